This design comes from an exercise in tuning for small area, a short achievable clock period and few clock cycles per item on the open sky130 flow, not from production work. The RTL was checked by simulation tests, not by an equivalence proof against the original design. Order is by start time. A run may have started before the one above it ended, and the first run may already hold edits. The series may have gaps, and a smaller design here may also do less where the tests do not look.

[flow/design.v]
`timescale 1ns/1ps
module gcd(opa, opb, start, resetn, clk, result, done);
input wire [31:0] opa;
input wire [31:0] opb;
input wire start, resetn;
input wire clk;
output wire [31:0] result;
output wire done;
reg     [31:0] r;
reg     [31:0] opa_reg;
reg     [31:0] opb_reg;
reg     start_reg;
reg     done_reg;
reg     run_reg;
wire    [31:0] mod_r;
wire    mod_ready;
assign result = opa_reg;
assign done = done_reg;
assign r_is_zero = (r == 0);
assign init = ({start,start_reg,run_reg} == 3'b100);
assign done_sig = run_reg & (r_is_zero | (opb_reg == 0)) & ~init;
assign r_run = run_reg;
mod mod1 (clk,resetn,r_run,opa_reg,opb_reg,mod_r,mod_ready);
always@(*) begin
    r = (mod_ready)?mod_r:32'b1;
end
always @(posedge clk or negedge resetn) begin
    if (~resetn)
        done_reg <= 0;
    else if(init)
        done_reg <= 0;
    else if (done_sig)
        done_reg <= 1;
end
always @(posedge clk or negedge resetn) begin
    if (~resetn)
        start_reg <= 0 ;
    else
        start_reg <= start;
end
always @(posedge clk or negedge resetn) begin
    if (~resetn)
        run_reg <= 0;
    else if (init)
        run_reg <= 1;
    else if (done_sig)
        run_reg <= 0;
end
always @(posedge clk or negedge resetn) begin
    if (~resetn) begin
        opa_reg <= 0;
        opb_reg <= 0;
    end
    else if (init)begin
        opa_reg <= opa;
        opb_reg <= opb;
    end
    else if (run_reg & mod_ready) begin
        opa_reg <= opb_reg;
        opb_reg <= r;
    end
end
endmodule
module mod(clk,resetn,run,A,B,result,ready);
input clk;
input resetn;
input run;
input [31:0] A,B;
output [31:0] result;
output ready;
reg [31:0] A_TEMP;
reg [33:0] B_TEMP;
reg [2:0] state,ns;
reg [33:0] temp;
wire flag1,flag2;
wire [33:0] bl,br,btemp,temptemp,templ,tempr;
wire [31:0] asub,atemp;
parameter s0=3'h0;
parameter s1=3'h1;
parameter s2=3'h2;
parameter s3=3'h3;
parameter s4=3'h4;
parameter s5=3'h5;
assign atemp = A_TEMP;
assign btemp = B_TEMP;
assign temptemp = temp;
assign flag1=(B_TEMP>{2'b0,A_TEMP});
assign flag2=(temp==1);
shl shl1( .a(btemp) , .al(bl) );
shr shr1( .a(btemp) , .ar(br) );
shl shl2( .a(temptemp) , .al(templ) );
shr shr2( .a(temptemp) , .ar(tempr) );
assign asub = A_TEMP - B_TEMP[31:0];
assign result=(state==s5)?A_TEMP:32'b0;
assign ready = (state == s5);
always@(posedge clk or negedge resetn) begin
  if(!resetn)
    state<=s0;
  else 
    state<=ns;
end
always @(posedge clk or negedge resetn) begin
    if (~resetn) begin
        temp<=34'b1;
        A_TEMP<=32'b0;
        B_TEMP<=34'b0;
    end
    else if(state==s1) begin
        temp<=1;
        A_TEMP<=A;
        B_TEMP<={2'b0,B};
    end
    else if(state==s2)
	 begin
	   B_TEMP<=bl;
	   temp<=templ;
    end
   else if(state==s3)
	  begin
       B_TEMP <= br;
		 temp <= tempr;
	  end
   else if(state==s4)
	  begin
	    temp <= tempr;
		 B_TEMP <= br;
	    if(!flag1) A_TEMP <= asub;
	  end
end
always@(*)
  case(state)
     s0 : if(run) 
            ns = s1;
        else 
            ns = s0;
     s1 : if(~run) ns = s0 ;
            else ns = s2;
     s2 : if(~run) 
            ns = s0 ;
          else
          if(flag1)
           ns=s3;
          else 
           ns=s2;
     s3 : if(~run) ns = s0; else ns=s4;
     s4 : if(~run) 
            ns = s0 ;
          else
            if(flag2)
               ns=s5;
            else
               ns=s4;  
     s5 : if (run) ns=s1; else ns = s0;
     default : ns=s0;
  endcase
endmodule
module shl(a,al);
input [33:0] a;
output [33:0] al;
assign al[33:1] = a[32:0];
assign al[0] = 0;
endmodule
module shr(a,ar);
input [33:0] a;
output [33:0] ar;
assign ar[32:0] = a[33:1];
assign ar[33] = 0;
endmodule
[flow/run.sh]
#!/bin/bash
# synth_recipe.tcl (not shown) runs the flow's synth.tcl, then flattens the netlist and writes it again
# the make line also repeats each setting of config.mk as NAME=value (left out here)
make -C /OpenROAD-flow-scripts/flow DESIGN_CONFIG=/design/flow/config.mk WORK_HOME=/design/flow/orfs CLKGATE_MAP_FILE= SYNTH_SCRIPT=/design/flow/synth_recipe.tcl finish
[flow/config.mk]
export PLATFORM = sky130hd
export DESIGN_NAME = gcd
export DESIGN_NICKNAME = gcd
export VERILOG_FILES = /design/flow/design.v
export SDC_FILE = /design/flow/constraint.sdc
export NUM_CORES = 4
export LEC_CHECK = 0
export CAP_MARGIN = 20
export CORE_MARGIN = 2
export CORE_UTILIZATION = 40
export SLEW_MARGIN = 20
[flow/constraint.sdc]
create_clock -name core_clock -period 4.0 [get_ports {clk}]
set_input_delay 0.8000 -clock core_clock [delete_from_list [all_inputs] [get_ports {clk}]]
set_output_delay 0.8000 -clock core_clock [all_outputs]
set_load 0.01 [all_outputs]
==> results of run 1 <==
[Yosys cell counts, types with 3 or more instances]
| cell | count |
|---|---|
| o21a_1 | 3 |
| o21ai_1 | 18 |
| nand3_1 | 10 |
| nor3_1 | 12 |
| and2_1 | 3 |
| clkbuf_1 | 84 |
| nor2_1 | 169 |
| buf_2 | 14 |
| xnor2_1 | 14 |
| o21ai_0 | 88 |
| o211ai_1 | 4 |
| o22ai_1 | 6 |
| xor2_1 | 12 |
| and3_1 | 6 |
| mux2i_1 | 36 |
| ha_1 | 63 |
| a21oi_2 | 4 |
| a22o_1 | 36 |
| dfrtp_1 | 169 |
| nor2b_1 | 36 |
| a32oi_1 | 33 |
| a21o_1 | 36 |
| a31oi_1 | 76 |
| nand2b_1 | 4 |
| o221ai_1 | 4 |
| or3_1 | 3 |
| nand4_1 | 13 |
| a21oi_1 | 133 |
| nor4_1 | 25 |
| nand2_1 | 226 |
| inv_1 | 74 |
| buf_1 | 10 |
| a221o_1 | 5 |
[final cells by class]
cell class,count,area [um^2],area share (%)
multi-input cells,1116,6709,49.62
flip-flops and latches,170,4262,31.52
repair buffers,119,1205,8.912
well taps,384,480.5,3.554
clock buffers,19,442.9,3.276
inverters,75,281.5,2.082
clock inverters,13,140.1,1.036
[worst max-delay path, cell delays in order (launching register included)]
cell and delay, ns:
dfrtp_1 0.41, inv_1 0.07, ha_1 0.40, a21o_1 0.21
a21o_1 0.17, a21oi_1 0.16, o21ai_1 0.12, a211oi_2 0.30
a21oi_2 0.13, nor2_4 0.50, buf_4 0.30, a2bb2oi_1 0.18
o21ai_0 0.13
[stage by stage]
step | hold WS (ns) | std cells | worst slack (ns)
after floorplan | 0.4984 | 1472 | 1.517
after global placement | 0.5112 | 1864 | 0.9602
after detailed placement | 0.5088 | 1864 | 0.9096
after CTS | 0.4765 | 1896 | 0.8018
after global routing | 0.5114 | 1896 | 0.5948
final | 0.4479 | 1896 | 0.7794
[worst max-delay path by stage]
stage	end	cells past startpoint	slack (ns)	start
6_report	mod1.A_TEMP[20]	12	0.78	mod1.B_TEMP[19]
5_1_grt	mod1.A_TEMP[20]	12	0.59	mod1.B_TEMP[19]
4_1_cts	mod1.A_TEMP[20]	12	0.80	mod1.B_TEMP[19]
3_5_place_dp	mod1.A_TEMP[20]	12	0.91	mod1.B_TEMP[7]
3_3_place_gp	mod1.A_TEMP[20]	12	0.96	mod1.B_TEMP[19]
2_1_floorplan	mod1.A_TEMP[31]	12	1.52	mod1.B_TEMP[14]
[logic make-up after synthesis]
group / count (synthesis) / synth area share [%]
and+or+nand+nor: 519 / 19.45
AOI/OAI and AO/OA: 471 / 25.78
buffers and inverters: 186 / 6.298
DFF: 170 / 36.49
adders and majority gates: 64 / 6.931
muxes: 36 / 3.090
xor gates and xnor gates: 26 / 1.953
[metal layers]
metal	up-vias	share of wire [%]
met5	-	0
met1	5191	48
met2	197	47
met3	35	3.0
met4	0	1.6
li1	5235	-
==> results.cfg, run 1 <==
[final_layout]
num-nets-final = 1630
layout_commonest_cell = nand2_1
drive_above_1_share_pct = 5.225
top_regs = mod1.B_TEMP: 34 flops, mod1.temp: 34 flops
layout_common_cells = nand2_1, nor2_1, dfrtp_1
post-route-cell-area_um2 = 13520
fin_util_pct = 47.11
nFillCells = 2880
area_growth_syn_to_layout_pct = 15.94
n_antenna_cell = 0

[placement]
io_buffers = 99
place_area_um2 = 12940
gp_congestion = 0.8539
dp_hpwl_mm = 22.65

[logic_synthesis]
synthTopCellsByArea = dfrtp_1, nand2_1, ha_1
ys_types = 67
yosys.area.top_type = dfrtp_1
netlist.area_leader.share_pct = 36.27
ys_seq_area_share_pct = 36.49
netlist_area_um2 = 11660
synth_area_per_cell_um2 = 7.922
yosys_warnings = 6
synth_edf_count = 0
syn-num-nets = 1603
synthCells = 1472
ys_seq_elements = 170
async_flop_share_pct = 100.0
synthFlopType = dfrtp_1

[clocking]
path_clk_slew_ns = 0.07
cts_buffers = 17
cts-resized-gates = 0
htreeDepth = 4
clockRootBuffer = clkbuf_16
hold_buffers = 0
postCtsSetupBuffers = 0
clock-sinks = 170
cts_max_path_buffers = 2
cts_tree = done
clk_latency_ns = 0.44

[sta]
setup_violations = 0
finalClockSkew_ns = 0.01731
max_freq_mhz = 310.5
final.min_clock_period_ns = 3.221
hold_violations = 0
slew_violations = 0
min_period_over_period_pct = 80.52
rsz0062_at_grt = false
slew_headroom_pct = 36.27
tns_ns = 0
worst_pin_slew_ns = 0.9559

[die]
io_pins = 100
die_x_um = 174.7
dieHeight_um = 174.7
dieArea_um2 = 30530
start_util_pct = 40.63
core-area_um2 = 28700
num_rows = 62

[drt]
wl_per_cell_um = 17.40
drtIter0Drc = 875
drtAntennaViolNets = 0
num_vias = 10660
routed_wl_mm = 32.99
drt_pass1_iterations = 5
vias_per_cell = 5.621
drcViolationCount = 0

[worst_setup_path]
cp-start-kind = register
arrival_ns = 3.51
endpoint_kind = register
worstPathMaxFanout = 22
rr_worst_depth = 12
r2r_slack_ns = 0.78
required_ns = 4.29
reg2reg_from = mod1.B_TEMP[19]
worstReg2RegEnd = mod1.A_TEMP[20]
critPathKind = reg -> reg

[global_route]
grt_pass1_vias = 10020
grt_max_degree = 98
gr-usage-all-layers_pct = 21.64
use_met3_pct = 2.720
gr-total-overflow = 0
grt_util_met1_pct = 30.00
top_usage_layer = met2
use_met2_pct = 35.84
grt_pass1_wl_mm = 53.83
antenna_found_initial = 0

[status]
status = complete, no violations

[job]
cap_violations = 0

[min_path]
hold_class = in -> async
Testbench counts, summed over its fixed seeds: cycles 1,113,683, items 8,000.
Power of run 1 is not shown: the default activity estimate is doubtful for this run.
==> run 2: changes to the inputs <==
==> flow/design.v (replaced) <==
`timescale 1ns/1ps
module gcd(opa, opb, start, resetn, clk, result, done);
input wire [31:0] opa;
input wire [31:0] opb;
input wire start, resetn;
input wire clk;
output wire [31:0] result;
output wire done;
reg  [31:0] A, B;
reg  [4:0]  k;
reg         flag;        
reg         rest;        
reg         run_reg;
reg         done_reg;
reg         start_reg;
assign result = B;
assign done   = done_reg;
wire init  = start & ~start_reg & ~run_reg;
wire swapcase = flag | ~B[0];               
wire [31:0] X = swapcase ? 32'd0 : A;
wire [31:0] Y = (swapcase | A[0]) ? B : 32'd0;
wire [31:0] xy_eq;      
wire        xy_gt;
wire        xy_same;
absdiff ad0 (.x(X), .y(Y), .d(xy_eq), .gt(xy_gt), .eq(xy_same));
wire [3:0] xl = X[4:1] ^ Y[4:1];
wire force1 = swapcase & (flag | ~A[0]);
wire [1:0] sh = force1 ? 2'd0 :
                xl[0] ? 2'd0 :
                xl[1] ? 2'd1 :
                xl[2] ? 2'd2 : 2'd3;
reg  [31:0] nA;
always @(*) begin
    case (sh)
        2'd0: nA = {1'b0, xy_eq[31:1]};
        2'd1: nA = {2'b0, xy_eq[31:2]};
        2'd2: nA = {3'b0, xy_eq[31:3]};
        default: nA = {4'b0, xy_eq[31:4]};
    endcase
end
wire swap   = swapcase | ~(xy_gt | xy_same);
wire finish = run_reg & ~rest & ~flag & xy_same;    
wire k1     = (k == 5'd1);
wire kz     = (k == 5'd0);
always @(posedge clk) begin
    if (init)
        A <= opa;
    else
        A <= nA;
end
always @(posedge clk) begin
    if (init)
        B <= opb;
    else if (run_reg & (rest | (finish & ~swapcase & ~kz)))
        B <= {B[30:0], 1'b0};
    else if (run_reg & swap)
        B <= A;
end
always @(posedge clk) begin
    if (init) begin
        k    <= 5'd0;
        flag <= 1'b0;
    end else if (rest | finish) begin
        k    <= k - 5'd1;
    end else begin
        if (flag) k <= k + 5'd1;
        flag <= ~flag & ~A[0] & ~B[0];
    end
end
always @(posedge clk or negedge resetn) begin
    if (~resetn) begin
        run_reg   <= 1'b0;
        done_reg  <= 1'b0;
        start_reg <= 1'b0;
        rest      <= 1'b0;
    end else begin
        start_reg <= start;
        if (init) begin
            run_reg  <= 1'b1;
            done_reg <= 1'b0;
            rest     <= 1'b0;
        end else if (run_reg) begin
            if ((finish & (swapcase | kz | k1)) | (rest & k1)) begin
                run_reg  <= 1'b0;
                done_reg <= 1'b1;
                rest     <= 1'b0;
            end else if (finish) begin
                rest     <= 1'b1;
            end
        end
    end
end
endmodule
module absdiff(x, y, d, gt, eq);
input  [31:0] x, y;
output [31:0] d;
output gt, eq;
wire [31:0] g0 = x & ~y;
wire [31:0] p0 = ~(x ^ y);
wire [31:0] G [0:5];
wire [31:0] P [0:5];
assign G[0] = g0;
assign P[0] = p0;
genvar l, i;
generate
    for (l = 0; l < 5; l = l + 1) begin : lv
        for (i = 0; i < 32; i = i + 1) begin : bt
            if (i & (1 << l)) begin : op
                assign G[l+1][i] = G[l][i] | (P[l][i] & G[l][((i >> l) << l) - 1]);
                assign P[l+1][i] = P[l][i] & P[l][((i >> l) << l) - 1];
            end else begin : pass
                assign G[l+1][i] = G[l][i];
                assign P[l+1][i] = P[l][i];
            end
        end
    end
endgenerate
wire cin = G[5][31];
wire [31:0] c = {G[5][30:0] | (P[5][30:0] & {31{cin}}), cin};
assign d  = p0 ^ c ^ {32{~cin}};
assign gt = cin;
assign eq = P[5][31];
endmodule
==> results.cfg, run 2 <==
[logic_synthesis]
synthTopCellsByArea = edfxtp_1, dfxtp_1, mux2i_1
syn-num-nets = 920
async_flop_share_pct = 5.405
ys_top_cells_by_count = nand2_1, a21oi_1, o21ai_0
synth_area_per_cell_um2 = 8.062
ys_seq_elements = 74
yosysMostFrequentCell = nand2_1
netlist_area_um2 = 6595
synthCells = 818
yosys_warnings = 2
synth_edf_count = 32
ys_seq_area_share_pct = 27.62
synthFlopType = dfxtp_1
yosys.area.top_type = edfxtp_1
netlist.area_leader.share_pct = 14.57
ys_types = 78

[final_layout]
num-nets-final = 1044
layout_commonest_cell = nand2_1
top_regs = A: 32 flops, B: 32 flops, k: 5 flops
fin_util_pct = 53.13
fin_cells = 1163
area_growth_syn_to_layout_pct = 28.89
drive_above_1_share_pct = 12.99
layout_common_cells = nand2_1, clkdlybuf4s50_1, a21oi_1
n_antenna_cell = 0

[min_path]
min_to = done_reg
hold_class = reg -> reg
min_delay_path_depth = 1
hp-start = done_reg

[status]
status = complete, no violations

[worst_setup_path]
crit_chain = nor2b_1 -> nand2b_1 -> buf_12 -> nand2_1 -> ha_2 -> and4_1 -> and3_1 -> buf_4 -> nand3_2 -> nor3b_4 -> a21o_1 -> nand3_2 -> buf_6 -> mux2i_1 -> o21ai_0
r2r_slack_ns = 0.21
reg2reg_from = B[0]
worstPathMaxFanout = 19
slowest_delay_ns = 0.39
path_delay_family = simple AND/OR/NAND/NOR gates
cp-start-kind = register
rr_worst_depth = 15
path_buf_inv = 3
crit_top_cell = nand3_2
endpoint_kind = register
slowest_stage = ha_2
critPathKind = reg -> reg
worstReg2RegEnd = B[1]
required_ns = 4.08
arrival_ns = 3.87

[sta]
worst_pin_slew_ns = 0.8702
rsz0062_at_grt = false
hold_violations = 0
min_period_over_period_pct = 94.78
slew_headroom_pct = 41.77
finalClockSkew_ns = 0.009441
setup_violations = 0
final.min_clock_period_ns = 3.791
max_freq_mhz = 263.8
tns_ns = 0
slew_violations = 0

[clocking]
hold_buffers = 0
cts_tree = done
htreeDepth = 3
clock-sinks = 74
cts_max_path_buffers = 2
clockRootBuffer = clkbuf_16
path_clk_slew_ns = 0.06
cts_buffers = 9
clk_latency_ns = 0.35

[global_route]
antenna_found_initial = 0
grt_max_degree = 47
grt_pass1_wl_mm = 37.83
gr-total-overflow = 0
gr-usage-all-layers_pct = 27.23
grt_pass1_vias = 6733

[die]
start_util_pct = 41.22
core-area_um2 = 16000
io_pins = 100
dieArea_um2 = 17530
num_rows = 46
dieHeight_um = 132.4
die_x_um = 132.4

[job]
cap_violations = 0

[drt]
num_vias = 6873
drcViolationCount = 0
drt_pass1_iterations = 5
drtIter0Drc = 548
routed_wl_mm = 23.99
drtAntennaViolNets = 0
wl_per_cell_um = 20.62
vias_per_cell = 5.910

[placement]
dp_cells = 1143
gp_congestion = 1.004
dp_hpwl_mm = 18.23
io_buffers = 99
## run 2: cell count changes after synthesis, moves of 38 or more
cell | before | now
clkbuf_1 | 84 | 28
inv_1 | 74 | 8
nor2_1 | 169 | 45
nand2_1 | 226 | 119
dfrtp_1 | 169 | 4
dfxtp_1 | 0 | 38
a31oi_1 | 76 | 13
a21oi_1 | 133 | 75
## run 2: kinds of logic after synthesis
logic type	after synthesis	share of synthesized area [%]
AO/OA/AOI/OAI	284	28.67
AND/OR/NAND/NOR	284	21.13
flip-flops	74	27.62
buffers and inverters	61	4.420
multiplexers	46	7.001
adder cells (fa/ha/maj)	35	6.640
XOR/XNOR	34	4.515
## run 2: per-layer routing
| layer | GRT usage [%] | part of all wire (%) |
|---|---|---|
| met5 | 0 | 0 |
| met4 | 8.841 | 2.7 |
| met3 | 3.768 | 5.3 |
| met2 | 43.35 | 45 |
| met1 | 38.08 | 47 |
## run 2: what timing repair did
action / CTS / global route
gates resized for setup: 0 / 13
setup buffers: 0 / 4
endpoints found under the setup margin: 0 / 52
## run 2: final cells by class
class | instances | area, um^2
repair buffers | 166 | 1526
multi-input cells | 683 | 4557
fillers | 1593 | 7500
inverters | 8 | 30.03
flip-flops and latches | 74 | 1822
clock buffers | 9 | 225.2
well taps | 216 | 270.3
clock inverters | 7 | 70.07
## run 2: per-stage QoR
step | hold slack, ns | cell area (um^2) | setup WS, ns
floorplan | 0.4853 | 6608 | 0.06765
global placement | 0.5087 | 8118 | 0.02480
detailed placement | 0.5054 | 8118 | 0.07654
CTS | 0.5252 | 8413 | 0.05669
global route | 0.5524 | 8501 | 0.002407
finish | 0.5194 | 8501 | 0.2089
## run 2: worst max path at each step
stage | from | endpoint | slack, ns | cells after the start
2_1_floorplan | B[0] | B[0] | 0.07 | 16
3_5_place_dp | B[0] | A[25] | 0.08 | 15
5_1_grt | B[0] | k[3] | 0.002 | 16
6_report | B[0] | B[1] | 0.21 | 15
3_3_place_gp | B[0] | A[25] | 0.02 | 15
4_1_cts | B[0] | A[25] | 0.06 | 15
Testbench counts for the RTL of run 2, summed over its fixed seeds: cycles 174,482, items 8,000.
Power of run 2 is left out: the tool's default activity adds up to more than one toggle a clock period on the data nets, which glitch-free logic cannot reach.
==> run 3: changes to the inputs <==
--- a/flow/config.mk
+++ b/flow/config.mk
@@ -8,4 +8,5 @@
 export CAP_MARGIN = 20
 export CORE_MARGIN = 2
 export CORE_UTILIZATION = 40
+export SETUP_SLACK_MARGIN = 1.2
 export SLEW_MARGIN = 20
==> results.cfg, run 3 <==
[status]
status = complete, no violations

[clocking]
clockRootBuffer = clkbuf_16
clock-sinks = 74
htreeDepth = 3
hold_buffers = 0
cts_buffers = 9
path_clk_slew_ns = 0.07
cts_max_path_buffers = 2
cts_tree = done
clk_latency_ns = 0.36

[worst_setup_path]
startpoint = B[0]
endpoint_kind = register
crit_top_cell = a21oi_4
cp-start-kind = register
worstPathMaxFanout = 8
reg2reg_from = B[0]
worstReg2RegEnd = B[15]
r2r_slack_ns = 0.46
rr_worst_depth = 16
critPathKind = reg -> reg
slowest_delay_ns = 0.45
arrival_ns = 3.62
endpoint = B[15]
slowest_stage = a221o_2
required_ns = 4.08
crit_chain = nor2b_4 -> nand2b_4 -> buf_6 -> nand2_4 -> ha_4 -> a21oi_4 -> o21ai_4 -> a221o_2 -> a21oi_4 -> buf_4 -> nand2_8 -> buf_8 -> o21ai_2 -> nand2_1 -> nand3_4 -> bufbuf_16

[sta]
worst_pin_slew_ns = 1.006
min_period_over_period_pct = 88.39
slew_headroom_pct = 32.67
setup_violations = 0
final.min_clock_period_ns = 3.536
tns_ns = 0
hold_violations = 0
slew_violations = 0
max_freq_mhz = 282.8
rsz0062_at_grt = true
finalClockSkew_ns = 0.01420
holdWs_ns = 0.5364

[final_layout]
drive_above_1_share_pct = 30.20
nFillCells = 1401
post-route-cell-area_um2 = 10090
layout_commonest_cell = nand2_1
layout_common_cells = nand2_1, clkdlybuf4s50_1, buf_4
top_regs = A: 32 flops, B: 32 flops, k: 5 flops
num-nets-final = 1097
area_growth_syn_to_layout_pct = 52.95
n_antenna_cell = 0

[drt]
routed_wl_mm = 27.57
drt_pass1_iterations = 5
drtAntennaViolNets = 0
drtIter0Drc = 537
drcViolationCount = 0
vias_per_cell = 5.984
wl_per_cell_um = 22.67
num_vias = 7277

[logic_synthesis]
ys_seq_elements = 74
syn-num-nets = 920
synth_area_per_cell_um2 = 8.062
yosysMostFrequentCell = nand2_1
ys_seq_area_share_pct = 27.62
synthFlopType = dfxtp_1
synth_edf_count = 32
ys_types = 78
async_flop_share_pct = 5.405
synthTopCellsByArea = edfxtp_1, dfxtp_1, mux2i_1
netlist.area_leader.share_pct = 14.57
yosys_warnings = 2
netlist_area_um2 = 6595
synthCells = 818
ys_top_cells_by_count = nand2_1, a21oi_1, o21ai_0
yosys.area.top_type = edfxtp_1

[die]
dieHeight_um = 132.4
start_util_pct = 41.22
num_rows = 46
io_pins = 100
die_x_um = 132.4
dieArea_um2 = 17530
core-area_um2 = 16000

[global_route]
grt_max_degree = 48
grt_pass1_vias = 7317
gr-usage-all-layers_pct = 30.88
gr-total-overflow = 0
antenna_found_initial = 0
grt_pass1_wl_mm = 42.07

[placement]
dp_hpwl_mm = 19.44
gp_congestion = 0.9807
io_buffers = 99
place_area_um2 = 8482

[job]
cap_violations = 0

[min_path]
hold_class = reg -> reg
run 3: area by class of cell:
| class | instances | area, um^2 | share of cell area [%] |
|---|---|---|---|
| clock inverters | 5 | 45.04 | 0.4465 |
| multi-input cells | 684 | 5498 | 54.50 |
| inverters | 8 | 30.03 | 0.2977 |
| well taps | 216 | 270.3 | 2.679 |
| repair buffers | 218 | 2167 | 21.48 |
| clock buffers | 11 | 254.0 | 2.518 |
| flip-flops and latches | 74 | 1823 | 18.07 |
run 3: kinds of logic (layout without fill, tap and decap cells):
family | after synthesis | after routing | share of synthesized area [%]
AOI/OAI and AO/OA | 284 | 284 | 28.67
and+or+nand+nor | 284 | 285 | 21.13
DFF | 74 | 74 | 27.62
buffers and inverters | 61 | 242 | 4.420
muxes | 46 | 46 | 7.001
adders and majority gates | 35 | 35 | 6.640
xor gates and xnor gates | 34 | 34 | 4.515
run 3: worst min-delay path by stage:
stage,depth (start not counted),from,end,slack [ns]
finish,1,done_reg,done_reg,0.54
global route,1,done_reg,done_reg,0.54
CTS,1,done_reg,done_reg,0.54
global placement,1,done_reg,done_reg,0.50
detailed placement,1,done_reg,done_reg,0.53
floorplan,2,k[4],k[4],0.49
run 3: worst max-delay path: cells and delay by family, from the launching register on:
| family | cells | cell delay [ns] |
|---|---|---|
| buf+inv | 4 | 0.80 |
| flops | 1 | 0.36 |
| simple gates | 6 | 0.86 |
| fa+ha+maj | 1 | 0.22 |
| compound gates | 5 | 1.03 |
run 3: per-layer routing:
metal	part of all wire [%]	GRT usage, %	vias up
met2	48	51.44	314
met1	43	40.55	3495
li1	-	-	3392
met4	3.6	11.59	0
met3	6.1	4.498	76
met5	0	0	-
run 3: repair_timing:
item                                    in CTS  in global routing
setup buffers                               42                 12
gates resized for setup                    114                 30
endpoints found under the setup margin     104                104
cloned                                       4                  3
pin swaps                                   46                 19
run 3: per-stage QoR:
step / setup WS, ns / cells / utilization [%]
after global placement: -0.07481 / 1139 / 53.01
after detailed placement: -0.006180 / 1139 / 53.01
after CTS: 0.5861 / 1201 / 61.01
final: 0.4644 / 1216 / 63.04
after floorplan: 0.5446 / 818 / -
after global routing: 0.3868 / 1216 / 63.04
Power of run 3 is left out for the same reason.
==> run 4: changes to the inputs <==
--- a/flow/design.v
+++ b/flow/design.v
@@ -10,21 +10,22 @@
 reg  [4:0]  k;
 reg         flag;        
 reg         rest;        
+reg         sc;          
+reg         ys;          
 reg         run_reg;
 reg         done_reg;
 reg         start_reg;
 assign result = B;
 assign done   = done_reg;
 wire init  = start & ~start_reg & ~run_reg;
-wire swapcase = flag | ~B[0];               
-wire [31:0] X = swapcase ? 32'd0 : A;
-wire [31:0] Y = (swapcase | A[0]) ? B : 32'd0;
-wire [31:0] xy_eq;      
-wire        xy_gt;
-wire        xy_same;
-absdiff ad0 (.x(X), .y(Y), .d(xy_eq), .gt(xy_gt), .eq(xy_same));
+wire [31:0] X = sc ? 32'd0 : A;
+wire [31:0] Y = ys ? B : 32'd0;
+wire [31:0] xy_d;       
+wire        xy_gt;      
+wire        xy_same;    
+absdiff ad0 (.x(X), .y(Y), .d(xy_d), .gt(xy_gt), .eq(xy_same));
 wire [3:0] xl = X[4:1] ^ Y[4:1];
-wire force1 = swapcase & (flag | ~A[0]);
+wire force1 = sc & (flag | ~A[0]);
 wire [1:0] sh = force1 ? 2'd0 :
                 xl[0] ? 2'd0 :
                 xl[1] ? 2'd1 :
@@ -32,16 +33,19 @@
 reg  [31:0] nA;
 always @(*) begin
     case (sh)
-        2'd0: nA = {1'b0, xy_eq[31:1]};
-        2'd1: nA = {2'b0, xy_eq[31:2]};
-        2'd2: nA = {3'b0, xy_eq[31:3]};
-        default: nA = {4'b0, xy_eq[31:4]};
+        2'd0: nA = {1'b0, xy_d[31:1]};
+        2'd1: nA = {2'b0, xy_d[31:2]};
+        2'd2: nA = {3'b0, xy_d[31:3]};
+        default: nA = {4'b0, xy_d[31:4]};
     endcase
 end
-wire swap   = swapcase | ~(xy_gt | xy_same);
+wire nA0 = force1 ? B[1] : (|xl);           
+wire swap   = sc | ~(xy_gt | xy_same);
 wire finish = run_reg & ~rest & ~flag & xy_same;    
 wire k1     = (k == 5'd1);
 wire kz     = (k == 5'd0);
+wire nflag = ~flag & ~A[0] & ~B[0];
+wire nsc   = nflag | (sc & ~A[0]);
 always @(posedge clk) begin
     if (init)
         A <= opa;
@@ -51,7 +55,7 @@
 always @(posedge clk) begin
     if (init)
         B <= opb;
-    else if (run_reg & (rest | (finish & ~swapcase & ~kz)))
+    else if (run_reg & (rest | (finish & ~sc & ~kz)))
         B <= {B[30:0], 1'b0};
     else if (run_reg & swap)
         B <= A;
@@ -60,11 +64,17 @@
     if (init) begin
         k    <= 5'd0;
         flag <= 1'b0;
-    end else if (rest | finish) begin
-        k    <= k - 5'd1;
+        sc   <= ~opb[0];
+        ys   <= ~opb[0] | opa[0];
     end else begin
-        if (flag) k <= k + 5'd1;
-        flag <= ~flag & ~A[0] & ~B[0];
+        if (rest | finish) begin
+            k    <= k - 5'd1;
+        end else begin
+            if (flag) k <= k + 5'd1;
+            flag <= nflag;
+        end
+        sc <= nsc;
+        ys <= nsc | nA0;
     end
 end
 always @(posedge clk or negedge resetn) begin
@@ -80,7 +90,7 @@
             done_reg <= 1'b0;
             rest     <= 1'b0;
         end else if (run_reg) begin
-            if ((finish & (swapcase | kz | k1)) | (rest & k1)) begin
+            if ((finish & (sc | kz | k1)) | (rest & k1)) begin
                 run_reg  <= 1'b0;
                 done_reg <= 1'b1;
                 rest     <= 1'b0;
--- a/flow/config.mk
+++ b/flow/config.mk
@@ -8,5 +8,4 @@
 export CAP_MARGIN = 20
 export CORE_MARGIN = 2
 export CORE_UTILIZATION = 40
-export SETUP_SLACK_MARGIN = 1.2
 export SLEW_MARGIN = 20
==> results.cfg, run 4 <==
[die]
dieArea_um2 = 17230
dieHeight_um = 131.3
num_rows = 46
core-area_um2 = 15890
io_pins = 100
start_util_pct = 40.79
die_x_um = 131.3

[worst_setup_path]
reg2reg_from = ys
worstPathMaxFanout = 32
critPathKind = reg -> reg
cp-start-kind = register
required_ns = 4.24
slowest_stage = or4_1
arrival_ns = 4.12
worstReg2RegEnd = A[18]
slowest_delay_ns = 0.50
endpoint_kind = register
crit_chain = buf_12 -> nand2_1 -> ha_1 -> a21o_1 -> a31o_1 -> a221o_1 -> or4_1 -> nor2b_1 -> nor2_8 -> mux2i_1 -> xnor2_1 -> o22ai_1 -> o41ai_1
crit_cells = 13
path_buf_inv = 1
path_delay_family = compound AO/OA/AOI/OAI gates
rr_worst_depth = 13
r2r_slack_ns = 0.12

[logic_synthesis]
ys_types = 73
syn-num-nets = 927
yosys.area.top_type = edfxtp_1
yosys_warnings = 2
yosysMostFrequentCell = nand2_1
netlist.area_leader.share_pct = 14.83
ys_top_cells_by_count = nand2_1, o21ai_0, a21oi_1
synth_edf_count = 32
synthFlopType = dfxtp_1
synthTopCellsByArea = edfxtp_1, dfxtp_1, nand2_1
ys_seq_area_share_pct = 28.73
ys_seq_elements = 76
synth_area_per_cell_um2 = 7.855
netlist_area_um2 = 6480
async_flop_share_pct = 5.263
synthCells = 825

[final_layout]
num-nets-final = 1058
fin_util_pct = 53.62
post-route-cell-area_um2 = 8518
layout_commonest_cell = nand2_1
layout_common_cells = nand2_1, clkdlybuf4s50_1, o21ai_0
area_growth_syn_to_layout_pct = 31.45
n_antenna_cell = 0
top_regs = A: 32 flops, B: 32 flops, k: 5 flops
drive_above_1_share_pct = 11.86

[clocking]
cts_buffers = 9
cts_max_path_buffers = 2
clk_latency_ns = 0.35
htreeDepth = 3
clock-sinks = 76
postCtsSetupBuffers = 0
cts_tree = done
clockRootBuffer = clkbuf_16
path_clk_slew_ns = 0.06

[min_path]
min_to = done_reg
hold_class = reg -> reg
hp-start = done_reg
min_delay_path_depth = 2

[job]
cap_violations = 0

[placement]
place_area_um2 = 8158
dp_hpwl_mm = 17.41
place_ws_ns = -0.2817
gp_congestion = 0.9843
io_buffers = 99

[sta]
finalClockSkew_ns = 0.006078
slew_headroom_pct = 45.43
holdWs_ns = 0.4888
slew_violations = 0
min_period_over_period_pct = 96.89
final.min_clock_period_ns = 3.876
setup_slack_ns = 0.1242
max_freq_mhz = 258.0
hold_violations = 0
worst_pin_slew_ns = 0.8155
setup_violations = 0

[drt]
drt_pass1_iterations = 6
routed_wl_mm = 23.86
drtAntennaViolNets = 0
vias_per_cell = 5.996
drcViolationCount = 0
drtIter0Drc = 679
wl_per_cell_um = 20.27
num_vias = 7057

[global_route]
use_met3_pct = 4.128
use_met2_pct = 42.81
grt_pass1_vias = 6965
antenna_found_initial = 0
gr-usage-all-layers_pct = 27.32
gr-total-overflow = 0
grt_pass1_wl_mm = 37.57
grt_util_met1_pct = 37.47
top_usage_layer = met2
grt_max_degree = 92

[status]
status = complete, no violations
==> run 4: per-stage QoR <==
stage	cells	setup TNS [ns]
final	1177	0
after global routing	1177	-0.04373
after CTS	1177	0
after detailed placement	1161	-13.24
after global placement	1161	-4.621
after floorplan	825	0
==> run 4: worst max path at each step <==
stage / from / to / slack (ns)
after floorplan: sc / B[0] / 0.02
after global placement: sc / A[26] / -0.22
after detailed placement: sc / B[26] / -0.28
after CTS: sc / A[18] / 0.06
after global routing: sc / A[27] / -0.04
final: ys / A[18] / 0.12
==> run 4: layer usage <==
layer	part of all wire (%)	vias to the layer above
li1	-	3333
met1	46	3357
met2	45	320
met3	6.3	47
met4	3.0	0
met5	0	-
==> run 4: cell type report <==
cell class              instances  area [um^2]
clock buffers                  12        246.5
multi-input cells             685         4405
fillers                      1515         7367
inverters                      10        37.54
well taps                     216        270.3
clock inverters                 4        72.57
flip-flops and latches         76         1866
repair buffers                174         1620
==> run 4: logic make-up after synthesis <==
family	synth area share (%)
buffers and inverters	4.055
flip-flops	28.73
AND/OR/NAND/NOR	21.32
XOR/XNOR	4.306
adder cells (fa/ha/maj)	6.758
multiplexers	6.970
AO/OA/AOI/OAI	27.86
==> run 4: what timing repair did <==
item / 4_1_cts / 5_1_grt
gates cloned: 0 / 0
resized for setup: 2 / 8
pin swaps: 0 / 0
hold endpoints to repair: 0 / 0
setup endpoints to repair: 94 / 93
hold buffers: 0 / 0
==> run 4: tightest hold or removal path: cells and delay by family, from the launching register on <==
family           cells  cell delay [ns]
DFF                  1             0.35
and+or+nand+nor      2             0.11
Testbench counts for the RTL of run 4, summed over its fixed seeds: cycles 174,482, items 8,000.
Power of run 4 is left out for the same reason.
==> run 5: changes to the inputs <==
==> flow/flow/run.sh (new file) <==
#!/bin/bash
set -e
export BUFFER_PORTS_ARGS="-buffer_cell sky130_fd_sc_hd__buf_1"
bash standard.sh > standard.log 2>&1
==> flow/standard.sh (new file) <==
#!/bin/bash
# synth_recipe.tcl (not shown) runs the flow's synth.tcl, then flattens the netlist and writes it again
# the make line also repeats each setting of config.mk as NAME=value (left out here)
make -C /OpenROAD-flow-scripts/flow DESIGN_CONFIG=/design/flow/config.mk WORK_HOME=/design/flow/orfs CLKGATE_MAP_FILE= SYNTH_SCRIPT=/design/flow/synth_recipe.tcl "${@:-finish}"
removed: flow/run.sh
==> results.cfg, run 5 <==
[drt]
routed_wl_mm = 21.66
drcViolationCount = 0
num_vias = 6810
vias_per_cell = 5.821
drtAntennaViolNets = 0
drt_pass1_iterations = 5
wl_per_cell_um = 18.51
drtIter0Drc = 557

[logic_synthesis]
async_flop_share_pct = 5.263
ys_seq_elements = 76
netlist.area_leader.share_pct = 14.83
synth_area_per_cell_um2 = 7.855
synth_edf_count = 32
yosysMostFrequentCell = nand2_1
netlist_area_um2 = 6480
ys_seq_area_share_pct = 28.73
yosys_warnings = 2
yosys.area.top_type = edfxtp_1
ys_types = 73
synthCells = 825
synthFlopType = dfxtp_1
synthTopCellsByArea = edfxtp_1, dfxtp_1, nand2_1
syn-num-nets = 927
ys_top_cells_by_count = nand2_1, o21ai_0, a21oi_1

[worst_setup_path]
worstReg2RegEnd = A[14]
rr_worst_depth = 14
arrival_ns = 4.11
worstPathMaxFanout = 32
endpoint_kind = register
r2r_slack_ns = 0.16
cp-start-kind = register
reg2reg_from = ys
required_ns = 4.27
critPathKind = reg -> reg

[clocking]
cts_tree = done
cts_buffers = 9
cts_max_path_buffers = 2
htreeDepth = 3
clk_latency_ns = 0.35
path_clk_slew_ns = 0.06
clock-sinks = 76
clockRootBuffer = clkbuf_16

[global_route]
gr-total-overflow = 0
grt_pass1_vias = 6617
grt_max_degree = 78
gr-usage-all-layers_pct = 25.01
grt_pass1_wl_mm = 34.84
antenna_found_initial = 0

[sta]
finalClockSkew_ns = 0.006095
final.min_clock_period_ns = 3.837
slew_headroom_pct = 52.29
max_freq_mhz = 260.6
worst_pin_slew_ns = 0.7157
slew_violations = 0
setup_violations = 0
min_period_over_period_pct = 95.93
hold_violations = 0

[die]
dieHeight_um = 131.3
num_rows = 46
start_util_pct = 40.79
die_x_um = 131.3
core-area_um2 = 15890
dieArea_um2 = 17230
io_pins = 100

[status]
status = complete, no violations

[final_layout]
top_regs = A: 32 flops, B: 32 flops, k: 5 flops
post-route-cell-area_um2 = 7893
layout_common_cells = nand2_1, buf_1, o21ai_0
area_growth_syn_to_layout_pct = 21.80
num-nets-final = 1051
n_antenna_cell = 0
layout_commonest_cell = nand2_1
drive_above_1_share_pct = 11.64

[placement]
dp_hpwl_mm = 16.04
io_buffers = 99
gp_congestion = 0.9549
place_area_um2 = 7428

[min_path]
hold_class = in -> async

[job]
cap_violations = 0
-- run 5: worst max-delay path by stage --
stage | endpoint | slack, ns | start
after global routing | A[18] | -0.05 | ys
final | A[14] | 0.16 | ys
after detailed placement | A[12] | 0.13 | ys
after floorplan | B[0] | 0.02 | sc
after global placement | A[22] | 0.18 | ys
after CTS | A[18] | 0.09 | ys
-- run 5: area by class of cell --
| cell class | instances | area, um^2 |
|---|---|---|
| inverters | 10 | 37.54 |
| multi-input cells | 685 | 4442 |
| clock buffers | 15 | 331.6 |
| well taps | 216 | 270.3 |
| clock inverters | 1 | 5.005 |
| flip-flops and latches | 76 | 1862 |
| repair buffers | 167 | 944.7 |
| fillers | 1642 | 7993 |
-- run 5: logic make-up after synthesis --
logic type | synth area share [%]
DFF | 28.73
AOI/OAI and AO/OA | 27.86
and+or+nand+nor | 21.32
xor gates and xnor gates | 4.306
buffers and inverters | 4.055
adders and majority gates | 6.758
muxes | 6.970
-- run 5: timing repair --
| action | in CTS | in global routing |
|---|---|---|
| setup endpoints to repair | 0 | 63 |
| hold buffers | 0 | 0 |
| setup buffers | 0 | 6 |
| gates resized for setup | 0 | 12 |
| endpoints found under the hold margin | 0 | 0 |
-- run 5: worst max-delay path, stage by stage (launching register included) --
cell and delay (ns):
dfxtp_1 0.35, buf_12 0.21, nand2_1 0.09, ha_1 0.29
a21o_1 0.20, a31o_1 0.24, a221o_1 0.37, or4_1 0.57
nand2b_4 0.14, buf_4 0.18, mux2i_1 0.24, xnor2_1 0.24
o32ai_1 0.17, mux2_2 0.28, o21ai_1 0.17
-- run 5: metal layers --
layer | share of wire (%) | global-route usage [%] | routed length, um | up-vias
met3 | 6.1 | 4.475 | 1324 | 49
met4 | 3.5 | 10.02 | 751 | 0
li1 | - | - | - | 3307
met2 | 43 | 38.65 | 9301 | 245
met5 | 0 | 0 | 0 | -
met1 | 47 | 34.59 | 10290 | 3209
-- run 5: per-stage QoR --
step                      hold WS [ns]  worst slack [ns]  std cells  utilization, %  TNS (ns)
after floorplan                 0.4781           0.02190        825               -         0
after global placement          0.4703            0.1822       1148           46.76         0
after detailed placement        0.4732            0.1295       1148           46.76         0
after CTS                       0.2718           0.09186       1164           48.88         0
after global routing            0.2822          -0.05059       1170           49.68  -0.05190
final                           0.2700            0.1627       1170           49.68         0
Power of run 5 is left out for the same reason.
==> run 6: changes to the inputs <==
--- a/flow/config.mk
+++ b/flow/config.mk
@@ -5,6 +5,7 @@
 export SDC_FILE = /design/flow/constraint.sdc
 export NUM_CORES = 4
 export LEC_CHECK = 0
+export ABC_AREA = 1
 export CAP_MARGIN = 20
 export CORE_MARGIN = 2
 export CORE_UTILIZATION = 40
==> results.cfg, run 6 <==
[clocking]
hold_buffers = 0
postCtsSetupBuffers = 0
cts_max_path_buffers = 2
clock-sinks = 76
cts_buffers = 9
clockRootBuffer = clkbuf_16
cts-resized-gates = 0
path_clk_slew_ns = 0.06
cts_tree = done
clk_latency_ns = 0.35
htreeDepth = 3

[placement]
dp_hpwl_mm = 15.70
dp_cells = 1529
io_buffers = 99
gp_congestion = 0.8846

[logic_synthesis]
ys_seq_area_share_pct = 25.95
synthCells = 1233
ys_top_cells_by_count = nand2_1, inv_1, o21ai_0
synth_area_per_cell_um2 = 5.819
yosysMostFrequentCell = nand2_1
yosys_warnings = 2
netlist.area_leader.share_pct = 26.11
synthFlopType = dfxtp_1
synth_edf_count = 32
ys_types = 42
netlist_area_um2 = 7174
syn-num-nets = 1335
synthTopCellsByArea = nand2_1, edfxtp_1, dfxtp_1
yosys.area.top_type = nand2_1
ys_seq_elements = 76
async_flop_share_pct = 5.263

[worst_setup_path]
crit_chain = buf_12 -> nand2_1 -> ha_1 -> nand2_2 -> nor2_2 -> nand2_1 -> nor2_2 -> inv_2 -> nor2_2 -> nand3_1 -> nand2_2 -> nand2_4 -> nand3_2 -> buf_12
arrival_ns = 3.67
worstReg2RegEnd = B[16]
endpoint_kind = register
path_buf_inv = 3
r2r_slack_ns = 0.37
slowest_delay_ns = 0.53
required_ns = 4.04
crit_top_cell = nor2_2
critPathKind = reg -> reg
rr_worst_depth = 14
worstPathMaxFanout = 28
slowest_stage = dfxtp_1
cp-start-kind = register
reg2reg_from = ys
path_delay_family = simple AND/OR/NAND/NOR gates

[sta]
slew_violations = 0
min_period_over_period_pct = 90.63
setup_violations = 0
final.min_clock_period_ns = 3.625
rsz0062_at_grt = false
worst_pin_slew_ns = 0.6509
finalClockSkew_ns = 0.006167
max_freq_mhz = 275.9
tns_ns = 0
hold_violations = 0
slew_headroom_pct = 56.56

[die]
die_x_um = 137.9
num_rows = 48
core-area_um2 = 17420
dieHeight_um = 137.9
io_pins = 100
start_util_pct = 41.19
dieArea_um2 = 19020

[drt]
drt_pass1_iterations = 5
wl_per_cell_um = 13.56
drtAntennaViolNets = 0
vias_per_cell = 5.054
drcViolationCount = 0
routed_wl_mm = 20.96
drtIter0Drc = 601
num_vias = 7808

[final_layout]
top_regs = A: 32 flops, B: 32 flops, k: 5 flops
area_growth_syn_to_layout_pct = 12.50
regArea_um2 = 1862
n_antenna_cell = 0
nFillCells = 1903
num-nets-final = 1417
multi_input_area_um2 = 4493
fin_cells = 1545
layout_commonest_cell = nand2_1
layout_common_cells = nand2_1, inv_1, buf_1
drive_above_1_share_pct = 5.833

[global_route]
grt_pass1_vias = 7090
grt_pass1_wl_mm = 33.92
gr-usage-all-layers_pct = 22.38
gr-total-overflow = 0
grt_max_degree = 58
antenna_found_initial = 0

[job]
cap_violations = 0

[status]
status = complete, no violations

[min_path]
hold_class = in -> async
[run 6: worst reg2reg max path: stages, from the launching register on]
cell	delay, ns
dfxtp_1	0.53
buf_12	0.21
nand2_1	0.08
ha_1	0.39
nand2_2	0.12
nor2_2	0.17
nand2_1	0.12
nor2_2	0.27
inv_2	0.13
nor2_2	0.22
nand3_1	0.11
nand2_2	0.16
nand2_4	0.21
nand3_2	0.31
buf_12	0.24
[run 6: metal layers]
layer	GRT usage (%)	routed length, um	vias up
li1	-	-	4075
met1	30.36	9930	3512
met2	37.02	9648	194
met3	3.180	1009	27
met4	6.463	367	0
met5	0	0	-
[run 6: layout make-up]
type / count / share of cell area, %
Multi-Input combinational cell: 951 / 55.67
Sequential cell: 76 / 23.07
Tap cell: 225 / 3.488
Clock inverter: 6 / 0.4960
Clock buffer: 10 / 2.837
Inverter: 158 / 7.363
Timing Repair Buffer: 119 / 7.084
[run 6: logic make-up after synthesis]
kind of cell / synth area share (%)
AOI/OAI and AO/OA: 14.61
xor gates and xnor gates: 0.7325
adders and majority gates: 6.104
buffers and inverters: 11.49
DFF: 25.95
and+or+nand+nor: 41.11
[run 6: how the worst max path moves through the flow]
stage	startpoint	cells past startpoint	slack (ns)	endpoint
CTS	ys	14	0.40	B[16]
global route	ys	15	0.1	B[11]
finish	ys	14	0.37	B[16]
global placement	ys	14	0.53	B[15]
detailed placement	ys	14	0.43	B[13]
floorplan	sc	15	0.43	B[0]
[run 6: metrics by stage]
stage	area [um^2]	setup slack (ns)	hold WS [ns]	util, %
after global routing	8071	0.09829	0.2838	46.34
final	8071	0.3749	0.2674	46.34
after floorplan	7174	0.4324	0.4564	-
after global placement	7802	0.5299	0.4758	44.80
after CTS	8071	0.4001	0.2601	46.34
after detailed placement	7802	0.4332	0.4770	44.80
Power of run 6 is not shown: the default activity estimate is doubtful for this run.
==> run 7: changes to the inputs <==
--- a/flow/config.mk
+++ b/flow/config.mk
@@ -5,8 +5,8 @@
 export SDC_FILE = /design/flow/constraint.sdc
 export NUM_CORES = 4
 export LEC_CHECK = 0
-export ABC_AREA = 1
 export CAP_MARGIN = 20
 export CORE_MARGIN = 2
 export CORE_UTILIZATION = 40
+export GPL_TIMING_DRIVEN = 0
 export SLEW_MARGIN = 20
==> results.cfg, run 7 <==
[status]
status = complete, no violations

[final_layout]
n_antenna_cell = 0
area_growth_syn_to_layout_pct = 22.11
layout_commonest_cell = nand2_1
layout_common_cells = nand2_1, buf_1, o21ai_0
num-nets-final = 1045
top_regs = A: 32 flops, B: 32 flops, k: 5 flops
drive_above_1_share_pct = 12.45

[logic_synthesis]
synth_edf_count = 32
synth_area_per_cell_um2 = 7.855
ys_top_cells_by_count = nand2_1, o21ai_0, a21oi_1
ys_seq_elements = 76
netlist.area_leader.share_pct = 14.83
syn-num-nets = 927
ys_types = 73
synthCells = 825
synthTopCellsByArea = edfxtp_1, dfxtp_1, nand2_1
yosys.area.top_type = edfxtp_1
synthFlopType = dfxtp_1
ys_seq_area_share_pct = 28.73
yosys_warnings = 2
netlist_area_um2 = 6480
yosysMostFrequentCell = nand2_1
async_flop_share_pct = 5.263

[sta]
holdWs_ns = 0.2642
slew_violations = 0
min_period_over_period_pct = 98.50
final.min_clock_period_ns = 3.940
slew_headroom_pct = 35.63
max_freq_mhz = 253.8
finalClockSkew_ns = 0.01236
rsz0062_at_grt = true
hold_violations = 0
setup_violations = 0
worst_pin_slew_ns = 0.9635

[global_route]
use_met3_pct = 4.784
antenna_found_initial = 0
grt_pass1_vias = 6502
grt_util_met1_pct = 38.32
grt_max_degree = 20
top_usage_layer = met2
gr-usage-all-layers_pct = 27.03
gr-total-overflow = 0
grt_pass1_wl_mm = 36.74
use_met2_pct = 42.25

[die]
die_x_um = 131.3
num_rows = 46
start_util_pct = 40.79
dieHeight_um = 131.3
io_pins = 100
core-area_um2 = 15890
dieArea_um2 = 17230

[clocking]
clockRootBuffer = clkbuf_16
path_clk_slew_ns = 0.06
cts_buffers = 9
hold_buffers = 0
clock-sinks = 76
htreeDepth = 3
clk_latency_ns = 0.36
cts_tree = done
cts_max_path_buffers = 2

[drt]
drcViolationCount = 0
routed_wl_mm = 24.21
drtIter0Drc = 858
wl_per_cell_um = 20.80
num_vias = 7034
drt_pass1_iterations = 5
drtAntennaViolNets = 0
vias_per_cell = 6.043

[placement]
dp_hpwl_mm = 17.61
gp_congestion = 0.9651
io_buffers = 99

[worst_setup_path]
critPathKind = reg -> reg
worstPathMaxFanout = 10
cp-start-kind = register
arrival_ns = 4.18
endpoint_kind = register
required_ns = 4.24

[min_path]
hold_class = in -> async

[job]
cap_violations = 0
[run 7: changes by cell type after synthesis, sizes merged, moves of 14 or more]
cell	delta
xnor2	+19
nor2	-39
a31oi	+14
nand2	-392
mux2i	+44
o21ai	-32
nand3	-63
nor2b	+36
inv	-148
[run 7: path summary, 6_finish.rpt]
path                                from   endpoint  slack, ns  cells after the start
worst max-delay path                  sc      A[13]       0.06                     14
worst min-delay path              resetn   done_reg       0.26                      1
worst max register to register        sc      A[13]       0.06                     14
worst min register to register  done_reg   done_reg       0.48                      2
max in group asynchronous         resetn  start_reg       3.55                      1
min in group core_clock         done_reg   done_reg       0.48                      2
[run 7: metal layers]
layer	vias up	share of wire (%)
li1	3295	-
met1	3338	45
met2	354	45
met3	47	8.2
met4	0	2.2
met5	-	0
[run 7: what timing repair did]
| action | 4_1_cts | 5_1_grt |
|---|---|---|
| resized for setup | 54 | 41 |
| setup endpoints to repair | 102 | 90 |
| setup buffers | 9 | 6 |
| pin swaps | 12 | 16 |
[run 7: worst max-delay path, stage by stage, from the launching register on]
cell       delay (ns)
dfxtp_4          0.38
clkbuf_16        0.18
nor2b_4          0.13
ha_4             0.23
a21o_1           0.20
a31o_4           0.28
a221o_1          0.37
or4_4            0.50
nor2b_1          0.16
buf_6            0.17
or3_1            0.40
and3_4           0.22
or2_1            0.24
a2bb2oi_1        0.14
a22o_1           0.23
[run 7: metrics by stage]
step                      setup TNS [ns]  utilization [%]  instances  setup slack (ns)  cell area [um^2]
after floorplan                        0                -        825           0.02190              6499
after global placement           -118.82            44.95       1140            -1.501              7141
after detailed placement         -120.96            45.12       1141            -1.540              7168
after CTS                              0            48.65       1163          0.001902              7727
after global routing            -0.05226            49.81       1164          -0.01981              7913
final                                  0            49.81       1164           0.06005              7913
[run 7: final cells by class]
type / count / area [um^2]
buffer: 46 / 275.3
clock buffer: 11 / 242.7
clock inverter: 5 / 36.28
fill: 1638 / 7973
inverter: 10 / 37.54
multi-input combinational: 685 / 4657
sequential: 76 / 1869
tap: 216 / 270.3
timing repair buffer: 115 / 524.3
[run 7: cells by family after synthesis]
logic type | after synthesis | synth area share (%)
DFF | 76 | 28.73
adders and majority gates | 35 | 6.758
AOI/OAI and AO/OA | 284 | 27.86
muxes | 45 | 6.970
and+or+nand+nor | 290 | 21.32
xor gates and xnor gates | 31 | 4.306
buffers and inverters | 64 | 4.055
Power of run 7 is left out: the tool's default activity adds up to more than one toggle a clock period on the data nets, which glitch-free logic cannot reach.
==> run 8: changes to the inputs <==
==> flow/config.mk (replaced) <==
export PLATFORM = sky130hd
export DESIGN_NAME = gcd
export DESIGN_NICKNAME = gcd
export VERILOG_FILES = /design/flow/design.v
export SDC_FILE = /design/flow/constraint.sdc
export NUM_CORES = 4
export LEC_CHECK = 0
export ABC_AREA = 1
export CAP_MARGIN = 20
export CORE_MARGIN = 2
export CORE_UTILIZATION = 60
export SLEW_MARGIN = 20
==> results.cfg, run 8 <==
[sta]
final.min_clock_period_ns = 3.635
slew_violations = 0
setup_slack_ns = 0.3645
rsz0062_at_grt = false
slew_headroom_pct = 38.66
finalClockSkew_ns = 0.004464
min_period_over_period_pct = 90.89
setup_violations = 0
hold_violations = 0
max_freq_mhz = 275.1
tns_ns = 0
worst_pin_slew_ns = 0.9175

[die]
die_x_um = 113.4
io_pins = 100
dieArea_um2 = 12850
num_rows = 39
dieHeight_um = 113.4
start_util_pct = 62.04
core-area_um2 = 11560

[global_route]
gr-total-overflow = 0
grt_pass1_wl_mm = 33.49
grt_pass1_vias = 7184
antenna_found_initial = 0
grt_max_degree = 104
gr-usage-all-layers_pct = 31.77

[logic_synthesis]
syn-num-nets = 1335
ys_seq_area_share_pct = 25.95
netlist_area_um2 = 7174
yosys.area.top_type = nand2_1
synth_edf_count = 32
ys_top_cells_by_count = nand2_1, inv_1, o21ai_0
async_flop_share_pct = 5.263
synthFlopType = dfxtp_1
synthCells = 1233
ys_seq_elements = 76
synthTopCellsByArea = nand2_1, edfxtp_1, dfxtp_1
yosysMostFrequentCell = nand2_1
netlist.area_leader.share_pct = 26.11
synth_area_per_cell_um2 = 5.819
yosys_warnings = 2
ys_types = 42

[worst_setup_path]
worstReg2RegEnd = B[15]
endpoint = B[15]
arrival_ns = 3.66
startpoint = sc
worstPathMaxFanout = 55
r2r_slack_ns = 0.36
required_ns = 4.03
critPathKind = reg -> reg
reg2reg_from = sc
rr_worst_depth = 15
cp-start-kind = register
endpoint_kind = register

[final_layout]
drive_above_1_share_pct = 5.615
top_regs = A: 32 flops, B: 32 flops, k: 5 flops
area_growth_syn_to_layout_pct = 11.23
num-nets-final = 1415
layout_commonest_cell = nand2_1
layout_common_cells = nand2_1, inv_1, buf_1
nFillCells = 1082

[drt]
drtIter0Drc = 618
num_vias = 7969
vias_per_cell = 5.451
drcViolationCount = 0
routed_wl_mm = 19.80
wl_per_cell_um = 13.54
drtAntennaViolNets = 0
drt_pass1_iterations = 5

[placement]
dp_hpwl_mm = 14.46
io_buffers = 99
gp_congestion = 0.9252
place_ws_ns = 0.4258

[clocking]
htreeDepth = 3
clock-sinks = 76
hold_buffers = 0
clk_latency_ns = 0.35
postCtsSetupBuffers = 0
path_clk_slew_ns = 0.06
cts_tree = done
clockRootBuffer = clkbuf_16
cts-resized-gates = 0
cts_buffers = 9
cts_max_path_buffers = 2

[min_path]
hold_class = in -> async

[status]
status = complete, no violations

[job]
cap_violations = 0
[run 8: cell types whose count changed after synthesis, sizes merged, moves of 32 or more]
cell | before | now
mux2i | 44 | 0
inv | 10 | 158
nor2b | 36 | 0
nand2 | 126 | 518
nand3 | 25 | 88
nor2 | 41 | 80
o21ai | 88 | 120
[run 8: how the worst min path moves through the flow]
stage                      to  cells past startpoint      from  slack, ns
global placement     done_reg                      2  done_reg       0.47
CTS                 start_reg                      1    resetn       0.27
floorplan                k[4]                      2      k[4]       0.46
global route             rest                      1    resetn       0.29
finish              start_reg                      1    resetn       0.27
detailed placement   done_reg                      2  done_reg       0.47
[run 8: cells by family after synthesis]
group | Yosys count | synth area share [%]
AO/OA/AOI/OAI | 198 | 14.61
XOR/XNOR | 6 | 0.7325
adder cells (fa/ha/maj) | 35 | 6.104
buffers and inverters | 206 | 11.49
flip-flops | 76 | 25.95
AND/OR/NAND/NOR | 712 | 41.11
[run 8: layer usage]
layer  GRT usage [%]  share of wire [%]  up-vias
met2           51.62                 46      317
li1                -                  -     4076
met3           3.910                7.0       50
met1           42.29                 44     3526
met4           14.55                2.9        0
met5               0                  0        -
[run 8: worst max-delay path, cell delays in order (launching register included)]
cell and delay (ns):
dfxtp_1 0.33, buf_4 0.26, nor2_1 0.09, ha_1 0.36, nand2_1 0.10, inv_1 0.07
nand2_1 0.07, nand2_1 0.07, a21oi_1 0.34, nand2_2 0.38, nand2_4 0.21, nand2_8 0.24
o21ai_0 0.24, nand2_1 0.07, nand3_1 0.09, buf_4 0.35
[run 8: cell type report]
type                            instances  area (um^2)  share of cell area (%)
Antenna cell                            1        2.502                 0.03136
Clock buffer                           14        295.3                   3.700
Clock inverter                          2        37.54                  0.4704
Inverter                              158        593.1                   7.432
Multi-Input combinational cell        951         4488                   56.24
Sequential cell                        76         1862                   23.33
Tap cell                              143        178.9                   2.242
Timing Repair Buffer                  117        523.0                   6.554
[run 8: per-stage QoR]
stage	instances	hold slack (ns)	cell area (um^2)	util, %
detailed placement	1445	0.4739	7645	66.10
finish	1462	0.2718	7980	69.00
floorplan	1233	0.4564	7174	-
global placement	1444	0.4662	7634	66.01
CTS	1461	0.2730	7978	68.98
global route	1461	0.2922	7978	68.98
Power of run 8 is not shown: the default activity estimate is doubtful for this run.
==> run 9: changes to the inputs <==
--- a/flow/config.mk
+++ b/flow/config.mk
@@ -8,5 +8,5 @@
 export ABC_AREA = 1
 export CAP_MARGIN = 20
 export CORE_MARGIN = 2
-export CORE_UTILIZATION = 60
+export CORE_UTILIZATION = 75
 export SLEW_MARGIN = 20
==> results.cfg, run 9 <==
[status]
status = complete, no violations

[final_layout]
area_growth_syn_to_layout_pct = 8.284
drive_above_1_share_pct = 5.403
num-nets-final = 1411
layout_commonest_cell = nand2_1
top_regs = A: 32 flops, B: 32 flops, k: 5 flops
layout_common_cells = nand2_1, inv_1, buf_1
n_antenna_cell = 0

[global_route]
grt_pass1_wl_mm = 31.55
gr-usage-all-layers_pct = 37.32
top_usage_layer = met2
grt_max_degree = 61
grt_pass1_vias = 7314
use_met2_pct = 61.74
antenna_found_initial = 0
gr-total-overflow = 0
grt_util_met1_pct = 47.82
use_met3_pct = 6.349

[worst_setup_path]
critPathKind = reg -> reg
rr_worst_depth = 17
crit_chain = buf_4 -> nor2_1 -> ha_1 -> nand2_1 -> nand2_1 -> nand2_1 -> nand2_1 -> a21oi_1 -> nand2_2 -> a21oi_4 -> o21ai_0 -> nand3_1 -> nand2_1 -> nand2_1 -> nand2_1 -> o21ai_1 -> nand2_1
endpoint = A[16]
endpoint_kind = register
crit_top_cell = nand2_1
arrival_ns = 3.87
worstReg2RegEnd = A[16]
startpoint = sc
cp-start-kind = register
required_ns = 4.25
worstPathMaxFanout = 24
path_delay_family = compound AO/OA/AOI/OAI gates
path_buf_inv = 1
crit_cells = 17
slowest_stage = a21oi_4
reg2reg_from = sc
r2r_slack_ns = 0.38
slowest_delay_ns = 0.66

[sta]
tns_ns = 0
setup_slack_ns = 0.3802
final.min_clock_period_ns = 3.620
hold_violations = 0
slew_headroom_pct = 21.63
setup_violations = 0
finalClockSkew_ns = 0.01304
slew_violations = 0
min_period_over_period_pct = 90.49
worst_pin_slew_ns = 1.174
max_freq_mhz = 276.3
rsz0062_at_grt = false

[clocking]
postCtsSetupBuffers = 0
clock-sinks = 76
cts_tree = done
cts-resized-gates = 0
clk_latency_ns = 0.36
htreeDepth = 3
cts_buffers = 9
clockRootBuffer = clkbuf_8
hold_buffers = 0
path_clk_slew_ns = 0.09
cts_max_path_buffers = 2

[job]
cap_violations = 0

[logic_synthesis]
syn-num-nets = 1335
ys_top_cells_by_count = nand2_1, inv_1, o21ai_0
yosysMostFrequentCell = nand2_1
synthFlopType = dfxtp_1
netlist.area_leader.share_pct = 26.11
synthCells = 1233
ys_seq_area_share_pct = 25.95
synthTopCellsByArea = nand2_1, edfxtp_1, dfxtp_1
yosys_warnings = 2
ys_types = 42
ys_seq_elements = 76
yosys.area.top_type = nand2_1
async_flop_share_pct = 5.263
synth_area_per_cell_um2 = 5.819
synth_edf_count = 32
netlist_area_um2 = 7174

[drt]
drcViolationCount = 0
drtAntennaViolNets = 0
vias_per_cell = 5.586
drt_pass1_iterations = 5
wl_per_cell_um = 13.15
drtIter0Drc = 603
num_vias = 8061
routed_wl_mm = 18.98

[die]
num_rows = 35
core-area_um2 = 9240
io_pins = 100
start_util_pct = 77.64
die_x_um = 101.8
dieArea_um2 = 10360
dieHeight_um = 101.8

[placement]
place_ws_ns = 0.5254
gp_congestion = 0.9587
dp_hpwl_mm = 13.69
io_buffers = 99

[min_path]
hold_class = in -> async
==> run 9: cell counts after synthesis <==
Identical to the previous run, type by type.
==> run 9: layout make-up <==
cell class	instances	area (um^2)
Tap cell	129	161.4
Fill cell	653	1471
Clock inverter	7	63.81
Clock buffer	9	123.9
Timing Repair Buffer	113	476.7
Multi-Input combinational cell	951	4488
Inverter	158	593.1
Sequential cell	76	1862
==> run 9: worst min-delay path by stage <==
stage	startpoint	endpoint	cells past startpoint
finish	resetn	start_reg	1
global route	resetn	start_reg	1
CTS	resetn	start_reg	1
detailed placement	flag	flag	2
global placement	done_reg	done_reg	2
floorplan	k[4]	k[4]	2
==> run 9: kinds of logic after synthesis <==
logic type | count (synthesis) | share of synthesized area (%)
compound gates | 198 | 14.61
xor+xnor | 6 | 0.7325
fa+ha+maj | 35 | 6.104
buf+inv | 206 | 11.49
flops | 76 | 25.95
simple gates | 712 | 41.11
==> run 9: per-stage QoR <==
step	util, %	instances	instance area (um^2)	hold slack, ns
2_1_floorplan	-	1233	7174	0.4564
3_3_place_gp	82.04	1427	7581	0.4641
3_5_place_dp	82.04	1427	7581	0.4811
4_1_cts	84.08	1443	7769	0.2453
5_1_grt	84.08	1443	7769	0.2598
6_report	84.08	1443	7769	0.2450
==> run 9: routing by layer <==
metal | vias up | wire length (um)
met5 | - | 0
met4 | 0 | 562
met3 | 63 | 1829
met2 | 425 | 8775
met1 | 3506 | 7813
li1 | 4067 | -
Power of run 9 is not shown: the default activity estimate is doubtful for this run.
==> run 10: changes to the inputs <==
--- a/flow/config.mk
+++ b/flow/config.mk
@@ -8,5 +8,6 @@
 export ABC_AREA = 1
 export CAP_MARGIN = 20
 export CORE_MARGIN = 2
-export CORE_UTILIZATION = 75
+export CORE_UTILIZATION = 40
+export CTS_BUF_LIST = sky130_fd_sc_hd__clkbuf_4 sky130_fd_sc_hd__clkbuf_8
 export SLEW_MARGIN = 20
==> results.cfg, run 10 <==
[status]
status = complete, no violations

[final_layout]
layout_commonest_cell = nand2_1
nFillCells = 1909
n_antenna_cell = 0
multi_input_area_um2 = 4493
layout_common_cells = nand2_1, inv_1, buf_1
num-nets-final = 1417
drive_above_1_share_pct = 5.909
top_regs = A: 32 flops, B: 32 flops, k: 5 flops
regArea_um2 = 1862
area_growth_syn_to_layout_pct = 11.14

[sta]
slew_violations = 0
slew_headroom_pct = 55.01
setup_violations = 0
min_period_over_period_pct = 90.12
finalClockSkew_ns = 0.01187
worst_pin_slew_ns = 0.6742
final.min_clock_period_ns = 3.605
tns_ns = 0
max_freq_mhz = 277.4
rsz0062_at_grt = false
hold_violations = 0

[logic_synthesis]
yosysMostFrequentCell = nand2_1
synthTopCellsByArea = nand2_1, edfxtp_1, dfxtp_1
syn-num-nets = 1335
netlist.area_leader.share_pct = 26.11
synth_edf_count = 32
ys_seq_elements = 76
yosys.area.top_type = nand2_1
synthFlopType = dfxtp_1
ys_top_cells_by_count = nand2_1, inv_1, o21ai_0
synthCells = 1233
yosys_warnings = 2
yosys.area_share.xor_xnor_pct = 0.7325
synth_top_family_by_area = simple AND/OR/NAND/NOR gates
synth_area_per_cell_um2 = 5.819
ys_types = 42
async_flop_share_pct = 5.263
synth_compound_area_share_pct = 14.61
netlist_area_um2 = 7174
synth-simple-area-share_pct = 41.11
synth_mux_area_share_pct = 0
ys_seq_area_share_pct = 25.95
synth_fa_ha_area_share_pct = 6.104

[clocking]
clockRootBuffer = clkbuf_8
cts-resized-gates = 0
htreeDepth = 3
clk_latency_ns = 0.39
cts_max_path_buffers = 2
cts_tree = done
hold_buffers = 0
postCtsSetupBuffers = 0
clock-sinks = 76
path_clk_slew_ns = 0.08
cts_buffers = 9

[global_route]
use_met2_pct = 36.99
gr-total-overflow = 0
gr-usage-all-layers_pct = 22.47
grt_pass1_vias = 7065
use_met3_pct = 3.472
antenna_found_initial = 0
top_usage_layer = met2
grt_max_degree = 58
grt_util_met1_pct = 30.24
grt_pass1_wl_mm = 33.89

[die]
die_x_um = 137.9
io_pins = 100
start_util_pct = 41.19
core-area_um2 = 17420
num_rows = 48
dieArea_um2 = 19020
dieHeight_um = 137.9

[worst_setup_path]
cp-start-kind = register
required_ns = 4.08
endpoint_kind = register
slowest_delay_ns = 0.53
worstPathMaxFanout = 28
crit_top_cell = nor2_2
critPathKind = reg -> reg
slowest_stage = dfxtp_1
arrival_ns = 3.68
crit_chain = buf_12 -> nand2_1 -> ha_1 -> nand2_2 -> nor2_2 -> nand2_1 -> nor2_2 -> inv_2 -> nor2_2 -> nand3_1 -> nand2_2 -> nand2_4 -> nand3_2 -> buf_12

[placement]
dp_hpwl_mm = 15.70
gp_congestion = 0.8846
io_buffers = 99

[drt]
wl_per_cell_um = 13.53
drtIter0Drc = 602
vias_per_cell = 5.073
drtAntennaViolNets = 0
drt_pass1_iterations = 8
routed_wl_mm = 20.91
drcViolationCount = 0
num_vias = 7838

[min_path]
hold_class = in -> async

[job]
cap_violations = 0
run 10: metal layers:
metal / share of wire [%] / wire length (um) / vias to the layer above
met5: 0 / 0 / -
met1: 47 / 9823 / 3519
li1: - / - / 4077
met4: 1.8 / 384 / 0
met2: 46 / 9588 / 214
met3: 5.3 / 1109 / 28
run 10: logic make-up (layout without fill, tap and decap cells):
family	Yosys count	after routing
buf+inv	206	293
fa+ha+maj	35	35
flops	76	76
compound gates	198	198
xor+xnor	6	6
simple gates	712	712
run 10: cell type report:
class / instances / share of cell area, %
clock buffer: 10 / 1.648
timing repair buffer: 119 / 7.171
multi-input combinational: 951 / 56.35
inverter: 158 / 7.453
tap: 225 / 3.531
clock inverter: 6 / 0.5021
sequential: 76 / 23.35
run 10: final timing paths:
| path | depth (start not counted) | slack, ns | end | from |
|---|---|---|---|---|
| max | 14 | 0.40 | B[18] | ys |
| min | 1 | 0.23 | start_reg | resetn |
| max reg2reg | 14 | 0.40 | B[18] | ys |
| min reg2reg | 2 | 0.50 | flag | flag |
| max in group asynchronous | 1 | 3.59 | run_reg | resetn |
| min in group core_clock | 2 | 0.50 | flag | flag |
run 10: per-stage QoR:
| step | utilization [%] | setup WS [ns] | hold slack [ns] | instance area [um^2] | cells |
|---|---|---|---|---|---|
| after detailed placement | 44.80 | 0.4332 | 0.4770 | 7802 | 1529 |
| after global placement | 44.80 | 0.5299 | 0.4758 | 7802 | 1529 |
| final | 45.78 | 0.3951 | 0.2292 | 7974 | 1545 |
| after global routing | 45.78 | 0.09031 | 0.2309 | 7974 | 1545 |
| after CTS | 45.78 | 0.3930 | 0.2142 | 7974 | 1545 |
| after floorplan | - | 0.4324 | 0.4564 | 7174 | 1233 |
run 10: worst max-delay path: cells and delay by family, from the launching register on:
| family | cells | cell delay [ns] |
|---|---|---|
| AND/OR/NAND/NOR | 10 | 1.75 |
| buffers and inverters | 3 | 0.58 |
| flip-flops | 1 | 0.53 |
| adder cells (fa/ha/maj) | 1 | 0.39 |
Power of run 10 is not shown: the default activity estimate is doubtful for this run.
==> run 11: changes to the inputs <==
--- a/flow/design.v
+++ b/flow/design.v
@@ -15,9 +15,11 @@
 reg         run_reg;
 reg         done_reg;
 reg         start_reg;
+reg         first;       
+wire done_now;
 assign result = B;
-assign done   = done_reg;
-wire init  = start & ~start_reg & ~run_reg;
+assign done   = done_reg | done_now;
+wire init  = start & ~start_reg & (~run_reg | done_now);
 wire [31:0] X = sc ? 32'd0 : A;
 wire [31:0] Y = ys ? B : 32'd0;
 wire [31:0] xy_d;       
@@ -44,6 +46,7 @@
 wire finish = run_reg & ~rest & ~flag & xy_same;    
 wire k1     = (k == 5'd1);
 wire kz     = (k == 5'd0);
+assign done_now = finish & ~sc & kz & ~first;
 wire nflag = ~flag & ~A[0] & ~B[0];
 wire nsc   = nflag | (sc & ~A[0]);
 always @(posedge clk) begin
@@ -83,8 +86,10 @@
         done_reg  <= 1'b0;
         start_reg <= 1'b0;
         rest      <= 1'b0;
+        first     <= 1'b0;
     end else begin
         start_reg <= start;
+        first     <= init;
         if (init) begin
             run_reg  <= 1'b1;
             done_reg <= 1'b0;
--- a/flow/config.mk
+++ b/flow/config.mk
@@ -9,5 +9,4 @@
 export CAP_MARGIN = 20
 export CORE_MARGIN = 2
 export CORE_UTILIZATION = 40
-export CTS_BUF_LIST = sky130_fd_sc_hd__clkbuf_4 sky130_fd_sc_hd__clkbuf_8
 export SLEW_MARGIN = 20
==> results.cfg, run 11 <==
[status]
status = complete, no violations

[sta]
tns_ns = 0
max_freq_mhz = 279.1
rsz0062_at_grt = false
min_period_over_period_pct = 89.58
setup_violations = 0
worst_pin_slew_ns = 0.8373
final.min_clock_period_ns = 3.583
slew_headroom_pct = 44.12
slew_violations = 0
finalClockSkew_ns = 0.01344
hold_violations = 0

[logic_synthesis]
ys_types = 46
synthCells = 1174
async_flop_share_pct = 6.494
netlist_area_um2 = 7151
ys_seq_area_share_pct = 26.39
synthTopCellsByArea = nand2_1, edfxtp_1, dfxtp_1
synth_area_per_cell_um2 = 6.091
yosysMostFrequentCell = nand2_1
synth_edf_count = 32
syn-num-nets = 1276
ys_seq_elements = 77
netlist.area_leader.share_pct = 23.04
yosys.area.top_type = nand2_1
ys_top_cells_by_count = nand2_1, inv_1, a21oi_1
yosys_warnings = 2
synthFlopType = dfxtp_1

[drt]
drtIter0Drc = 649
wl_per_cell_um = 15.67
vias_per_cell = 5.145
num_vias = 7645
drtAntennaViolNets = 0
drcViolationCount = 0
drt_pass1_iterations = 5
routed_wl_mm = 23.29

[worst_setup_path]
arrival_ns = 3.83
cp-start-kind = register
critPathKind = reg -> reg
endpoint_kind = register
worstPathMaxFanout = 32
required_ns = 4.25

[die]
io_pins = 100
dieArea_um2 = 18960
core-area_um2 = 17420
dieHeight_um = 137.7
num_rows = 48
die_x_um = 137.7
start_util_pct = 41.06

[placement]
dp_cells = 1470
dp_hpwl_mm = 17.49
gp_congestion = 0.9705
place_area_um2 = 7665
io_buffers = 99

[global_route]
antenna_found_initial = 0
gr-usage-all-layers_pct = 25.12
gr-total-overflow = 0
grt_pass1_vias = 6805
grt_pass1_wl_mm = 36.46
grt_max_degree = 53

[clocking]
cts-resized-gates = 0
cts_buffers = 9
path_clk_slew_ns = 0.07
postCtsSetupBuffers = 0
clock-sinks = 77
hold_buffers = 0
cts_tree = done
cts_max_path_buffers = 2
htreeDepth = 3
clk_latency_ns = 0.36
clockRootBuffer = clkbuf_16

[final_layout]
post-route-cell-area_um2 = 7959
area_growth_syn_to_layout_pct = 11.30
drive_above_1_share_pct = 6.423
n_antenna_cell = 0
layout_common_cells = nand2_1, inv_1, buf_1
layout_commonest_cell = nand2_1
num-nets-final = 1358
top_regs = A: 32 flops, B: 32 flops, k: 5 flops
fin_util_pct = 45.70
fin_cells = 1486

[job]
cap_violations = 0

[min_path]
hold_class = in -> async
run 11: worst paths after layout:
path / cells past startpoint / slack, ns / end / start
max in group asynchronous: 1 / 3.46 / start_reg / resetn
min reg2reg: 2 / 0.52 / flag / flag
min: 1 / 0.31 / first / resetn
max: 17 / 0.42 / A[7] / ys
min in group core_clock: 2 / 0.52 / flag / flag
max reg2reg: 17 / 0.42 / A[7] / ys
run 11: layer usage:
layer	vias up	routed length [um]	track usage, %	part of all wire, %
met5	-	0	0	0
met4	0	480	7.937	2.1
met3	35	1606	4.231	6.9
met2	253	9812	37.09	42
met1	3433	11390	37.06	49
li1	3924	-	-	-
run 11: layout make-up:
type / instances / area (um^2)
Clock buffer: 11 / 254.0
Clock inverter: 5 / 40.04
Fill cell: 1900 / 9458
Inverter: 145 / 545.5
Multi-Input combinational cell: 908 / 4434
Sequential cell: 77 / 1887
Tap cell: 225 / 281.5
Timing Repair Buffer: 115 / 516.7
run 11: critical path: stages (launching register included):
cell      delay (ns)
dfxtp_1         0.35
buf_12          0.21
nand2_1         0.09
ha_1            0.35
nand2_1         0.18
nor2_2          0.08
nand2_2         0.23
nor2_4          0.10
nand2_1         0.10
nor2_2          0.05
nand4_1         0.09
nand2_1         0.07
nand2_2         0.07
clkinv_2        0.31
nor2_2          0.73
o21ai_0         0.20
nor2_1          0.18
nor3_2          0.05
run 11: cells by family after synthesis:
family	count (synthesis)	synth area share (%)
adder cells (fa/ha/maj)	35	6.124
XOR/XNOR	11	1.557
buffers and inverters	189	11.60
AND/OR/NAND/NOR	672	40.11
AO/OA/AOI/OAI	190	14.23
flip-flops	77	26.39
run 11: stage by stage:
stage,setup slack [ns],hold slack [ns]
2_1_floorplan,0.3624,0.4747
3_3_place_gp,0.5987,0.5037
3_5_place_dp,0.5041,0.5027
4_1_cts,0.4171,0.3001
5_1_grt,0.1088,0.3142
6_report,0.4168,0.3059
Testbench counts for the RTL of run 11, summed over its fixed seeds: cycles 169,285, items 8,000.
Power of run 11 is not shown: default switching activity piles up to over one toggle a cycle in this logic, so the estimate is an artifact.
==> run 12: changes to the inputs <==
--- a/flow/config.mk
+++ b/flow/config.mk
@@ -9,4 +9,5 @@
 export CAP_MARGIN = 20
 export CORE_MARGIN = 2
 export CORE_UTILIZATION = 40
+export CTS_BUF_LIST = sky130_fd_sc_hd__clkbuf_4 sky130_fd_sc_hd__clkbuf_8
 export SLEW_MARGIN = 20
==> results.cfg, run 12 <==
[sta]
max_freq_mhz = 276.1
slew_violations = 0
setup_violations = 0
min_period_over_period_pct = 90.55
tns_ns = 0
slew_headroom_pct = 45.03
hold_violations = 0
rsz0062_at_grt = false
worst_pin_slew_ns = 0.8237
finalClockSkew_ns = 0.02381
final.min_clock_period_ns = 3.622

[global_route]
gr-usage-all-layers_pct = 25.00
grt_pass1_vias = 6770
grt_pass1_wl_mm = 36.32
gr-total-overflow = 0
antenna_found_initial = 0
grt_max_degree = 53

[worst_setup_path]
critPathKind = reg -> out
worstPathMaxFanout = 24
path_delay_family = simple AND/OR/NAND/NOR gates
crit_chain = buf_4 -> nor2_1 -> ha_1 -> nand2_1 -> nor2_2 -> nand2_1 -> nor2_1 -> nand2_1 -> nor2_2 -> nand4_1 -> nand2_1 -> buf_1
required_ns = 3.20
slowest_stage = ha_1
endpoint_kind = output port
cp-start-kind = register
path_buf_inv = 2
arrival_ns = 2.82
crit_top_cell = nand2_1
r2r_slack_ns = 0.43
slowest_delay_ns = 0.39

[placement]
io_buffers = 99
dp_hpwl_mm = 17.49
gp_congestion = 0.9705

[logic_synthesis]
ys_top_cells_by_count = nand2_1, inv_1, a21oi_1
syn-num-nets = 1276
ys_seq_elements = 77
netlist_area_um2 = 7151
synth_area_per_cell_um2 = 6.091
ys_seq_area_share_pct = 26.39
synthTopCellsByArea = nand2_1, edfxtp_1, dfxtp_1
synthFlopType = dfxtp_1
synthCells = 1174
yosysMostFrequentCell = nand2_1
ys_types = 46
synth_edf_count = 32
netlist.area_leader.share_pct = 23.04
async_flop_share_pct = 6.494
yosys.area.top_type = nand2_1
yosys_warnings = 2

[clocking]
hold_buffers = 0
clockRootBuffer = clkbuf_8
cts_tree = done
clk_latency_ns = 0.39
clock-sinks = 77
htreeDepth = 3
path_clk_slew_ns = 0.09
postCtsSetupBuffers = 0
cts_buffers = 9
cts-resized-gates = 0
cts_max_path_buffers = 2

[die]
dieHeight_um = 137.7
core-area_um2 = 17420
dieArea_um2 = 18960
io_pins = 100
num_rows = 48
die_x_um = 137.7
start_util_pct = 41.06

[final_layout]
top_regs = A: 32 flops, B: 32 flops, k: 5 flops
area_growth_syn_to_layout_pct = 10.01
fin_util_pct = 45.17
layout_common_cells = nand2_1, inv_1, buf_1
layout_commonest_cell = nand2_1
num-nets-final = 1358
drive_above_1_share_pct = 6.503
n_antenna_cell = 0

[drt]
drt_pass1_iterations = 6
wl_per_cell_um = 15.63
vias_per_cell = 5.151
routed_wl_mm = 23.23
drtAntennaViolNets = 0
drtIter0Drc = 748
drcViolationCount = 0
num_vias = 7654

[job]
cap_violations = 0

[status]
status = complete, no violations

[min_path]
hold_class = in -> async
-- run 12: per-stage QoR --
step	setup slack (ns)	cells	instance area, um^2	hold slack (ns)
CTS	0.3686	1486	7866	0.2546
global route	0.1050	1486	7866	0.2667
detailed placement	0.5041	1470	7665	0.5027
floorplan	0.3624	1174	7151	0.4747
finish	0.3782	1486	7866	0.2718
global placement	0.5987	1470	7665	0.5037
-- run 12: cell type report --
type	instances	area, um^2
clock buffer	10	131.4
clock inverter	6	70.07
fill	1907	9550
inverter	145	545.5
multi-input combinational	908	4434
sequential	77	1887
tap	225	281.5
timing repair buffer	115	516.7
-- run 12: cells by family (layout without fill, tap and decap cells) --
kind of cell | count (synthesis) | after routing | share of synthesized area [%]
simple gates | 672 | 672 | 40.11
buf+inv | 189 | 276 | 11.60
compound gates | 190 | 190 | 14.23
xor+xnor | 11 | 11 | 1.557
fa+ha+maj | 35 | 35 | 6.124
flops | 77 | 77 | 26.39
-- run 12: path summary, 6_finish.rpt --
check | startpoint | to | cells after the start
worst max-delay path | sc | done | 12
worst min-delay path | resetn | first | 1
worst max register to register | ys | A[7] | 17
worst min register to register | flag | flag | 2
max in group asynchronous | resetn | start_reg | 1
min in group core_clock | flag | flag | 2
-- run 12: worst reg2reg max path: stages (launching register included) --
cell      delay (ns)
dfxtp_1         0.36
buf_12          0.21
nand2_1         0.09
ha_1            0.35
nand2_1         0.18
nor2_2          0.08
nand2_2         0.23
nor2_4          0.11
nand2_1         0.10
nor2_2          0.05
nand4_1         0.09
nand2_1         0.07
nand2_2         0.08
clkinv_2        0.31
nor2_2          0.74
o21ai_0         0.21
nor2_1          0.18
nor3_2          0.05
-- run 12: routing by layer --
metal / vias to the layer above / GRT usage [%] / routed length [um]
li1: 3927 / - / -
met1: 3432 / 37.34 / 11290
met2: 261 / 36.68 / 9731
met3: 34 / 3.790 / 1658
met4: 0 / 7.937 / 544
met5: - / 0 / 0
Power of run 12 is left out for the same reason.
==> run 13: changes to the inputs <==
--- a/flow/design.v
+++ b/flow/design.v
@@ -55,14 +55,14 @@
     else
         A <= nA;
 end
-always @(posedge clk) begin
-    if (init)
-        B <= opb;
-    else if (run_reg & (rest | (finish & ~sc & ~kz)))
-        B <= {B[30:0], 1'b0};
-    else if (run_reg & swap)
-        B <= A;
-end
+wire b_ld   = init;
+wire b_sh   = ~init & run_reg & (rest | (finish & ~sc & ~kz));
+wire b_sw   = ~init & run_reg & ~(rest | (finish & ~sc & ~kz)) & swap;
+wire b_hold = ~(b_ld | b_sh | b_sw);
+wire [31:0] nB = ({32{b_ld}} & opb) | ({32{b_sh}} & {B[30:0], 1'b0}) |
+                 ({32{b_sw}} & A) | ({32{b_hold}} & B);
+always @(posedge clk)
+    B <= nB;
 always @(posedge clk) begin
     if (init) begin
         k    <= 5'd0;
==> results.cfg, run 13 <==
[placement]
io_buffers = 99
gp_congestion = 0.9720
dp_hpwl_mm = 16.67

[final_layout]
area_growth_syn_to_layout_pct = 12.07
num-nets-final = 1467
top_regs = A: 32 flops, B: 32 flops, k: 5 flops
layout_commonest_cell = nand2_1
n_antenna_cell = 0
layout_common_cells = nand2_1, inv_1, buf_1
drive_above_1_share_pct = 4.964

[sta]
max_freq_mhz = 268.9
rsz0062_at_grt = false
setup_violations = 0
finalClockSkew_ns = 0.01700
tns_ns = 0
min_period_over_period_pct = 92.97
hold_violations = 0
final.min_clock_period_ns = 3.719
worst_pin_slew_ns = 1.064
slew_violations = 0
slew_headroom_pct = 28.63

[drt]
vias_per_cell = 4.986
drtAntennaViolNets = 0
num_vias = 7953
drtIter0Drc = 611
drt_pass1_iterations = 5
routed_wl_mm = 22.37
wl_per_cell_um = 14.03
drcViolationCount = 0

[logic_synthesis]
synth-simple-area-share_pct = 47.80
ys_top_cells_by_count = nand2_1, inv_1, nand3_1
synth_fa_ha_area_share_pct = 6.249
synth_top_family_by_area = simple AND/OR/NAND/NOR gates
synth_edf_count = 0
ys_seq_elements = 77
ys_seq_area_share_pct = 22.35
synthFlopType = dfxtp_1
synthCells = 1278
ys_types = 39
netlist_area_um2 = 7008
synthTopCellsByArea = nand2_1, dfxtp_1, inv_1
synth_area_per_cell_um2 = 5.484
netlist.area_leader.share_pct = 31.07
synth_compound_area_share_pct = 11.37
yosysMostFrequentCell = nand2_1
syn-num-nets = 1380
synth_mux_area_share_pct = 0
yosys.area.top_type = nand2_1
yosys_warnings = 2
yosys.area_share.xor_xnor_pct = 1.250
async_flop_share_pct = 6.494

[die]
die_x_um = 136.4
num_rows = 48
core-area_um2 = 17240
io_pins = 100
dieHeight_um = 136.4
dieArea_um2 = 18590
start_util_pct = 40.66

[clocking]
clk_latency_ns = 0.39
clockRootBuffer = clkbuf_8
cts_buffers = 9
clock-sinks = 77
hold_buffers = 0
cts_max_path_buffers = 2
path_clk_slew_ns = 0.09
cts_tree = done
htreeDepth = 3

[status]
status = complete, no violations

[global_route]
gr-total-overflow = 0
grt_max_degree = 47
grt_pass1_vias = 7213
antenna_found_initial = 0
grt_pass1_wl_mm = 36.22
gr-usage-all-layers_pct = 24.88

[worst_setup_path]
required_ns = 4.34
arrival_ns = 4.05
cp-start-kind = register
worstPathMaxFanout = 22
critPathKind = reg -> reg
endpoint_kind = register

[min_path]
hold_class = in -> async

[job]
cap_violations = 0
## run 13: cell types whose count changed after synthesis, moves of 9 or more
| cell | delta |
|---|---|
| clkbuf_1 | +11 |
| dfxtp_1 | +32 |
| edfxtp_1 | -32 |
| nand2_1 | +141 |
| nand2_2 | -11 |
| nand3_1 | +20 |
| nand4_1 | -9 |
| o21ai_0 | -31 |
## run 13: logic make-up (layout without fill, tap and decap cells)
| logic type | count (synthesis) | count (layout) |
|---|---|---|
| compound gates | 146 | 146 |
| xor+xnor | 10 | 10 |
| fa+ha+maj | 35 | 35 |
| buf+inv | 196 | 288 |
| flops | 77 | 77 |
| simple gates | 814 | 814 |
## run 13: layout make-up
type                            count  area [um^2]
Clock inverter                      5        83.83
Timing Repair Buffer              118        526.8
Inverter                          154        578.1
Fill cell                        1925         9383
Tap cell                          225        281.5
Multi-Input combinational cell   1005         4672
Clock buffer                       11        145.1
Sequential cell                    77         1567
## run 13: worst paths after layout
kind | startpoint | to | slack, ns | cells after the start
max | sc | A[20] | 0.28 | 20
min | resetn | first | 0.25 | 1
max reg2reg | sc | A[20] | 0.28 | 20
min reg2reg | A[23] | B[23] | 0.45 | 2
max in group asynchronous | resetn | done_reg | 3.54 | 1
min in group core_clock | A[23] | B[23] | 0.45 | 2
## run 13: repair_timing
item	CTS	global route
resized for setup	0	4
endpoints found under the setup margin	0	42
setup buffers	0	1
## run 13: worst max-delay path: stages, from the launching register on
cell and delay, ns:
dfxtp_1 0.34, buf_4 0.29, nor2_1 0.09, ha_1 0.40
nand2_2 0.13, nor2_2 0.05, nand2_1 0.09, inv_2 0.08
nand2_2 0.17, inv_2 0.08, nand2_2 0.08, nor2_4 0.04
nand4_2 0.08, nand2_2 0.07, nand2_4 0.13, inv_2 0.10
nor2_1 0.67, inv_1 0.37, a21oi_1 0.23, nor2_1 0.07
nand2_1 0.06
## run 13: routing by layer
| metal | GRT usage, % | part of all wire (%) | vias to the layer above |
|---|---|---|---|
| li1 | - | - | 4176 |
| met1 | 33.12 | 47 | 3507 |
| met2 | 40.31 | 45 | 231 |
| met3 | 3.952 | 5.8 | 39 |
| met4 | 9.549 | 2.6 | 0 |
| met5 | 0 | 0 | - |
## run 13: per-stage QoR
stage	hold WS [ns]	worst slack [ns]	instances	utilization (%)	instance area, um^2
global placement	0.4345	0.1277	1578	44.12	7605
CTS	0.2366	0.1672	1594	45.45	7834
detailed placement	0.4358	0.2012	1578	44.12	7605
global route	0.2591	0.03340	1595	45.56	7854
finish	0.2482	0.2814	1595	45.56	7854
floorplan	0.4231	1.007	1278	-	7008
Testbench counts for the RTL of run 13, summed over its fixed seeds: cycles 169,285, items 8,000.
Power of run 13 is left out for the same reason.
==> run 14: changes to the inputs <==
--- a/flow/design.v
+++ b/flow/design.v
@@ -107,32 +107,97 @@
 end
 endmodule
 module absdiff(x, y, d, gt, eq);
-input  [31:0] x, y;
-output [31:0] d;
-output gt, eq;
-wire [31:0] g0 = x & ~y;
-wire [31:0] p0 = ~(x ^ y);
-wire [31:0] G [0:5];
-wire [31:0] P [0:5];
-assign G[0] = g0;
-assign P[0] = p0;
-genvar l, i;
-generate
-    for (l = 0; l < 5; l = l + 1) begin : lv
-        for (i = 0; i < 32; i = i + 1) begin : bt
-            if (i & (1 << l)) begin : op
-                assign G[l+1][i] = G[l][i] | (P[l][i] & G[l][((i >> l) << l) - 1]);
-                assign P[l+1][i] = P[l][i] & P[l][((i >> l) << l) - 1];
-            end else begin : pass
-                assign G[l+1][i] = G[l][i];
-                assign P[l+1][i] = P[l][i];
-            end
-        end
-    end
-endgenerate
-wire cin = G[5][31];
-wire [31:0] c = {G[5][30:0] | (P[5][30:0] & {31{cin}}), cin};
-assign d  = p0 ^ c ^ {32{~cin}};
-assign gt = cin;
-assign eq = P[5][31];
+input [31:0] x, y; output [31:0] d; output gt, eq;
+wire [31:0] g0 = x & ~y; wire [31:0] p0 = ~(x ^ y);
+wire g1_1 = g0[1] | (p0[1] & g0[0]); wire p1_1 = p0[1] & p0[0];
+wire g1_3 = g0[3] | (p0[3] & g0[2]); wire p1_3 = p0[3] & p0[2];
+wire g1_5 = g0[5] | (p0[5] & g0[4]); wire p1_5 = p0[5] & p0[4];
+wire g1_7 = g0[7] | (p0[7] & g0[6]); wire p1_7 = p0[7] & p0[6];
+wire g1_9 = g0[9] | (p0[9] & g0[8]); wire p1_9 = p0[9] & p0[8];
+wire g1_11 = g0[11] | (p0[11] & g0[10]); wire p1_11 = p0[11] & p0[10];
+wire g1_13 = g0[13] | (p0[13] & g0[12]); wire p1_13 = p0[13] & p0[12];
+wire g1_15 = g0[15] | (p0[15] & g0[14]); wire p1_15 = p0[15] & p0[14];
+wire g1_17 = g0[17] | (p0[17] & g0[16]); wire p1_17 = p0[17] & p0[16];
+wire g1_19 = g0[19] | (p0[19] & g0[18]); wire p1_19 = p0[19] & p0[18];
+wire g1_21 = g0[21] | (p0[21] & g0[20]); wire p1_21 = p0[21] & p0[20];
+wire g1_23 = g0[23] | (p0[23] & g0[22]); wire p1_23 = p0[23] & p0[22];
+wire g1_25 = g0[25] | (p0[25] & g0[24]); wire p1_25 = p0[25] & p0[24];
+wire g1_27 = g0[27] | (p0[27] & g0[26]); wire p1_27 = p0[27] & p0[26];
+wire g1_29 = g0[29] | (p0[29] & g0[28]); wire p1_29 = p0[29] & p0[28];
+wire g1_31 = g0[31] | (p0[31] & g0[30]); wire p1_31 = p0[31] & p0[30];
+wire g2_3 = g1_3 | (p1_3 & g1_1); wire p2_3 = p1_3 & p1_1;
+wire g2_7 = g1_7 | (p1_7 & g1_5); wire p2_7 = p1_7 & p1_5;
+wire g2_11 = g1_11 | (p1_11 & g1_9); wire p2_11 = p1_11 & p1_9;
+wire g2_15 = g1_15 | (p1_15 & g1_13); wire p2_15 = p1_15 & p1_13;
+wire g2_19 = g1_19 | (p1_19 & g1_17); wire p2_19 = p1_19 & p1_17;
+wire g2_23 = g1_23 | (p1_23 & g1_21); wire p2_23 = p1_23 & p1_21;
+wire g2_27 = g1_27 | (p1_27 & g1_25); wire p2_27 = p1_27 & p1_25;
+wire g2_31 = g1_31 | (p1_31 & g1_29); wire p2_31 = p1_31 & p1_29;
+wire g3_7 = g2_7 | (p2_7 & g2_3); wire p3_7 = p2_7 & p2_3;
+wire g3_15 = g2_15 | (p2_15 & g2_11); wire p3_15 = p2_15 & p2_11;
+wire g3_23 = g2_23 | (p2_23 & g2_19); wire p3_23 = p2_23 & p2_19;
+wire g3_31 = g2_31 | (p2_31 & g2_27); wire p3_31 = p2_31 & p2_27;
+wire g4_15 = g3_15 | (p3_15 & g3_7); wire p4_15 = p3_15 & p3_7;
+wire g4_31 = g3_31 | (p3_31 & g3_23); wire p4_31 = p3_31 & p3_23;
+wire g5_31 = g4_31 | (p4_31 & g4_15); wire p5_31 = p4_31 & p4_15;
+wire g6_23 = g3_23 | (p3_23 & g4_15); wire p6_23 = p3_23 & p4_15;
+wire g7_11 = g2_11 | (p2_11 & g3_7); wire p7_11 = p2_11 & p3_7;
+wire g7_19 = g2_19 | (p2_19 & g4_15); wire p7_19 = p2_19 & p4_15;
+wire g7_27 = g2_27 | (p2_27 & g6_23); wire p7_27 = p2_27 & p6_23;
+wire g8_5 = g1_5 | (p1_5 & g2_3); wire p8_5 = p1_5 & p2_3;
+wire g8_9 = g1_9 | (p1_9 & g3_7); wire p8_9 = p1_9 & p3_7;
+wire g8_13 = g1_13 | (p1_13 & g7_11); wire p8_13 = p1_13 & p7_11;
+wire g8_17 = g1_17 | (p1_17 & g4_15); wire p8_17 = p1_17 & p4_15;
+wire g8_21 = g1_21 | (p1_21 & g7_19); wire p8_21 = p1_21 & p7_19;
+wire g8_25 = g1_25 | (p1_25 & g6_23); wire p8_25 = p1_25 & p6_23;
+wire g8_29 = g1_29 | (p1_29 & g7_27); wire p8_29 = p1_29 & p7_27;
+wire g9_2 = g0[2] | (p0[2] & g1_1); wire p9_2 = p0[2] & p1_1;
+wire g9_4 = g0[4] | (p0[4] & g2_3); wire p9_4 = p0[4] & p2_3;
+wire g9_6 = g0[6] | (p0[6] & g8_5); wire p9_6 = p0[6] & p8_5;
+wire g9_8 = g0[8] | (p0[8] & g3_7); wire p9_8 = p0[8] & p3_7;
+wire g9_10 = g0[10] | (p0[10] & g8_9); wire p9_10 = p0[10] & p8_9;
+wire g9_12 = g0[12] | (p0[12] & g7_11); wire p9_12 = p0[12] & p7_11;
+wire g9_14 = g0[14] | (p0[14] & g8_13); wire p9_14 = p0[14] & p8_13;
+wire g9_16 = g0[16] | (p0[16] & g4_15); wire p9_16 = p0[16] & p4_15;
+wire g9_18 = g0[18] | (p0[18] & g8_17); wire p9_18 = p0[18] & p8_17;
+wire g9_20 = g0[20] | (p0[20] & g7_19); wire p9_20 = p0[20] & p7_19;
+wire g9_22 = g0[22] | (p0[22] & g8_21); wire p9_22 = p0[22] & p8_21;
+wire g9_24 = g0[24] | (p0[24] & g6_23); wire p9_24 = p0[24] & p6_23;
+wire g9_26 = g0[26] | (p0[26] & g8_25); wire p9_26 = p0[26] & p8_25;
+wire g9_28 = g0[28] | (p0[28] & g7_27); wire p9_28 = p0[28] & p7_27;
+wire g9_30 = g0[30] | (p0[30] & g8_29); wire p9_30 = p0[30] & p8_29;
+wire cin = g5_31;
+assign gt = cin; assign eq = p5_31;
+assign d[0] = 1'b0;
+assign d[1] = p0[1] ^ (cin ? (g0[0] | p0[0]) : ~g0[0]);
+assign d[2] = p0[2] ^ (cin ? (g1_1 | p1_1) : ~g1_1);
+assign d[3] = p0[3] ^ (cin ? (g9_2 | p9_2) : ~g9_2);
+assign d[4] = p0[4] ^ (cin ? (g2_3 | p2_3) : ~g2_3);
+assign d[5] = p0[5] ^ (cin ? (g9_4 | p9_4) : ~g9_4);
+assign d[6] = p0[6] ^ (cin ? (g8_5 | p8_5) : ~g8_5);
+assign d[7] = p0[7] ^ (cin ? (g9_6 | p9_6) : ~g9_6);
+assign d[8] = p0[8] ^ (cin ? (g3_7 | p3_7) : ~g3_7);
+assign d[9] = p0[9] ^ (cin ? (g9_8 | p9_8) : ~g9_8);
+assign d[10] = p0[10] ^ (cin ? (g8_9 | p8_9) : ~g8_9);
+assign d[11] = p0[11] ^ (cin ? (g9_10 | p9_10) : ~g9_10);
+assign d[12] = p0[12] ^ (cin ? (g7_11 | p7_11) : ~g7_11);
+assign d[13] = p0[13] ^ (cin ? (g9_12 | p9_12) : ~g9_12);
+assign d[14] = p0[14] ^ (cin ? (g8_13 | p8_13) : ~g8_13);
+assign d[15] = p0[15] ^ (cin ? (g9_14 | p9_14) : ~g9_14);
+assign d[16] = p0[16] ^ (cin ? (g4_15 | p4_15) : ~g4_15);
+assign d[17] = p0[17] ^ (cin ? (g9_16 | p9_16) : ~g9_16);
+assign d[18] = p0[18] ^ (cin ? (g8_17 | p8_17) : ~g8_17);
+assign d[19] = p0[19] ^ (cin ? (g9_18 | p9_18) : ~g9_18);
+assign d[20] = p0[20] ^ (cin ? (g7_19 | p7_19) : ~g7_19);
+assign d[21] = p0[21] ^ (cin ? (g9_20 | p9_20) : ~g9_20);
+assign d[22] = p0[22] ^ (cin ? (g8_21 | p8_21) : ~g8_21);
+assign d[23] = p0[23] ^ (cin ? (g9_22 | p9_22) : ~g9_22);
+assign d[24] = p0[24] ^ (cin ? (g6_23 | p6_23) : ~g6_23);
+assign d[25] = p0[25] ^ (cin ? (g9_24 | p9_24) : ~g9_24);
+assign d[26] = p0[26] ^ (cin ? (g8_25 | p8_25) : ~g8_25);
+assign d[27] = p0[27] ^ (cin ? (g9_26 | p9_26) : ~g9_26);
+assign d[28] = p0[28] ^ (cin ? (g7_27 | p7_27) : ~g7_27);
+assign d[29] = p0[29] ^ (cin ? (g9_28 | p9_28) : ~g9_28);
+assign d[30] = p0[30] ^ (cin ? (g8_29 | p8_29) : ~g8_29);
+assign d[31] = p0[31] ^ (cin ? (g9_30 | p9_30) : ~g9_30);
 endmodule
==> results.cfg, run 14 <==
[sta]
final.min_clock_period_ns = 3.544
slew_headroom_pct = 48.37
tns_ns = 0
min_period_over_period_pct = 88.59
finalClockSkew_ns = 0.01525
max_freq_mhz = 282.2
rsz0062_at_grt = false
setup_violations = 0
worst_pin_slew_ns = 0.7716
slew_violations = 0
hold_violations = 0

[worst_setup_path]
slowest_delay_ns = 0.37
required_ns = 3.20
crit_chain = buf_4 -> nand2_1 -> ha_1 -> nand2_2 -> nor2_1 -> nand2_1 -> inv_2 -> nand2_2 -> inv_2 -> nand4_2 -> nor2_1 -> nand3b_1 -> nand2_1 -> buf_1
crit_top_cell = nand2_1
slowest_stage = ha_1
path_buf_inv = 4
endpoint_kind = output port
critPathKind = reg -> out
cp-start-kind = register
reg2reg_from = ys
arrival_ns = 2.74
path_delay_family = simple AND/OR/NAND/NOR gates
startpoint = ys
worstPathMaxFanout = 18

[job]
cap_violations = 0

[drt]
drtIter0Drc = 471
wl_met1_mm = 10.07
drtAntennaViolNets = 0
vias_per_cell = 5.107
num_vias = 7140
routed_wl_mm = 20.63
top_layer = met4
wl_met3_mm = 1.032
wl_per_cell_um = 14.76
drt_pass1_iterations = 7
drcViolationCount = 0
met2_length_mm = 9.082

[global_route]
grt_pass1_wl_mm = 33.93
antenna_found_initial = 0
gr-total-overflow = 0
gr-usage-all-layers_pct = 24.20
grt_pass1_vias = 6644
grt_max_degree = 65

[clocking]
cts-resized-gates = 0
path_clk_slew_ns = 0.09
cts_tree = done
clk_latency_ns = 0.39
cts_buffers = 9
hold_buffers = 0
postCtsSetupBuffers = 0
htreeDepth = 3
clockRootBuffer = clkbuf_8
cts_max_path_buffers = 2
clock-sinks = 77

[status]
status = complete, no violations

[logic_synthesis]
netlist.area_leader.share_pct = 22.04
synthCells = 1093
syn-num-nets = 1196
yosys.area.top_type = dfxtp_1
yosys_warnings = 1
yosysMostFrequentCell = nand2_1
netlist_area_um2 = 6541
ys_top_cells_by_count = nand2_1, inv_1, nand3_1
async_flop_share_pct = 6.494
ys_seq_area_share_pct = 23.95
synth_edf_count = 0
synthTopCellsByArea = dfxtp_1, nand2_1, inv_1
ys_types = 46
synth_area_per_cell_um2 = 5.985
synthFlopType = dfxtp_1
ys_seq_elements = 77

[min_path]
hold_class = in -> async

[final_layout]
layout_common_cells = nand2_1, inv_1, nand3_1
n_antenna_cell = 0
drive_above_1_share_pct = 6.345
num-nets-final = 1281
top_regs = A: 32 flops, B: 32 flops, k: 5 flops
area_growth_syn_to_layout_pct = 11.42
layout_commonest_cell = nand2_1

[die]
die_x_um = 131.9
start_util_pct = 41.03
io_pins = 100
core-area_um2 = 15940
dieArea_um2 = 17390
num_rows = 46
dieHeight_um = 131.9

[placement]
dp_hpwl_mm = 14.84
gp_congestion = 0.8872
io_buffers = 99
run 14: changes by cell type after synthesis, sizes merged, moves of 4 or more:
cell	previous run	this run
nor3	14	8
o22ai	2	9
or2	4	8
o21ai	37	75
nand3	95	105
a22oi	5	31
nand2	594	377
o211ai	4	14
a21oi	85	27
run 14: cells by family (layout without fill, tap and decap cells):
kind of cell,count (synthesis),after routing,share of synthesized area (%)
adders and majority gates,36,36,6.886
muxes,1,1,0.1530
DFF,77,77,23.95
xor gates and xnor gates,14,14,2.334
AOI/OAI and AO/OA,167,167,15.63
buffers and inverters,196,285,12.34
and+or+nand+nor,602,602,38.71
run 14: layer usage:
layer,track usage (%),up-vias
met4,7.729,0
met1,33.81,3227
met3,2.845,29
met5,0,-
li1,-,3672
met2,38.92,212
run 14: worst paths after layout:
check	end	slack, ns	cells past startpoint
max in group asynchronous	run_reg	3.47	1
hold / removal	first	0.27	1
min in group core_clock	B[18]	0.49	2
hold reg to reg	B[18]	0.49	2
setup / recovery	done	0.46	14
setup reg to reg	A[1]	0.50	18
run 14: cell type report:
cell class,instances,area (um^2)
inverters,154,580.6
multi-input cells,820,4170
flip-flops and latches,77,1567
clock buffers,13,166.4
repair buffers,116,524.3
well taps,216,270.3
clock inverters,2,10.01
fillers,1775,8655
run 14: stage by stage:
stage          util [%]  setup WS, ns  instance area (um^2)  hold WS [ns]  instances
2_1_floorplan         -         1.041                  6541        0.4559       1093
3_3_place_gp      44.61        0.6066                  7112        0.4747       1383
3_5_place_dp      44.61        0.5669                  7112        0.4733       1383
4_1_cts           45.72        0.4486                  7288        0.2656       1398
5_1_grt           45.72        0.1903                  7288        0.2930       1398
6_report          45.72        0.4563                  7288        0.2701       1398
Testbench counts for the RTL of run 14, summed over its fixed seeds: cycles 169,285, items 8,000.
Power of run 14 is left out for the same reason.
==> run 15: changes to the inputs <==
==> flow/flow/run.sh (replaced) <==
#!/bin/bash
# The standard layout, with two changes:
#  - the smallest buffer (buf_1) on every port;
#  - synthesis maps the logic with flow/abc.script (the standard synthesis
#    script otherwise unchanged: same passes, flattening and renaming).
set -e
export BUFFER_PORTS_ARGS="-buffer_cell sky130_fd_sc_hd__buf_1"
export FLOW_ABC_SCRIPT="$PWD/flow/abc.script"
{
  echo 'proc abc {args} {'
  echo '  set i [lsearch -exact $args -script]'
  echo '  if {$i >= 0} { lset args [expr {$i + 1}] $::env(FLOW_ABC_SCRIPT) }'
  echo '  yosys abc {*}$args'
  echo '}'
  cat synth_recipe.tcl
} > flow_synth.tcl
bash standard.sh SYNTH_SCRIPT="$PWD/flow_synth.tcl" finish > standard.log 2>&1
==> flow/flow/abc.script (new file) <==
strash
dch
map -B 0.5
topo
stime -c
buffer -c
upsize -c
dnsize -c
==> results.cfg, run 15 <==
[logic_synthesis]
ys_seq_area_share_pct = 23.80
syn-num-nets = 1107
yosys_warnings = 1
netlist.area_leader.share_pct = 21.90
ys_seq_elements = 77
yosys.area.top_type = dfxtp_1
synthTopCellsByArea = dfxtp_1, nand2_1, inv_1
netlist_area_um2 = 6581
ys_top_cells_by_count = nand2_1, inv_1, nand3_1
synth_area_per_cell_um2 = 6.555
synthFlopType = dfxtp_1
synthCells = 1004
synth_edf_count = 0
async_flop_share_pct = 6.494
ys_types = 54
yosysMostFrequentCell = nand2_1

[sta]
hold_violations = 0
setup_slack_ns = 0.3377
rsz0062_at_grt = true
setup_violations = 0
slew_violations = 0
final.min_clock_period_ns = 3.662
slew_headroom_pct = 54.74
max_freq_mhz = 273.0
finalClockSkew_ns = 0.01187
holdWs_ns = 0.2867
worst_pin_slew_ns = 0.6782
min_period_over_period_pct = 91.56

[final_layout]
area_growth_syn_to_layout_pct = 12.30
post-route-cell-area_um2 = 7391
num-nets-final = 1190
fin_cells = 1308
n_antenna_cell = 0
layout_commonest_cell = nand2_1
top_regs = A: 32 flops, B: 32 flops, k: 5 flops
drive_above_1_share_pct = 8.150
layout_common_cells = nand2_1, inv_1, buf_1

[worst_setup_path]
reg2reg_from = sc
crit_chain = buf_12 -> nor2_1 -> ha_1 -> nand2_1 -> nor2_2 -> nand2_1 -> inv_1 -> nand2_1 -> inv_2 -> and3_4 -> nand4_2 -> nand2_2 -> nand3_4 -> inv_4 -> nor3_4 -> inv_4 -> nand3_4 -> o221ai_1
endpoint_kind = register
cp-start-kind = register
endpoint = B[7]
required_ns = 4.28
arrival_ns = 3.94
slowest_stage = nand3_4
slowest_delay_ns = 0.43
worstReg2RegEnd = B[7]
r2r_slack_ns = 0.34
worstPathMaxFanout = 36
critPathKind = reg -> reg
startpoint = sc
rr_worst_depth = 18
crit_top_cell = nand2_1

[clocking]
clk_latency_ns = 0.38
cts_buffers = 9
clockRootBuffer = clkbuf_8
postCtsSetupBuffers = 0
clock-sinks = 77
htreeDepth = 3
cts_max_path_buffers = 2
path_clk_slew_ns = 0.09
cts_tree = done

[drt]
drtAntennaViolNets = 0
num_vias = 6909
drt_pass1_iterations = 5
drtIter0Drc = 475
vias_per_cell = 5.282
drcViolationCount = 0
routed_wl_mm = 20.54
wl_per_cell_um = 15.70

[placement]
place_area_um2 = 7132
dp_cells = 1292
place_ws_ns = 0.2139
io_buffers = 99
gp_congestion = 0.9000
dp_hpwl_mm = 14.74

[die]
io_pins = 100
start_util_pct = 41.13
dieHeight_um = 132.3
dieArea_um2 = 17500
num_rows = 46
core-area_um2 = 16000
die_x_um = 132.3

[status]
status = complete, no violations

[global_route]
grt_max_degree = 66
antenna_found_initial = 0
gr-usage-all-layers_pct = 23.68
grt_pass1_wl_mm = 33.59
gr-total-overflow = 0
grt_pass1_vias = 6629

[min_path]
hold_class = in -> async

[job]
cap_violations = 0
run 15: area by class of cell:
| type | instances | area (um^2) |
|---|---|---|
| sequential | 77 | 1567 |
| inverter | 146 | 553.0 |
| clock inverter | 4 | 95.09 |
| clock buffer | 12 | 158.9 |
| multi-input combinational | 737 | 4210 |
| timing repair buffer | 116 | 536.8 |
| fill | 1787 | 8610 |
| tap | 216 | 270.3 |
run 15: kinds of logic after synthesis:
family                     after synthesis  synth area share [%]
and+or+nand+nor                        448                 29.56
AOI/OAI and AO/OA                      231                 24.14
buffers and inverters                  190                 12.36
DFF                                     77                 23.80
adders and majority gates               36                 6.844
xor gates and xnor gates                21                 3.137
muxes                                    1                0.1521
run 15: critical path: cells and delay by family (launching register included):
family | cells | cell delay (ns)
and+or+nand+nor | 11 | 1.69
adders and majority gates | 1 | 0.39
buffers and inverters | 5 | 0.77
DFF | 1 | 0.36
AOI/OAI and AO/OA | 1 | 0.32
run 15: timing repair:
| action | in CTS | in global routing |
|---|---|---|
| endpoints found under the setup margin | 0 | 28 |
| hold endpoints to repair | 0 | 0 |
| gates resized for setup | 0 | 3 |
| hold buffers | 0 | 0 |
run 15: per-stage QoR:
step	utilization (%)	setup TNS [ns]
after floorplan	-	0
after global placement	44.57	0
after detailed placement	44.57	0
after CTS	46.16	0
after global routing	46.19	-0.04368
final	46.19	0
run 15: worst min-delay path by stage:
stage	from	to	slack, ns
2_1_floorplan	k[3]	k[3]	0.44
3_3_place_gp	k[3]	k[3]	0.47
3_5_place_dp	k[3]	k[3]	0.47
4_1_cts	resetn	done_reg	0.27
5_1_grt	resetn	start_reg	0.28
6_report	resetn	rest	0.29
run 15: layer usage:
metal	global-route usage (%)	part of all wire (%)	up-vias	wire (um)
met5	0	0	-	0
met4	8.303	2.1	0	439
met3	3.114	5.8	27	1201
met2	38.28	45	213	9140
met1	32.47	47	3148	9753
li1	-	-	3521	-
Power of run 15 is left out for the same reason.
==> run 16: changes to the inputs <==
==> flow/flow/abc.script (replaced) <==
strash
dch -f
amap
topo
stime -c
buffer -c
upsize -c
dnsize -c
==> results.cfg, run 16 <==
[logic_synthesis]
ys_types = 61
yosys_warnings = 1
yosys.area.top_type = dfxtp_1
synth_mux_area_share_pct = 0
yosys.area_share.xor_xnor_pct = 0.4663
synth_top_family_by_area = compound AO/OA/AOI/OAI gates
synth-simple-area-share_pct = 18.34
async_flop_share_pct = 6.494
synthTopCellsByArea = dfxtp_1, ha_1, nand2_1
synth_compound_area_share_pct = 37.23
syn-num-nets = 839
synth_fa_ha_area_share_pct = 7.993
netlist.area_leader.share_pct = 25.58
synthFlopType = dfxtp_1
synth_area_per_cell_um2 = 7.657
synth_edf_count = 0
yosysMostFrequentCell = nand2_1
ys_seq_area_share_pct = 27.80
synthCells = 736
ys_top_cells_by_count = nand2_1, dfxtp_1, inv_1, nor2_1, a21oi_1
ys_seq_elements = 77
netlist_area_um2 = 5635

[die]
num_rows = 43
die_x_um = 122.7
dieArea_um2 = 15050
dieHeight_um = 122.7
start_util_pct = 40.76
core-area_um2 = 13830
io_pins = 100

[clocking]
cts_tree = done
clk_latency_ns = 0.39
cts_max_path_buffers = 2
clockRootBuffer = clkbuf_8
htreeDepth = 3
clock-sinks = 77
path_clk_slew_ns = 0.08
cts_buffers = 9

[worst_setup_path]
crit_chain = bufbuf_16 -> nor2b_1 -> ha_1 -> nand4_1 -> or2_2 -> or3_4 -> or4_4 -> nor3_4 -> or2_4 -> buf_6
r2r_slack_ns = 0.10
slowest_stage = or4_4
worstPathMaxFanout = 12
required_ns = 3.20
slowest_delay_ns = 0.50
cp-start-kind = register
path_buf_inv = 2
path_delay_family = simple AND/OR/NAND/NOR gates
endpoint_kind = output port
critPathKind = reg -> out
arrival_ns = 3.22

[sta]
holdWs_ns = 0.2718
rsz0062_at_grt = true
finalClockSkew_ns = 0.01578
setup_violations = 1
final.min_clock_period_ns = 4.020
setup_slack_ns = -0.01961
tns_ns = -0.01961
slew_violations = 0
min_period_over_period_pct = 100.5
max_freq_mhz = 248.8
slew_headroom_pct = 50.97
worst_pin_slew_ns = 0.7316
hold_violations = 0

[drt]
wl_per_cell_um = 18.00
drcViolationCount = 0
num_vias = 6486
drtIter0Drc = 632
drtAntennaViolNets = 0
routed_wl_mm = 20.03
vias_per_cell = 5.827
drt_pass1_iterations = 6

[final_layout]
fin_cells = 1113
n_antenna_cell = 0
area_growth_syn_to_layout_pct = 34.70
drive_above_1_share_pct = 22.72
layout_common_cells = buf_4, buf_1, nand2_1
layout_commonest_cell = buf_4
top_regs = A: 32 flops, B: 32 flops, k: 5 flops
nFillCells = 1349
num-nets-final = 1032
post-route-cell-area_um2 = 7591

[status]
so.violations = negative setup slack
status = complete, but fails checks

[global_route]
grt_pass1_wl_mm = 31.30
grt_max_degree = 32
top_usage_layer = met2
use_met3_pct = 3.717
gr-usage-all-layers_pct = 26.43
use_met2_pct = 42.51
grt_util_met1_pct = 34.97
grt_pass1_vias = 6172
gr-total-overflow = 0
antenna_found_initial = 0

[placement]
dp_cells = 1071
gp_congestion = 0.9216
place_area_um2 = 6839
dp_hpwl_mm = 14.35
io_buffers = 99

[min_path]
hold_class = in -> async

[job]
cap_violations = 0
-- run 16: cell types whose count changed after synthesis, moves of 20 or more --
cell | previous run | this run
nand2_1 | 264 | 84
a222oi_1 | 0 | 25
nor2b_1 | 0 | 25
a22oi_1 | 25 | 3
a22o_1 | 0 | 20
nand3_1 | 73 | 2
inv_1 | 140 | 68
o22a_1 | 2 | 27
-- run 16: kinds of logic after synthesis --
family,count (synthesis)
AO/OA/AOI/OAI,283
flip-flops,77
adder cells (fa/ha/maj),36
buffers and inverters,116
XOR/XNOR,3
AND/OR/NAND/NOR,221
-- run 16: path summary, 6_finish.rpt --
path,from,to,cells after the start
setup / recovery,sc,done,10
hold / removal,resetn,start_reg,1
setup reg to reg,sc,B[1],16
hold reg to reg,B[29],B[29],2
max in group asynchronous,resetn,rest,1
min in group core_clock,B[29],B[29],2
-- run 16: metal layers --
| metal | up-vias | wire length (um) |
|---|---|---|
| met5 | - | 0 |
| met4 | 0 | 537 |
| met3 | 42 | 1281 |
| met2 | 228 | 9258 |
| met1 | 3084 | 8951 |
| li1 | 3132 | - |
-- run 16: cell type report --
cell class	count	area [um^2]	area share [%]
Clock buffer	13	166.4	2.192
Clock inverter	2	10.01	0.1319
Inverter	77	294.0	3.873
Multi-Input combinational cell	543	3864	50.90
Sequential cell	77	1574	20.74
Tap cell	180	225.2	2.967
Timing Repair Buffer	221	1458	19.20
-- run 16: what timing repair did --
action,CTS,global route
hold buffers,0,0
cloned,1,1
setup buffers,7,18
resized for setup,13,43
setup endpoints to repair,10,51
pin swaps,7,12
-- run 16: through the flow --
step	utilization, %	setup WS, ns
2_1_floorplan	-	0.02668
3_3_place_gp	49.46	-0.04239
3_5_place_dp	49.46	-0.1273
4_1_cts	52.11	-0.05553
5_1_grt	54.90	-0.09056
6_report	54.90	-0.01961
Power of run 16 is left out for the same reason.
==> run 17: changes to the inputs <==
--- a/flow/design.v
+++ b/flow/design.v
@@ -55,14 +55,14 @@
     else
         A <= nA;
 end
-wire b_ld   = init;
-wire b_sh   = ~init & run_reg & (rest | (finish & ~sc & ~kz));
-wire b_sw   = ~init & run_reg & ~(rest | (finish & ~sc & ~kz)) & swap;
-wire b_hold = ~(b_ld | b_sh | b_sw);
-wire [31:0] nB = ({32{b_ld}} & opb) | ({32{b_sh}} & {B[30:0], 1'b0}) |
-                 ({32{b_sw}} & A) | ({32{b_hold}} & B);
-always @(posedge clk)
-    B <= nB;
+always @(posedge clk) begin
+    if (init)
+        B <= opb;
+    else if (run_reg & (rest | (finish & ~sc & ~kz)))
+        B <= {B[30:0], 1'b0};
+    else if (run_reg & swap)
+        B <= A;
+end
 always @(posedge clk) begin
     if (init) begin
         k    <= 5'd0;
==> flow/flow/run.sh (replaced) <==
#!/bin/bash
set -e
export BUFFER_PORTS_ARGS="-buffer_cell sky130_fd_sc_hd__buf_1"
bash standard.sh > standard.log 2>&1
removed: flow/flow/abc.script
==> results.cfg, run 17 <==
[worst_setup_path]
cp-start-kind = register
required_ns = 3.20
rr_worst_depth = 19
crit_chain = buf_12 -> nand2_1 -> ha_1 -> nand2_1 -> nor2_2 -> nand2_2 -> nor2_4 -> nand4_1 -> nor2_1 -> nand3b_1 -> nand2_1 -> buf_1
crit_top_cell = nand2_1
slowest_stage = ha_1
endpoint_kind = output port
worstPathMaxFanout = 32
slowest_delay_ns = 0.39
critPathKind = reg -> out
arrival_ns = 2.69

[sta]
slew_headroom_pct = 39.09
max_freq_mhz = 286.5
worst_pin_slew_ns = 0.9126
slew_violations = 0
setup_slack_ns = 0.5092
setup_violations = 0
final.min_clock_period_ns = 3.491
min_period_over_period_pct = 87.27
rsz0062_at_grt = false
hold_violations = 0
finalClockSkew_ns = 0.01696
tns_ns = 0

[logic_synthesis]
synth_area_per_cell_um2 = 6.204
yosys.area.top_type = nand2_1
yosys_warnings = 1
ys_seq_elements = 77
ys_seq_area_share_pct = 27.93
synth_edf_count = 32
netlist.area_leader.share_pct = 20.06
syn-num-nets = 1192
netlist_area_um2 = 6756
ys_types = 45
synthCells = 1089
synthTopCellsByArea = nand2_1, edfxtp_1, dfxtp_1
async_flop_share_pct = 6.494
yosysMostFrequentCell = nand2_1
ys_top_cells_by_count = nand2_1, inv_1, nor2_1
synthFlopType = dfxtp_1

[clocking]
htreeDepth = 3
postCtsSetupBuffers = 0
cts-resized-gates = 0
cts_max_path_buffers = 2
cts_buffers = 9
clock-sinks = 77
path_clk_slew_ns = 0.08
clockRootBuffer = clkbuf_8
clk_latency_ns = 0.38
hold_buffers = 0
cts_tree = done

[placement]
dp_hpwl_mm = 14.74
io_buffers = 99
gp_congestion = 0.9045
place_ws_ns = 0.6247

[drt]
drtIter0Drc = 495
drcViolationCount = 0
drtAntennaViolNets = 0
vias_per_cell = 5.018
drt_pass1_iterations = 5
routed_wl_mm = 20.06
wl_per_cell_um = 14.34
num_vias = 7020

[global_route]
grt_max_degree = 46
grt_pass1_vias = 6605
gr-total-overflow = 0
gr-usage-all-layers_pct = 22.41
grt_pass1_wl_mm = 32.19
antenna_found_initial = 1

[die]
die_x_um = 134.0
core-area_um2 = 16520
num_rows = 47
dieArea_um2 = 17950
dieHeight_um = 134.0
io_pins = 100
start_util_pct = 40.89

[final_layout]
n_antenna_cell = 0
top_regs = A: 32 flops, B: 32 flops, k: 5 flops
drive_above_1_share_pct = 6.701
nFillCells = 1818
layout_commonest_cell = nand2_1
layout_common_cells = nand2_1, inv_1, buf_1
num-nets-final = 1277
area_growth_syn_to_layout_pct = 12.33

[job]
cap_violations = 0

[min_path]
hold_class = in -> async

[status]
status = complete, no violations
-- run 17: cell count changes in the layout (fill, tap and decap cells not counted), moves of 23 or more --
cell	before	now
a222oi_1	25	0
buf_4	109	13
dfxtp_1	70	40
edfxtp_1	0	32
inv_1	68	138
nand2_1	83	361
nand3_1	2	82
nor2b_1	23	0
o21ai_0	31	78
o221ai_1	24	0
o22a_1	27	2
-- run 17: final cells by class --
| cell class | instances | area (um^2) | share of cell area [%] |
|---|---|---|---|
| clock buffers | 10 | 137.6 | 1.813 |
| flip-flops and latches | 77 | 1887 | 24.86 |
| multi-input cells | 825 | 4125 | 54.35 |
| repair buffers | 115 | 529.3 | 6.973 |
| clock inverters | 6 | 86.33 | 1.137 |
| inverters | 146 | 549.3 | 7.237 |
| well taps | 220 | 275.3 | 3.627 |
-- run 17: final timing paths --
path / startpoint / end / slack, ns
max in group asynchronous: resetn / done_reg / 3.49
max reg2reg: ys / A[24] / 0.53
min: resetn / start_reg / 0.28
max: ys / done / 0.51
min in group core_clock: done_reg / done_reg / 0.51
min reg2reg: done_reg / done_reg / 0.51
-- run 17: metrics by stage --
stage / instance area (um^2) / std cells / utilization (%) / hold slack, ns
floorplan: 6756 / 1089 / - / 0.4643
global placement: 7366 / 1383 / 44.57 / 0.4868
detailed placement: 7366 / 1383 / 44.57 / 0.4896
CTS: 7590 / 1399 / 45.93 / 0.2561
global route: 7590 / 1399 / 45.93 / 0.2739
finish: 7590 / 1399 / 45.93 / 0.2779
-- run 17: logic make-up (layout without fill, tap and decap cells) --
group | count (synthesis) | after routing | share of synthesized area (%)
AND/OR/NAND/NOR | 578 | 578 | 35.81
adder cells (fa/ha/maj) | 36 | 36 | 6.667
buffers and inverters | 187 | 277 | 11.22
flip-flops | 77 | 77 | 27.93
AO/OA/AOI/OAI | 200 | 200 | 16.48
XOR/XNOR | 10 | 10 | 1.741
multiplexers | 1 | 1 | 0.1482
-- run 17: worst max-delay path, delay by kind of cell, from the launching register on --
family / cells / cell delay [ns]
flops: 1 / 0.36
buf+inv: 2 / 0.36
simple gates: 9 / 1.18
fa+ha+maj: 1 / 0.39
-- run 17: per-layer routing --
metal | part of all wire, % | GRT usage, % | vias up
li1 | - | - | 3667
met1 | 49 | 30.70 | 3141
met2 | 44 | 36.01 | 187
met3 | 4.9 | 3.061 | 25
met4 | 2.0 | 8.333 | 0
met5 | 0 | 0 | -
Testbench counts for the RTL of run 17, summed over its fixed seeds: cycles 169,285, items 8,000.
Power of run 17 is left out for the same reason.
==> run 18: changes to the inputs <==
--- a/flow/design.v
+++ b/flow/design.v
@@ -28,19 +28,10 @@
 absdiff ad0 (.x(X), .y(Y), .d(xy_d), .gt(xy_gt), .eq(xy_same));
 wire [3:0] xl = X[4:1] ^ Y[4:1];
 wire force1 = sc & (flag | ~A[0]);
-wire [1:0] sh = force1 ? 2'd0 :
-                xl[0] ? 2'd0 :
-                xl[1] ? 2'd1 :
-                xl[2] ? 2'd2 : 2'd3;
-reg  [31:0] nA;
-always @(*) begin
-    case (sh)
-        2'd0: nA = {1'b0, xy_d[31:1]};
-        2'd1: nA = {2'b0, xy_d[31:2]};
-        2'd2: nA = {3'b0, xy_d[31:3]};
-        default: nA = {4'b0, xy_d[31:4]};
-    endcase
-end
+wire s1 = ~force1 & ~xl[0] & (xl[1] | ~xl[2]);    
+wire s2 = ~force1 & ~xl[0] & ~xl[1];              
+wire [31:0] st1 = s1 ? {2'b0, xy_d[31:2]} : {1'b0, xy_d[31:1]};
+wire [31:0] nA  = s2 ? {2'b0, st1[31:2]} : st1;
 wire nA0 = force1 ? B[1] : (|xl);           
 wire swap   = sc | ~(xy_gt | xy_same);
 wire finish = run_reg & ~rest & ~flag & xy_same;    
@@ -55,14 +46,14 @@
     else
         A <= nA;
 end
-always @(posedge clk) begin
-    if (init)
-        B <= opb;
-    else if (run_reg & (rest | (finish & ~sc & ~kz)))
-        B <= {B[30:0], 1'b0};
-    else if (run_reg & swap)
-        B <= A;
-end
+wire b_ld   = init;
+wire b_sh   = ~init & run_reg & (rest | (finish & ~sc & ~kz));
+wire b_sw   = ~init & run_reg & ~(rest | (finish & ~sc & ~kz)) & swap;
+wire b_hold = ~(b_ld | b_sh | b_sw);
+wire [31:0] nB = ({32{b_ld}} & opb) | ({32{b_sh}} & {B[30:0], 1'b0}) |
+                 ({32{b_sw}} & A) | ({32{b_hold}} & B);
+always @(posedge clk)
+    B <= nB;
 always @(posedge clk) begin
     if (init) begin
         k    <= 5'd0;
==> results.cfg, run 18 <==
[status]
status = complete, no violations

[final_layout]
n_antenna_cell = 0
layout_common_cells = nand2_1, nand3_1, inv_1
layout_commonest_cell = nand2_1
area_growth_syn_to_layout_pct = 11.21
num-nets-final = 1178
drive_above_1_share_pct = 6.204
top_regs = A: 32 flops, B: 32 flops, k: 5 flops

[sta]
min_period_over_period_pct = 88.12
setup_violations = 0
slew_violations = 0
final.min_clock_period_ns = 3.525
tns_ns = 0
hold_violations = 0
worst_pin_slew_ns = 0.7164
finalClockSkew_ns = 0.01243
max_freq_mhz = 283.7
rsz0062_at_grt = false
slew_headroom_pct = 52.19

[worst_setup_path]
slowest_stage = ha_1
required_ns = 4.24
arrival_ns = 3.76
worstReg2RegEnd = B[15]
crit_chain = buf_4 -> nor2_1 -> ha_1 -> nand2_1 -> nor2_1 -> nand2_1 -> nor2_1 -> nand4_1 -> nor2_1 -> nand3b_1 -> nand2_1 -> nand2_2 -> nand3_1 -> clkinvlp_4 -> buf_8 -> nand2_1 -> o2111ai_1
critPathKind = reg -> reg
worstPathMaxFanout = 22
rr_worst_depth = 17
r2r_slack_ns = 0.48
cp-start-kind = register
startpoint = sc
reg2reg_from = sc
slowest_delay_ns = 0.36
endpoint = B[15]
endpoint_kind = register

[logic_synthesis]
yosysMostFrequentCell = nand2_1
synth_area_per_cell_um2 = 6.170
synthFlopType = dfxtp_1
async_flop_share_pct = 6.494
netlist.area_leader.share_pct = 23.48
synthTopCellsByArea = dfxtp_1, nand2_1, nand3_1
syn-num-nets = 1098
synth_edf_count = 0
ys_types = 41
ys_top_cells_by_count = nand2_1, nand3_1, inv_1
netlist_area_um2 = 6140
yosys_warnings = 1
synthCells = 995
ys_seq_area_share_pct = 25.51
ys_seq_elements = 77
yosys.area.top_type = dfxtp_1

[global_route]
grt_max_degree = 48
gr-usage-all-layers_pct = 20.94
grt_pass1_vias = 5961
antenna_found_initial = 0
gr-total-overflow = 0
grt_pass1_wl_mm = 27.99

[clocking]
clk_latency_ns = 0.38
clock-sinks = 77
path_clk_slew_ns = 0.08
htreeDepth = 3
cts_buffers = 9
cts_tree = done
cts_max_path_buffers = 2
cts-resized-gates = 0
postCtsSetupBuffers = 0
hold_buffers = 0
clockRootBuffer = clkbuf_8

[die]
dieHeight_um = 127.9
die_x_um = 127.9
dieArea_um2 = 16360
start_util_pct = 40.69
io_pins = 100
num_rows = 45
core-area_um2 = 15090

[drt]
wl_per_cell_um = 13.03
num_vias = 6393
vias_per_cell = 5.042
drtIter0Drc = 305
drtAntennaViolNets = 0
drt_pass1_iterations = 4
routed_wl_mm = 16.52
drcViolationCount = 0

[placement]
gp_congestion = 0.8352
dp_hpwl_mm = 12.31
io_buffers = 99

[job]
cap_violations = 0

[min_path]
hold_class = in -> async
[run 18: cell types whose count changed in the layout (fill, tap and decap cells not counted), moves of 25 or more]
| cell | delta |
|---|---|
| inv_1 | -25 |
| nand3_1 | +56 |
| o21ai_0 | -61 |
| o2111ai_1 | +30 |
| dfxtp_1 | +32 |
| a21oi_1 | -34 |
| nor2_1 | -27 |
| edfxtp_1 | -32 |
[run 18: worst min path at each step]
stage,start,to,slack [ns]
after floorplan,A[0],B[0],0.46
after global placement,done_reg,done_reg,0.49
after detailed placement,done_reg,done_reg,0.49
after CTS,resetn,start_reg,0.28
after global routing,resetn,run_reg,0.28
final,resetn,run_reg,0.29
[run 18: logic make-up (layout without fill, tap and decap cells)]
group	count (synthesis)	count (layout)	share of synthesized area [%]
adder cells (fa/ha/maj)	36	36	7.336
AO/OA/AOI/OAI	117	117	12.27
buffers and inverters	164	249	11.23
AND/OR/NAND/NOR	583	583	41.08
XOR/XNOR	18	18	2.568
flip-flops	77	77	25.51
[run 18: through the flow]
stage	cells	worst slack, ns	hold slack (ns)	area [um^2]	util (%)
after floorplan	995	1.092	0.4633	6140	-
final	1268	0.4752	0.2862	6828	45.25
after global routing	1268	0.01433	0.2848	6828	45.25
after CTS	1267	0.4641	0.2773	6809	45.12
after global placement	1251	0.6228	0.4907	6604	43.76
after detailed placement	1251	0.4954	0.4940	6604	43.76
[run 18: final cells by class]
cell class / instances / area, um^2
multi-input combinational: 754 / 3890
fill: 1719 / 8262
clock buffer: 15 / 175.2
tap: 188 / 235.2
inverter: 122 / 461.7
clock inverter: 1 / 30.03
timing repair buffer: 111 / 469.2
sequential: 77 / 1567
[run 18: critical path: cells and delay by family, from the launching register on]
kind,cells,cell delay [ns]
buffers and inverters,3,0.87
adders and majority gates,1,0.36
and+or+nand+nor,12,1.68
AOI/OAI and AO/OA,1,0.11
DFF,1,0.33
[run 18: layer usage]
| metal | track usage (%) | part of all wire [%] |
|---|---|---|
| met4 | 5.365 | 1.2 |
| met3 | 3.589 | 4.1 |
| met2 | 34.89 | 46 |
| met5 | 0 | 0 |
| met1 | 28.17 | 49 |
Testbench counts for the RTL of run 18, summed over its fixed seeds: cycles 169,285, items 8,000.
Power of run 18 is left out for the same reason.
==> run 19: changes to the inputs <==
--- a/flow/design.v
+++ b/flow/design.v
@@ -8,10 +8,8 @@
 output wire done;
 reg  [31:0] A, B;
 reg  [4:0]  k;
-reg         flag;        
 reg         rest;        
 reg         sc;          
-reg         ys;          
 reg         run_reg;
 reg         done_reg;
 reg         start_reg;
@@ -20,55 +18,50 @@
 assign result = B;
 assign done   = done_reg | done_now;
 wire init  = start & ~start_reg & (~run_reg | done_now);
+wire st    = ~A[0] & ~B[0];                 
 wire [31:0] X = sc ? 32'd0 : A;
-wire [31:0] Y = ys ? B : 32'd0;
+wire [31:0] Y = A[0] ? B : 32'd0;
 wire [31:0] xy_d;       
 wire        xy_gt;      
 wire        xy_same;    
 absdiff ad0 (.x(X), .y(Y), .d(xy_d), .gt(xy_gt), .eq(xy_same));
 wire [3:0] xl = X[4:1] ^ Y[4:1];
-wire force1 = sc & (flag | ~A[0]);
-wire s1 = ~force1 & ~xl[0] & (xl[1] | ~xl[2]);    
-wire s2 = ~force1 & ~xl[0] & ~xl[1];              
+wire s1 = ~st & ~xl[0] & (xl[1] | ~xl[2]);    
+wire s2 = ~st & ~xl[0] & ~xl[1];              
 wire [31:0] st1 = s1 ? {2'b0, xy_d[31:2]} : {1'b0, xy_d[31:1]};
 wire [31:0] nA  = s2 ? {2'b0, st1[31:2]} : st1;
-wire nA0 = force1 ? B[1] : (|xl);           
 wire swap   = sc | ~(xy_gt | xy_same);
-wire finish = run_reg & ~rest & ~flag & xy_same;    
+wire finish = run_reg & ~rest & xy_same;    
 wire k1     = (k == 5'd1);
 wire kz     = (k == 5'd0);
 assign done_now = finish & ~sc & kz & ~first;
-wire nflag = ~flag & ~A[0] & ~B[0];
-wire nsc   = nflag | (sc & ~A[0]);
 always @(posedge clk) begin
     if (init)
         A <= opa;
     else
         A <= nA;
 end
+wire b_rs   = rest | (finish & ~sc & ~kz);
 wire b_ld   = init;
-wire b_sh   = ~init & run_reg & (rest | (finish & ~sc & ~kz));
-wire b_sw   = ~init & run_reg & ~(rest | (finish & ~sc & ~kz)) & swap;
-wire b_hold = ~(b_ld | b_sh | b_sw);
+wire b_sh   = ~init & run_reg & b_rs;
+wire b_sw   = ~init & run_reg & ~b_rs & swap;
+wire b_st   = ~init & run_reg & ~rest & ~finish & st;
+wire b_hold = ~(b_ld | b_sh | b_sw | b_st);
 wire [31:0] nB = ({32{b_ld}} & opb) | ({32{b_sh}} & {B[30:0], 1'b0}) |
-                 ({32{b_sw}} & A) | ({32{b_hold}} & B);
+                 ({32{b_sw}} & A) | ({32{b_st}} & {1'b0, B[31:1]}) |
+                 ({32{b_hold}} & B);
 always @(posedge clk)
     B <= nB;
 always @(posedge clk) begin
     if (init) begin
-        k    <= 5'd0;
-        flag <= 1'b0;
-        sc   <= ~opb[0];
-        ys   <= ~opb[0] | opa[0];
+        k  <= 5'd0;
+        sc <= opa[0] & ~opb[0];
     end else begin
-        if (rest | finish) begin
-            k    <= k - 5'd1;
-        end else begin
-            if (flag) k <= k + 5'd1;
-            flag <= nflag;
-        end
-        sc <= nsc;
-        ys <= nsc | nA0;
+        if (b_rs)
+            k <= k - 5'd1;
+        else if (st & ~finish)
+            k <= k + 5'd1;
+        sc <= st & A[1] & ~B[1];
     end
 end
 always @(posedge clk or negedge resetn) begin
@@ -86,7 +79,7 @@
             done_reg <= 1'b0;
             rest     <= 1'b0;
         end else if (run_reg) begin
-            if ((finish & (sc | kz | k1)) | (rest & k1)) begin
+            if ((finish & (kz | (k1 & ~sc))) | (rest & k1)) begin
                 run_reg  <= 1'b0;
                 done_reg <= 1'b1;
                 rest     <= 1'b0;
==> results.cfg, run 19 <==
[status]
status = complete, no violations

[clocking]
postCtsSetupBuffers = 0
cts_buffers = 9
cts_tree = done
cts-resized-gates = 0
clock-sinks = 75
cts_max_path_buffers = 2
clk_latency_ns = 0.39
hold_buffers = 0
htreeDepth = 3
path_clk_slew_ns = 0.08
clockRootBuffer = clkbuf_8

[logic_synthesis]
synthCells = 1019
ys_seq_area_share_pct = 23.64
synthFlopType = dfxtp_1
netlist_area_um2 = 6457
ys_top_cells_by_count = nand2_1, nand3_1, inv_1
ys_types = 42
synth_edf_count = 0
yosys_warnings = 1
async_flop_share_pct = 6.667
netlist.area_leader.share_pct = 21.70
yosys.area.top_type = dfxtp_1
yosysMostFrequentCell = nand2_1
ys_seq_elements = 75
synthTopCellsByArea = dfxtp_1, nand2_1, nand3_1
syn-num-nets = 1122
synth_area_per_cell_um2 = 6.337

[worst_setup_path]
worstReg2RegEnd = A[7]
endpoint_kind = output port
slowest_stage = buf_4
cp-start-kind = register
arrival_ns = 2.72
worstPathMaxFanout = 34
slowest_delay_ns = 0.37
critPathKind = reg -> out
crit_top_cell = nand2_1
rr_worst_depth = 17
r2r_slack_ns = 0.52
required_ns = 3.20
crit_chain = buf_4 -> nor2_1 -> ha_1 -> nand2_1 -> nor2_2 -> nand2_2 -> nor2_4 -> nand3_2 -> inv_2 -> nand4_1 -> nand2_1 -> buf_1
reg2reg_from = sc

[sta]
slew_violations = 0
max_freq_mhz = 283.8
hold_violations = 0
worst_pin_slew_ns = 0.8075
rsz0062_at_grt = false
min_period_over_period_pct = 88.08
finalClockSkew_ns = 0.01295
tns_ns = 0
setup_violations = 0
slew_headroom_pct = 46.16
final.min_clock_period_ns = 3.523

[die]
io_pins = 100
start_util_pct = 40.80
dieArea_um2 = 17180
num_rows = 46
dieHeight_um = 131.1
core-area_um2 = 15830
die_x_um = 131.1

[final_layout]
layout_commonest_cell = nand2_1
area_growth_syn_to_layout_pct = 11.32
num-nets-final = 1201
top_regs = A: 32 flops, B: 32 flops, k: 5 flops
nFillCells = 1773
drive_above_1_share_pct = 8.976
multi_input_area_um2 = 4215
n_antenna_cell = 0
regArea_um2 = 1526
layout_common_cells = nand2_1, nand3_1, inv_1

[drt]
wl_per_cell_um = 14.45
vias_per_cell = 5.261
drt_pass1_iterations = 5
drtAntennaViolNets = 0
drtIter0Drc = 462
drcViolationCount = 0
routed_wl_mm = 19.05
num_vias = 6939

[global_route]
gr-usage-all-layers_pct = 23.21
grt_pass1_vias = 6752
antenna_found_initial = 0
grt_max_degree = 68
grt_pass1_wl_mm = 31.76
gr-total-overflow = 0

[placement]
gp_congestion = 0.8625
io_buffers = 99
dp_hpwl_mm = 14.14

[job]
cap_violations = 0

[min_path]
hold_class = in -> async
## run 19: changes by cell type in the layout (fill, tap and decap cells not counted), moves of 6 or more
| cell | previous run | this run |
|---|---|---|
| a22oi_2 | 0 | 29 |
| buf_4 | 11 | 17 |
| nand2_1 | 337 | 287 |
| nand3_1 | 138 | 182 |
| nand4_1 | 7 | 40 |
| o2111ai_1 | 31 | 1 |
| o21ai_0 | 17 | 24 |
| o21ai_1 | 19 | 12 |
## run 19: critical path, delay by kind of cell, from the launching register on
family                     cells  cell delay, ns
adders and majority gates      1            0.35
buffers and inverters          3            0.59
and+or+nand+nor                8            1.09
DFF                            1            0.31
## run 19: layout make-up
cell class / instances / area share, %
inverter: 121 / 6.353
tap: 216 / 3.760
timing repair buffer: 117 / 7.224
clock inverter: 3 / 0.5570
multi-input combinational: 774 / 58.64
clock buffer: 13 / 2.228
sequential: 75 / 21.24
## run 19: worst max path at each step
stage	from	end	cells past startpoint
final	sc	done	12
after detailed placement	sc	A[2]	18
after CTS	sc	done	12
after global placement	sc	A[15]	18
after floorplan	A[0]	A[20]	20
after global routing	sc	B[0]	15
## run 19: logic make-up (layout without fill, tap and decap cells)
logic type	Yosys count	after routing	synth area share (%)
AOI/OAI and AO/OA	117	117	13.29
and+or+nand+nor	605	605	42.63
adders and majority gates	36	36	6.975
buffers and inverters	170	254	11.30
DFF	75	75	23.64
xor gates and xnor gates	16	16	2.170
## run 19: metrics by stage
| step | util [%] | hold slack, ns | area, um^2 | std cells | setup slack (ns) |
|---|---|---|---|---|---|
| floorplan | - | 0.4435 | 6457 | 1019 | 1.115 |
| global placement | 44.15 | 0.4701 | 6988 | 1303 | 0.5644 |
| detailed placement | 44.15 | 0.4745 | 6988 | 1303 | 0.5273 |
| CTS | 45.42 | 0.2426 | 7188 | 1319 | 0.4712 |
| global route | 45.42 | 0.2626 | 7188 | 1319 | 0.1415 |
| finish | 45.42 | 0.2563 | 7188 | 1319 | 0.4770 |
## run 19: per-layer routing
layer  vias to the layer above  global-route usage, %  part of all wire (%)
met4                         0                  7.071                   1.7
met1                      3215                  30.24                    47
met3                        21                  3.815                   3.8
met5                         -                      0                     0
met2                       154                  39.44                    47
li1                       3549                      -                     -
Testbench counts for the RTL of run 19, summed over its fixed seeds: cycles 164,847, items 8,000.
Power of run 19 is left out for the same reason.
==> run 20: changes to the inputs <==
==> flow/design.v: back to that of run 18 <==
--- a/flow/config.mk
+++ b/flow/config.mk
@@ -6,8 +6,8 @@
 export NUM_CORES = 4
 export LEC_CHECK = 0
 export ABC_AREA = 1
-export CAP_MARGIN = 20
+export CAP_MARGIN = 0
 export CORE_MARGIN = 2
 export CORE_UTILIZATION = 40
 export CTS_BUF_LIST = sky130_fd_sc_hd__clkbuf_4 sky130_fd_sc_hd__clkbuf_8
-export SLEW_MARGIN = 20
+export SLEW_MARGIN = 0
==> results.cfg, run 20 <==
[sta]
max_freq_mhz = 283.4
setup_violations = 0
rsz0062_at_grt = true
min_period_over_period_pct = 88.22
hold_violations = 0
slew_violations = 0
worst_pin_slew_ns = 1.120
slew_headroom_pct = 25.24
final.min_clock_period_ns = 3.529
finalClockSkew_ns = 0.01269

[global_route]
grt_pass1_vias = 5961
grt_pass1_wl_mm = 27.99
antenna_found_initial = 0
gr-total-overflow = 0
gr-usage-all-layers_pct = 20.94
grt_max_degree = 48

[logic_synthesis]
synth_area_per_cell_um2 = 6.170
yosysMostFrequentCell = nand2_1
syn-num-nets = 1098
yosys_warnings = 1
ys_types = 41
async_flop_share_pct = 6.494
synthCells = 995
ys_seq_area_share_pct = 25.51
netlist.area_leader.share_pct = 23.48
synthTopCellsByArea = dfxtp_1, nand2_1, nand3_1
netlist_area_um2 = 6140
yosys.area.top_type = dfxtp_1
ys_top_cells_by_count = nand2_1, nand3_1, inv_1
synthFlopType = dfxtp_1
synth_edf_count = 0
ys_seq_elements = 77

[drt]
drtAntennaViolNets = 0
vias_per_cell = 5.063
drcViolationCount = 0
num_vias = 6415
wl_per_cell_um = 13.10
drt_pass1_iterations = 4
routed_wl_mm = 16.60
drtIter0Drc = 299

[final_layout]
fin_util_pct = 45.12
layout_common_cells = nand2_1, nand3_1, inv_1
top_regs = A: 32 flops, B: 32 flops, k: 5 flops
layout_commonest_cell = nand2_1
n_antenna_cell = 0
num-nets-final = 1177
drive_above_1_share_pct = 6.024
area_growth_syn_to_layout_pct = 10.90

[worst_setup_path]
arrival_ns = 3.77
endpoint_kind = register
required_ns = 4.24
critPathKind = reg -> reg
worstPathMaxFanout = 31
cp-start-kind = register

[die]
start_util_pct = 40.69
die_x_um = 127.9
io_pins = 100
core-area_um2 = 15090
num_rows = 45
dieHeight_um = 127.9
dieArea_um2 = 16360

[clocking]
cts_tree = done
clock-sinks = 77
htreeDepth = 3
clockRootBuffer = clkbuf_8
postCtsSetupBuffers = 0
cts_max_path_buffers = 2
path_clk_slew_ns = 0.08
cts_buffers = 9
hold_buffers = 0
clk_latency_ns = 0.38
cts-resized-gates = 0

[placement]
gp_congestion = 0.8352
dp_hpwl_mm = 12.31
io_buffers = 99

[job]
cap_violations = 0

[min_path]
hold_class = in -> async

[status]
status = complete, no violations
==> run 20: path summary, 6_finish.rpt <==
| path | slack [ns] | end | depth (start not counted) | from |
|---|---|---|---|---|
| setup / recovery | 0.47 | B[15] | 16 | sc |
| hold reg to reg | 0.50 | k[0] | 2 | k[0] |
| max in group asynchronous | 3.48 | first | 1 | resetn |
| setup reg to reg | 0.47 | B[15] | 16 | sc |
| min in group core_clock | 0.50 | k[0] | 2 | k[0] |
| hold / removal | 0.29 | run_reg | 1 | resetn |
==> run 20: cells by family (layout without fill, tap and decap cells) <==
kind of cell | count (synthesis) | after routing | synth area share [%]
AO/OA/AOI/OAI | 117 | 117 | 12.27
XOR/XNOR | 18 | 18 | 2.568
buffers and inverters | 164 | 248 | 11.23
AND/OR/NAND/NOR | 583 | 583 | 41.08
adder cells (fa/ha/maj) | 36 | 36 | 7.336
flip-flops | 77 | 77 | 25.51
==> run 20: area by class of cell <==
cell class	count	area (um^2)
clock buffers	15	175.2
clock inverters	1	30.03
fillers	1719	8280
inverters	122	457.9
multi-input cells	754	3890
flip-flops and latches	77	1567
well taps	188	235.2
repair buffers	110	454.2
==> run 20: per-stage QoR <==
| step | instance area (um^2) | hold WS [ns] | setup slack [ns] | setup TNS [ns] | cells |
|---|---|---|---|---|---|
| detailed placement | 6604 | 0.4940 | 0.4954 | 0 | 1251 |
| floorplan | 6140 | 0.4633 | 1.092 | 0 | 995 |
| finish | 6809 | 0.2862 | 0.4711 | 0 | 1267 |
| CTS | 6809 | 0.2773 | 0.4641 | 0 | 1267 |
| global route | 6809 | 0.2848 | -0.01069 | -0.01069 | 1267 |
| global placement | 6604 | 0.4907 | 0.6228 | 0 | 1251 |
==> run 20: critical path, stage by stage, from the launching register on <==
cell,delay [ns]
dfxtp_1,0.33
buf_4,0.26
nor2_1,0.11
ha_1,0.36
nand2_1,0.09
nor2_1,0.24
nand2_1,0.12
nor2_1,0.16
nand4_1,0.17
nor2_1,0.12
nand3b_1,0.10
nand2_1,0.09
nand2_2,0.19
nand3_1,0.18
inv_1,0.49
nand2_1,0.21
o2111ai_1,0.13
==> run 20: per-layer routing <==
layer	wire, um	vias to the layer above	share of wire (%)	track usage [%]
li1	-	3399	-	-
met1	8150	2875	49	28.17
met2	7555	128	46	34.89
met3	692	13	4.2	3.589
met4	198	0	1.2	5.365
met5	0	-	0	0
Testbench counts for the RTL of run 20, summed over its fixed seeds: cycles 169,285, items 8,000.
Power of run 20 is left out for the same reason.
==> run 21: changes to the inputs <==
--- a/flow/config.mk
+++ b/flow/config.mk
@@ -6,8 +6,9 @@
 export NUM_CORES = 4
 export LEC_CHECK = 0
 export ABC_AREA = 1
-export CAP_MARGIN = 0
+export CAP_MARGIN = 20
 export CORE_MARGIN = 2
 export CORE_UTILIZATION = 40
 export CTS_BUF_LIST = sky130_fd_sc_hd__clkbuf_4 sky130_fd_sc_hd__clkbuf_8
-export SLEW_MARGIN = 0
+export SETUP_SLACK_MARGIN = 0.3
+export SLEW_MARGIN = 20
==> results.cfg, run 21 <==
[worst_setup_path]
rr_worst_depth = 17
worstReg2RegEnd = A[2]
cp-start-kind = register
worstPathMaxFanout = 13
endpoint_kind = output port
critPathKind = reg -> out
crit_chain = buf_4 -> nand2_1 -> ha_1 -> inv_2 -> nor3_4 -> nand2_1 -> nor2_1 -> nand4_1 -> nor2_1 -> nand3b_1 -> nand2_1 -> buf_1
path_buf_inv = 3
reg2reg_from = ys
startpoint = ys
required_ns = 3.20
path_delay_family = simple AND/OR/NAND/NOR gates
r2r_slack_ns = 0.70
crit_cells = 12
slowest_stage = dfxtp_1
endpoint = done
arrival_ns = 2.61
crit_top_cell = nand2_1
slowest_delay_ns = 0.35

[logic_synthesis]
ys_types = 41
syn-num-nets = 1098
ys_seq_area_share_pct = 25.51
netlist_area_um2 = 6140
yosys_warnings = 1
synthCells = 995
netlist.area_leader.share_pct = 23.48
synthFlopType = dfxtp_1
synth_area_per_cell_um2 = 6.170
synth_edf_count = 0
async_flop_share_pct = 6.494
ys_top_cells_by_count = nand2_1, nand3_1, inv_1
synthTopCellsByArea = dfxtp_1, nand2_1, nand3_1
ys_seq_elements = 77
yosys.area.top_type = dfxtp_1
yosysMostFrequentCell = nand2_1

[drt]
wl_per_cell_um = 13.04
routed_wl_mm = 16.55
drtIter0Drc = 350
drcViolationCount = 0
vias_per_cell = 5.046
drtAntennaViolNets = 0
drt_pass1_iterations = 5
num_vias = 6403

[die]
dieArea_um2 = 16360
die_x_um = 127.9
dieHeight_um = 127.9
io_pins = 100
num_rows = 45
core-area_um2 = 15090
start_util_pct = 40.69

[global_route]
grt_max_degree = 48
gr-usage-all-layers_pct = 20.94
grt_pass1_vias = 5961
grt_pass1_wl_mm = 27.99
gr-total-overflow = 0
antenna_found_initial = 0

[clocking]
cts_tree = done
hold_buffers = 0
clk_latency_ns = 0.38
cts_max_path_buffers = 2
clockRootBuffer = clkbuf_8
cts_buffers = 9
htreeDepth = 3
clock-sinks = 77
path_clk_slew_ns = 0.09

[final_layout]
layout_common_cells = nand2_1, nand3_1, inv_1
area_growth_syn_to_layout_pct = 11.53
fin_util_pct = 45.38
top_regs = A: 32 flops, B: 32 flops, k: 5 flops
drive_above_1_share_pct = 6.383
nFillCells = 1720
regArea_um2 = 1567
multi_input_area_um2 = 3892
num-nets-final = 1179
n_antenna_cell = 0
layout_commonest_cell = nand2_1

[sta]
tns_ns = 0
rsz0062_at_grt = false
final.min_clock_period_ns = 3.411
slew_violations = 0
hold_violations = 0
setup_violations = 0
worst_pin_slew_ns = 0.7364
setup_slack_ns = 0.5889
max_freq_mhz = 293.2
slew_headroom_pct = 50.85
min_period_over_period_pct = 85.28
finalClockSkew_ns = 0.01334

[min_path]
hold_class = in -> async

[placement]
dp_hpwl_mm = 12.31
io_buffers = 99
gp_congestion = 0.8352
place_ws_ns = 0.4954

[status]
status = complete, no violations

[job]
cap_violations = 0
run 21: area by class of cell:
type,count,share of cell area [%]
well taps,188,3.435
multi-input cells,754,56.84
repair buffers,112,7.071
clock buffers,15,2.558
clock inverters,1,0.4385
flip-flops and latches,77,22.88
inverters,122,6.779
run 21: metrics by stage:
step                area (um^2)  std cells  hold WS [ns]
floorplan                  6140        995        0.4633
global placement           6604       1251        0.4907
detailed placement         6604       1251        0.4940
CTS                        6809       1267        0.2773
global route               6848       1269        0.2848
finish                     6848       1269        0.2860
run 21: how the worst min path moves through the flow:
stage / from / slack [ns] / cells past startpoint / to
4_1_cts: resetn / 0.28 / 1 / start_reg
5_1_grt: resetn / 0.28 / 1 / run_reg
6_report: resetn / 0.29 / 1 / run_reg
3_5_place_dp: done_reg / 0.49 / 2 / done_reg
2_1_floorplan: A[0] / 0.46 / 2 / B[0]
3_3_place_gp: done_reg / 0.49 / 2 / done_reg
run 21: cells by family (layout without fill, tap and decap cells):
kind of cell               after synthesis  after routing  share of synthesized area (%)
adders and majority gates               36             36                          7.336
DFF                                     77             77                          25.51
buffers and inverters                  164            250                          11.23
AOI/OAI and AO/OA                      117            117                          12.27
xor gates and xnor gates                18             18                          2.568
and+or+nand+nor                        583            583                          41.08
run 21: per-layer routing:
| layer | global-route usage, % | share of wire [%] | vias to the layer above |
|---|---|---|---|
| met4 | 5.365 | 1.2 | 0 |
| li1 | - | - | 3411 |
| met1 | 28.17 | 49 | 2865 |
| met5 | 0 | 0 | - |
| met2 | 34.89 | 46 | 114 |
| met3 | 3.589 | 3.8 | 13 |
run 21: repair_timing:
item	CTS	global route
buffers inserted	0	1
gates resized for setup	0	6
endpoints found under the setup margin	0	40
endpoints found under the hold margin	0	0
Power of run 21 is left out for the same reason.
==> run 22: changes to the inputs <==
--- a/flow/config.mk
+++ b/flow/config.mk
@@ -10,5 +10,5 @@
 export CORE_MARGIN = 2
 export CORE_UTILIZATION = 40
 export CTS_BUF_LIST = sky130_fd_sc_hd__clkbuf_4 sky130_fd_sc_hd__clkbuf_8
-export SETUP_SLACK_MARGIN = 0.3
+export SETUP_SLACK_MARGIN = 0.6
 export SLEW_MARGIN = 20
==> results.cfg, run 22 <==
[worst_setup_path]
r2r_slack_ns = 0.89
crit_cells = 12
reg2reg_from = ys
rr_worst_depth = 19
path_buf_inv = 2
worstPathMaxFanout = 6
slowest_stage = dfxtp_4
crit_top_cell = nand2_1
arrival_ns = 2.47
path_delay_family = simple AND/OR/NAND/NOR gates
endpoint_kind = output port
required_ns = 3.20
cp-start-kind = register
crit_chain = clkbuf_16 -> nand2_1 -> ha_4 -> nand2_1 -> nor2_2 -> nand2_2 -> nor2_4 -> nand4_1 -> nor2_1 -> nand3b_1 -> nand2_1 -> clkbuf_2
endpoint = done
slowest_delay_ns = 0.45
worstReg2RegEnd = B[0]
startpoint = ys
critPathKind = reg -> out

[clocking]
clk_latency_ns = 0.38
cts_tree = done
path_clk_slew_ns = 0.09
cts_max_path_buffers = 2
hold_buffers = 0
clockRootBuffer = clkbuf_8
cts_buffers = 9
clock-sinks = 77
htreeDepth = 3

[sta]
finalClockSkew_ns = 0.01302
max_freq_mhz = 305.6
final.min_clock_period_ns = 3.272
hold_violations = 0
slew_violations = 0
setup_violations = 0
worst_pin_slew_ns = 0.5911
rsz0062_at_grt = false
tns_ns = 0
min_period_over_period_pct = 81.79
slew_headroom_pct = 60.54

[logic_synthesis]
ys_top_cells_by_count = nand2_1, nand3_1, inv_1
netlist.area_leader.share_pct = 23.48
ys_seq_area_share_pct = 25.51
synth_area_per_cell_um2 = 6.170
yosys.area_share.xor_xnor_pct = 2.568
synth_fa_ha_area_share_pct = 7.336
yosysMostFrequentCell = nand2_1
synth_top_family_by_area = simple AND/OR/NAND/NOR gates
synth-simple-area-share_pct = 41.08
ys_types = 41
synth_compound_area_share_pct = 12.27
synthFlopType = dfxtp_1
synthTopCellsByArea = dfxtp_1, nand2_1, nand3_1
async_flop_share_pct = 6.494
netlist_area_um2 = 6140
synth_edf_count = 0
yosys.area.top_type = dfxtp_1
yosys_warnings = 1
ys_seq_elements = 77
synth_mux_area_share_pct = 0
synthCells = 995
syn-num-nets = 1098

[die]
core-area_um2 = 15090
dieArea_um2 = 16360
num_rows = 45
dieHeight_um = 127.9
start_util_pct = 40.69
io_pins = 100
die_x_um = 127.9

[final_layout]
drive_above_1_share_pct = 11.87
top_regs = A: 32 flops, B: 32 flops, k: 5 flops
layout_commonest_cell = nand2_1
n_antenna_cell = 0
nFillCells = 1649
num-nets-final = 1202
regArea_um2 = 1572
area_growth_syn_to_layout_pct = 21.68
multi_input_area_um2 = 4237
layout_common_cells = nand2_1, nand3_1, inv_1

[drt]
drt_pass1_iterations = 4
drtAntennaViolNets = 0
num_vias = 6599
drcViolationCount = 0
vias_per_cell = 5.108
wl_met3_um = 599
drtIter0Drc = 353
routed_wl_mm = 17.83
met2_length_mm = 8.310
wl_per_cell_um = 13.80
top_layer = met4
wl_met1_mm = 8.652

[placement]
io_buffers = 99
dp_hpwl_mm = 12.31
gp_congestion = 0.8352

[global_route]
antenna_found_initial = 0
grt_pass1_wl_mm = 28.46
gr-usage-all-layers_pct = 21.44
grt_pass1_vias = 5997
gr-total-overflow = 0
grt_max_degree = 48

[job]
cap_violations = 0

[min_path]
hold_class = in -> async

[status]
status = complete, no violations
## run 22: routing by layer
metal  vias up  track usage, %
met5         -               0
met4         0           6.206
met3        16           3.673
met2       115           35.51
met1      3016           28.73
li1       3452               -
## run 22: kinds of logic after synthesis
kind of cell             count (synthesis)
AND/OR/NAND/NOR                        583
XOR/XNOR                                18
AO/OA/AOI/OAI                          117
adder cells (fa/ha/maj)                 36
flip-flops                              77
buffers and inverters                  164
## run 22: worst min-delay path by stage
stage	slack (ns)	endpoint	start
final	0.28	done_reg	resetn
after floorplan	0.46	B[0]	A[0]
after global placement	0.49	done_reg	done_reg
after global routing	0.28	run_reg	resetn
after detailed placement	0.49	done_reg	done_reg
after CTS	0.28	start_reg	resetn
## run 22: metrics by stage
stage	instance area (um^2)	std cells	hold WS (ns)	setup WS [ns]	util (%)
finish	7471	1292	0.2823	0.7282	49.51
global route	7471	1292	0.2848	0.5598	49.51
CTS	6918	1273	0.2773	0.6101	45.85
detailed placement	6604	1251	0.4940	0.4954	43.76
global placement	6604	1251	0.4907	0.6228	43.76
floorplan	6140	995	0.4633	1.092	-
## run 22: area by class of cell
cell class                      count  area share [%]
Clock buffer                       15           2.345
Clock inverter                      1          0.4019
Inverter                          122           6.314
Multi-Input combinational cell    754           56.71
Sequential cell                    77           21.04
Tap cell                          188           3.149
Timing Repair Buffer              134           9.948
Timing Repair inverter              1          0.1005
## run 22: what timing repair did
item / CTS / global route
setup buffers: 4 / 16
endpoints found under the setup margin: 32 / 63
cloned: 2 / 3
resized for setup: 15 / 53
pin swaps: 0 / 21
Power of run 22 is left out for the same reason.
==> run 23: changes to the inputs <==
--- a/flow/config.mk
+++ b/flow/config.mk
@@ -10,5 +10,5 @@
 export CORE_MARGIN = 2
 export CORE_UTILIZATION = 40
 export CTS_BUF_LIST = sky130_fd_sc_hd__clkbuf_4 sky130_fd_sc_hd__clkbuf_8
-export SETUP_SLACK_MARGIN = 0.6
+export SETUP_SLACK_MARGIN = 0.2
 export SLEW_MARGIN = 20
==> results.cfg, run 23 <==
[status]
status = complete, no violations

[sta]
tns_ns = 0
final.min_clock_period_ns = 3.492
finalClockSkew_ns = 0.01235
setup_violations = 0
worst_pin_slew_ns = 0.7176
rsz0062_at_grt = false
hold_violations = 0
slew_violations = 0
slew_headroom_pct = 52.11
max_freq_mhz = 286.4
min_period_over_period_pct = 87.30

[final_layout]
multi_input_area_um2 = 3890
top_regs = A: 32 flops, B: 32 flops, k: 5 flops
area_growth_syn_to_layout_pct = 11.37
layout_common_cells = nand2_1, nand3_1, inv_1
layout_commonest_cell = nand2_1
nFillCells = 1719
drive_above_1_share_pct = 6.290
regArea_um2 = 1567
fin_util_pct = 45.32
num-nets-final = 1179
n_antenna_cell = 0

[global_route]
gr-usage-all-layers_pct = 20.94
antenna_found_initial = 0
grt_pass1_wl_mm = 27.99
grt_max_degree = 48
gr-total-overflow = 0
grt_pass1_vias = 5961

[clocking]
clock-sinks = 77
path_clk_slew_ns = 0.08
hold_buffers = 0
cts_tree = done
cts_buffers = 9
cts_max_path_buffers = 2
clockRootBuffer = clkbuf_8
clk_latency_ns = 0.37
htreeDepth = 3

[worst_setup_path]
path_buf_inv = 2
cp-start-kind = register
required_ns = 3.20
reg2reg_from = sc
arrival_ns = 2.69
rr_worst_depth = 17
r2r_slack_ns = 0.62
slowest_stage = ha_1
crit_chain = buf_4 -> nor2_1 -> ha_1 -> nand2_1 -> nor2_1 -> nand2_1 -> nor2_1 -> nand4_1 -> nor2_1 -> nand3b_1 -> nand2_1 -> buf_1
slowest_delay_ns = 0.36
crit_cells = 12
worstPathMaxFanout = 22
path_delay_family = simple AND/OR/NAND/NOR gates
critPathKind = reg -> out
worstReg2RegEnd = A[2]
endpoint_kind = output port
crit_top_cell = nor2_1

[logic_synthesis]
netlist_area_um2 = 6140
syn-num-nets = 1098
ys_seq_elements = 77
yosys_warnings = 1
synth_fa_ha_area_share_pct = 7.336
synthTopCellsByArea = dfxtp_1, nand2_1, nand3_1
yosysMostFrequentCell = nand2_1
synth_mux_area_share_pct = 0
ys_types = 41
synth_compound_area_share_pct = 12.27
yosys.area_share.xor_xnor_pct = 2.568
yosys.area.top_type = dfxtp_1
synth_top_family_by_area = simple AND/OR/NAND/NOR gates
ys_seq_area_share_pct = 25.51
synthCells = 995
synth-simple-area-share_pct = 41.08
async_flop_share_pct = 6.494
synth_area_per_cell_um2 = 6.170
synth_edf_count = 0
ys_top_cells_by_count = nand2_1, nand3_1, inv_1
synthFlopType = dfxtp_1
netlist.area_leader.share_pct = 23.48

[die]
io_pins = 100
core-area_um2 = 15090
start_util_pct = 40.69
num_rows = 45
die_x_um = 127.9
dieArea_um2 = 16360
dieHeight_um = 127.9

[placement]
gp_congestion = 0.8352
dp_hpwl_mm = 12.31
io_buffers = 99

[drt]
num_vias = 6370
drtAntennaViolNets = 0
vias_per_cell = 5.020
drtIter0Drc = 314
wl_per_cell_um = 13.03
routed_wl_mm = 16.54
drt_pass1_iterations = 4
drcViolationCount = 0

[min_path]
hold_class = in -> async

[job]
cap_violations = 0
==> run 23: cell counts after synthesis <==
Identical to the previous run, type by type.
==> run 23: cells by family (layout without fill, tap and decap cells) <==
| logic type | Yosys count | count (layout) |
|---|---|---|
| adders and majority gates | 36 | 36 |
| and+or+nand+nor | 583 | 583 |
| buffers and inverters | 164 | 250 |
| AOI/OAI and AO/OA | 117 | 117 |
| xor gates and xnor gates | 18 | 18 |
| DFF | 77 | 77 |
==> run 23: worst max path at each step <==
| stage | startpoint | end |
|---|---|---|
| 6_report | sc | done |
| 3_5_place_dp | sc | B[30] |
| 5_1_grt | sc | done |
| 4_1_cts | sc | B[30] |
| 3_3_place_gp | sc | B[14] |
| 2_1_floorplan | sc | done |
==> run 23: area by class of cell <==
type	instances	share of cell area, %
Timing Repair Buffer	112	6.972
Multi-Input combinational cell	754	56.89
Tap cell	188	3.440
Sequential cell	77	22.91
Clock buffer	15	2.562
Clock inverter	1	0.4392
Inverter	122	6.789
==> run 23: layer usage <==
layer | vias to the layer above | wire length [um] | GRT usage, %
met5 | - | 0 | 0
met4 | 0 | 203 | 5.365
met3 | 15 | 623 | 3.589
met2 | 107 | 7564 | 34.89
met1 | 2844 | 8150 | 28.17
li1 | 3404 | - | -
==> run 23: through the flow <==
| step | cell area, um^2 | setup slack (ns) | hold WS, ns | std cells |
|---|---|---|---|---|
| floorplan | 6140 | 1.092 | 0.4633 | 995 |
| global placement | 6604 | 0.6228 | 0.4907 | 1251 |
| detailed placement | 6604 | 0.4954 | 0.4940 | 1251 |
| CTS | 6809 | 0.4641 | 0.2773 | 1267 |
| global route | 6838 | 0.2125 | 0.2848 | 1269 |
| finish | 6838 | 0.5078 | 0.2868 | 1269 |
==> run 23: what timing repair did <==
action / 4_1_cts / 5_1_grt
resized for setup: 0 / 3
setup buffers: 0 / 1
endpoints found under the setup margin: 0 / 32
Power of run 23 is left out for the same reason.
==> run 24: changes to the inputs <==
--- a/flow/config.mk
+++ b/flow/config.mk
@@ -10,5 +10,5 @@
 export CORE_MARGIN = 2
 export CORE_UTILIZATION = 40
 export CTS_BUF_LIST = sky130_fd_sc_hd__clkbuf_4 sky130_fd_sc_hd__clkbuf_8
-export SETUP_SLACK_MARGIN = 0.2
+export SETUP_SLACK_MARGIN = 0.4
 export SLEW_MARGIN = 20
==> results.cfg, run 24 <==
[logic_synthesis]
synth_edf_count = 0
ys_types = 41
ys_seq_area_share_pct = 25.51
synthTopCellsByArea = dfxtp_1, nand2_1, nand3_1
async_flop_share_pct = 6.494
yosysMostFrequentCell = nand2_1
netlist_area_um2 = 6140
synthCells = 995
synth_area_per_cell_um2 = 6.170
yosys_warnings = 1
ys_top_cells_by_count = nand2_1, nand3_1, inv_1
yosys.area.top_type = dfxtp_1
syn-num-nets = 1098
ys_seq_elements = 77
synthFlopType = dfxtp_1
netlist.area_leader.share_pct = 23.48

[sta]
rsz0062_at_grt = false
holdWs_ns = 0.2854
slew_headroom_pct = 49.77
worst_pin_slew_ns = 0.7526
tns_ns = 0
setup_violations = 0
hold_violations = 0
final.min_clock_period_ns = 3.362
max_freq_mhz = 297.4
slew_violations = 0
min_period_over_period_pct = 84.05
finalClockSkew_ns = 0.01399

[clocking]
hold_buffers = 0
cts_tree = done
htreeDepth = 3
cts_buffers = 9
clock-sinks = 77
path_clk_slew_ns = 0.08
clockRootBuffer = clkbuf_8
clk_latency_ns = 0.38
cts_max_path_buffers = 2

[min_path]
hold_class = in -> async

[worst_setup_path]
worstPathMaxFanout = 22
worstReg2RegEnd = A[2]
startpoint = sc
r2r_slack_ns = 0.76
cp-start-kind = register
endpoint = done
reg2reg_from = sc
endpoint_kind = output port
arrival_ns = 2.56
rr_worst_depth = 17
critPathKind = reg -> out
required_ns = 3.20

[drt]
vias_per_cell = 5.061
wl_per_cell_um = 13.10
drtIter0Drc = 323
drt_pass1_iterations = 4
drcViolationCount = 0
num_vias = 6443
drtAntennaViolNets = 0
routed_wl_mm = 16.67

[die]
io_pins = 100
dieHeight_um = 127.9
die_x_um = 127.9
core-area_um2 = 15090
dieArea_um2 = 16360
start_util_pct = 40.69
num_rows = 45

[final_layout]
fin_cells = 1273
top_regs = A: 32 flops, B: 32 flops, k: 5 flops
layout_common_cells = nand2_1, nand3_1, inv_1
num-nets-final = 1183
fin_util_pct = 45.86
n_antenna_cell = 0
layout_commonest_cell = nand2_1
area_growth_syn_to_layout_pct = 12.72
nFillCells = 1717
drive_above_1_share_pct = 7.465

[placement]
io_buffers = 99
dp_cells = 1251
gp_congestion = 0.8352
dp_hpwl_mm = 12.31

[global_route]
grt_pass1_vias = 5961
antenna_found_initial = 0
gr-usage-all-layers_pct = 20.94
grt_max_degree = 48
grt_pass1_wl_mm = 27.99
gr-total-overflow = 0

[job]
cap_violations = 0

[status]
status = complete, no violations
[run 24: cell counts after synthesis]
No cell type changed its count.
[run 24: per-stage QoR]
| stage | cell area (um^2) | setup slack (ns) |
|---|---|---|
| after floorplan | 6140 | 1.092 |
| after global placement | 6604 | 0.6228 |
| after detailed placement | 6604 | 0.4954 |
| after CTS | 6809 | 0.4641 |
| after global routing | 6920 | 0.4119 |
| final | 6920 | 0.6380 |
[run 24: layout make-up]
cell class	count	area [um^2]	area share, %
well taps	188	235.2	3.399
repair buffers	116	539.3	7.792
multi-input cells	754	3908	56.46
flip-flops and latches	77	1569	22.67
clock buffers	15	175.2	2.531
clock inverters	1	30.03	0.4339
inverters	122	464.2	6.708
[run 24: worst min path at each step]
stage,startpoint,endpoint,slack [ns],depth (start not counted)
3_5_place_dp,done_reg,done_reg,0.49,2
6_report,resetn,run_reg,0.29,1
3_3_place_gp,done_reg,done_reg,0.49,2
2_1_floorplan,A[0],B[0],0.46,2
5_1_grt,resetn,run_reg,0.28,1
4_1_cts,resetn,start_reg,0.28,1
[run 24: routing by layer]
metal,track usage [%],vias to the layer above,wire length [um],part of all wire (%)
li1,-,3422,-,-
met1,28.17,2891,8083,48
met2,34.89,118,7730,46
met3,3.589,12,671,4.0
met4,5.365,0,189,1.1
met5,0,-,0,0
[run 24: kinds of logic after synthesis]
group	synth area share [%]
AOI/OAI and AO/OA	12.27
DFF	25.51
xor gates and xnor gates	2.568
adders and majority gates	7.336
buffers and inverters	11.23
and+or+nand+nor	41.08
[run 24: what timing repair did]
item,4_1_cts,5_1_grt
gates resized for setup,0,21
setup endpoints to repair,0,63
buffers inserted,0,4
[run 24: critical path: stages, from the launching register on]
cell,delay [ns]
dfxtp_2,0.39
buf_12,0.17
nor2_1,0.07
ha_1,0.35
nand2_1,0.11
nor2_2,0.19
nand2_2,0.10
nor2_2,0.17
nand4_1,0.16
nor2_1,0.12
nand3b_1,0.10
nand2_1,0.09
buf_1,0.15
Power of run 24 is left out for the same reason.
==> run 25: changes to the inputs <==
--- a/flow/design.v
+++ b/flow/design.v
@@ -26,12 +26,25 @@
 wire        xy_gt;      
 wire        xy_same;    
 absdiff ad0 (.x(X), .y(Y), .d(xy_d), .gt(xy_gt), .eq(xy_same));
-wire [3:0] xl = X[4:1] ^ Y[4:1];
+wire [7:0] xl = X[8:1] ^ Y[8:1];
 wire force1 = sc & (flag | ~A[0]);
-wire s1 = ~force1 & ~xl[0] & (xl[1] | ~xl[2]);    
-wire s2 = ~force1 & ~xl[0] & ~xl[1];              
-wire [31:0] st1 = s1 ? {2'b0, xy_d[31:2]} : {1'b0, xy_d[31:1]};
-wire [31:0] nA  = s2 ? {2'b0, st1[31:2]} : st1;
+reg  [2:0] sa;           
+always @(*) begin
+    casez (xl)
+        8'b???????1: sa = 3'd0;
+        8'b??????10: sa = 3'd1;
+        8'b?????100: sa = 3'd2;
+        8'b????1000: sa = 3'd3;
+        8'b???10000: sa = 3'd4;
+        8'b??100000: sa = 3'd5;
+        8'b?1000000: sa = 3'd6;
+        default:     sa = 3'd7;
+    endcase
+end
+wire [2:0] sft = force1 ? 3'd0 : sa;
+wire [31:0] st1 = sft[0] ? {2'b0, xy_d[31:2]} : {1'b0, xy_d[31:1]};
+wire [31:0] st2 = sft[1] ? {2'b0, st1[31:2]} : st1;
+wire [31:0] nA  = sft[2] ? {4'b0, st2[31:4]} : st2;
 wire nA0 = force1 ? B[1] : (|xl);           
 wire swap   = sc | ~(xy_gt | xy_same);
 wire finish = run_reg & ~rest & ~flag & xy_same;    
==> results.cfg, run 25 <==
[logic_synthesis]
synthTopCellsByArea = dfxtp_1, nand2_1, nand3_1
netlist_area_um2 = 6629
ys_top_cells_by_count = nand2_1, nand3_1, inv_1
synthCells = 1090
synth-simple-area-share_pct = 43.20
yosys.area_share.xor_xnor_pct = 2.114
netlist.area_leader.share_pct = 21.74
synth_compound_area_share_pct = 13.21
ys_types = 46
synth_fa_ha_area_share_pct = 6.795
synth_top_family_by_area = simple AND/OR/NAND/NOR gates
synthFlopType = dfxtp_1
synth_edf_count = 0
ys_seq_elements = 77
synth_area_per_cell_um2 = 6.082
syn-num-nets = 1193
yosys.area.top_type = dfxtp_1
async_flop_share_pct = 6.494
synth_mux_area_share_pct = 0
yosysMostFrequentCell = nand2_1
ys_seq_area_share_pct = 23.63
yosys_warnings = 1

[worst_setup_path]
cp-start-kind = register
slowest_delay_ns = 0.40
required_ns = 3.20
crit_top_cell = nand2_1
reg2reg_from = ys
crit_chain = buf_12 -> nand2_1 -> ha_1 -> nand2_1 -> nor2_1 -> nand2_1 -> nor3_2 -> nand2_1 -> nor2_2 -> nand4_1 -> nand2_1 -> buf_1
startpoint = ys
path_buf_inv = 2
critPathKind = reg -> out
endpoint_kind = output port
crit_cells = 12
rr_worst_depth = 20
endpoint = done
worstReg2RegEnd = B[13]
r2r_slack_ns = 0.65
arrival_ns = 2.61
path_delay_family = simple AND/OR/NAND/NOR gates
slowest_stage = dfxtp_4
worstPathMaxFanout = 16

[sta]
slew_violations = 0
final.min_clock_period_ns = 3.411
max_freq_mhz = 293.1
setup_violations = 0
slew_headroom_pct = 63.22
holdWs_ns = 0.2573
finalClockSkew_ns = 0.01708
worst_pin_slew_ns = 0.5510
rsz0062_at_grt = false
min_period_over_period_pct = 85.28
tns_ns = 0
hold_violations = 0

[status]
status = complete, no violations

[final_layout]
top_regs = A: 32 flops, B: 32 flops, k: 5 flops
layout_commonest_cell = nand2_1
drive_above_1_share_pct = 7.404
area_growth_syn_to_layout_pct = 12.68
layout_common_cells = nand2_1, nand3_1, inv_1
fin_cells = 1395
fin_util_pct = 45.53
num-nets-final = 1273
n_antenna_cell = 0

[clocking]
clk_latency_ns = 0.39
path_clk_slew_ns = 0.10
cts_max_path_buffers = 2
clock-sinks = 77
cts_tree = done
htreeDepth = 3
cts_buffers = 9
clockRootBuffer = clkbuf_8

[global_route]
gr-total-overflow = 0
gr-usage-all-layers_pct = 25.45
grt_pass1_vias = 6803
grt_max_degree = 40
antenna_found_initial = 0
grt_pass1_wl_mm = 35.42

[die]
dieHeight_um = 132.7
num_rows = 47
die_x_um = 132.7
dieArea_um2 = 17620
io_pins = 100
core-area_um2 = 16410
start_util_pct = 40.40

[min_path]
hold_class = in -> async

[placement]
dp_cells = 1377
dp_hpwl_mm = 17.20
gp_congestion = 0.9137
io_buffers = 99

[drt]
wl_per_cell_um = 16.30
drt_pass1_iterations = 9
drtAntennaViolNets = 0
vias_per_cell = 5.267
num_vias = 7348
drcViolationCount = 0
drtIter0Drc = 479
routed_wl_mm = 22.73

[job]
cap_violations = 0
-- run 25: cell types whose count changed in the layout (fill, tap and decap cells not counted), moves of 6 or more --
cell	previous run	this run
o21ai_0	17	29
o2111ai_1	31	18
nand2_1	336	361
nand3_1	138	186
a22oi_2	0	10
clkbuf_4	6	0
-- run 25: worst min path at each step --
stage                start   endpoint  slack (ns)  depth (start not counted)
finish              resetn   done_reg        0.26                          1
global route        resetn  start_reg        0.26                          1
CTS                 resetn   done_reg        0.25                          1
detailed placement   A[29]      B[29]        0.47                          2
global placement     A[29]      B[29]        0.46                          2
floorplan            A[10]      B[10]        0.45                          2
-- run 25: stage by stage --
step	cell area [um^2]	worst slack, ns
after floorplan	6629	1.004
after global placement	7148	0.5243
after detailed placement	7148	0.4537
after CTS	7358	0.4522
after global routing	7470	0.3992
final	7470	0.5887
-- run 25: final cells by class --
cell class / instances / area (um^2)
clock buffers: 9 / 123.9
fillers: 1788 / 8937
inverters: 126 / 478.0
flip-flops and latches: 77 / 1572
repair buffers: 116 / 556.8
clock inverters: 7 / 82.58
multi-input cells: 840 / 4382
well taps: 220 / 275.3
-- run 25: kinds of logic after synthesis --
group | count (synthesis)
buffers and inverters | 173
and+or+nand+nor | 655
AOI/OAI and AO/OA | 133
DFF | 77
xor gates and xnor gates | 16
adders and majority gates | 36
-- run 25: worst reg2reg max path, cell delays in order (launching register included) --
cell and delay [ns]:
dfxtp_4 0.40, buf_12 0.16, nand2_1 0.08, ha_1 0.39, nand2_1 0.15, inv_1 0.08
nand2_1 0.06, nand2_2 0.12, nand2_2 0.08, nand2_4 0.10, nand2_2 0.07, nand2_4 0.09
nand2_2 0.06, nand2_2 0.08, buf_4 0.30, o21ai_0 0.16, nand4_1 0.16, buf_6 0.25
inv_4 0.16, a22oi_1 0.17, o211ai_1 0.12
-- run 25: repair_timing --
item                                    in CTS  in global routing
hold buffers                                 0                  0
endpoints found under the setup margin       1                 68
cloned                                       0                  1
pin swaps                                    0                  1
gates resized for setup                      1                 20
buffers inserted                             0                  1
-- run 25: routing by layer --
metal	track usage, %	up-vias	routed length (um)
li1	-	3759	-
met5	0	-	0
met3	5.211	49	1216
met1	31.37	3301	9745
met2	43.64	239	11010
met4	9.677	0	760
Testbench counts for the RTL of run 25, summed over its fixed seeds: cycles 161,565, items 8,000.
Power of run 25 is left out for the same reason.
==> run 26: changes to the inputs <==
==> flow/design.v (replaced) <==
`timescale 1ns/1ps
module gcd(opa, opb, start, resetn, clk, result, done);
input wire [31:0] opa;
input wire [31:0] opb;
input wire start, resetn;
input wire clk;
output wire [31:0] result;
output wire done;
reg  [31:0] A, B;
reg  [4:0]  k;
reg         flag;        
reg         rest;        
reg         sc;          
reg         ys;          
reg         run_reg;
reg         done_reg;
reg         start_reg;
reg         first;       
wire done_now;
assign result = B;
assign done   = done_reg | done_now;
wire init  = start & ~start_reg & (~run_reg | done_now);
wire [31:0] X = sc ? 32'd0 : A;
wire [31:0] Y = ys ? B : 32'd0;
wire [31:0] xy_d;       
wire        xy_gt;      
wire        xy_same;    
absdiff ad0 (.x(X), .y(Y), .d(xy_d), .gt(xy_gt), .eq(xy_same));
wire [3:0] xl = X[4:1] ^ Y[4:1];
wire force1 = sc & (flag | ~A[0]);
wire s1 = ~force1 & ~xl[0] & (xl[1] | ~xl[2]);    
wire s2 = ~force1 & ~xl[0] & ~xl[1];              
wire [31:0] st1 = s1 ? {2'b0, xy_d[31:2]} : {1'b0, xy_d[31:1]};
wire [31:0] nA  = s2 ? {2'b0, st1[31:2]} : st1;
wire nA0 = force1 ? B[1] : (|xl);           
wire swap   = sc | ~(xy_gt | xy_same);
wire finish = run_reg & ~rest & ~flag & xy_same;    
wire k1     = (k == 5'd1);
wire kz     = (k == 5'd0);
assign done_now = finish & ~sc & kz & ~first;
wire nflag = ~flag & ~A[0] & ~B[0];
wire nsc   = nflag | (sc & ~A[0]);
always @(posedge clk) begin
    if (init)
        A <= opa;
    else
        A <= nA;
end
wire b_ld   = init;
wire b_sh   = ~init & run_reg & (rest | (finish & ~sc & ~kz));
wire b_sw   = ~init & run_reg & ~(rest | (finish & ~sc & ~kz)) & swap;
wire b_hold = ~(b_ld | b_sh | b_sw);
wire [31:0] nB = ({32{b_ld}} & opb) | ({32{b_sh}} & {B[30:0], 1'b0}) |
                 ({32{b_sw}} & A) | ({32{b_hold}} & B);
always @(posedge clk)
    B <= nB;
always @(posedge clk) begin
    if (init) begin
        k    <= 5'd0;
        flag <= 1'b0;
        sc   <= ~opb[0];
        ys   <= ~opb[0] | opa[0];
    end else begin
        if (rest | finish) begin
            k    <= k - 5'd1;
        end else begin
            if (flag) k <= k + 5'd1;
            flag <= nflag;
        end
        sc <= nsc;
        ys <= nsc | nA0;
    end
end
always @(posedge clk or negedge resetn) begin
    if (~resetn) begin
        run_reg   <= 1'b0;
        done_reg  <= 1'b0;
        start_reg <= 1'b0;
        rest      <= 1'b0;
        first     <= 1'b0;
    end else begin
        start_reg <= start;
        first     <= init;
        if (init) begin
            run_reg  <= 1'b1;
            done_reg <= 1'b0;
            rest     <= 1'b0;
        end else if (run_reg) begin
            if ((finish & (sc | kz | k1)) | (rest & k1)) begin
                run_reg  <= 1'b0;
                done_reg <= 1'b1;
                rest     <= 1'b0;
            end else if (finish) begin
                rest     <= 1'b1;
            end
        end
    end
end
endmodule
module absdiff(x, y, d, gt, eq);
input [31:0] x, y; output [31:0] d; output gt, eq;
wire [31:0] g0 = x & ~y; wire [31:0] p0 = ~(x ^ y);
wire g1_1 = g0[1] | (p0[1] & g0[0]); wire p1_1 = p0[1] & p0[0];
wire g1_3 = g0[3] | (p0[3] & g0[2]); wire p1_3 = p0[3] & p0[2];
wire g1_5 = g0[5] | (p0[5] & g0[4]); wire p1_5 = p0[5] & p0[4];
wire g1_7 = g0[7] | (p0[7] & g0[6]); wire p1_7 = p0[7] & p0[6];
wire g1_9 = g0[9] | (p0[9] & g0[8]); wire p1_9 = p0[9] & p0[8];
wire g1_11 = g0[11] | (p0[11] & g0[10]); wire p1_11 = p0[11] & p0[10];
wire g1_13 = g0[13] | (p0[13] & g0[12]); wire p1_13 = p0[13] & p0[12];
wire g1_15 = g0[15] | (p0[15] & g0[14]); wire p1_15 = p0[15] & p0[14];
wire g1_17 = g0[17] | (p0[17] & g0[16]); wire p1_17 = p0[17] & p0[16];
wire g1_19 = g0[19] | (p0[19] & g0[18]); wire p1_19 = p0[19] & p0[18];
wire g1_21 = g0[21] | (p0[21] & g0[20]); wire p1_21 = p0[21] & p0[20];
wire g1_23 = g0[23] | (p0[23] & g0[22]); wire p1_23 = p0[23] & p0[22];
wire g1_25 = g0[25] | (p0[25] & g0[24]); wire p1_25 = p0[25] & p0[24];
wire g1_27 = g0[27] | (p0[27] & g0[26]); wire p1_27 = p0[27] & p0[26];
wire g1_29 = g0[29] | (p0[29] & g0[28]); wire p1_29 = p0[29] & p0[28];
wire g1_31 = g0[31] | (p0[31] & g0[30]); wire p1_31 = p0[31] & p0[30];
wire g2_2 = g0[2] | (p0[2] & g1_1); wire p2_2 = p0[2] & p1_1;
wire g2_3 = g1_3 | (p1_3 & g1_1); wire p2_3 = p1_3 & p1_1;
wire g2_6 = g0[6] | (p0[6] & g1_5); wire p2_6 = p0[6] & p1_5;
wire g2_7 = g1_7 | (p1_7 & g1_5); wire p2_7 = p1_7 & p1_5;
wire g2_10 = g0[10] | (p0[10] & g1_9); wire p2_10 = p0[10] & p1_9;
wire g2_11 = g1_11 | (p1_11 & g1_9); wire p2_11 = p1_11 & p1_9;
wire g2_14 = g0[14] | (p0[14] & g1_13); wire p2_14 = p0[14] & p1_13;
wire g2_15 = g1_15 | (p1_15 & g1_13); wire p2_15 = p1_15 & p1_13;
wire g2_18 = g0[18] | (p0[18] & g1_17); wire p2_18 = p0[18] & p1_17;
wire g2_19 = g1_19 | (p1_19 & g1_17); wire p2_19 = p1_19 & p1_17;
wire g2_22 = g0[22] | (p0[22] & g1_21); wire p2_22 = p0[22] & p1_21;
wire g2_23 = g1_23 | (p1_23 & g1_21); wire p2_23 = p1_23 & p1_21;
wire g2_26 = g0[26] | (p0[26] & g1_25); wire p2_26 = p0[26] & p1_25;
wire g2_27 = g1_27 | (p1_27 & g1_25); wire p2_27 = p1_27 & p1_25;
wire g2_30 = g0[30] | (p0[30] & g1_29); wire p2_30 = p0[30] & p1_29;
wire g2_31 = g1_31 | (p1_31 & g1_29); wire p2_31 = p1_31 & p1_29;
wire g3_4 = g0[4] | (p0[4] & g2_3); wire p3_4 = p0[4] & p2_3;
wire g3_5 = g1_5 | (p1_5 & g2_3); wire p3_5 = p1_5 & p2_3;
wire g3_6 = g2_6 | (p2_6 & g2_3); wire p3_6 = p2_6 & p2_3;
wire g3_7 = g2_7 | (p2_7 & g2_3); wire p3_7 = p2_7 & p2_3;
wire g3_12 = g0[12] | (p0[12] & g2_11); wire p3_12 = p0[12] & p2_11;
wire g3_13 = g1_13 | (p1_13 & g2_11); wire p3_13 = p1_13 & p2_11;
wire g3_14 = g2_14 | (p2_14 & g2_11); wire p3_14 = p2_14 & p2_11;
wire g3_15 = g2_15 | (p2_15 & g2_11); wire p3_15 = p2_15 & p2_11;
wire g3_20 = g0[20] | (p0[20] & g2_19); wire p3_20 = p0[20] & p2_19;
wire g3_21 = g1_21 | (p1_21 & g2_19); wire p3_21 = p1_21 & p2_19;
wire g3_22 = g2_22 | (p2_22 & g2_19); wire p3_22 = p2_22 & p2_19;
wire g3_23 = g2_23 | (p2_23 & g2_19); wire p3_23 = p2_23 & p2_19;
wire g3_28 = g0[28] | (p0[28] & g2_27); wire p3_28 = p0[28] & p2_27;
wire g3_29 = g1_29 | (p1_29 & g2_27); wire p3_29 = p1_29 & p2_27;
wire g3_30 = g2_30 | (p2_30 & g2_27); wire p3_30 = p2_30 & p2_27;
wire g3_31 = g2_31 | (p2_31 & g2_27); wire p3_31 = p2_31 & p2_27;
wire g4_8 = g0[8] | (p0[8] & g3_7); wire p4_8 = p0[8] & p3_7;
wire g4_9 = g1_9 | (p1_9 & g3_7); wire p4_9 = p1_9 & p3_7;
wire g4_10 = g2_10 | (p2_10 & g3_7); wire p4_10 = p2_10 & p3_7;
wire g4_11 = g2_11 | (p2_11 & g3_7); wire p4_11 = p2_11 & p3_7;
wire g4_12 = g3_12 | (p3_12 & g3_7); wire p4_12 = p3_12 & p3_7;
wire g4_13 = g3_13 | (p3_13 & g3_7); wire p4_13 = p3_13 & p3_7;
wire g4_14 = g3_14 | (p3_14 & g3_7); wire p4_14 = p3_14 & p3_7;
wire g4_15 = g3_15 | (p3_15 & g3_7); wire p4_15 = p3_15 & p3_7;
wire g4_24 = g0[24] | (p0[24] & g3_23); wire p4_24 = p0[24] & p3_23;
wire g4_25 = g1_25 | (p1_25 & g3_23); wire p4_25 = p1_25 & p3_23;
wire g4_26 = g2_26 | (p2_26 & g3_23); wire p4_26 = p2_26 & p3_23;
wire g4_27 = g2_27 | (p2_27 & g3_23); wire p4_27 = p2_27 & p3_23;
wire g4_28 = g3_28 | (p3_28 & g3_23); wire p4_28 = p3_28 & p3_23;
wire g4_29 = g3_29 | (p3_29 & g3_23); wire p4_29 = p3_29 & p3_23;
wire g4_30 = g3_30 | (p3_30 & g3_23); wire p4_30 = p3_30 & p3_23;
wire g4_31 = g3_31 | (p3_31 & g3_23); wire p4_31 = p3_31 & p3_23;
wire g5_16 = g0[16] | (p0[16] & g4_15); wire p5_16 = p0[16] & p4_15;
wire g5_17 = g1_17 | (p1_17 & g4_15); wire p5_17 = p1_17 & p4_15;
wire g5_18 = g2_18 | (p2_18 & g4_15); wire p5_18 = p2_18 & p4_15;
wire g5_19 = g2_19 | (p2_19 & g4_15); wire p5_19 = p2_19 & p4_15;
wire g5_20 = g3_20 | (p3_20 & g4_15); wire p5_20 = p3_20 & p4_15;
wire g5_21 = g3_21 | (p3_21 & g4_15); wire p5_21 = p3_21 & p4_15;
wire g5_22 = g3_22 | (p3_22 & g4_15); wire p5_22 = p3_22 & p4_15;
wire g5_23 = g3_23 | (p3_23 & g4_15); wire p5_23 = p3_23 & p4_15;
wire g5_24 = g4_24 | (p4_24 & g4_15); wire p5_24 = p4_24 & p4_15;
wire g5_25 = g4_25 | (p4_25 & g4_15); wire p5_25 = p4_25 & p4_15;
wire g5_26 = g4_26 | (p4_26 & g4_15); wire p5_26 = p4_26 & p4_15;
wire g5_27 = g4_27 | (p4_27 & g4_15); wire p5_27 = p4_27 & p4_15;
wire g5_28 = g4_28 | (p4_28 & g4_15); wire p5_28 = p4_28 & p4_15;
wire g5_29 = g4_29 | (p4_29 & g4_15); wire p5_29 = p4_29 & p4_15;
wire g5_30 = g4_30 | (p4_30 & g4_15); wire p5_30 = p4_30 & p4_15;
wire g5_31 = g4_31 | (p4_31 & g4_15); wire p5_31 = p4_31 & p4_15;
wire cin = g5_31;
assign gt = cin; assign eq = p5_31;
assign d[0] = 1'b0;
assign d[1] = p0[1] ^ (cin ? (g0[0] | p0[0]) : ~g0[0]);
assign d[2] = p0[2] ^ (cin ? (g1_1 | p1_1) : ~g1_1);
assign d[3] = p0[3] ^ (cin ? (g2_2 | p2_2) : ~g2_2);
assign d[4] = p0[4] ^ (cin ? (g2_3 | p2_3) : ~g2_3);
assign d[5] = p0[5] ^ (cin ? (g3_4 | p3_4) : ~g3_4);
assign d[6] = p0[6] ^ (cin ? (g3_5 | p3_5) : ~g3_5);
assign d[7] = p0[7] ^ (cin ? (g3_6 | p3_6) : ~g3_6);
assign d[8] = p0[8] ^ (cin ? (g3_7 | p3_7) : ~g3_7);
assign d[9] = p0[9] ^ (cin ? (g4_8 | p4_8) : ~g4_8);
assign d[10] = p0[10] ^ (cin ? (g4_9 | p4_9) : ~g4_9);
assign d[11] = p0[11] ^ (cin ? (g4_10 | p4_10) : ~g4_10);
assign d[12] = p0[12] ^ (cin ? (g4_11 | p4_11) : ~g4_11);
assign d[13] = p0[13] ^ (cin ? (g4_12 | p4_12) : ~g4_12);
assign d[14] = p0[14] ^ (cin ? (g4_13 | p4_13) : ~g4_13);
assign d[15] = p0[15] ^ (cin ? (g4_14 | p4_14) : ~g4_14);
assign d[16] = p0[16] ^ (cin ? (g4_15 | p4_15) : ~g4_15);
assign d[17] = p0[17] ^ (cin ? (g5_16 | p5_16) : ~g5_16);
assign d[18] = p0[18] ^ (cin ? (g5_17 | p5_17) : ~g5_17);
assign d[19] = p0[19] ^ (cin ? (g5_18 | p5_18) : ~g5_18);
assign d[20] = p0[20] ^ (cin ? (g5_19 | p5_19) : ~g5_19);
assign d[21] = p0[21] ^ (cin ? (g5_20 | p5_20) : ~g5_20);
assign d[22] = p0[22] ^ (cin ? (g5_21 | p5_21) : ~g5_21);
assign d[23] = p0[23] ^ (cin ? (g5_22 | p5_22) : ~g5_22);
assign d[24] = p0[24] ^ (cin ? (g5_23 | p5_23) : ~g5_23);
assign d[25] = p0[25] ^ (cin ? (g5_24 | p5_24) : ~g5_24);
assign d[26] = p0[26] ^ (cin ? (g5_25 | p5_25) : ~g5_25);
assign d[27] = p0[27] ^ (cin ? (g5_26 | p5_26) : ~g5_26);
assign d[28] = p0[28] ^ (cin ? (g5_27 | p5_27) : ~g5_27);
assign d[29] = p0[29] ^ (cin ? (g5_28 | p5_28) : ~g5_28);
assign d[30] = p0[30] ^ (cin ? (g5_29 | p5_29) : ~g5_29);
assign d[31] = p0[31] ^ (cin ? (g5_30 | p5_30) : ~g5_30);
endmodule
==> results.cfg, run 26 <==
[die]
start_util_pct = 40.73
core-area_um2 = 17180
num_rows = 48
io_pins = 100
dieHeight_um = 136.3
dieArea_um2 = 18570
die_x_um = 136.3

[final_layout]
layout_common_cells = nand2_1, nand3_1, nor2_1
n_antenna_cell = 0
drive_above_1_share_pct = 6.642
top_regs = A: 32 flops, B: 32 flops, k: 5 flops
layout_commonest_cell = nand2_1
area_growth_syn_to_layout_pct = 14.57
num-nets-final = 1438

[worst_setup_path]
r2r_slack_ns = 0.62
rr_worst_depth = 18
cp-start-kind = register
endpoint_kind = output port
critPathKind = reg -> out
arrival_ns = 2.61
slowest_stage = dfxtp_4
required_ns = 3.20
crit_chain = buf_6 -> nor2_1 -> ha_1 -> nand2_2 -> nor3_4 -> nand2_1 -> nor2_4 -> nand2_2 -> nor2_4 -> nand4_2 -> nand2_1 -> buf_1
worstReg2RegEnd = B[2]
reg2reg_from = sc
slowest_delay_ns = 0.42
worstPathMaxFanout = 11

[logic_synthesis]
netlist_area_um2 = 6997
synthTopCellsByArea = nand2_1, dfxtp_1, nand3_1
async_flop_share_pct = 6.494
synthCells = 1241
synth_edf_count = 0
yosys.area.top_type = nand2_1
ys_types = 38
yosys_warnings = 1
ys_seq_elements = 77
synth_area_per_cell_um2 = 5.638
ys_top_cells_by_count = nand2_1, nand3_1, nor2_1
netlist.area_leader.share_pct = 23.71
yosysMostFrequentCell = nand2_1
synthFlopType = dfxtp_1
ys_seq_area_share_pct = 22.39
syn-num-nets = 1344

[sta]
slew_violations = 0
setup_violations = 0
rsz0062_at_grt = false
hold_violations = 0
finalClockSkew_ns = 0.01417
tns_ns = 0
max_freq_mhz = 293.2
slew_headroom_pct = 39.95
min_period_over_period_pct = 85.26
final.min_clock_period_ns = 3.411
worst_pin_slew_ns = 0.8979

[drt]
wl_per_cell_um = 14.22
drt_pass1_iterations = 5
vias_per_cell = 5.139
drtIter0Drc = 641
routed_wl_mm = 22.26
num_vias = 8043
drcViolationCount = 0
drtAntennaViolNets = 0

[clocking]
clk_latency_ns = 0.39
htreeDepth = 3
cts_tree = done
clock-sinks = 77
path_clk_slew_ns = 0.08
cts_buffers = 9
clockRootBuffer = clkbuf_8
cts_max_path_buffers = 2

[global_route]
antenna_found_initial = 0
grt_pass1_vias = 7032
gr-total-overflow = 0
gr-usage-all-layers_pct = 23.10
grt_max_degree = 37
grt_pass1_wl_mm = 34.27

[min_path]
hold_class = in -> async

[status]
status = complete, no violations

[placement]
dp_hpwl_mm = 14.66
io_buffers = 99
gp_congestion = 0.8833

[job]
cap_violations = 0
-- run 26: worst max path at each step --
stage	startpoint	endpoint	slack, ns	depth (start not counted)
after CTS	ys	B[1]	0.43	20
after global placement	sc	B[17]	0.11	14
after detailed placement	sc	B[6]	0.10	14
after global routing	sc	done	0.39	12
final	sc	done	0.59	12
after floorplan	sc	done	1.00	12
-- run 26: area by class of cell --
| type | count | area (um^2) |
|---|---|---|
| Multi-Input combinational cell | 987 | 4788 |
| Inverter | 134 | 505.5 |
| Fill cell | 1890 | 9160 |
| Clock buffer | 11 | 151.4 |
| Clock inverter | 5 | 58.81 |
| Timing Repair Buffer | 126 | 659.4 |
| Sequential cell | 77 | 1572 |
| Tap cell | 225 | 281.5 |
-- run 26: metal layers --
| layer | global-route usage (%) | part of all wire [%] |
|---|---|---|
| met3 | 3.132 | 6.4 |
| met1 | 32.22 | 47 |
| met5 | 0 | 0 |
| met4 | 7.581 | 2.2 |
| met2 | 36.68 | 44 |
-- run 26: cell families (layout without fill, tap and decap cells) --
kind of cell / Yosys count / in the layout / share of synthesized area (%)
AO/OA/AOI/OAI: 82 / 82 / 6.456
XOR/XNOR: 2 / 2 / 0.2504
adder cells (fa/ha/maj): 36 / 36 / 6.438
buffers and inverters: 182 / 276 / 11.12
flip-flops: 77 / 77 / 22.39
AND/OR/NAND/NOR: 862 / 867 / 53.34
-- run 26: critical path: cells and delay by family (launching register included) --
| family | cells | cell delay (ns) |
|---|---|---|
| adder cells (fa/ha/maj) | 1 | 0.35 |
| buffers and inverters | 2 | 0.32 |
| flip-flops | 1 | 0.42 |
| AND/OR/NAND/NOR | 9 | 1.13 |
-- run 26: timing repair --
item | CTS | global route
gates resized for setup | 5 | 21
hold buffers | 0 | 0
pin swaps | 3 | 6
gates cloned | 2 | 3
setup buffers | 4 | 7
setup endpoints to repair | 39 | 65
-- run 26: through the flow --
step	std cells	utilization, %	hold WS [ns]	cell area [um^2]	setup slack [ns]
2_1_floorplan	1241	-	0.4665	6997	1.001
6_report	1565	46.67	0.2680	8016	0.5895
3_5_place_dp	1533	43.68	0.4918	7503	0.1043
5_1_grt	1565	46.67	0.2609	8016	0.3925
3_3_place_gp	1533	43.68	0.4867	7503	0.1130
4_1_cts	1555	45.31	0.2517	7782	0.4322
Testbench counts for the RTL of run 26, summed over its fixed seeds: cycles 169,285, items 8,000.
Power of run 26 is left out for the same reason.
==> run 27: changes to the inputs <==
==> flow/design.v: back to that of run 19 <==
==> results.cfg, run 27 <==
[status]
status = complete, no violations

[logic_synthesis]
synth_area_per_cell_um2 = 6.337
ys_seq_elements = 75
netlist_area_um2 = 6457
synth_mux_area_share_pct = 0
ys_top_cells_by_count = nand2_1, nand3_1, inv_1
async_flop_share_pct = 6.667
netlist.area_leader.share_pct = 21.70
synth_compound_area_share_pct = 13.29
synth_edf_count = 0
ys_seq_area_share_pct = 23.64
synthTopCellsByArea = dfxtp_1, nand2_1, nand3_1
yosysMostFrequentCell = nand2_1
syn-num-nets = 1122
yosys.area.top_type = dfxtp_1
synthFlopType = dfxtp_1
yosys.area_share.xor_xnor_pct = 2.170
synth-simple-area-share_pct = 42.63
ys_types = 42
yosys_warnings = 1
synth_fa_ha_area_share_pct = 6.975
synth_top_family_by_area = simple AND/OR/NAND/NOR gates
synthCells = 1019

[die]
start_util_pct = 40.80
num_rows = 46
dieArea_um2 = 17180
core-area_um2 = 15830
dieHeight_um = 131.1
die_x_um = 131.1
io_pins = 100

[drt]
drcViolationCount = 0
drtIter0Drc = 503
num_vias = 6955
wl_per_cell_um = 14.82
routed_wl_mm = 19.56
drtAntennaViolNets = 0
vias_per_cell = 5.269
drt_pass1_iterations = 5

[final_layout]
nFillCells = 1767
n_antenna_cell = 0
post-route-cell-area_um2 = 7254
num-nets-final = 1202
area_growth_syn_to_layout_pct = 12.34
drive_above_1_share_pct = 9.058
fin_util_pct = 45.83
regArea_um2 = 1526
multi_input_area_um2 = 4223
top_regs = A: 32 flops, B: 32 flops, k: 5 flops
layout_common_cells = nand2_1, nand3_1, inv_1
layout_commonest_cell = nand2_1

[worst_setup_path]
worstPathMaxFanout = 16
startpoint = A[0]
crit_chain = buf_4 -> nand2_1 -> ha_1 -> nand2_1 -> nor2_2 -> nand2_2 -> nor2_4 -> nand3_2 -> inv_2 -> nand4_1 -> nand2_1 -> buf_1
crit_top_cell = nand2_1
rr_worst_depth = 19
required_ns = 3.20
slowest_delay_ns = 0.40
cp-start-kind = register
worstReg2RegEnd = B[0]
reg2reg_from = A[0]
path_buf_inv = 3
endpoint_kind = output port
endpoint = done
arrival_ns = 2.61
slowest_stage = ha_1
r2r_slack_ns = 0.66
path_delay_family = simple AND/OR/NAND/NOR gates
critPathKind = reg -> out
crit_cells = 12

[sta]
final.min_clock_period_ns = 3.414
slew_violations = 0
worst_pin_slew_ns = 0.6072
tns_ns = 0
rsz0062_at_grt = true
min_period_over_period_pct = 85.34
finalClockSkew_ns = 0.01415
max_freq_mhz = 292.9
setup_violations = 0
slew_headroom_pct = 59.47
hold_violations = 0

[global_route]
grt_pass1_wl_mm = 31.76
grt_pass1_vias = 6752
antenna_found_initial = 0
top_usage_layer = met2
gr-usage-all-layers_pct = 23.21
use_met3_pct = 3.815
use_met2_pct = 39.44
grt_max_degree = 68
grt_util_met1_pct = 30.24
gr-total-overflow = 0

[clocking]
clockRootBuffer = clkbuf_8
cts_buffers = 9
hold_buffers = 0
clock-sinks = 75
cts_max_path_buffers = 2
cts-resized-gates = 0
clk_latency_ns = 0.39
cts_tree = done
path_clk_slew_ns = 0.08
postCtsSetupBuffers = 0
htreeDepth = 3

[job]
cap_violations = 0

[placement]
dp_hpwl_mm = 14.14
gp_congestion = 0.8625
place_area_um2 = 6988
io_buffers = 99

[min_path]
hold_class = in -> async
[run 27: cell types whose count changed after synthesis, sizes merged, moves of 8 or more]
cell | previous run | this run
nand2 | 452 | 297
nor2 | 141 | 66
nand3 | 244 | 183
nand4 | 5 | 41
a22oi | 0 | 31
o21ai | 12 | 37
a21oi | 52 | 29
inv | 134 | 121
xor2 | 2 | 13
clkbuf | 12 | 20
[run 27: final cells by class]
cell class / count / area share [%]
multi-input combinational: 774 / 58.21
sequential: 75 / 21.04
timing repair buffer: 118 / 7.934
inverter: 121 / 6.330
tap: 216 / 3.725
clock buffer: 13 / 2.208
clock inverter: 3 / 0.5519
[run 27: cells by family (layout without fill, tap and decap cells)]
family	after synthesis	in the layout
xor+xnor	16	16
fa+ha+maj	36	36
simple gates	605	605
buf+inv	170	255
compound gates	117	117
flops	75	75
[run 27: how the worst min path moves through the flow]
stage          startpoint    end  slack (ns)  cells past startpoint
2_1_floorplan        k[4]   k[4]        0.44                      1
3_5_place_dp        A[31]  B[31]        0.47                      2
3_3_place_gp         k[4]   k[4]        0.47                      1
5_1_grt            resetn   rest        0.26                      1
4_1_cts            resetn   rest        0.24                      1
6_report           resetn   rest        0.26                      1
[run 27: stage by stage]
| stage | hold WS [ns] | setup WS (ns) | std cells |
|---|---|---|---|
| after floorplan | 0.4435 | 1.115 | 1019 |
| after CTS | 0.2426 | 0.4712 | 1319 |
| final | 0.2566 | 0.5864 | 1320 |
| after global placement | 0.4701 | 0.5644 | 1303 |
| after detailed placement | 0.4745 | 0.5273 | 1303 |
| after global routing | 0.2625 | 0.3513 | 1320 |
[run 27: metal layers]
layer | part of all wire [%] | vias up | wire length, um
met3 | 3.7 | 26 | 729
met2 | 47 | 147 | 9181
met1 | 47 | 3225 | 9213
met4 | 2.2 | 0 | 440
li1 | - | 3557 | -
met5 | 0 | - | 0
Testbench counts for the RTL of run 27, summed over its fixed seeds: cycles 164,847, items 8,000.
Power of run 27 is left out for the same reason.
==> run 28: changes to the inputs <==
==> flow/design.v: back to that of run 18 <==
--- a/flow/config.mk
+++ b/flow/config.mk
@@ -5,7 +5,7 @@
 export SDC_FILE = /design/flow/constraint.sdc
 export NUM_CORES = 4
 export LEC_CHECK = 0
-export ABC_AREA = 1
+export ABC_AREA = 0
 export CAP_MARGIN = 20
 export CORE_MARGIN = 2
 export CORE_UTILIZATION = 40
==> results.cfg, run 28 <==
[sta]
hold_violations = 0
holdWs_ns = 0.2482
finalClockSkew_ns = 0.01199
setup_slack_ns = 0.4431
max_freq_mhz = 281.1
slew_violations = 0
worst_pin_slew_ns = 0.8743
tns_ns = 0
rsz0062_at_grt = true
final.min_clock_period_ns = 3.557
slew_headroom_pct = 41.36
min_period_over_period_pct = 88.92
setup_violations = 0

[final_layout]
top_regs = A: 32 flops, B: 32 flops, k: 5 flops
n_antenna_cell = 0
layout_commonest_cell = nand2_1
layout_common_cells = nand2_1, buf_1, buf_4
num-nets-final = 1181
nFillCells = 1752
drive_above_1_share_pct = 17.64
area_growth_syn_to_layout_pct = 26.32

[die]
core-area_um2 = 17120
dieHeight_um = 135.8
io_pins = 100
start_util_pct = 40.58
die_x_um = 135.8
dieArea_um2 = 18430
num_rows = 48

[logic_synthesis]
synthCells = 944
netlist.area_leader.share_pct = 20.75
ys_top_cells_by_count = nand2_1, dfxtp_1, a21oi_1
synthFlopType = dfxtp_1
yosysMostFrequentCell = nand2_1
synth_area_per_cell_um2 = 7.357
yosys_warnings = 1
synthTopCellsByArea = dfxtp_1, nand2_1, ha_1
async_flop_share_pct = 6.494
ys_seq_area_share_pct = 22.55
ys_seq_elements = 77
synth_edf_count = 0
ys_types = 82
syn-num-nets = 1047
netlist_area_um2 = 6945
yosys.area.top_type = dfxtp_1

[global_route]
top_usage_layer = met2
grt_util_met1_pct = 34.22
grt_max_degree = 39
gr-total-overflow = 0
antenna_found_initial = 0
gr-usage-all-layers_pct = 26.50
grt_pass1_wl_mm = 38.61
use_met3_pct = 4.377
grt_pass1_vias = 7282
use_met2_pct = 44.36

[clocking]
clk_latency_ns = 0.39
hold_buffers = 0
htreeDepth = 3
clock-sinks = 77
path_clk_slew_ns = 0.09
clockRootBuffer = clkbuf_8
cts_max_path_buffers = 2
cts_tree = done
cts_buffers = 9

[placement]
io_buffers = 99
place_ws_ns = 0.1359
dp_hpwl_mm = 17.84
gp_congestion = 0.9444

[worst_setup_path]
crit_chain = clkbuf_16 -> nand2_1 -> ha_4 -> a211oi_4 -> o211ai_4 -> a221oi_4 -> o2111a_2 -> o31a_1 -> buf_6 -> buf_4 -> a211oi_1 -> a21oi_1 -> xnor2_2 -> mux2i_1 -> o221a_1
worstPathMaxFanout = 8
endpoint_kind = register
slowest_stage = dfxtp_4
slowest_delay_ns = 0.45
cp-start-kind = register
required_ns = 4.27
path_buf_inv = 3
path_delay_family = compound AO/OA/AOI/OAI gates
critPathKind = reg -> reg
arrival_ns = 3.82

[drt]
drtIter0Drc = 806
num_vias = 7973
wl_per_cell_um = 19.92
vias_per_cell = 6.096
drtAntennaViolNets = 0
routed_wl_mm = 26.06
drt_pass1_iterations = 6
drcViolationCount = 0

[min_path]
hold_class = in -> async

[job]
cap_violations = 0

[status]
status = complete, no violations
-- run 28: cell types whose count changed after synthesis, sizes merged, moves of 14 or more --
cell / change
nor3: +14
clkbuf: +25
o21ai: +26
inv: -106
nand3: -167
nand4: -27
nand2: -143
mux2i: +20
nor2b: +33
xnor2: +24
a21oi: +37
o211ai: +34
-- run 28: area by class of cell --
class,count,area (um^2),area share (%)
Clock inverter,5,50.05,0.5705
Sequential cell,77,1572,17.91
Tap cell,225,281.5,3.209
Timing Repair Buffer,193,1240,14.13
Clock buffer,11,145.1,1.654
Inverter,15,58.81,0.6703
Multi-Input combinational cell,782,5426,61.85
-- run 28: final timing paths --
check / startpoint / endpoint / slack, ns / cells after the start
max: ys / A[20] / 0.44 / 15
min in group core_clock: A[3] / B[3] / 0.48 / 2
max reg2reg: ys / A[20] / 0.44 / 15
min: resetn / start_reg / 0.25 / 1
min reg2reg: A[3] / B[3] / 0.48 / 2
max in group asynchronous: resetn / first / 3.54 / 1
-- run 28: logic make-up (layout without fill, tap and decap cells) --
group                    count (synthesis)  count (layout)  synth area share (%)
multiplexers                            22              22                 3.207
XOR/XNOR                                39              39                 5.026
AO/OA/AOI/OAI                          341             342                 34.39
buffers and inverters                   86             224                 5.476
adder cells (fa/ha/maj)                 36              36                 6.485
AND/OR/NAND/NOR                        343             343                 22.86
flip-flops                              77              77                 22.55
-- run 28: metal layers --
metal | vias up | wire [um]
li1 | 3788 | -
met1 | 3733 | 10920
met3 | 75 | 1917
met4 | 0 | 995
met2 | 377 | 12220
met5 | - | 0
-- run 28: repair_timing --
item,in CTS,in global routing
endpoints found under the setup margin,63,67
setup buffers,10,15
gates cloned,1,5
pin swaps,5,25
gates resized for setup,14,76
-- run 28: metrics by stage --
step	std cells	util (%)	instance area, um^2
after CTS	1288	47.69	8163
final	1308	51.26	8773
after detailed placement	1261	45.71	7824
after global routing	1308	51.26	8773
after global placement	1261	45.71	7824
after floorplan	944	-	6947
Testbench counts for the RTL of run 28, summed over its fixed seeds: cycles 169,285, items 8,000.
Power of run 28 is left out for the same reason.
==> run 29: changes to the inputs <==
--- a/flow/config.mk
+++ b/flow/config.mk
@@ -5,10 +5,10 @@
 export SDC_FILE = /design/flow/constraint.sdc
 export NUM_CORES = 4
 export LEC_CHECK = 0
-export ABC_AREA = 0
+export ABC_AREA = 1
 export CAP_MARGIN = 20
 export CORE_MARGIN = 2
-export CORE_UTILIZATION = 40
+export CORE_UTILIZATION = 50
 export CTS_BUF_LIST = sky130_fd_sc_hd__clkbuf_4 sky130_fd_sc_hd__clkbuf_8
 export SETUP_SLACK_MARGIN = 0.4
 export SLEW_MARGIN = 20
==> results.cfg, run 29 <==
[logic_synthesis]
synthTopCellsByArea = dfxtp_1, nand2_1, nand3_1
synth-simple-area-share_pct = 41.08
yosys.area_share.xor_xnor_pct = 2.568
async_flop_share_pct = 6.494
ys_types = 41
synthCells = 995
synth_edf_count = 0
synth_top_family_by_area = simple AND/OR/NAND/NOR gates
netlist_area_um2 = 6140
ys_seq_area_share_pct = 25.51
synth_fa_ha_area_share_pct = 7.336
syn-num-nets = 1098
netlist.area_leader.share_pct = 23.48
synthFlopType = dfxtp_1
synth_compound_area_share_pct = 12.27
yosys_warnings = 1
yosys.area.top_type = dfxtp_1
synth_area_per_cell_um2 = 6.170
ys_top_cells_by_count = nand2_1, nand3_1, inv_1
ys_seq_elements = 77
yosysMostFrequentCell = nand2_1
synth_mux_area_share_pct = 0

[clocking]
cts_buffers = 9
path_clk_slew_ns = 0.09
clockRootBuffer = clkbuf_8
clock-sinks = 77
cts_tree = done
clk_latency_ns = 0.39
htreeDepth = 3
cts_max_path_buffers = 2

[sta]
slew_headroom_pct = 56.63
hold_violations = 0
setup_violations = 0
worst_pin_slew_ns = 0.6499
tns_ns = 0
slew_violations = 0
final.min_clock_period_ns = 3.379
min_period_over_period_pct = 84.46
rsz0062_at_grt = false
finalClockSkew_ns = 0.01092
max_freq_mhz = 296.0

[global_route]
grt_pass1_wl_mm = 28.86
gr-total-overflow = 0
grt_pass1_vias = 6096
gr-usage-all-layers_pct = 27.16
grt_max_degree = 68
antenna_found_initial = 0

[worst_setup_path]
endpoint_kind = output port
worstPathMaxFanout = 9
cp-start-kind = register
required_ns = 3.20
critPathKind = reg -> out
arrival_ns = 2.58

[job]
cap_violations = 0

[status]
status = complete, no violations

[final_layout]
fin_util_pct = 57.75
layout_common_cells = nand2_1, nand3_1, inv_1
top_regs = A: 32 flops, B: 32 flops, k: 5 flops
num-nets-final = 1187
layout_commonest_cell = nand2_1
drive_above_1_share_pct = 7.622
area_growth_syn_to_layout_pct = 12.98
n_antenna_cell = 0

[placement]
dp_hpwl_mm = 12.27
io_buffers = 99
gp_congestion = 0.9088

[drt]
routed_wl_mm = 17.10
drtAntennaViolNets = 0
vias_per_cell = 5.255
drtIter0Drc = 374
wl_per_cell_um = 13.83
num_vias = 6495
drt_pass1_iterations = 5
drcViolationCount = 0

[min_path]
hold_class = in -> async

[die]
core-area_um2 = 12010
num_rows = 40
dieHeight_um = 114.8
die_x_um = 114.8
dieArea_um2 = 13180
start_util_pct = 51.11
io_pins = 100
==> run 29: changes by cell type after synthesis, sizes merged, moves of 33 or more <==
cell,delta
inv,+106
nand3,+123
a21oi,-36
a22oi,-38
o211ai,-33
nor2b,-33
nand2,+198
==> run 29: worst paths after layout <==
path / start / endpoint / slack (ns) / cells after the start
worst max-delay path: sc / done / 0.62 / 12
worst min-delay path: resetn / rest / 0.25 / 1
worst max register to register: sc / A[0] / 0.76 / 17
worst min register to register: k[3] / k[3] / 0.51 / 3
max in group asynchronous: resetn / first / 3.54 / 1
min in group core_clock: k[3] / k[3] / 0.51 / 3
==> run 29: layout make-up <==
class                      count  area, um^2
clock inverter                 7       98.84
inverter                     122       470.5
tap                          147       183.9
fill                        1319        5075
multi-input combinational    754        3918
timing repair inverter         2       15.01
clock buffer                   9       123.9
sequential                    77        1574
timing repair buffer         118       553.0
==> run 29: logic make-up (layout without fill, tap and decap cells) <==
group	after synthesis	in the layout
adder cells (fa/ha/maj)	36	36
buffers and inverters	164	258
AND/OR/NAND/NOR	583	583
XOR/XNOR	18	18
flip-flops	77	77
AO/OA/AOI/OAI	117	117
==> run 29: worst max-delay path, cell delays in order, from the launching register on <==
cell	delay (ns)
dfxtp_4	0.42
buf_4	0.19
nor2_1	0.07
ha_1	0.33
inv_1	0.10
nor3_4	0.23
nand2_1	0.12
nor2_2	0.15
nand4_1	0.15
nor2_1	0.11
nand3b_1	0.10
nand2_1	0.07
buf_1	0.15
==> run 29: per-layer routing <==
layer | wire length (um) | share of wire, % | vias to the layer above | global-route usage [%]
li1 | - | - | 3430 | -
met1 | 8196 | 48 | 2890 | 36.31
met2 | 7850 | 46 | 153 | 44.81
met5 | 0 | 0 | - | 0
met4 | 319 | 1.9 | 0 | 8.996
met3 | 732 | 4.3 | 22 | 4.533
==> run 29: what timing repair did <==
action,in CTS,in global routing
hold buffers,0,0
pin swaps,0,0
setup endpoints to repair,42,69
setup buffers,5,3
cloned,1,1
gates resized for setup,5,15
==> run 29: metrics by stage <==
step	hold WS, ns	setup WS (ns)	std cells	instance area [um^2]
floorplan	0.4633	1.092	995	6140
global placement	0.4971	0.4263	1209	6545
detailed placement	0.4960	0.3161	1209	6545
CTS	0.2492	0.4724	1231	6822
global route	0.2641	0.3937	1236	6937
finish	0.2540	0.6214	1236	6937
Power of run 29 is left out for the same reason.
==> run 30: changes to the inputs <==
--- a/flow/design.v
+++ b/flow/design.v
@@ -160,35 +160,35 @@
 wire cin = g5_31;
 assign gt = cin; assign eq = p5_31;
 assign d[0] = 1'b0;
-assign d[1] = p0[1] ^ (cin ? (g0[0] | p0[0]) : ~g0[0]);
-assign d[2] = p0[2] ^ (cin ? (g1_1 | p1_1) : ~g1_1);
-assign d[3] = p0[3] ^ (cin ? (g9_2 | p9_2) : ~g9_2);
-assign d[4] = p0[4] ^ (cin ? (g2_3 | p2_3) : ~g2_3);
-assign d[5] = p0[5] ^ (cin ? (g9_4 | p9_4) : ~g9_4);
-assign d[6] = p0[6] ^ (cin ? (g8_5 | p8_5) : ~g8_5);
-assign d[7] = p0[7] ^ (cin ? (g9_6 | p9_6) : ~g9_6);
-assign d[8] = p0[8] ^ (cin ? (g3_7 | p3_7) : ~g3_7);
-assign d[9] = p0[9] ^ (cin ? (g9_8 | p9_8) : ~g9_8);
-assign d[10] = p0[10] ^ (cin ? (g8_9 | p8_9) : ~g8_9);
-assign d[11] = p0[11] ^ (cin ? (g9_10 | p9_10) : ~g9_10);
-assign d[12] = p0[12] ^ (cin ? (g7_11 | p7_11) : ~g7_11);
-assign d[13] = p0[13] ^ (cin ? (g9_12 | p9_12) : ~g9_12);
-assign d[14] = p0[14] ^ (cin ? (g8_13 | p8_13) : ~g8_13);
-assign d[15] = p0[15] ^ (cin ? (g9_14 | p9_14) : ~g9_14);
-assign d[16] = p0[16] ^ (cin ? (g4_15 | p4_15) : ~g4_15);
-assign d[17] = p0[17] ^ (cin ? (g9_16 | p9_16) : ~g9_16);
-assign d[18] = p0[18] ^ (cin ? (g8_17 | p8_17) : ~g8_17);
-assign d[19] = p0[19] ^ (cin ? (g9_18 | p9_18) : ~g9_18);
-assign d[20] = p0[20] ^ (cin ? (g7_19 | p7_19) : ~g7_19);
-assign d[21] = p0[21] ^ (cin ? (g9_20 | p9_20) : ~g9_20);
-assign d[22] = p0[22] ^ (cin ? (g8_21 | p8_21) : ~g8_21);
-assign d[23] = p0[23] ^ (cin ? (g9_22 | p9_22) : ~g9_22);
-assign d[24] = p0[24] ^ (cin ? (g6_23 | p6_23) : ~g6_23);
-assign d[25] = p0[25] ^ (cin ? (g9_24 | p9_24) : ~g9_24);
-assign d[26] = p0[26] ^ (cin ? (g8_25 | p8_25) : ~g8_25);
-assign d[27] = p0[27] ^ (cin ? (g9_26 | p9_26) : ~g9_26);
-assign d[28] = p0[28] ^ (cin ? (g7_27 | p7_27) : ~g7_27);
-assign d[29] = p0[29] ^ (cin ? (g9_28 | p9_28) : ~g9_28);
-assign d[30] = p0[30] ^ (cin ? (g8_29 | p8_29) : ~g8_29);
-assign d[31] = p0[31] ^ (cin ? (g9_30 | p9_30) : ~g9_30);
+assign d[1] = p0[1] ^ (g0[0] | (p0[0] & cin)) ^ ~cin;
+assign d[2] = p0[2] ^ (g1_1 | (p1_1 & cin)) ^ ~cin;
+assign d[3] = p0[3] ^ (g9_2 | (p9_2 & cin)) ^ ~cin;
+assign d[4] = p0[4] ^ (g2_3 | (p2_3 & cin)) ^ ~cin;
+assign d[5] = p0[5] ^ (g9_4 | (p9_4 & cin)) ^ ~cin;
+assign d[6] = p0[6] ^ (g8_5 | (p8_5 & cin)) ^ ~cin;
+assign d[7] = p0[7] ^ (g9_6 | (p9_6 & cin)) ^ ~cin;
+assign d[8] = p0[8] ^ (g3_7 | (p3_7 & cin)) ^ ~cin;
+assign d[9] = p0[9] ^ (g9_8 | (p9_8 & cin)) ^ ~cin;
+assign d[10] = p0[10] ^ (g8_9 | (p8_9 & cin)) ^ ~cin;
+assign d[11] = p0[11] ^ (g9_10 | (p9_10 & cin)) ^ ~cin;
+assign d[12] = p0[12] ^ (g7_11 | (p7_11 & cin)) ^ ~cin;
+assign d[13] = p0[13] ^ (g9_12 | (p9_12 & cin)) ^ ~cin;
+assign d[14] = p0[14] ^ (g8_13 | (p8_13 & cin)) ^ ~cin;
+assign d[15] = p0[15] ^ (g9_14 | (p9_14 & cin)) ^ ~cin;
+assign d[16] = p0[16] ^ (g4_15 | (p4_15 & cin)) ^ ~cin;
+assign d[17] = p0[17] ^ (g9_16 | (p9_16 & cin)) ^ ~cin;
+assign d[18] = p0[18] ^ (g8_17 | (p8_17 & cin)) ^ ~cin;
+assign d[19] = p0[19] ^ (g9_18 | (p9_18 & cin)) ^ ~cin;
+assign d[20] = p0[20] ^ (g7_19 | (p7_19 & cin)) ^ ~cin;
+assign d[21] = p0[21] ^ (g9_20 | (p9_20 & cin)) ^ ~cin;
+assign d[22] = p0[22] ^ (g8_21 | (p8_21 & cin)) ^ ~cin;
+assign d[23] = p0[23] ^ (g9_22 | (p9_22 & cin)) ^ ~cin;
+assign d[24] = p0[24] ^ (g6_23 | (p6_23 & cin)) ^ ~cin;
+assign d[25] = p0[25] ^ (g9_24 | (p9_24 & cin)) ^ ~cin;
+assign d[26] = p0[26] ^ (g8_25 | (p8_25 & cin)) ^ ~cin;
+assign d[27] = p0[27] ^ (g9_26 | (p9_26 & cin)) ^ ~cin;
+assign d[28] = p0[28] ^ (g7_27 | (p7_27 & cin)) ^ ~cin;
+assign d[29] = p0[29] ^ (g9_28 | (p9_28 & cin)) ^ ~cin;
+assign d[30] = p0[30] ^ (g8_29 | (p8_29 & cin)) ^ ~cin;
+assign d[31] = p0[31] ^ (g9_30 | (p9_30 & cin)) ^ ~cin;
 endmodule
--- a/flow/config.mk
+++ b/flow/config.mk
@@ -8,7 +8,7 @@
 export ABC_AREA = 1
 export CAP_MARGIN = 20
 export CORE_MARGIN = 2
-export CORE_UTILIZATION = 50
+export CORE_UTILIZATION = 40
 export CTS_BUF_LIST = sky130_fd_sc_hd__clkbuf_4 sky130_fd_sc_hd__clkbuf_8
 export SETUP_SLACK_MARGIN = 0.4
 export SLEW_MARGIN = 20
==> results.cfg, run 30 <==
[drt]
wl_per_cell_um = 13.43
drtAntennaViolNets = 0
routed_wl_mm = 16.88
drcViolationCount = 0
num_vias = 6489
drt_pass1_iterations = 5
vias_per_cell = 5.162
drtIter0Drc = 417

[clocking]
cts_buffers = 9
hold_buffers = 0
cts_max_path_buffers = 2
htreeDepth = 3
cts_tree = done
clock-sinks = 77
clockRootBuffer = clkbuf_8
path_clk_slew_ns = 0.09
clk_latency_ns = 0.39

[global_route]
grt_max_degree = 54
grt_pass1_wl_mm = 28.68
grt_pass1_vias = 6219
gr-total-overflow = 0
antenna_found_initial = 0
gr-usage-all-layers_pct = 21.61

[logic_synthesis]
synth-simple-area-share_pct = 43.37
ys_types = 40
ys_top_cells_by_count = nand2_1, nand3_1, inv_1
yosys.area.top_type = dfxtp_1
synth_area_per_cell_um2 = 6.199
synth_compound_area_share_pct = 9.681
synth_mux_area_share_pct = 0
synth_top_family_by_area = simple AND/OR/NAND/NOR gates
syn-num-nets = 1084
ys_seq_area_share_pct = 25.73
synthFlopType = dfxtp_1
yosys_warnings = 1
synthTopCellsByArea = dfxtp_1, nand2_1, nand3_1
synthCells = 982
ys_seq_elements = 77
yosys.area_share.xor_xnor_pct = 2.878
synth_fa_ha_area_share_pct = 7.194
async_flop_share_pct = 6.494
synth_edf_count = 0
yosysMostFrequentCell = nand2_1
netlist_area_um2 = 6087
netlist.area_leader.share_pct = 23.68

[final_layout]
drive_above_1_share_pct = 6.735
nFillCells = 1647
area_growth_syn_to_layout_pct = 13.75
num-nets-final = 1166
layout_common_cells = nand2_1, nand3_1, inv_1
layout_commonest_cell = nand2_1
fin_util_pct = 46.06
n_antenna_cell = 0
top_regs = A: 32 flops, B: 32 flops, k: 5 flops

[die]
io_pins = 100
start_util_pct = 40.49
num_rows = 45
dieArea_um2 = 16220
die_x_um = 127.4
core-area_um2 = 15030
dieHeight_um = 127.4

[worst_setup_path]
endpoint_kind = output port
crit_top_cell = nand2_1
crit_chain = buf_6 -> nor2_1 -> ha_1 -> nand2_1 -> inv_2 -> nand2_1 -> inv_2 -> nand2_1 -> inv_2 -> nand2_2 -> nor2_4 -> nand2_1 -> nor2_1 -> nand2_1 -> nand2_1 -> buf_1
cp-start-kind = register
slowest_stage = dfxtp_2
arrival_ns = 2.55
required_ns = 3.20
worstPathMaxFanout = 14
critPathKind = reg -> out
slowest_delay_ns = 0.37

[sta]
max_freq_mhz = 298.5
hold_violations = 0
finalClockSkew_ns = 0.01529
final.min_clock_period_ns = 3.350
setup_slack_ns = 0.6502
slew_violations = 0
rsz0062_at_grt = false
slew_headroom_pct = 30.40
min_period_over_period_pct = 83.75
worst_pin_slew_ns = 1.043
setup_violations = 0
tns_ns = 0

[job]
cap_violations = 0

[min_path]
hold_class = in -> async

[placement]
io_buffers = 99
gp_congestion = 0.8813
dp_hpwl_mm = 12.75
place_ws_ns = 0.3735

[status]
status = complete, no violations
## run 30: path summary, 6_finish.rpt
check                      startpoint   endpoint  slack (ns)  cells past startpoint
max                                sc       done        0.65                     16
min                            resetn  start_reg        0.25                      1
max reg2reg                        sc      A[26]        0.75                     22
min reg2reg                      flag       flag        0.49                      2
max in group asynchronous      resetn       rest        3.52                      1
min in group core_clock          flag       flag        0.49                      2
## run 30: area by class of cell
class                   count  area (um^2)  area share [%]
clock buffers              12        158.9           2.295
clock inverters             4        95.09           1.373
inverters                 114        432.9           6.252
multi-input cells         745         3869           55.87
flip-flops and latches     77         1569           22.66
well taps                 188        235.2           3.397
repair buffers            117        564.3           8.150
## run 30: layer usage
layer	share of wire, %	global-route usage (%)
met1	49	28.91
met2	44	35.77
met3	4.7	3.811
met4	1.7	6.335
met5	0	0
## run 30: cells by family after synthesis
family | count (synthesis)
flops | 77
xor+xnor | 20
fa+ha+maj | 35
simple gates | 604
compound gates | 86
buf+inv | 160
## run 30: timing repair
action | in CTS | in global routing
setup buffers | 0 | 0
endpoints found under the setup margin | 19 | 64
resized for setup | 2 | 15
endpoints found under the hold margin | 0 | 0
## run 30: per-stage QoR
step | std cells | instance area, um^2 | hold WS (ns)
6_report | 1257 | 6924 | 0.2541
5_1_grt | 1257 | 6924 | 0.2539
4_1_cts | 1257 | 6873 | 0.2430
3_5_place_dp | 1241 | 6609 | 0.4861
3_3_place_gp | 1241 | 6609 | 0.4885
2_1_floorplan | 982 | 6087 | 0.4592
## run 30: critical path: cells and delay by family (launching register included)
kind          cells  cell delay, ns
flops             1            0.37
buf+inv           5            0.54
simple gates     10            0.90
fa+ha+maj         1            0.36
Testbench counts for the RTL of run 30, summed over its fixed seeds: cycles 169,285, items 8,000.
Power of run 30 is left out for the same reason.
==> run 31: changes to the inputs <==
==> flow/design.v: back to that of run 18 <==
==> flow/flow/run.sh (replaced) <==
#!/bin/bash
set -e
export BUFFER_PORTS_ARGS="-buffer_cell sky130_fd_sc_hd__buf_1"
export CTS_ARGS="-sink_clustering_enable -repair_clock_nets -buf_list {sky130_fd_sc_hd__clkbuf_4 sky130_fd_sc_hd__clkbuf_8} -dont_use_dummy_load"
bash standard.sh > standard.log 2>&1
==> results.cfg, run 31 <==
[min_path]
hold_class = in -> async

[logic_synthesis]
synthTopCellsByArea = dfxtp_1, nand2_1, nand3_1
synth_compound_area_share_pct = 12.27
syn-num-nets = 1098
netlist.area_leader.share_pct = 23.48
ys_types = 41
synth_area_per_cell_um2 = 6.170
synth_top_family_by_area = simple AND/OR/NAND/NOR gates
async_flop_share_pct = 6.494
yosys.area.top_type = dfxtp_1
ys_seq_area_share_pct = 25.51
ys_top_cells_by_count = nand2_1, nand3_1, inv_1
ys_seq_elements = 77
yosysMostFrequentCell = nand2_1
synth_mux_area_share_pct = 0
synthFlopType = dfxtp_1
netlist_area_um2 = 6140
synth-simple-area-share_pct = 41.08
yosys.area_share.xor_xnor_pct = 2.568
synth_edf_count = 0
synth_fa_ha_area_share_pct = 7.336
synthCells = 995
yosys_warnings = 1

[worst_setup_path]
worstReg2RegEnd = B[0]
r2r_slack_ns = 0.78
crit_chain = buf_2 -> nor2_1 -> ha_1 -> nand2_1 -> nor3_2 -> nand2_1 -> nor2_2 -> nand4_1 -> nor2_1 -> nand3b_1 -> nand2_1 -> buf_1
crit_top_cell = nand2_1
slowest_stage = dfxtp_2
slowest_delay_ns = 0.39
startpoint = sc
cp-start-kind = register
worstPathMaxFanout = 7
required_ns = 3.20
critPathKind = reg -> out
reg2reg_from = sc
rr_worst_depth = 17
endpoint_kind = output port
arrival_ns = 2.57
endpoint = done

[sta]
tns_ns = 0
min_period_over_period_pct = 84.34
final.min_clock_period_ns = 3.374
rsz0062_at_grt = false
max_freq_mhz = 296.4
hold_violations = 0
finalClockSkew_ns = 0.01728
slew_headroom_pct = 50.67
slew_violations = 0
worst_pin_slew_ns = 0.7391
setup_violations = 0

[placement]
dp_hpwl_mm = 12.31
place_area_um2 = 6604
gp_congestion = 0.8352
io_buffers = 99

[final_layout]
nFillCells = 1721
num-nets-final = 1183
n_antenna_cell = 0
post-route-cell-area_um2 = 6838
drive_above_1_share_pct = 6.865
area_growth_syn_to_layout_pct = 11.37
top_regs = A: 32 flops, B: 32 flops, k: 5 flops
layout_commonest_cell = nand2_1
layout_common_cells = nand2_1, nand3_1, inv_1
fin_util_pct = 45.32

[drt]
routed_wl_mm = 16.65
num_vias = 6406
drt_pass1_iterations = 4
drcViolationCount = 0
vias_per_cell = 5.060
wl_per_cell_um = 13.15
drtAntennaViolNets = 0
drtIter0Drc = 300

[die]
die_x_um = 127.9
io_pins = 100
num_rows = 45
core-area_um2 = 15090
dieHeight_um = 127.9
start_util_pct = 40.69
dieArea_um2 = 16360

[clocking]
cts_max_path_buffers = 2
path_clk_slew_ns = 0.07
htreeDepth = 3
cts_buffers = 9
clock-sinks = 77
cts_tree = done
clockRootBuffer = clkbuf_8
clk_latency_ns = 0.37

[global_route]
gr-usage-all-layers_pct = 20.94
grt_max_degree = 48
grt_pass1_vias = 5960
antenna_found_initial = 0
grt_pass1_wl_mm = 27.97
gr-total-overflow = 0

[job]
cap_violations = 0

[status]
status = complete, no violations
[run 31: cell count changes in the layout (fill, tap and decap cells not counted), sizes merged, moves of 3 or more]
cell / before / now
bufinv: 3 / 0
o21ai: 12 / 36
o21bai: 1 / 4
nand2: 313 / 352
clkbuf: 12 / 9
or2: 9 / 6
nand3: 201 / 139
nand4: 3 / 8
xor2: 15 / 11
inv: 113 / 119
o211ai: 2 / 7
a21oi: 27 / 30
[run 31: kinds of logic after synthesis]
logic type / after synthesis
AO/OA/AOI/OAI: 117
XOR/XNOR: 18
adder cells (fa/ha/maj): 36
buffers and inverters: 164
flip-flops: 77
AND/OR/NAND/NOR: 583
[run 31: routing by layer]
metal / vias to the layer above / part of all wire (%) / global-route usage, %
li1: 3413 / - / -
met1: 2877 / 49 / 28.09
met2: 103 / 46 / 35.11
met3: 13 / 3.4 / 3.464
met4: 0 / 1.1 / 5.301
met5: - / 0 / 0
[run 31: worst min-delay path by stage]
stage                         from   endpoint  slack, ns  cells after the start
after floorplan               A[0]       B[0]       0.46                      2
after global placement    done_reg   done_reg       0.49                      2
after detailed placement  done_reg   done_reg       0.49                      2
after CTS                   resetn  start_reg       0.28                      1
after global routing        resetn    run_reg       0.28                      1
final                       resetn    run_reg       0.28                      1
[run 31: what timing repair did]
action	in CTS	in global routing
gates resized for setup	0	21
hold buffers	0	0
setup endpoints to repair	0	63
endpoints found under the hold margin	0	0
buffers inserted	0	4
[run 31: per-stage QoR]
| step | worst slack (ns) | hold slack, ns | std cells |
|---|---|---|---|
| floorplan | 1.092 | 0.4633 | 995 |
| global placement | 0.6228 | 0.4907 | 1251 |
| detailed placement | 0.4954 | 0.4940 | 1251 |
| CTS | 0.4661 | 0.2762 | 1260 |
| global route | 0.4012 | 0.2841 | 1266 |
| finish | 0.6262 | 0.2846 | 1266 |
[run 31: layout make-up]
cell class | count | area [um^2] | share of cell area [%]
Clock buffer | 9 | 123.9 | 1.812
Inverter | 122 | 465.4 | 6.807
Multi-Input combinational cell | 754 | 3908 | 57.15
Tap cell | 188 | 235.2 | 3.440
Sequential cell | 77 | 1569 | 22.95
Timing Repair Buffer | 116 | 536.8 | 7.850
[run 31: critical path: cells and delay by family, from the launching register on]
family	cells	cell delay (ns)
simple gates	9	1.06
flops	1	0.39
buf+inv	2	0.38
fa+ha+maj	1	0.37
Testbench counts for the RTL of run 31, summed over its fixed seeds: cycles 169,285, items 8,000.
Power of run 31 is left out for the same reason.
==> run 32: changes to the inputs <==
==> flow/flow/run.sh (replaced) <==
#!/bin/bash
set -e
export BUFFER_PORTS_ARGS="-buffer_cell sky130_fd_sc_hd__buf_1"
export RECOVER_POWER=100
export CTS_ARGS="-sink_clustering_enable -repair_clock_nets -buf_list {sky130_fd_sc_hd__clkbuf_4 sky130_fd_sc_hd__clkbuf_8} -dont_use_dummy_load"
bash standard.sh > standard.log 2>&1
==> results.cfg, run 32 <==
[min_path]
hold_class = in -> async

[global_route]
grt_max_degree = 48
gr-usage-all-layers_pct = 20.94
grt_pass1_wl_mm = 27.97
gr-total-overflow = 0
antenna_found_initial = 0
grt_pass1_vias = 5960

[status]
status = complete, no violations

[drt]
drt_pass1_iterations = 5
drcViolationCount = 0
vias_per_cell = 5.086
routed_wl_mm = 16.69
num_vias = 6439
drtIter0Drc = 309
wl_per_cell_um = 13.18
drtAntennaViolNets = 0

[final_layout]
layout_common_cells = nand2_1, nand3_1, inv_1
layout_commonest_cell = nand2_1
num-nets-final = 1183
n_antenna_cell = 0
fin_cells = 1266
area_growth_syn_to_layout_pct = 11.11
top_regs = A: 32 flops, B: 32 flops, k: 5 flops
drive_above_1_share_pct = 6.308

[clocking]
hold_buffers = 0
cts_max_path_buffers = 2
cts_tree = done
cts_buffers = 9
htreeDepth = 3
path_clk_slew_ns = 0.07
clk_latency_ns = 0.37
clockRootBuffer = clkbuf_8
clock-sinks = 77

[logic_synthesis]
ys_types = 41
yosys.area.top_type = dfxtp_1
netlist_area_um2 = 6140
async_flop_share_pct = 6.494
ys_top_cells_by_count = nand2_1, nand3_1, inv_1
yosysMostFrequentCell = nand2_1
netlist.area_leader.share_pct = 23.48
synthCells = 995
ys_seq_elements = 77
synth_edf_count = 0
ys_seq_area_share_pct = 25.51
yosys_warnings = 1
synth_area_per_cell_um2 = 6.170
synthTopCellsByArea = dfxtp_1, nand2_1, nand3_1
synthFlopType = dfxtp_1
syn-num-nets = 1098

[worst_setup_path]
arrival_ns = 2.66
critPathKind = reg -> out
path_delay_family = simple AND/OR/NAND/NOR gates
crit_chain = buf_2 -> nor2_1 -> ha_1 -> nand2_1 -> nor3_2 -> nand2_1 -> nor2_2 -> nand4_1 -> nor2_1 -> nand3b_1 -> nand2_1 -> buf_1
required_ns = 3.20
crit_top_cell = nand2_1
worstPathMaxFanout = 7
path_buf_inv = 2
slowest_delay_ns = 0.45
endpoint_kind = output port
cp-start-kind = register
slowest_stage = dfxtp_1

[sta]
min_period_over_period_pct = 86.52
worst_pin_slew_ns = 0.7373
slew_violations = 0
final.min_clock_period_ns = 3.461
rsz0062_at_grt = false
tns_ns = 0
slew_headroom_pct = 50.79
hold_violations = 0
setup_violations = 0
max_freq_mhz = 288.9
finalClockSkew_ns = 0.01644

[die]
dieArea_um2 = 16360
num_rows = 45
core-area_um2 = 15090
die_x_um = 127.9
io_pins = 100
start_util_pct = 40.69
dieHeight_um = 127.9

[placement]
io_buffers = 99
dp_hpwl_mm = 12.31
gp_congestion = 0.8352
dp_cells = 1251

[job]
cap_violations = 0
[run 32: cell types whose count changed in the layout (fill, tap and decap cells not counted)]
cell | previous run | this run
buf_1 | 99 | 98
nand3_1 | 138 | 139
buf_4 | 11 | 10
clkbuf_1 | 0 | 1
nor2_1 | 55 | 59
nor2_2 | 10 | 6
dfxtp_1 | 70 | 71
nand3_2 | 1 | 0
dfxtp_2 | 2 | 1
clkbuf_4 | 0 | 1
[run 32: final timing paths]
path                         from      end  slack (ns)  cells after the start
setup / recovery               sc     done        0.54                     12
hold / removal             resetn  run_reg        0.29                      1
setup reg to reg               sc     B[0]        0.66                     17
hold reg to reg              k[0]     k[0]        0.50                      2
max in group asynchronous  resetn    first        3.49                      1
min in group core_clock      k[0]     k[0]        0.50                      2
[run 32: per-stage QoR]
stage	hold slack [ns]	worst slack, ns	util, %	area [um^2]
global route	0.2838	0.2172	45.21	6822
floorplan	0.4633	1.092	-	6140
detailed placement	0.4940	0.4954	43.76	6604
finish	0.2852	0.5392	45.21	6822
CTS	0.2762	0.4661	44.59	6728
global placement	0.4907	0.6228	43.76	6604
[run 32: layout make-up]
class | count | area (um^2)
Timing Repair Buffer | 116 | 536.8
Fill cell | 1725 | 8268
Multi-Input combinational cell | 754 | 3892
Inverter | 122 | 465.4
Clock buffer | 9 | 123.9
Tap cell | 188 | 235.2
Sequential cell | 77 | 1568
[run 32: timing repair]
item                       CTS  global route
buffers inserted             0             4
hold endpoints to repair     0             0
setup endpoints to repair    0            63
resized for setup            0            21
[run 32: cells by family (layout without fill, tap and decap cells)]
| kind of cell | after synthesis | after routing | share of synthesized area (%) |
|---|---|---|---|
| simple gates | 583 | 583 | 41.08 |
| flops | 77 | 77 | 25.51 |
| xor+xnor | 18 | 18 | 2.568 |
| buf+inv | 164 | 247 | 11.23 |
| compound gates | 117 | 117 | 12.27 |
| fa+ha+maj | 36 | 36 | 7.336 |
[run 32: metal layers]
layer  GRT usage (%)  wire (um)  part of all wire, %  vias up
met2           35.11       7683                   46      124
met3           3.464        642                  3.8       13
met5               0          0                    0        -
met1           28.09       8173                   49     2889
li1                -          -                    -     3413
met4           5.301        191                  1.1        0
Power of run 32 is left out for the same reason.
==> run 33: changes to the inputs <==
==> flow/flow/run.sh (replaced) <==
#!/bin/bash
set -e
export BUFFER_PORTS_ARGS="-buffer_cell sky130_fd_sc_hd__buf_1"
export CTS_ARGS="-sink_clustering_enable -repair_clock_nets -buf_list {sky130_fd_sc_hd__clkbuf_4 sky130_fd_sc_hd__clkbuf_8} -dont_use_dummy_load"
bash standard.sh > standard.log 2>&1
--- a/flow/config.mk
+++ b/flow/config.mk
@@ -10,5 +10,5 @@
 export CORE_MARGIN = 2
 export CORE_UTILIZATION = 40
 export CTS_BUF_LIST = sky130_fd_sc_hd__clkbuf_4 sky130_fd_sc_hd__clkbuf_8
-export SETUP_SLACK_MARGIN = 0.4
+export SETUP_SLACK_MARGIN = 0.5
 export SLEW_MARGIN = 20
==> results.cfg, run 33 <==
[logic_synthesis]
synth-simple-area-share_pct = 41.08
async_flop_share_pct = 6.494
netlist_area_um2 = 6140
ys_seq_elements = 77
synth_compound_area_share_pct = 12.27
yosysMostFrequentCell = nand2_1
ys_top_cells_by_count = nand2_1, nand3_1, inv_1
ys_seq_area_share_pct = 25.51
yosys.area.top_type = dfxtp_1
ys_types = 41
synth_top_family_by_area = simple AND/OR/NAND/NOR gates
synth_fa_ha_area_share_pct = 7.336
synth_area_per_cell_um2 = 6.170
netlist.area_leader.share_pct = 23.48
synth_edf_count = 0
yosys_warnings = 1
synthCells = 995
synthTopCellsByArea = dfxtp_1, nand2_1, nand3_1
synth_mux_area_share_pct = 0
syn-num-nets = 1098
yosys.area_share.xor_xnor_pct = 2.568
synthFlopType = dfxtp_1

[sta]
tns_ns = 0
slew_headroom_pct = 60.88
rsz0062_at_grt = false
hold_violations = 0
worst_pin_slew_ns = 0.5860
slew_violations = 0
max_freq_mhz = 303.9
finalClockSkew_ns = 0.01693
holdWs_ns = 0.2826
setup_violations = 0
final.min_clock_period_ns = 3.290
min_period_over_period_pct = 82.26

[die]
die_x_um = 127.9
io_pins = 100
dieHeight_um = 127.9
core-area_um2 = 15090
dieArea_um2 = 16360
start_util_pct = 40.69
num_rows = 45

[worst_setup_path]
cp-start-kind = register
required_ns = 3.20
worstPathMaxFanout = 19
endpoint_kind = output port
critPathKind = reg -> out
arrival_ns = 2.49

[final_layout]
area_growth_syn_to_layout_pct = 13.16
n_antenna_cell = 0
layout_common_cells = nand2_1, nand3_1, inv_1
layout_commonest_cell = nand2_1
num-nets-final = 1189
fin_util_pct = 46.04
top_regs = A: 32 flops, B: 32 flops, k: 5 flops
drive_above_1_share_pct = 7.749
nFillCells = 1702

[clocking]
htreeDepth = 3
path_clk_slew_ns = 0.08
cts_max_path_buffers = 2
cts_tree = done
clock-sinks = 77
cts_buffers = 9
clk_latency_ns = 0.37
clockRootBuffer = clkbuf_8

[status]
status = complete, no violations

[global_route]
grt_max_degree = 48
antenna_found_initial = 0
grt_pass1_wl_mm = 28.43
grt_pass1_vias = 5986
gr-usage-all-layers_pct = 21.44
gr-total-overflow = 0

[drt]
num_vias = 6519
drtIter0Drc = 296
drtAntennaViolNets = 0
drt_pass1_iterations = 5
drcViolationCount = 0
vias_per_cell = 5.125
wl_per_cell_um = 13.51
routed_wl_mm = 17.19

[placement]
io_buffers = 99
dp_hpwl_mm = 12.31
gp_congestion = 0.8352

[min_path]
hold_class = in -> async

[job]
cap_violations = 0
## run 33: cell count changes in the layout (fill, tap and decap cells not counted), sizes merged
cell / before / now
clkinvlp: 1 / 3
clkbuf: 11 / 10
inv: 119 / 118
buf: 114 / 120
## run 33: metrics by stage
stage / instances / setup WS, ns / cell area (um^2)
floorplan: 995 / 1.092 / 6140
global placement: 1251 / 0.6228 / 6604
detailed placement: 1251 / 0.4954 / 6604
CTS: 1265 / 0.5120 / 6784
global route: 1272 / 0.4920 / 6948
finish: 1272 / 0.7097 / 6948
## run 33: what timing repair did
item / in CTS / in global routing
gates resized for setup: 3 / 29
pin swaps: 0 / 6
endpoints found under the setup margin: 27 / 64
hold buffers: 0 / 0
gates cloned: 1 / 1
setup buffers: 4 / 6
## run 33: metal layers
layer | global-route usage, % | share of wire [%] | up-vias
met5 | 0 | 0 | -
li1 | - | - | 3421
met1 | 28.55 | 48 | 2933
met4 | 5.624 | 1.3 | 0
met2 | 35.92 | 46 | 151
met3 | 3.756 | 5.0 | 14
## run 33: cell type report
type | instances | area [um^2] | share of cell area (%)
multi-input cells | 754 | 3953 | 56.89
flip-flops and latches | 77 | 1572 | 22.62
repair buffers | 121 | 585.6 | 8.428
inverters | 122 | 471.7 | 6.789
well taps | 188 | 235.2 | 3.386
clock buffers | 9 | 123.9 | 1.783
repair inverters | 1 | 7.507 | 0.1080
## run 33: cell families after synthesis
| family | after synthesis |
|---|---|
| xor gates and xnor gates | 18 |
| buffers and inverters | 164 |
| and+or+nand+nor | 583 |
| AOI/OAI and AO/OA | 117 |
| adders and majority gates | 36 |
| DFF | 77 |
## run 33: final timing paths
kind | from | endpoint | slack [ns] | depth (start not counted)
setup reg to reg | ys | A[2] | 0.86 | 17
hold / removal | resetn | done_reg | 0.28 | 1
min in group core_clock | k[0] | k[0] | 0.50 | 2
hold reg to reg | k[0] | k[0] | 0.50 | 2
setup / recovery | ys | done | 0.71 | 12
max in group asynchronous | resetn | rest | 3.49 | 1
## run 33: worst max-delay path: stages (launching register included)
cell	delay (ns)
dfxtp_2	0.37
buf_12	0.17
nand2_1	0.07
ha_1	0.34
inv_1	0.11
nor3_2	0.18
nand2_1	0.14
nor2_4	0.13
nand4_1	0.15
nor2_1	0.12
nand3b_1	0.10
nand2_1	0.09
buf_1	0.15
Power of run 33 is left out for the same reason.
==> run 34: changes to the inputs <==
==> flow/design.v: back to that of run 30 <==
==> results.cfg, run 34 <==
[logic_synthesis]
ys_types = 40
yosys.area.top_type = dfxtp_1
synthTopCellsByArea = dfxtp_1, nand2_1, nand3_1
netlist_area_um2 = 6087
synthCells = 982
async_flop_share_pct = 6.494
syn-num-nets = 1084
ys_seq_elements = 77
synth_edf_count = 0
yosysMostFrequentCell = nand2_1
yosys_warnings = 1
synthFlopType = dfxtp_1
netlist.area_leader.share_pct = 23.68
ys_seq_area_share_pct = 25.73
synth_area_per_cell_um2 = 6.199
ys_top_cells_by_count = nand2_1, nand3_1, inv_1

[final_layout]
n_antenna_cell = 0
layout_commonest_cell = nand2_1
area_growth_syn_to_layout_pct = 12.89
layout_common_cells = nand2_1, nand3_1, inv_1
top_regs = A: 32 flops, B: 32 flops, k: 5 flops
num-nets-final = 1171
fin_util_pct = 45.71
drive_above_1_share_pct = 6.842

[global_route]
grt_max_degree = 54
grt_pass1_vias = 6195
gr-total-overflow = 0
antenna_found_initial = 0
grt_pass1_wl_mm = 28.57
gr-usage-all-layers_pct = 21.54

[drt]
wl_per_cell_um = 13.69
drtIter0Drc = 364
drcViolationCount = 0
drt_pass1_iterations = 7
num_vias = 6497
routed_wl_mm = 17.18
vias_per_cell = 5.177
drtAntennaViolNets = 0

[worst_setup_path]
arrival_ns = 2.49
worstReg2RegEnd = A[22]
rr_worst_depth = 22
r2r_slack_ns = 0.85
endpoint_kind = output port
path_delay_family = simple AND/OR/NAND/NOR gates
worstPathMaxFanout = 14
required_ns = 3.20
slowest_delay_ns = 0.37
startpoint = sc
cp-start-kind = register
crit_top_cell = nand2_1
path_buf_inv = 3
crit_cells = 14
crit_chain = buf_8 -> nor2_1 -> ha_1 -> nand2_1 -> nor2_1 -> nand2_1 -> inv_2 -> nand2_2 -> nor2_4 -> nand2_1 -> nor2_1 -> nand2_1 -> nand2_1 -> clkbuf_2
endpoint = done
slowest_stage = dfxtp_2
reg2reg_from = sc
critPathKind = reg -> out

[sta]
rsz0062_at_grt = false
hold_violations = 0
worst_pin_slew_ns = 0.9827
slew_violations = 0
max_freq_mhz = 303.6
slew_headroom_pct = 34.41
setup_violations = 0
tns_ns = 0
finalClockSkew_ns = 0.02055
min_period_over_period_pct = 82.34
final.min_clock_period_ns = 3.294

[clocking]
clk_latency_ns = 0.38
cts_buffers = 9
cts_tree = done
htreeDepth = 3
clock-sinks = 77
clockRootBuffer = clkbuf_8
path_clk_slew_ns = 0.08
cts_max_path_buffers = 2

[die]
dieHeight_um = 127.4
num_rows = 45
dieArea_um2 = 16220
die_x_um = 127.4
core-area_um2 = 15030
start_util_pct = 40.49
io_pins = 100

[placement]
dp_hpwl_mm = 12.75
gp_congestion = 0.8813
io_buffers = 99

[status]
status = complete, no violations

[job]
cap_violations = 0

[min_path]
hold_class = in -> async
==> run 34: area by class of cell <==
cell class	instances	area, um^2
clock buffers	9	123.9
fillers	1655	8162
inverters	114	432.9
multi-input cells	745	3879
flip-flops and latches	77	1569
well taps	188	235.2
repair buffers	122	631.9
==> run 34: kinds of logic (layout without fill, tap and decap cells) <==
kind of cell	after synthesis	count (layout)	synth area share (%)
AO/OA/AOI/OAI	86	86	9.681
adder cells (fa/ha/maj)	35	35	7.194
XOR/XNOR	20	20	2.878
flip-flops	77	77	25.73
AND/OR/NAND/NOR	604	604	43.37
buffers and inverters	160	245	11.14
==> run 34: worst min-delay path by stage <==
| stage | from | end | slack [ns] |
|---|---|---|---|
| after floorplan | flag | flag | 0.46 |
| after global placement | flag | flag | 0.49 |
| after global routing | resetn | start_reg | 0.26 |
| after detailed placement | flag | flag | 0.49 |
| after CTS | resetn | start_reg | 0.24 |
| final | resetn | start_reg | 0.27 |
==> run 34: layer usage <==
layer / GRT usage (%) / wire [um] / up-vias
met5: 0 / 0 / -
met4: 6.335 / 263 / 0
met3: 3.936 / 860 / 24
met2: 35.61 / 7616 / 143
met1: 28.75 / 8436 / 2925
li1: - / - / 3405
==> run 34: repair_timing <==
action,4_1_cts,5_1_grt
resized for setup,3,21
buffers inserted,0,4
setup endpoints to repair,48,64
cloned,0,1
hold endpoints to repair,0,0
hold buffers,0,0
pin swaps,0,3
==> run 34: per-stage QoR <==
| step | worst slack [ns] | cells | hold slack, ns | instance area (um^2) |
|---|---|---|---|---|
| floorplan | 1.103 | 982 | 0.4592 | 6087 |
| global placement | 0.4791 | 1241 | 0.4885 | 6609 |
| global route | 0.4979 | 1255 | 0.2594 | 6872 |
| CTS | 0.5071 | 1250 | 0.2428 | 6745 |
| detailed placement | 0.3735 | 1241 | 0.4861 | 6609 |
| finish | 0.7065 | 1255 | 0.2658 | 6872 |
Testbench counts for the RTL of run 34, summed over its fixed seeds: cycles 169,285, items 8,000.
Power of run 34 is left out for the same reason.
==> run 35: changes to the inputs <==
==> flow/design.v: back to that of run 18 <==
--- a/flow/config.mk
+++ b/flow/config.mk
@@ -10,5 +10,6 @@
 export CORE_MARGIN = 2
 export CORE_UTILIZATION = 40
 export CTS_BUF_LIST = sky130_fd_sc_hd__clkbuf_4 sky130_fd_sc_hd__clkbuf_8
+export PLACE_DENSITY = 0.8
 export SETUP_SLACK_MARGIN = 0.5
 export SLEW_MARGIN = 20
==> results.cfg, run 35 <==
[status]
status = complete, no violations

[logic_synthesis]
synth_area_per_cell_um2 = 6.170
synthFlopType = dfxtp_1
synthTopCellsByArea = dfxtp_1, nand2_1, nand3_1
netlist_area_um2 = 6140
synthCells = 995
ys_types = 41
yosysMostFrequentCell = nand2_1
ys_seq_area_share_pct = 25.51
async_flop_share_pct = 6.494
ys_top_cells_by_count = nand2_1, nand3_1, inv_1
netlist.area_leader.share_pct = 23.48
yosys_warnings = 1
syn-num-nets = 1098
synth_edf_count = 0
yosys.area.top_type = dfxtp_1
ys_seq_elements = 77

[drt]
drt_pass1_iterations = 5
num_vias = 6725
routed_wl_mm = 17.33
drcViolationCount = 0
drtAntennaViolNets = 0
vias_per_cell = 5.283
drtIter0Drc = 378
wl_per_cell_um = 13.62

[worst_setup_path]
endpoint_kind = output port
worstReg2RegEnd = B[18]
required_ns = 3.20
worstPathMaxFanout = 13
arrival_ns = 2.57
cp-start-kind = register
reg2reg_from = ys
r2r_slack_ns = 0.77
critPathKind = reg -> out
rr_worst_depth = 14
startpoint = ys

[clocking]
cts_max_path_buffers = 2
clockRootBuffer = clkbuf_8
clk_latency_ns = 0.38
clock-sinks = 77
cts_tree = done
cts_buffers = 9
htreeDepth = 3
path_clk_slew_ns = 0.09

[global_route]
grt_pass1_wl_mm = 28.68
antenna_found_initial = 0
use_met3_pct = 5.467
use_met2_pct = 34.92
gr-total-overflow = 0
grt_util_met1_pct = 27.58
grt_pass1_vias = 6315
grt_max_degree = 68
gr-usage-all-layers_pct = 21.42
top_usage_layer = met2

[sta]
worst_pin_slew_ns = 1.038
tns_ns = 0
setup_slack_ns = 0.6330
finalClockSkew_ns = 0.02311
slew_violations = 0
hold_violations = 0
rsz0062_at_grt = false
max_freq_mhz = 297.0
final.min_clock_period_ns = 3.367
slew_headroom_pct = 30.73
setup_violations = 0
min_period_over_period_pct = 84.18

[die]
die_x_um = 127.9
start_util_pct = 40.69
core-area_um2 = 15090
dieHeight_um = 127.9
num_rows = 45
dieArea_um2 = 16360
io_pins = 100

[placement]
place_ws_ns = 0.3791
io_buffers = 99
gp_congestion = 0.8785
dp_hpwl_mm = 12.49
place_area_um2 = 6596

[final_layout]
layout_commonest_cell = nand2_1
nFillCells = 1590
post-route-cell-area_um2 = 6973
area_growth_syn_to_layout_pct = 13.57
n_antenna_cell = 0
drive_above_1_share_pct = 7.834
num-nets-final = 1190
top_regs = A: 32 flops, B: 32 flops, k: 5 flops
layout_common_cells = nand2_1, nand3_1, inv_1

[job]
cap_violations = 0

[min_path]
hold_class = in -> async
[run 35: changes by cell type in the layout (fill, tap and decap cells not counted), sizes merged, moves of 5 or more]
| cell | previous run | this run |
|---|---|---|
| o21ai | 12 | 36 |
| nand3 | 201 | 139 |
| nand2 | 313 | 352 |
| nand4 | 3 | 8 |
| inv | 113 | 119 |
| o211ai | 2 | 7 |
[run 35: final cells by class]
cell class | count | area (um^2) | area share, %
clock buffer | 9 | 123.9 | 1.776
inverter | 122 | 470.5 | 6.747
multi-input combinational | 754 | 3973 | 56.97
sequential | 77 | 1574 | 22.57
tap | 188 | 235.2 | 3.373
timing repair buffer | 121 | 581.8 | 8.344
timing repair inverter | 2 | 15.01 | 0.2153
[run 35: critical path, cell delays in order (launching register included)]
cell,delay (ns)
dfxtp_4,0.40
buf_6,0.16
nand2_1,0.08
ha_1,0.33
nand2_2,0.10
nor3_4,0.23
nand2_2,0.10
nor2_2,0.15
nand4_1,0.15
nor2_1,0.12
nand3b_1,0.10
nand2_1,0.12
clkbuf_2,0.15
[run 35: worst max path at each step]
stage	end	slack (ns)	cells after the start
after floorplan	done	1.09	12
after global placement	B[28]	0.53	16
after detailed placement	B[18]	0.38	16
after CTS	done	0.53	12
after global routing	done	0.47	12
final	done	0.63	12
[run 35: logic make-up after synthesis]
family / after synthesis / share of synthesized area (%)
xor gates and xnor gates: 18 / 2.568
AOI/OAI and AO/OA: 117 / 12.27
adders and majority gates: 36 / 7.336
buffers and inverters: 164 / 11.23
and+or+nand+nor: 583 / 41.08
DFF: 77 / 25.51
[run 35: routing by layer]
layer  vias up  share of wire [%]
met2       169                 46
met5         -                  0
li1       3429                  -
met3        23                6.0
met4         0                1.6
met1      3104                 46
[run 35: timing repair]
item	4_1_cts	5_1_grt
hold buffers	0	0
endpoints found under the setup margin	58	69
gates resized for setup	6	21
pin swaps	0	4
buffers inserted	3	9
gates cloned	1	1
[run 35: through the flow]
| stage | hold WS (ns) | instances | util (%) |
|---|---|---|---|
| 2_1_floorplan | 0.4633 | 995 | - |
| 3_5_place_dp | 0.4837 | 1250 | 43.71 |
| 3_3_place_gp | 0.4857 | 1250 | 43.71 |
| 6_report | 0.2732 | 1273 | 46.21 |
| 5_1_grt | 0.2703 | 1273 | 46.21 |
| 4_1_cts | 0.2644 | 1263 | 44.90 |
Testbench counts for the RTL of run 35, summed over its fixed seeds: cycles 169,285, items 8,000.
Power of run 35 is left out for the same reason.
==> run 36: changes to the inputs <==
--- a/flow/design.v
+++ b/flow/design.v
@@ -71,28 +71,23 @@
         ys <= nsc | nA0;
     end
 end
+always @(posedge clk) begin
+    first <= init;
+    rest  <= ~init & (rest | finish);
+end
 always @(posedge clk or negedge resetn) begin
     if (~resetn) begin
         run_reg   <= 1'b0;
         done_reg  <= 1'b0;
         start_reg <= 1'b0;
-        rest      <= 1'b0;
-        first     <= 1'b0;
     end else begin
         start_reg <= start;
-        first     <= init;
         if (init) begin
             run_reg  <= 1'b1;
             done_reg <= 1'b0;
-            rest     <= 1'b0;
-        end else if (run_reg) begin
-            if ((finish & (sc | kz | k1)) | (rest & k1)) begin
-                run_reg  <= 1'b0;
-                done_reg <= 1'b1;
-                rest     <= 1'b0;
-            end else if (finish) begin
-                rest     <= 1'b1;
-            end
+        end else if (run_reg & ((finish & (sc | kz | k1)) | (rest & k1))) begin
+            run_reg  <= 1'b0;
+            done_reg <= 1'b1;
         end
     end
 end
@@ -160,35 +155,35 @@
 wire cin = g5_31;
 assign gt = cin; assign eq = p5_31;
 assign d[0] = 1'b0;
-assign d[1] = p0[1] ^ (cin ? (g0[0] | p0[0]) : ~g0[0]);
-assign d[2] = p0[2] ^ (cin ? (g1_1 | p1_1) : ~g1_1);
-assign d[3] = p0[3] ^ (cin ? (g9_2 | p9_2) : ~g9_2);
-assign d[4] = p0[4] ^ (cin ? (g2_3 | p2_3) : ~g2_3);
-assign d[5] = p0[5] ^ (cin ? (g9_4 | p9_4) : ~g9_4);
-assign d[6] = p0[6] ^ (cin ? (g8_5 | p8_5) : ~g8_5);
-assign d[7] = p0[7] ^ (cin ? (g9_6 | p9_6) : ~g9_6);
-assign d[8] = p0[8] ^ (cin ? (g3_7 | p3_7) : ~g3_7);
-assign d[9] = p0[9] ^ (cin ? (g9_8 | p9_8) : ~g9_8);
-assign d[10] = p0[10] ^ (cin ? (g8_9 | p8_9) : ~g8_9);
-assign d[11] = p0[11] ^ (cin ? (g9_10 | p9_10) : ~g9_10);
-assign d[12] = p0[12] ^ (cin ? (g7_11 | p7_11) : ~g7_11);
-assign d[13] = p0[13] ^ (cin ? (g9_12 | p9_12) : ~g9_12);
-assign d[14] = p0[14] ^ (cin ? (g8_13 | p8_13) : ~g8_13);
-assign d[15] = p0[15] ^ (cin ? (g9_14 | p9_14) : ~g9_14);
-assign d[16] = p0[16] ^ (cin ? (g4_15 | p4_15) : ~g4_15);
-assign d[17] = p0[17] ^ (cin ? (g9_16 | p9_16) : ~g9_16);
-assign d[18] = p0[18] ^ (cin ? (g8_17 | p8_17) : ~g8_17);
-assign d[19] = p0[19] ^ (cin ? (g9_18 | p9_18) : ~g9_18);
-assign d[20] = p0[20] ^ (cin ? (g7_19 | p7_19) : ~g7_19);
-assign d[21] = p0[21] ^ (cin ? (g9_20 | p9_20) : ~g9_20);
-assign d[22] = p0[22] ^ (cin ? (g8_21 | p8_21) : ~g8_21);
-assign d[23] = p0[23] ^ (cin ? (g9_22 | p9_22) : ~g9_22);
-assign d[24] = p0[24] ^ (cin ? (g6_23 | p6_23) : ~g6_23);
-assign d[25] = p0[25] ^ (cin ? (g9_24 | p9_24) : ~g9_24);
-assign d[26] = p0[26] ^ (cin ? (g8_25 | p8_25) : ~g8_25);
-assign d[27] = p0[27] ^ (cin ? (g9_26 | p9_26) : ~g9_26);
-assign d[28] = p0[28] ^ (cin ? (g7_27 | p7_27) : ~g7_27);
-assign d[29] = p0[29] ^ (cin ? (g9_28 | p9_28) : ~g9_28);
-assign d[30] = p0[30] ^ (cin ? (g8_29 | p8_29) : ~g8_29);
-assign d[31] = p0[31] ^ (cin ? (g9_30 | p9_30) : ~g9_30);
+assign d[1] = p0[1] ^ (g0[0] | (p0[0] & cin)) ^ ~cin;
+assign d[2] = p0[2] ^ (g1_1 | (p1_1 & cin)) ^ ~cin;
+assign d[3] = p0[3] ^ (g9_2 | (p9_2 & cin)) ^ ~cin;
+assign d[4] = p0[4] ^ (g2_3 | (p2_3 & cin)) ^ ~cin;
+assign d[5] = p0[5] ^ (g9_4 | (p9_4 & cin)) ^ ~cin;
+assign d[6] = p0[6] ^ (g8_5 | (p8_5 & cin)) ^ ~cin;
+assign d[7] = p0[7] ^ (g9_6 | (p9_6 & cin)) ^ ~cin;
+assign d[8] = p0[8] ^ (g3_7 | (p3_7 & cin)) ^ ~cin;
+assign d[9] = p0[9] ^ (g9_8 | (p9_8 & cin)) ^ ~cin;
+assign d[10] = p0[10] ^ (g8_9 | (p8_9 & cin)) ^ ~cin;
+assign d[11] = p0[11] ^ (g9_10 | (p9_10 & cin)) ^ ~cin;
+assign d[12] = p0[12] ^ (g7_11 | (p7_11 & cin)) ^ ~cin;
+assign d[13] = p0[13] ^ (g9_12 | (p9_12 & cin)) ^ ~cin;
+assign d[14] = p0[14] ^ (g8_13 | (p8_13 & cin)) ^ ~cin;
+assign d[15] = p0[15] ^ (g9_14 | (p9_14 & cin)) ^ ~cin;
+assign d[16] = p0[16] ^ (g4_15 | (p4_15 & cin)) ^ ~cin;
+assign d[17] = p0[17] ^ (g9_16 | (p9_16 & cin)) ^ ~cin;
+assign d[18] = p0[18] ^ (g8_17 | (p8_17 & cin)) ^ ~cin;
+assign d[19] = p0[19] ^ (g9_18 | (p9_18 & cin)) ^ ~cin;
+assign d[20] = p0[20] ^ (g7_19 | (p7_19 & cin)) ^ ~cin;
+assign d[21] = p0[21] ^ (g9_20 | (p9_20 & cin)) ^ ~cin;
+assign d[22] = p0[22] ^ (g8_21 | (p8_21 & cin)) ^ ~cin;
+assign d[23] = p0[23] ^ (g9_22 | (p9_22 & cin)) ^ ~cin;
+assign d[24] = p0[24] ^ (g6_23 | (p6_23 & cin)) ^ ~cin;
+assign d[25] = p0[25] ^ (g9_24 | (p9_24 & cin)) ^ ~cin;
+assign d[26] = p0[26] ^ (g8_25 | (p8_25 & cin)) ^ ~cin;
+assign d[27] = p0[27] ^ (g9_26 | (p9_26 & cin)) ^ ~cin;
+assign d[28] = p0[28] ^ (g7_27 | (p7_27 & cin)) ^ ~cin;
+assign d[29] = p0[29] ^ (g9_28 | (p9_28 & cin)) ^ ~cin;
+assign d[30] = p0[30] ^ (g8_29 | (p8_29 & cin)) ^ ~cin;
+assign d[31] = p0[31] ^ (g9_30 | (p9_30 & cin)) ^ ~cin;
 endmodule
--- a/flow/config.mk
+++ b/flow/config.mk
@@ -10,6 +10,5 @@
 export CORE_MARGIN = 2
 export CORE_UTILIZATION = 40
 export CTS_BUF_LIST = sky130_fd_sc_hd__clkbuf_4 sky130_fd_sc_hd__clkbuf_8
-export PLACE_DENSITY = 0.8
 export SETUP_SLACK_MARGIN = 0.5
 export SLEW_MARGIN = 20
==> results.cfg, run 36 <==
[status]
status = complete, no violations

[clocking]
postCtsSetupBuffers = 0
clk_latency_ns = 0.38
clockRootBuffer = clkbuf_8
cts_tree = done
cts_max_path_buffers = 2
path_clk_slew_ns = 0.08
clock-sinks = 77
hold_buffers = 0
htreeDepth = 3
cts_buffers = 9

[job]
cap_violations = 0

[drt]
drtAntennaViolNets = 0
num_vias = 6495
wl_per_cell_um = 13.16
drcViolationCount = 0
drtIter0Drc = 345
routed_wl_mm = 16.87
drt_pass1_iterations = 5
vias_per_cell = 5.066

[logic_synthesis]
synth_area_per_cell_um2 = 5.971
async_flop_share_pct = 3.896
yosysMostFrequentCell = nand2_1
ys_seq_elements = 77
ys_types = 34
syn-num-nets = 1117
synth_edf_count = 0
synthFlopType = dfxtp_1
netlist_area_um2 = 6061
netlist.area_leader.share_pct = 24.44
yosys.area.top_type = dfxtp_1
ys_top_cells_by_count = nand2_1, nand3_1, inv_1
yosys_warnings = 1
synthTopCellsByArea = dfxtp_1, nand2_1, nand3_1
synthCells = 1015
ys_seq_area_share_pct = 25.68

[global_route]
grt_pass1_vias = 6152
gr-total-overflow = 0
antenna_found_initial = 0
grt_max_degree = 40
gr-usage-all-layers_pct = 21.27
grt_pass1_wl_mm = 28.43

[worst_setup_path]
worstPathMaxFanout = 8
path_delay_family = simple AND/OR/NAND/NOR gates
r2r_slack_ns = 0.80
worstReg2RegEnd = A[7]
path_buf_inv = 2
slowest_stage = dfxtp_4
crit_chain = clkbuf_4 -> nor2_1 -> ha_1 -> nand3_2 -> nor2_4 -> nand2_2 -> nor2_4 -> nand2_1 -> nor2_2 -> nand2_1 -> nand2_1 -> clkbuf_2
slowest_delay_ns = 0.39
endpoint_kind = output port
critPathKind = reg -> out
required_ns = 3.20
reg2reg_from = sc
cp-start-kind = register
rr_worst_depth = 19
arrival_ns = 2.48
crit_top_cell = nand2_1

[final_layout]
num-nets-final = 1202
fin_cells = 1282
n_antenna_cell = 0
top_regs = A: 32 flops, B: 32 flops, k: 5 flops
layout_commonest_cell = nand2_1
drive_above_1_share_pct = 6.375
layout_common_cells = nand2_1, nand3_1, inv_1
area_growth_syn_to_layout_pct = 13.05

[sta]
rsz0062_at_grt = false
setup_violations = 0
slew_headroom_pct = 31.70
max_freq_mhz = 305.1
final.min_clock_period_ns = 3.278
finalClockSkew_ns = 0.01595
worst_pin_slew_ns = 1.023
tns_ns = 0
setup_slack_ns = 0.7223
slew_violations = 0
hold_violations = 0
min_period_over_period_pct = 81.94

[placement]
io_buffers = 99
place_ws_ns = 0.4056
dp_cells = 1270
dp_hpwl_mm = 12.33
gp_congestion = 0.8705

[die]
num_rows = 44
io_pins = 100
core-area_um2 = 14640
start_util_pct = 41.39
dieHeight_um = 127.1
die_x_um = 127.1
dieArea_um2 = 16150

[min_path]
hold_class = in -> async
run 36: cell families after synthesis:
kind of cell	after synthesis	synth area share, %
AO/OA/AOI/OAI	52	4.748
flip-flops	77	25.68
buffers and inverters	159	10.74
adder cells (fa/ha/maj)	35	7.225
AND/OR/NAND/NOR	669	48.29
XOR/XNOR	23	3.324
run 36: worst register-to-register path, cell delays in order (launching register included):
cell and delay (ns):
dfxtp_4 0.39, clkbuf_4 0.21, nor2_1 0.07, ha_1 0.31, nand2_1 0.15, inv_1 0.06
nand2_1 0.06, nand2_1 0.04, nor2_1 0.08, nand2_1 0.08, a21oi_2 0.34, nand2_8 0.18
buf_4 0.23, nand3_1 0.08, nand2_1 0.09, or2_2 0.30, nand3_1 0.09, nand3_1 0.10
nand3_1 0.14, nand3_1 0.08
run 36: worst max path at each step:
| stage | slack (ns) | end | cells after the start | from |
|---|---|---|---|---|
| 3_5_place_dp | 0.41 | A[9] | 21 | ys |
| 3_3_place_gp | 0.55 | A[10] | 21 | ys |
| 6_report | 0.72 | done | 12 | sc |
| 4_1_cts | 0.52 | A[24] | 21 | ys |
| 2_1_floorplan | 1.10 | A[11] | 20 | sc |
| 5_1_grt | 0.50 | done | 14 | sc |
run 36: stage by stage:
step           instance area, um^2  hold WS (ns)  util (%)
2_1_floorplan                 6061        0.4451         -
3_3_place_gp                  6575        0.4560     44.90
3_5_place_dp                  6575        0.4647     44.90
4_1_cts                       6708        0.2110     45.80
5_1_grt                       6852        0.2142     46.79
6_report                      6852        0.2241     46.79
run 36: metal layers:
| layer | GRT usage [%] | vias to the layer above | share of wire, % |
|---|---|---|---|
| met2 | 35.67 | 124 | 46 |
| met4 | 5.301 | 0 | 0.99 |
| li1 | - | 3416 | - |
| met1 | 27.81 | 2941 | 48 |
| met3 | 4.816 | 14 | 4.9 |
| met5 | 0 | - | 0 |
run 36: layout make-up:
| cell class | instances | area [um^2] |
|---|---|---|
| Inverter | 117 | 450.4 |
| Timing Repair Buffer | 115 | 558.0 |
| Sequential cell | 77 | 1564 |
| Fill cell | 1659 | 7792 |
| Multi-Input combinational cell | 780 | 3925 |
| Tap cell | 184 | 230.2 |
| Clock buffer | 9 | 123.9 |
run 36: what timing repair did:
action | CTS | global route
gates resized for setup | 2 | 28
endpoints found under the setup margin | 47 | 64
pin swaps | 0 | 4
cloned | 0 | 3
Testbench counts for the RTL of run 36, summed over its fixed seeds: cycles 169,285, items 8,000.
Power of run 36 is left out for the same reason.
==> run 37: changes to the inputs <==
--- a/flow/design.v
+++ b/flow/design.v
@@ -71,23 +71,28 @@
         ys <= nsc | nA0;
     end
 end
-always @(posedge clk) begin
-    first <= init;
-    rest  <= ~init & (rest | finish);
-end
 always @(posedge clk or negedge resetn) begin
     if (~resetn) begin
         run_reg   <= 1'b0;
         done_reg  <= 1'b0;
         start_reg <= 1'b0;
+        rest      <= 1'b0;
+        first     <= 1'b0;
     end else begin
         start_reg <= start;
+        first     <= init;
         if (init) begin
             run_reg  <= 1'b1;
             done_reg <= 1'b0;
-        end else if (run_reg & ((finish & (sc | kz | k1)) | (rest & k1))) begin
-            run_reg  <= 1'b0;
-            done_reg <= 1'b1;
+            rest     <= 1'b0;
+        end else if (run_reg) begin
+            if ((finish & (sc | kz | k1)) | (rest & k1)) begin
+                run_reg  <= 1'b0;
+                done_reg <= 1'b1;
+                rest     <= 1'b0;
+            end else if (finish) begin
+                rest     <= 1'b1;
+            end
         end
     end
 end
==> flow/flow/run.sh (replaced) <==
#!/bin/bash
set -e
export BUFFER_PORTS_ARGS="-buffer_cell sky130_fd_sc_hd__buf_1"
export CTS_ARGS="-sink_clustering_enable -repair_clock_nets -buf_list {sky130_fd_sc_hd__clkbuf_4 sky130_fd_sc_hd__clkbuf_8} -dont_use_dummy_load -sink_clustering_size 30 -sink_clustering_max_diameter 100"
bash standard.sh > standard.log 2>&1
==> results.cfg, run 37 <==
[status]
status = complete, no violations

[worst_setup_path]
rr_worst_depth = 22
worstReg2RegEnd = A[22]
worstPathMaxFanout = 14
required_ns = 3.20
critPathKind = reg -> out
cp-start-kind = register
arrival_ns = 2.49
reg2reg_from = sc
r2r_slack_ns = 0.85
endpoint_kind = output port

[final_layout]
n_antenna_cell = 0
top_regs = A: 32 flops, B: 32 flops, k: 5 flops
drive_above_1_share_pct = 6.842
fin_cells = 1255
layout_commonest_cell = nand2_1
regArea_um2 = 1569
multi_input_area_um2 = 3879
area_growth_syn_to_layout_pct = 12.89
nFillCells = 1655
layout_common_cells = nand2_1, nand3_1, inv_1
num-nets-final = 1171

[global_route]
gr-usage-all-layers_pct = 21.54
gr-total-overflow = 0
grt_pass1_vias = 6195
antenna_found_initial = 0
grt_pass1_wl_mm = 28.57
grt_max_degree = 54

[logic_synthesis]
synthTopCellsByArea = dfxtp_1, nand2_1, nand3_1
ys_seq_area_share_pct = 25.73
yosys.area.top_type = dfxtp_1
synthFlopType = dfxtp_1
async_flop_share_pct = 6.494
synthCells = 982
synth_area_per_cell_um2 = 6.199
ys_top_cells_by_count = nand2_1, nand3_1, inv_1
ys_types = 40
yosys_warnings = 1
netlist_area_um2 = 6087
ys_seq_elements = 77
synth_edf_count = 0
netlist.area_leader.share_pct = 23.68
yosysMostFrequentCell = nand2_1
syn-num-nets = 1084

[sta]
min_period_over_period_pct = 82.34
tns_ns = 0
slew_headroom_pct = 34.41
finalClockSkew_ns = 0.02055
setup_violations = 0
hold_violations = 0
setup_slack_ns = 0.7065
worst_pin_slew_ns = 0.9827
final.min_clock_period_ns = 3.294
holdWs_ns = 0.2658
slew_violations = 0
rsz0062_at_grt = false
max_freq_mhz = 303.6

[min_path]
hold_class = in -> async

[clocking]
path_clk_slew_ns = 0.08
hold_buffers = 0
clock-sinks = 77
htreeDepth = 3
cts_buffers = 9
clockRootBuffer = clkbuf_8
cts_tree = done
clk_latency_ns = 0.38
cts_max_path_buffers = 2

[placement]
place_ws_ns = 0.3735
dp_hpwl_mm = 12.75
io_buffers = 99
dp_cells = 1241
gp_congestion = 0.8813

[die]
start_util_pct = 40.49
num_rows = 45
die_x_um = 127.4
dieArea_um2 = 16220
dieHeight_um = 127.4
core-area_um2 = 15030
io_pins = 100

[drt]
vias_per_cell = 5.177
routed_wl_mm = 17.18
num_vias = 6497
drt_pass1_iterations = 7
drcViolationCount = 0
drtIter0Drc = 364
drtAntennaViolNets = 0
wl_per_cell_um = 13.69

[job]
cap_violations = 0
==> run 37: layer usage <==
layer  vias up  wire length (um)  global-route usage [%]
met1      2925              8436                   28.75
met5         -                 0                       0
met4         0               263                   6.335
li1       3405                 -                       -
met2       143              7616                   35.61
met3        24               860                   3.936
==> run 37: through the flow <==
stage | util (%) | instance area (um^2)
global route | 45.71 | 6872
detailed placement | 43.96 | 6609
CTS | 44.87 | 6745
floorplan | - | 6087
global placement | 43.96 | 6609
finish | 45.71 | 6872
==> run 37: critical path, cell delays in order, from the launching register on <==
cell,delay [ns]
dfxtp_2,0.37
buf_8,0.17
nor2_1,0.06
ha_1,0.36
nand2_1,0.12
nor2_1,0.13
nand2_1,0.10
inv_2,0.08
nand2_2,0.08
nor2_4,0.12
nand2_1,0.08
nor2_1,0.12
nand2_1,0.10
nand2_1,0.09
clkbuf_2,0.13
==> run 37: logic make-up after synthesis <==
kind of cell	share of synthesized area (%)
flops	25.73
xor+xnor	2.878
simple gates	43.37
fa+ha+maj	7.194
compound gates	9.681
buf+inv	11.14
==> run 37: worst max-delay path by stage <==
| stage | from | end | slack, ns | cells past startpoint |
|---|---|---|---|---|
| 4_1_cts | sc | B[10] | 0.51 | 20 |
| 3_3_place_gp | sc | B[0] | 0.48 | 20 |
| 6_report | sc | done | 0.71 | 14 |
| 5_1_grt | ys | done | 0.50 | 16 |
| 2_1_floorplan | sc | done | 1.10 | 14 |
| 3_5_place_dp | sc | B[10] | 0.37 | 20 |
==> run 37: area by class of cell <==
cell class,count,share of cell area (%)
clock buffer,9,1.803
inverter,114,6.300
multi-input combinational,745,56.45
sequential,77,22.83
tap,188,3.423
timing repair buffer,122,9.195
==> run 37: timing repair <==
action                                  in CTS  in global routing
resized for setup                            3                 21
gates cloned                                 0                  1
endpoints found under the setup margin      48                 64
buffers inserted                             0                  4
pin swaps                                    0                  3
Testbench counts for the RTL of run 37, summed over its fixed seeds: cycles 169,285, items 8,000.
Power of run 37 is left out for the same reason.
==> run 38: changes to the inputs <==
--- a/flow/design.v
+++ b/flow/design.v
@@ -71,28 +71,23 @@
         ys <= nsc | nA0;
     end
 end
+always @(posedge clk) begin
+    first <= init;
+    rest  <= ~init & (rest | finish);
+end
 always @(posedge clk or negedge resetn) begin
     if (~resetn) begin
         run_reg   <= 1'b0;
         done_reg  <= 1'b0;
         start_reg <= 1'b0;
-        rest      <= 1'b0;
-        first     <= 1'b0;
     end else begin
         start_reg <= start;
-        first     <= init;
         if (init) begin
             run_reg  <= 1'b1;
             done_reg <= 1'b0;
-            rest     <= 1'b0;
-        end else if (run_reg) begin
-            if ((finish & (sc | kz | k1)) | (rest & k1)) begin
-                run_reg  <= 1'b0;
-                done_reg <= 1'b1;
-                rest     <= 1'b0;
-            end else if (finish) begin
-                rest     <= 1'b1;
-            end
+        end else if (run_reg & ((finish & (sc | kz | k1)) | (rest & k1))) begin
+            run_reg  <= 1'b0;
+            done_reg <= 1'b1;
         end
     end
 end
==> flow/flow/run.sh (replaced) <==
#!/bin/bash
set -e
export BUFFER_PORTS_ARGS="-buffer_cell sky130_fd_sc_hd__buf_1"
export CTS_ARGS="-sink_clustering_enable -repair_clock_nets -buf_list {sky130_fd_sc_hd__clkbuf_4 sky130_fd_sc_hd__clkbuf_8} -dont_use_dummy_load"
bash standard.sh > standard.log 2>&1
--- a/flow/config.mk
+++ b/flow/config.mk
@@ -10,5 +10,5 @@
 export CORE_MARGIN = 2
 export CORE_UTILIZATION = 40
 export CTS_BUF_LIST = sky130_fd_sc_hd__clkbuf_4 sky130_fd_sc_hd__clkbuf_8
-export SETUP_SLACK_MARGIN = 0.5
+export SETUP_SLACK_MARGIN = 0.45
 export SLEW_MARGIN = 20
==> results.cfg, run 38 <==
[sta]
max_freq_mhz = 302.2
slew_headroom_pct = 30.96
worst_pin_slew_ns = 1.035
rsz0062_at_grt = false
hold_violations = 0
min_period_over_period_pct = 82.71
setup_violations = 0
slew_violations = 0
finalClockSkew_ns = 0.01561
tns_ns = 0
final.min_clock_period_ns = 3.309

[logic_synthesis]
synth_area_per_cell_um2 = 5.971
synthFlopType = dfxtp_1
ys_types = 34
syn-num-nets = 1117
synth_edf_count = 0
ys_top_cells_by_count = nand2_1, nand3_1, inv_1
netlist_area_um2 = 6061
ys_seq_area_share_pct = 25.68
synthTopCellsByArea = dfxtp_1, nand2_1, nand3_1
netlist.area_leader.share_pct = 24.44
async_flop_share_pct = 3.896
ys_seq_elements = 77
yosys.area.top_type = dfxtp_1
yosys_warnings = 1
synthCells = 1015
yosysMostFrequentCell = nand2_1

[clocking]
clk_latency_ns = 0.38
cts_tree = done
htreeDepth = 3
cts_max_path_buffers = 2
hold_buffers = 0
postCtsSetupBuffers = 0
cts_buffers = 9
clockRootBuffer = clkbuf_8
path_clk_slew_ns = 0.07
clock-sinks = 77

[worst_setup_path]
path_buf_inv = 3
rr_worst_depth = 21
startpoint = ys
r2r_slack_ns = 0.78
crit_cells = 14
arrival_ns = 2.51
crit_top_cell = nand2_1
slowest_delay_ns = 0.39
critPathKind = reg -> out
worstReg2RegEnd = A[9]
endpoint_kind = output port
crit_chain = buf_4 -> nand2_1 -> ha_1 -> nand2_1 -> inv_2 -> nand3_2 -> nor2_4 -> nand2_2 -> nor2_4 -> nand2_1 -> nor2_2 -> nand2_1 -> nand2_1 -> clkbuf_2
path_delay_family = simple AND/OR/NAND/NOR gates
slowest_stage = dfxtp_2
cp-start-kind = register
worstPathMaxFanout = 8
reg2reg_from = sc
required_ns = 3.20

[min_path]
hold_class = in -> async

[final_layout]
layout_common_cells = nand2_1, nand3_1, inv_1
top_regs = A: 32 flops, B: 32 flops, k: 5 flops
multi_input_area_um2 = 3906
num-nets-final = 1201
n_antenna_cell = 0
nFillCells = 1668
layout_commonest_cell = nand2_1
area_growth_syn_to_layout_pct = 12.63
drive_above_1_share_pct = 6.108
regArea_um2 = 1562

[die]
start_util_pct = 41.39
dieHeight_um = 127.1
io_pins = 100
dieArea_um2 = 16150
core-area_um2 = 14640
die_x_um = 127.1
num_rows = 44

[drt]
vias_per_cell = 5.042
drcViolationCount = 0
routed_wl_mm = 16.66
wl_per_cell_um = 13.00
drtIter0Drc = 336
drtAntennaViolNets = 0
num_vias = 6459
drt_pass1_iterations = 5

[placement]
io_buffers = 99
dp_hpwl_mm = 12.33
gp_congestion = 0.8705

[global_route]
gr-total-overflow = 0
grt_pass1_wl_mm = 28.43
gr-usage-all-layers_pct = 21.27
antenna_found_initial = 0
grt_pass1_vias = 6152
grt_max_degree = 40

[job]
cap_violations = 0

[status]
status = complete, no violations
-- run 38: cell count changes in the layout (fill, tap and decap cells not counted), sizes merged, moves of 3 or more --
cell,before,now
nand4,3,34
buf,120,112
o2111ai,31,0
inv,113,116
nand3,201,170
nand2,313,375
-- run 38: cells by family after synthesis --
kind of cell,synth area share [%]
DFF,25.68
buffers and inverters,10.74
adders and majority gates,7.225
AOI/OAI and AO/OA,4.748
and+or+nand+nor,48.29
xor gates and xnor gates,3.324
-- run 38: per-stage QoR --
stage          utilization [%]  hold slack (ns)  area [um^2]  instances  worst slack [ns]
4_1_cts                  45.80           0.2110         6708       1279            0.5187
3_3_place_gp             44.90           0.4560         6575       1270            0.5450
6_report                 46.62           0.2253         6827       1281            0.6914
5_1_grt                  46.62           0.2142         6827       1281            0.4493
3_5_place_dp             44.90           0.4647         6575       1270            0.4056
2_1_floorplan                -           0.4451         6061       1015             1.104
-- run 38: how the worst max path moves through the flow --
stage / end
after floorplan: A[11]
after global routing: done
after global placement: A[10]
after detailed placement: A[9]
final: done
after CTS: A[24]
-- run 38: per-layer routing --
metal  global-route usage [%]  wire [um]  vias up
met1                    27.81       7992     2896
li1                         -          -     3411
met2                    35.67       7676      138
met3                    4.816        827       14
met4                    5.301        160        0
met5                        0          0        -
-- run 38: cell type report --
type / count / share of cell area, %
Sequential cell: 77 / 22.87
Timing Repair Buffer: 115 / 8.120
Inverter: 117 / 6.598
Tap cell: 184 / 3.372
Clock buffer: 9 / 1.815
Multi-Input combinational cell: 779 / 57.22
-- run 38: timing repair --
action                     CTS  global route
pin swaps                    0             3
setup endpoints to repair   25            64
gates cloned                 0             2
gates resized for setup      2            24
Testbench counts for the RTL of run 38, summed over its fixed seeds: cycles 169,285, items 8,000.
Power of run 38 is left out for the same reason.
==> run 39: changes to the inputs <==
--- a/flow/config.mk
+++ b/flow/config.mk
@@ -10,5 +10,5 @@
 export CORE_MARGIN = 2
 export CORE_UTILIZATION = 40
 export CTS_BUF_LIST = sky130_fd_sc_hd__clkbuf_4 sky130_fd_sc_hd__clkbuf_8
-export SETUP_SLACK_MARGIN = 0.45
+export SETUP_SLACK_MARGIN = 0.55
 export SLEW_MARGIN = 20
==> results.cfg, run 39 <==
[clocking]
cts_max_path_buffers = 2
clock-sinks = 77
htreeDepth = 3
clockRootBuffer = clkbuf_8
hold_buffers = 0
cts_tree = done
clk_latency_ns = 0.38
path_clk_slew_ns = 0.08
cts_buffers = 9

[worst_setup_path]
slowest_delay_ns = 0.45
startpoint = sc
crit_top_cell = nand2_1
path_buf_inv = 3
slowest_stage = dfxtp_4
cp-start-kind = register
required_ns = 3.20
worstPathMaxFanout = 10
endpoint_kind = output port
path_delay_family = simple AND/OR/NAND/NOR gates
critPathKind = reg -> out
crit_cells = 14
rr_worst_depth = 19
arrival_ns = 2.51
reg2reg_from = sc
crit_chain = clkbuf_16 -> nor2_1 -> ha_1 -> nand2_1 -> inv_2 -> nand3_1 -> nor2_2 -> nand2_4 -> nor2_4 -> nand2_1 -> nor2_2 -> nand2_2 -> nand2_1 -> buf_2

[global_route]
grt_util_met1_pct = 27.71
use_met3_pct = 4.816
gr-total-overflow = 0
gr-usage-all-layers_pct = 21.29
antenna_found_initial = 0
grt_max_degree = 40
top_usage_layer = met2
use_met2_pct = 35.90
grt_pass1_wl_mm = 28.47
grt_pass1_vias = 6152

[die]
dieHeight_um = 127.1
io_pins = 100
core-area_um2 = 14640
start_util_pct = 41.39
dieArea_um2 = 16150
num_rows = 44
die_x_um = 127.1

[logic_synthesis]
netlist.area_leader.share_pct = 24.44
ys_top_cells_by_count = nand2_1, nand3_1, inv_1
ys_types = 34
async_flop_share_pct = 3.896
netlist_area_um2 = 6061
synth_edf_count = 0
synthCells = 1015
syn-num-nets = 1117
yosys.area.top_type = dfxtp_1
synthFlopType = dfxtp_1
synth_area_per_cell_um2 = 5.971
synthTopCellsByArea = dfxtp_1, nand2_1, nand3_1
ys_seq_elements = 77
ys_seq_area_share_pct = 25.68
yosys_warnings = 1
yosysMostFrequentCell = nand2_1

[drt]
wl_per_cell_um = 13.35
drcViolationCount = 0
routed_wl_mm = 17.19
drt_pass1_iterations = 6
num_vias = 6538
vias_per_cell = 5.076
drtAntennaViolNets = 0
drtIter0Drc = 375

[placement]
dp_hpwl_mm = 12.33
dp_cells = 1270
gp_congestion = 0.8705
io_buffers = 99

[final_layout]
layout_commonest_cell = nand2_1
layout_common_cells = nand2_1, nand3_1, inv_1
area_growth_syn_to_layout_pct = 15.30
nFillCells = 1642
n_antenna_cell = 0
fin_cells = 1288
top_regs = A: 32 flops, B: 32 flops, k: 5 flops
drive_above_1_share_pct = 7.065
num-nets-final = 1208

[sta]
worst_pin_slew_ns = 1.041
rsz0062_at_grt = false
slew_headroom_pct = 30.54
finalClockSkew_ns = 0.01505
max_freq_mhz = 302.3
final.min_clock_period_ns = 3.308
setup_violations = 0
hold_violations = 0
min_period_over_period_pct = 82.71
slew_violations = 0
tns_ns = 0

[status]
status = complete, no violations

[min_path]
hold_class = in -> async

[job]
cap_violations = 0
run 39: cell counts after synthesis:
Identical to the previous run, type by type.
run 39: layer usage:
metal / vias to the layer above / part of all wire (%)
met5: - / 0
met4: 0 / 0.90
met3: 15 / 5.1
met2: 135 / 46
met1: 2955 / 47
li1: 3433 / -
run 39: path summary, 6_finish.rpt:
kind	end	slack [ns]
setup reg to reg	A[9]	0.79
max in group asynchronous	run_reg	3.63
hold / removal	start_reg	0.22
setup / recovery	done	0.69
hold reg to reg	B[4]	0.46
min in group core_clock	B[4]	0.46
run 39: cells by family after synthesis:
kind of cell	count (synthesis)	synth area share (%)
buffers and inverters	159	10.74
AOI/OAI and AO/OA	52	4.748
DFF	77	25.68
xor gates and xnor gates	23	3.324
and+or+nand+nor	669	48.29
adders and majority gates	35	7.225
run 39: stage by stage:
stage	hold WS, ns	util (%)	area, um^2	worst slack, ns
detailed placement	0.4647	44.90	6575	0.4056
global placement	0.4560	44.90	6575	0.5450
floorplan	0.4451	-	6061	1.104
CTS	0.2110	45.92	6724	0.6041
global route	0.2142	47.72	6988	0.5210
finish	0.2228	47.72	6988	0.6917
run 39: cell type report:
| class | count | area (um^2) | area share [%] |
|---|---|---|---|
| Multi-Input combinational cell | 780 | 3945 | 56.45 |
| Sequential cell | 77 | 1564 | 22.38 |
| Timing Repair Buffer | 121 | 655.6 | 9.382 |
| Inverter | 117 | 469.2 | 6.714 |
| Tap cell | 184 | 230.2 | 3.295 |
| Clock buffer | 9 | 123.9 | 1.773 |
run 39: what timing repair did:
action | 4_1_cts | 5_1_grt
gates resized for setup | 5 | 38
pin swaps | 0 | 7
setup buffers | 0 | 4
cloned | 0 | 5
hold endpoints to repair | 0 | 0
setup endpoints to repair | 53 | 64
Power of run 39 is left out for the same reason.
==> run 40: changes to the inputs <==
--- a/flow/config.mk
+++ b/flow/config.mk
@@ -8,7 +8,6 @@
 export ABC_AREA = 1
 export CAP_MARGIN = 20
 export CORE_MARGIN = 2
-export CORE_UTILIZATION = 40
-export CTS_BUF_LIST = sky130_fd_sc_hd__clkbuf_4 sky130_fd_sc_hd__clkbuf_8
-export SETUP_SLACK_MARGIN = 0.55
+export CORE_UTILIZATION = 45
+export SETUP_SLACK_MARGIN = 0.5
 export SLEW_MARGIN = 20
==> results.cfg, run 40 <==
[status]
status = complete, no violations

[logic_synthesis]
yosys_warnings = 1
synth_fa_ha_area_share_pct = 7.225
yosysMostFrequentCell = nand2_1
synth_compound_area_share_pct = 4.748
yosys.area.top_type = dfxtp_1
ys_top_cells_by_count = nand2_1, nand3_1, inv_1
netlist.area_leader.share_pct = 24.44
synthCells = 1015
syn-num-nets = 1117
ys_seq_elements = 77
yosys.area_share.xor_xnor_pct = 3.324
ys_seq_area_share_pct = 25.68
synth_edf_count = 0
async_flop_share_pct = 3.896
synth_top_family_by_area = simple AND/OR/NAND/NOR gates
synth_mux_area_share_pct = 0
synthFlopType = dfxtp_1
synth_area_per_cell_um2 = 5.971
netlist_area_um2 = 6061
synth-simple-area-share_pct = 48.29
ys_types = 34
synthTopCellsByArea = dfxtp_1, nand2_1, nand3_1

[global_route]
grt_max_degree = 50
grt_pass1_wl_mm = 27.49
gr-usage-all-layers_pct = 23.45
antenna_found_initial = 0
grt_pass1_vias = 5900
gr-total-overflow = 0

[final_layout]
fin_util_pct = 52.06
fin_cells = 1275
drive_above_1_share_pct = 6.460
multi_input_area_um2 = 3933
area_growth_syn_to_layout_pct = 13.29
regArea_um2 = 1564
num-nets-final = 1203
layout_common_cells = nand2_1, nand3_1, inv_1
layout_commonest_cell = nand2_1
n_antenna_cell = 0
nFillCells = 1462
top_regs = A: 32 flops, B: 32 flops, k: 5 flops

[worst_setup_path]
crit_chain = buf_12 -> nand2_1 -> ha_4 -> nand2_1 -> inv_2 -> nand2_1 -> inv_2 -> nand2_1 -> inv_2 -> nand2_2 -> nor2_4 -> nand2_1 -> nor2_2 -> nand2_1 -> nand2_1 -> clkbuf_2
required_ns = 3.20
endpoint_kind = output port
worstPathMaxFanout = 12
crit_top_cell = nand2_1
slowest_delay_ns = 0.38
arrival_ns = 2.45
cp-start-kind = register
slowest_stage = dfxtp_4
critPathKind = reg -> out
path_delay_family = simple AND/OR/NAND/NOR gates
path_buf_inv = 5

[clocking]
path_clk_slew_ns = 0.07
cts_tree = done
clockRootBuffer = clkbuf_8
cts_max_path_buffers = 2
htreeDepth = 3
hold_buffers = 0
clk_latency_ns = 0.38
cts_buffers = 9
clock-sinks = 77

[die]
io_pins = 100
die_x_um = 120.1
num_rows = 42
dieArea_um2 = 14410
core-area_um2 = 13190
dieHeight_um = 120.1
start_util_pct = 45.95

[sta]
slew_violations = 0
holdWs_ns = 0.2293
rsz0062_at_grt = false
setup_violations = 0
final.min_clock_period_ns = 3.248
max_freq_mhz = 307.9
finalClockSkew_ns = 0.02008
hold_violations = 0
min_period_over_period_pct = 81.19
worst_pin_slew_ns = 1.040
tns_ns = 0
slew_headroom_pct = 30.59

[drt]
met2_length_mm = 7.685
drcViolationCount = 0
drtIter0Drc = 354
wl_per_cell_um = 13.08
vias_per_cell = 5.039
drtAntennaViolNets = 0
num_vias = 6425
wl_met3_um = 775
wl_met1_mm = 8.003
drt_pass1_iterations = 4
routed_wl_mm = 16.68
top_layer = met4

[placement]
dp_hpwl_mm = 11.94
dp_cells = 1261
io_buffers = 99
gp_congestion = 0.8279

[job]
cap_violations = 0

[min_path]
hold_class = in -> async
[run 40: per-stage QoR]
step	setup WS, ns	instance area, um^2
floorplan	1.104	6061
global placement	0.3147	6558
detailed placement	0.3741	6564
CTS	0.5181	6733
global route	0.5030	6867
finish	0.7524	6867
[run 40: cell families (layout without fill, tap and decap cells)]
| family | count (synthesis) | after routing |
|---|---|---|
| AOI/OAI and AO/OA | 52 | 52 |
| xor gates and xnor gates | 23 | 23 |
| adders and majority gates | 35 | 35 |
| buffers and inverters | 159 | 242 |
| DFF | 77 | 77 |
| and+or+nand+nor | 669 | 670 |
[run 40: final cells by class]
class / instances / share of cell area (%)
clock buffer: 9 / 1.804
sequential: 77 / 22.78
timing repair buffer: 116 / 8.455
tap: 176 / 3.207
inverter: 117 / 6.487
multi-input combinational: 780 / 57.27
[run 40: worst register-to-register path: cells and delay by family, from the launching register on]
family	cells	cell delay [ns]
fa+ha+maj	1	0.25
simple gates	14	1.82
buf+inv	6	0.75
flops	1	0.37
[run 40: per-layer routing]
| layer | vias up | GRT usage (%) |
|---|---|---|
| met3 | 21 | 4.848 |
| li1 | 3420 | - |
| met4 | 0 | 5.662 |
| met5 | - | 0 |
| met1 | 2857 | 30.88 |
| met2 | 127 | 39.17 |
[run 40: worst paths after layout]
check                      startpoint  endpoint  slack [ns]  cells past startpoint
max in group asynchronous      resetn   run_reg        3.61                      1
setup reg to reg                   sc     A[18]        0.76                     21
setup / recovery                   ys      done        0.75                     16
hold / removal                 resetn  done_reg        0.23                      1
min in group core_clock          A[4]      B[4]        0.46                      2
hold reg to reg                  A[4]      B[4]        0.46                      2
[run 40: what timing repair did]
item / in CTS / in global routing
setup buffers: 2 / 0
endpoints found under the setup margin: 61 / 64
gates cloned: 0 / 3
gates resized for setup: 7 / 19
pin swaps: 0 / 2
Power of run 40 is left out for the same reason.
==> run 41: changes to the inputs <==
--- a/flow/config.mk
+++ b/flow/config.mk
@@ -8,6 +8,7 @@
 export ABC_AREA = 1
 export CAP_MARGIN = 20
 export CORE_MARGIN = 2
-export CORE_UTILIZATION = 45
+export CORE_UTILIZATION = 40
+export GPL_ROUTABILITY_DRIVEN = 0
 export SETUP_SLACK_MARGIN = 0.5
 export SLEW_MARGIN = 20
==> results.cfg, run 41 <==
[logic_synthesis]
yosysMostFrequentCell = nand2_1
async_flop_share_pct = 3.896
netlist_area_um2 = 6061
netlist.area_leader.share_pct = 24.44
ys_top_cells_by_count = nand2_1, nand3_1, inv_1
synthCells = 1015
synthFlopType = dfxtp_1
ys_seq_area_share_pct = 25.68
synth_area_per_cell_um2 = 5.971
synth_edf_count = 0
ys_seq_elements = 77
synthTopCellsByArea = dfxtp_1, nand2_1, nand3_1
syn-num-nets = 1117
yosys_warnings = 1
ys_types = 34
yosys.area.top_type = dfxtp_1

[global_route]
antenna_found_initial = 0
gr-total-overflow = 0
grt_pass1_wl_mm = 28.43
grt_pass1_vias = 6152
grt_max_degree = 40
gr-usage-all-layers_pct = 21.27

[final_layout]
layout_common_cells = nand2_1, nand3_1, inv_1
regArea_um2 = 1564
nFillCells = 1659
n_antenna_cell = 0
layout_commonest_cell = nand2_1
multi_input_area_um2 = 3925
drive_above_1_share_pct = 6.375
num-nets-final = 1202
area_growth_syn_to_layout_pct = 13.05
top_regs = A: 32 flops, B: 32 flops, k: 5 flops
fin_util_pct = 46.79

[die]
io_pins = 100
dieArea_um2 = 16150
die_x_um = 127.1
dieHeight_um = 127.1
start_util_pct = 41.39
core-area_um2 = 14640
num_rows = 44

[sta]
worst_pin_slew_ns = 1.023
min_period_over_period_pct = 81.94
max_freq_mhz = 305.1
rsz0062_at_grt = false
tns_ns = 0
finalClockSkew_ns = 0.01595
setup_violations = 0
final.min_clock_period_ns = 3.278
hold_violations = 0
slew_headroom_pct = 31.70
slew_violations = 0

[worst_setup_path]
startpoint = sc
r2r_slack_ns = 0.80
required_ns = 3.20
slowest_delay_ns = 0.39
slowest_stage = dfxtp_4
reg2reg_from = sc
endpoint_kind = output port
cp-start-kind = register
rr_worst_depth = 19
arrival_ns = 2.48
crit_chain = clkbuf_4 -> nor2_1 -> ha_1 -> nand3_2 -> nor2_4 -> nand2_2 -> nor2_4 -> nand2_1 -> nor2_2 -> nand2_1 -> nand2_1 -> clkbuf_2
worstReg2RegEnd = A[7]
crit_top_cell = nand2_1
critPathKind = reg -> out
worstPathMaxFanout = 8

[clocking]
clockRootBuffer = clkbuf_8
cts_tree = done
cts_max_path_buffers = 2
htreeDepth = 3
cts_buffers = 9
clk_latency_ns = 0.38
postCtsSetupBuffers = 0
hold_buffers = 0
path_clk_slew_ns = 0.08
clock-sinks = 77

[drt]
num_vias = 6495
wl_met3_um = 833
wl_met1_mm = 8.049
top_layer = met4
met2_length_mm = 7.814
drt_pass1_iterations = 5
drcViolationCount = 0
vias_per_cell = 5.066
drtIter0Drc = 345
routed_wl_mm = 16.87
drtAntennaViolNets = 0
wl_per_cell_um = 13.16

[min_path]
hold_class = in -> async

[status]
status = complete, no violations

[placement]
io_buffers = 99
dp_hpwl_mm = 12.33

[job]
cap_violations = 0
==> run 41: changes by cell type in the layout (fill, tap and decap cells not counted) <==
| cell | delta |
|---|---|
| inv_4 | -1 |
| clkbuf_16 | -1 |
| a21oi_4 | -1 |
| buf_8 | +2 |
| buf_4 | -2 |
| buf_12 | -1 |
| inv_8 | +1 |
| a21oi_2 | +1 |
| clkbuf_4 | +1 |
==> run 41: critical path, delay by kind of cell (launching register included) <==
family	cells	cell delay [ns]
buf+inv	2	0.34
fa+ha+maj	1	0.38
simple gates	9	0.99
flops	1	0.39
==> run 41: layout make-up <==
| class | instances | share of cell area (%) |
|---|---|---|
| multi-input cells | 780 | 57.29 |
| flip-flops and latches | 77 | 22.83 |
| repair buffers | 115 | 8.145 |
| inverters | 117 | 6.574 |
| well taps | 184 | 3.360 |
| clock buffers | 9 | 1.808 |
==> run 41: how the worst max path moves through the flow <==
stage / to / slack, ns / depth (start not counted)
after floorplan: A[11] / 1.10 / 20
after global placement: A[10] / 0.55 / 21
after detailed placement: A[9] / 0.41 / 21
after CTS: A[24] / 0.52 / 21
after global routing: done / 0.50 / 14
final: done / 0.72 / 12
==> run 41: metrics by stage <==
step,cells,setup slack [ns],cell area [um^2],hold WS (ns)
6_report,1282,0.7223,6852,0.2241
5_1_grt,1282,0.4988,6852,0.2142
4_1_cts,1279,0.5187,6708,0.2110
3_5_place_dp,1270,0.4056,6575,0.4647
3_3_place_gp,1270,0.5450,6575,0.4560
2_1_floorplan,1015,1.104,6061,0.4451
==> run 41: kinds of logic after synthesis <==
kind of cell	count (synthesis)	synth area share, %
buffers and inverters	159	10.74
AO/OA/AOI/OAI	52	4.748
flip-flops	77	25.68
AND/OR/NAND/NOR	669	48.29
XOR/XNOR	23	3.324
adder cells (fa/ha/maj)	35	7.225
==> run 41: per-layer routing <==
metal,up-vias,global-route usage [%]
met4,0,5.301
li1,3416,-
met5,-,0
met1,2941,27.81
met3,14,4.816
met2,124,35.67
==> run 41: repair_timing <==
action	4_1_cts	5_1_grt
pin swaps	0	4
gates resized for setup	2	28
endpoints found under the setup margin	47	64
cloned	0	3
Power of run 41 is left out for the same reason.
==> run 42: changes to the inputs <==
==> flow/flow/run.sh (replaced) <==
#!/bin/bash
set -e
export BUFFER_PORTS_ARGS="-buffer_cell sky130_fd_sc_hd__buf_1"
export CTS_ARGS="-sink_clustering_enable -repair_clock_nets -buf_list {sky130_fd_sc_hd__clkbuf_4 sky130_fd_sc_hd__clkbuf_8} -dont_use_dummy_load"
bash standard.sh MATCH_CELL_FOOTPRINT=0 finish > standard.log 2>&1
--- a/flow/config.mk
+++ b/flow/config.mk
@@ -9,6 +9,6 @@
 export CAP_MARGIN = 20
 export CORE_MARGIN = 2
 export CORE_UTILIZATION = 40
-export GPL_ROUTABILITY_DRIVEN = 0
+export CTS_BUF_LIST = sky130_fd_sc_hd__clkbuf_4 sky130_fd_sc_hd__clkbuf_8
 export SETUP_SLACK_MARGIN = 0.5
 export SLEW_MARGIN = 20
==> results.cfg, run 42 <==
[clocking]
path_clk_slew_ns = 0.08
clock-sinks = 77
clk_latency_ns = 0.38
clockRootBuffer = clkbuf_8
cts_buffers = 9
cts_tree = done
hold_buffers = 0
htreeDepth = 3
postCtsSetupBuffers = 0
cts_max_path_buffers = 2

[worst_setup_path]
path_delay_family = simple AND/OR/NAND/NOR gates
required_ns = 3.20
cp-start-kind = register
slowest_stage = dfxtp_4
worstPathMaxFanout = 8
arrival_ns = 2.48
crit_top_cell = nand2_1
slowest_delay_ns = 0.39
path_buf_inv = 2
crit_chain = clkbuf_4 -> nor2_1 -> ha_1 -> nand3_2 -> nor2_4 -> nand2_2 -> nor2_4 -> nand2_1 -> nor2_2 -> nand2_1 -> nand2_1 -> clkbuf_2
critPathKind = reg -> out
endpoint_kind = output port

[final_layout]
layout_commonest_cell = nand2_1
layout_common_cells = nand2_1, nand3_1, inv_1
area_growth_syn_to_layout_pct = 13.05
num-nets-final = 1202
post-route-cell-area_um2 = 6852
fin_util_pct = 46.79
top_regs = A: 32 flops, B: 32 flops, k: 5 flops
drive_above_1_share_pct = 6.375
n_antenna_cell = 0

[drt]
drtAntennaViolNets = 0
drtIter0Drc = 345
wl_per_cell_um = 13.16
drt_pass1_iterations = 5
routed_wl_mm = 16.87
num_vias = 6495
drcViolationCount = 0
vias_per_cell = 5.066

[logic_synthesis]
netlist_area_um2 = 6061
yosys_warnings = 1
synth_edf_count = 0
syn-num-nets = 1117
async_flop_share_pct = 3.896
yosys.area.top_type = dfxtp_1
ys_top_cells_by_count = nand2_1, nand3_1, inv_1
netlist.area_leader.share_pct = 24.44
synthTopCellsByArea = dfxtp_1, nand2_1, nand3_1
ys_seq_elements = 77
synth_area_per_cell_um2 = 5.971
synthCells = 1015
yosysMostFrequentCell = nand2_1
ys_types = 34
synthFlopType = dfxtp_1
ys_seq_area_share_pct = 25.68

[sta]
setup_violations = 0
slew_headroom_pct = 31.70
slew_violations = 0
tns_ns = 0
max_freq_mhz = 305.1
finalClockSkew_ns = 0.01595
final.min_clock_period_ns = 3.278
min_period_over_period_pct = 81.94
worst_pin_slew_ns = 1.023
rsz0062_at_grt = false
setup_slack_ns = 0.7223
hold_violations = 0

[global_route]
grt_pass1_vias = 6152
gr-total-overflow = 0
grt_max_degree = 40
gr-usage-all-layers_pct = 21.27
grt_pass1_wl_mm = 28.43
antenna_found_initial = 0

[die]
start_util_pct = 41.39
dieHeight_um = 127.1
die_x_um = 127.1
dieArea_um2 = 16150
core-area_um2 = 14640
io_pins = 100
num_rows = 44

[placement]
dp_hpwl_mm = 12.33
io_buffers = 99
gp_congestion = 0.8705
place_area_um2 = 6575
place_ws_ns = 0.4056

[min_path]
hold_class = in -> async

[status]
status = complete, no violations

[job]
cap_violations = 0
run 42: cell counts after synthesis:
No cell type changed its count.
run 42: kinds of logic after synthesis:
logic type                 after synthesis  share of synthesized area, %
adders and majority gates               35                         7.225
xor gates and xnor gates                23                         3.324
AOI/OAI and AO/OA                       52                         4.748
and+or+nand+nor                        669                         48.29
DFF                                     77                         25.68
buffers and inverters                  159                         10.74
run 42: worst reg2reg max path, stage by stage (launching register included):
cell and delay (ns):
dfxtp_4 0.39, clkbuf_4 0.21, nor2_1 0.07, ha_1 0.31, nand2_1 0.15, inv_1 0.06, nand2_1 0.06, nand2_1 0.04
nor2_1 0.08, nand2_1 0.08, a21oi_2 0.34, nand2_8 0.18, buf_4 0.23, nand3_1 0.08, nand2_1 0.09, or2_2 0.30
nand3_1 0.09, nand3_1 0.10, nand3_1 0.14, nand3_1 0.08
run 42: cell type report:
cell class / count / area, um^2
Timing Repair Buffer: 115 / 558.0
Tap cell: 184 / 230.2
Multi-Input combinational cell: 780 / 3925
Fill cell: 1659 / 7792
Clock buffer: 9 / 123.9
Inverter: 117 / 450.4
Sequential cell: 77 / 1564
run 42: final timing paths:
check | slack [ns] | depth (start not counted) | to | from
setup / recovery | 0.72 | 12 | done | sc
hold / removal | 0.22 | 1 | start_reg | resetn
setup reg to reg | 0.80 | 19 | A[7] | sc
hold reg to reg | 0.46 | 2 | B[4] | A[4]
max in group asynchronous | 3.63 | 1 | run_reg | resetn
min in group core_clock | 0.46 | 2 | B[4] | A[4]
run 42: repair_timing:
action | 4_1_cts | 5_1_grt
endpoints found under the setup margin | 47 | 64
gates resized for setup | 3 | 28
pin swaps | 0 | 4
gates cloned | 0 | 3
run 42: routing by layer:
metal  vias to the layer above  share of wire, %  track usage [%]
met5                         -                 0                0
met1                      2941                48            27.81
met4                         0              0.99            5.301
li1                       3416                 -                -
met3                        14               4.9            4.816
met2                       124                46            35.67
run 42: stage by stage:
stage / std cells / hold WS [ns]
floorplan: 1015 / 0.4451
global placement: 1270 / 0.4560
detailed placement: 1270 / 0.4647
CTS: 1279 / 0.2110
global route: 1282 / 0.2142
finish: 1282 / 0.2241
Power of run 42 is left out for the same reason.
==> run 43: changes to the inputs <==
==> flow/flow/run.sh (replaced) <==
#!/bin/bash
set -e
export BUFFER_PORTS_ARGS="-buffer_cell sky130_fd_sc_hd__buf_1"
export CTS_ARGS="-sink_clustering_enable -repair_clock_nets -buf_list {sky130_fd_sc_hd__clkbuf_4 sky130_fd_sc_hd__clkbuf_8} -dont_use_dummy_load"
bash standard.sh > standard.log 2>&1
--- a/flow/config.mk
+++ b/flow/config.mk
@@ -8,7 +8,7 @@
 export ABC_AREA = 1
 export CAP_MARGIN = 20
 export CORE_MARGIN = 2
-export CORE_UTILIZATION = 40
+export CORE_UTILIZATION = 35
 export CTS_BUF_LIST = sky130_fd_sc_hd__clkbuf_4 sky130_fd_sc_hd__clkbuf_8
 export SETUP_SLACK_MARGIN = 0.5
 export SLEW_MARGIN = 20
==> results.cfg, run 43 <==
[worst_setup_path]
slowest_delay_ns = 0.40
crit_chain = buf_8 -> nand2_1 -> ha_1 -> nand2_1 -> inv_1 -> nand3_1 -> nor2_2 -> nand2_2 -> nor2_4 -> nand2_1 -> nor2_2 -> nand2_1 -> nand2_1 -> clkbuf_2
path_buf_inv = 3
r2r_slack_ns = 0.77
path_delay_family = simple AND/OR/NAND/NOR gates
critPathKind = reg -> out
slowest_stage = dfxtp_4
worstPathMaxFanout = 14
required_ns = 3.20
crit_top_cell = nand2_1
endpoint_kind = output port
arrival_ns = 2.50
cp-start-kind = register

[sta]
min_period_over_period_pct = 82.57
final.min_clock_period_ns = 3.303
worst_pin_slew_ns = 0.5893
setup_slack_ns = 0.6970
tns_ns = 0
slew_violations = 0
slew_headroom_pct = 60.65
rsz0062_at_grt = false
hold_violations = 0
finalClockSkew_ns = 0.01445
setup_violations = 0
max_freq_mhz = 302.8

[placement]
place_ws_ns = 0.4331
dp_hpwl_mm = 13.37
gp_congestion = 0.8723
io_buffers = 99

[drt]
num_vias = 6558
wl_per_cell_um = 13.65
drcViolationCount = 0
routed_wl_mm = 18.11
drtIter0Drc = 453
drtAntennaViolNets = 0
drt_pass1_iterations = 5
vias_per_cell = 4.942

[global_route]
gr-total-overflow = 0
antenna_found_initial = 0
gr-usage-all-layers_pct = 20.10
grt_pass1_vias = 6129
grt_pass1_wl_mm = 29.62
grt_max_degree = 44

[clocking]
clockRootBuffer = clkbuf_8
cts_tree = done
path_clk_slew_ns = 0.08
clk_latency_ns = 0.38
htreeDepth = 3
clock-sinks = 77
cts_buffers = 9
cts_max_path_buffers = 2

[logic_synthesis]
synthFlopType = dfxtp_1
netlist_area_um2 = 6061
synthCells = 1015
yosysMostFrequentCell = nand2_1
synthTopCellsByArea = dfxtp_1, nand2_1, nand3_1
yosys.area.top_type = dfxtp_1
ys_top_cells_by_count = nand2_1, nand3_1, inv_1
synth_area_per_cell_um2 = 5.971
yosys_warnings = 1
async_flop_share_pct = 3.896
ys_seq_area_share_pct = 25.68
syn-num-nets = 1117
netlist.area_leader.share_pct = 24.44
synth_edf_count = 0
ys_seq_elements = 77
ys_types = 34

[final_layout]
area_growth_syn_to_layout_pct = 14.91
top_regs = A: 32 flops, B: 32 flops, k: 5 flops
layout_commonest_cell = nand2_1
n_antenna_cell = 0
nFillCells = 1925
layout_common_cells = nand2_1, nand3_1, inv_1
num-nets-final = 1206
drive_above_1_share_pct = 6.624

[job]
cap_violations = 0

[die]
dieHeight_um = 135.6
start_util_pct = 35.41
dieArea_um2 = 18380
num_rows = 48
core-area_um2 = 17120
die_x_um = 135.6
io_pins = 100

[min_path]
hold_class = in -> async

[status]
status = complete, no violations
-- run 43: final cells by class --
| class | instances | area [um^2] | share of cell area [%] |
|---|---|---|---|
| inverters | 117 | 444.2 | 6.378 |
| well taps | 225 | 281.5 | 4.042 |
| multi-input cells | 779 | 3930 | 56.43 |
| flip-flops and latches | 77 | 1564 | 22.46 |
| repair buffers | 120 | 620.6 | 8.911 |
| clock buffers | 9 | 123.9 | 1.779 |
-- run 43: path summary, 6_finish.rpt --
check,depth (start not counted),start,to
max,14,ys,done
min,1,resetn,start_reg
max reg2reg,20,ys,A[23]
min reg2reg,2,A[24],B[24]
max in group asynchronous,1,resetn,run_reg
min in group core_clock,2,A[24],B[24]
-- run 43: worst register-to-register path, cell delays in order (launching register included) --
cell     delay (ns)
dfxtp_4        0.40
buf_8          0.16
nand2_1        0.07
ha_1           0.32
nand2_1        0.09
inv_1          0.08
nand3_1        0.13
nor2_2         0.15
nand2_2        0.10
nor2_4         0.16
nand2_1        0.10
nor2_2         0.11
nand2_1        0.07
nand2_1        0.10
nand3_4        0.16
inv_4          0.16
buf_8          0.20
nor3_2         0.05
buf_4          0.24
nand3_1        0.18
nand3_1        0.10
-- run 43: metal layers --
layer	routed length, um	global-route usage, %
met5	0	0
met4	267	5.903
met3	1042	4.153
met2	8063	32.58
met1	8739	26.95
-- run 43: cells by family after synthesis --
group | Yosys count | share of synthesized area (%)
buffers and inverters | 159 | 10.74
DFF | 77 | 25.68
xor gates and xnor gates | 23 | 3.324
AOI/OAI and AO/OA | 52 | 4.748
adders and majority gates | 35 | 7.225
and+or+nand+nor | 669 | 48.29
-- run 43: timing repair --
item / in CTS / in global routing
hold buffers: 0 / 0
endpoints found under the setup margin: 30 / 64
pin swaps: 0 / 2
setup buffers: 0 / 5
resized for setup: 5 / 19
cloned: 0 / 1
-- run 43: stage by stage --
stage	area, um^2	cells	hold WS (ns)	util [%]
after floorplan	6061	1015	0.4451	-
final	6964	1327	0.2097	40.69
after CTS	6794	1320	0.1979	39.69
after detailed placement	6651	1311	0.4611	38.86
after global placement	6651	1311	0.4563	38.86
after global routing	6964	1327	0.2072	40.69
Power of run 43 is left out for the same reason.

==> separate check: timing with driven ports <==
The results above use ideal ports. As a check the final layouts listed here were re-extracted and re-timed, cells and wires unchanged. Step 1 assumes that a clkbuf_16 drives the clock port and a buf_2 every other input. Step 2 also shifts input and output timing later by t, the mid clock arrival at the registers, as if the neighbouring blocks saw the same clock. Three values: ideal ports, drivers, drivers and shift; two values: the first two.
run | t, ns | setup WS [ns] | worst setup path after step 2 | cell pins on the clock port's net
run 1 | 0.481 | 0.779 / 0.779 / 0.779 | register to register | 1
run 2 | 0.388 | 0.209 / 0.209 / 0.209 | register to register | 1
run 3 | 0.398 | 0.464 / 0.464 / 0.464 | register to register | 1
run 4 | 0.388 | 0.124 / 0.124 / 0.124 | register to register | 1
run 5 | 0.391 | 0.163 / 0.163 / 0.163 | register to register | 1
run 6 | 0.385 | 0.375 / 0.375 / 0.375 | register to register | 1
run 7 | 0.394 | 0.060 / 0.060 / 0.060 | register to register | 1
run 8 | 0.388 | 0.365 / 0.364 / 0.364 | register to register | 1
run 9 | 0.396 | 0.380 / 0.380 / 0.380 | register to register | 1
run 10 | 0.420 | 0.395 / 0.395 / 0.395 | register to register | 1
run 11 | 0.393 | 0.417 / 0.377 / 0.417 | register to register | 1
run 12 | 0.421 | 0.378 / 0.340 / 0.428 | register to register | 1
run 13 | 0.424 | 0.281 / 0.281 / 0.281 | register to register | 1
run 14 | 0.419 | 0.456 / 0.421 / 0.504 | register to register | 1
run 15 | 0.415 | 0.338 / 0.338 / 0.338 | register to register | 1
run 16 | 0.419 | -0.020 / -0.057 / 0.104 | register to register | 1
run 17 | 0.410 | 0.509 / 0.471 / 0.528 | register to register | 1
run 18 | 0.405 | 0.475 / 0.471 / 0.475 | register to register | 1
run 19 | 0.416 | 0.477 / 0.439 / 0.520 | register to register | 1
run 20 | 0.406 | 0.471 / 0.471 / 0.471 | register to register | 1
run 21 | 0.404 | 0.589 / 0.553 / 0.703 | register to register | 1
run 22 | 0.407 | 0.728 / 0.692 / 0.894 | register to register | 1
run 23 | 0.404 | 0.508 / 0.472 / 0.625 | register to register | 1
run 24 | 0.406 | 0.638 / 0.602 / 0.758 | register to register | 1
run 25 | 0.416 | 0.589 / 0.552 / 0.654 | register to register | 1
run 26 | 0.418 | 0.589 / 0.550 / 0.619 | register to register | 1
run 27 | 0.416 | 0.586 / 0.548 / 0.663 | register to register | 1
run 28 | 0.419 | 0.443 / 0.443 / 0.443 | register to register | 1
run 29 | 0.416 | 0.621 / 0.585 / 0.764 | register to register | 1
run 30 | 0.415 | 0.650 / 0.613 / 0.746 | register to register | 1
run 31 | 0.399 | 0.626 / 0.590 / 0.781 | register to register | 1
run 32 | 0.398 | 0.539 / 0.503 / 0.663 | register to register | 1
run 33 | 0.401 | 0.710 / 0.674 / 0.865 | register to register | 1
run 34 | 0.403 | 0.706 / 0.669 / 0.854 | register to register | 1
run 35 | 0.406 | 0.633 / 0.599 / 0.768 | register to register | 1
run 36 | 0.406 | 0.722 / 0.686 / 0.801 | register to register | 1
run 37 | 0.403 | 0.706 / 0.669 / 0.854 | register to register | 1
run 38 | 0.405 | 0.691 / 0.655 / 0.783 | register to register | 1
run 39 | 0.407 | 0.692 / 0.655 / 0.787 | register to register | 1
run 40 | 0.409 | 0.752 / 0.716 / 0.758 | register to register | 1
run 41 | 0.406 | 0.722 / 0.686 / 0.801 | register to register | 1
run 42 | 0.406 | 0.722 / 0.686 / 0.801 | register to register | 1
run 43 | 0.411 | 0.697 / 0.658 / 0.770 | register to register | 1
For run 8, which loses most, drivers alone change the setup slack by -0.001 ns; drivers and shift together by -0.001 ns.
